Source: an optimization exercise on an open RTL-to-GDS flow (aim: small area). Production flows keep margins and buffers that such runs may drop. Only simulation tests tie the RTL to the original design; equivalence was not proved. Order is by start time. A run may have started before the one above it ended, and the first run may already hold edits. Some runs may be left out. An edit can pass the tests and still lose a function that they never use. The clock port is modelled as an ideal driver, which makes a skipped or thinned clock tree look cheaper than it is; a real chip needs a root buffer or a tree. No activity file was given, so power comes from the tool's default toggle rates.

===== flow/design.v =====
module Mul(
  input         clock,
  input         reset,
  input         io_mulValid,
  input  [31:0] io_multiplicand,
  input  [31:0] io_multiplier,
  output        io_outValid,
  output [31:0] io_resultLow
);
  reg  _T;  
  wire [63:0] _T_1 = io_multiplicand * io_multiplier;  
  reg [63:0] _T_2;  
  assign io_outValid = _T;  
  assign io_resultLow = _T_2[31:0];  
  always @(posedge clock) begin
    if (reset) begin
      _T <= 1'h0;
    end else begin
      _T <= io_mulValid;
    end
    if (reset) begin
      _T_2 <= 64'h0;
    end else begin
      _T_2 <= _T_1;
    end
  end
endmodule
module Acc(
  input         clock,
  input         reset,
  input  [7:0]  io_iniVal,
  input  [7:0]  io_counter,
  input  [32:0] io_inputVal,
  output [32:0] io_outputVal
);
  wire  valid = io_inputVal[32];  
  wire [31:0] inVal = io_inputVal[31:0];  
  reg [7:0] accCntReg;  
  wire  cntFinish = accCntReg == io_counter;  
  wire [7:0] _T_3 = accCntReg + 8'h1;  
  wire  _T_5 = valid | cntFinish;  
  wire  _T_6 = accCntReg == 8'h0;  
  wire  _T_7 = cntFinish | _T_6;  
  wire [31:0] _GEN_2 = {{24'd0}, io_iniVal};  
  wire [31:0] _T_9 = inVal + _GEN_2;  
  reg [31:0] accValReg;  
  wire [31:0] _T_11 = inVal + accValReg;  
  wire [31:0] _T_15 = cntFinish ? accValReg : 32'h0;  
  assign io_outputVal = {cntFinish,_T_15};  
  always @(posedge clock) begin
    if (reset) begin
      accCntReg <= 8'h0;
    end else if (_T_5) begin
      if (cntFinish) begin
        accCntReg <= {{7'd0}, valid};
      end else begin
        accCntReg <= _T_3;
      end
    end
    if (reset) begin
      accValReg <= 32'h0;
    end else if (_T_5) begin
      if (valid) begin
        if (_T_7) begin
          accValReg <= _T_9;
        end else begin
          accValReg <= _T_11;
        end
      end else begin
        accValReg <= 32'h0;
      end
    end
  end
endmodule
module ALU0(
  input         clock,
  input         reset,
  input  [20:0] io_cfg,
  input  [32:0] io_inputs_0,
  input  [32:0] io_inputs_1,
  output [32:0] io_outputs_0
);
  wire  Mul_clock;  
  wire  Mul_reset;  
  wire  Mul_io_mulValid;  
  wire [31:0] Mul_io_multiplicand;  
  wire [31:0] Mul_io_multiplier;  
  wire  Mul_io_outValid;  
  wire [31:0] Mul_io_resultLow;  
  wire  Acc_clock;  
  wire  Acc_reset;  
  wire [7:0] Acc_io_iniVal;  
  wire [7:0] Acc_io_counter;  
  wire [32:0] Acc_io_inputVal;  
  wire [32:0] Acc_io_outputVal;  
  reg [32:0] inputsWire_0;  
  reg [32:0] inputsWire_1;  
  wire  _T_2 = inputsWire_0[32] & inputsWire_1[32];  
  wire  _T_18 = 5'h1 == io_cfg[4:0];  
  wire  _T_19 = _T_18 & _T_2;  
  wire  _T_20 = 5'h2 == io_cfg[4:0];  
  wire  _T_21 = _T_20 ? _T_2 : _T_19;  
  wire  _T_22 = 5'h3 == io_cfg[4:0];  
  wire  _T_23 = _T_22 ? _T_2 : _T_21;  
  wire  _T_24 = 5'h6 == io_cfg[4:0];  
  wire  _T_25 = _T_24 ? _T_2 : _T_23;  
  wire  _T_26 = 5'h7 == io_cfg[4:0];  
  wire  _T_27 = _T_26 ? _T_2 : _T_25;  
  wire  _T_28 = 5'hf == io_cfg[4:0];  
  wire  _T_29 = _T_28 ? inputsWire_0[32] : _T_27;  
  wire  _T_30 = 5'h10 == io_cfg[4:0];  
  wire  en = _T_30 ? inputsWire_0[32] : _T_29;  
  wire  _T_32 = ~io_inputs_0[32];  
  wire  _T_33 = en & _T_32;  
  wire  _T_35 = _T_33 | reset;  
  wire  _T_39 = ~io_inputs_1[32];  
  wire  _T_40 = en & _T_39;  
  wire  _T_42 = _T_40 | reset;  
  wire [31:0] _T_48 = inputsWire_0[31:0] + inputsWire_1[31:0];  
  wire [32:0] _T_49 = {en,_T_48};  
  wire [31:0] _T_53 = inputsWire_0[31:0] - inputsWire_1[31:0];  
  wire [32:0] _T_54 = {en,_T_53};  
  wire  _T_56 = io_cfg[4:0] == 5'h3;  
  wire [32:0] _T_60 = {Mul_io_outValid,Mul_io_resultLow};  
  wire [31:0] _T_63 = inputsWire_0[31:0] | inputsWire_1[31:0];  
  wire [32:0] _T_64 = {en,_T_63};  
  wire [31:0] _T_67 = inputsWire_0[31:0] ^ inputsWire_1[31:0];  
  wire [32:0] _T_68 = {en,_T_67};  
  reg [32:0] _T_71;  
  wire [32:0] _T_74 = _T_18 ? _T_49 : 33'h0;  
  wire [32:0] _T_76 = _T_20 ? _T_54 : _T_74;  
  wire [32:0] _T_78 = _T_22 ? _T_60 : _T_76;  
  wire [32:0] _T_80 = _T_24 ? _T_64 : _T_78;  
  wire [32:0] _T_82 = _T_26 ? _T_68 : _T_80;  
  wire [32:0] _T_84 = _T_28 ? inputsWire_0 : _T_82;  
  Mul Mul (  
    .clock(Mul_clock),
    .reset(Mul_reset),
    .io_mulValid(Mul_io_mulValid),
    .io_multiplicand(Mul_io_multiplicand),
    .io_multiplier(Mul_io_multiplier),
    .io_outValid(Mul_io_outValid),
    .io_resultLow(Mul_io_resultLow)
  );
  Acc Acc (  
    .clock(Acc_clock),
    .reset(Acc_reset),
    .io_iniVal(Acc_io_iniVal),
    .io_counter(Acc_io_counter),
    .io_inputVal(Acc_io_inputVal),
    .io_outputVal(Acc_io_outputVal)
  );
  assign io_outputs_0 = _T_30 ? Acc_io_outputVal : _T_84;  
  assign Mul_clock = clock;
  assign Mul_reset = reset;
  assign Mul_io_mulValid = en & _T_56;  
  assign Mul_io_multiplicand = inputsWire_0[31:0];  
  assign Mul_io_multiplier = inputsWire_1[31:0];  
  assign Acc_clock = clock;
  assign Acc_reset = reset;
  assign Acc_io_iniVal = io_cfg[20:13];  
  assign Acc_io_counter = io_cfg[12:5];  
  assign Acc_io_inputVal = _T_71;  
  always @(posedge clock) begin
    if (_T_35) begin
      inputsWire_0 <= 33'h0;
    end else if (io_inputs_0[32]) begin
      inputsWire_0 <= io_inputs_0;
    end
    if (_T_42) begin
      inputsWire_1 <= 33'h0;
    end else if (io_inputs_1[32]) begin
      inputsWire_1 <= io_inputs_1;
    end
    if (reset) begin
      _T_71 <= 33'h0;
    end else begin
      _T_71 <= io_inputs_0;
    end
  end
endmodule
module CfgMem(
  input         clock,
  input         reset,
  input         io_cfgEn,
  input  [31:0] io_cfgData,
  output [20:0] io_cfgOut
);
  reg [31:0] outWire_0;  
  assign io_cfgOut = outWire_0[20:0];  
  always @(posedge clock) begin
    if (reset) begin
      outWire_0 <= 32'h0;
    end else if (io_cfgEn) begin
      outWire_0 <= io_cfgData;
    end
  end
endmodule
module PE0(
  input         clock,
  input         reset,
  input         io_cfgEn,
  input  [31:0] io_cfgData,
  input  [32:0] io_inputs_0,
  input  [32:0] io_inputs_1,
  output [32:0] io_outputs_0
);
  wire  ALU0_clock;  
  wire  ALU0_reset;  
  wire [20:0] ALU0_io_cfg;  
  wire [32:0] ALU0_io_inputs_0;  
  wire [32:0] ALU0_io_inputs_1;  
  wire [32:0] ALU0_io_outputs_0;  
  wire  CfgMem_clock;  
  wire  CfgMem_reset;  
  wire  CfgMem_io_cfgEn;  
  wire [31:0] CfgMem_io_cfgData;  
  wire [20:0] CfgMem_io_cfgOut;  
  ALU0 ALU0 (  
    .clock(ALU0_clock),
    .reset(ALU0_reset),
    .io_cfg(ALU0_io_cfg),
    .io_inputs_0(ALU0_io_inputs_0),
    .io_inputs_1(ALU0_io_inputs_1),
    .io_outputs_0(ALU0_io_outputs_0)
  );
  CfgMem CfgMem (  
    .clock(CfgMem_clock),
    .reset(CfgMem_reset),
    .io_cfgEn(CfgMem_io_cfgEn),
    .io_cfgData(CfgMem_io_cfgData),
    .io_cfgOut(CfgMem_io_cfgOut)
  );
  assign io_outputs_0 = ALU0_io_outputs_0;  
  assign ALU0_clock = clock;
  assign ALU0_reset = reset;
  assign ALU0_io_cfg = CfgMem_io_cfgOut;  
  assign ALU0_io_inputs_0 = io_inputs_0;  
  assign ALU0_io_inputs_1 = io_inputs_1;  
  assign CfgMem_clock = clock;
  assign CfgMem_reset = reset;
  assign CfgMem_io_cfgEn = io_cfgEn;  
  assign CfgMem_io_cfgData = io_cfgData;  
endmodule

===== flow/run.sh =====
#!/bin/bash
# synth_recipe.tcl (not shown) runs the flow's synth.tcl, then flattens the netlist and writes it again
# the make line also repeats each setting of config.mk as NAME=value (left out here)
make -C /OpenROAD-flow-scripts/flow DESIGN_CONFIG=/design/flow/config.mk WORK_HOME=/design/flow/orfs CLKGATE_MAP_FILE= SYNTH_SCRIPT=/design/flow/synth_recipe.tcl finish

===== flow/config.mk =====
export PLATFORM = sky130hd
export DESIGN_NAME = PE0
export DESIGN_NICKNAME = PE0
export VERILOG_FILES = /design/flow/design.v
export SDC_FILE = /design/flow/constraint.sdc
export NUM_CORES = 8
export LEC_CHECK = 0
export CAP_MARGIN = 20
export CORE_MARGIN = 2
export CORE_UTILIZATION = 40
export SLEW_MARGIN = 20

===== flow/constraint.sdc =====
create_clock -name core_clock -period 10.0 [get_ports {clock}]
set_input_delay 2.0000 -clock core_clock [delete_from_list [all_inputs] [get_ports {clock}]]
set_output_delay 2.0000 -clock core_clock [all_outputs]
set_load 0.01 [all_outputs]

==> impl_metrics.py, run 1 <==
metrics = {
    "yosys": {
        "ys.flop_type": "dfxtp_1",
        "synth_area_leaders": "fa_1 (29%), dfxtp_1 (14%), ha_1 (11%), nor2_1 (7.8%), inv_1 (6.4%)",
        "synth_seq_cells": 193,
        "syn_area_per_cell_um2": 8.33,
        "yosysSeqAreaShare_pct": 13.7,
        "yosys.area.top_type_share_pct": 29.2,
        "synth_edf_count": 0,
        "yosysWarnings": 4,
        "synth_nets": 4143,
        "yosys.cell_types.count": 94,
        "async_flop_share_pct": 0,
        "synth_largest_area_cell": "fa_1",
        "synthCells": 3381,
        "yosysMostFrequentCell": "nor2_1",
        "synth_commonest_cells": "nor2_1 (582), inv_1 (478), fa_1 (411), nand2_1 (298), ha_1 (250)",
        "netlist_area_mm2": 0.0282,
    },
    "floorplan": {
        "num_rows": 97,
        "initial_core_util_pct": 40.3,
        "ios": 134,
        "core_area_mm2": 0.0699,
        "die_w_um": 269,
        "die-area_mm2": 0.0726,
        "die-height_um": 269,
    },
    "critical_path": {
        "worst-path-stages": 27,
        "start_kind": "flop",
        "rr_worst_depth": 27,
        "cp_slowest_cell": "a31oi_1",
        "worstSetupPathType": "reg2reg",
        "cp.buffers_inverters": 8,
        "worst_ep_arrival_time_ps": 8800,
        "cp_top_family": "adder cells",
        "critPathCaptureType": "flop",
        "slowest_delay_ps": 640,
        "crit_top_cell": "fa_1",
        "path_max_fanout": 13,
        "crit_required_ps": 10380,
    },
    "global_routing": {
        "grt.total_usage_pct": 27.4,
        "gr-usage-met1_pct": 35.7,
        "grt_max_degree": 79,
        "use_met2_pct": 43.8,
        "grt_pass1_vias": 24400,
        "globalRouteMet3Util_pct": 4.58,
        "grt_pass1_wl_um": 150000,
        "antenna_found_initial": 1,
        "grt_most_used_layer": "met2",
        "overflow": 0,
    },
    "place": {
        "port-buffer-count": 122,
        "dp_hpwl_um": 75800,
        "place_congestion": 0.967,
    },
    "pwr": {
        "cellLeakagePower_uw": 0.0142,
        "p_per_area_mw_per_mm2": 102,
        "ir_drop_mv": 0.141,
    },
    "final_layout": {
        "finish.utilization_pct": 44.4,
        "nets": 4181,
        "fillerInstances": 7014,
        "drive_above_1_share_pct": 4.52,
        "syn_to_final_growth_pct": 10.1,
    },
    "clock_tree": {
        "cts_tree": "yes",
        "cts_max_level": 4,
        "post-cts-setup-buffer-count": 0,
        "cts.sinks": 193,
        "clk_pin_slew_worst_paths_ps": 90,
        "cts_root_buf": "clkbuf_16",
        "ctsHoldBuffers": 0,
        "cts_buffers": 17,
        "clk_latency_ps": 510,
        "cts-resized-gates": 0,
        "cts.path.max_buffers": 2,
    },
    "sta": {
        "report.final.setup_viol": 0,
        "fmax_ghz": 0.119,
        "whs_ps": 484,
        "slew_violations": 0,
        "min_period_over_period_pct": 84.2,
        "worst_pin_slew_ps": 1120,
        "finalHoldViolations": 0,
        "rsz0062_at_grt": "no",
        "fin_skew_ps": 16.3,
        "relSlewSlack_pct": 25.5,
        "period_minus_slack_ps": 8420,
        "tns_ps": 0,
    },
    "routing": {
        "totalWireLength_um": 98200,
        "antenna_left": 0,
        "drc": 0,
        "drt_pass1_iterations": 6,
        "drtIter0Drc": 2438,
        "via_per_inst": 5.52,
        "vias": 24100,
        "wl_per_cell_um": 22.5,
    },
    "hold_path": {
        "hold_depth": 2,
        "hp-class": "reg2reg",
    },
    "run": {
        "max-cap-violations": 0,
    },
    "run_status": {
        "status": "complete, no violations",
    },
}
==> registers in the layout, summed over array words and instances, names as in the netlist <==
register            cells
ALU0.Acc.accCntReg      8
ALU0.Acc.accValReg     32
ALU0.inputsWire_1      33
ALU0._T_71             33
ALU0.inputsWire_0      33
CfgMem.outWire_0       21
ALU0.Mul._T_2          32
ALU0.Mul._T             1
==> final timing paths <==
check                                              to             startpoint  slack (ps)
worst min register to register  ALU0.inputsWire_1[32]  ALU0.inputsWire_1[32]         480
worst min-delay path            ALU0.inputsWire_1[32]  ALU0.inputsWire_1[32]         480
worst max register to register      ALU0.Mul._T_2[29]   ALU0.inputsWire_0[6]        1580
worst max-delay path                ALU0.Mul._T_2[29]   ALU0.inputsWire_0[6]        1580
==> cell type report <==
cell class              instances  area, µm²  area share [%]
flip-flops and latches        193       3860            12.5
repair buffers                192       1730            5.59
diodes                          1       2.50         0.00807
multi-input cells            2520      21800            70.2
inverters                     495       1860            5.99
well taps                     940       1180            3.79
clock buffers                  17        425            1.37
clock inverters                15        170           0.548
==> cell usage in the layout (no fill, tap or decap), drive strengths merged, types with 28 or more instances in the layout <==
cell             n
a21o            38
a21oi          150
and2            28
buf             73
clkdlybuf4s50  119
dfxtp          193
fa             411
ha             250
inv            489
mux2i          104
nand2          298
nand3           37
nor2           583
nor2b           47
o21ai          100
xnor2           82
xor2            43
==> per-stage QoR <==
step,setup WS (ps),instance area [µm²],cells,total power (µW)
2_1_floorplan,3190,28200,3381,1870
3_3_place_gp,1670,30400,4340,2380
3_5_place_dp,1700,30400,4340,2390
4_1_cts,1650,31000,4372,3150
5_1_grt,1340,31000,4372,3350
6_report,1580,31000,4373,3150
==> power breakdown <==
group / total [µW] / internal [µW] / switching (µW)
logic: 1470 / 584 / 890
registers: 931 / 837 / 94.5
clock network: 745 / 355 / 390
==> worst min-delay path, stage by stage (launching register included) <==
cell	delay [ps]
dfxtp_1	330
a21oi_1	60
nor2_1	70
==> metal layers <==
metal	vias to the layer above	wire length [µm]
li1	10900	-
met2	1126	44400
met3	205	7890
met1	11900	40500
met4	0	5370
met5	-	0
==> cell families (layout without fill, tap and decap cells) <==
group	after synthesis	after routing	synth area share, %
xor gates and xnor gates	125	125	3.89
buffers and inverters	668	719	9.00
and+or+nand+nor	1090	1090	16.3
DFF	193	193	13.7
other	0	1	0
AOI/OAI and AO/OA	530	530	12.7
muxes	114	114	4.10
adders and majority gates	661	661	40.3
==> inputs of run 2 (changes only) <==
==> flow/design.v (replaced) <==
module PE0(
  input         clock,
  input         reset,
  input         io_cfgEn,
  input  [31:0] io_cfgData,
  input  [32:0] io_inputs_0,
  input  [32:0] io_inputs_1,
  output [32:0] io_outputs_0
);
  reg  [4:0]  op;
  reg  [7:0]  accCnt;
  reg  [7:0]  accIni;
  always @(posedge clock) begin
    if (reset) begin
      op <= 5'h0; accCnt <= 8'h0; accIni <= 8'h0;
    end else if (io_cfgEn) begin
      op <= io_cfgData[4:0]; accCnt <= io_cfgData[12:5]; accIni <= io_cfgData[20:13];
    end
  end
  wire isAdd  = op == 5'h1;
  wire isSub  = op == 5'h2;
  wire isMul  = op == 5'h3;
  wire isOr   = op == 5'h6;
  wire isXor  = op == 5'h7;
  wire isPass = op == 5'hf;
  wire isAcc  = op == 5'h10;
  reg        v0, v1;
  reg [31:0] a, b;
  wire both = v0 & v1;
  wire en = ((isAdd | isSub | isMul | isOr | isXor) & both) | ((isPass | isAcc) & v0);
  always @(posedge clock) begin
    if (reset) v0 <= 1'b0;
    else if (io_inputs_0[32]) v0 <= 1'b1;
    else if (en) v0 <= 1'b0;
    if (reset) v1 <= 1'b0;
    else if (io_inputs_1[32]) v1 <= 1'b1;
    else if (en) v1 <= 1'b0;
    if (io_inputs_0[32]) a <= io_inputs_0[31:0];
    if (io_inputs_1[32]) b <= io_inputs_1[31:0];
  end
  wire [31:0] prodw;
  mul32 u_mul(.x(a), .y(b), .p(prodw));
  reg        mulV;
  reg [31:0] prod;
  always @(posedge clock) begin
    if (reset) mulV <= 1'b0;
    else mulV <= en & isMul;
    prod <= prodw;
  end
  reg        accV, accZ;
  reg [7:0]  cnt;
  reg [31:0] acc;
  wire fin = cnt == accCnt;
  wire first = fin | (cnt == 8'h0);
  wire [31:0] accB = first ? {24'h0, accIni} : acc;
  wire [31:0] accSum;
  add_acc u_acc(.x(a), .y(accB), .s(accSum));
  always @(posedge clock) begin
    if (reset) accV <= 1'b0;
    else accV <= io_inputs_0[32];
    if (reset) begin
      cnt <= 8'h0;
      accZ <= 1'b1;
    end else if (accV | fin) begin
      cnt <= fin ? {7'h0, accV} : cnt + 8'h1;
      accZ <= ~accV;
    end
    if (accV) acc <= accSum;
  end
  wire [31:0] addsub;
  add_sub u_as(.x(a), .y(b ^ {32{isSub}}), .ci(isSub), .s(addsub));
  wire selAS  = isAdd | isSub;
  wire selAcc = isAcc & ~accZ;
  wire [31:0] data;
  out_mux u_om(.addsub(addsub), .prod(prod), .acc(acc), .a(a), .b(b), .sAS(selAS), .sMul(isMul),
    .sAcc(selAcc), .sPass(isPass), .sOr(isOr), .sXor(isXor), .y(data));
  wire valid = ((selAS | isOr | isXor) & both) | (isPass & v0) | (isMul & mulV) | (isAcc & fin);
  wire [32:0] out = {valid, data};
  assign io_outputs_0 = out;
endmodule
module mul32(
  input  [31:0] x,
  input  [31:0] y,
  output [31:0] p
);
  wire two1 = y[1] & ~y[0];
  wire pp2;
  booth_pp0 u_pp2(.one(y[0]), .neg(y[1]), .x0(x[0]), .pp(pp2));
  wire pp3;
  booth_pp u_pp3(.one(y[0]), .two(two1), .neg(y[1]), .x1(x[1]), .x0(x[0]), .pp(pp3));
  wire pp4;
  booth_pp u_pp4(.one(y[0]), .two(two1), .neg(y[1]), .x1(x[2]), .x0(x[1]), .pp(pp4));
  wire pp5;
  booth_pp u_pp5(.one(y[0]), .two(two1), .neg(y[1]), .x1(x[3]), .x0(x[2]), .pp(pp5));
  wire pp6;
  booth_pp u_pp6(.one(y[0]), .two(two1), .neg(y[1]), .x1(x[4]), .x0(x[3]), .pp(pp6));
  wire pp7;
  booth_pp u_pp7(.one(y[0]), .two(two1), .neg(y[1]), .x1(x[5]), .x0(x[4]), .pp(pp7));
  wire pp8;
  booth_pp u_pp8(.one(y[0]), .two(two1), .neg(y[1]), .x1(x[6]), .x0(x[5]), .pp(pp8));
  wire pp9;
  booth_pp u_pp9(.one(y[0]), .two(two1), .neg(y[1]), .x1(x[7]), .x0(x[6]), .pp(pp9));
  wire pp10;
  booth_pp u_pp10(.one(y[0]), .two(two1), .neg(y[1]), .x1(x[8]), .x0(x[7]), .pp(pp10));
  wire pp11;
  booth_pp u_pp11(.one(y[0]), .two(two1), .neg(y[1]), .x1(x[9]), .x0(x[8]), .pp(pp11));
  wire pp12;
  booth_pp u_pp12(.one(y[0]), .two(two1), .neg(y[1]), .x1(x[10]), .x0(x[9]), .pp(pp12));
  wire pp13;
  booth_pp u_pp13(.one(y[0]), .two(two1), .neg(y[1]), .x1(x[11]), .x0(x[10]), .pp(pp13));
  wire pp14;
  booth_pp u_pp14(.one(y[0]), .two(two1), .neg(y[1]), .x1(x[12]), .x0(x[11]), .pp(pp14));
  wire pp15;
  booth_pp u_pp15(.one(y[0]), .two(two1), .neg(y[1]), .x1(x[13]), .x0(x[12]), .pp(pp15));
  wire pp16;
  booth_pp u_pp16(.one(y[0]), .two(two1), .neg(y[1]), .x1(x[14]), .x0(x[13]), .pp(pp16));
  wire pp17;
  booth_pp u_pp17(.one(y[0]), .two(two1), .neg(y[1]), .x1(x[15]), .x0(x[14]), .pp(pp17));
  wire pp18;
  booth_pp u_pp18(.one(y[0]), .two(two1), .neg(y[1]), .x1(x[16]), .x0(x[15]), .pp(pp18));
  wire pp19;
  booth_pp u_pp19(.one(y[0]), .two(two1), .neg(y[1]), .x1(x[17]), .x0(x[16]), .pp(pp19));
  wire pp20;
  booth_pp u_pp20(.one(y[0]), .two(two1), .neg(y[1]), .x1(x[18]), .x0(x[17]), .pp(pp20));
  wire pp21;
  booth_pp u_pp21(.one(y[0]), .two(two1), .neg(y[1]), .x1(x[19]), .x0(x[18]), .pp(pp21));
  wire pp22;
  booth_pp u_pp22(.one(y[0]), .two(two1), .neg(y[1]), .x1(x[20]), .x0(x[19]), .pp(pp22));
  wire pp23;
  booth_pp u_pp23(.one(y[0]), .two(two1), .neg(y[1]), .x1(x[21]), .x0(x[20]), .pp(pp23));
  wire pp24;
  booth_pp u_pp24(.one(y[0]), .two(two1), .neg(y[1]), .x1(x[22]), .x0(x[21]), .pp(pp24));
  wire pp25;
  booth_pp u_pp25(.one(y[0]), .two(two1), .neg(y[1]), .x1(x[23]), .x0(x[22]), .pp(pp25));
  wire pp26;
  booth_pp u_pp26(.one(y[0]), .two(two1), .neg(y[1]), .x1(x[24]), .x0(x[23]), .pp(pp26));
  wire pp27;
  booth_pp u_pp27(.one(y[0]), .two(two1), .neg(y[1]), .x1(x[25]), .x0(x[24]), .pp(pp27));
  wire pp28;
  booth_pp u_pp28(.one(y[0]), .two(two1), .neg(y[1]), .x1(x[26]), .x0(x[25]), .pp(pp28));
  wire pp29;
  booth_pp u_pp29(.one(y[0]), .two(two1), .neg(y[1]), .x1(x[27]), .x0(x[26]), .pp(pp29));
  wire pp30;
  booth_pp u_pp30(.one(y[0]), .two(two1), .neg(y[1]), .x1(x[28]), .x0(x[27]), .pp(pp30));
  wire pp31;
  booth_pp u_pp31(.one(y[0]), .two(two1), .neg(y[1]), .x1(x[29]), .x0(x[28]), .pp(pp31));
  wire pp32;
  booth_pp u_pp32(.one(y[0]), .two(two1), .neg(y[1]), .x1(x[30]), .x0(x[29]), .pp(pp32));
  wire pp33;
  booth_pp u_pp33(.one(y[0]), .two(two1), .neg(y[1]), .x1(x[31]), .x0(x[30]), .pp(pp33));
  wire one34 = y[2] ^ y[1];
  wire two35 = (y[3] & ~y[2] & ~y[1]) | (~y[3] & y[2] & y[1]);
  wire pp36;
  booth_pp0 u_pp36(.one(one34), .neg(y[3]), .x0(x[0]), .pp(pp36));
  wire pp37;
  booth_pp u_pp37(.one(one34), .two(two35), .neg(y[3]), .x1(x[1]), .x0(x[0]), .pp(pp37));
  wire pp38;
  booth_pp u_pp38(.one(one34), .two(two35), .neg(y[3]), .x1(x[2]), .x0(x[1]), .pp(pp38));
  wire pp39;
  booth_pp u_pp39(.one(one34), .two(two35), .neg(y[3]), .x1(x[3]), .x0(x[2]), .pp(pp39));
  wire pp40;
  booth_pp u_pp40(.one(one34), .two(two35), .neg(y[3]), .x1(x[4]), .x0(x[3]), .pp(pp40));
  wire pp41;
  booth_pp u_pp41(.one(one34), .two(two35), .neg(y[3]), .x1(x[5]), .x0(x[4]), .pp(pp41));
  wire pp42;
  booth_pp u_pp42(.one(one34), .two(two35), .neg(y[3]), .x1(x[6]), .x0(x[5]), .pp(pp42));
  wire pp43;
  booth_pp u_pp43(.one(one34), .two(two35), .neg(y[3]), .x1(x[7]), .x0(x[6]), .pp(pp43));
  wire pp44;
  booth_pp u_pp44(.one(one34), .two(two35), .neg(y[3]), .x1(x[8]), .x0(x[7]), .pp(pp44));
  wire pp45;
  booth_pp u_pp45(.one(one34), .two(two35), .neg(y[3]), .x1(x[9]), .x0(x[8]), .pp(pp45));
  wire pp46;
  booth_pp u_pp46(.one(one34), .two(two35), .neg(y[3]), .x1(x[10]), .x0(x[9]), .pp(pp46));
  wire pp47;
  booth_pp u_pp47(.one(one34), .two(two35), .neg(y[3]), .x1(x[11]), .x0(x[10]), .pp(pp47));
  wire pp48;
  booth_pp u_pp48(.one(one34), .two(two35), .neg(y[3]), .x1(x[12]), .x0(x[11]), .pp(pp48));
  wire pp49;
  booth_pp u_pp49(.one(one34), .two(two35), .neg(y[3]), .x1(x[13]), .x0(x[12]), .pp(pp49));
  wire pp50;
  booth_pp u_pp50(.one(one34), .two(two35), .neg(y[3]), .x1(x[14]), .x0(x[13]), .pp(pp50));
  wire pp51;
  booth_pp u_pp51(.one(one34), .two(two35), .neg(y[3]), .x1(x[15]), .x0(x[14]), .pp(pp51));
  wire pp52;
  booth_pp u_pp52(.one(one34), .two(two35), .neg(y[3]), .x1(x[16]), .x0(x[15]), .pp(pp52));
  wire pp53;
  booth_pp u_pp53(.one(one34), .two(two35), .neg(y[3]), .x1(x[17]), .x0(x[16]), .pp(pp53));
  wire pp54;
  booth_pp u_pp54(.one(one34), .two(two35), .neg(y[3]), .x1(x[18]), .x0(x[17]), .pp(pp54));
  wire pp55;
  booth_pp u_pp55(.one(one34), .two(two35), .neg(y[3]), .x1(x[19]), .x0(x[18]), .pp(pp55));
  wire pp56;
  booth_pp u_pp56(.one(one34), .two(two35), .neg(y[3]), .x1(x[20]), .x0(x[19]), .pp(pp56));
  wire pp57;
  booth_pp u_pp57(.one(one34), .two(two35), .neg(y[3]), .x1(x[21]), .x0(x[20]), .pp(pp57));
  wire pp58;
  booth_pp u_pp58(.one(one34), .two(two35), .neg(y[3]), .x1(x[22]), .x0(x[21]), .pp(pp58));
  wire pp59;
  booth_pp u_pp59(.one(one34), .two(two35), .neg(y[3]), .x1(x[23]), .x0(x[22]), .pp(pp59));
  wire pp60;
  booth_pp u_pp60(.one(one34), .two(two35), .neg(y[3]), .x1(x[24]), .x0(x[23]), .pp(pp60));
  wire pp61;
  booth_pp u_pp61(.one(one34), .two(two35), .neg(y[3]), .x1(x[25]), .x0(x[24]), .pp(pp61));
  wire pp62;
  booth_pp u_pp62(.one(one34), .two(two35), .neg(y[3]), .x1(x[26]), .x0(x[25]), .pp(pp62));
  wire pp63;
  booth_pp u_pp63(.one(one34), .two(two35), .neg(y[3]), .x1(x[27]), .x0(x[26]), .pp(pp63));
  wire pp64;
  booth_pp u_pp64(.one(one34), .two(two35), .neg(y[3]), .x1(x[28]), .x0(x[27]), .pp(pp64));
  wire pp65;
  booth_pp u_pp65(.one(one34), .two(two35), .neg(y[3]), .x1(x[29]), .x0(x[28]), .pp(pp65));
  wire one66 = y[4] ^ y[3];
  wire two67 = (y[5] & ~y[4] & ~y[3]) | (~y[5] & y[4] & y[3]);
  wire pp68;
  booth_pp0 u_pp68(.one(one66), .neg(y[5]), .x0(x[0]), .pp(pp68));
  wire pp69;
  booth_pp u_pp69(.one(one66), .two(two67), .neg(y[5]), .x1(x[1]), .x0(x[0]), .pp(pp69));
  wire pp70;
  booth_pp u_pp70(.one(one66), .two(two67), .neg(y[5]), .x1(x[2]), .x0(x[1]), .pp(pp70));
  wire pp71;
  booth_pp u_pp71(.one(one66), .two(two67), .neg(y[5]), .x1(x[3]), .x0(x[2]), .pp(pp71));
  wire pp72;
  booth_pp u_pp72(.one(one66), .two(two67), .neg(y[5]), .x1(x[4]), .x0(x[3]), .pp(pp72));
  wire pp73;
  booth_pp u_pp73(.one(one66), .two(two67), .neg(y[5]), .x1(x[5]), .x0(x[4]), .pp(pp73));
  wire pp74;
  booth_pp u_pp74(.one(one66), .two(two67), .neg(y[5]), .x1(x[6]), .x0(x[5]), .pp(pp74));
  wire pp75;
  booth_pp u_pp75(.one(one66), .two(two67), .neg(y[5]), .x1(x[7]), .x0(x[6]), .pp(pp75));
  wire pp76;
  booth_pp u_pp76(.one(one66), .two(two67), .neg(y[5]), .x1(x[8]), .x0(x[7]), .pp(pp76));
  wire pp77;
  booth_pp u_pp77(.one(one66), .two(two67), .neg(y[5]), .x1(x[9]), .x0(x[8]), .pp(pp77));
  wire pp78;
  booth_pp u_pp78(.one(one66), .two(two67), .neg(y[5]), .x1(x[10]), .x0(x[9]), .pp(pp78));
  wire pp79;
  booth_pp u_pp79(.one(one66), .two(two67), .neg(y[5]), .x1(x[11]), .x0(x[10]), .pp(pp79));
  wire pp80;
  booth_pp u_pp80(.one(one66), .two(two67), .neg(y[5]), .x1(x[12]), .x0(x[11]), .pp(pp80));
  wire pp81;
  booth_pp u_pp81(.one(one66), .two(two67), .neg(y[5]), .x1(x[13]), .x0(x[12]), .pp(pp81));
  wire pp82;
  booth_pp u_pp82(.one(one66), .two(two67), .neg(y[5]), .x1(x[14]), .x0(x[13]), .pp(pp82));
  wire pp83;
  booth_pp u_pp83(.one(one66), .two(two67), .neg(y[5]), .x1(x[15]), .x0(x[14]), .pp(pp83));
  wire pp84;
  booth_pp u_pp84(.one(one66), .two(two67), .neg(y[5]), .x1(x[16]), .x0(x[15]), .pp(pp84));
  wire pp85;
  booth_pp u_pp85(.one(one66), .two(two67), .neg(y[5]), .x1(x[17]), .x0(x[16]), .pp(pp85));
  wire pp86;
  booth_pp u_pp86(.one(one66), .two(two67), .neg(y[5]), .x1(x[18]), .x0(x[17]), .pp(pp86));
  wire pp87;
  booth_pp u_pp87(.one(one66), .two(two67), .neg(y[5]), .x1(x[19]), .x0(x[18]), .pp(pp87));
  wire pp88;
  booth_pp u_pp88(.one(one66), .two(two67), .neg(y[5]), .x1(x[20]), .x0(x[19]), .pp(pp88));
  wire pp89;
  booth_pp u_pp89(.one(one66), .two(two67), .neg(y[5]), .x1(x[21]), .x0(x[20]), .pp(pp89));
  wire pp90;
  booth_pp u_pp90(.one(one66), .two(two67), .neg(y[5]), .x1(x[22]), .x0(x[21]), .pp(pp90));
  wire pp91;
  booth_pp u_pp91(.one(one66), .two(two67), .neg(y[5]), .x1(x[23]), .x0(x[22]), .pp(pp91));
  wire pp92;
  booth_pp u_pp92(.one(one66), .two(two67), .neg(y[5]), .x1(x[24]), .x0(x[23]), .pp(pp92));
  wire pp93;
  booth_pp u_pp93(.one(one66), .two(two67), .neg(y[5]), .x1(x[25]), .x0(x[24]), .pp(pp93));
  wire pp94;
  booth_pp u_pp94(.one(one66), .two(two67), .neg(y[5]), .x1(x[26]), .x0(x[25]), .pp(pp94));
  wire pp95;
  booth_pp u_pp95(.one(one66), .two(two67), .neg(y[5]), .x1(x[27]), .x0(x[26]), .pp(pp95));
  wire one96 = y[6] ^ y[5];
  wire two97 = (y[7] & ~y[6] & ~y[5]) | (~y[7] & y[6] & y[5]);
  wire pp98;
  booth_pp0 u_pp98(.one(one96), .neg(y[7]), .x0(x[0]), .pp(pp98));
  wire pp99;
  booth_pp u_pp99(.one(one96), .two(two97), .neg(y[7]), .x1(x[1]), .x0(x[0]), .pp(pp99));
  wire pp100;
  booth_pp u_pp100(.one(one96), .two(two97), .neg(y[7]), .x1(x[2]), .x0(x[1]), .pp(pp100));
  wire pp101;
  booth_pp u_pp101(.one(one96), .two(two97), .neg(y[7]), .x1(x[3]), .x0(x[2]), .pp(pp101));
  wire pp102;
  booth_pp u_pp102(.one(one96), .two(two97), .neg(y[7]), .x1(x[4]), .x0(x[3]), .pp(pp102));
  wire pp103;
  booth_pp u_pp103(.one(one96), .two(two97), .neg(y[7]), .x1(x[5]), .x0(x[4]), .pp(pp103));
  wire pp104;
  booth_pp u_pp104(.one(one96), .two(two97), .neg(y[7]), .x1(x[6]), .x0(x[5]), .pp(pp104));
  wire pp105;
  booth_pp u_pp105(.one(one96), .two(two97), .neg(y[7]), .x1(x[7]), .x0(x[6]), .pp(pp105));
  wire pp106;
  booth_pp u_pp106(.one(one96), .two(two97), .neg(y[7]), .x1(x[8]), .x0(x[7]), .pp(pp106));
  wire pp107;
  booth_pp u_pp107(.one(one96), .two(two97), .neg(y[7]), .x1(x[9]), .x0(x[8]), .pp(pp107));
  wire pp108;
  booth_pp u_pp108(.one(one96), .two(two97), .neg(y[7]), .x1(x[10]), .x0(x[9]), .pp(pp108));
  wire pp109;
  booth_pp u_pp109(.one(one96), .two(two97), .neg(y[7]), .x1(x[11]), .x0(x[10]), .pp(pp109));
  wire pp110;
  booth_pp u_pp110(.one(one96), .two(two97), .neg(y[7]), .x1(x[12]), .x0(x[11]), .pp(pp110));
  wire pp111;
  booth_pp u_pp111(.one(one96), .two(two97), .neg(y[7]), .x1(x[13]), .x0(x[12]), .pp(pp111));
  wire pp112;
  booth_pp u_pp112(.one(one96), .two(two97), .neg(y[7]), .x1(x[14]), .x0(x[13]), .pp(pp112));
  wire pp113;
  booth_pp u_pp113(.one(one96), .two(two97), .neg(y[7]), .x1(x[15]), .x0(x[14]), .pp(pp113));
  wire pp114;
  booth_pp u_pp114(.one(one96), .two(two97), .neg(y[7]), .x1(x[16]), .x0(x[15]), .pp(pp114));
  wire pp115;
  booth_pp u_pp115(.one(one96), .two(two97), .neg(y[7]), .x1(x[17]), .x0(x[16]), .pp(pp115));
  wire pp116;
  booth_pp u_pp116(.one(one96), .two(two97), .neg(y[7]), .x1(x[18]), .x0(x[17]), .pp(pp116));
  wire pp117;
  booth_pp u_pp117(.one(one96), .two(two97), .neg(y[7]), .x1(x[19]), .x0(x[18]), .pp(pp117));
  wire pp118;
  booth_pp u_pp118(.one(one96), .two(two97), .neg(y[7]), .x1(x[20]), .x0(x[19]), .pp(pp118));
  wire pp119;
  booth_pp u_pp119(.one(one96), .two(two97), .neg(y[7]), .x1(x[21]), .x0(x[20]), .pp(pp119));
  wire pp120;
  booth_pp u_pp120(.one(one96), .two(two97), .neg(y[7]), .x1(x[22]), .x0(x[21]), .pp(pp120));
  wire pp121;
  booth_pp u_pp121(.one(one96), .two(two97), .neg(y[7]), .x1(x[23]), .x0(x[22]), .pp(pp121));
  wire pp122;
  booth_pp u_pp122(.one(one96), .two(two97), .neg(y[7]), .x1(x[24]), .x0(x[23]), .pp(pp122));
  wire pp123;
  booth_pp u_pp123(.one(one96), .two(two97), .neg(y[7]), .x1(x[25]), .x0(x[24]), .pp(pp123));
  wire one124 = y[8] ^ y[7];
  wire two125 = (y[9] & ~y[8] & ~y[7]) | (~y[9] & y[8] & y[7]);
  wire pp126;
  booth_pp0 u_pp126(.one(one124), .neg(y[9]), .x0(x[0]), .pp(pp126));
  wire pp127;
  booth_pp u_pp127(.one(one124), .two(two125), .neg(y[9]), .x1(x[1]), .x0(x[0]), .pp(pp127));
  wire pp128;
  booth_pp u_pp128(.one(one124), .two(two125), .neg(y[9]), .x1(x[2]), .x0(x[1]), .pp(pp128));
  wire pp129;
  booth_pp u_pp129(.one(one124), .two(two125), .neg(y[9]), .x1(x[3]), .x0(x[2]), .pp(pp129));
  wire pp130;
  booth_pp u_pp130(.one(one124), .two(two125), .neg(y[9]), .x1(x[4]), .x0(x[3]), .pp(pp130));
  wire pp131;
  booth_pp u_pp131(.one(one124), .two(two125), .neg(y[9]), .x1(x[5]), .x0(x[4]), .pp(pp131));
  wire pp132;
  booth_pp u_pp132(.one(one124), .two(two125), .neg(y[9]), .x1(x[6]), .x0(x[5]), .pp(pp132));
  wire pp133;
  booth_pp u_pp133(.one(one124), .two(two125), .neg(y[9]), .x1(x[7]), .x0(x[6]), .pp(pp133));
  wire pp134;
  booth_pp u_pp134(.one(one124), .two(two125), .neg(y[9]), .x1(x[8]), .x0(x[7]), .pp(pp134));
  wire pp135;
  booth_pp u_pp135(.one(one124), .two(two125), .neg(y[9]), .x1(x[9]), .x0(x[8]), .pp(pp135));
  wire pp136;
  booth_pp u_pp136(.one(one124), .two(two125), .neg(y[9]), .x1(x[10]), .x0(x[9]), .pp(pp136));
  wire pp137;
  booth_pp u_pp137(.one(one124), .two(two125), .neg(y[9]), .x1(x[11]), .x0(x[10]), .pp(pp137));
  wire pp138;
  booth_pp u_pp138(.one(one124), .two(two125), .neg(y[9]), .x1(x[12]), .x0(x[11]), .pp(pp138));
  wire pp139;
  booth_pp u_pp139(.one(one124), .two(two125), .neg(y[9]), .x1(x[13]), .x0(x[12]), .pp(pp139));
  wire pp140;
  booth_pp u_pp140(.one(one124), .two(two125), .neg(y[9]), .x1(x[14]), .x0(x[13]), .pp(pp140));
  wire pp141;
  booth_pp u_pp141(.one(one124), .two(two125), .neg(y[9]), .x1(x[15]), .x0(x[14]), .pp(pp141));
  wire pp142;
  booth_pp u_pp142(.one(one124), .two(two125), .neg(y[9]), .x1(x[16]), .x0(x[15]), .pp(pp142));
  wire pp143;
  booth_pp u_pp143(.one(one124), .two(two125), .neg(y[9]), .x1(x[17]), .x0(x[16]), .pp(pp143));
  wire pp144;
  booth_pp u_pp144(.one(one124), .two(two125), .neg(y[9]), .x1(x[18]), .x0(x[17]), .pp(pp144));
  wire pp145;
  booth_pp u_pp145(.one(one124), .two(two125), .neg(y[9]), .x1(x[19]), .x0(x[18]), .pp(pp145));
  wire pp146;
  booth_pp u_pp146(.one(one124), .two(two125), .neg(y[9]), .x1(x[20]), .x0(x[19]), .pp(pp146));
  wire pp147;
  booth_pp u_pp147(.one(one124), .two(two125), .neg(y[9]), .x1(x[21]), .x0(x[20]), .pp(pp147));
  wire pp148;
  booth_pp u_pp148(.one(one124), .two(two125), .neg(y[9]), .x1(x[22]), .x0(x[21]), .pp(pp148));
  wire pp149;
  booth_pp u_pp149(.one(one124), .two(two125), .neg(y[9]), .x1(x[23]), .x0(x[22]), .pp(pp149));
  wire one150 = y[10] ^ y[9];
  wire two151 = (y[11] & ~y[10] & ~y[9]) | (~y[11] & y[10] & y[9]);
  wire pp152;
  booth_pp0 u_pp152(.one(one150), .neg(y[11]), .x0(x[0]), .pp(pp152));
  wire pp153;
  booth_pp u_pp153(.one(one150), .two(two151), .neg(y[11]), .x1(x[1]), .x0(x[0]), .pp(pp153));
  wire pp154;
  booth_pp u_pp154(.one(one150), .two(two151), .neg(y[11]), .x1(x[2]), .x0(x[1]), .pp(pp154));
  wire pp155;
  booth_pp u_pp155(.one(one150), .two(two151), .neg(y[11]), .x1(x[3]), .x0(x[2]), .pp(pp155));
  wire pp156;
  booth_pp u_pp156(.one(one150), .two(two151), .neg(y[11]), .x1(x[4]), .x0(x[3]), .pp(pp156));
  wire pp157;
  booth_pp u_pp157(.one(one150), .two(two151), .neg(y[11]), .x1(x[5]), .x0(x[4]), .pp(pp157));
  wire pp158;
  booth_pp u_pp158(.one(one150), .two(two151), .neg(y[11]), .x1(x[6]), .x0(x[5]), .pp(pp158));
  wire pp159;
  booth_pp u_pp159(.one(one150), .two(two151), .neg(y[11]), .x1(x[7]), .x0(x[6]), .pp(pp159));
  wire pp160;
  booth_pp u_pp160(.one(one150), .two(two151), .neg(y[11]), .x1(x[8]), .x0(x[7]), .pp(pp160));
  wire pp161;
  booth_pp u_pp161(.one(one150), .two(two151), .neg(y[11]), .x1(x[9]), .x0(x[8]), .pp(pp161));
  wire pp162;
  booth_pp u_pp162(.one(one150), .two(two151), .neg(y[11]), .x1(x[10]), .x0(x[9]), .pp(pp162));
  wire pp163;
  booth_pp u_pp163(.one(one150), .two(two151), .neg(y[11]), .x1(x[11]), .x0(x[10]), .pp(pp163));
  wire pp164;
  booth_pp u_pp164(.one(one150), .two(two151), .neg(y[11]), .x1(x[12]), .x0(x[11]), .pp(pp164));
  wire pp165;
  booth_pp u_pp165(.one(one150), .two(two151), .neg(y[11]), .x1(x[13]), .x0(x[12]), .pp(pp165));
  wire pp166;
  booth_pp u_pp166(.one(one150), .two(two151), .neg(y[11]), .x1(x[14]), .x0(x[13]), .pp(pp166));
  wire pp167;
  booth_pp u_pp167(.one(one150), .two(two151), .neg(y[11]), .x1(x[15]), .x0(x[14]), .pp(pp167));
  wire pp168;
  booth_pp u_pp168(.one(one150), .two(two151), .neg(y[11]), .x1(x[16]), .x0(x[15]), .pp(pp168));
  wire pp169;
  booth_pp u_pp169(.one(one150), .two(two151), .neg(y[11]), .x1(x[17]), .x0(x[16]), .pp(pp169));
  wire pp170;
  booth_pp u_pp170(.one(one150), .two(two151), .neg(y[11]), .x1(x[18]), .x0(x[17]), .pp(pp170));
  wire pp171;
  booth_pp u_pp171(.one(one150), .two(two151), .neg(y[11]), .x1(x[19]), .x0(x[18]), .pp(pp171));
  wire pp172;
  booth_pp u_pp172(.one(one150), .two(two151), .neg(y[11]), .x1(x[20]), .x0(x[19]), .pp(pp172));
  wire pp173;
  booth_pp u_pp173(.one(one150), .two(two151), .neg(y[11]), .x1(x[21]), .x0(x[20]), .pp(pp173));
  wire one174 = y[12] ^ y[11];
  wire two175 = (y[13] & ~y[12] & ~y[11]) | (~y[13] & y[12] & y[11]);
  wire pp176;
  booth_pp0 u_pp176(.one(one174), .neg(y[13]), .x0(x[0]), .pp(pp176));
  wire pp177;
  booth_pp u_pp177(.one(one174), .two(two175), .neg(y[13]), .x1(x[1]), .x0(x[0]), .pp(pp177));
  wire pp178;
  booth_pp u_pp178(.one(one174), .two(two175), .neg(y[13]), .x1(x[2]), .x0(x[1]), .pp(pp178));
  wire pp179;
  booth_pp u_pp179(.one(one174), .two(two175), .neg(y[13]), .x1(x[3]), .x0(x[2]), .pp(pp179));
  wire pp180;
  booth_pp u_pp180(.one(one174), .two(two175), .neg(y[13]), .x1(x[4]), .x0(x[3]), .pp(pp180));
  wire pp181;
  booth_pp u_pp181(.one(one174), .two(two175), .neg(y[13]), .x1(x[5]), .x0(x[4]), .pp(pp181));
  wire pp182;
  booth_pp u_pp182(.one(one174), .two(two175), .neg(y[13]), .x1(x[6]), .x0(x[5]), .pp(pp182));
  wire pp183;
  booth_pp u_pp183(.one(one174), .two(two175), .neg(y[13]), .x1(x[7]), .x0(x[6]), .pp(pp183));
  wire pp184;
  booth_pp u_pp184(.one(one174), .two(two175), .neg(y[13]), .x1(x[8]), .x0(x[7]), .pp(pp184));
  wire pp185;
  booth_pp u_pp185(.one(one174), .two(two175), .neg(y[13]), .x1(x[9]), .x0(x[8]), .pp(pp185));
  wire pp186;
  booth_pp u_pp186(.one(one174), .two(two175), .neg(y[13]), .x1(x[10]), .x0(x[9]), .pp(pp186));
  wire pp187;
  booth_pp u_pp187(.one(one174), .two(two175), .neg(y[13]), .x1(x[11]), .x0(x[10]), .pp(pp187));
  wire pp188;
  booth_pp u_pp188(.one(one174), .two(two175), .neg(y[13]), .x1(x[12]), .x0(x[11]), .pp(pp188));
  wire pp189;
  booth_pp u_pp189(.one(one174), .two(two175), .neg(y[13]), .x1(x[13]), .x0(x[12]), .pp(pp189));
  wire pp190;
  booth_pp u_pp190(.one(one174), .two(two175), .neg(y[13]), .x1(x[14]), .x0(x[13]), .pp(pp190));
  wire pp191;
  booth_pp u_pp191(.one(one174), .two(two175), .neg(y[13]), .x1(x[15]), .x0(x[14]), .pp(pp191));
  wire pp192;
  booth_pp u_pp192(.one(one174), .two(two175), .neg(y[13]), .x1(x[16]), .x0(x[15]), .pp(pp192));
  wire pp193;
  booth_pp u_pp193(.one(one174), .two(two175), .neg(y[13]), .x1(x[17]), .x0(x[16]), .pp(pp193));
  wire pp194;
  booth_pp u_pp194(.one(one174), .two(two175), .neg(y[13]), .x1(x[18]), .x0(x[17]), .pp(pp194));
  wire pp195;
  booth_pp u_pp195(.one(one174), .two(two175), .neg(y[13]), .x1(x[19]), .x0(x[18]), .pp(pp195));
  wire one196 = y[14] ^ y[13];
  wire two197 = (y[15] & ~y[14] & ~y[13]) | (~y[15] & y[14] & y[13]);
  wire pp198;
  booth_pp0 u_pp198(.one(one196), .neg(y[15]), .x0(x[0]), .pp(pp198));
  wire pp199;
  booth_pp u_pp199(.one(one196), .two(two197), .neg(y[15]), .x1(x[1]), .x0(x[0]), .pp(pp199));
  wire pp200;
  booth_pp u_pp200(.one(one196), .two(two197), .neg(y[15]), .x1(x[2]), .x0(x[1]), .pp(pp200));
  wire pp201;
  booth_pp u_pp201(.one(one196), .two(two197), .neg(y[15]), .x1(x[3]), .x0(x[2]), .pp(pp201));
  wire pp202;
  booth_pp u_pp202(.one(one196), .two(two197), .neg(y[15]), .x1(x[4]), .x0(x[3]), .pp(pp202));
  wire pp203;
  booth_pp u_pp203(.one(one196), .two(two197), .neg(y[15]), .x1(x[5]), .x0(x[4]), .pp(pp203));
  wire pp204;
  booth_pp u_pp204(.one(one196), .two(two197), .neg(y[15]), .x1(x[6]), .x0(x[5]), .pp(pp204));
  wire pp205;
  booth_pp u_pp205(.one(one196), .two(two197), .neg(y[15]), .x1(x[7]), .x0(x[6]), .pp(pp205));
  wire pp206;
  booth_pp u_pp206(.one(one196), .two(two197), .neg(y[15]), .x1(x[8]), .x0(x[7]), .pp(pp206));
  wire pp207;
  booth_pp u_pp207(.one(one196), .two(two197), .neg(y[15]), .x1(x[9]), .x0(x[8]), .pp(pp207));
  wire pp208;
  booth_pp u_pp208(.one(one196), .two(two197), .neg(y[15]), .x1(x[10]), .x0(x[9]), .pp(pp208));
  wire pp209;
  booth_pp u_pp209(.one(one196), .two(two197), .neg(y[15]), .x1(x[11]), .x0(x[10]), .pp(pp209));
  wire pp210;
  booth_pp u_pp210(.one(one196), .two(two197), .neg(y[15]), .x1(x[12]), .x0(x[11]), .pp(pp210));
  wire pp211;
  booth_pp u_pp211(.one(one196), .two(two197), .neg(y[15]), .x1(x[13]), .x0(x[12]), .pp(pp211));
  wire pp212;
  booth_pp u_pp212(.one(one196), .two(two197), .neg(y[15]), .x1(x[14]), .x0(x[13]), .pp(pp212));
  wire pp213;
  booth_pp u_pp213(.one(one196), .two(two197), .neg(y[15]), .x1(x[15]), .x0(x[14]), .pp(pp213));
  wire pp214;
  booth_pp u_pp214(.one(one196), .two(two197), .neg(y[15]), .x1(x[16]), .x0(x[15]), .pp(pp214));
  wire pp215;
  booth_pp u_pp215(.one(one196), .two(two197), .neg(y[15]), .x1(x[17]), .x0(x[16]), .pp(pp215));
  wire one216 = y[16] ^ y[15];
  wire two217 = (y[17] & ~y[16] & ~y[15]) | (~y[17] & y[16] & y[15]);
  wire pp218;
  booth_pp0 u_pp218(.one(one216), .neg(y[17]), .x0(x[0]), .pp(pp218));
  wire pp219;
  booth_pp u_pp219(.one(one216), .two(two217), .neg(y[17]), .x1(x[1]), .x0(x[0]), .pp(pp219));
  wire pp220;
  booth_pp u_pp220(.one(one216), .two(two217), .neg(y[17]), .x1(x[2]), .x0(x[1]), .pp(pp220));
  wire pp221;
  booth_pp u_pp221(.one(one216), .two(two217), .neg(y[17]), .x1(x[3]), .x0(x[2]), .pp(pp221));
  wire pp222;
  booth_pp u_pp222(.one(one216), .two(two217), .neg(y[17]), .x1(x[4]), .x0(x[3]), .pp(pp222));
  wire pp223;
  booth_pp u_pp223(.one(one216), .two(two217), .neg(y[17]), .x1(x[5]), .x0(x[4]), .pp(pp223));
  wire pp224;
  booth_pp u_pp224(.one(one216), .two(two217), .neg(y[17]), .x1(x[6]), .x0(x[5]), .pp(pp224));
  wire pp225;
  booth_pp u_pp225(.one(one216), .two(two217), .neg(y[17]), .x1(x[7]), .x0(x[6]), .pp(pp225));
  wire pp226;
  booth_pp u_pp226(.one(one216), .two(two217), .neg(y[17]), .x1(x[8]), .x0(x[7]), .pp(pp226));
  wire pp227;
  booth_pp u_pp227(.one(one216), .two(two217), .neg(y[17]), .x1(x[9]), .x0(x[8]), .pp(pp227));
  wire pp228;
  booth_pp u_pp228(.one(one216), .two(two217), .neg(y[17]), .x1(x[10]), .x0(x[9]), .pp(pp228));
  wire pp229;
  booth_pp u_pp229(.one(one216), .two(two217), .neg(y[17]), .x1(x[11]), .x0(x[10]), .pp(pp229));
  wire pp230;
  booth_pp u_pp230(.one(one216), .two(two217), .neg(y[17]), .x1(x[12]), .x0(x[11]), .pp(pp230));
  wire pp231;
  booth_pp u_pp231(.one(one216), .two(two217), .neg(y[17]), .x1(x[13]), .x0(x[12]), .pp(pp231));
  wire pp232;
  booth_pp u_pp232(.one(one216), .two(two217), .neg(y[17]), .x1(x[14]), .x0(x[13]), .pp(pp232));
  wire pp233;
  booth_pp u_pp233(.one(one216), .two(two217), .neg(y[17]), .x1(x[15]), .x0(x[14]), .pp(pp233));
  wire one234 = y[18] ^ y[17];
  wire two235 = (y[19] & ~y[18] & ~y[17]) | (~y[19] & y[18] & y[17]);
  wire pp236;
  booth_pp0 u_pp236(.one(one234), .neg(y[19]), .x0(x[0]), .pp(pp236));
  wire pp237;
  booth_pp u_pp237(.one(one234), .two(two235), .neg(y[19]), .x1(x[1]), .x0(x[0]), .pp(pp237));
  wire pp238;
  booth_pp u_pp238(.one(one234), .two(two235), .neg(y[19]), .x1(x[2]), .x0(x[1]), .pp(pp238));
  wire pp239;
  booth_pp u_pp239(.one(one234), .two(two235), .neg(y[19]), .x1(x[3]), .x0(x[2]), .pp(pp239));
  wire pp240;
  booth_pp u_pp240(.one(one234), .two(two235), .neg(y[19]), .x1(x[4]), .x0(x[3]), .pp(pp240));
  wire pp241;
  booth_pp u_pp241(.one(one234), .two(two235), .neg(y[19]), .x1(x[5]), .x0(x[4]), .pp(pp241));
  wire pp242;
  booth_pp u_pp242(.one(one234), .two(two235), .neg(y[19]), .x1(x[6]), .x0(x[5]), .pp(pp242));
  wire pp243;
  booth_pp u_pp243(.one(one234), .two(two235), .neg(y[19]), .x1(x[7]), .x0(x[6]), .pp(pp243));
  wire pp244;
  booth_pp u_pp244(.one(one234), .two(two235), .neg(y[19]), .x1(x[8]), .x0(x[7]), .pp(pp244));
  wire pp245;
  booth_pp u_pp245(.one(one234), .two(two235), .neg(y[19]), .x1(x[9]), .x0(x[8]), .pp(pp245));
  wire pp246;
  booth_pp u_pp246(.one(one234), .two(two235), .neg(y[19]), .x1(x[10]), .x0(x[9]), .pp(pp246));
  wire pp247;
  booth_pp u_pp247(.one(one234), .two(two235), .neg(y[19]), .x1(x[11]), .x0(x[10]), .pp(pp247));
  wire pp248;
  booth_pp u_pp248(.one(one234), .two(two235), .neg(y[19]), .x1(x[12]), .x0(x[11]), .pp(pp248));
  wire pp249;
  booth_pp u_pp249(.one(one234), .two(two235), .neg(y[19]), .x1(x[13]), .x0(x[12]), .pp(pp249));
  wire one250 = y[20] ^ y[19];
  wire two251 = (y[21] & ~y[20] & ~y[19]) | (~y[21] & y[20] & y[19]);
  wire pp252;
  booth_pp0 u_pp252(.one(one250), .neg(y[21]), .x0(x[0]), .pp(pp252));
  wire pp253;
  booth_pp u_pp253(.one(one250), .two(two251), .neg(y[21]), .x1(x[1]), .x0(x[0]), .pp(pp253));
  wire pp254;
  booth_pp u_pp254(.one(one250), .two(two251), .neg(y[21]), .x1(x[2]), .x0(x[1]), .pp(pp254));
  wire pp255;
  booth_pp u_pp255(.one(one250), .two(two251), .neg(y[21]), .x1(x[3]), .x0(x[2]), .pp(pp255));
  wire pp256;
  booth_pp u_pp256(.one(one250), .two(two251), .neg(y[21]), .x1(x[4]), .x0(x[3]), .pp(pp256));
  wire pp257;
  booth_pp u_pp257(.one(one250), .two(two251), .neg(y[21]), .x1(x[5]), .x0(x[4]), .pp(pp257));
  wire pp258;
  booth_pp u_pp258(.one(one250), .two(two251), .neg(y[21]), .x1(x[6]), .x0(x[5]), .pp(pp258));
  wire pp259;
  booth_pp u_pp259(.one(one250), .two(two251), .neg(y[21]), .x1(x[7]), .x0(x[6]), .pp(pp259));
  wire pp260;
  booth_pp u_pp260(.one(one250), .two(two251), .neg(y[21]), .x1(x[8]), .x0(x[7]), .pp(pp260));
  wire pp261;
  booth_pp u_pp261(.one(one250), .two(two251), .neg(y[21]), .x1(x[9]), .x0(x[8]), .pp(pp261));
  wire pp262;
  booth_pp u_pp262(.one(one250), .two(two251), .neg(y[21]), .x1(x[10]), .x0(x[9]), .pp(pp262));
  wire pp263;
  booth_pp u_pp263(.one(one250), .two(two251), .neg(y[21]), .x1(x[11]), .x0(x[10]), .pp(pp263));
  wire one264 = y[22] ^ y[21];
  wire two265 = (y[23] & ~y[22] & ~y[21]) | (~y[23] & y[22] & y[21]);
  wire pp266;
  booth_pp0 u_pp266(.one(one264), .neg(y[23]), .x0(x[0]), .pp(pp266));
  wire pp267;
  booth_pp u_pp267(.one(one264), .two(two265), .neg(y[23]), .x1(x[1]), .x0(x[0]), .pp(pp267));
  wire pp268;
  booth_pp u_pp268(.one(one264), .two(two265), .neg(y[23]), .x1(x[2]), .x0(x[1]), .pp(pp268));
  wire pp269;
  booth_pp u_pp269(.one(one264), .two(two265), .neg(y[23]), .x1(x[3]), .x0(x[2]), .pp(pp269));
  wire pp270;
  booth_pp u_pp270(.one(one264), .two(two265), .neg(y[23]), .x1(x[4]), .x0(x[3]), .pp(pp270));
  wire pp271;
  booth_pp u_pp271(.one(one264), .two(two265), .neg(y[23]), .x1(x[5]), .x0(x[4]), .pp(pp271));
  wire pp272;
  booth_pp u_pp272(.one(one264), .two(two265), .neg(y[23]), .x1(x[6]), .x0(x[5]), .pp(pp272));
  wire pp273;
  booth_pp u_pp273(.one(one264), .two(two265), .neg(y[23]), .x1(x[7]), .x0(x[6]), .pp(pp273));
  wire pp274;
  booth_pp u_pp274(.one(one264), .two(two265), .neg(y[23]), .x1(x[8]), .x0(x[7]), .pp(pp274));
  wire pp275;
  booth_pp u_pp275(.one(one264), .two(two265), .neg(y[23]), .x1(x[9]), .x0(x[8]), .pp(pp275));
  wire one276 = y[24] ^ y[23];
  wire two277 = (y[25] & ~y[24] & ~y[23]) | (~y[25] & y[24] & y[23]);
  wire pp278;
  booth_pp0 u_pp278(.one(one276), .neg(y[25]), .x0(x[0]), .pp(pp278));
  wire pp279;
  booth_pp u_pp279(.one(one276), .two(two277), .neg(y[25]), .x1(x[1]), .x0(x[0]), .pp(pp279));
  wire pp280;
  booth_pp u_pp280(.one(one276), .two(two277), .neg(y[25]), .x1(x[2]), .x0(x[1]), .pp(pp280));
  wire pp281;
  booth_pp u_pp281(.one(one276), .two(two277), .neg(y[25]), .x1(x[3]), .x0(x[2]), .pp(pp281));
  wire pp282;
  booth_pp u_pp282(.one(one276), .two(two277), .neg(y[25]), .x1(x[4]), .x0(x[3]), .pp(pp282));
  wire pp283;
  booth_pp u_pp283(.one(one276), .two(two277), .neg(y[25]), .x1(x[5]), .x0(x[4]), .pp(pp283));
  wire pp284;
  booth_pp u_pp284(.one(one276), .two(two277), .neg(y[25]), .x1(x[6]), .x0(x[5]), .pp(pp284));
  wire pp285;
  booth_pp u_pp285(.one(one276), .two(two277), .neg(y[25]), .x1(x[7]), .x0(x[6]), .pp(pp285));
  wire one286 = y[26] ^ y[25];
  wire two287 = (y[27] & ~y[26] & ~y[25]) | (~y[27] & y[26] & y[25]);
  wire pp288;
  booth_pp0 u_pp288(.one(one286), .neg(y[27]), .x0(x[0]), .pp(pp288));
  wire pp289;
  booth_pp u_pp289(.one(one286), .two(two287), .neg(y[27]), .x1(x[1]), .x0(x[0]), .pp(pp289));
  wire pp290;
  booth_pp u_pp290(.one(one286), .two(two287), .neg(y[27]), .x1(x[2]), .x0(x[1]), .pp(pp290));
  wire pp291;
  booth_pp u_pp291(.one(one286), .two(two287), .neg(y[27]), .x1(x[3]), .x0(x[2]), .pp(pp291));
  wire pp292;
  booth_pp u_pp292(.one(one286), .two(two287), .neg(y[27]), .x1(x[4]), .x0(x[3]), .pp(pp292));
  wire pp293;
  booth_pp u_pp293(.one(one286), .two(two287), .neg(y[27]), .x1(x[5]), .x0(x[4]), .pp(pp293));
  wire one294 = y[28] ^ y[27];
  wire two295 = (y[29] & ~y[28] & ~y[27]) | (~y[29] & y[28] & y[27]);
  wire pp296;
  booth_pp0 u_pp296(.one(one294), .neg(y[29]), .x0(x[0]), .pp(pp296));
  wire pp297;
  booth_pp u_pp297(.one(one294), .two(two295), .neg(y[29]), .x1(x[1]), .x0(x[0]), .pp(pp297));
  wire pp298;
  booth_pp u_pp298(.one(one294), .two(two295), .neg(y[29]), .x1(x[2]), .x0(x[1]), .pp(pp298));
  wire pp299;
  booth_pp u_pp299(.one(one294), .two(two295), .neg(y[29]), .x1(x[3]), .x0(x[2]), .pp(pp299));
  wire one300 = y[30] ^ y[29];
  wire two301 = (y[31] & ~y[30] & ~y[29]) | (~y[31] & y[30] & y[29]);
  wire pp302;
  booth_pp0 u_pp302(.one(one300), .neg(y[31]), .x0(x[0]), .pp(pp302));
  wire pp303;
  booth_pp u_pp303(.one(one300), .two(two301), .neg(y[31]), .x1(x[1]), .x0(x[0]), .pp(pp303));
  wire s304, c305;
  ha_cell u_s304(.a(y[25]), .b(pp116), .s(s304), .co(c305));
  wire s306, c307;
  ha_cell u_s306(.a(pp117), .b(pp143), .s(s306), .co(c307));
  wire s308, c309;
  fa_cell u_s308(.a(y[27]), .b(pp118), .c(pp144), .s(s308), .co(c309));
  wire s310, c311;
  ha_cell u_s310(.a(pp168), .b(pp190), .s(s310), .co(c311));
  wire s312, c313;
  fa_cell u_s312(.a(pp119), .b(pp145), .c(pp169), .s(s312), .co(c313));
  wire s314, c315;
  ha_cell u_s314(.a(pp191), .b(pp211), .s(s314), .co(c315));
  wire s316, c317;
  fa_cell u_s316(.a(y[29]), .b(pp120), .c(pp146), .s(s316), .co(c317));
  wire s318, c319;
  fa_cell u_s318(.a(pp170), .b(pp192), .c(pp212), .s(s318), .co(c319));
  wire s320, c321;
  ha_cell u_s320(.a(pp230), .b(pp246), .s(s320), .co(c321));
  wire s322, c323;
  fa_cell u_s322(.a(pp121), .b(pp147), .c(pp171), .s(s322), .co(c323));
  wire s324, c325;
  fa_cell u_s324(.a(pp193), .b(pp213), .c(pp231), .s(s324), .co(c325));
  wire s326, c327;
  ha_cell u_s326(.a(pp247), .b(pp261), .s(s326), .co(c327));
  wire s328, c329;
  fa_cell u_s328(.a(y[31]), .b(pp122), .c(pp148), .s(s328), .co(c329));
  wire s330, c331;
  fa_cell u_s330(.a(pp172), .b(pp194), .c(pp214), .s(s330), .co(c331));
  wire s332, c333;
  fa_cell u_s332(.a(pp232), .b(pp248), .c(pp262), .s(s332), .co(c333));
  wire s334, c335;
  ha_cell u_s334(.a(pp274), .b(pp284), .s(s334), .co(c335));
  wire s336, c337;
  fa_cell u_s336(.a(pp123), .b(pp149), .c(pp173), .s(s336), .co(c337));
  wire s338, c339;
  fa_cell u_s338(.a(pp195), .b(pp215), .c(pp233), .s(s338), .co(c339));
  wire s340, c341;
  fa_cell u_s340(.a(pp249), .b(pp263), .c(pp275), .s(s340), .co(c341));
  wire n342 = pp285 ^ pp293;
  wire s343, c344;
  ha_cell u_s343(.a(y[17]), .b(pp108), .s(s343), .co(c344));
  wire s345, c346;
  ha_cell u_s345(.a(pp109), .b(pp135), .s(s345), .co(c346));
  wire s347, c348;
  fa_cell u_s347(.a(y[19]), .b(pp110), .c(pp136), .s(s347), .co(c348));
  wire s349, c350;
  ha_cell u_s349(.a(pp160), .b(pp182), .s(s349), .co(c350));
  wire s351, c352;
  fa_cell u_s351(.a(pp111), .b(pp137), .c(pp161), .s(s351), .co(c352));
  wire s353, c354;
  ha_cell u_s353(.a(pp183), .b(pp203), .s(s353), .co(c354));
  wire s355, c356;
  fa_cell u_s355(.a(y[21]), .b(pp112), .c(pp138), .s(s355), .co(c356));
  wire s357, c358;
  fa_cell u_s357(.a(pp162), .b(pp184), .c(pp204), .s(s357), .co(c358));
  wire s359, c360;
  ha_cell u_s359(.a(pp22), .b(pp222), .s(s359), .co(c360));
  wire s361, c362;
  fa_cell u_s361(.a(pp113), .b(pp139), .c(pp163), .s(s361), .co(c362));
  wire s363, c364;
  fa_cell u_s363(.a(pp185), .b(pp205), .c(pp223), .s(s363), .co(c364));
  wire s365, c366;
  ha_cell u_s365(.a(pp23), .b(pp239), .s(s365), .co(c366));
  wire s367, c368;
  fa_cell u_s367(.a(y[23]), .b(pp114), .c(pp140), .s(s367), .co(c368));
  wire s369, c370;
  fa_cell u_s369(.a(pp164), .b(pp186), .c(pp206), .s(s369), .co(c370));
  wire s371, c372;
  fa_cell u_s371(.a(pp224), .b(pp24), .c(pp240), .s(s371), .co(c372));
  wire s373, c374;
  ha_cell u_s373(.a(pp254), .b(pp266), .s(s373), .co(c374));
  wire s375, c376;
  fa_cell u_s375(.a(pp115), .b(pp141), .c(pp165), .s(s375), .co(c376));
  wire s377, c378;
  fa_cell u_s377(.a(pp187), .b(pp207), .c(pp225), .s(s377), .co(c378));
  wire s379, c380;
  fa_cell u_s379(.a(pp241), .b(pp25), .c(pp255), .s(s379), .co(c380));
  wire s381, c382;
  ha_cell u_s381(.a(pp267), .b(pp57), .s(s381), .co(c382));
  wire s383, c384;
  fa_cell u_s383(.a(pp142), .b(pp166), .c(pp188), .s(s383), .co(c384));
  wire s385, c386;
  fa_cell u_s385(.a(pp208), .b(pp226), .c(pp242), .s(s385), .co(c386));
  wire s387, c388;
  fa_cell u_s387(.a(pp256), .b(pp26), .c(pp268), .s(s387), .co(c388));
  wire s389, c390;
  fa_cell u_s389(.a(pp278), .b(pp58), .c(pp88), .s(s389), .co(c390));
  wire s391, c392;
  fa_cell u_s391(.a(pp167), .b(pp189), .c(pp209), .s(s391), .co(c392));
  wire s393, c394;
  fa_cell u_s393(.a(pp227), .b(pp243), .c(pp257), .s(s393), .co(c394));
  wire s395, c396;
  fa_cell u_s395(.a(pp269), .b(pp27), .c(pp279), .s(s395), .co(c396));
  wire s397, c398;
  fa_cell u_s397(.a(pp59), .b(pp89), .c(c305), .s(s397), .co(c398));
  wire s399, c400;
  fa_cell u_s399(.a(pp210), .b(pp228), .c(pp244), .s(s399), .co(c400));
  wire s401, c402;
  fa_cell u_s401(.a(pp258), .b(pp270), .c(pp28), .s(s401), .co(c402));
  wire s403, c404;
  fa_cell u_s403(.a(pp280), .b(pp288), .c(pp60), .s(s403), .co(c404));
  wire s405, c406;
  fa_cell u_s405(.a(pp90), .b(c307), .c(s308), .s(s405), .co(c406));
  wire s407, c408;
  fa_cell u_s407(.a(pp229), .b(pp245), .c(pp259), .s(s407), .co(c408));
  wire s409, c410;
  fa_cell u_s409(.a(pp271), .b(pp281), .c(pp289), .s(s409), .co(c410));
  wire s411, c412;
  fa_cell u_s411(.a(pp29), .b(pp61), .c(pp91), .s(s411), .co(c412));
  wire s413, c414;
  fa_cell u_s413(.a(c309), .b(c311), .c(s312), .s(s413), .co(c414));
  wire s415, c416;
  fa_cell u_s415(.a(pp260), .b(pp272), .c(pp282), .s(s415), .co(c416));
  wire s417, c418;
  fa_cell u_s417(.a(pp290), .b(pp296), .c(pp30), .s(s417), .co(c418));
  wire s419, c420;
  fa_cell u_s419(.a(pp62), .b(pp92), .c(c313), .s(s419), .co(c420));
  wire s421, c422;
  fa_cell u_s421(.a(c315), .b(s316), .c(s318), .s(s421), .co(c422));
  wire s423, c424;
  fa_cell u_s423(.a(pp273), .b(pp283), .c(pp291), .s(s423), .co(c424));
  wire s425, c426;
  fa_cell u_s425(.a(pp297), .b(pp31), .c(pp63), .s(s425), .co(c426));
  wire s427, c428;
  fa_cell u_s427(.a(pp93), .b(c317), .c(c319), .s(s427), .co(c428));
  wire s429, c430;
  fa_cell u_s429(.a(c321), .b(s322), .c(s324), .s(s429), .co(c430));
  wire s431, c432;
  fa_cell u_s431(.a(pp292), .b(pp298), .c(pp302), .s(s431), .co(c432));
  wire s433, c434;
  fa_cell u_s433(.a(pp32), .b(pp64), .c(pp94), .s(s433), .co(c434));
  wire s435, c436;
  fa_cell u_s435(.a(c323), .b(c325), .c(c327), .s(s435), .co(c436));
  wire s437, c438;
  fa_cell u_s437(.a(s328), .b(s330), .c(s332), .s(s437), .co(c438));
  wire s439, c440;
  fa_cell u_s439(.a(pp299), .b(pp303), .c(pp33), .s(s439), .co(c440));
  wire s441, c442;
  fa_cell u_s441(.a(pp65), .b(pp95), .c(c329), .s(s441), .co(c442));
  wire s443, c444;
  fa_cell u_s443(.a(c331), .b(c333), .c(c335), .s(s443), .co(c444));
  wire s445, c446;
  fa_cell u_s445(.a(n342), .b(s336), .c(s338), .s(s445), .co(c446));
  wire s447, c448;
  ha_cell u_s447(.a(y[11]), .b(pp102), .s(s447), .co(c448));
  wire s449, c450;
  ha_cell u_s449(.a(pp103), .b(pp129), .s(s449), .co(c450));
  wire s451, c452;
  fa_cell u_s451(.a(y[13]), .b(pp104), .c(pp130), .s(s451), .co(c452));
  wire s453, c454;
  ha_cell u_s453(.a(pp14), .b(pp154), .s(s453), .co(c454));
  wire s455, c456;
  fa_cell u_s455(.a(pp105), .b(pp131), .c(pp15), .s(s455), .co(c456));
  wire s457, c458;
  ha_cell u_s457(.a(pp155), .b(pp177), .s(s457), .co(c458));
  wire s459, c460;
  fa_cell u_s459(.a(y[15]), .b(pp106), .c(pp132), .s(s459), .co(c460));
  wire s461, c462;
  fa_cell u_s461(.a(pp156), .b(pp16), .c(pp178), .s(s461), .co(c462));
  wire s463, c464;
  ha_cell u_s463(.a(pp198), .b(pp48), .s(s463), .co(c464));
  wire s465, c466;
  fa_cell u_s465(.a(pp107), .b(pp133), .c(pp157), .s(s465), .co(c466));
  wire s467, c468;
  fa_cell u_s467(.a(pp17), .b(pp179), .c(pp199), .s(s467), .co(c468));
  wire s469, c470;
  ha_cell u_s469(.a(pp49), .b(pp79), .s(s469), .co(c470));
  wire s471, c472;
  fa_cell u_s471(.a(pp134), .b(pp158), .c(pp18), .s(s471), .co(c472));
  wire s473, c474;
  fa_cell u_s473(.a(pp180), .b(pp200), .c(pp218), .s(s473), .co(c474));
  wire s475, c476;
  fa_cell u_s475(.a(pp50), .b(pp80), .c(s343), .s(s475), .co(c476));
  wire s477, c478;
  fa_cell u_s477(.a(pp159), .b(pp181), .c(pp19), .s(s477), .co(c478));
  wire s479, c480;
  fa_cell u_s479(.a(pp201), .b(pp219), .c(pp51), .s(s479), .co(c480));
  wire s481, c482;
  fa_cell u_s481(.a(pp81), .b(c344), .c(s345), .s(s481), .co(c482));
  wire s483, c484;
  fa_cell u_s483(.a(pp20), .b(pp202), .c(pp220), .s(s483), .co(c484));
  wire s485, c486;
  fa_cell u_s485(.a(pp236), .b(pp52), .c(pp82), .s(s485), .co(c486));
  wire s487, c488;
  fa_cell u_s487(.a(c346), .b(s347), .c(s349), .s(s487), .co(c488));
  wire s489, c490;
  fa_cell u_s489(.a(pp21), .b(pp221), .c(pp237), .s(s489), .co(c490));
  wire s491, c492;
  fa_cell u_s491(.a(pp53), .b(pp83), .c(c348), .s(s491), .co(c492));
  wire s493, c494;
  fa_cell u_s493(.a(c350), .b(s351), .c(s353), .s(s493), .co(c494));
  wire s495, c496;
  fa_cell u_s495(.a(pp238), .b(pp252), .c(pp54), .s(s495), .co(c496));
  wire s497, c498;
  fa_cell u_s497(.a(pp84), .b(c352), .c(c354), .s(s497), .co(c498));
  wire s499, c500;
  fa_cell u_s499(.a(s355), .b(s357), .c(s359), .s(s499), .co(c500));
  wire s501, c502;
  fa_cell u_s501(.a(pp253), .b(pp55), .c(pp85), .s(s501), .co(c502));
  wire s503, c504;
  fa_cell u_s503(.a(c356), .b(c358), .c(c360), .s(s503), .co(c504));
  wire s505, c506;
  fa_cell u_s505(.a(s361), .b(s363), .c(s365), .s(s505), .co(c506));
  wire s507, c508;
  fa_cell u_s507(.a(pp56), .b(pp86), .c(c362), .s(s507), .co(c508));
  wire s509, c510;
  fa_cell u_s509(.a(c364), .b(c366), .c(s367), .s(s509), .co(c510));
  wire s511, c512;
  fa_cell u_s511(.a(s369), .b(s371), .c(s373), .s(s511), .co(c512));
  wire s513, c514;
  fa_cell u_s513(.a(pp87), .b(c368), .c(c370), .s(s513), .co(c514));
  wire s515, c516;
  fa_cell u_s515(.a(c372), .b(c374), .c(s375), .s(s515), .co(c516));
  wire s517, c518;
  fa_cell u_s517(.a(s377), .b(s379), .c(s381), .s(s517), .co(c518));
  wire s519, c520;
  fa_cell u_s519(.a(c376), .b(c378), .c(c380), .s(s519), .co(c520));
  wire s521, c522;
  fa_cell u_s521(.a(c382), .b(s304), .c(s383), .s(s521), .co(c522));
  wire s523, c524;
  fa_cell u_s523(.a(s385), .b(s387), .c(s389), .s(s523), .co(c524));
  wire s525, c526;
  fa_cell u_s525(.a(c384), .b(c386), .c(c388), .s(s525), .co(c526));
  wire s527, c528;
  fa_cell u_s527(.a(c390), .b(s306), .c(s391), .s(s527), .co(c528));
  wire s529, c530;
  fa_cell u_s529(.a(s393), .b(s395), .c(s397), .s(s529), .co(c530));
  wire s531, c532;
  fa_cell u_s531(.a(c392), .b(c394), .c(c396), .s(s531), .co(c532));
  wire s533, c534;
  fa_cell u_s533(.a(s310), .b(s399), .c(s401), .s(s533), .co(c534));
  wire s535, c536;
  fa_cell u_s535(.a(s403), .b(c398), .c(s405), .s(s535), .co(c536));
  wire s537, c538;
  fa_cell u_s537(.a(c400), .b(c402), .c(c404), .s(s537), .co(c538));
  wire s539, c540;
  fa_cell u_s539(.a(s314), .b(s407), .c(s409), .s(s539), .co(c540));
  wire s541, c542;
  fa_cell u_s541(.a(s411), .b(c406), .c(s413), .s(s541), .co(c542));
  wire s543, c544;
  fa_cell u_s543(.a(c408), .b(c410), .c(c412), .s(s543), .co(c544));
  wire s545, c546;
  fa_cell u_s545(.a(s320), .b(s415), .c(s417), .s(s545), .co(c546));
  wire s547, c548;
  fa_cell u_s547(.a(s419), .b(c414), .c(s421), .s(s547), .co(c548));
  wire s549, c550;
  fa_cell u_s549(.a(c416), .b(c418), .c(s326), .s(s549), .co(c550));
  wire s551, c552;
  fa_cell u_s551(.a(s423), .b(s425), .c(c420), .s(s551), .co(c552));
  wire s553, c554;
  fa_cell u_s553(.a(s427), .b(c422), .c(s429), .s(s553), .co(c554));
  wire s555, c556;
  fa_cell u_s555(.a(c424), .b(c426), .c(s334), .s(s555), .co(c556));
  wire s557, c558;
  fa_cell u_s557(.a(s431), .b(s433), .c(c428), .s(s557), .co(c558));
  wire s559, c560;
  fa_cell u_s559(.a(s435), .b(c430), .c(s437), .s(s559), .co(c560));
  wire s561, c562;
  fa_cell u_s561(.a(c432), .b(c434), .c(s340), .s(s561), .co(c562));
  wire s563, c564;
  fa_cell u_s563(.a(s439), .b(c436), .c(s441), .s(s563), .co(c564));
  wire s565, c566;
  fa_cell u_s565(.a(s443), .b(c438), .c(s445), .s(s565), .co(c566));
  wire s567, c568;
  ha_cell u_s567(.a(y[7]), .b(pp40), .s(s567), .co(c568));
  wire s569, c570;
  ha_cell u_s569(.a(pp41), .b(pp71), .s(s569), .co(c570));
  wire s571, c572;
  fa_cell u_s571(.a(y[9]), .b(pp10), .c(pp100), .s(s571), .co(c572));
  wire s573, c574;
  ha_cell u_s573(.a(pp126), .b(pp42), .s(s573), .co(c574));
  wire s575, c576;
  fa_cell u_s575(.a(pp101), .b(pp11), .c(pp127), .s(s575), .co(c576));
  wire s577, c578;
  ha_cell u_s577(.a(pp43), .b(pp73), .s(s577), .co(c578));
  wire s579, c580;
  fa_cell u_s579(.a(pp12), .b(pp128), .c(pp152), .s(s579), .co(c580));
  wire s581, c582;
  fa_cell u_s581(.a(pp44), .b(pp74), .c(s447), .s(s581), .co(c582));
  wire s583, c584;
  fa_cell u_s583(.a(pp13), .b(pp153), .c(pp45), .s(s583), .co(c584));
  wire s585, c586;
  fa_cell u_s585(.a(pp75), .b(c448), .c(s449), .s(s585), .co(c586));
  wire s587, c588;
  fa_cell u_s587(.a(pp176), .b(pp46), .c(pp76), .s(s587), .co(c588));
  wire s589, c590;
  fa_cell u_s589(.a(c450), .b(s451), .c(s453), .s(s589), .co(c590));
  wire s591, c592;
  fa_cell u_s591(.a(pp47), .b(pp77), .c(c452), .s(s591), .co(c592));
  wire s593, c594;
  fa_cell u_s593(.a(c454), .b(s455), .c(s457), .s(s593), .co(c594));
  wire s595, c596;
  fa_cell u_s595(.a(pp78), .b(c456), .c(c458), .s(s595), .co(c596));
  wire s597, c598;
  fa_cell u_s597(.a(s459), .b(s461), .c(s463), .s(s597), .co(c598));
  wire s599, c600;
  fa_cell u_s599(.a(c460), .b(c462), .c(c464), .s(s599), .co(c600));
  wire s601, c602;
  fa_cell u_s601(.a(s465), .b(s467), .c(s469), .s(s601), .co(c602));
  wire s603, c604;
  fa_cell u_s603(.a(c466), .b(c468), .c(c470), .s(s603), .co(c604));
  wire s605, c606;
  fa_cell u_s605(.a(s471), .b(s473), .c(s475), .s(s605), .co(c606));
  wire s607, c608;
  fa_cell u_s607(.a(c472), .b(c474), .c(s477), .s(s607), .co(c608));
  wire s609, c610;
  fa_cell u_s609(.a(s479), .b(c476), .c(s481), .s(s609), .co(c610));
  wire s611, c612;
  fa_cell u_s611(.a(c478), .b(c480), .c(s483), .s(s611), .co(c612));
  wire s613, c614;
  fa_cell u_s613(.a(s485), .b(c482), .c(s487), .s(s613), .co(c614));
  wire s615, c616;
  fa_cell u_s615(.a(c484), .b(c486), .c(s489), .s(s615), .co(c616));
  wire s617, c618;
  fa_cell u_s617(.a(s491), .b(c488), .c(s493), .s(s617), .co(c618));
  wire s619, c620;
  fa_cell u_s619(.a(c490), .b(s495), .c(c492), .s(s619), .co(c620));
  wire s621, c622;
  fa_cell u_s621(.a(s497), .b(c494), .c(s499), .s(s621), .co(c622));
  wire s623, c624;
  fa_cell u_s623(.a(c496), .b(s501), .c(c498), .s(s623), .co(c624));
  wire s625, c626;
  fa_cell u_s625(.a(s503), .b(c500), .c(s505), .s(s625), .co(c626));
  wire s627, c628;
  fa_cell u_s627(.a(c502), .b(c504), .c(s507), .s(s627), .co(c628));
  wire s629, c630;
  fa_cell u_s629(.a(c506), .b(s509), .c(s511), .s(s629), .co(c630));
  wire s631, c632;
  fa_cell u_s631(.a(c508), .b(s513), .c(c510), .s(s631), .co(c632));
  wire s633, c634;
  fa_cell u_s633(.a(c512), .b(s515), .c(s517), .s(s633), .co(c634));
  wire s635, c636;
  fa_cell u_s635(.a(c514), .b(s519), .c(c516), .s(s635), .co(c636));
  wire s637, c638;
  fa_cell u_s637(.a(c518), .b(s521), .c(s523), .s(s637), .co(c638));
  wire s639, c640;
  fa_cell u_s639(.a(c520), .b(s525), .c(c522), .s(s639), .co(c640));
  wire s641, c642;
  fa_cell u_s641(.a(c524), .b(s527), .c(s529), .s(s641), .co(c642));
  wire s643, c644;
  fa_cell u_s643(.a(c526), .b(s531), .c(c528), .s(s643), .co(c644));
  wire s645, c646;
  fa_cell u_s645(.a(s533), .b(c530), .c(s535), .s(s645), .co(c646));
  wire s647, c648;
  fa_cell u_s647(.a(c532), .b(s537), .c(c534), .s(s647), .co(c648));
  wire s649, c650;
  fa_cell u_s649(.a(s539), .b(c536), .c(s541), .s(s649), .co(c650));
  wire s651, c652;
  fa_cell u_s651(.a(c538), .b(s543), .c(c540), .s(s651), .co(c652));
  wire s653, c654;
  fa_cell u_s653(.a(s545), .b(c542), .c(s547), .s(s653), .co(c654));
  wire s655, c656;
  fa_cell u_s655(.a(c544), .b(c546), .c(s549), .s(s655), .co(c656));
  wire s657, c658;
  fa_cell u_s657(.a(s551), .b(c548), .c(s553), .s(s657), .co(c658));
  wire s659, c660;
  fa_cell u_s659(.a(c550), .b(s555), .c(c552), .s(s659), .co(c660));
  wire s661, c662;
  fa_cell u_s661(.a(s557), .b(c554), .c(s559), .s(s661), .co(c662));
  wire s663, c664;
  fa_cell u_s663(.a(c556), .b(s561), .c(c558), .s(s663), .co(c664));
  wire s665, c666;
  fa_cell u_s665(.a(c560), .b(s563), .c(s565), .s(s665), .co(c666));
  wire s667, c668;
  ha_cell u_s667(.a(y[5]), .b(pp38), .s(s667), .co(c668));
  wire s669, c670;
  ha_cell u_s669(.a(pp39), .b(pp69), .s(s669), .co(c670));
  wire s671, c672;
  fa_cell u_s671(.a(pp70), .b(pp8), .c(pp98), .s(s671), .co(c672));
  wire s673, c674;
  fa_cell u_s673(.a(pp9), .b(pp99), .c(c568), .s(s673), .co(c674));
  wire s675, c676;
  fa_cell u_s675(.a(pp72), .b(c570), .c(s571), .s(s675), .co(c676));
  wire s677, c678;
  fa_cell u_s677(.a(c572), .b(c574), .c(s575), .s(s677), .co(c678));
  wire s679, c680;
  fa_cell u_s679(.a(c576), .b(c578), .c(s579), .s(s679), .co(c680));
  wire s681, c682;
  fa_cell u_s681(.a(c580), .b(s583), .c(c582), .s(s681), .co(c682));
  wire s683, c684;
  fa_cell u_s683(.a(c584), .b(s587), .c(c586), .s(s683), .co(c684));
  wire s685, c686;
  fa_cell u_s685(.a(c588), .b(s591), .c(c590), .s(s685), .co(c686));
  wire s687, c688;
  fa_cell u_s687(.a(c592), .b(s595), .c(c594), .s(s687), .co(c688));
  wire s689, c690;
  fa_cell u_s689(.a(c596), .b(s599), .c(c598), .s(s689), .co(c690));
  wire s691, c692;
  fa_cell u_s691(.a(c600), .b(s603), .c(c602), .s(s691), .co(c692));
  wire s693, c694;
  fa_cell u_s693(.a(c604), .b(s607), .c(c606), .s(s693), .co(c694));
  wire s695, c696;
  fa_cell u_s695(.a(c608), .b(s611), .c(c610), .s(s695), .co(c696));
  wire s697, c698;
  fa_cell u_s697(.a(c612), .b(s615), .c(c614), .s(s697), .co(c698));
  wire s699, c700;
  fa_cell u_s699(.a(c616), .b(s619), .c(c618), .s(s699), .co(c700));
  wire s701, c702;
  fa_cell u_s701(.a(c620), .b(s623), .c(c622), .s(s701), .co(c702));
  wire s703, c704;
  fa_cell u_s703(.a(c624), .b(c626), .c(s627), .s(s703), .co(c704));
  wire s705, c706;
  fa_cell u_s705(.a(c628), .b(c630), .c(s631), .s(s705), .co(c706));
  wire s707, c708;
  fa_cell u_s707(.a(c632), .b(c634), .c(s635), .s(s707), .co(c708));
  wire s709, c710;
  fa_cell u_s709(.a(c636), .b(c638), .c(s639), .s(s709), .co(c710));
  wire s711, c712;
  fa_cell u_s711(.a(c640), .b(s643), .c(c642), .s(s711), .co(c712));
  wire s713, c714;
  fa_cell u_s713(.a(c644), .b(s647), .c(c646), .s(s713), .co(c714));
  wire s715, c716;
  fa_cell u_s715(.a(c648), .b(s651), .c(c650), .s(s715), .co(c716));
  wire s717, c718;
  fa_cell u_s717(.a(c652), .b(s655), .c(c654), .s(s717), .co(c718));
  wire s719, c720;
  fa_cell u_s719(.a(c656), .b(s659), .c(c658), .s(s719), .co(c720));
  wire s721, c722;
  fa_cell u_s721(.a(c660), .b(s663), .c(c662), .s(s721), .co(c722));
  wire s723, c724;
  ha_cell u_s723(.a(y[3]), .b(pp36), .s(s723), .co(c724));
  wire s725, c726;
  ha_cell u_s725(.a(pp37), .b(pp5), .s(s725), .co(c726));
  wire s727, c728;
  fa_cell u_s727(.a(pp6), .b(pp68), .c(s667), .s(s727), .co(c728));
  wire s729, c730;
  fa_cell u_s729(.a(pp7), .b(c668), .c(s669), .s(s729), .co(c730));
  wire s731, c732;
  fa_cell u_s731(.a(c670), .b(s567), .c(s671), .s(s731), .co(c732));
  wire s733, c734;
  fa_cell u_s733(.a(c672), .b(s569), .c(s673), .s(s733), .co(c734));
  wire s735, c736;
  fa_cell u_s735(.a(s573), .b(c674), .c(s675), .s(s735), .co(c736));
  wire s737, c738;
  fa_cell u_s737(.a(s577), .b(c676), .c(s677), .s(s737), .co(c738));
  wire s739, c740;
  fa_cell u_s739(.a(c678), .b(s581), .c(s679), .s(s739), .co(c740));
  wire s741, c742;
  fa_cell u_s741(.a(c680), .b(s585), .c(s681), .s(s741), .co(c742));
  wire s743, c744;
  fa_cell u_s743(.a(s589), .b(c682), .c(s683), .s(s743), .co(c744));
  wire s745, c746;
  fa_cell u_s745(.a(s593), .b(c684), .c(s685), .s(s745), .co(c746));
  wire s747, c748;
  fa_cell u_s747(.a(s597), .b(c686), .c(s687), .s(s747), .co(c748));
  wire s749, c750;
  fa_cell u_s749(.a(s601), .b(c688), .c(s689), .s(s749), .co(c750));
  wire s751, c752;
  fa_cell u_s751(.a(c690), .b(s691), .c(s605), .s(s751), .co(c752));
  wire s753, c754;
  fa_cell u_s753(.a(c692), .b(s609), .c(s693), .s(s753), .co(c754));
  wire s755, c756;
  fa_cell u_s755(.a(s613), .b(c694), .c(s695), .s(s755), .co(c756));
  wire s757, c758;
  fa_cell u_s757(.a(s617), .b(c696), .c(s697), .s(s757), .co(c758));
  wire s759, c760;
  fa_cell u_s759(.a(s621), .b(c698), .c(s699), .s(s759), .co(c760));
  wire s761, c762;
  fa_cell u_s761(.a(s625), .b(c700), .c(s701), .s(s761), .co(c762));
  wire s763, c764;
  fa_cell u_s763(.a(s629), .b(c702), .c(s703), .s(s763), .co(c764));
  wire s765, c766;
  fa_cell u_s765(.a(s633), .b(c704), .c(s705), .s(s765), .co(c766));
  wire s767, c768;
  fa_cell u_s767(.a(s637), .b(c706), .c(s707), .s(s767), .co(c768));
  wire s769, c770;
  fa_cell u_s769(.a(c708), .b(s641), .c(s709), .s(s769), .co(c770));
  wire s771, c772;
  fa_cell u_s771(.a(c710), .b(s645), .c(s711), .s(s771), .co(c772));
  wire s773, c774;
  fa_cell u_s773(.a(s649), .b(c712), .c(s713), .s(s773), .co(c774));
  wire s775, c776;
  fa_cell u_s775(.a(s653), .b(c714), .c(s715), .s(s775), .co(c776));
  wire s777, c778;
  fa_cell u_s777(.a(s657), .b(c716), .c(s717), .s(s777), .co(c778));
  wire s779, c780;
  fa_cell u_s779(.a(s661), .b(c718), .c(s719), .s(s779), .co(c780));
  wire s781, c782;
  fa_cell u_s781(.a(s665), .b(c720), .c(s721), .s(s781), .co(c782));
  wire s783, c784;
  ha_cell u_s783(.a(y[1]), .b(pp2), .s(s783), .co(c784));
  wire s785, c786;
  ha_cell u_s785(.a(pp3), .b(c784), .s(s785), .co(c786));
  wire s787, c788;
  fa_cell u_s787(.a(pp4), .b(s723), .c(c786), .s(s787), .co(c788));
  wire s789, c790;
  fa_cell u_s789(.a(s725), .b(c724), .c(c788), .s(s789), .co(c790));
  wire s791, c792;
  fa_cell u_s791(.a(s727), .b(c726), .c(c790), .s(s791), .co(c792));
  wire s793, c794;
  fa_cell u_s793(.a(s729), .b(c728), .c(c792), .s(s793), .co(c794));
  wire s795, c796;
  fa_cell u_s795(.a(s731), .b(c730), .c(c794), .s(s795), .co(c796));
  wire s797, c798;
  fa_cell u_s797(.a(s733), .b(c732), .c(c796), .s(s797), .co(c798));
  wire s799, c800;
  fa_cell u_s799(.a(s735), .b(c734), .c(c798), .s(s799), .co(c800));
  wire s801, c802;
  fa_cell u_s801(.a(s737), .b(c736), .c(c800), .s(s801), .co(c802));
  wire s803, c804;
  fa_cell u_s803(.a(s739), .b(c738), .c(c802), .s(s803), .co(c804));
  wire s805, c806;
  fa_cell u_s805(.a(s741), .b(c740), .c(c804), .s(s805), .co(c806));
  wire s807, c808;
  fa_cell u_s807(.a(s743), .b(c742), .c(c806), .s(s807), .co(c808));
  wire s809, c810;
  fa_cell u_s809(.a(s745), .b(c744), .c(c808), .s(s809), .co(c810));
  wire s811, c812;
  ha_cell u_s811(.a(s747), .b(c746), .s(s811), .co(c812));
  wire s813, c814;
  fa_cell u_s813(.a(s749), .b(c748), .c(c812), .s(s813), .co(c814));
  wire s815, c816;
  fa_cell u_s815(.a(s751), .b(c750), .c(c814), .s(s815), .co(c816));
  wire s817, c818;
  fa_cell u_s817(.a(s753), .b(c752), .c(c816), .s(s817), .co(c818));
  wire s819, c820;
  fa_cell u_s819(.a(s755), .b(c754), .c(c818), .s(s819), .co(c820));
  wire s821, c822;
  fa_cell u_s821(.a(s757), .b(c756), .c(c820), .s(s821), .co(c822));
  wire s823, c824;
  fa_cell u_s823(.a(s759), .b(c758), .c(c822), .s(s823), .co(c824));
  wire s825, c826;
  fa_cell u_s825(.a(s761), .b(c760), .c(c824), .s(s825), .co(c826));
  wire s827, c828;
  fa_cell u_s827(.a(s763), .b(c762), .c(c826), .s(s827), .co(c828));
  wire n829 = s811 ^ c810;
  wire n830 = s813 ^ (c810 & s811);
  wire n831 = s811 & s813;
  wire n832 = s815 ^ (c810 & n831);
  wire n833 = n831 & s815;
  wire n834 = s817 ^ (c810 & n833);
  wire n835 = n833 & s817;
  wire n836 = s819 ^ (c810 & n835);
  wire n837 = n835 & s819;
  wire n838 = s821 ^ (c810 & n837);
  wire n839 = n837 & s821;
  wire n840 = s823 ^ (c810 & n839);
  wire n841 = n839 & s823;
  wire n842 = s825 ^ (c810 & n841);
  wire n843 = n841 & s825;
  wire n844 = s827 ^ (c810 & n843);
  wire n845 = n843 & s827;
  wire n846 = c810 & n845;
  wire n847 = c828 | n846;
  wire s848, c849;
  ha_cell u_s848(.a(s765), .b(c764), .s(s848), .co(c849));
  wire s850, c851;
  fa_cell u_s850(.a(s767), .b(c766), .c(c849), .s(s850), .co(c851));
  wire s852, c853;
  fa_cell u_s852(.a(s769), .b(c768), .c(c851), .s(s852), .co(c853));
  wire s854, c855;
  fa_cell u_s854(.a(s771), .b(c770), .c(c853), .s(s854), .co(c855));
  wire s856, c857;
  fa_cell u_s856(.a(s773), .b(c772), .c(c855), .s(s856), .co(c857));
  wire s858, c859;
  fa_cell u_s858(.a(s775), .b(c774), .c(c857), .s(s858), .co(c859));
  wire s860, c861;
  fa_cell u_s860(.a(s777), .b(c776), .c(c859), .s(s860), .co(c861));
  wire s862, c863;
  fa_cell u_s862(.a(s779), .b(c778), .c(c861), .s(s862), .co(c863));
  wire s864, c865;
  fa_cell u_s864(.a(s781), .b(c780), .c(c863), .s(s864), .co(c865));
  wire n866 = s848 ^ n847;
  wire n867 = s850 ^ (n847 & s848);
  wire n868 = s848 & s850;
  wire n869 = s852 ^ (n847 & n868);
  wire n870 = n868 & s852;
  wire n871 = s854 ^ (n847 & n870);
  wire n872 = n870 & s854;
  wire n873 = s856 ^ (n847 & n872);
  wire n874 = n872 & s856;
  wire n875 = s858 ^ (n847 & n874);
  wire n876 = n874 & s858;
  wire n877 = s860 ^ (n847 & n876);
  wire n878 = n876 & s860;
  wire n879 = s862 ^ (n847 & n878);
  wire n880 = n878 & s862;
  wire n881 = s864 ^ (n847 & n880);
  wire n882 = n880 & s864;
  assign p = {n881, n879, n877, n875, n873, n871, n869, n867, n866, n844, n842, n840, n838, n836, n834, n832, n830, n829, s809, s807, s805, s803, s801, s799, s797, s795, s793, s791, s789, s787, s785, s783};
endmodule
module add_acc(
  input  [31:0] x,
  input  [31:0] y,
  output [31:0] s
);
  wire s1, c2;
  ha_cell u_s1(.a(x[0]), .b(y[0]), .s(s1), .co(c2));
  wire s3, c4;
  fa_cell u_s3(.a(x[1]), .b(y[1]), .c(c2), .s(s3), .co(c4));
  wire s5, c6;
  fa_cell u_s5(.a(x[2]), .b(y[2]), .c(c4), .s(s5), .co(c6));
  wire s7, c8;
  fa_cell u_s7(.a(x[3]), .b(y[3]), .c(c6), .s(s7), .co(c8));
  wire s9, c10;
  fa_cell u_s9(.a(x[4]), .b(y[4]), .c(c8), .s(s9), .co(c10));
  wire s11, c12;
  fa_cell u_s11(.a(x[5]), .b(y[5]), .c(c10), .s(s11), .co(c12));
  wire s13, c14;
  fa_cell u_s13(.a(x[6]), .b(y[6]), .c(c12), .s(s13), .co(c14));
  wire s15, c16;
  fa_cell u_s15(.a(x[7]), .b(y[7]), .c(c14), .s(s15), .co(c16));
  wire s17, c18;
  fa_cell u_s17(.a(x[8]), .b(y[8]), .c(c16), .s(s17), .co(c18));
  wire s19, c20;
  fa_cell u_s19(.a(x[9]), .b(y[9]), .c(c18), .s(s19), .co(c20));
  wire s21, c22;
  fa_cell u_s21(.a(x[10]), .b(y[10]), .c(c20), .s(s21), .co(c22));
  wire s23, c24;
  fa_cell u_s23(.a(x[11]), .b(y[11]), .c(c22), .s(s23), .co(c24));
  wire s25, c26;
  fa_cell u_s25(.a(x[12]), .b(y[12]), .c(c24), .s(s25), .co(c26));
  wire s27, c28;
  fa_cell u_s27(.a(x[13]), .b(y[13]), .c(c26), .s(s27), .co(c28));
  wire s29, c30;
  fa_cell u_s29(.a(x[14]), .b(y[14]), .c(c28), .s(s29), .co(c30));
  wire s31, c32;
  fa_cell u_s31(.a(x[15]), .b(y[15]), .c(c30), .s(s31), .co(c32));
  wire s33, c34;
  fa_cell u_s33(.a(x[16]), .b(y[16]), .c(c32), .s(s33), .co(c34));
  wire s35, c36;
  fa_cell u_s35(.a(x[17]), .b(y[17]), .c(c34), .s(s35), .co(c36));
  wire s37, c38;
  fa_cell u_s37(.a(x[18]), .b(y[18]), .c(c36), .s(s37), .co(c38));
  wire s39, c40;
  fa_cell u_s39(.a(x[19]), .b(y[19]), .c(c38), .s(s39), .co(c40));
  wire s41, c42;
  ha_cell u_s41(.a(x[20]), .b(y[20]), .s(s41), .co(c42));
  wire s43, c44;
  fa_cell u_s43(.a(x[21]), .b(y[21]), .c(c42), .s(s43), .co(c44));
  wire s45, c46;
  fa_cell u_s45(.a(x[22]), .b(y[22]), .c(c44), .s(s45), .co(c46));
  wire s47, c48;
  fa_cell u_s47(.a(x[23]), .b(y[23]), .c(c46), .s(s47), .co(c48));
  wire s49, c50;
  fa_cell u_s49(.a(x[24]), .b(y[24]), .c(c48), .s(s49), .co(c50));
  wire s51, c52;
  fa_cell u_s51(.a(x[25]), .b(y[25]), .c(c50), .s(s51), .co(c52));
  wire s53, c54;
  fa_cell u_s53(.a(x[26]), .b(y[26]), .c(c52), .s(s53), .co(c54));
  wire s55, c56;
  fa_cell u_s55(.a(x[27]), .b(y[27]), .c(c54), .s(s55), .co(c56));
  wire s57, c58;
  fa_cell u_s57(.a(x[28]), .b(y[28]), .c(c56), .s(s57), .co(c58));
  wire s59, c60;
  fa_cell u_s59(.a(x[29]), .b(y[29]), .c(c58), .s(s59), .co(c60));
  wire s61, c62;
  fa_cell u_s61(.a(x[30]), .b(y[30]), .c(c60), .s(s61), .co(c62));
  wire s63, c64;
  fa_cell u_s63(.a(x[31]), .b(y[31]), .c(c62), .s(s63), .co(c64));
  wire n65 = s41 ^ c40;
  wire n66 = s43 ^ (c40 & s41);
  wire n67 = s41 & s43;
  wire n68 = s45 ^ (c40 & n67);
  wire n69 = n67 & s45;
  wire n70 = s47 ^ (c40 & n69);
  wire n71 = n69 & s47;
  wire n72 = s49 ^ (c40 & n71);
  wire n73 = n71 & s49;
  wire n74 = s51 ^ (c40 & n73);
  wire n75 = n73 & s51;
  wire n76 = s53 ^ (c40 & n75);
  wire n77 = n75 & s53;
  wire n78 = s55 ^ (c40 & n77);
  wire n79 = n77 & s55;
  wire n80 = s57 ^ (c40 & n79);
  wire n81 = n79 & s57;
  wire n82 = s59 ^ (c40 & n81);
  wire n83 = n81 & s59;
  wire n84 = s61 ^ (c40 & n83);
  wire n85 = n83 & s61;
  wire n86 = s63 ^ (c40 & n85);
  wire n87 = n85 & s63;
  assign s = {n86, n84, n82, n80, n78, n76, n74, n72, n70, n68, n66, n65, s39, s37, s35, s33, s31, s29, s27, s25, s23, s21, s19, s17, s15, s13, s11, s9, s7, s5, s3, s1};
endmodule
module add_sub(
  input  [31:0] x,
  input  [31:0] y,
  input  ci,
  output [31:0] s
);
  wire s1, c2;
  fa_cell u_s1(.a(x[0]), .b(y[0]), .c(ci), .s(s1), .co(c2));
  wire s3, c4;
  fa_cell u_s3(.a(x[1]), .b(y[1]), .c(c2), .s(s3), .co(c4));
  wire s5, c6;
  fa_cell u_s5(.a(x[2]), .b(y[2]), .c(c4), .s(s5), .co(c6));
  wire s7, c8;
  fa_cell u_s7(.a(x[3]), .b(y[3]), .c(c6), .s(s7), .co(c8));
  wire s9, c10;
  fa_cell u_s9(.a(x[4]), .b(y[4]), .c(c8), .s(s9), .co(c10));
  wire s11, c12;
  fa_cell u_s11(.a(x[5]), .b(y[5]), .c(c10), .s(s11), .co(c12));
  wire s13, c14;
  fa_cell u_s13(.a(x[6]), .b(y[6]), .c(c12), .s(s13), .co(c14));
  wire s15, c16;
  fa_cell u_s15(.a(x[7]), .b(y[7]), .c(c14), .s(s15), .co(c16));
  wire s17, c18;
  fa_cell u_s17(.a(x[8]), .b(y[8]), .c(c16), .s(s17), .co(c18));
  wire s19, c20;
  fa_cell u_s19(.a(x[9]), .b(y[9]), .c(c18), .s(s19), .co(c20));
  wire s21, c22;
  fa_cell u_s21(.a(x[10]), .b(y[10]), .c(c20), .s(s21), .co(c22));
  wire s23, c24;
  fa_cell u_s23(.a(x[11]), .b(y[11]), .c(c22), .s(s23), .co(c24));
  wire s25, c26;
  ha_cell u_s25(.a(x[12]), .b(y[12]), .s(s25), .co(c26));
  wire s27, c28;
  fa_cell u_s27(.a(x[13]), .b(y[13]), .c(c26), .s(s27), .co(c28));
  wire s29, c30;
  fa_cell u_s29(.a(x[14]), .b(y[14]), .c(c28), .s(s29), .co(c30));
  wire s31, c32;
  fa_cell u_s31(.a(x[15]), .b(y[15]), .c(c30), .s(s31), .co(c32));
  wire s33, c34;
  fa_cell u_s33(.a(x[16]), .b(y[16]), .c(c32), .s(s33), .co(c34));
  wire s35, c36;
  fa_cell u_s35(.a(x[17]), .b(y[17]), .c(c34), .s(s35), .co(c36));
  wire s37, c38;
  fa_cell u_s37(.a(x[18]), .b(y[18]), .c(c36), .s(s37), .co(c38));
  wire s39, c40;
  fa_cell u_s39(.a(x[19]), .b(y[19]), .c(c38), .s(s39), .co(c40));
  wire s41, c42;
  fa_cell u_s41(.a(x[20]), .b(y[20]), .c(c40), .s(s41), .co(c42));
  wire s43, c44;
  fa_cell u_s43(.a(x[21]), .b(y[21]), .c(c42), .s(s43), .co(c44));
  wire n45 = s25 ^ c24;
  wire n46 = s27 ^ (c24 & s25);
  wire n47 = s25 & s27;
  wire n48 = s29 ^ (c24 & n47);
  wire n49 = n47 & s29;
  wire n50 = s31 ^ (c24 & n49);
  wire n51 = n49 & s31;
  wire n52 = s33 ^ (c24 & n51);
  wire n53 = n51 & s33;
  wire n54 = s35 ^ (c24 & n53);
  wire n55 = n53 & s35;
  wire n56 = s37 ^ (c24 & n55);
  wire n57 = n55 & s37;
  wire n58 = s39 ^ (c24 & n57);
  wire n59 = n57 & s39;
  wire n60 = s41 ^ (c24 & n59);
  wire n61 = n59 & s41;
  wire n62 = s43 ^ (c24 & n61);
  wire n63 = n61 & s43;
  wire n64 = c24 & n63;
  wire n65 = c44 | n64;
  wire s66, c67;
  ha_cell u_s66(.a(x[22]), .b(y[22]), .s(s66), .co(c67));
  wire s68, c69;
  fa_cell u_s68(.a(x[23]), .b(y[23]), .c(c67), .s(s68), .co(c69));
  wire s70, c71;
  fa_cell u_s70(.a(x[24]), .b(y[24]), .c(c69), .s(s70), .co(c71));
  wire s72, c73;
  fa_cell u_s72(.a(x[25]), .b(y[25]), .c(c71), .s(s72), .co(c73));
  wire s74, c75;
  fa_cell u_s74(.a(x[26]), .b(y[26]), .c(c73), .s(s74), .co(c75));
  wire s76, c77;
  fa_cell u_s76(.a(x[27]), .b(y[27]), .c(c75), .s(s76), .co(c77));
  wire s78, c79;
  fa_cell u_s78(.a(x[28]), .b(y[28]), .c(c77), .s(s78), .co(c79));
  wire s80, c81;
  fa_cell u_s80(.a(x[29]), .b(y[29]), .c(c79), .s(s80), .co(c81));
  wire s82, c83;
  fa_cell u_s82(.a(x[30]), .b(y[30]), .c(c81), .s(s82), .co(c83));
  wire s84, c85;
  fa_cell u_s84(.a(x[31]), .b(y[31]), .c(c83), .s(s84), .co(c85));
  wire n86 = s66 ^ n65;
  wire n87 = s68 ^ (n65 & s66);
  wire n88 = s66 & s68;
  wire n89 = s70 ^ (n65 & n88);
  wire n90 = n88 & s70;
  wire n91 = s72 ^ (n65 & n90);
  wire n92 = n90 & s72;
  wire n93 = s74 ^ (n65 & n92);
  wire n94 = n92 & s74;
  wire n95 = s76 ^ (n65 & n94);
  wire n96 = n94 & s76;
  wire n97 = s78 ^ (n65 & n96);
  wire n98 = n96 & s78;
  wire n99 = s80 ^ (n65 & n98);
  wire n100 = n98 & s80;
  wire n101 = s82 ^ (n65 & n100);
  wire n102 = n100 & s82;
  wire n103 = s84 ^ (n65 & n102);
  wire n104 = n102 & s84;
  assign s = {n103, n101, n99, n97, n95, n93, n91, n89, n87, n86, n62, n60, n58, n56, n54, n52, n50, n48, n46, n45, s23, s21, s19, s17, s15, s13, s11, s9, s7, s5, s3, s1};
endmodule
module out_mux(input [31:0] addsub, input [31:0] prod, input [31:0] acc, input [31:0] a,
  input [31:0] b, input sAS, input sMul, input sAcc, input sPass, input sOr, input sXor, output [31:0] y);
  wire [31:0] nor_ab = ~(a | b);
  wire [31:0] nand_ab = ~(a & b);
  wire [31:0] nv = ~(({32{sXor}} & nand_ab) | {32{sOr}});
  wire [31:0] lg = ~(nor_ab | nv);
  assign y = ({32{sAS}} & addsub) | ({32{sMul}} & prod) | ({32{sAcc}} & acc) | ({32{sPass}} & a) | lg;
endmodule
module logic_unit(input [31:0] a, input [31:0] b, input s1, input s2, input s3, output [31:0] y);
  genvar i;
  generate for (i = 0; i < 32; i = i + 1) begin : g
    assign y[i] = a[i] ? (b[i] ? s2 : s3) : (b[i] & s1);
  end endgenerate
endmodule
module booth_pp(input one, input two, input neg, input x1, input x0, output pp);
  assign pp = ((one & x1) | (two & x0)) ^ neg;
endmodule
module booth_pp0(input one, input neg, input x0, output pp);
  assign pp = (one & x0) ^ neg;
endmodule
module fa_cell(input a, input b, input c, output s, output co);
  assign s = a ^ b ^ c;
  assign co = (a & b) | (a & c) | (b & c);
endmodule
module ha_cell(input a, input b, output s, output co);
  assign s = a ^ b;
  assign co = a & b;
endmodule
==> flow/flow/run.sh (new file) <==
#!/bin/bash
# Standard ORFS layout with two area steps added:
#  1. after synthesis, every combinational cell starts at the smallest drive strength of its family
#     (the flow's repair steps size up what timing needs);
#  2. after clock tree synthesis, cells sized up by repair are tried at a smaller size again and kept
#     there when timing, slew and capacitance limits still hold.
# Each tool's output goes to a log of its own in the work folder.
set -euo pipefail
W=$(pwd)
R=$W/orfs/results/$FLOW_PLATFORM/PE0/base
LIB=$(ls $FLOW_HOME/platforms/$FLOW_PLATFORM/lib/sky130_fd_sc_hd__tt_025C_1v80.lib)

bash standard.sh synth > $W/log_synth.txt 2>&1

cat > $W/minsize_run.tcl <<EOT
read_db $R/1_synth.odb
source $W/flow/minsize.tcl
write_db $R/1_synth.odb
EOT
openroad -no_init -exit $W/minsize_run.tcl > $W/log_minsize.txt 2>&1
touch $R/1_synth.sdc

bash standard.sh cts > $W/log_cts.txt 2>&1

cat > $W/recover_run.tcl <<EOT
read_liberty $LIB
read_db $R/4_cts.odb
read_sdc $R/4_cts.sdc
source $FLOW_HOME/platforms/$FLOW_PLATFORM/setRC.tcl
set_propagated_clock [all_clocks]
source $W/flow/recover.tcl
write_db $R/4_cts.odb
EOT
RECOVER_MARGIN=${RECOVER_MARGIN:-0.1} openroad -no_init -exit $W/recover_run.tcl > $W/log_recover.txt 2>&1
touch $R/4_cts.sdc

bash standard.sh finish > $W/log_finish.txt 2>&1
==> flow/flow/minsize.tcl (new file) <==
# Swap every standard cell for the smallest-area cell of its family (same name apart from the
# drive-strength suffix), so that later repair steps size up only where timing needs it.
set db [ord::get_db]
set lib_masters [dict create]
foreach lib [$db getLibs] {
  foreach m [$lib getMasters] {
    set n [$m getName]
    if {[regexp {^(sky130_fd_sc_hd__[a-z0-9]+)_([0-9]+)$} $n -> base sz]} {
      dict lappend lib_masters $base $m
    }
  }
}
set dont_use [split [string trim [expr {[info exists ::env(DONT_USE_CELLS)] ? $::env(DONT_USE_CELLS) : ""}]]]
set swapped 0
set saved 0
foreach inst [[$db getChip] getBlock] { }
foreach inst [[[$db getChip] getBlock] getInsts] {
  set m [$inst getMaster]
  if {![regexp {^(sky130_fd_sc_hd__[a-z0-9]+)_([0-9]+)$} [$m getName] -> base sz]} { continue }
  if {[string match "*dfx*" $base] || [string match "*edf*" $base] || [string match "*conb*" $base]} { continue }
  set best $m
  set barea [expr {[$m getWidth] * [$m getHeight]}]
  foreach c [dict get $lib_masters $base] {
    if {[lsearch -exact $dont_use [$c getName]] >= 0} { continue }
    set a [expr {[$c getWidth] * [$c getHeight]}]
    if {$a < $barea} { set best $c; set barea $a }
  }
  if {$best ne $m} {
    set saved [expr {$saved + [$m getWidth] * [$m getHeight] - $barea}]
    $inst swapMaster $best
    incr swapped
  }
}
puts "minsize: swapped $swapped cells, [expr {$saved / 1e6}] um2"
==> flow/flow/recover.tcl (new file) <==
# Area recovery after placement: try each sized-up standard cell at the smallest size of its
# family, keep the swap when setup/hold slack stays above the margins and no slew or capacitance
# limit is broken.
set margin [expr {1e-9 * ([info exists ::env(RECOVER_MARGIN)] ? $::env(RECOVER_MARGIN) : 0.05)}]
set db [ord::get_db]
set block [[$db getChip] getBlock]
set fam [dict create]
foreach lib [$db getLibs] {
  foreach m [$lib getMasters] {
    if {[regexp {^(sky130_fd_sc_hd__[a-z0-9]+)_([0-9]+)$} [$m getName] -> base sz]} { dict lappend fam $base $m }
  }
}
proc area {m} { return [expr {[$m getWidth] * [$m getHeight]}] }
proc ok {margin} {
  estimate_parasitics -placement
  if {[sta::max_slew_violation_count] > 0} { return 0 }
  if {[sta::max_capacitance_violation_count] > 0} { return 0 }
  if {[sta::worst_slack_cmd max] < $margin} { return 0 }
  if {[sta::worst_slack_cmd min] < 0} { return 0 }
  return 1
}
estimate_parasitics -placement
set margin [expr {min($margin, [sta::worst_slack_cmd max])}]
puts "recover: start ws [sta::worst_slack_cmd max] slew [sta::max_slew_violation_count] cap [sta::max_capacitance_violation_count]"
set cands {}
foreach inst [$block getInsts] {
  set m [$inst getMaster]
  if {[$m getType] ne "CORE"} { continue }
  if {![regexp {^(sky130_fd_sc_hd__[a-z0-9]+)_([0-9]+)$} [$m getName] -> base sz]} { continue }
  if {[string match "*clkbuf*" $base] || [string match "*clkinv*" $base] || [string match "*conb*" $base]} { continue }
  if {[$inst isFixed]} { continue }
  set opts {}
  foreach c [dict get $fam $base] {
    if {[area $c] < [area $m] && [$c getWidth] <= [$m getWidth]} { lappend opts [list [area $c] $c] }
  }
  if {[llength $opts]} { lappend cands [list [expr {[area $m] - [lindex [lsort -real -index 0 $opts] 0 0]}] $inst [lsort -real -index 0 $opts]] }
}
set saved 0; set n 0
foreach c [lsort -real -decreasing -index 0 $cands] {
  lassign $c d inst opts
  set orig [$inst getMaster]
  foreach o $opts {
    lassign $o a m
    replace_cell [$inst getName] [$m getName]
    if {[ok $margin]} { set saved [expr {$saved + [area $orig] - $a}]; incr n; break }
    replace_cell [$inst getName] [$orig getName]
    estimate_parasitics -placement
  }
}
puts "recover: swapped $n cells, saved [expr {$saved / 1e6}] um2, ws [sta::worst_slack_cmd max]"
==> flow/standard.sh (new file) <==
#!/bin/bash
# synth_recipe.tcl (not shown) runs the flow's synth.tcl, then flattens the netlist and writes it again
# the make line also repeats each setting of config.mk as NAME=value (left out here)
make -C /OpenROAD-flow-scripts/flow DESIGN_CONFIG=/design/flow/config.mk WORK_HOME=/design/flow/orfs CLKGATE_MAP_FILE= SYNTH_SCRIPT=/design/flow/synth_recipe.tcl "${@:-finish}"
--- a/flow/config.mk
+++ b/flow/config.mk
@@ -10,2 +10,4 @@
 export CORE_UTILIZATION = 40
 export SLEW_MARGIN = 20
+export SYNTH_HIERARCHICAL = 1
+export SYNTH_MINIMUM_KEEP_SIZE = 0
removed: flow/run.sh
==> run 2 against run 1 <==
Core utilization up 1.6 points. Routed wire length shrank 36%. Clock skew increased by 11 ps. Via count is 38% lower.
==> impl_metrics.py, run 2 <==
metrics = {
    "run_status": {
        "status": "complete, no violations",
    },
    "floorplan": {
        "initial_core_util_pct": 40.5,
        "num_rows": 80,
        "core_area_mm2": 0.0476,
        "die-height_um": 224,
        "die-area_mm2": 0.0500,
        "die_w_um": 224,
        "ios": 134,
    },
    "critical_path": {
        "crit_required_ps": 10230,
        "crit_top_cell": "fa_2",
        "worstSetupPathType": "reg2reg",
        "cp_slowest_cell": "or4b_4",
        "slowest_delay_ps": 480,
        "cp_top_family": "adder cells",
        "critPathCaptureType": "flop",
        "worst_ep_arrival_time_ps": 9950,
        "path_max_fanout": 6,
        "cp.buffers_inverters": 1,
        "reg2reg_setup_slack_ps": 280,
        "start_kind": "flop",
        "rr_worst_depth": 29,
        "r2r-end": "acc[31]",
        "regToRegStartpoint": "cnt[0]",
    },
    "routing": {
        "via_per_inst": 6.12,
        "antenna_left": 0,
        "wl_met3_um": 4840,
        "totalWireLength_um": 63100,
        "highest_layer": "met4",
        "drt_pass1_iterations": 6,
        "vias": 15000,
        "dr_wl_met2_um": 29700,
        "drt-met1-wl_um": 25700,
        "drc": 0,
        "wl_per_cell_um": 25.7,
        "drtIter0Drc": 1607,
    },
    "clock_tree": {
        "clk_latency_ps": 490,
        "cts_buffers": 17,
        "cts_tree": "yes",
        "cts_root_buf": "clkbuf_16",
        "cts.sinks": 162,
        "clk_pin_slew_worst_paths_ps": 80,
        "cts.path.max_buffers": 2,
        "cts_max_level": 4,
        "ctsHoldBuffers": 0,
    },
    "final_layout": {
        "multiInputGateArea_mm2": 0.0146,
        "final_common_cell": "xnor2_1",
        "seqCellArea_mm2": 0.00421,
        "fillerInstances": 4495,
        "nets": 2268,
        "syn_to_final_growth_pct": 13.6,
        "layout_common_cells": "xnor2_1 (340), a22oi_1 (320), fa_1 (287), clkdlybuf4s50_1 (108), edfxtp_1 (96)",
        "drive_above_1_share_pct": 5.06,
        "layoutNonFillerInstCount": 2454,
    },
    "global_routing": {
        "antenna_found_initial": 1,
        "grt_pass1_vias": 15800,
        "grt_pass1_wl_um": 95900,
        "grt_max_degree": 41,
        "overflow": 0,
        "grt.total_usage_pct": 25.7,
    },
    "yosys": {
        "synthCells": 1710,
        "synth_nets": 2153,
        "yosysWarnings": 7,
        "netlist_area_mm2": 0.0193,
        "syn_area_per_cell_um2": 11.3,
    },
    "place": {
        "pre_cts_slack_ps": -334,
        "port-buffer-count": 122,
        "dp_cells": 2416,
        "place_congestion": 0.921,
        "dp_hpwl_um": 46000,
    },
    "sta": {
        "slew_violations": 0,
        "period_minus_slack_ps": 9720,
        "rsz0062_at_grt": "no",
        "relSlewSlack_pct": 19.6,
        "finalHoldViolations": 0,
        "worst_pin_slew_ps": 1210,
        "fin_ws_ps": 277,
        "fin_skew_ps": 27.2,
        "min_period_over_period_pct": 97.2,
        "fmax_ghz": 0.103,
        "report.final.setup_viol": 0,
    },
    "hold_path": {
        "hold_end": "mulV",
        "min_from": "v0",
        "hold_depth": 2,
        "hp-class": "reg2reg",
    },
    "run": {
        "max-cap-violations": 0,
    },
}
## run 2: routing by layer
layer	track usage, %	vias up
met1	33.0	7734
met2	41.3	762
li1	-	6352
met3	5.68	162
met5	0	-
met4	12.0	0
## run 2: stage by stage
stage               hold WS (ps)  util (%)  TNS (ps)  area (µm²)
detailed placement           481      45.4     -2740       21600
global route                 538      46.0         0       21900
floorplan                    451         -         0       19300
global placement             471      45.4     -1340       21600
finish                       497      46.0         0       21900
CTS                          490      46.8         0       22300
## run 2: worst max-delay path by stage
stage,from,endpoint,slack (ps),cells past startpoint
after global routing,op[2],io_outputs_0[31],20,24
after detailed placement,cnt[0],acc[30],-330,29
after global placement,cnt[0],acc[31],-200,29
final,cnt[0],acc[31],280,29
after CTS,op[2],io_outputs_0[23],8,23
after floorplan,cnt[2],acc[31],210,29
## run 2: layout make-up
type | count | area share, %
clock inverters | 13 | 0.383
flip-flops and latches | 162 | 19.2
clock buffers | 19 | 2.12
multi-input cells | 1406 | 66.7
repair buffers | 230 | 7.91
inverters | 8 | 0.137
diodes | 1 | 0.0114
well taps | 615 | 3.51
## run 2: worst reg2reg max path, delay by kind of cell (launching register included)
kind | cells | cell delay, ps
compound gates | 1 | 70
xor+xnor | 1 | 150
fa+ha+maj | 21 | 7520
buf+inv | 1 | 70
flops | 1 | 320
mux | 1 | 280
simple gates | 4 | 1060
## run 2: repair_timing
action | 4_1_cts | 5_1_grt
setup buffers | 2 | 0
cloned | 0 | 0
setup endpoints to repair | 22 | 26
pin swaps | 3 | 1
resized for setup | 10 | 24
Power of run 2 is not shown: default switching activity piles up to over one toggle a cycle in this logic, so the estimate is an artifact.
==> run 3: too many edits to list; what changed since run 2 <==
flow/design.v: 1475 -> 1419 lines; modules unchanged: 6
  mul32: edited, 1161 -> 1101 lines, shown in part
  add_acc: edited, 94 -> 102 lines
  add_sub: edited, 112 -> 111 lines
  removed: booth_pp0
==> module mul32, changes in run 3, first 33 of 1916 lines <==
@@ -5,1157 +5,1097 @@
 );
   wire two1 = y[1] & ~y[0];
-  wire pp2;
-  booth_pp0 u_pp2(.one(y[0]), .neg(y[1]), .x0(x[0]), .pp(pp2));
-  wire pp3;
-  booth_pp u_pp3(.one(y[0]), .two(two1), .neg(y[1]), .x1(x[1]), .x0(x[0]), .pp(pp3));
+  wire t2 = y[0] & x[0];
+  wire nb3 = y[1] & ~t2;
   wire pp4;
-  booth_pp u_pp4(.one(y[0]), .two(two1), .neg(y[1]), .x1(x[2]), .x0(x[1]), .pp(pp4));
+  booth_pp u_pp4(.one(y[0]), .two(two1), .neg(y[1]), .x1(x[1]), .x0(x[0]), .pp(pp4));
   wire pp5;
-  booth_pp u_pp5(.one(y[0]), .two(two1), .neg(y[1]), .x1(x[3]), .x0(x[2]), .pp(pp5));
+  booth_pp u_pp5(.one(y[0]), .two(two1), .neg(y[1]), .x1(x[2]), .x0(x[1]), .pp(pp5));
   wire pp6;
-  booth_pp u_pp6(.one(y[0]), .two(two1), .neg(y[1]), .x1(x[4]), .x0(x[3]), .pp(pp6));
+  booth_pp u_pp6(.one(y[0]), .two(two1), .neg(y[1]), .x1(x[3]), .x0(x[2]), .pp(pp6));
   wire pp7;
-  booth_pp u_pp7(.one(y[0]), .two(two1), .neg(y[1]), .x1(x[5]), .x0(x[4]), .pp(pp7));
+  booth_pp u_pp7(.one(y[0]), .two(two1), .neg(y[1]), .x1(x[4]), .x0(x[3]), .pp(pp7));
   wire pp8;
-  booth_pp u_pp8(.one(y[0]), .two(two1), .neg(y[1]), .x1(x[6]), .x0(x[5]), .pp(pp8));
+  booth_pp u_pp8(.one(y[0]), .two(two1), .neg(y[1]), .x1(x[5]), .x0(x[4]), .pp(pp8));
   wire pp9;
-  booth_pp u_pp9(.one(y[0]), .two(two1), .neg(y[1]), .x1(x[7]), .x0(x[6]), .pp(pp9));
+  booth_pp u_pp9(.one(y[0]), .two(two1), .neg(y[1]), .x1(x[6]), .x0(x[5]), .pp(pp9));
   wire pp10;
-  booth_pp u_pp10(.one(y[0]), .two(two1), .neg(y[1]), .x1(x[8]), .x0(x[7]), .pp(pp10));
+  booth_pp u_pp10(.one(y[0]), .two(two1), .neg(y[1]), .x1(x[7]), .x0(x[6]), .pp(pp10));
   wire pp11;
-  booth_pp u_pp11(.one(y[0]), .two(two1), .neg(y[1]), .x1(x[9]), .x0(x[8]), .pp(pp11));
+  booth_pp u_pp11(.one(y[0]), .two(two1), .neg(y[1]), .x1(x[8]), .x0(x[7]), .pp(pp11));
==> module add_acc as of run 3 <==
module add_acc(
  input  [31:0] x,
  input  [31:0] y,
  output [31:0] s
);
  wire s1, c2;
  ha_cell u_s1(.a(x[0]), .b(y[0]), .s(s1), .co(c2));
  wire s3, c4;
  fa_cell u_s3(.a(x[1]), .b(y[1]), .c(c2), .s(s3), .co(c4));
  wire s5, c6;
  fa_cell u_s5(.a(x[2]), .b(y[2]), .c(c4), .s(s5), .co(c6));
  wire s7, c8;
  fa_cell u_s7(.a(x[3]), .b(y[3]), .c(c6), .s(s7), .co(c8));
  wire s9, c10;
  fa_cell u_s9(.a(x[4]), .b(y[4]), .c(c8), .s(s9), .co(c10));
  wire s11, c12;
  fa_cell u_s11(.a(x[5]), .b(y[5]), .c(c10), .s(s11), .co(c12));
  wire s13, c14;
  fa_cell u_s13(.a(x[6]), .b(y[6]), .c(c12), .s(s13), .co(c14));
  wire s15, c16;
  fa_cell u_s15(.a(x[7]), .b(y[7]), .c(c14), .s(s15), .co(c16));
  wire s17, c18;
  fa_cell u_s17(.a(x[8]), .b(y[8]), .c(c16), .s(s17), .co(c18));
  wire s19, c20;
  fa_cell u_s19(.a(x[9]), .b(y[9]), .c(c18), .s(s19), .co(c20));
  wire s21, c22;
  fa_cell u_s21(.a(x[10]), .b(y[10]), .c(c20), .s(s21), .co(c22));
  wire s23, c24;
  fa_cell u_s23(.a(x[11]), .b(y[11]), .c(c22), .s(s23), .co(c24));
  wire s25, c26;
  fa_cell u_s25(.a(x[12]), .b(y[12]), .c(c24), .s(s25), .co(c26));
  wire s27, c28;
  fa_cell u_s27(.a(x[13]), .b(y[13]), .c(c26), .s(s27), .co(c28));
  wire s29, c30;
  fa_cell u_s29(.a(x[14]), .b(y[14]), .c(c28), .s(s29), .co(c30));
  wire s31, c32;
  fa_cell u_s31(.a(x[15]), .b(y[15]), .c(c30), .s(s31), .co(c32));
  wire s33, c34;
  ha_cell u_s33(.a(x[16]), .b(y[16]), .s(s33), .co(c34));
  wire s35, c36;
  fa_cell u_s35(.a(x[17]), .b(y[17]), .c(c34), .s(s35), .co(c36));
  wire s37, c38;
  fa_cell u_s37(.a(x[18]), .b(y[18]), .c(c36), .s(s37), .co(c38));
  wire s39, c40;
  fa_cell u_s39(.a(x[19]), .b(y[19]), .c(c38), .s(s39), .co(c40));
  wire s41, c42;
  fa_cell u_s41(.a(x[20]), .b(y[20]), .c(c40), .s(s41), .co(c42));
  wire s43, c44;
  fa_cell u_s43(.a(x[21]), .b(y[21]), .c(c42), .s(s43), .co(c44));
  wire s45, c46;
  fa_cell u_s45(.a(x[22]), .b(y[22]), .c(c44), .s(s45), .co(c46));
  wire s47, c48;
  fa_cell u_s47(.a(x[23]), .b(y[23]), .c(c46), .s(s47), .co(c48));
  wire n49 = s33 ^ c32;
  wire n50 = s35 ^ (c32 & s33);
  wire n51 = s33 & s35;
  wire n52 = s37 ^ (c32 & n51);
  wire n53 = n51 & s37;
  wire n54 = s39 ^ (c32 & n53);
  wire n55 = n53 & s39;
  wire n56 = s41 ^ (c32 & n55);
  wire n57 = n55 & s41;
  wire n58 = s43 ^ (c32 & n57);
  wire n59 = n57 & s43;
  wire n60 = s45 ^ (c32 & n59);
  wire n61 = n59 & s45;
  wire n62 = s47 ^ (c32 & n61);
  wire n63 = n61 & s47;
  wire n64 = c32 & n63;
  wire n65 = c48 | n64;
  wire s66, c67;
  ha_cell u_s66(.a(x[24]), .b(y[24]), .s(s66), .co(c67));
  wire s68, c69;
  fa_cell u_s68(.a(x[25]), .b(y[25]), .c(c67), .s(s68), .co(c69));
  wire s70, c71;
  fa_cell u_s70(.a(x[26]), .b(y[26]), .c(c69), .s(s70), .co(c71));
  wire s72, c73;
  fa_cell u_s72(.a(x[27]), .b(y[27]), .c(c71), .s(s72), .co(c73));
  wire s74, c75;
  fa_cell u_s74(.a(x[28]), .b(y[28]), .c(c73), .s(s74), .co(c75));
  wire s76, c77;
  fa_cell u_s76(.a(x[29]), .b(y[29]), .c(c75), .s(s76), .co(c77));
  wire s78, c79;
  fa_cell u_s78(.a(x[30]), .b(y[30]), .c(c77), .s(s78), .co(c79));
  wire n80 = x[31] ^ y[31] ^ c79;
  wire n81 = s66 ^ n65;
  wire n82 = s68 ^ (n65 & s66);
  wire n83 = s66 & s68;
  wire n84 = s70 ^ (n65 & n83);
  wire n85 = n83 & s70;
  wire n86 = s72 ^ (n65 & n85);
  wire n87 = n85 & s72;
  wire n88 = s74 ^ (n65 & n87);
  wire n89 = n87 & s74;
  wire n90 = s76 ^ (n65 & n89);
  wire n91 = n89 & s76;
  wire n92 = s78 ^ (n65 & n91);
  wire n93 = n91 & s78;
  wire n94 = n80 ^ (n65 & n93);
  wire n95 = n93 & n80;
  assign s = {n94, n92, n90, n88, n86, n84, n82, n81, n62, n60, n58, n56, n54, n52, n50, n49, s31, s29, s27, s25, s23, s21, s19, s17, s15, s13, s11, s9, s7, s5, s3, s1};
endmodule
==> module add_sub, changes in run 3 <==
@@ -88,25 +88,24 @@
   wire s82, c83;
   fa_cell u_s82(.a(x[30]), .b(y[30]), .c(c81), .s(s82), .co(c83));
-  wire s84, c85;
-  fa_cell u_s84(.a(x[31]), .b(y[31]), .c(c83), .s(s84), .co(c85));
-  wire n86 = s66 ^ n65;
-  wire n87 = s68 ^ (n65 & s66);
-  wire n88 = s66 & s68;
-  wire n89 = s70 ^ (n65 & n88);
-  wire n90 = n88 & s70;
-  wire n91 = s72 ^ (n65 & n90);
-  wire n92 = n90 & s72;
-  wire n93 = s74 ^ (n65 & n92);
-  wire n94 = n92 & s74;
-  wire n95 = s76 ^ (n65 & n94);
-  wire n96 = n94 & s76;
-  wire n97 = s78 ^ (n65 & n96);
-  wire n98 = n96 & s78;
-  wire n99 = s80 ^ (n65 & n98);
-  wire n100 = n98 & s80;
-  wire n101 = s82 ^ (n65 & n100);
-  wire n102 = n100 & s82;
-  wire n103 = s84 ^ (n65 & n102);
-  wire n104 = n102 & s84;
-  assign s = {n103, n101, n99, n97, n95, n93, n91, n89, n87, n86, n62, n60, n58, n56, n54, n52, n50, n48, n46, n45, s23, s21, s19, s17, s15, s13, s11, s9, s7, s5, s3, s1};
+  wire n84 = x[31] ^ y[31] ^ c83;
+  wire n85 = s66 ^ n65;
+  wire n86 = s68 ^ (n65 & s66);
+  wire n87 = s66 & s68;
+  wire n88 = s70 ^ (n65 & n87);
+  wire n89 = n87 & s70;
+  wire n90 = s72 ^ (n65 & n89);
+  wire n91 = n89 & s72;
+  wire n92 = s74 ^ (n65 & n91);
+  wire n93 = n91 & s74;
+  wire n94 = s76 ^ (n65 & n93);
+  wire n95 = n93 & s76;
+  wire n96 = s78 ^ (n65 & n95);
+  wire n97 = n95 & s78;
+  wire n98 = s80 ^ (n65 & n97);
+  wire n99 = n97 & s80;
+  wire n100 = s82 ^ (n65 & n99);
+  wire n101 = n99 & s82;
+  wire n102 = n84 ^ (n65 & n101);
+  wire n103 = n101 & n84;
+  assign s = {n102, n100, n98, n96, n94, n92, n90, n88, n86, n85, n62, n60, n58, n56, n54, n52, n50, n48, n46, n45, s23, s21, s19, s17, s15, s13, s11, s9, s7, s5, s3, s1};
 endmodule
==> run 3 against run 2 <==
Still clean. Maximum frequency decreased by 0.19%. Critical path depth decreased by 5. Via count decreased by 2.9%. Critical endpoint is now prod[31]. Clock skew decreased by 10 ps. Final cell count decreased by 0.41%. Largest cell class unchanged.
==> impl_metrics.py, run 3 <==
metrics = {
    "run_status": {
        "status": "complete, no violations",
    },
    "routing": {
        "drtIter0Drc": 1498,
        "drt_pass1_iterations": 17,
        "drc": 0,
        "via_per_inst": 5.97,
        "wl_per_cell_um": 24.8,
        "totalWireLength_um": 60600,
        "vias": 14600,
        "antenna_left": 0,
    },
    "sta": {
        "fin_skew_ps": 17.0,
        "period_minus_slack_ps": 9740,
        "report.final.setup_viol": 0,
        "slew_violations": 0,
        "fin_ws_ps": 258,
        "min_period_over_period_pct": 97.4,
        "rsz0062_at_grt": "yes",
        "relSlewSlack_pct": 22.3,
        "fmax_ghz": 0.103,
        "whs_ps": 491,
        "worst_pin_slew_ps": 1170,
        "finalHoldViolations": 0,
    },
    "final_layout": {
        "drive_above_1_share_pct": 5.77,
        "nets": 2234,
        "final_common_cell": "xnor2_1",
        "antennaDiodeCount": 0,
        "fillerInstances": 4431,
        "layout_common_cells": "xnor2_1 (346), a22oi_1 (319), fa_1 (263), clkdlybuf4s50_1 (105), edfxtp_1 (96)",
        "syn_to_final_growth_pct": 13.7,
    },
    "run": {
        "max-cap-violations": 0,
    },
    "global_routing": {
        "grt.total_usage_pct": 25.3,
        "antenna_found_initial": 1,
        "grt_pass1_wl_um": 93700,
        "grt_pass1_vias": 15100,
        "overflow": 0,
        "grt_max_degree": 41,
    },
    "place": {
        "dp_hpwl_um": 45500,
        "pre_cts_slack_ps": 228,
        "place_congestion": 0.927,
        "port-buffer-count": 122,
    },
    "clock_tree": {
        "cts_root_buf": "clkbuf_16",
        "cts_buffers": 17,
        "cts.path.max_buffers": 2,
        "cts_max_level": 4,
        "clk_latency_ps": 490,
        "clk_pin_slew_worst_paths_ps": 70,
        "cts.sinks": 162,
        "cts_tree": "yes",
    },
    "critical_path": {
        "worst_ep_arrival_time_ps": 10110,
        "crit_top_cell": "fa_1",
        "path_cells": "buf_1 > buf_1 > a22oi_1 > xnor2_1 > fa_1 > fa_1 > fa_1 > fa_1 > ha_1 > fa_2 > fa_1 > fa_1 > fa_1 > fa_1 > fa_1 > fa_1 > fa_2 > fa_2 > fa_1 > xor2_1 > xnor2_1 > xnor2_1 > xnor3_1 > xnor3_1",
        "cp.buffers_inverters": 2,
        "cp_slowest_cell": "buf_1",
        "critPathCaptureType": "flop",
        "worstSetupPathType": "reg2reg",
        "cp_top_family": "adder cells",
        "start_kind": "flop",
        "path_max_fanout": 17,
        "crit_required_ps": 10370,
        "slowest_delay_ps": 790,
    },
    "yosys": {
        "syn_area_per_cell_um2": 11.1,
        "synthCells": 1709,
        "netlist_area_mm2": 0.0189,
        "synth_nets": 2119,
        "yosysWarnings": 7,
    },
    "floorplan": {
        "initial_core_util_pct": 40.5,
        "core_area_mm2": 0.0467,
        "num_rows": 79,
        "die_w_um": 221,
        "ios": 134,
        "die-height_um": 221,
        "die-area_mm2": 0.0490,
    },
    "hold_path": {
        "hp-class": "reg2reg",
    },
}
[run 3: path summary, 6_finish.rpt]
path / startpoint / endpoint / slack, ps / cells after the start
setup / recovery: a[6] / prod[31] / 260 / 24
hold / removal: v0 / mulV / 490 / 2
setup reg to reg: a[6] / prod[31] / 260 / 24
hold reg to reg: v0 / mulV / 490 / 2
[run 3: timing repair]
action | 4_1_cts | 5_1_grt
endpoints found under the setup margin | 14 | 22
pin swaps | 1 | 1
hold buffers | 0 | 0
resized for setup | 14 | 40
setup buffers | 2 | 2
[run 3: worst reg2reg max path: cells and delay by family (launching register included)]
kind / cells / cell delay (ps)
xor+xnor: 6 / 1610
flops: 1 / 630
buf+inv: 2 / 1270
compound gates: 1 / 200
fa+ha+maj: 15 / 5920
[run 3: through the flow]
step | instance area, µm² | TNS, ps | instances | util (%)
finish | 21500 | 0 | 2444 | 46.1
global route | 21500 | -13.0 | 2444 | 46.1
CTS | 21900 | 0 | 2442 | 46.9
detailed placement | 21300 | 0 | 2408 | 45.7
global placement | 21300 | 0 | 2408 | 45.7
floorplan | 19000 | 0 | 1709 | -
[run 3: layout make-up]
class                           instances  area [µm²]  share of cell area (%)
Multi-Input combinational cell       1404       14300                    66.4
Sequential cell                       162        4210                    19.6
Timing Repair Buffer                  230        1690                    7.86
Tap cell                              607         759                    3.53
Clock buffer                           19         454                    2.11
Clock inverter                         13        80.1                   0.372
Inverter                                9        33.8                   0.157
[run 3: per-layer routing]
layer  share of wire (%)  GRT usage [%]  vias to the layer above  wire length (µm)
li1                    -              -                     6312                 -
met1                  42           35.0                     7531             25600
met2                  47           40.4                      632             28600
met3                 7.2           3.73                      102              4360
met4                 3.3           9.52                        2              2000
met5               0.015              0                        -                 9
Power of run 3 is left out for the same reason.
==> inputs of run 4 (changes only) <==
--- a/flow/design.v
+++ b/flow/design.v
@@ -683,500 +683,530 @@
   wire s342, c343;
   fa_cell u_s342(.a(pp258), .b(pp273), .c(pp286), .s(s342), .co(c343));
-  wire n344 = nb318 ^ pp127 ^ pp154;
-  wire n345 = pp179 ^ pp202 ^ pp223;
-  wire n346 = pp242 ^ pp259 ^ pp274;
-  wire n347 = pp287 ^ pp298;
-  wire s348, c349;
-  ha_cell u_s348(.a(nb227), .b(pp113), .s(s348), .co(c349));
-  wire s350, c351;
-  fa_cell u_s350(.a(pp114), .b(pp141), .c(pp166), .s(s350), .co(c351));
-  wire s352, c353;
-  fa_cell u_s352(.a(nb246), .b(pp115), .c(pp142), .s(s352), .co(c353));
-  wire s354, c355;
-  ha_cell u_s354(.a(pp167), .b(pp190), .s(s354), .co(c355));
-  wire s356, c357;
-  fa_cell u_s356(.a(pp116), .b(pp143), .c(pp168), .s(s356), .co(c357));
-  wire s358, c359;
-  fa_cell u_s358(.a(pp191), .b(pp212), .c(pp23), .s(s358), .co(c359));
-  wire s360, c361;
-  fa_cell u_s360(.a(nb263), .b(pp117), .c(pp144), .s(s360), .co(c361));
-  wire s362, c363;
-  fa_cell u_s362(.a(pp169), .b(pp192), .c(pp213), .s(s362), .co(c363));
-  wire s364, c365;
-  ha_cell u_s364(.a(pp232), .b(pp24), .s(s364), .co(c365));
-  wire s366, c367;
-  fa_cell u_s366(.a(pp118), .b(pp145), .c(pp170), .s(s366), .co(c367));
-  wire s368, c369;
-  fa_cell u_s368(.a(pp193), .b(pp214), .c(pp233), .s(s368), .co(c369));
-  wire s370, c371;
-  fa_cell u_s370(.a(pp25), .b(pp250), .c(pp265), .s(s370), .co(c371));
-  wire s372, c373;
-  fa_cell u_s372(.a(nb278), .b(pp119), .c(pp146), .s(s372), .co(c373));
-  wire s374, c375;
-  fa_cell u_s374(.a(pp171), .b(pp194), .c(pp215), .s(s374), .co(c375));
-  wire s376, c377;
-  fa_cell u_s376(.a(pp234), .b(pp251), .c(pp26), .s(s376), .co(c377));
-  wire s378, c379;
-  ha_cell u_s378(.a(pp266), .b(pp279), .s(s378), .co(c379));
-  wire s380, c381;
-  fa_cell u_s380(.a(pp120), .b(pp147), .c(pp172), .s(s380), .co(c381));
-  wire s382, c383;
-  fa_cell u_s382(.a(pp195), .b(pp216), .c(pp235), .s(s382), .co(c383));
-  wire s384, c385;
-  fa_cell u_s384(.a(pp252), .b(pp267), .c(pp27), .s(s384), .co(c385));
-  wire s386, c387;
-  fa_cell u_s386(.a(pp280), .b(pp60), .c(pp91), .s(s386), .co(c387));
-  wire s388, c389;
-  fa_cell u_s388(.a(pp148), .b(pp173), .c(pp196), .s(s388), .co(c389));
-  wire s390, c391;
-  fa_cell u_s390(.a(pp217), .b(pp236), .c(pp253), .s(s390), .co(c391));
-  wire s392, c393;
-  fa_cell u_s392(.a(pp268), .b(pp28), .c(pp281), .s(s392), .co(c393));
-  wire s394, c395;
-  fa_cell u_s394(.a(pp292), .b(pp61), .c(pp92), .s(s394), .co(c395));
-  wire s396, c397;
-  fa_cell u_s396(.a(pp197), .b(pp218), .c(pp237), .s(s396), .co(c397));
-  wire s398, c399;
-  fa_cell u_s398(.a(pp254), .b(pp269), .c(pp282), .s(s398), .co(c399));
-  wire s400, c401;
-  fa_cell u_s400(.a(pp29), .b(pp293), .c(pp62), .s(s400), .co(c401));
-  wire s402, c403;
-  fa_cell u_s402(.a(pp93), .b(t301), .c(c321), .s(s402), .co(c403));
-  wire s404, c405;
-  fa_cell u_s404(.a(pp219), .b(pp238), .c(pp255), .s(s404), .co(c405));
-  wire s406, c407;
-  fa_cell u_s406(.a(pp270), .b(pp283), .c(pp294), .s(s406), .co(c407));
-  wire s408, c409;
-  fa_cell u_s408(.a(pp30), .b(pp303), .c(pp63), .s(s408), .co(c409));
-  wire s410, c411;
-  fa_cell u_s410(.a(pp94), .b(c323), .c(s324), .s(s410), .co(c411));
-  wire s412, c413;
-  fa_cell u_s412(.a(pp256), .b(pp271), .c(pp284), .s(s412), .co(c413));
-  wire s414, c415;
-  fa_cell u_s414(.a(pp295), .b(pp304), .c(pp31), .s(s414), .co(c415));
-  wire s416, c417;
-  fa_cell u_s416(.a(pp64), .b(pp95), .c(t310), .s(s416), .co(c417));
-  wire s418, c419;
-  fa_cell u_s418(.a(c325), .b(c327), .c(s328), .s(s418), .co(c419));
-  wire s420, c421;
-  fa_cell u_s420(.a(pp272), .b(pp285), .c(pp296), .s(s420), .co(c421));
-  wire s422, c423;
-  fa_cell u_s422(.a(pp305), .b(pp312), .c(pp32), .s(s422), .co(c423));
-  wire s424, c425;
-  fa_cell u_s424(.a(pp65), .b(pp96), .c(c329), .s(s424), .co(c425));
-  wire s426, c427;
-  fa_cell u_s426(.a(c331), .b(s332), .c(s334), .s(s426), .co(c427));
-  wire s428, c429;
-  fa_cell u_s428(.a(pp297), .b(pp306), .c(pp313), .s(s428), .co(c429));
-  wire s430, c431;
-  fa_cell u_s430(.a(pp33), .b(pp66), .c(pp97), .s(s430), .co(c431));
-  wire s432, c433;
-  fa_cell u_s432(.a(t317), .b(c333), .c(c335), .s(s432), .co(c433));
-  wire s434, c435;
-  fa_cell u_s434(.a(c337), .b(s338), .c(s340), .s(s434), .co(c435));
-  wire n436 = pp307 ^ pp314 ^ pp319;
-  wire n437 = pp34 ^ pp67 ^ pp98;
-  wire n438 = c339 ^ c341 ^ c343;
-  wire n439 = n344 ^ n345 ^ n346;
-  wire s440, c441;
-  ha_cell u_s440(.a(nb158), .b(pp107), .s(s440), .co(c441));
-  wire s442, c443;
-  fa_cell u_s442(.a(pp108), .b(pp135), .c(pp15), .s(s442), .co(c443));
-  wire s444, c445;
-  fa_cell u_s444(.a(nb183), .b(pp109), .c(pp136), .s(s444), .co(c445));
-  wire s446, c447;
-  ha_cell u_s446(.a(pp16), .b(pp161), .s(s446), .co(c447));
-  wire s448, c449;
-  fa_cell u_s448(.a(pp110), .b(pp137), .c(pp162), .s(s448), .co(c449));
-  wire s450, c451;
-  fa_cell u_s450(.a(pp17), .b(pp185), .c(pp50), .s(s450), .co(c451));
-  wire s452, c453;
-  fa_cell u_s452(.a(nb206), .b(pp111), .c(pp138), .s(s452), .co(c453));
-  wire s454, c455;
-  fa_cell u_s454(.a(pp163), .b(pp18), .c(pp186), .s(s454), .co(c455));
-  wire s456, c457;
-  ha_cell u_s456(.a(pp207), .b(pp51), .s(s456), .co(c457));
-  wire s458, c459;
-  fa_cell u_s458(.a(pp112), .b(pp139), .c(pp164), .s(s458), .co(c459));
-  wire s460, c461;
-  fa_cell u_s460(.a(pp187), .b(pp19), .c(pp208), .s(s460), .co(c461));
-  wire s462, c463;
-  fa_cell u_s462(.a(pp52), .b(pp83), .c(t226), .s(s462), .co(c463));
-  wire s464, c465;
-  fa_cell u_s464(.a(pp140), .b(pp165), .c(pp188), .s(s464), .co(c465));
-  wire s466, c467;
-  fa_cell u_s466(.a(pp20), .b(pp209), .c(pp228), .s(s466), .co(c467));
-  wire s468, c469;
-  fa_cell u_s468(.a(pp53), .b(pp84), .c(s348), .s(s468), .co(c469));
-  wire s470, c471;
-  fa_cell u_s470(.a(pp189), .b(pp21), .c(pp210), .s(s470), .co(c471));
-  wire s472, c473;
-  fa_cell u_s472(.a(pp229), .b(pp54), .c(pp85), .s(s472), .co(c473));
-  wire s474, c475;
-  fa_cell u_s474(.a(t245), .b(c349), .c(s350), .s(s474), .co(c475));
-  wire s476, c477;
-  fa_cell u_s476(.a(pp211), .b(pp22), .c(pp230), .s(s476), .co(c477));
-  wire s478, c479;
-  fa_cell u_s478(.a(pp247), .b(pp55), .c(pp86), .s(s478), .co(c479));
-  wire s480, c481;
-  fa_cell u_s480(.a(c351), .b(s352), .c(s354), .s(s480), .co(c481));
-  wire s482, c483;
-  fa_cell u_s482(.a(pp231), .b(pp248), .c(pp56), .s(s482), .co(c483));
-  wire s484, c485;
-  fa_cell u_s484(.a(pp87), .b(t262), .c(c353), .s(s484), .co(c485));
-  wire s486, c487;
-  fa_cell u_s486(.a(c355), .b(s356), .c(s358), .s(s486), .co(c487));
-  wire s488, c489;
-  fa_cell u_s488(.a(pp249), .b(pp264), .c(pp57), .s(s488), .co(c489));
-  wire s490, c491;
-  fa_cell u_s490(.a(pp88), .b(c357), .c(c359), .s(s490), .co(c491));
-  wire s492, c493;
-  fa_cell u_s492(.a(s360), .b(s362), .c(s364), .s(s492), .co(c493));
-  wire s494, c495;
-  fa_cell u_s494(.a(pp58), .b(pp89), .c(t277), .s(s494), .co(c495));
-  wire s496, c497;
-  fa_cell u_s496(.a(c361), .b(c363), .c(c365), .s(s496), .co(c497));
-  wire s498, c499;
-  fa_cell u_s498(.a(s366), .b(s368), .c(s370), .s(s498), .co(c499));
-  wire s500, c501;
-  fa_cell u_s500(.a(pp59), .b(pp90), .c(c367), .s(s500), .co(c501));
-  wire s502, c503;
-  fa_cell u_s502(.a(c369), .b(c371), .c(s372), .s(s502), .co(c503));
-  wire s504, c505;
-  fa_cell u_s504(.a(s374), .b(s376), .c(s378), .s(s504), .co(c505));
-  wire s506, c507;
-  fa_cell u_s506(.a(t290), .b(c373), .c(c375), .s(s506), .co(c507));
-  wire s508, c509;
-  fa_cell u_s508(.a(c377), .b(c379), .c(s380), .s(s508), .co(c509));
-  wire s510, c511;
-  fa_cell u_s510(.a(s382), .b(s384), .c(s386), .s(s510), .co(c511));
-  wire s512, c513;
-  fa_cell u_s512(.a(c381), .b(c383), .c(c385), .s(s512), .co(c513));
-  wire s514, c515;
-  fa_cell u_s514(.a(c387), .b(s320), .c(s388), .s(s514), .co(c515));
-  wire s516, c517;
-  fa_cell u_s516(.a(s390), .b(s392), .c(s394), .s(s516), .co(c517));
-  wire s518, c519;
-  fa_cell u_s518(.a(c389), .b(c391), .c(c393), .s(s518), .co(c519));
-  wire s520, c521;
-  fa_cell u_s520(.a(c395), .b(s322), .c(s396), .s(s520), .co(c521));
-  wire s522, c523;
-  fa_cell u_s522(.a(s398), .b(s400), .c(s402), .s(s522), .co(c523));
-  wire s524, c525;
-  fa_cell u_s524(.a(c397), .b(c399), .c(c401), .s(s524), .co(c525));
-  wire s526, c527;
-  fa_cell u_s526(.a(s326), .b(s404), .c(s406), .s(s526), .co(c527));
-  wire s528, c529;
-  fa_cell u_s528(.a(s408), .b(c403), .c(s410), .s(s528), .co(c529));
-  wire s530, c531;
-  fa_cell u_s530(.a(c405), .b(c407), .c(c409), .s(s530), .co(c531));
-  wire s532, c533;
-  fa_cell u_s532(.a(s330), .b(s412), .c(s414), .s(s532), .co(c533));
-  wire s534, c535;
-  fa_cell u_s534(.a(s416), .b(c411), .c(s418), .s(s534), .co(c535));
-  wire s536, c537;
-  fa_cell u_s536(.a(c413), .b(c415), .c(c417), .s(s536), .co(c537));
-  wire s538, c539;
-  fa_cell u_s538(.a(s336), .b(s420), .c(s422), .s(s538), .co(c539));
-  wire s540, c541;
-  fa_cell u_s540(.a(s424), .b(c419), .c(s426), .s(s540), .co(c541));
-  wire s542, c543;
-  fa_cell u_s542(.a(c421), .b(c423), .c(s342), .s(s542), .co(c543));
-  wire s544, c545;
-  fa_cell u_s544(.a(s428), .b(s430), .c(c425), .s(s544), .co(c545));
-  wire s546, c547;
-  fa_cell u_s546(.a(s432), .b(c427), .c(s434), .s(s546), .co(c547));
-  wire n548 = c429 ^ c431 ^ n347;
-  wire n549 = n436 ^ n437 ^ c433;
-  wire n550 = n438 ^ c435 ^ n439;
+  wire x344, x345;
+  xor2_cell u_x344(.a(nb318), .b(pp127), .y(x344));
+  xor2_cell u_x345(.a(x344), .b(pp154), .y(x345));
+  wire x346, x347;
+  xor2_cell u_x346(.a(pp179), .b(pp202), .y(x346));
+  xor2_cell u_x347(.a(x346), .b(pp223), .y(x347));
+  wire x348, x349;
+  xor2_cell u_x348(.a(pp242), .b(pp259), .y(x348));
+  xor2_cell u_x349(.a(x348), .b(pp274), .y(x349));
+  wire n350 = pp287 ^ pp298;
+  wire s351, c352;
+  ha_cell u_s351(.a(nb227), .b(pp113), .s(s351), .co(c352));
+  wire s353, c354;
+  fa_cell u_s353(.a(pp114), .b(pp141), .c(pp166), .s(s353), .co(c354));
+  wire s355, c356;
+  fa_cell u_s355(.a(nb246), .b(pp115), .c(pp142), .s(s355), .co(c356));
+  wire s357, c358;
+  ha_cell u_s357(.a(pp167), .b(pp190), .s(s357), .co(c358));
+  wire s359, c360;
+  fa_cell u_s359(.a(pp116), .b(pp143), .c(pp168), .s(s359), .co(c360));
+  wire s361, c362;
+  fa_cell u_s361(.a(pp191), .b(pp212), .c(pp23), .s(s361), .co(c362));
+  wire s363, c364;
+  fa_cell u_s363(.a(nb263), .b(pp117), .c(pp144), .s(s363), .co(c364));
+  wire s365, c366;
+  fa_cell u_s365(.a(pp169), .b(pp192), .c(pp213), .s(s365), .co(c366));
+  wire s367, c368;
+  ha_cell u_s367(.a(pp232), .b(pp24), .s(s367), .co(c368));
+  wire s369, c370;
+  fa_cell u_s369(.a(pp118), .b(pp145), .c(pp170), .s(s369), .co(c370));
+  wire s371, c372;
+  fa_cell u_s371(.a(pp193), .b(pp214), .c(pp233), .s(s371), .co(c372));
+  wire s373, c374;
+  fa_cell u_s373(.a(pp25), .b(pp250), .c(pp265), .s(s373), .co(c374));
+  wire s375, c376;
+  fa_cell u_s375(.a(nb278), .b(pp119), .c(pp146), .s(s375), .co(c376));
+  wire s377, c378;
+  fa_cell u_s377(.a(pp171), .b(pp194), .c(pp215), .s(s377), .co(c378));
+  wire s379, c380;
+  fa_cell u_s379(.a(pp234), .b(pp251), .c(pp26), .s(s379), .co(c380));
+  wire s381, c382;
+  ha_cell u_s381(.a(pp266), .b(pp279), .s(s381), .co(c382));
+  wire s383, c384;
+  fa_cell u_s383(.a(pp120), .b(pp147), .c(pp172), .s(s383), .co(c384));
+  wire s385, c386;
+  fa_cell u_s385(.a(pp195), .b(pp216), .c(pp235), .s(s385), .co(c386));
+  wire s387, c388;
+  fa_cell u_s387(.a(pp252), .b(pp267), .c(pp27), .s(s387), .co(c388));
+  wire s389, c390;
+  fa_cell u_s389(.a(pp280), .b(pp60), .c(pp91), .s(s389), .co(c390));
+  wire s391, c392;
+  fa_cell u_s391(.a(pp148), .b(pp173), .c(pp196), .s(s391), .co(c392));
+  wire s393, c394;
+  fa_cell u_s393(.a(pp217), .b(pp236), .c(pp253), .s(s393), .co(c394));
+  wire s395, c396;
+  fa_cell u_s395(.a(pp268), .b(pp28), .c(pp281), .s(s395), .co(c396));
+  wire s397, c398;
+  fa_cell u_s397(.a(pp292), .b(pp61), .c(pp92), .s(s397), .co(c398));
+  wire s399, c400;
+  fa_cell u_s399(.a(pp197), .b(pp218), .c(pp237), .s(s399), .co(c400));
+  wire s401, c402;
+  fa_cell u_s401(.a(pp254), .b(pp269), .c(pp282), .s(s401), .co(c402));
+  wire s403, c404;
+  fa_cell u_s403(.a(pp29), .b(pp293), .c(pp62), .s(s403), .co(c404));
+  wire s405, c406;
+  fa_cell u_s405(.a(pp93), .b(t301), .c(c321), .s(s405), .co(c406));
+  wire s407, c408;
+  fa_cell u_s407(.a(pp219), .b(pp238), .c(pp255), .s(s407), .co(c408));
+  wire s409, c410;
+  fa_cell u_s409(.a(pp270), .b(pp283), .c(pp294), .s(s409), .co(c410));
+  wire s411, c412;
+  fa_cell u_s411(.a(pp30), .b(pp303), .c(pp63), .s(s411), .co(c412));
+  wire s413, c414;
+  fa_cell u_s413(.a(pp94), .b(c323), .c(s324), .s(s413), .co(c414));
+  wire s415, c416;
+  fa_cell u_s415(.a(pp256), .b(pp271), .c(pp284), .s(s415), .co(c416));
+  wire s417, c418;
+  fa_cell u_s417(.a(pp295), .b(pp304), .c(pp31), .s(s417), .co(c418));
+  wire s419, c420;
+  fa_cell u_s419(.a(pp64), .b(pp95), .c(t310), .s(s419), .co(c420));
+  wire s421, c422;
+  fa_cell u_s421(.a(c325), .b(c327), .c(s328), .s(s421), .co(c422));
+  wire s423, c424;
+  fa_cell u_s423(.a(pp272), .b(pp285), .c(pp296), .s(s423), .co(c424));
+  wire s425, c426;
+  fa_cell u_s425(.a(pp305), .b(pp312), .c(pp32), .s(s425), .co(c426));
+  wire s427, c428;
+  fa_cell u_s427(.a(pp65), .b(pp96), .c(c329), .s(s427), .co(c428));
+  wire s429, c430;
+  fa_cell u_s429(.a(c331), .b(s332), .c(s334), .s(s429), .co(c430));
+  wire s431, c432;
+  fa_cell u_s431(.a(pp297), .b(pp306), .c(pp313), .s(s431), .co(c432));
+  wire s433, c434;
+  fa_cell u_s433(.a(pp33), .b(pp66), .c(pp97), .s(s433), .co(c434));
+  wire s435, c436;
+  fa_cell u_s435(.a(t317), .b(c333), .c(c335), .s(s435), .co(c436));
+  wire s437, c438;
+  fa_cell u_s437(.a(c337), .b(s338), .c(s340), .s(s437), .co(c438));
+  wire x439, x440;
+  xor2_cell u_x439(.a(pp307), .b(pp314), .y(x439));
+  xor2_cell u_x440(.a(x439), .b(pp319), .y(x440));
+  wire x441, x442;
+  xor2_cell u_x441(.a(pp34), .b(pp67), .y(x441));
+  xor2_cell u_x442(.a(x441), .b(pp98), .y(x442));
+  wire x443, x444;
+  xor2_cell u_x443(.a(c339), .b(c341), .y(x443));
+  xor2_cell u_x444(.a(x443), .b(c343), .y(x444));
+  wire x445, x446;
+  xor2_cell u_x445(.a(n350), .b(x345), .y(x445));
+  xor2_cell u_x446(.a(x445), .b(x347), .y(x446));
+  wire s447, c448;
+  ha_cell u_s447(.a(nb158), .b(pp107), .s(s447), .co(c448));
+  wire s449, c450;
+  fa_cell u_s449(.a(pp108), .b(pp135), .c(pp15), .s(s449), .co(c450));
+  wire s451, c452;
+  fa_cell u_s451(.a(nb183), .b(pp109), .c(pp136), .s(s451), .co(c452));
+  wire s453, c454;
+  ha_cell u_s453(.a(pp16), .b(pp161), .s(s453), .co(c454));
+  wire s455, c456;
+  fa_cell u_s455(.a(pp110), .b(pp137), .c(pp162), .s(s455), .co(c456));
+  wire s457, c458;
+  fa_cell u_s457(.a(pp17), .b(pp185), .c(pp50), .s(s457), .co(c458));
+  wire s459, c460;
+  fa_cell u_s459(.a(nb206), .b(pp111), .c(pp138), .s(s459), .co(c460));
+  wire s461, c462;
+  fa_cell u_s461(.a(pp163), .b(pp18), .c(pp186), .s(s461), .co(c462));
+  wire s463, c464;
+  ha_cell u_s463(.a(pp207), .b(pp51), .s(s463), .co(c464));
+  wire s465, c466;
+  fa_cell u_s465(.a(pp112), .b(pp139), .c(pp164), .s(s465), .co(c466));
+  wire s467, c468;
+  fa_cell u_s467(.a(pp187), .b(pp19), .c(pp208), .s(s467), .co(c468));
+  wire s469, c470;
+  fa_cell u_s469(.a(pp52), .b(pp83), .c(t226), .s(s469), .co(c470));
+  wire s471, c472;
+  fa_cell u_s471(.a(pp140), .b(pp165), .c(pp188), .s(s471), .co(c472));
+  wire s473, c474;
+  fa_cell u_s473(.a(pp20), .b(pp209), .c(pp228), .s(s473), .co(c474));
+  wire s475, c476;
+  fa_cell u_s475(.a(pp53), .b(pp84), .c(s351), .s(s475), .co(c476));
+  wire s477, c478;
+  fa_cell u_s477(.a(pp189), .b(pp21), .c(pp210), .s(s477), .co(c478));
+  wire s479, c480;
+  fa_cell u_s479(.a(pp229), .b(pp54), .c(pp85), .s(s479), .co(c480));
+  wire s481, c482;
+  fa_cell u_s481(.a(t245), .b(c352), .c(s353), .s(s481), .co(c482));
+  wire s483, c484;
+  fa_cell u_s483(.a(pp211), .b(pp22), .c(pp230), .s(s483), .co(c484));
+  wire s485, c486;
+  fa_cell u_s485(.a(pp247), .b(pp55), .c(pp86), .s(s485), .co(c486));
+  wire s487, c488;
+  fa_cell u_s487(.a(c354), .b(s355), .c(s357), .s(s487), .co(c488));
+  wire s489, c490;
+  fa_cell u_s489(.a(pp231), .b(pp248), .c(pp56), .s(s489), .co(c490));
+  wire s491, c492;
+  fa_cell u_s491(.a(pp87), .b(t262), .c(c356), .s(s491), .co(c492));
+  wire s493, c494;
+  fa_cell u_s493(.a(c358), .b(s359), .c(s361), .s(s493), .co(c494));
+  wire s495, c496;
+  fa_cell u_s495(.a(pp249), .b(pp264), .c(pp57), .s(s495), .co(c496));
+  wire s497, c498;
+  fa_cell u_s497(.a(pp88), .b(c360), .c(c362), .s(s497), .co(c498));
+  wire s499, c500;
+  fa_cell u_s499(.a(s363), .b(s365), .c(s367), .s(s499), .co(c500));
+  wire s501, c502;
+  fa_cell u_s501(.a(pp58), .b(pp89), .c(t277), .s(s501), .co(c502));
+  wire s503, c504;
+  fa_cell u_s503(.a(c364), .b(c366), .c(c368), .s(s503), .co(c504));
+  wire s505, c506;
+  fa_cell u_s505(.a(s369), .b(s371), .c(s373), .s(s505), .co(c506));
+  wire s507, c508;
+  fa_cell u_s507(.a(pp59), .b(pp90), .c(c370), .s(s507), .co(c508));
+  wire s509, c510;
+  fa_cell u_s509(.a(c372), .b(c374), .c(s375), .s(s509), .co(c510));
+  wire s511, c512;
+  fa_cell u_s511(.a(s377), .b(s379), .c(s381), .s(s511), .co(c512));
+  wire s513, c514;
+  fa_cell u_s513(.a(t290), .b(c376), .c(c378), .s(s513), .co(c514));
+  wire s515, c516;
+  fa_cell u_s515(.a(c380), .b(c382), .c(s383), .s(s515), .co(c516));
+  wire s517, c518;
+  fa_cell u_s517(.a(s385), .b(s387), .c(s389), .s(s517), .co(c518));
+  wire s519, c520;
+  fa_cell u_s519(.a(c384), .b(c386), .c(c388), .s(s519), .co(c520));
+  wire s521, c522;
+  fa_cell u_s521(.a(c390), .b(s320), .c(s391), .s(s521), .co(c522));
+  wire s523, c524;
+  fa_cell u_s523(.a(s393), .b(s395), .c(s397), .s(s523), .co(c524));
+  wire s525, c526;
+  fa_cell u_s525(.a(c392), .b(c394), .c(c396), .s(s525), .co(c526));
+  wire s527, c528;
+  fa_cell u_s527(.a(c398), .b(s322), .c(s399), .s(s527), .co(c528));
+  wire s529, c530;
+  fa_cell u_s529(.a(s401), .b(s403), .c(s405), .s(s529), .co(c530));
+  wire s531, c532;
+  fa_cell u_s531(.a(c400), .b(c402), .c(c404), .s(s531), .co(c532));
+  wire s533, c534;
+  fa_cell u_s533(.a(s326), .b(s407), .c(s409), .s(s533), .co(c534));
+  wire s535, c536;
+  fa_cell u_s535(.a(s411), .b(c406), .c(s413), .s(s535), .co(c536));
+  wire s537, c538;
+  fa_cell u_s537(.a(c408), .b(c410), .c(c412), .s(s537), .co(c538));
+  wire s539, c540;
+  fa_cell u_s539(.a(s330), .b(s415), .c(s417), .s(s539), .co(c540));
+  wire s541, c542;
+  fa_cell u_s541(.a(s419), .b(c414), .c(s421), .s(s541), .co(c542));
+  wire s543, c544;
+  fa_cell u_s543(.a(c416), .b(c418), .c(c420), .s(s543), .co(c544));
+  wire s545, c546;
+  fa_cell u_s545(.a(s336), .b(s423), .c(s425), .s(s545), .co(c546));
+  wire s547, c548;
+  fa_cell u_s547(.a(s427), .b(c422), .c(s429), .s(s547), .co(c548));
+  wire s549, c550;
+  fa_cell u_s549(.a(c424), .b(c426), .c(s342), .s(s549), .co(c550));
   wire s551, c552;
-  ha_cell u_s551(.a(nb102), .b(pp10), .s(s551), .co(c552));
+  fa_cell u_s551(.a(s431), .b(s433), .c(c428), .s(s551), .co(c552));
   wire s553, c554;
-  fa_cell u_s553(.a(pp104), .b(pp11), .c(pp44), .s(s553), .co(c554));
-  wire s555, c556;
-  fa_cell u_s555(.a(nb131), .b(pp105), .c(pp12), .s(s555), .co(c556));
-  wire s557, c558;
-  ha_cell u_s557(.a(pp132), .b(pp45), .s(s557), .co(c558));
-  wire s559, c560;
-  fa_cell u_s559(.a(pp106), .b(pp13), .c(pp133), .s(s559), .co(c560));
+  fa_cell u_s553(.a(s435), .b(c430), .c(s437), .s(s553), .co(c554));
+  wire x555, x556;
+  xor2_cell u_x555(.a(c432), .b(c434), .y(x555));
+  xor2_cell u_x556(.a(x555), .b(x349), .y(x556));
+  wire x557, x558;
+  xor2_cell u_x557(.a(x440), .b(x442), .y(x557));
+  xor2_cell u_x558(.a(x557), .b(c436), .y(x558));
+  wire x559, x560;
+  xor2_cell u_x559(.a(x444), .b(c438), .y(x559));
+  xor2_cell u_x560(.a(x559), .b(x446), .y(x560));
   wire s561, c562;
-  fa_cell u_s561(.a(pp46), .b(pp77), .c(t157), .s(s561), .co(c562));
+  ha_cell u_s561(.a(nb102), .b(pp10), .s(s561), .co(c562));
   wire s563, c564;
-  fa_cell u_s563(.a(pp134), .b(pp14), .c(pp159), .s(s563), .co(c564));
+  fa_cell u_s563(.a(pp104), .b(pp11), .c(pp44), .s(s563), .co(c564));
   wire s565, c566;
-  fa_cell u_s565(.a(pp47), .b(pp78), .c(s440), .s(s565), .co(c566));
+  fa_cell u_s565(.a(nb131), .b(pp105), .c(pp12), .s(s565), .co(c566));
   wire s567, c568;
-  fa_cell u_s567(.a(pp160), .b(pp48), .c(pp79), .s(s567), .co(c568));
+  ha_cell u_s567(.a(pp132), .b(pp45), .s(s567), .co(c568));
   wire s569, c570;
-  fa_cell u_s569(.a(t182), .b(c441), .c(s442), .s(s569), .co(c570));
+  fa_cell u_s569(.a(pp106), .b(pp13), .c(pp133), .s(s569), .co(c570));
   wire s571, c572;
-  fa_cell u_s571(.a(pp184), .b(pp49), .c(pp80), .s(s571), .co(c572));
+  fa_cell u_s571(.a(pp46), .b(pp77), .c(t157), .s(s571), .co(c572));
   wire s573, c574;
-  fa_cell u_s573(.a(c443), .b(s444), .c(s446), .s(s573), .co(c574));
+  fa_cell u_s573(.a(pp134), .b(pp14), .c(pp159), .s(s573), .co(c574));
   wire s575, c576;
-  fa_cell u_s575(.a(pp81), .b(t205), .c(c445), .s(s575), .co(c576));
+  fa_cell u_s575(.a(pp47), .b(pp78), .c(s447), .s(s575), .co(c576));
   wire s577, c578;
-  fa_cell u_s577(.a(c447), .b(s448), .c(s450), .s(s577), .co(c578));
+  fa_cell u_s577(.a(pp160), .b(pp48), .c(pp79), .s(s577), .co(c578));
   wire s579, c580;
-  fa_cell u_s579(.a(pp82), .b(c449), .c(c451), .s(s579), .co(c580));
+  fa_cell u_s579(.a(t182), .b(c448), .c(s449), .s(s579), .co(c580));
   wire s581, c582;
-  fa_cell u_s581(.a(s452), .b(s454), .c(s456), .s(s581), .co(c582));
+  fa_cell u_s581(.a(pp184), .b(pp49), .c(pp80), .s(s581), .co(c582));
   wire s583, c584;
-  fa_cell u_s583(.a(c453), .b(c455), .c(c457), .s(s583), .co(c584));
+  fa_cell u_s583(.a(c450), .b(s451), .c(s453), .s(s583), .co(c584));
   wire s585, c586;
-  fa_cell u_s585(.a(s458), .b(s460), .c(s462), .s(s585), .co(c586));
+  fa_cell u_s585(.a(pp81), .b(t205), .c(c452), .s(s585), .co(c586));
   wire s587, c588;
-  fa_cell u_s587(.a(c459), .b(c461), .c(c463), .s(s587), .co(c588));
+  fa_cell u_s587(.a(c454), .b(s455), .c(s457), .s(s587), .co(c588));
   wire s589, c590;
-  fa_cell u_s589(.a(s464), .b(s466), .c(s468), .s(s589), .co(c590));
+  fa_cell u_s589(.a(pp82), .b(c456), .c(c458), .s(s589), .co(c590));
   wire s591, c592;
-  fa_cell u_s591(.a(c465), .b(c467), .c(s470), .s(s591), .co(c592));
+  fa_cell u_s591(.a(s459), .b(s461), .c(s463), .s(s591), .co(c592));
   wire s593, c594;
-  fa_cell u_s593(.a(s472), .b(c469), .c(s474), .s(s593), .co(c594));
+  fa_cell u_s593(.a(c460), .b(c462), .c(c464), .s(s593), .co(c594));
   wire s595, c596;
-  fa_cell u_s595(.a(c471), .b(c473), .c(s476), .s(s595), .co(c596));
+  fa_cell u_s595(.a(s465), .b(s467), .c(s469), .s(s595), .co(c596));
   wire s597, c598;
-  fa_cell u_s597(.a(s478), .b(c475), .c(s480), .s(s597), .co(c598));
+  fa_cell u_s597(.a(c466), .b(c468), .c(c470), .s(s597), .co(c598));
   wire s599, c600;
-  fa_cell u_s599(.a(c477), .b(c479), .c(s482), .s(s599), .co(c600));
+  fa_cell u_s599(.a(s471), .b(s473), .c(s475), .s(s599), .co(c600));
   wire s601, c602;
-  fa_cell u_s601(.a(s484), .b(c481), .c(s486), .s(s601), .co(c602));
+  fa_cell u_s601(.a(c472), .b(c474), .c(s477), .s(s601), .co(c602));
   wire s603, c604;
-  fa_cell u_s603(.a(c483), .b(s488), .c(c485), .s(s603), .co(c604));
+  fa_cell u_s603(.a(s479), .b(c476), .c(s481), .s(s603), .co(c604));
   wire s605, c606;
-  fa_cell u_s605(.a(s490), .b(c487), .c(s492), .s(s605), .co(c606));
+  fa_cell u_s605(.a(c478), .b(c480), .c(s483), .s(s605), .co(c606));
   wire s607, c608;
-  fa_cell u_s607(.a(c489), .b(s494), .c(c491), .s(s607), .co(c608));
+  fa_cell u_s607(.a(s485), .b(c482), .c(s487), .s(s607), .co(c608));
   wire s609, c610;
-  fa_cell u_s609(.a(s496), .b(c493), .c(s498), .s(s609), .co(c610));
+  fa_cell u_s609(.a(c484), .b(c486), .c(s489), .s(s609), .co(c610));
   wire s611, c612;
-  fa_cell u_s611(.a(c495), .b(c497), .c(s500), .s(s611), .co(c612));
+  fa_cell u_s611(.a(s491), .b(c488), .c(s493), .s(s611), .co(c612));
   wire s613, c614;
-  fa_cell u_s613(.a(c499), .b(s502), .c(s504), .s(s613), .co(c614));
+  fa_cell u_s613(.a(c490), .b(s495), .c(c492), .s(s613), .co(c614));
   wire s615, c616;
-  fa_cell u_s615(.a(c501), .b(s506), .c(c503), .s(s615), .co(c616));
+  fa_cell u_s615(.a(s497), .b(c494), .c(s499), .s(s615), .co(c616));
   wire s617, c618;
-  fa_cell u_s617(.a(c505), .b(s508), .c(s510), .s(s617), .co(c618));
+  fa_cell u_s617(.a(c496), .b(s501), .c(c498), .s(s617), .co(c618));
   wire s619, c620;
-  fa_cell u_s619(.a(c507), .b(s512), .c(c509), .s(s619), .co(c620));
+  fa_cell u_s619(.a(s503), .b(c500), .c(s505), .s(s619), .co(c620));
   wire s621, c622;
-  fa_cell u_s621(.a(c511), .b(s514), .c(s516), .s(s621), .co(c622));
+  fa_cell u_s621(.a(c502), .b(c504), .c(s507), .s(s621), .co(c622));
   wire s623, c624;
-  fa_cell u_s623(.a(c513), .b(s518), .c(c515), .s(s623), .co(c624));
+  fa_cell u_s623(.a(c506), .b(s509), .c(s511), .s(s623), .co(c624));
   wire s625, c626;
-  fa_cell u_s625(.a(c517), .b(s520), .c(s522), .s(s625), .co(c626));
+  fa_cell u_s625(.a(c508), .b(s513), .c(c510), .s(s625), .co(c626));
   wire s627, c628;
-  fa_cell u_s627(.a(c519), .b(s524), .c(c521), .s(s627), .co(c628));
+  fa_cell u_s627(.a(c512), .b(s515), .c(s517), .s(s627), .co(c628));
   wire s629, c630;
-  fa_cell u_s629(.a(s526), .b(c523), .c(s528), .s(s629), .co(c630));
+  fa_cell u_s629(.a(c514), .b(s519), .c(c516), .s(s629), .co(c630));
   wire s631, c632;
-  fa_cell u_s631(.a(c525), .b(s530), .c(c527), .s(s631), .co(c632));
+  fa_cell u_s631(.a(c518), .b(s521), .c(s523), .s(s631), .co(c632));
   wire s633, c634;
-  fa_cell u_s633(.a(s532), .b(c529), .c(s534), .s(s633), .co(c634));
+  fa_cell u_s633(.a(c520), .b(s525), .c(c522), .s(s633), .co(c634));
   wire s635, c636;
-  fa_cell u_s635(.a(c531), .b(s536), .c(c533), .s(s635), .co(c636));
+  fa_cell u_s635(.a(c524), .b(s527), .c(s529), .s(s635), .co(c636));
   wire s637, c638;
-  fa_cell u_s637(.a(s538), .b(c535), .c(s540), .s(s637), .co(c638));
+  fa_cell u_s637(.a(c526), .b(s531), .c(c528), .s(s637), .co(c638));
   wire s639, c640;
-  fa_cell u_s639(.a(c537), .b(c539), .c(s542), .s(s639), .co(c640));
+  fa_cell u_s639(.a(s533), .b(c530), .c(s535), .s(s639), .co(c640));
   wire s641, c642;
-  fa_cell u_s641(.a(s544), .b(c541), .c(s546), .s(s641), .co(c642));
-  wire n643 = c543 ^ n548 ^ c545;
-  wire n644 = n549 ^ c547 ^ n550;
+  fa_cell u_s641(.a(c532), .b(s537), .c(c534), .s(s641), .co(c642));
+  wire s643, c644;
+  fa_cell u_s643(.a(s539), .b(c536), .c(s541), .s(s643), .co(c644));
   wire s645, c646;
-  ha_cell u_s645(.a(nb71), .b(pp41), .s(s645), .co(c646));
+  fa_cell u_s645(.a(c538), .b(s543), .c(c540), .s(s645), .co(c646));
   wire s647, c648;
-  fa_cell u_s647(.a(pp42), .b(pp73), .c(pp9), .s(s647), .co(c648));
+  fa_cell u_s647(.a(s545), .b(c542), .c(s547), .s(s647), .co(c648));
   wire s649, c650;
-  fa_cell u_s649(.a(pp103), .b(pp43), .c(pp74), .s(s649), .co(c650));
+  fa_cell u_s649(.a(c544), .b(c546), .c(s549), .s(s649), .co(c650));
   wire s651, c652;
-  fa_cell u_s651(.a(pp75), .b(t130), .c(c552), .s(s651), .co(c652));
-  wire s653, c654;
-  fa_cell u_s653(.a(pp76), .b(c554), .c(s555), .s(s653), .co(c654));
-  wire s655, c656;
-  fa_cell u_s655(.a(c556), .b(c558), .c(s559), .s(s655), .co(c656));
+  fa_cell u_s651(.a(s551), .b(c548), .c(s553), .s(s651), .co(c652));
+  wire x653, x654;
+  xor2_cell u_x653(.a(c550), .b(x556), .y(x653));
+  xor2_cell u_x654(.a(x653), .b(c552), .y(x654));
+  wire x655, x656;
+  xor2_cell u_x655(.a(x558), .b(c554), .y(x655));
+  xor2_cell u_x656(.a(x655), .b(x560), .y(x656));
   wire s657, c658;
-  fa_cell u_s657(.a(c560), .b(c562), .c(s563), .s(s657), .co(c658));
+  ha_cell u_s657(.a(nb71), .b(pp41), .s(s657), .co(c658));
   wire s659, c660;
-  fa_cell u_s659(.a(c564), .b(s567), .c(c566), .s(s659), .co(c660));
+  fa_cell u_s659(.a(pp42), .b(pp73), .c(pp9), .s(s659), .co(c660));
   wire s661, c662;
-  fa_cell u_s661(.a(c568), .b(s571), .c(c570), .s(s661), .co(c662));
+  fa_cell u_s661(.a(pp103), .b(pp43), .c(pp74), .s(s661), .co(c662));
   wire s663, c664;
-  fa_cell u_s663(.a(c572), .b(s575), .c(c574), .s(s663), .co(c664));
+  fa_cell u_s663(.a(pp75), .b(t130), .c(c562), .s(s663), .co(c664));
   wire s665, c666;
-  fa_cell u_s665(.a(c576), .b(s579), .c(c578), .s(s665), .co(c666));
+  fa_cell u_s665(.a(pp76), .b(c564), .c(s565), .s(s665), .co(c666));
   wire s667, c668;
-  fa_cell u_s667(.a(c580), .b(s583), .c(c582), .s(s667), .co(c668));
+  fa_cell u_s667(.a(c566), .b(c568), .c(s569), .s(s667), .co(c668));
   wire s669, c670;
-  fa_cell u_s669(.a(c584), .b(s587), .c(c586), .s(s669), .co(c670));
+  fa_cell u_s669(.a(c570), .b(c572), .c(s573), .s(s669), .co(c670));
   wire s671, c672;
-  fa_cell u_s671(.a(c588), .b(s591), .c(c590), .s(s671), .co(c672));
+  fa_cell u_s671(.a(c574), .b(s577), .c(c576), .s(s671), .co(c672));
   wire s673, c674;
-  fa_cell u_s673(.a(c592), .b(s595), .c(c594), .s(s673), .co(c674));
+  fa_cell u_s673(.a(c578), .b(s581), .c(c580), .s(s673), .co(c674));
   wire s675, c676;
-  fa_cell u_s675(.a(c596), .b(s599), .c(c598), .s(s675), .co(c676));
+  fa_cell u_s675(.a(c582), .b(s585), .c(c584), .s(s675), .co(c676));
   wire s677, c678;
-  fa_cell u_s677(.a(c600), .b(s603), .c(c602), .s(s677), .co(c678));
+  fa_cell u_s677(.a(c586), .b(s589), .c(c588), .s(s677), .co(c678));
   wire s679, c680;
-  fa_cell u_s679(.a(c604), .b(s607), .c(c606), .s(s679), .co(c680));
+  fa_cell u_s679(.a(c590), .b(s593), .c(c592), .s(s679), .co(c680));
   wire s681, c682;
-  fa_cell u_s681(.a(c608), .b(c610), .c(s611), .s(s681), .co(c682));
+  fa_cell u_s681(.a(c594), .b(s597), .c(c596), .s(s681), .co(c682));
   wire s683, c684;
-  fa_cell u_s683(.a(c612), .b(c614), .c(s615), .s(s683), .co(c684));
+  fa_cell u_s683(.a(c598), .b(s601), .c(c600), .s(s683), .co(c684));
   wire s685, c686;
-  fa_cell u_s685(.a(c616), .b(c618), .c(s619), .s(s685), .co(c686));
+  fa_cell u_s685(.a(c602), .b(s605), .c(c604), .s(s685), .co(c686));
   wire s687, c688;
-  fa_cell u_s687(.a(c620), .b(c622), .c(s623), .s(s687), .co(c688));
+  fa_cell u_s687(.a(c606), .b(s609), .c(c608), .s(s687), .co(c688));
   wire s689, c690;
-  fa_cell u_s689(.a(c624), .b(s627), .c(c626), .s(s689), .co(c690));
+  fa_cell u_s689(.a(c610), .b(s613), .c(c612), .s(s689), .co(c690));
   wire s691, c692;
-  fa_cell u_s691(.a(c628), .b(s631), .c(c630), .s(s691), .co(c692));
+  fa_cell u_s691(.a(c614), .b(s617), .c(c616), .s(s691), .co(c692));
   wire s693, c694;
-  fa_cell u_s693(.a(c632), .b(s635), .c(c634), .s(s693), .co(c694));
+  fa_cell u_s693(.a(c618), .b(c620), .c(s621), .s(s693), .co(c694));
   wire s695, c696;
-  fa_cell u_s695(.a(c636), .b(s639), .c(c638), .s(s695), .co(c696));
-  wire n697 = c640 ^ n643 ^ c642;
-  wire s698, c699;
-  ha_cell u_s698(.a(nb38), .b(pp39), .s(s698), .co(c699));
-  wire s700, c701;
-  fa_cell u_s700(.a(pp40), .b(pp7), .c(t70), .s(s700), .co(c701));
-  wire s702, c703;
-  fa_cell u_s702(.a(pp72), .b(pp8), .c(s645), .s(s702), .co(c703));
-  wire s704, c705;
-  fa_cell u_s704(.a(t101), .b(c646), .c(s647), .s(s704), .co(c705));
-  wire s706, c707;
-  fa_cell u_s706(.a(c648), .b(s551), .c(s649), .s(s706), .co(c707));
-  wire s708, c709;
-  fa_cell u_s708(.a(c650), .b(s553), .c(s651), .s(s708), .co(c709));
-  wire s710, c711;
-  fa_cell u_s710(.a(s557), .b(c652), .c(s653), .s(s710), .co(c711));
-  wire s712, c713;
-  fa_cell u_s712(.a(s561), .b(c654), .c(s655), .s(s712), .co(c713));
-  wire s714, c715;
-  fa_cell u_s714(.a(c656), .b(s565), .c(s657), .s(s714), .co(c715));
-  wire s716, c717;
-  fa_cell u_s716(.a(c658), .b(s569), .c(s659), .s(s716), .co(c717));
-  wire s718, c719;
-  fa_cell u_s718(.a(s573), .b(c660), .c(s661), .s(s718), .co(c719));
-  wire s720, c721;
-  fa_cell u_s720(.a(s577), .b(c662), .c(s663), .s(s720), .co(c721));
-  wire s722, c723;
-  fa_cell u_s722(.a(s581), .b(c664), .c(s665), .s(s722), .co(c723));
-  wire s724, c725;
-  fa_cell u_s724(.a(s585), .b(c666), .c(s667), .s(s724), .co(c725));
-  wire s726, c727;
-  fa_cell u_s726(.a(c668), .b(s669), .c(s589), .s(s726), .co(c727));
-  wire s728, c729;
-  fa_cell u_s728(.a(c670), .b(s593), .c(s671), .s(s728), .co(c729));
-  wire s730, c731;
-  fa_cell u_s730(.a(s597), .b(c672), .c(s673), .s(s730), .co(c731));
-  wire s732, c733;
-  fa_cell u_s732(.a(s601), .b(c674), .c(s675), .s(s732), .co(c733));
-  wire s734, c735;
-  fa_cell u_s734(.a(s605), .b(c676), .c(s677), .s(s734), .co(c735));
-  wire s736, c737;
-  fa_cell u_s736(.a(s609), .b(c678), .c(s679), .s(s736), .co(c737));
-  wire s738, c739;
-  fa_cell u_s738(.a(s613), .b(c680), .c(s681), .s(s738), .co(c739));
-  wire s740, c741;
-  fa_cell u_s740(.a(s617), .b(c682), .c(s683), .s(s740), .co(c741));
-  wire s742, c743;
-  fa_cell u_s742(.a(s621), .b(c684), .c(s685), .s(s742), .co(c743));
-  wire s744, c745;
-  fa_cell u_s744(.a(c686), .b(s625), .c(s687), .s(s744), .co(c745));
-  wire s746, c747;
-  fa_cell u_s746(.a(c688), .b(s629), .c(s689), .s(s746), .co(c747));
-  wire s748, c749;
-  fa_cell u_s748(.a(s633), .b(c690), .c(s691), .s(s748), .co(c749));
-  wire s750, c751;
-  fa_cell u_s750(.a(s637), .b(c692), .c(s693), .s(s750), .co(c751));
-  wire s752, c753;
-  fa_cell u_s752(.a(s641), .b(c694), .c(s695), .s(s752), .co(c753));
-  wire n754 = n644 ^ c696 ^ n697;
+  fa_cell u_s695(.a(c622), .b(c624), .c(s625), .s(s695), .co(c696));
+  wire s697, c698;
+  fa_cell u_s697(.a(c626), .b(c628), .c(s629), .s(s697), .co(c698));
+  wire s699, c700;
+  fa_cell u_s699(.a(c630), .b(c632), .c(s633), .s(s699), .co(c700));
+  wire s701, c702;
+  fa_cell u_s701(.a(c634), .b(s637), .c(c636), .s(s701), .co(c702));
+  wire s703, c704;
+  fa_cell u_s703(.a(c638), .b(s641), .c(c640), .s(s703), .co(c704));
+  wire s705, c706;
+  fa_cell u_s705(.a(c642), .b(s645), .c(c644), .s(s705), .co(c706));
+  wire s707, c708;
+  fa_cell u_s707(.a(c646), .b(s649), .c(c648), .s(s707), .co(c708));
+  wire x709, x710;
+  xor2_cell u_x709(.a(c650), .b(x654), .y(x709));
+  xor2_cell u_x710(.a(x709), .b(c652), .y(x710));
+  wire s711, c712;
+  ha_cell u_s711(.a(nb38), .b(pp39), .s(s711), .co(c712));
+  wire s713, c714;
+  fa_cell u_s713(.a(pp40), .b(pp7), .c(t70), .s(s713), .co(c714));
+  wire s715, c716;
+  fa_cell u_s715(.a(pp72), .b(pp8), .c(s657), .s(s715), .co(c716));
+  wire s717, c718;
+  fa_cell u_s717(.a(t101), .b(c658), .c(s659), .s(s717), .co(c718));
+  wire s719, c720;
+  fa_cell u_s719(.a(c660), .b(s561), .c(s661), .s(s719), .co(c720));
+  wire s721, c722;
+  fa_cell u_s721(.a(c662), .b(s563), .c(s663), .s(s721), .co(c722));
+  wire s723, c724;
+  fa_cell u_s723(.a(s567), .b(c664), .c(s665), .s(s723), .co(c724));
+  wire s725, c726;
+  fa_cell u_s725(.a(s571), .b(c666), .c(s667), .s(s725), .co(c726));
+  wire s727, c728;
+  fa_cell u_s727(.a(c668), .b(s575), .c(s669), .s(s727), .co(c728));
+  wire s729, c730;
+  fa_cell u_s729(.a(c670), .b(s579), .c(s671), .s(s729), .co(c730));
+  wire s731, c732;
+  fa_cell u_s731(.a(s583), .b(c672), .c(s673), .s(s731), .co(c732));
+  wire s733, c734;
+  fa_cell u_s733(.a(s587), .b(c674), .c(s675), .s(s733), .co(c734));
+  wire s735, c736;
+  fa_cell u_s735(.a(s591), .b(c676), .c(s677), .s(s735), .co(c736));
+  wire s737, c738;
+  fa_cell u_s737(.a(s595), .b(c678), .c(s679), .s(s737), .co(c738));
+  wire s739, c740;
+  fa_cell u_s739(.a(c680), .b(s681), .c(s599), .s(s739), .co(c740));
+  wire s741, c742;
+  fa_cell u_s741(.a(c682), .b(s603), .c(s683), .s(s741), .co(c742));
+  wire s743, c744;
+  fa_cell u_s743(.a(s607), .b(c684), .c(s685), .s(s743), .co(c744));
+  wire s745, c746;
+  fa_cell u_s745(.a(s611), .b(c686), .c(s687), .s(s745), .co(c746));
+  wire s747, c748;
+  fa_cell u_s747(.a(s615), .b(c688), .c(s689), .s(s747), .co(c748));
+  wire s749, c750;
+  fa_cell u_s749(.a(s619), .b(c690), .c(s691), .s(s749), .co(c750));
+  wire s751, c752;
+  fa_cell u_s751(.a(s623), .b(c692), .c(s693), .s(s751), .co(c752));
+  wire s753, c754;
+  fa_cell u_s753(.a(s627), .b(c694), .c(s695), .s(s753), .co(c754));
   wire s755, c756;
-  ha_cell u_s755(.a(nb3), .b(pp4), .s(s755), .co(c756));
+  fa_cell u_s755(.a(s631), .b(c696), .c(s697), .s(s755), .co(c756));
   wire s757, c758;
-  fa_cell u_s757(.a(pp5), .b(t37), .c(c756), .s(s757), .co(c758));
+  fa_cell u_s757(.a(c698), .b(s635), .c(s699), .s(s757), .co(c758));
   wire s759, c760;
-  fa_cell u_s759(.a(pp6), .b(s698), .c(c758), .s(s759), .co(c760));
+  fa_cell u_s759(.a(c700), .b(s639), .c(s701), .s(s759), .co(c760));
   wire s761, c762;
-  fa_cell u_s761(.a(s700), .b(c699), .c(c760), .s(s761), .co(c762));
+  fa_cell u_s761(.a(s643), .b(c702), .c(s703), .s(s761), .co(c762));
   wire s763, c764;
-  fa_cell u_s763(.a(s702), .b(c701), .c(c762), .s(s763), .co(c764));
+  fa_cell u_s763(.a(s647), .b(c704), .c(s705), .s(s763), .co(c764));
   wire s765, c766;
-  fa_cell u_s765(.a(s704), .b(c703), .c(c764), .s(s765), .co(c766));
-  wire s767, c768;
-  fa_cell u_s767(.a(s706), .b(c705), .c(c766), .s(s767), .co(c768));
+  fa_cell u_s765(.a(s651), .b(c706), .c(s707), .s(s765), .co(c766));
+  wire x767, x768;
+  xor2_cell u_x767(.a(x656), .b(c708), .y(x767));
+  xor2_cell u_x768(.a(x767), .b(x710), .y(x768));
   wire s769, c770;
-  fa_cell u_s769(.a(s708), .b(c707), .c(c768), .s(s769), .co(c770));
+  ha_cell u_s769(.a(nb3), .b(pp4), .s(s769), .co(c770));
   wire s771, c772;
-  fa_cell u_s771(.a(s710), .b(c709), .c(c770), .s(s771), .co(c772));
+  fa_cell u_s771(.a(pp5), .b(t37), .c(c770), .s(s771), .co(c772));
   wire s773, c774;
-  fa_cell u_s773(.a(s712), .b(c711), .c(c772), .s(s773), .co(c774));
+  fa_cell u_s773(.a(pp6), .b(s711), .c(c772), .s(s773), .co(c774));
   wire s775, c776;
-  fa_cell u_s775(.a(s714), .b(c713), .c(c774), .s(s775), .co(c776));
+  fa_cell u_s775(.a(s713), .b(c712), .c(c774), .s(s775), .co(c776));
   wire s777, c778;
-  fa_cell u_s777(.a(s716), .b(c715), .c(c776), .s(s777), .co(c778));
+  fa_cell u_s777(.a(s715), .b(c714), .c(c776), .s(s777), .co(c778));
   wire s779, c780;
-  fa_cell u_s779(.a(s718), .b(c717), .c(c778), .s(s779), .co(c780));
+  fa_cell u_s779(.a(s717), .b(c716), .c(c778), .s(s779), .co(c780));
   wire s781, c782;
-  fa_cell u_s781(.a(s720), .b(c719), .c(c780), .s(s781), .co(c782));
+  fa_cell u_s781(.a(s719), .b(c718), .c(c780), .s(s781), .co(c782));
   wire s783, c784;
-  fa_cell u_s783(.a(s722), .b(c721), .c(c782), .s(s783), .co(c784));
+  fa_cell u_s783(.a(s721), .b(c720), .c(c782), .s(s783), .co(c784));
   wire s785, c786;
-  fa_cell u_s785(.a(s724), .b(c723), .c(c784), .s(s785), .co(c786));
+  fa_cell u_s785(.a(s723), .b(c722), .c(c784), .s(s785), .co(c786));
   wire s787, c788;
-  fa_cell u_s787(.a(s726), .b(c725), .c(c786), .s(s787), .co(c788));
+  fa_cell u_s787(.a(s725), .b(c724), .c(c786), .s(s787), .co(c788));
   wire s789, c790;
-  fa_cell u_s789(.a(s728), .b(c727), .c(c788), .s(s789), .co(c790));
+  fa_cell u_s789(.a(s727), .b(c726), .c(c788), .s(s789), .co(c790));
   wire s791, c792;
-  fa_cell u_s791(.a(s730), .b(c729), .c(c790), .s(s791), .co(c792));
+  fa_cell u_s791(.a(s729), .b(c728), .c(c790), .s(s791), .co(c792));
   wire s793, c794;
-  ha_cell u_s793(.a(s732), .b(c731), .s(s793), .co(c794));
+  fa_cell u_s793(.a(s731), .b(c730), .c(c792), .s(s793), .co(c794));
   wire s795, c796;
-  fa_cell u_s795(.a(s734), .b(c733), .c(c794), .s(s795), .co(c796));
+  fa_cell u_s795(.a(s733), .b(c732), .c(c794), .s(s795), .co(c796));
   wire s797, c798;
-  fa_cell u_s797(.a(s736), .b(c735), .c(c796), .s(s797), .co(c798));
+  fa_cell u_s797(.a(s735), .b(c734), .c(c796), .s(s797), .co(c798));
   wire s799, c800;
-  fa_cell u_s799(.a(s738), .b(c737), .c(c798), .s(s799), .co(c800));
+  fa_cell u_s799(.a(s737), .b(c736), .c(c798), .s(s799), .co(c800));
   wire s801, c802;
-  fa_cell u_s801(.a(s740), .b(c739), .c(c800), .s(s801), .co(c802));
+  fa_cell u_s801(.a(s739), .b(c738), .c(c800), .s(s801), .co(c802));
   wire s803, c804;
-  fa_cell u_s803(.a(s742), .b(c741), .c(c802), .s(s803), .co(c804));
+  fa_cell u_s803(.a(s741), .b(c740), .c(c802), .s(s803), .co(c804));
   wire s805, c806;
-  fa_cell u_s805(.a(s744), .b(c743), .c(c804), .s(s805), .co(c806));
+  fa_cell u_s805(.a(s743), .b(c742), .c(c804), .s(s805), .co(c806));
   wire s807, c808;
-  fa_cell u_s807(.a(s746), .b(c745), .c(c806), .s(s807), .co(c808));
+  ha_cell u_s807(.a(s745), .b(c744), .s(s807), .co(c808));
   wire s809, c810;
-  fa_cell u_s809(.a(s748), .b(c747), .c(c808), .s(s809), .co(c810));
+  fa_cell u_s809(.a(s747), .b(c746), .c(c808), .s(s809), .co(c810));
   wire s811, c812;
-  fa_cell u_s811(.a(s750), .b(c749), .c(c810), .s(s811), .co(c812));
+  fa_cell u_s811(.a(s749), .b(c748), .c(c810), .s(s811), .co(c812));
   wire s813, c814;
-  fa_cell u_s813(.a(s752), .b(c751), .c(c812), .s(s813), .co(c814));
-  wire n815 = n754 ^ c753 ^ c814;
-  wire n816 = s793 ^ c792;
-  wire n817 = s795 ^ (c792 & s793);
-  wire n818 = s793 & s795;
-  wire n819 = s797 ^ (c792 & n818);
-  wire n820 = n818 & s797;
-  wire n821 = s799 ^ (c792 & n820);
-  wire n822 = n820 & s799;
-  wire n823 = s801 ^ (c792 & n822);
-  wire n824 = n822 & s801;
-  wire n825 = s803 ^ (c792 & n824);
-  wire n826 = n824 & s803;
-  wire n827 = s805 ^ (c792 & n826);
-  wire n828 = n826 & s805;
-  wire n829 = s807 ^ (c792 & n828);
-  wire n830 = n828 & s807;
-  wire n831 = s809 ^ (c792 & n830);
-  wire n832 = n830 & s809;
-  wire n833 = s811 ^ (c792 & n832);
-  wire n834 = n832 & s811;
-  wire n835 = s813 ^ (c792 & n834);
-  wire n836 = n834 & s813;
-  wire n837 = n815 ^ (c792 & n836);
-  wire n838 = n836 & n815;
-  assign p = {n837, n835, n833, n831, n829, n827, n825, n823, n821, n819, n817, n816, s791, s789, s787, s785, s783, s781, s779, s777, s775, s773, s771, s769, s767, s765, s763, s761, s759, s757, s755, t2};
+  fa_cell u_s813(.a(s751), .b(c750), .c(c812), .s(s813), .co(c814));
+  wire s815, c816;
+  fa_cell u_s815(.a(s753), .b(c752), .c(c814), .s(s815), .co(c816));
+  wire s817, c818;
+  fa_cell u_s817(.a(s755), .b(c754), .c(c816), .s(s817), .co(c818));
+  wire s819, c820;
+  fa_cell u_s819(.a(s757), .b(c756), .c(c818), .s(s819), .co(c820));
+  wire s821, c822;
+  fa_cell u_s821(.a(s759), .b(c758), .c(c820), .s(s821), .co(c822));
+  wire s823, c824;
+  fa_cell u_s823(.a(s761), .b(c760), .c(c822), .s(s823), .co(c824));
+  wire s825, c826;
+  fa_cell u_s825(.a(s763), .b(c762), .c(c824), .s(s825), .co(c826));
+  wire s827, c828;
+  fa_cell u_s827(.a(s765), .b(c764), .c(c826), .s(s827), .co(c828));
+  wire x829, x830;
+  xor2_cell u_x829(.a(x768), .b(c766), .y(x829));
+  xor2_cell u_x830(.a(x829), .b(c828), .y(x830));
+  wire n831 = s807 ^ c806;
+  wire n832 = s809 ^ (c806 & s807);
+  wire n833 = s807 & s809;
+  wire n834 = s811 ^ (c806 & n833);
+  wire n835 = n833 & s811;
+  wire n836 = s813 ^ (c806 & n835);
+  wire n837 = n835 & s813;
+  wire n838 = s815 ^ (c806 & n837);
+  wire n839 = n837 & s815;
+  wire n840 = s817 ^ (c806 & n839);
+  wire n841 = n839 & s817;
+  wire n842 = s819 ^ (c806 & n841);
+  wire n843 = n841 & s819;
+  wire n844 = s821 ^ (c806 & n843);
+  wire n845 = n843 & s821;
+  wire n846 = s823 ^ (c806 & n845);
+  wire n847 = n845 & s823;
+  wire n848 = s825 ^ (c806 & n847);
+  wire n849 = n847 & s825;
+  wire n850 = s827 ^ (c806 & n849);
+  wire n851 = n849 & s827;
+  wire n852 = x830 ^ (c806 & n851);
+  wire n853 = n851 & x830;
+  assign p = {n852, n850, n848, n846, n844, n842, n840, n838, n836, n834, n832, n831, s805, s803, s801, s799, s797, s795, s793, s791, s789, s787, s785, s783, s781, s779, s777, s775, s773, s771, s769, t2};
 endmodule
 module add_acc(
@@ -1264,21 +1294,23 @@
   wire s78, c79;
   fa_cell u_s78(.a(x[30]), .b(y[30]), .c(c77), .s(s78), .co(c79));
-  wire n80 = x[31] ^ y[31] ^ c79;
-  wire n81 = s66 ^ n65;
-  wire n82 = s68 ^ (n65 & s66);
-  wire n83 = s66 & s68;
-  wire n84 = s70 ^ (n65 & n83);
-  wire n85 = n83 & s70;
-  wire n86 = s72 ^ (n65 & n85);
-  wire n87 = n85 & s72;
-  wire n88 = s74 ^ (n65 & n87);
-  wire n89 = n87 & s74;
-  wire n90 = s76 ^ (n65 & n89);
-  wire n91 = n89 & s76;
-  wire n92 = s78 ^ (n65 & n91);
-  wire n93 = n91 & s78;
-  wire n94 = n80 ^ (n65 & n93);
-  wire n95 = n93 & n80;
-  assign s = {n94, n92, n90, n88, n86, n84, n82, n81, n62, n60, n58, n56, n54, n52, n50, n49, s31, s29, s27, s25, s23, s21, s19, s17, s15, s13, s11, s9, s7, s5, s3, s1};
+  wire x80, x81;
+  xor2_cell u_x80(.a(x[31]), .b(y[31]), .y(x80));
+  xor2_cell u_x81(.a(x80), .b(c79), .y(x81));
+  wire n82 = s66 ^ n65;
+  wire n83 = s68 ^ (n65 & s66);
+  wire n84 = s66 & s68;
+  wire n85 = s70 ^ (n65 & n84);
+  wire n86 = n84 & s70;
+  wire n87 = s72 ^ (n65 & n86);
+  wire n88 = n86 & s72;
+  wire n89 = s74 ^ (n65 & n88);
+  wire n90 = n88 & s74;
+  wire n91 = s76 ^ (n65 & n90);
+  wire n92 = n90 & s76;
+  wire n93 = s78 ^ (n65 & n92);
+  wire n94 = n92 & s78;
+  wire n95 = x81 ^ (n65 & n94);
+  wire n96 = n94 & x81;
+  assign s = {n95, n93, n91, n89, n87, n85, n83, n82, n62, n60, n58, n56, n54, n52, n50, n49, s31, s29, s27, s25, s23, s21, s19, s17, s15, s13, s11, s9, s7, s5, s3, s1};
 endmodule
 module add_sub(
@@ -1371,25 +1403,27 @@
   wire s82, c83;
   fa_cell u_s82(.a(x[30]), .b(y[30]), .c(c81), .s(s82), .co(c83));
-  wire n84 = x[31] ^ y[31] ^ c83;
-  wire n85 = s66 ^ n65;
-  wire n86 = s68 ^ (n65 & s66);
-  wire n87 = s66 & s68;
-  wire n88 = s70 ^ (n65 & n87);
-  wire n89 = n87 & s70;
-  wire n90 = s72 ^ (n65 & n89);
-  wire n91 = n89 & s72;
-  wire n92 = s74 ^ (n65 & n91);
-  wire n93 = n91 & s74;
-  wire n94 = s76 ^ (n65 & n93);
-  wire n95 = n93 & s76;
-  wire n96 = s78 ^ (n65 & n95);
-  wire n97 = n95 & s78;
-  wire n98 = s80 ^ (n65 & n97);
-  wire n99 = n97 & s80;
-  wire n100 = s82 ^ (n65 & n99);
-  wire n101 = n99 & s82;
-  wire n102 = n84 ^ (n65 & n101);
-  wire n103 = n101 & n84;
-  assign s = {n102, n100, n98, n96, n94, n92, n90, n88, n86, n85, n62, n60, n58, n56, n54, n52, n50, n48, n46, n45, s23, s21, s19, s17, s15, s13, s11, s9, s7, s5, s3, s1};
+  wire x84, x85;
+  xor2_cell u_x84(.a(x[31]), .b(y[31]), .y(x84));
+  xor2_cell u_x85(.a(x84), .b(c83), .y(x85));
+  wire n86 = s66 ^ n65;
+  wire n87 = s68 ^ (n65 & s66);
+  wire n88 = s66 & s68;
+  wire n89 = s70 ^ (n65 & n88);
+  wire n90 = n88 & s70;
+  wire n91 = s72 ^ (n65 & n90);
+  wire n92 = n90 & s72;
+  wire n93 = s74 ^ (n65 & n92);
+  wire n94 = n92 & s74;
+  wire n95 = s76 ^ (n65 & n94);
+  wire n96 = n94 & s76;
+  wire n97 = s78 ^ (n65 & n96);
+  wire n98 = n96 & s78;
+  wire n99 = s80 ^ (n65 & n98);
+  wire n100 = n98 & s80;
+  wire n101 = s82 ^ (n65 & n100);
+  wire n102 = n100 & s82;
+  wire n103 = x85 ^ (n65 & n102);
+  wire n104 = n102 & x85;
+  assign s = {n103, n101, n99, n97, n95, n93, n91, n89, n87, n86, n62, n60, n58, n56, n54, n52, n50, n48, n46, n45, s23, s21, s19, s17, s15, s13, s11, s9, s7, s5, s3, s1};
 endmodule
 module out_mux(input [31:0] addsub, input [31:0] prod, input [31:0] acc, input [31:0] a,
@@ -1414,4 +1448,7 @@
   assign co = (a & b) | (a & c) | (b & c);
 endmodule
+module xor2_cell(input a, input b, output y);
+  assign y = a ^ b;
+endmodule
 module ha_cell(input a, input b, output s, output co);
   assign s = a ^ b;
==> flow/flow/run.sh (replaced) <==
#!/bin/bash
# Standard ORFS layout with area-recovery steps added:
#  1. after synthesis, every combinational cell starts at the smallest cell of its Liberty
#     cell_footprint (the flow's own repair steps then size up what timing needs);
#  2. after clock tree synthesis and again after global routing, each cell is tried at a smaller
#     cell of the same footprint and kept there when setup/hold timing, slew and capacitance limits
#     still hold.
# Each tool's output goes to a log of its own in the work folder.
set -euo pipefail
W=$(pwd)
R=$W/orfs/results/$FLOW_PLATFORM/PE0/base
export RECOVER_LIB=$FLOW_HOME/platforms/$FLOW_PLATFORM/lib/sky130_fd_sc_hd__tt_025C_1v80.lib
SETRC=$FLOW_HOME/platforms/$FLOW_PLATFORM/setRC.tcl

bash standard.sh synth > $W/log_synth.txt 2>&1

cat > $W/minsize_run.tcl <<EOT
read_db $R/1_synth.odb
source $W/flow/minsize.tcl
write_db $R/1_synth.odb
EOT
openroad -no_init -exit $W/minsize_run.tcl > $W/log_minsize.txt 2>&1
touch $R/1_synth.sdc

bash standard.sh cts > $W/log_cts.txt 2>&1

recover() { # stage odb sdc global-routing-parasitics
cat > $W/recover_$1.tcl <<EOT
read_liberty $RECOVER_LIB
read_db $2
read_sdc $3
source $SETRC
set_propagated_clock [all_clocks]
source $W/flow/recover.tcl
write_db $2
EOT
RECOVER_GRT=$4 RECOVER_MARGIN=0.1 openroad -no_init -exit $W/recover_$1.tcl > $W/log_recover_$1.txt 2>&1
touch $3
}
recover cts $R/4_cts.odb $R/4_cts.sdc 0

bash standard.sh grt > $W/log_grt.txt 2>&1
recover grt $R/5_1_grt.odb $R/5_1_grt.sdc 1

bash standard.sh finish > $W/log_finish.txt 2>&1
==> flow/flow/footprints.tcl (new file) <==
# Reads each cell's cell_footprint from the Liberty file: dict cell -> footprint.
proc read_footprints {lib} {
  set f [open $lib r]
  set fp [dict create]
  set cell ""
  while {[gets $f line] >= 0} {
    if {[regexp {^\s*cell\s*\(\s*"?([A-Za-z0-9_]+)"?\s*\)} $line -> c]} { set cell $c; continue }
    if {$cell ne "" && [regexp {^\s*cell_footprint\s*:\s*"?([A-Za-z0-9_]+)"?} $line -> p]} {
      dict set fp $cell $p
      set cell ""
    }
  }
  close $f
  return $fp
}
==> flow/flow/minsize.tcl (replaced) <==
# Swap every combinational cell for the smallest-area cell with the same Liberty cell_footprint
# and pins, so that the later repair steps size up only what timing needs.
source [file join [file dirname [info script]] footprints.tcl]
set fpmap [read_footprints $::env(RECOVER_LIB)]
set dont_use [expr {[info exists ::env(DONT_USE_CELLS)] ? $::env(DONT_USE_CELLS) : ""}]
set db [ord::get_db]
proc pins_of {m} { set p {}; foreach t [$m getMTerms] { lappend p [$t getName] }; return [lsort $p] }
proc area {m} { return [expr {[$m getWidth] * [$m getHeight]}] }
set fam [dict create]
foreach lib [$db getLibs] {
  foreach m [$lib getMasters] {
    set n [$m getName]
    if {[dict exists $fpmap $n] && [lsearch -exact $dont_use $n] < 0} { dict lappend fam [dict get $fpmap $n] $m }
  }
}
set swapped 0
set saved 0
foreach inst [[[$db getChip] getBlock] getInsts] {
  set m [$inst getMaster]
  set mn [$m getName]
  if {![dict exists $fpmap $mn]} { continue }
  set base [dict get $fpmap $mn]
  set kind [string map {sky130_fd_sc_hd__ ""} $base]
  if {[regexp {^(clkbuf|clkinv|conb|edf|df|sdf|dl[a-z]*x|dlr|dlx|tap|fill|decap)} $kind]} { continue }
  set best $m
  foreach c [dict get $fam $base] {
    if {[area $c] < [area $best] && [pins_of $c] eq [pins_of $m]} { set best $c }
  }
  if {$best ne $m} {
    set saved [expr {$saved + [area $m] - [area $best]}]
    $inst swapMaster $best
    incr swapped
  }
}
puts "minsize: swapped $swapped cells, [expr {$saved / 1e6}] um2"
--- a/flow/flow/recover.tcl
+++ b/flow/flow/recover.tcl
@@ -5,13 +5,21 @@
 set db [ord::get_db]
 set block [[$db getChip] getBlock]
+# cells are grouped by their Liberty cell_footprint, as the resizer groups them with
+# -match_cell_footprint
+source [file join [file dirname [info script]] footprints.tcl]
+set fpmap [read_footprints $::env(RECOVER_LIB)]
+set dont_use [expr {[info exists ::env(DONT_USE_CELLS)] ? $::env(DONT_USE_CELLS) : ""}]
 set fam [dict create]
 foreach lib [$db getLibs] {
   foreach m [$lib getMasters] {
-    if {[regexp {^(sky130_fd_sc_hd__[a-z0-9]+)_([0-9]+)$} [$m getName] -> base sz]} { dict lappend fam $base $m }
+    set n [$m getName]
+    if {[dict exists $fpmap $n] && [lsearch -exact $dont_use $n] < 0} { dict lappend fam [dict get $fpmap $n] $m }
   }
 }
+proc pins_of {m} { set p {}; foreach t [$m getMTerms] { lappend p [$t getName] }; return [lsort $p] }
 proc area {m} { return [expr {[$m getWidth] * [$m getHeight]}] }
+set ::par_mode [expr {[info exists ::env(RECOVER_GRT)] && $::env(RECOVER_GRT) ? "-global_routing" : "-placement"}]
 proc ok {margin} {
-  estimate_parasitics -placement
+  estimate_parasitics $::par_mode
   if {[sta::max_slew_violation_count] > 0} { return 0 }
   if {[sta::max_capacitance_violation_count] > 0} { return 0 }
@@ -20,5 +28,5 @@
   return 1
 }
-estimate_parasitics -placement
+estimate_parasitics $::par_mode
 set margin [expr {min($margin, [sta::worst_slack_cmd max])}]
 puts "recover: start ws [sta::worst_slack_cmd max] slew [sta::max_slew_violation_count] cap [sta::max_capacitance_violation_count]"
@@ -27,10 +35,16 @@
   set m [$inst getMaster]
   if {[$m getType] ne "CORE"} { continue }
-  if {![regexp {^(sky130_fd_sc_hd__[a-z0-9]+)_([0-9]+)$} [$m getName] -> base sz]} { continue }
-  if {[string match "*clkbuf*" $base] || [string match "*clkinv*" $base] || [string match "*conb*" $base]} { continue }
+  set mn [$m getName]
+  if {![dict exists $fpmap $mn]} { continue }
+  set base [dict get $fpmap $mn]
+  set kind [string map {sky130_fd_sc_hd__ ""} $base]
+  if {[regexp {^(clkbuf|clkinv|conb|edf|df|sdf|dl[a-z]*x|dlr|dlx|tap|fill|decap)} $kind]} { continue }
+  set net_is_clock 0
+  foreach it [$inst getITerms] { set n [$it getNet]; if {$n ne "NULL" && [$n getSigType] eq "CLOCK"} { set net_is_clock 1 } }
+  if {$net_is_clock} { continue }
   if {[$inst isFixed]} { continue }
   set opts {}
   foreach c [dict get $fam $base] {
-    if {[area $c] < [area $m] && [$c getWidth] <= [$m getWidth]} { lappend opts [list [area $c] $c] }
+    if {[area $c] < [area $m] && [$c getWidth] <= [$m getWidth] && [pins_of $c] eq [pins_of $m]} { lappend opts [list [area $c] $c] }
   }
   if {[llength $opts]} { lappend cands [list [expr {[area $m] - [lindex [lsort -real -index 0 $opts] 0 0]}] $inst [lsort -real -index 0 $opts]] }
@@ -45,5 +59,5 @@
     if {[ok $margin]} { set saved [expr {$saved + [area $orig] - $a}]; incr n; break }
     replace_cell [$inst getName] [$orig getName]
-    estimate_parasitics -placement
+    estimate_parasitics $::par_mode
   }
 }
==> run 4 against run 3 <==
Still clean. Global-route usage shrank 0.40 points. Core utilization shrank 1.5 points. Maximum frequency grew 0.10%. Register-to-register slack gained 60 ps. Synthesized cell count grew 0.47%. Sequential share of layout area grew 0.63 points. Die area grew 0.23%. Hold slack gained 7.0 ps. Largest cell class unchanged.
==> impl_metrics.py, run 4 <==
metrics = {
    "run_status": {
        "status": "complete, no violations",
    },
    "global_routing": {
        "antenna_found_initial": 0,
        "grt_pass1_vias": 15100,
        "grt_pass1_wl_um": 92300,
        "overflow": 0,
        "grt_max_degree": 41,
        "grt.total_usage_pct": 24.9,
    },
    "sta": {
        "tns_ps": 0,
        "period_minus_slack_ps": 9730,
        "rsz0062_at_grt": "no",
        "report.final.setup_viol": 0,
        "relSlewSlack_pct": 22.2,
        "fin_skew_ps": 29.0,
        "slew_violations": 0,
        "fmax_ghz": 0.103,
        "worst_pin_slew_ps": 1170,
        "min_period_over_period_pct": 97.3,
        "finalHoldViolations": 0,
    },
    "yosys": {
        "syn_area_per_cell_um2": 11.0,
        "synthCells": 1717,
        "yosysWarnings": 7,
        "synth_nets": 2127,
        "netlist_area_mm2": 0.0190,
    },
    "critical_path": {
        "r2r-end": "acc[27]",
        "worstSetupPathType": "reg2out",
        "regToRegStartpoint": "cnt[0]",
        "slowest_delay_ps": 420,
        "reg2reg_setup_slack_ps": 320,
        "worst_ep_arrival_time_ps": 7730,
        "cp_slowest_cell": "fa_1",
        "start_kind": "flop",
        "rr_worst_depth": 27,
        "crit_top_cell": "fa_1",
        "path_max_fanout": 4,
        "critPathCaptureType": "primary output",
        "crit_required_ps": 8000,
        "cp_top_family": "adder cells",
        "path_cells": "nor2_2 > nand3_2 > xnor2_1 > fa_1 > fa_1 > fa_2 > fa_1 > fa_1 > fa_1 > fa_1 > fa_1 > fa_1 > fa_1 > fa_1 > fa_2 > nand4_1 > clkbuf_2 > nor2_1 > a41o_1 > ha_1 > xor2_1 > a22oi_2 > o311ai_2 > buf_1",
        "cp.buffers_inverters": 2,
    },
    "clock_tree": {
        "cts_root_buf": "clkbuf_16",
        "clk_latency_ps": 520,
        "cts.path.max_buffers": 2,
        "cts_buffers": 17,
        "cts_max_level": 4,
        "clk_pin_slew_worst_paths_ps": 80,
        "ctsHoldBuffers": 0,
        "cts.sinks": 162,
        "cts_tree": "yes",
    },
    "floorplan": {
        "ios": 134,
        "core_area_mm2": 0.0467,
        "die-height_um": 222,
        "num_rows": 79,
        "die_w_um": 222,
        "initial_core_util_pct": 40.6,
        "die-area_mm2": 0.0492,
    },
    "routing": {
        "antenna_left": 0,
        "drtIter0Drc": 1313,
        "wl_per_cell_um": 24.7,
        "drc": 0,
        "drt_pass1_iterations": 16,
        "totalWireLength_um": 60500,
        "via_per_inst": 5.94,
        "vias": 14500,
    },
    "final_layout": {
        "layout_common_cells": "xnor2_1 (319), a22oi_1 (319), fa_1 (270), buf_1 (185), edfxtp_1 (96)",
        "stdcell_area_mm2": 0.0208,
        "seqCellArea_mm2": 0.00421,
        "drive_above_1_share_pct": 5.27,
        "multiInputGateArea_mm2": 0.0143,
        "nets": 2236,
        "syn_to_final_growth_pct": 9.84,
        "antennaDiodeCount": 0,
        "fillerInstances": 4587,
    },
    "place": {
        "place_area_mm2": 0.0213,
        "dp_hpwl_um": 44400,
        "place_congestion": 0.882,
        "port-buffer-count": 122,
    },
    "hold_path": {
        "min_from": "v0",
        "hp-class": "reg2reg",
        "hold_end": "mulV",
        "hold_depth": 2,
    },
    "run": {
        "max-cap-violations": 0,
    },
}
-- run 4: worst min-delay path, cell delays in order, from the launching register on --
cell and delay (ps):
dfxtp_1 350, nand3_1 80, a21oi_1 40
-- run 4: metal layers --
layer | track usage [%] | share of wire (%) | routed length, µm
met5 | 0 | 0 | 0
met2 | 39.4 | 47 | 28300
met4 | 11.9 | 4.5 | 2730
met1 | 32.3 | 41 | 24700
met3 | 5.91 | 7.8 | 4730
-- run 4: area by class of cell --
type | instances | area share, %
tap | 607 | 3.65
clock inverter | 13 | 0.799
sequential | 162 | 20.2
inverter | 8 | 0.144
timing repair buffer | 226 | 4.33
multi-input combinational | 1411 | 68.6
clock buffer | 19 | 2.28
-- run 4: repair_timing --
| action | CTS | global route |
|---|---|---|
| cloned | 0 | 0 |
| pin swaps | 1 | 1 |
| buffers inserted | 1 | 0 |
| endpoints found under the setup margin | 11 | 29 |
| resized for setup | 7 | 13 |
-- run 4: worst max-delay path by stage --
stage / from / end / cells past startpoint
after global routing: op[2] / io_outputs_0[23] / 24
after global placement: op[2] / io_outputs_0[23] / 23
after detailed placement: cnt[0] / acc[25] / 27
final: op[2] / io_outputs_0[23] / 24
after CTS: op[2] / io_outputs_0[23] / 24
after floorplan: b[7] / prod[31] / 24
-- run 4: stage by stage --
stage | setup slack, ps | utilization (%) | hold slack, ps | std cells
detailed placement | 223 | 45.7 | 482 | 2413
global placement | 212 | 45.7 | 477 | 2413
global route | 7.02 | 44.7 | 521 | 2446
floorplan | 13.2 | - | 451 | 1717
CTS | 50.8 | 47.1 | 487 | 2446
finish | 268 | 44.6 | 498 | 2446
Power of run 4 is left out for the same reason.
==> inputs of run 5 (changes only) <==
--- a/flow/flow/run.sh
+++ b/flow/flow/run.sh
@@ -3,5 +3,6 @@
 #  1. after synthesis, every combinational cell starts at the smallest cell of its Liberty
 #     cell_footprint (the flow's own repair steps then size up what timing needs);
-#  2. after clock tree synthesis and again after global routing, each cell is tried at a smaller
+#  2. the clock tree is built without dummy loads;
+#  3. after clock tree synthesis and again after global routing, each cell is tried at a smaller
 #     cell of the same footprint and kept there when setup/hold timing, slew and capacitance limits
 #     still hold.
@@ -23,5 +24,6 @@
 touch $R/1_synth.sdc
 
-bash standard.sh cts > $W/log_cts.txt 2>&1
+# clock tree without dummy loads (CTS adds them only to balance its branches)
+bash standard.sh "CTS_ARGS=-sink_clustering_enable -repair_clock_nets -dont_use_dummy_load" cts > $W/log_cts.txt 2>&1
 
 recover() { # stage odb sdc global-routing-parasitics
==> run 5 against run 4 <==
Still clean. Sequential share of layout area rose by 0.21 points. Die area is the same. Register-to-register slack got worse by 20 ps. Synthesized area is the same. Critical path depth fell by 1. Final cell count decreased by 0.61%. Worst setup slack gained 28 ps. Hold slack got worse by 9.1 ps. Non-clock buffer count is the same. Maximum frequency grew 0.29%. Design area fell by 1.0%.
==> impl_metrics.py, run 5 <==
metrics = {
    "run_status": {
        "status": "complete, no violations",
    },
    "sta": {
        "rsz0062_at_grt": "no",
        "report.final.setup_viol": 0,
        "slew_violations": 0,
        "relSlewSlack_pct": 23.3,
        "period_minus_slack_ps": 9700,
        "tns_ps": 0,
        "fmax_ghz": 0.103,
        "finalHoldViolations": 0,
        "fin_skew_ps": 29.9,
        "min_period_over_period_pct": 97.0,
        "worst_pin_slew_ps": 1150,
    },
    "global_routing": {
        "overflow": 0,
        "grt.total_usage_pct": 24.9,
        "grt_max_degree": 41,
        "antenna_found_initial": 0,
        "grt_pass1_vias": 15000,
        "grt_pass1_wl_um": 92200,
    },
    "clock_tree": {
        "cts.sinks": 162,
        "cts_tree": "yes",
        "cts_root_buf": "clkbuf_16",
        "cts.path.max_buffers": 2,
        "cts_max_level": 4,
        "clk_pin_slew_worst_paths_ps": 80,
        "clk_latency_ps": 490,
        "cts_buffers": 17,
    },
    "routing": {
        "drtIter0Drc": 1226,
        "wl_per_cell_um": 24.9,
        "vias": 14500,
        "via_per_inst": 5.98,
        "drc": 0,
        "antenna_left": 0,
        "totalWireLength_um": 60600,
        "drt_pass1_iterations": 16,
        "wl_met3_um": 4430,
        "highest_layer": "met4",
        "drt-met1-wl_um": 25100,
        "dr_wl_met2_um": 28500,
    },
    "floorplan": {
        "die-area_mm2": 0.0492,
        "die-height_um": 222,
        "num_rows": 79,
        "core_area_mm2": 0.0467,
        "initial_core_util_pct": 40.6,
        "die_w_um": 222,
        "ios": 134,
    },
    "place": {
        "place_congestion": 0.882,
        "port-buffer-count": 122,
        "dp_hpwl_um": 44400,
    },
    "final_layout": {
        "antennaDiodeCount": 0,
        "layout_common_cells": "xnor2_1 (319), a22oi_1 (319), fa_1 (270), buf_1 (185), edfxtp_1 (96)",
        "syn_to_final_growth_pct": 8.70,
        "nets": 2236,
        "drive_above_1_share_pct": 4.50,
    },
    "yosys": {
        "synth_nets": 2127,
        "synthCells": 1717,
        "netlist_area_mm2": 0.0190,
        "syn_area_per_cell_um2": 11.0,
        "yosysWarnings": 7,
    },
    "hold_path": {
        "hold_end": "mulV",
        "min_from": "v0",
        "hp-class": "reg2reg",
        "hold_depth": 2,
    },
    "critical_path": {
        "path_max_fanout": 18,
        "worstSetupPathType": "reg2reg",
        "regToRegStartpoint": "b[13]",
        "r2r-end": "prod[31]",
        "start_kind": "flop",
        "reg2reg_setup_slack_ps": 300,
        "crit_required_ps": 10400,
        "critPathCaptureType": "flop",
        "worst_ep_arrival_time_ps": 10100,
        "rr_worst_depth": 23,
    },
    "run": {
        "max-cap-violations": 0,
    },
}
-- run 5: layout make-up --
cell class / instances / area [µm²]
tap: 607 / 759
sequential: 162 / 4210
multi-input combinational: 1411 / 14300
clock buffer: 17 / 425
fill: 4609 / 26000
inverter: 8 / 30.0
timing repair buffer: 226 / 902
-- run 5: through the flow --
step | hold WS (ps) | instances | worst slack (ps) | instance area, µm² | util, %
finish | 489 | 2431 | 296 | 20600 | 44.2
global route | 519 | 2431 | 13.2 | 20600 | 44.2
CTS | 477 | 2431 | 1.49 | 21800 | 46.6
detailed placement | 482 | 2413 | 223 | 21300 | 45.7
global placement | 477 | 2413 | 212 | 21300 | 45.7
floorplan | 451 | 1717 | 13.2 | 19000 | -
-- run 5: what timing repair did --
action | CTS | global route
gates resized for setup | 6 | 15
pin swaps | 1 | 1
buffers inserted | 1 | 0
setup endpoints to repair | 11 | 29
hold endpoints to repair | 0 | 0
hold buffers | 0 | 0
-- run 5: how the worst max path moves through the flow --
| stage | to | slack (ps) | depth (start not counted) | start |
|---|---|---|---|---|
| floorplan | prod[31] | 10 | 24 | b[7] |
| global placement | io_outputs_0[23] | 210 | 23 | op[2] |
| detailed placement | acc[25] | 220 | 27 | cnt[0] |
| CTS | io_outputs_0[23] | 1 | 24 | op[2] |
| global route | io_outputs_0[23] | 10 | 24 | op[2] |
| finish | prod[31] | 300 | 23 | b[13] |
-- run 5: per-layer routing --
metal / GRT usage, % / up-vias
met1: 32.6 / 7458
met5: 0 / -
li1: - / 6300
met2: 39.3 / 648
met4: 12.2 / 0
met3: 5.25 / 123
-- run 5: worst max-delay path: stages (launching register included) --
cell and delay [ps]:
edfxtp_1 310, buf_1 760, xor2_1 200, buf_1 790
a22oi_1 240, xnor2_1 210, fa_1 560, fa_1 440
fa_1 390, fa_1 510, fa_1 450, fa_1 440
fa_1 390, fa_1 390, fa_1 390, fa_1 400
fa_1 400, fa_1 400, fa_1 400, fa_1 390
fa_1 570, nand2_1 70, nor4_1 340, xor2_1 190
Power of run 5 is left out for the same reason.
==> inputs of run 6 (changes only) <==
--- a/flow/design.v
+++ b/flow/design.v
@@ -8,21 +8,23 @@
   output [32:0] io_outputs_0
 );
-  reg  [4:0]  op;
+  wire [4:0] opIn = io_cfgData[4:0];
+  reg  isAdd, isSub, isMul, isOr, isXor, isPass, isAcc;
   reg  [7:0]  accCnt;
   reg  [7:0]  accIni;
   always @(posedge clock) begin
     if (reset) begin
-      op <= 5'h0; accCnt <= 8'h0; accIni <= 8'h0;
+      {isAdd, isSub, isMul, isOr, isXor, isPass, isAcc} <= 7'h0;
+      accCnt <= 8'h0; accIni <= 8'h0;
     end else if (io_cfgEn) begin
-      op <= io_cfgData[4:0]; accCnt <= io_cfgData[12:5]; accIni <= io_cfgData[20:13];
+      isAdd <= opIn == 5'h1;
+      isSub <= opIn == 5'h2;
+      isMul <= opIn == 5'h3;
+      isOr <= opIn == 5'h6;
+      isXor <= opIn == 5'h7;
+      isPass <= opIn == 5'hf;
+      isAcc <= opIn == 5'h10;
+      accCnt <= io_cfgData[12:5]; accIni <= io_cfgData[20:13];
     end
   end
-  wire isAdd  = op == 5'h1;
-  wire isSub  = op == 5'h2;
-  wire isMul  = op == 5'h3;
-  wire isOr   = op == 5'h6;
-  wire isXor  = op == 5'h7;
-  wire isPass = op == 5'hf;
-  wire isAcc  = op == 5'h10;
   reg        v0, v1;
   reg [31:0] a, b;
@@ -660,553 +662,553 @@
   booth_pp u_pp319(.one(one315), .two(two316), .neg(y[31]), .x1(x[1]), .x0(x[0]), .pp(pp319));
   wire s320, c321;
-  ha_cell u_s320(.a(nb291), .b(pp121), .s(s320), .co(c321));
+  fa_cell u_s320(.a(nb38), .b(pp39), .c(pp6), .s(s320), .co(c321));
   wire s322, c323;
-  fa_cell u_s322(.a(pp122), .b(pp149), .c(pp174), .s(s322), .co(c323));
+  fa_cell u_s322(.a(pp40), .b(pp7), .c(t70), .s(s322), .co(c323));
   wire s324, c325;
-  fa_cell u_s324(.a(nb302), .b(pp123), .c(pp150), .s(s324), .co(c325));
+  fa_cell u_s324(.a(nb71), .b(pp41), .c(pp72), .s(s324), .co(c325));
   wire s326, c327;
-  ha_cell u_s326(.a(pp175), .b(pp198), .s(s326), .co(c327));
+  fa_cell u_s326(.a(pp8), .b(c323), .c(s324), .s(s326), .co(c327));
   wire s328, c329;
-  fa_cell u_s328(.a(pp124), .b(pp151), .c(pp176), .s(s328), .co(c329));
+  fa_cell u_s328(.a(pp42), .b(pp73), .c(pp9), .s(s328), .co(c329));
   wire s330, c331;
-  fa_cell u_s330(.a(pp199), .b(pp220), .c(pp239), .s(s330), .co(c331));
+  fa_cell u_s330(.a(t101), .b(c325), .c(s328), .s(s330), .co(c331));
   wire s332, c333;
-  fa_cell u_s332(.a(nb311), .b(pp125), .c(pp152), .s(s332), .co(c333));
+  fa_cell u_s332(.a(nb102), .b(pp10), .c(pp103), .s(s332), .co(c333));
   wire s334, c335;
-  fa_cell u_s334(.a(pp177), .b(pp200), .c(pp221), .s(s334), .co(c335));
+  fa_cell u_s334(.a(pp43), .b(pp74), .c(c329), .s(s334), .co(c335));
   wire s336, c337;
-  ha_cell u_s336(.a(pp240), .b(pp257), .s(s336), .co(c337));
+  fa_cell u_s336(.a(s332), .b(s334), .c(c331), .s(s336), .co(c337));
   wire s338, c339;
-  fa_cell u_s338(.a(pp126), .b(pp153), .c(pp178), .s(s338), .co(c339));
+  fa_cell u_s338(.a(pp104), .b(pp11), .c(pp44), .s(s338), .co(c339));
   wire s340, c341;
-  fa_cell u_s340(.a(pp201), .b(pp222), .c(pp241), .s(s340), .co(c341));
+  fa_cell u_s340(.a(pp75), .b(t130), .c(c333), .s(s340), .co(c341));
   wire s342, c343;
-  fa_cell u_s342(.a(pp258), .b(pp273), .c(pp286), .s(s342), .co(c343));
-  wire x344, x345;
-  xor2_cell u_x344(.a(nb318), .b(pp127), .y(x344));
-  xor2_cell u_x345(.a(x344), .b(pp154), .y(x345));
-  wire x346, x347;
-  xor2_cell u_x346(.a(pp179), .b(pp202), .y(x346));
-  xor2_cell u_x347(.a(x346), .b(pp223), .y(x347));
-  wire x348, x349;
-  xor2_cell u_x348(.a(pp242), .b(pp259), .y(x348));
-  xor2_cell u_x349(.a(x348), .b(pp274), .y(x349));
-  wire n350 = pp287 ^ pp298;
-  wire s351, c352;
-  ha_cell u_s351(.a(nb227), .b(pp113), .s(s351), .co(c352));
-  wire s353, c354;
-  fa_cell u_s353(.a(pp114), .b(pp141), .c(pp166), .s(s353), .co(c354));
-  wire s355, c356;
-  fa_cell u_s355(.a(nb246), .b(pp115), .c(pp142), .s(s355), .co(c356));
-  wire s357, c358;
-  ha_cell u_s357(.a(pp167), .b(pp190), .s(s357), .co(c358));
-  wire s359, c360;
-  fa_cell u_s359(.a(pp116), .b(pp143), .c(pp168), .s(s359), .co(c360));
-  wire s361, c362;
-  fa_cell u_s361(.a(pp191), .b(pp212), .c(pp23), .s(s361), .co(c362));
-  wire s363, c364;
-  fa_cell u_s363(.a(nb263), .b(pp117), .c(pp144), .s(s363), .co(c364));
-  wire s365, c366;
-  fa_cell u_s365(.a(pp169), .b(pp192), .c(pp213), .s(s365), .co(c366));
-  wire s367, c368;
-  ha_cell u_s367(.a(pp232), .b(pp24), .s(s367), .co(c368));
-  wire s369, c370;
-  fa_cell u_s369(.a(pp118), .b(pp145), .c(pp170), .s(s369), .co(c370));
-  wire s371, c372;
-  fa_cell u_s371(.a(pp193), .b(pp214), .c(pp233), .s(s371), .co(c372));
-  wire s373, c374;
-  fa_cell u_s373(.a(pp25), .b(pp250), .c(pp265), .s(s373), .co(c374));
-  wire s375, c376;
-  fa_cell u_s375(.a(nb278), .b(pp119), .c(pp146), .s(s375), .co(c376));
-  wire s377, c378;
-  fa_cell u_s377(.a(pp171), .b(pp194), .c(pp215), .s(s377), .co(c378));
-  wire s379, c380;
-  fa_cell u_s379(.a(pp234), .b(pp251), .c(pp26), .s(s379), .co(c380));
-  wire s381, c382;
-  ha_cell u_s381(.a(pp266), .b(pp279), .s(s381), .co(c382));
-  wire s383, c384;
-  fa_cell u_s383(.a(pp120), .b(pp147), .c(pp172), .s(s383), .co(c384));
-  wire s385, c386;
-  fa_cell u_s385(.a(pp195), .b(pp216), .c(pp235), .s(s385), .co(c386));
-  wire s387, c388;
-  fa_cell u_s387(.a(pp252), .b(pp267), .c(pp27), .s(s387), .co(c388));
-  wire s389, c390;
-  fa_cell u_s389(.a(pp280), .b(pp60), .c(pp91), .s(s389), .co(c390));
-  wire s391, c392;
-  fa_cell u_s391(.a(pp148), .b(pp173), .c(pp196), .s(s391), .co(c392));
-  wire s393, c394;
-  fa_cell u_s393(.a(pp217), .b(pp236), .c(pp253), .s(s393), .co(c394));
-  wire s395, c396;
-  fa_cell u_s395(.a(pp268), .b(pp28), .c(pp281), .s(s395), .co(c396));
-  wire s397, c398;
-  fa_cell u_s397(.a(pp292), .b(pp61), .c(pp92), .s(s397), .co(c398));
-  wire s399, c400;
-  fa_cell u_s399(.a(pp197), .b(pp218), .c(pp237), .s(s399), .co(c400));
-  wire s401, c402;
-  fa_cell u_s401(.a(pp254), .b(pp269), .c(pp282), .s(s401), .co(c402));
-  wire s403, c404;
-  fa_cell u_s403(.a(pp29), .b(pp293), .c(pp62), .s(s403), .co(c404));
-  wire s405, c406;
-  fa_cell u_s405(.a(pp93), .b(t301), .c(c321), .s(s405), .co(c406));
-  wire s407, c408;
-  fa_cell u_s407(.a(pp219), .b(pp238), .c(pp255), .s(s407), .co(c408));
-  wire s409, c410;
-  fa_cell u_s409(.a(pp270), .b(pp283), .c(pp294), .s(s409), .co(c410));
-  wire s411, c412;
-  fa_cell u_s411(.a(pp30), .b(pp303), .c(pp63), .s(s411), .co(c412));
-  wire s413, c414;
-  fa_cell u_s413(.a(pp94), .b(c323), .c(s324), .s(s413), .co(c414));
-  wire s415, c416;
-  fa_cell u_s415(.a(pp256), .b(pp271), .c(pp284), .s(s415), .co(c416));
-  wire s417, c418;
-  fa_cell u_s417(.a(pp295), .b(pp304), .c(pp31), .s(s417), .co(c418));
-  wire s419, c420;
-  fa_cell u_s419(.a(pp64), .b(pp95), .c(t310), .s(s419), .co(c420));
-  wire s421, c422;
-  fa_cell u_s421(.a(c325), .b(c327), .c(s328), .s(s421), .co(c422));
-  wire s423, c424;
-  fa_cell u_s423(.a(pp272), .b(pp285), .c(pp296), .s(s423), .co(c424));
-  wire s425, c426;
-  fa_cell u_s425(.a(pp305), .b(pp312), .c(pp32), .s(s425), .co(c426));
-  wire s427, c428;
-  fa_cell u_s427(.a(pp65), .b(pp96), .c(c329), .s(s427), .co(c428));
-  wire s429, c430;
-  fa_cell u_s429(.a(c331), .b(s332), .c(s334), .s(s429), .co(c430));
-  wire s431, c432;
-  fa_cell u_s431(.a(pp297), .b(pp306), .c(pp313), .s(s431), .co(c432));
-  wire s433, c434;
-  fa_cell u_s433(.a(pp33), .b(pp66), .c(pp97), .s(s433), .co(c434));
-  wire s435, c436;
-  fa_cell u_s435(.a(t317), .b(c333), .c(c335), .s(s435), .co(c436));
-  wire s437, c438;
-  fa_cell u_s437(.a(c337), .b(s338), .c(s340), .s(s437), .co(c438));
-  wire x439, x440;
-  xor2_cell u_x439(.a(pp307), .b(pp314), .y(x439));
-  xor2_cell u_x440(.a(x439), .b(pp319), .y(x440));
-  wire x441, x442;
-  xor2_cell u_x441(.a(pp34), .b(pp67), .y(x441));
-  xor2_cell u_x442(.a(x441), .b(pp98), .y(x442));
-  wire x443, x444;
-  xor2_cell u_x443(.a(c339), .b(c341), .y(x443));
-  xor2_cell u_x444(.a(x443), .b(c343), .y(x444));
-  wire x445, x446;
-  xor2_cell u_x445(.a(n350), .b(x345), .y(x445));
-  xor2_cell u_x446(.a(x445), .b(x347), .y(x446));
-  wire s447, c448;
-  ha_cell u_s447(.a(nb158), .b(pp107), .s(s447), .co(c448));
-  wire s449, c450;
-  fa_cell u_s449(.a(pp108), .b(pp135), .c(pp15), .s(s449), .co(c450));
-  wire s451, c452;
-  fa_cell u_s451(.a(nb183), .b(pp109), .c(pp136), .s(s451), .co(c452));
-  wire s453, c454;
-  ha_cell u_s453(.a(pp16), .b(pp161), .s(s453), .co(c454));
-  wire s455, c456;
-  fa_cell u_s455(.a(pp110), .b(pp137), .c(pp162), .s(s455), .co(c456));
-  wire s457, c458;
-  fa_cell u_s457(.a(pp17), .b(pp185), .c(pp50), .s(s457), .co(c458));
-  wire s459, c460;
-  fa_cell u_s459(.a(nb206), .b(pp111), .c(pp138), .s(s459), .co(c460));
-  wire s461, c462;
-  fa_cell u_s461(.a(pp163), .b(pp18), .c(pp186), .s(s461), .co(c462));
-  wire s463, c464;
-  ha_cell u_s463(.a(pp207), .b(pp51), .s(s463), .co(c464));
-  wire s465, c466;
-  fa_cell u_s465(.a(pp112), .b(pp139), .c(pp164), .s(s465), .co(c466));
-  wire s467, c468;
-  fa_cell u_s467(.a(pp187), .b(pp19), .c(pp208), .s(s467), .co(c468));
-  wire s469, c470;
-  fa_cell u_s469(.a(pp52), .b(pp83), .c(t226), .s(s469), .co(c470));
-  wire s471, c472;
-  fa_cell u_s471(.a(pp140), .b(pp165), .c(pp188), .s(s471), .co(c472));
-  wire s473, c474;
-  fa_cell u_s473(.a(pp20), .b(pp209), .c(pp228), .s(s473), .co(c474));
-  wire s475, c476;
-  fa_cell u_s475(.a(pp53), .b(pp84), .c(s351), .s(s475), .co(c476));
-  wire s477, c478;
-  fa_cell u_s477(.a(pp189), .b(pp21), .c(pp210), .s(s477), .co(c478));
-  wire s479, c480;
-  fa_cell u_s479(.a(pp229), .b(pp54), .c(pp85), .s(s479), .co(c480));
-  wire s481, c482;
-  fa_cell u_s481(.a(t245), .b(c352), .c(s353), .s(s481), .co(c482));
-  wire s483, c484;
-  fa_cell u_s483(.a(pp211), .b(pp22), .c(pp230), .s(s483), .co(c484));
-  wire s485, c486;
-  fa_cell u_s485(.a(pp247), .b(pp55), .c(pp86), .s(s485), .co(c486));
-  wire s487, c488;
-  fa_cell u_s487(.a(c354), .b(s355), .c(s357), .s(s487), .co(c488));
-  wire s489, c490;
-  fa_cell u_s489(.a(pp231), .b(pp248), .c(pp56), .s(s489), .co(c490));
-  wire s491, c492;
-  fa_cell u_s491(.a(pp87), .b(t262), .c(c356), .s(s491), .co(c492));
-  wire s493, c494;
-  fa_cell u_s493(.a(c358), .b(s359), .c(s361), .s(s493), .co(c494));
-  wire s495, c496;
-  fa_cell u_s495(.a(pp249), .b(pp264), .c(pp57), .s(s495), .co(c496));
-  wire s497, c498;
-  fa_cell u_s497(.a(pp88), .b(c360), .c(c362), .s(s497), .co(c498));
-  wire s499, c500;
-  fa_cell u_s499(.a(s363), .b(s365), .c(s367), .s(s499), .co(c500));
-  wire s501, c502;
-  fa_cell u_s501(.a(pp58), .b(pp89), .c(t277), .s(s501), .co(c502));
-  wire s503, c504;
-  fa_cell u_s503(.a(c364), .b(c366), .c(c368), .s(s503), .co(c504));
-  wire s505, c506;
-  fa_cell u_s505(.a(s369), .b(s371), .c(s373), .s(s505), .co(c506));
-  wire s507, c508;
-  fa_cell u_s507(.a(pp59), .b(pp90), .c(c370), .s(s507), .co(c508));
-  wire s509, c510;
-  fa_cell u_s509(.a(c372), .b(c374), .c(s375), .s(s509), .co(c510));
-  wire s511, c512;
-  fa_cell u_s511(.a(s377), .b(s379), .c(s381), .s(s511), .co(c512));
-  wire s513, c514;
-  fa_cell u_s513(.a(t290), .b(c376), .c(c378), .s(s513), .co(c514));
-  wire s515, c516;
-  fa_cell u_s515(.a(c380), .b(c382), .c(s383), .s(s515), .co(c516));
-  wire s517, c518;
-  fa_cell u_s517(.a(s385), .b(s387), .c(s389), .s(s517), .co(c518));
-  wire s519, c520;
-  fa_cell u_s519(.a(c384), .b(c386), .c(c388), .s(s519), .co(c520));
-  wire s521, c522;
-  fa_cell u_s521(.a(c390), .b(s320), .c(s391), .s(s521), .co(c522));
-  wire s523, c524;
-  fa_cell u_s523(.a(s393), .b(s395), .c(s397), .s(s523), .co(c524));
-  wire s525, c526;
-  fa_cell u_s525(.a(c392), .b(c394), .c(c396), .s(s525), .co(c526));
-  wire s527, c528;
-  fa_cell u_s527(.a(c398), .b(s322), .c(s399), .s(s527), .co(c528));
-  wire s529, c530;
-  fa_cell u_s529(.a(s401), .b(s403), .c(s405), .s(s529), .co(c530));
-  wire s531, c532;
-  fa_cell u_s531(.a(c400), .b(c402), .c(c404), .s(s531), .co(c532));
-  wire s533, c534;
-  fa_cell u_s533(.a(s326), .b(s407), .c(s409), .s(s533), .co(c534));
-  wire s535, c536;
-  fa_cell u_s535(.a(s411), .b(c406), .c(s413), .s(s535), .co(c536));
-  wire s537, c538;
-  fa_cell u_s537(.a(c408), .b(c410), .c(c412), .s(s537), .co(c538));
-  wire s539, c540;
-  fa_cell u_s539(.a(s330), .b(s415), .c(s417), .s(s539), .co(c540));
-  wire s541, c542;
-  fa_cell u_s541(.a(s419), .b(c414), .c(s421), .s(s541), .co(c542));
-  wire s543, c544;
-  fa_cell u_s543(.a(c416), .b(c418), .c(c420), .s(s543), .co(c544));
-  wire s545, c546;
-  fa_cell u_s545(.a(s336), .b(s423), .c(s425), .s(s545), .co(c546));
-  wire s547, c548;
-  fa_cell u_s547(.a(s427), .b(c422), .c(s429), .s(s547), .co(c548));
-  wire s549, c550;
-  fa_cell u_s549(.a(c424), .b(c426), .c(s342), .s(s549), .co(c550));
-  wire s551, c552;
-  fa_cell u_s551(.a(s431), .b(s433), .c(c428), .s(s551), .co(c552));
-  wire s553, c554;
-  fa_cell u_s553(.a(s435), .b(c430), .c(s437), .s(s553), .co(c554));
-  wire x555, x556;
-  xor2_cell u_x555(.a(c432), .b(c434), .y(x555));
-  xor2_cell u_x556(.a(x555), .b(x349), .y(x556));
-  wire x557, x558;
-  xor2_cell u_x557(.a(x440), .b(x442), .y(x557));
-  xor2_cell u_x558(.a(x557), .b(c436), .y(x558));
-  wire x559, x560;
-  xor2_cell u_x559(.a(x444), .b(c438), .y(x559));
-  xor2_cell u_x560(.a(x559), .b(x446), .y(x560));
-  wire s561, c562;
-  ha_cell u_s561(.a(nb102), .b(pp10), .s(s561), .co(c562));
-  wire s563, c564;
-  fa_cell u_s563(.a(pp104), .b(pp11), .c(pp44), .s(s563), .co(c564));
-  wire s565, c566;
-  fa_cell u_s565(.a(nb131), .b(pp105), .c(pp12), .s(s565), .co(c566));
-  wire s567, c568;
-  ha_cell u_s567(.a(pp132), .b(pp45), .s(s567), .co(c568));
-  wire s569, c570;
-  fa_cell u_s569(.a(pp106), .b(pp13), .c(pp133), .s(s569), .co(c570));
-  wire s571, c572;
-  fa_cell u_s571(.a(pp46), .b(pp77), .c(t157), .s(s571), .co(c572));
-  wire s573, c574;
-  fa_cell u_s573(.a(pp134), .b(pp14), .c(pp159), .s(s573), .co(c574));
-  wire s575, c576;
-  fa_cell u_s575(.a(pp47), .b(pp78), .c(s447), .s(s575), .co(c576));
-  wire s577, c578;
-  fa_cell u_s577(.a(pp160), .b(pp48), .c(pp79), .s(s577), .co(c578));
-  wire s579, c580;
-  fa_cell u_s579(.a(t182), .b(c448), .c(s449), .s(s579), .co(c580));
-  wire s581, c582;
-  fa_cell u_s581(.a(pp184), .b(pp49), .c(pp80), .s(s581), .co(c582));
-  wire s583, c584;
-  fa_cell u_s583(.a(c450), .b(s451), .c(s453), .s(s583), .co(c584));
-  wire s585, c586;
-  fa_cell u_s585(.a(pp81), .b(t205), .c(c452), .s(s585), .co(c586));
-  wire s587, c588;
-  fa_cell u_s587(.a(c454), .b(s455), .c(s457), .s(s587), .co(c588));
-  wire s589, c590;
-  fa_cell u_s589(.a(pp82), .b(c456), .c(c458), .s(s589), .co(c590));
-  wire s591, c592;
-  fa_cell u_s591(.a(s459), .b(s461), .c(s463), .s(s591), .co(c592));
-  wire s593, c594;
-  fa_cell u_s593(.a(c460), .b(c462), .c(c464), .s(s593), .co(c594));
-  wire s595, c596;
-  fa_cell u_s595(.a(s465), .b(s467), .c(s469), .s(s595), .co(c596));
-  wire s597, c598;
-  fa_cell u_s597(.a(c466), .b(c468), .c(c470), .s(s597), .co(c598));
-  wire s599, c600;
-  fa_cell u_s599(.a(s471), .b(s473), .c(s475), .s(s599), .co(c600));
-  wire s601, c602;
-  fa_cell u_s601(.a(c472), .b(c474), .c(s477), .s(s601), .co(c602));
-  wire s603, c604;
-  fa_cell u_s603(.a(s479), .b(c476), .c(s481), .s(s603), .co(c604));
-  wire s605, c606;
-  fa_cell u_s605(.a(c478), .b(c480), .c(s483), .s(s605), .co(c606));
-  wire s607, c608;
-  fa_cell u_s607(.a(s485), .b(c482), .c(s487), .s(s607), .co(c608));
-  wire s609, c610;
-  fa_cell u_s609(.a(c484), .b(c486), .c(s489), .s(s609), .co(c610));
-  wire s611, c612;
-  fa_cell u_s611(.a(s491), .b(c488), .c(s493), .s(s611), .co(c612));
-  wire s613, c614;
-  fa_cell u_s613(.a(c490), .b(s495), .c(c492), .s(s613), .co(c614));
-  wire s615, c616;
-  fa_cell u_s615(.a(s497), .b(c494), .c(s499), .s(s615), .co(c616));
-  wire s617, c618;
-  fa_cell u_s617(.a(c496), .b(s501), .c(c498), .s(s617), .co(c618));
-  wire s619, c620;
-  fa_cell u_s619(.a(s503), .b(c500), .c(s505), .s(s619), .co(c620));
-  wire s621, c622;
-  fa_cell u_s621(.a(c502), .b(c504), .c(s507), .s(s621), .co(c622));
-  wire s623, c624;
-  fa_cell u_s623(.a(c506), .b(s509), .c(s511), .s(s623), .co(c624));
-  wire s625, c626;
-  fa_cell u_s625(.a(c508), .b(s513), .c(c510), .s(s625), .co(c626));
-  wire s627, c628;
-  fa_cell u_s627(.a(c512), .b(s515), .c(s517), .s(s627), .co(c628));
-  wire s629, c630;
-  fa_cell u_s629(.a(c514), .b(s519), .c(c516), .s(s629), .co(c630));
-  wire s631, c632;
-  fa_cell u_s631(.a(c518), .b(s521), .c(s523), .s(s631), .co(c632));
-  wire s633, c634;
-  fa_cell u_s633(.a(c520), .b(s525), .c(c522), .s(s633), .co(c634));
-  wire s635, c636;
-  fa_cell u_s635(.a(c524), .b(s527), .c(s529), .s(s635), .co(c636));
-  wire s637, c638;
-  fa_cell u_s637(.a(c526), .b(s531), .c(c528), .s(s637), .co(c638));
-  wire s639, c640;
-  fa_cell u_s639(.a(s533), .b(c530), .c(s535), .s(s639), .co(c640));
-  wire s641, c642;
-  fa_cell u_s641(.a(c532), .b(s537), .c(c534), .s(s641), .co(c642));
-  wire s643, c644;
-  fa_cell u_s643(.a(s539), .b(c536), .c(s541), .s(s643), .co(c644));
-  wire s645, c646;
-  fa_cell u_s645(.a(c538), .b(s543), .c(c540), .s(s645), .co(c646));
-  wire s647, c648;
-  fa_cell u_s647(.a(s545), .b(c542), .c(s547), .s(s647), .co(c648));
-  wire s649, c650;
-  fa_cell u_s649(.a(c544), .b(c546), .c(s549), .s(s649), .co(c650));
-  wire s651, c652;
-  fa_cell u_s651(.a(s551), .b(c548), .c(s553), .s(s651), .co(c652));
-  wire x653, x654;
-  xor2_cell u_x653(.a(c550), .b(x556), .y(x653));
-  xor2_cell u_x654(.a(x653), .b(c552), .y(x654));
-  wire x655, x656;
-  xor2_cell u_x655(.a(x558), .b(c554), .y(x655));
-  xor2_cell u_x656(.a(x655), .b(x560), .y(x656));
-  wire s657, c658;
-  ha_cell u_s657(.a(nb71), .b(pp41), .s(s657), .co(c658));
-  wire s659, c660;
-  fa_cell u_s659(.a(pp42), .b(pp73), .c(pp9), .s(s659), .co(c660));
-  wire s661, c662;
-  fa_cell u_s661(.a(pp103), .b(pp43), .c(pp74), .s(s661), .co(c662));
-  wire s663, c664;
-  fa_cell u_s663(.a(pp75), .b(t130), .c(c562), .s(s663), .co(c664));
-  wire s665, c666;
-  fa_cell u_s665(.a(pp76), .b(c564), .c(s565), .s(s665), .co(c666));
-  wire s667, c668;
-  fa_cell u_s667(.a(c566), .b(c568), .c(s569), .s(s667), .co(c668));
-  wire s669, c670;
-  fa_cell u_s669(.a(c570), .b(c572), .c(s573), .s(s669), .co(c670));
-  wire s671, c672;
-  fa_cell u_s671(.a(c574), .b(s577), .c(c576), .s(s671), .co(c672));
-  wire s673, c674;
-  fa_cell u_s673(.a(c578), .b(s581), .c(c580), .s(s673), .co(c674));
-  wire s675, c676;
-  fa_cell u_s675(.a(c582), .b(s585), .c(c584), .s(s675), .co(c676));
-  wire s677, c678;
-  fa_cell u_s677(.a(c586), .b(s589), .c(c588), .s(s677), .co(c678));
-  wire s679, c680;
-  fa_cell u_s679(.a(c590), .b(s593), .c(c592), .s(s679), .co(c680));
-  wire s681, c682;
-  fa_cell u_s681(.a(c594), .b(s597), .c(c596), .s(s681), .co(c682));
-  wire s683, c684;
-  fa_cell u_s683(.a(c598), .b(s601), .c(c600), .s(s683), .co(c684));
-  wire s685, c686;
-  fa_cell u_s685(.a(c602), .b(s605), .c(c604), .s(s685), .co(c686));
-  wire s687, c688;
-  fa_cell u_s687(.a(c606), .b(s609), .c(c608), .s(s687), .co(c688));
-  wire s689, c690;
-  fa_cell u_s689(.a(c610), .b(s613), .c(c612), .s(s689), .co(c690));
-  wire s691, c692;
-  fa_cell u_s691(.a(c614), .b(s617), .c(c616), .s(s691), .co(c692));
-  wire s693, c694;
-  fa_cell u_s693(.a(c618), .b(c620), .c(s621), .s(s693), .co(c694));
-  wire s695, c696;
-  fa_cell u_s695(.a(c622), .b(c624), .c(s625), .s(s695), .co(c696));
-  wire s697, c698;
-  fa_cell u_s697(.a(c626), .b(c628), .c(s629), .s(s697), .co(c698));
-  wire s699, c700;
-  fa_cell u_s699(.a(c630), .b(c632), .c(s633), .s(s699), .co(c700));
-  wire s701, c702;
-  fa_cell u_s701(.a(c634), .b(s637), .c(c636), .s(s701), .co(c702));
-  wire s703, c704;
-  fa_cell u_s703(.a(c638), .b(s641), .c(c640), .s(s703), .co(c704));
-  wire s705, c706;
-  fa_cell u_s705(.a(c642), .b(s645), .c(c644), .s(s705), .co(c706));
-  wire s707, c708;
-  fa_cell u_s707(.a(c646), .b(s649), .c(c648), .s(s707), .co(c708));
-  wire x709, x710;
-  xor2_cell u_x709(.a(c650), .b(x654), .y(x709));
-  xor2_cell u_x710(.a(x709), .b(c652), .y(x710));
-  wire s711, c712;
-  ha_cell u_s711(.a(nb38), .b(pp39), .s(s711), .co(c712));
-  wire s713, c714;
-  fa_cell u_s713(.a(pp40), .b(pp7), .c(t70), .s(s713), .co(c714));
-  wire s715, c716;
-  fa_cell u_s715(.a(pp72), .b(pp8), .c(s657), .s(s715), .co(c716));
-  wire s717, c718;
-  fa_cell u_s717(.a(t101), .b(c658), .c(s659), .s(s717), .co(c718));
-  wire s719, c720;
-  fa_cell u_s719(.a(c660), .b(s561), .c(s661), .s(s719), .co(c720));
-  wire s721, c722;
-  fa_cell u_s721(.a(c662), .b(s563), .c(s663), .s(s721), .co(c722));
-  wire s723, c724;
-  fa_cell u_s723(.a(s567), .b(c664), .c(s665), .s(s723), .co(c724));
-  wire s725, c726;
-  fa_cell u_s725(.a(s571), .b(c666), .c(s667), .s(s725), .co(c726));
-  wire s727, c728;
-  fa_cell u_s727(.a(c668), .b(s575), .c(s669), .s(s727), .co(c728));
-  wire s729, c730;
-  fa_cell u_s729(.a(c670), .b(s579), .c(s671), .s(s729), .co(c730));
-  wire s731, c732;
-  fa_cell u_s731(.a(s583), .b(c672), .c(s673), .s(s731), .co(c732));
-  wire s733, c734;
-  fa_cell u_s733(.a(s587), .b(c674), .c(s675), .s(s733), .co(c734));
-  wire s735, c736;
-  fa_cell u_s735(.a(s591), .b(c676), .c(s677), .s(s735), .co(c736));
-  wire s737, c738;
-  fa_cell u_s737(.a(s595), .b(c678), .c(s679), .s(s737), .co(c738));
-  wire s739, c740;
-  fa_cell u_s739(.a(c680), .b(s681), .c(s599), .s(s739), .co(c740));
-  wire s741, c742;
-  fa_cell u_s741(.a(c682), .b(s603), .c(s683), .s(s741), .co(c742));
-  wire s743, c744;
-  fa_cell u_s743(.a(s607), .b(c684), .c(s685), .s(s743), .co(c744));
-  wire s745, c746;
-  fa_cell u_s745(.a(s611), .b(c686), .c(s687), .s(s745), .co(c746));
-  wire s747, c748;
-  fa_cell u_s747(.a(s615), .b(c688), .c(s689), .s(s747), .co(c748));
-  wire s749, c750;
-  fa_cell u_s749(.a(s619), .b(c690), .c(s691), .s(s749), .co(c750));
-  wire s751, c752;
-  fa_cell u_s751(.a(s623), .b(c692), .c(s693), .s(s751), .co(c752));
-  wire s753, c754;
-  fa_cell u_s753(.a(s627), .b(c694), .c(s695), .s(s753), .co(c754));
-  wire s755, c756;
-  fa_cell u_s755(.a(s631), .b(c696), .c(s697), .s(s755), .co(c756));
-  wire s757, c758;
-  fa_cell u_s757(.a(c698), .b(s635), .c(s699), .s(s757), .co(c758));
-  wire s759, c760;
-  fa_cell u_s759(.a(c700), .b(s639), .c(s701), .s(s759), .co(c760));
-  wire s761, c762;
-  fa_cell u_s761(.a(s643), .b(c702), .c(s703), .s(s761), .co(c762));
-  wire s763, c764;
-  fa_cell u_s763(.a(s647), .b(c704), .c(s705), .s(s763), .co(c764));
-  wire s765, c766;
-  fa_cell u_s765(.a(s651), .b(c706), .c(s707), .s(s765), .co(c766));
-  wire x767, x768;
-  xor2_cell u_x767(.a(x656), .b(c708), .y(x767));
-  xor2_cell u_x768(.a(x767), .b(x710), .y(x768));
-  wire s769, c770;
-  ha_cell u_s769(.a(nb3), .b(pp4), .s(s769), .co(c770));
-  wire s771, c772;
-  fa_cell u_s771(.a(pp5), .b(t37), .c(c770), .s(s771), .co(c772));
-  wire s773, c774;
-  fa_cell u_s773(.a(pp6), .b(s711), .c(c772), .s(s773), .co(c774));
-  wire s775, c776;
-  fa_cell u_s775(.a(s713), .b(c712), .c(c774), .s(s775), .co(c776));
-  wire s777, c778;
-  fa_cell u_s777(.a(s715), .b(c714), .c(c776), .s(s777), .co(c778));
-  wire s779, c780;
-  fa_cell u_s779(.a(s717), .b(c716), .c(c778), .s(s779), .co(c780));
-  wire s781, c782;
-  fa_cell u_s781(.a(s719), .b(c718), .c(c780), .s(s781), .co(c782));
-  wire s783, c784;
-  fa_cell u_s783(.a(s721), .b(c720), .c(c782), .s(s783), .co(c784));
-  wire s785, c786;
-  fa_cell u_s785(.a(s723), .b(c722), .c(c784), .s(s785), .co(c786));
-  wire s787, c788;
-  fa_cell u_s787(.a(s725), .b(c724), .c(c786), .s(s787), .co(c788));
-  wire s789, c790;
-  fa_cell u_s789(.a(s727), .b(c726), .c(c788), .s(s789), .co(c790));
-  wire s791, c792;
-  fa_cell u_s791(.a(s729), .b(c728), .c(c790), .s(s791), .co(c792));
-  wire s793, c794;
-  fa_cell u_s793(.a(s731), .b(c730), .c(c792), .s(s793), .co(c794));
-  wire s795, c796;
-  fa_cell u_s795(.a(s733), .b(c732), .c(c794), .s(s795), .co(c796));
-  wire s797, c798;
-  fa_cell u_s797(.a(s735), .b(c734), .c(c796), .s(s797), .co(c798));
-  wire s799, c800;
-  fa_cell u_s799(.a(s737), .b(c736), .c(c798), .s(s799), .co(c800));
-  wire s801, c802;
-  fa_cell u_s801(.a(s739), .b(c738), .c(c800), .s(s801), .co(c802));
-  wire s803, c804;
-  fa_cell u_s803(.a(s741), .b(c740), .c(c802), .s(s803), .co(c804));
-  wire s805, c806;
-  fa_cell u_s805(.a(s743), .b(c742), .c(c804), .s(s805), .co(c806));
-  wire s807, c808;
-  ha_cell u_s807(.a(s745), .b(c744), .s(s807), .co(c808));
-  wire s809, c810;
-  fa_cell u_s809(.a(s747), .b(c746), .c(c808), .s(s809), .co(c810));
-  wire s811, c812;
-  fa_cell u_s811(.a(s749), .b(c748), .c(c810), .s(s811), .co(c812));
-  wire s813, c814;
-  fa_cell u_s813(.a(s751), .b(c750), .c(c812), .s(s813), .co(c814));
-  wire s815, c816;
-  fa_cell u_s815(.a(s753), .b(c752), .c(c814), .s(s815), .co(c816));
-  wire s817, c818;
-  fa_cell u_s817(.a(s755), .b(c754), .c(c816), .s(s817), .co(c818));
-  wire s819, c820;
-  fa_cell u_s819(.a(s757), .b(c756), .c(c818), .s(s819), .co(c820));
-  wire s821, c822;
-  fa_cell u_s821(.a(s759), .b(c758), .c(c820), .s(s821), .co(c822));
-  wire s823, c824;
-  fa_cell u_s823(.a(s761), .b(c760), .c(c822), .s(s823), .co(c824));
-  wire s825, c826;
-  fa_cell u_s825(.a(s763), .b(c762), .c(c824), .s(s825), .co(c826));
-  wire s827, c828;
-  fa_cell u_s827(.a(s765), .b(c764), .c(c826), .s(s827), .co(c828));
-  wire x829, x830;
-  xor2_cell u_x829(.a(x768), .b(c766), .y(x829));
-  xor2_cell u_x830(.a(x829), .b(c828), .y(x830));
-  wire n831 = s807 ^ c806;
-  wire n832 = s809 ^ (c806 & s807);
-  wire n833 = s807 & s809;
-  wire n834 = s811 ^ (c806 & n833);
-  wire n835 = n833 & s811;
-  wire n836 = s813 ^ (c806 & n835);
-  wire n837 = n835 & s813;
-  wire n838 = s815 ^ (c806 & n837);
-  wire n839 = n837 & s815;
-  wire n840 = s817 ^ (c806 & n839);
-  wire n841 = n839 & s817;
-  wire n842 = s819 ^ (c806 & n841);
-  wire n843 = n841 & s819;
-  wire n844 = s821 ^ (c806 & n843);
-  wire n845 = n843 & s821;
-  wire n846 = s823 ^ (c806 & n845);
-  wire n847 = n845 & s823;
-  wire n848 = s825 ^ (c806 & n847);
-  wire n849 = n847 & s825;
-  wire n850 = s827 ^ (c806 & n849);
-  wire n851 = n849 & s827;
-  wire n852 = x830 ^ (c806 & n851);
-  wire n853 = n851 & x830;
-  assign p = {n852, n850, n848, n846, n844, n842, n840, n838, n836, n834, n832, n831, s805, s803, s801, s799, s797, s795, s793, s791, s789, s787, s785, s783, s781, s779, s777, s775, s773, s771, s769, t2};
+  fa_cell u_s342(.a(s338), .b(c335), .c(s340), .s(s342), .co(c343));
+  wire s344, c345;
+  fa_cell u_s344(.a(nb131), .b(pp105), .c(pp12), .s(s344), .co(c345));
+  wire s346, c347;
+  fa_cell u_s346(.a(pp132), .b(pp45), .c(pp76), .s(s346), .co(c347));
+  wire s348, c349;
+  fa_cell u_s348(.a(c339), .b(s344), .c(s346), .s(s348), .co(c349));
+  wire s350, c351;
+  ha_cell u_s350(.a(c341), .b(s348), .s(s350), .co(c351));
+  wire s352, c353;
+  fa_cell u_s352(.a(pp106), .b(pp13), .c(pp133), .s(s352), .co(c353));
+  wire s354, c355;
+  fa_cell u_s354(.a(pp46), .b(pp77), .c(t157), .s(s354), .co(c355));
+  wire s356, c357;
+  fa_cell u_s356(.a(c345), .b(c347), .c(s352), .s(s356), .co(c357));
+  wire s358, c359;
+  fa_cell u_s358(.a(s354), .b(c349), .c(s356), .s(s358), .co(c359));
+  wire s360, c361;
+  fa_cell u_s360(.a(nb158), .b(pp107), .c(pp134), .s(s360), .co(c361));
+  wire s362, c363;
+  fa_cell u_s362(.a(pp14), .b(pp159), .c(pp47), .s(s362), .co(c363));
+  wire s364, c365;
+  fa_cell u_s364(.a(pp78), .b(c353), .c(c355), .s(s364), .co(c365));
+  wire s366, c367;
+  fa_cell u_s366(.a(s360), .b(s362), .c(s364), .s(s366), .co(c367));
+  wire s368, c369;
+  fa_cell u_s368(.a(c357), .b(c359), .c(s366), .s(s368), .co(c369));
+  wire s370, c371;
+  fa_cell u_s370(.a(pp108), .b(pp135), .c(pp15), .s(s370), .co(c371));
+  wire s372, c373;
+  fa_cell u_s372(.a(pp160), .b(pp48), .c(pp79), .s(s372), .co(c373));
+  wire s374, c375;
+  fa_cell u_s374(.a(t182), .b(c361), .c(c363), .s(s374), .co(c375));
+  wire s376, c377;
+  fa_cell u_s376(.a(s370), .b(s372), .c(c365), .s(s376), .co(c377));
+  wire s378, c379;
+  fa_cell u_s378(.a(s374), .b(c367), .c(s376), .s(s378), .co(c379));
+  wire s380, c381;
+  fa_cell u_s380(.a(nb183), .b(pp109), .c(pp136), .s(s380), .co(c381));
+  wire s382, c383;
+  fa_cell u_s382(.a(pp16), .b(pp161), .c(pp184), .s(s382), .co(c383));
+  wire s384, c385;
+  fa_cell u_s384(.a(pp49), .b(pp80), .c(c371), .s(s384), .co(c385));
+  wire s386, c387;
+  fa_cell u_s386(.a(c373), .b(s380), .c(s382), .s(s386), .co(c387));
+  wire s388, c389;
+  fa_cell u_s388(.a(c375), .b(s384), .c(s386), .s(s388), .co(c389));
+  wire s390, c391;
+  fa_cell u_s390(.a(c377), .b(s388), .c(c379), .s(s390), .co(c391));
+  wire s392, c393;
+  fa_cell u_s392(.a(pp110), .b(pp137), .c(pp162), .s(s392), .co(c393));
+  wire s394, c395;
+  fa_cell u_s394(.a(pp17), .b(pp185), .c(pp50), .s(s394), .co(c395));
+  wire s396, c397;
+  fa_cell u_s396(.a(pp81), .b(t205), .c(c381), .s(s396), .co(c397));
+  wire s398, c399;
+  fa_cell u_s398(.a(c383), .b(s392), .c(s394), .s(s398), .co(c399));
+  wire s400, c401;
+  fa_cell u_s400(.a(c385), .b(s396), .c(c387), .s(s400), .co(c401));
+  wire s402, c403;
+  fa_cell u_s402(.a(s398), .b(c389), .c(s400), .s(s402), .co(c403));
+  wire s404, c405;
+  fa_cell u_s404(.a(nb206), .b(pp111), .c(pp138), .s(s404), .co(c405));
+  wire s406, c407;
+  fa_cell u_s406(.a(pp163), .b(pp18), .c(pp186), .s(s406), .co(c407));
+  wire s408, c409;
+  fa_cell u_s408(.a(pp207), .b(pp51), .c(pp82), .s(s408), .co(c409));
+  wire s410, c411;
+  fa_cell u_s410(.a(c393), .b(c395), .c(s404), .s(s410), .co(c411));
+  wire s412, c413;
+  fa_cell u_s412(.a(s406), .b(s408), .c(c397), .s(s412), .co(c413));
+  wire s414, c415;
+  fa_cell u_s414(.a(c399), .b(s410), .c(c401), .s(s414), .co(c415));
+  wire s416, c417;
+  fa_cell u_s416(.a(s412), .b(c403), .c(s414), .s(s416), .co(c417));
+  wire s418, c419;
+  fa_cell u_s418(.a(pp112), .b(pp139), .c(pp164), .s(s418), .co(c419));
+  wire s420, c421;
+  fa_cell u_s420(.a(pp187), .b(pp19), .c(pp208), .s(s420), .co(c421));
+  wire s422, c423;
+  fa_cell u_s422(.a(pp52), .b(pp83), .c(t226), .s(s422), .co(c423));
+  wire s424, c425;
+  fa_cell u_s424(.a(c405), .b(c407), .c(c409), .s(s424), .co(c425));
+  wire s426, c427;
+  fa_cell u_s426(.a(s418), .b(s420), .c(s422), .s(s426), .co(c427));
+  wire s428, c429;
+  fa_cell u_s428(.a(s424), .b(c411), .c(s426), .s(s428), .co(c429));
+  wire s430, c431;
+  fa_cell u_s430(.a(c413), .b(s428), .c(c415), .s(s430), .co(c431));
+  wire s432, c433;
+  fa_cell u_s432(.a(nb227), .b(pp113), .c(pp140), .s(s432), .co(c433));
+  wire s434, c435;
+  fa_cell u_s434(.a(pp165), .b(pp188), .c(pp20), .s(s434), .co(c435));
+  wire s436, c437;
+  fa_cell u_s436(.a(pp209), .b(pp228), .c(pp53), .s(s436), .co(c437));
+  wire s438, c439;
+  fa_cell u_s438(.a(pp84), .b(c419), .c(c421), .s(s438), .co(c439));
+  wire s440, c441;
+  fa_cell u_s440(.a(c423), .b(s432), .c(s434), .s(s440), .co(c441));
+  wire s442, c443;
+  fa_cell u_s442(.a(s436), .b(c425), .c(s438), .s(s442), .co(c443));
+  wire s444, c445;
+  fa_cell u_s444(.a(c427), .b(s440), .c(c429), .s(s444), .co(c445));
+  wire s446, c447;
+  fa_cell u_s446(.a(s442), .b(s444), .c(c431), .s(s446), .co(c447));
+  wire s448, c449;
+  fa_cell u_s448(.a(pp114), .b(pp141), .c(pp166), .s(s448), .co(c449));
+  wire s450, c451;
+  fa_cell u_s450(.a(pp189), .b(pp21), .c(pp210), .s(s450), .co(c451));
+  wire s452, c453;
+  fa_cell u_s452(.a(pp229), .b(pp54), .c(pp85), .s(s452), .co(c453));
+  wire s454, c455;
+  fa_cell u_s454(.a(t245), .b(c433), .c(c435), .s(s454), .co(c455));
+  wire s456, c457;
+  fa_cell u_s456(.a(c437), .b(s448), .c(s450), .s(s456), .co(c457));
+  wire s458, c459;
+  fa_cell u_s458(.a(s452), .b(c439), .c(s454), .s(s458), .co(c459));
+  wire s460, c461;
+  fa_cell u_s460(.a(c441), .b(s456), .c(c443), .s(s460), .co(c461));
+  wire s462, c463;
+  fa_cell u_s462(.a(s458), .b(c445), .c(s460), .s(s462), .co(c463));
+  wire s464, c465;
+  fa_cell u_s464(.a(nb246), .b(pp115), .c(pp142), .s(s464), .co(c465));
+  wire s466, c467;
+  fa_cell u_s466(.a(pp167), .b(pp190), .c(pp211), .s(s466), .co(c467));
+  wire s468, c469;
+  fa_cell u_s468(.a(pp22), .b(pp230), .c(pp247), .s(s468), .co(c469));
+  wire s470, c471;
+  fa_cell u_s470(.a(pp55), .b(pp86), .c(c449), .s(s470), .co(c471));
+  wire s472, c473;
+  fa_cell u_s472(.a(c451), .b(c453), .c(s464), .s(s472), .co(c473));
+  wire s474, c475;
+  fa_cell u_s474(.a(s466), .b(s468), .c(c455), .s(s474), .co(c475));
+  wire s476, c477;
+  fa_cell u_s476(.a(s470), .b(c457), .c(s472), .s(s476), .co(c477));
+  wire s478, c479;
+  fa_cell u_s478(.a(c459), .b(s474), .c(s476), .s(s478), .co(c479));
+  wire s480, c481;
+  fa_cell u_s480(.a(c461), .b(s478), .c(c463), .s(s480), .co(c481));
+  wire s482, c483;
+  fa_cell u_s482(.a(pp116), .b(pp143), .c(pp168), .s(s482), .co(c483));
+  wire s484, c485;
+  fa_cell u_s484(.a(pp191), .b(pp212), .c(pp23), .s(s484), .co(c485));
+  wire s486, c487;
+  fa_cell u_s486(.a(pp231), .b(pp248), .c(pp56), .s(s486), .co(c487));
+  wire s488, c489;
+  fa_cell u_s488(.a(pp87), .b(t262), .c(c465), .s(s488), .co(c489));
+  wire s490, c491;
+  fa_cell u_s490(.a(c467), .b(c469), .c(s482), .s(s490), .co(c491));
+  wire s492, c493;
+  fa_cell u_s492(.a(s484), .b(s486), .c(c471), .s(s492), .co(c493));
+  wire s494, c495;
+  fa_cell u_s494(.a(s488), .b(c473), .c(s490), .s(s494), .co(c495));
+  wire s496, c497;
+  fa_cell u_s496(.a(c475), .b(s492), .c(c477), .s(s496), .co(c497));
+  wire s498, c499;
+  fa_cell u_s498(.a(s494), .b(c479), .c(s496), .s(s498), .co(c499));
+  wire s500, c501;
+  fa_cell u_s500(.a(nb263), .b(pp117), .c(pp144), .s(s500), .co(c501));
+  wire s502, c503;
+  fa_cell u_s502(.a(pp169), .b(pp192), .c(pp213), .s(s502), .co(c503));
+  wire s504, c505;
+  fa_cell u_s504(.a(pp232), .b(pp24), .c(pp249), .s(s504), .co(c505));
+  wire s506, c507;
+  fa_cell u_s506(.a(pp264), .b(pp57), .c(pp88), .s(s506), .co(c507));
+  wire s508, c509;
+  fa_cell u_s508(.a(c483), .b(c485), .c(c487), .s(s508), .co(c509));
+  wire s510, c511;
+  fa_cell u_s510(.a(s500), .b(s502), .c(s504), .s(s510), .co(c511));
+  wire s512, c513;
+  fa_cell u_s512(.a(s506), .b(c489), .c(s508), .s(s512), .co(c513));
+  wire s514, c515;
+  fa_cell u_s514(.a(c491), .b(s510), .c(c493), .s(s514), .co(c515));
+  wire s516, c517;
+  fa_cell u_s516(.a(c495), .b(s512), .c(s514), .s(s516), .co(c517));
+  wire s518, c519;
+  fa_cell u_s518(.a(c497), .b(s516), .c(c499), .s(s518), .co(c519));
+  wire s520, c521;
+  fa_cell u_s520(.a(pp118), .b(pp145), .c(pp170), .s(s520), .co(c521));
+  wire s522, c523;
+  fa_cell u_s522(.a(pp193), .b(pp214), .c(pp233), .s(s522), .co(c523));
+  wire s524, c525;
+  fa_cell u_s524(.a(pp25), .b(pp250), .c(pp265), .s(s524), .co(c525));
+  wire s526, c527;
+  fa_cell u_s526(.a(pp58), .b(pp89), .c(t277), .s(s526), .co(c527));
+  wire s528, c529;
+  fa_cell u_s528(.a(c501), .b(c503), .c(c505), .s(s528), .co(c529));
+  wire s530, c531;
+  fa_cell u_s530(.a(c507), .b(s520), .c(s522), .s(s530), .co(c531));
+  wire s532, c533;
+  fa_cell u_s532(.a(s524), .b(s526), .c(c509), .s(s532), .co(c533));
+  wire s534, c535;
+  fa_cell u_s534(.a(s528), .b(c511), .c(s530), .s(s534), .co(c535));
+  wire s536, c537;
+  fa_cell u_s536(.a(c513), .b(s532), .c(s534), .s(s536), .co(c537));
+  wire s538, c539;
+  fa_cell u_s538(.a(c515), .b(s536), .c(c517), .s(s538), .co(c539));
+  wire s540, c541;
+  fa_cell u_s540(.a(nb278), .b(pp119), .c(pp146), .s(s540), .co(c541));
+  wire s542, c543;
+  fa_cell u_s542(.a(pp171), .b(pp194), .c(pp215), .s(s542), .co(c543));
+  wire s544, c545;
+  fa_cell u_s544(.a(pp234), .b(pp251), .c(pp26), .s(s544), .co(c545));
+  wire s546, c547;
+  fa_cell u_s546(.a(pp266), .b(pp279), .c(pp59), .s(s546), .co(c547));
+  wire s548, c549;
+  fa_cell u_s548(.a(pp90), .b(c521), .c(c523), .s(s548), .co(c549));
+  wire s550, c551;
+  fa_cell u_s550(.a(c525), .b(c527), .c(s540), .s(s550), .co(c551));
+  wire s552, c553;
+  fa_cell u_s552(.a(s542), .b(s544), .c(s546), .s(s552), .co(c553));
+  wire s554, c555;
+  fa_cell u_s554(.a(c529), .b(s548), .c(c531), .s(s554), .co(c555));
+  wire s556, c557;
+  fa_cell u_s556(.a(s550), .b(s552), .c(c533), .s(s556), .co(c557));
+  wire s558, c559;
+  fa_cell u_s558(.a(c535), .b(s554), .c(s556), .s(s558), .co(c559));
+  wire s560, c561;
+  ha_cell u_s560(.a(c537), .b(s558), .s(s560), .co(c561));
+  wire s562, c563;
+  fa_cell u_s562(.a(pp120), .b(pp147), .c(pp172), .s(s562), .co(c563));
+  wire s564, c565;
+  fa_cell u_s564(.a(pp195), .b(pp216), .c(pp235), .s(s564), .co(c565));
+  wire s566, c567;
+  fa_cell u_s566(.a(pp252), .b(pp267), .c(pp27), .s(s566), .co(c567));
+  wire s568, c569;
+  fa_cell u_s568(.a(pp280), .b(pp60), .c(pp91), .s(s568), .co(c569));
+  wire s570, c571;
+  fa_cell u_s570(.a(t290), .b(c541), .c(c543), .s(s570), .co(c571));
+  wire s572, c573;
+  fa_cell u_s572(.a(c545), .b(c547), .c(s562), .s(s572), .co(c573));
+  wire s574, c575;
+  fa_cell u_s574(.a(s564), .b(s566), .c(s568), .s(s574), .co(c575));
+  wire s576, c577;
+  fa_cell u_s576(.a(c549), .b(s570), .c(c551), .s(s576), .co(c577));
+  wire s578, c579;
+  fa_cell u_s578(.a(c553), .b(s572), .c(s574), .s(s578), .co(c579));
+  wire s580, c581;
+  fa_cell u_s580(.a(c555), .b(s576), .c(s578), .s(s580), .co(c581));
+  wire s582, c583;
+  fa_cell u_s582(.a(c557), .b(s580), .c(c559), .s(s582), .co(c583));
+  wire s584, c585;
+  fa_cell u_s584(.a(nb291), .b(pp121), .c(pp148), .s(s584), .co(c585));
+  wire s586, c587;
+  fa_cell u_s586(.a(pp173), .b(pp196), .c(pp217), .s(s586), .co(c587));
+  wire s588, c589;
+  fa_cell u_s588(.a(pp236), .b(pp253), .c(pp268), .s(s588), .co(c589));
+  wire s590, c591;
+  fa_cell u_s590(.a(pp28), .b(pp281), .c(pp292), .s(s590), .co(c591));
+  wire s592, c593;
+  fa_cell u_s592(.a(pp61), .b(pp92), .c(c563), .s(s592), .co(c593));
+  wire s594, c595;
+  fa_cell u_s594(.a(c565), .b(c567), .c(c569), .s(s594), .co(c595));
+  wire s596, c597;
+  fa_cell u_s596(.a(s584), .b(s586), .c(s588), .s(s596), .co(c597));
+  wire s598, c599;
+  fa_cell u_s598(.a(s590), .b(c571), .c(s592), .s(s598), .co(c599));
+  wire s600, c601;
+  fa_cell u_s600(.a(s594), .b(c573), .c(c575), .s(s600), .co(c601));
+  wire s602, c603;
+  fa_cell u_s602(.a(s596), .b(c577), .c(c579), .s(s602), .co(c603));
+  wire s604, c605;
+  fa_cell u_s604(.a(s598), .b(s600), .c(c581), .s(s604), .co(c605));
+  wire s606, c607;
+  fa_cell u_s606(.a(s602), .b(s604), .c(c583), .s(s606), .co(c607));
+  wire s608, c609;
+  fa_cell u_s608(.a(pp122), .b(pp149), .c(pp174), .s(s608), .co(c609));
+  wire s610, c611;
+  fa_cell u_s610(.a(pp197), .b(pp218), .c(pp237), .s(s610), .co(c611));
+  wire s612, c613;
+  fa_cell u_s612(.a(pp254), .b(pp269), .c(pp282), .s(s612), .co(c613));
+  wire s614, c615;
+  fa_cell u_s614(.a(pp29), .b(pp293), .c(pp62), .s(s614), .co(c615));
+  wire s616, c617;
+  fa_cell u_s616(.a(pp93), .b(t301), .c(c585), .s(s616), .co(c617));
+  wire s618, c619;
+  fa_cell u_s618(.a(c587), .b(c589), .c(c591), .s(s618), .co(c619));
+  wire s620, c621;
+  fa_cell u_s620(.a(s608), .b(s610), .c(s612), .s(s620), .co(c621));
+  wire s622, c623;
+  fa_cell u_s622(.a(s614), .b(c593), .c(c595), .s(s622), .co(c623));
+  wire s624, c625;
+  fa_cell u_s624(.a(s616), .b(s618), .c(c597), .s(s624), .co(c625));
+  wire s626, c627;
+  fa_cell u_s626(.a(s620), .b(c599), .c(c601), .s(s626), .co(c627));
+  wire s628, c629;
+  fa_cell u_s628(.a(s622), .b(s624), .c(c603), .s(s628), .co(c629));
+  wire s630, c631;
+  fa_cell u_s630(.a(s626), .b(c605), .c(s628), .s(s630), .co(c631));
+  wire s632, c633;
+  fa_cell u_s632(.a(nb302), .b(pp123), .c(pp150), .s(s632), .co(c633));
+  wire s634, c635;
+  fa_cell u_s634(.a(pp175), .b(pp198), .c(pp219), .s(s634), .co(c635));
+  wire s636, c637;
+  fa_cell u_s636(.a(pp238), .b(pp255), .c(pp270), .s(s636), .co(c637));
+  wire s638, c639;
+  fa_cell u_s638(.a(pp283), .b(pp294), .c(pp30), .s(s638), .co(c639));
+  wire s640, c641;
+  fa_cell u_s640(.a(pp303), .b(pp63), .c(pp94), .s(s640), .co(c641));
+  wire s642, c643;
+  fa_cell u_s642(.a(c609), .b(c611), .c(c613), .s(s642), .co(c643));
+  wire s644, c645;
+  fa_cell u_s644(.a(c615), .b(s632), .c(s634), .s(s644), .co(c645));
+  wire s646, c647;
+  fa_cell u_s646(.a(s636), .b(s638), .c(s640), .s(s646), .co(c647));
+  wire s648, c649;
+  fa_cell u_s648(.a(c617), .b(c619), .c(s642), .s(s648), .co(c649));
+  wire s650, c651;
+  fa_cell u_s650(.a(c621), .b(s644), .c(s646), .s(s650), .co(c651));
+  wire s652, c653;
+  fa_cell u_s652(.a(c623), .b(c625), .c(s648), .s(s652), .co(c653));
+  wire s654, c655;
+  fa_cell u_s654(.a(s650), .b(c627), .c(s652), .s(s654), .co(c655));
+  wire s656, c657;
+  ha_cell u_s656(.a(c629), .b(s654), .s(s656), .co(c657));
+  wire s658, c659;
+  fa_cell u_s658(.a(pp124), .b(pp151), .c(pp176), .s(s658), .co(c659));
+  wire s660, c661;
+  fa_cell u_s660(.a(pp199), .b(pp220), .c(pp239), .s(s660), .co(c661));
+  wire s662, c663;
+  fa_cell u_s662(.a(pp256), .b(pp271), .c(pp284), .s(s662), .co(c663));
+  wire s664, c665;
+  fa_cell u_s664(.a(pp295), .b(pp304), .c(pp31), .s(s664), .co(c665));
+  wire s666, c667;
+  fa_cell u_s666(.a(pp64), .b(pp95), .c(t310), .s(s666), .co(c667));
+  wire s668, c669;
+  fa_cell u_s668(.a(c633), .b(c635), .c(c637), .s(s668), .co(c669));
+  wire s670, c671;
+  fa_cell u_s670(.a(c639), .b(c641), .c(s658), .s(s670), .co(c671));
+  wire s672, c673;
+  fa_cell u_s672(.a(s660), .b(s662), .c(s664), .s(s672), .co(c673));
+  wire s674, c675;
+  fa_cell u_s674(.a(s666), .b(c643), .c(s668), .s(s674), .co(c675));
+  wire s676, c677;
+  fa_cell u_s676(.a(c645), .b(c647), .c(s670), .s(s676), .co(c677));
+  wire s678, c679;
+  fa_cell u_s678(.a(s672), .b(c649), .c(c651), .s(s678), .co(c679));
+  wire s680, c681;
+  fa_cell u_s680(.a(s674), .b(s676), .c(c653), .s(s680), .co(c681));
+  wire s682, c683;
+  fa_cell u_s682(.a(s678), .b(c655), .c(s680), .s(s682), .co(c683));
+  wire s684, c685;
+  fa_cell u_s684(.a(nb311), .b(pp125), .c(pp152), .s(s684), .co(c685));
+  wire s686, c687;
+  fa_cell u_s686(.a(pp177), .b(pp200), .c(pp221), .s(s686), .co(c687));
+  wire s688, c689;
+  fa_cell u_s688(.a(pp240), .b(pp257), .c(pp272), .s(s688), .co(c689));
+  wire s690, c691;
+  fa_cell u_s690(.a(pp285), .b(pp296), .c(pp305), .s(s690), .co(c691));
+  wire s692, c693;
+  fa_cell u_s692(.a(pp312), .b(pp32), .c(pp65), .s(s692), .co(c693));
+  wire s694, c695;
+  fa_cell u_s694(.a(pp96), .b(c659), .c(c661), .s(s694), .co(c695));
+  wire s696, c697;
+  fa_cell u_s696(.a(c663), .b(c665), .c(c667), .s(s696), .co(c697));
+  wire s698, c699;
+  fa_cell u_s698(.a(s684), .b(s686), .c(s688), .s(s698), .co(c699));
+  wire s700, c701;
+  fa_cell u_s700(.a(s690), .b(s692), .c(c669), .s(s700), .co(c701));
+  wire s702, c703;
+  fa_cell u_s702(.a(s694), .b(s696), .c(c671), .s(s702), .co(c703));
+  wire s704, c705;
+  fa_cell u_s704(.a(c673), .b(s698), .c(c675), .s(s704), .co(c705));
+  wire s706, c707;
+  fa_cell u_s706(.a(s700), .b(c677), .c(s702), .s(s706), .co(c707));
+  wire s708, c709;
+  fa_cell u_s708(.a(c679), .b(s704), .c(s706), .s(s708), .co(c709));
+  wire s710, c711;
+  ha_cell u_s710(.a(c681), .b(s708), .s(s710), .co(c711));
+  wire s712, c713;
+  fa_cell u_s712(.a(pp126), .b(pp153), .c(pp178), .s(s712), .co(c713));
+  wire s714, c715;
+  fa_cell u_s714(.a(pp201), .b(pp222), .c(pp241), .s(s714), .co(c715));
+  wire s716, c717;
+  fa_cell u_s716(.a(pp258), .b(pp273), .c(pp286), .s(s716), .co(c717));
+  wire s718, c719;
+  fa_cell u_s718(.a(pp297), .b(pp306), .c(pp313), .s(s718), .co(c719));
+  wire s720, c721;
+  fa_cell u_s720(.a(pp33), .b(pp66), .c(pp97), .s(s720), .co(c721));
+  wire s722, c723;
+  fa_cell u_s722(.a(t317), .b(c685), .c(c687), .s(s722), .co(c723));
+  wire s724, c725;
+  fa_cell u_s724(.a(c689), .b(c691), .c(c693), .s(s724), .co(c725));
+  wire s726, c727;
+  fa_cell u_s726(.a(s712), .b(s714), .c(s716), .s(s726), .co(c727));
+  wire s728, c729;
+  fa_cell u_s728(.a(s718), .b(s720), .c(c695), .s(s728), .co(c729));
+  wire s730, c731;
+  fa_cell u_s730(.a(c697), .b(s722), .c(s724), .s(s730), .co(c731));
+  wire s732, c733;
+  fa_cell u_s732(.a(c699), .b(s726), .c(c701), .s(s732), .co(c733));
+  wire s734, c735;
+  fa_cell u_s734(.a(c703), .b(s728), .c(s730), .s(s734), .co(c735));
+  wire s736, c737;
+  fa_cell u_s736(.a(c705), .b(s732), .c(c707), .s(s736), .co(c737));
+  wire s738, c739;
+  fa_cell u_s738(.a(s734), .b(c709), .c(s736), .s(s738), .co(c739));
+  wire x740, x741;
+  xor2_cell u_x740(.a(nb318), .b(pp127), .y(x740));
+  xor2_cell u_x741(.a(x740), .b(pp154), .y(x741));
+  wire x742, x743;
+  xor2_cell u_x742(.a(pp179), .b(pp202), .y(x742));
+  xor2_cell u_x743(.a(x742), .b(pp223), .y(x743));
+  wire x744, x745;
+  xor2_cell u_x744(.a(pp242), .b(pp259), .y(x744));
+  xor2_cell u_x745(.a(x744), .b(pp274), .y(x745));
+  wire x746, x747;
+  xor2_cell u_x746(.a(pp287), .b(pp298), .y(x746));
+  xor2_cell u_x747(.a(x746), .b(pp307), .y(x747));
+  wire x748, x749;
+  xor2_cell u_x748(.a(pp314), .b(pp319), .y(x748));
+  xor2_cell u_x749(.a(x748), .b(pp34), .y(x749));
+  wire x750, x751;
+  xor2_cell u_x750(.a(pp67), .b(pp98), .y(x750));
+  xor2_cell u_x751(.a(x750), .b(c713), .y(x751));
+  wire x752, x753;
+  xor2_cell u_x752(.a(c715), .b(c717), .y(x752));
+  xor2_cell u_x753(.a(x752), .b(c719), .y(x753));
+  wire x754, x755;
+  xor2_cell u_x754(.a(c721), .b(x741), .y(x754));
+  xor2_cell u_x755(.a(x754), .b(x743), .y(x755));
+  wire x756, x757;
+  xor2_cell u_x756(.a(x745), .b(x747), .y(x756));
+  xor2_cell u_x757(.a(x756), .b(x749), .y(x757));
+  wire x758, x759;
+  xor2_cell u_x758(.a(c723), .b(c725), .y(x758));
+  xor2_cell u_x759(.a(x758), .b(x751), .y(x759));
+  wire x760, x761;
+  xor2_cell u_x760(.a(x753), .b(c727), .y(x760));
+  xor2_cell u_x761(.a(x760), .b(x755), .y(x761));
+  wire x762, x763;
+  xor2_cell u_x762(.a(x757), .b(c729), .y(x762));
+  xor2_cell u_x763(.a(x762), .b(c731), .y(x763));
+  wire x764, x765;
+  xor2_cell u_x764(.a(x759), .b(x761), .y(x764));
+  xor2_cell u_x765(.a(x764), .b(c733), .y(x765));
+  wire x766, x767;
+  xor2_cell u_x766(.a(c735), .b(x763), .y(x766));
+  xor2_cell u_x767(.a(x766), .b(x765), .y(x767));
+  wire x768, x769;
+  xor2_cell u_x768(.a(c737), .b(x767), .y(x768));
+  xor2_cell u_x769(.a(x768), .b(c739), .y(x769));
+  wire s770, c771;
+  ha_cell u_s770(.a(nb3), .b(pp4), .s(s770), .co(c771));
+  wire s772, c773;
+  fa_cell u_s772(.a(pp5), .b(t37), .c(c771), .s(s772), .co(c773));
+  wire s774, c775;
+  ha_cell u_s774(.a(s320), .b(c773), .s(s774), .co(c775));
+  wire s776, c777;
+  fa_cell u_s776(.a(c321), .b(s322), .c(c775), .s(s776), .co(c777));
+  wire s778, c779;
+  ha_cell u_s778(.a(s326), .b(c777), .s(s778), .co(c779));
+  wire s780, c781;
+  fa_cell u_s780(.a(c327), .b(s330), .c(c779), .s(s780), .co(c781));
+  wire s782, c783;
+  ha_cell u_s782(.a(s336), .b(c781), .s(s782), .co(c783));
+  wire s784, c785;
+  fa_cell u_s784(.a(c337), .b(s342), .c(c783), .s(s784), .co(c785));
+  wire s786, c787;
+  fa_cell u_s786(.a(c343), .b(s350), .c(c785), .s(s786), .co(c787));
+  wire s788, c789;
+  fa_cell u_s788(.a(c351), .b(s358), .c(c787), .s(s788), .co(c789));
+  wire s790, c791;
+  ha_cell u_s790(.a(s368), .b(c789), .s(s790), .co(c791));
+  wire s792, c793;
+  fa_cell u_s792(.a(c369), .b(s378), .c(c791), .s(s792), .co(c793));
+  wire s794, c795;
+  ha_cell u_s794(.a(s390), .b(c793), .s(s794), .co(c795));
+  wire s796, c797;
+  fa_cell u_s796(.a(s402), .b(c391), .c(c795), .s(s796), .co(c797));
+  wire s798, c799;
+  ha_cell u_s798(.a(s416), .b(c797), .s(s798), .co(c799));
+  wire s800, c801;
+  fa_cell u_s800(.a(c417), .b(s430), .c(c799), .s(s800), .co(c801));
+  wire s802, c803;
+  ha_cell u_s802(.a(s446), .b(c801), .s(s802), .co(c803));
+  wire s804, c805;
+  fa_cell u_s804(.a(s462), .b(c447), .c(c803), .s(s804), .co(c805));
+  wire s806, c807;
+  ha_cell u_s806(.a(s480), .b(c805), .s(s806), .co(c807));
+  wire s808, c809;
+  ha_cell u_s808(.a(s498), .b(c481), .s(s808), .co(c809));
+  wire s810, c811;
+  ha_cell u_s810(.a(s518), .b(c809), .s(s810), .co(c811));
+  wire s812, c813;
+  fa_cell u_s812(.a(s538), .b(c519), .c(c811), .s(s812), .co(c813));
+  wire s814, c815;
+  fa_cell u_s814(.a(c539), .b(s560), .c(c813), .s(s814), .co(c815));
+  wire s816, c817;
+  fa_cell u_s816(.a(c561), .b(s582), .c(c815), .s(s816), .co(c817));
+  wire s818, c819;
+  ha_cell u_s818(.a(s606), .b(c817), .s(s818), .co(c819));
+  wire s820, c821;
+  fa_cell u_s820(.a(s630), .b(c607), .c(c819), .s(s820), .co(c821));
+  wire s822, c823;
+  fa_cell u_s822(.a(c631), .b(s656), .c(c821), .s(s822), .co(c823));
+  wire s824, c825;
+  fa_cell u_s824(.a(c657), .b(s682), .c(c823), .s(s824), .co(c825));
+  wire s826, c827;
+  fa_cell u_s826(.a(c683), .b(s710), .c(c825), .s(s826), .co(c827));
+  wire s828, c829;
+  fa_cell u_s828(.a(c711), .b(s738), .c(c827), .s(s828), .co(c829));
+  wire n830 = x769 ^ c829;
+  wire n831 = s808 ^ c807;
+  wire n832 = s810 ^ (c807 & s808);
+  wire n833 = s808 & s810;
+  wire n834 = s812 ^ (c807 & n833);
+  wire n835 = n833 & s812;
+  wire n836 = s814 ^ (c807 & n835);
+  wire n837 = n835 & s814;
+  wire n838 = s816 ^ (c807 & n837);
+  wire n839 = n837 & s816;
+  wire n840 = s818 ^ (c807 & n839);
+  wire n841 = n839 & s818;
+  wire n842 = s820 ^ (c807 & n841);
+  wire n843 = n841 & s820;
+  wire n844 = s822 ^ (c807 & n843);
+  wire n845 = n843 & s822;
+  wire n846 = s824 ^ (c807 & n845);
+  wire n847 = n845 & s824;
+  wire n848 = s826 ^ (c807 & n847);
+  wire n849 = n847 & s826;
+  wire n850 = s828 ^ (c807 & n849);
+  wire n851 = n849 & s828;
+  wire n852 = n830 ^ (c807 & n851);
+  wire n853 = n851 & n830;
+  assign p = {n852, n850, n848, n846, n844, n842, n840, n838, n836, n834, n832, n831, s806, s804, s802, s800, s798, s796, s794, s792, s790, s788, s786, s784, s782, s780, s778, s776, s774, s772, s770, t2};
 endmodule
 module add_acc(
==> run 6 against run 5 <==
Still clean on timing, DRC and antenna. Routed wire length up 4.6%. Clock skew up 1.5 ps. First-iteration DRC count up 37%. Synthesized cell count down 0.41%. Final cell count down 0.49%.
==> impl_metrics.py, run 6 <==
metrics = {
    "final_layout": {
        "drive_above_1_share_pct": 3.48,
        "layout_common_cells": "a22oi_1 (320), xnor2_1 (288), fa_1 (281), buf_1 (178), xor2_1 (107)",
        "fillerInstances": 4517,
        "syn_to_final_growth_pct": 8.27,
        "nets": 2223,
        "final_common_cell": "a22oi_1",
        "finish.utilization_pct": 43.9,
    },
    "place": {
        "port-buffer-count": 122,
        "place_congestion": 0.951,
        "dp_hpwl_um": 46400,
    },
    "floorplan": {
        "core_area_mm2": 0.0467,
        "initial_core_util_pct": 40.5,
        "die_w_um": 221,
        "die-height_um": 221,
        "ios": 134,
        "num_rows": 79,
        "die-area_mm2": 0.0490,
    },
    "critical_path": {
        "path_cells": "xor2_1 > fa_1 > fa_1 > fa_1 > fa_1 > fa_1 > fa_1 > fa_1 > fa_1 > fa_1 > fa_1 > fa_1 > fa_1 > nand4_1 > clkbuf_2 > nor4_1 > clkbuf_2 > o2111ai_1 > xnor2_1 > a22oi_1 > o311ai_1 > buf_1",
        "start_kind": "flop",
        "critPathCaptureType": "primary output",
        "worstSetupPathType": "reg2out",
        "slowest_delay_ps": 470,
        "worst_ep_arrival_time_ps": 7740,
        "r2r-end": "prod[31]",
        "crit_start": "b[0]",
        "regToRegStartpoint": "b[13]",
        "cp_slowest_cell": "fa_1",
        "path_max_fanout": 8,
        "rr_worst_depth": 24,
        "crit_top_cell": "fa_1",
        "reg2reg_setup_slack_ps": 290,
        "crit_required_ps": 8000,
        "crit_end": "io_outputs_0[31]",
    },
    "sta": {
        "slew_violations": 0,
        "min_period_over_period_pct": 97.4,
        "worst_pin_slew_ps": 1280,
        "finalHoldViolations": 0,
        "tns_ps": 0,
        "relSlewSlack_pct": 14.7,
        "period_minus_slack_ps": 9740,
        "rsz0062_at_grt": "no",
        "report.final.setup_viol": 0,
        "fin_skew_ps": 31.4,
        "fmax_ghz": 0.103,
    },
    "routing": {
        "drtIter0Drc": 1682,
        "wl_per_cell_um": 26.2,
        "totalWireLength_um": 63400,
        "antenna_left": 0,
        "drc": 0,
        "vias": 14800,
        "drt_pass1_iterations": 17,
        "via_per_inst": 6.12,
    },
    "global_routing": {
        "grt_max_degree": 41,
        "grt_pass1_vias": 15700,
        "antenna_found_initial": 0,
        "grt.total_usage_pct": 26.3,
        "overflow": 0,
        "grt_pass1_wl_um": 97500,
    },
    "clock_tree": {
        "cts_tree": "yes",
        "cts_buffers": 17,
        "cts.path.max_buffers": 2,
        "cts.sinks": 164,
        "cts_max_level": 4,
        "clk_pin_slew_worst_paths_ps": 70,
        "ctsHoldBuffers": 0,
        "clk_latency_ps": 480,
        "cts_root_buf": "clkbuf_16",
    },
    "run": {
        "max-cap-violations": 0,
    },
    "yosys": {
        "netlist_area_mm2": 0.0189,
        "synthCells": 1710,
        "syn_area_per_cell_um2": 11.1,
        "yosysWarnings": 7,
        "synth_nets": 2120,
    },
    "hold_path": {
        "hp-class": "reg2reg",
    },
    "run_status": {
        "status": "complete, no violations",
    },
}
[run 6: how the worst min path moves through the flow]
stage	to	slack (ps)	start	depth (start not counted)
after floorplan	mulV	440	v0	2
after global placement	mulV	440	v0	2
after detailed placement	mulV	460	v0	2
after CTS	mulV	470	v0	2
after global routing	isAdd	500	isAdd	2
final	mulV	470	v0	2
[run 6: area by class of cell]
class	instances	area, µm²	area share [%]
clock buffer	17	425	2.08
multi-input combinational	1406	14200	69.1
sequential	164	4250	20.7
timing repair buffer	216	861	4.20
tap	607	759	3.71
antenna	1	2.50	0.0122
inverter	8	30.0	0.147
[run 6: timing repair]
action | 4_1_cts | 5_1_grt
setup buffers | 0 | 0
endpoints found under the hold margin | 0 | 0
resized for setup | 0 | 11
endpoints found under the setup margin | 0 | 19
[run 6: per-layer routing]
metal  track usage (%)  share of wire (%)  wire [µm]
met1              34.0                 40      25600
met2              43.3                 48      30400
met3              4.98                7.5       4740
met4              11.4                4.2       2690
met5                 0                  0          0
[run 6: stage by stage]
stage	area [µm²]	instances	hold WS (ps)	worst slack, ps
6_report	20500	2419	473	258
5_1_grt	20500	2418	503	50.2
4_1_cts	21600	2417	467	1.03
3_5_place_dp	21100	2400	456	371
3_3_place_gp	21100	2400	440	416
2_1_floorplan	18900	1710	437	28.8
[run 6: worst max-delay path, delay by kind of cell (launching register included)]
| kind | cells | cell delay [ps] |
|---|---|---|
| and+or+nand+nor | 2 | 310 |
| buffers and inverters | 3 | 680 |
| xor gates and xnor gates | 2 | 330 |
| adders and majority gates | 12 | 5050 |
| AOI/OAI and AO/OA | 3 | 510 |
| DFF | 1 | 410 |
Power of run 6 is left out for the same reason.
==> inputs of run 7 (changes only) <==
--- a/flow/design.v
+++ b/flow/design.v
@@ -1165,5 +1165,5 @@
   ha_cell u_s806(.a(s480), .b(c805), .s(s806), .co(c807));
   wire s808, c809;
-  ha_cell u_s808(.a(s498), .b(c481), .s(s808), .co(c809));
+  fa_cell u_s808(.a(s498), .b(c481), .c(c807), .s(s808), .co(c809));
   wire s810, c811;
   ha_cell u_s810(.a(s518), .b(c809), .s(s810), .co(c811));
@@ -1173,5 +1173,5 @@
   fa_cell u_s814(.a(c539), .b(s560), .c(c813), .s(s814), .co(c815));
   wire s816, c817;
-  fa_cell u_s816(.a(c561), .b(s582), .c(c815), .s(s816), .co(c817));
+  ha_cell u_s816(.a(c561), .b(s582), .s(s816), .co(c817));
   wire s818, c819;
   ha_cell u_s818(.a(s606), .b(c817), .s(s818), .co(c819));
@@ -1187,28 +1187,20 @@
   fa_cell u_s828(.a(c711), .b(s738), .c(c827), .s(s828), .co(c829));
   wire n830 = x769 ^ c829;
-  wire n831 = s808 ^ c807;
-  wire n832 = s810 ^ (c807 & s808);
-  wire n833 = s808 & s810;
-  wire n834 = s812 ^ (c807 & n833);
-  wire n835 = n833 & s812;
-  wire n836 = s814 ^ (c807 & n835);
-  wire n837 = n835 & s814;
-  wire n838 = s816 ^ (c807 & n837);
-  wire n839 = n837 & s816;
-  wire n840 = s818 ^ (c807 & n839);
-  wire n841 = n839 & s818;
-  wire n842 = s820 ^ (c807 & n841);
-  wire n843 = n841 & s820;
-  wire n844 = s822 ^ (c807 & n843);
-  wire n845 = n843 & s822;
-  wire n846 = s824 ^ (c807 & n845);
-  wire n847 = n845 & s824;
-  wire n848 = s826 ^ (c807 & n847);
-  wire n849 = n847 & s826;
-  wire n850 = s828 ^ (c807 & n849);
-  wire n851 = n849 & s828;
-  wire n852 = n830 ^ (c807 & n851);
-  wire n853 = n851 & n830;
-  assign p = {n852, n850, n848, n846, n844, n842, n840, n838, n836, n834, n832, n831, s806, s804, s802, s800, s798, s796, s794, s792, s790, s788, s786, s784, s782, s780, s778, s776, s774, s772, s770, t2};
+  wire n831 = s816 ^ c815;
+  wire n832 = s818 ^ (c815 & s816);
+  wire n833 = s816 & s818;
+  wire n834 = s820 ^ (c815 & n833);
+  wire n835 = n833 & s820;
+  wire n836 = s822 ^ (c815 & n835);
+  wire n837 = n835 & s822;
+  wire n838 = s824 ^ (c815 & n837);
+  wire n839 = n837 & s824;
+  wire n840 = s826 ^ (c815 & n839);
+  wire n841 = n839 & s826;
+  wire n842 = s828 ^ (c815 & n841);
+  wire n843 = n841 & s828;
+  wire n844 = n830 ^ (c815 & n843);
+  wire n845 = n843 & n830;
+  assign p = {n844, n842, n840, n838, n836, n834, n832, n831, s814, s812, s810, s808, s806, s804, s802, s800, s798, s796, s794, s792, s790, s788, s786, s784, s782, s780, s778, s776, s774, s772, s770, t2};
 endmodule
 module add_acc(
@@ -1347,7 +1339,7 @@
   fa_cell u_s23(.a(x[11]), .b(y[11]), .c(c22), .s(s23), .co(c24));
   wire s25, c26;
-  ha_cell u_s25(.a(x[12]), .b(y[12]), .s(s25), .co(c26));
+  fa_cell u_s25(.a(x[12]), .b(y[12]), .c(c24), .s(s25), .co(c26));
   wire s27, c28;
-  fa_cell u_s27(.a(x[13]), .b(y[13]), .c(c26), .s(s27), .co(c28));
+  ha_cell u_s27(.a(x[13]), .b(y[13]), .s(s27), .co(c28));
   wire s29, c30;
   fa_cell u_s29(.a(x[14]), .b(y[14]), .c(c28), .s(s29), .co(c30));
@@ -1366,29 +1358,29 @@
   wire s43, c44;
   fa_cell u_s43(.a(x[21]), .b(y[21]), .c(c42), .s(s43), .co(c44));
-  wire n45 = s25 ^ c24;
-  wire n46 = s27 ^ (c24 & s25);
-  wire n47 = s25 & s27;
-  wire n48 = s29 ^ (c24 & n47);
-  wire n49 = n47 & s29;
-  wire n50 = s31 ^ (c24 & n49);
+  wire s45, c46;
+  fa_cell u_s45(.a(x[22]), .b(y[22]), .c(c44), .s(s45), .co(c46));
+  wire n47 = s27 ^ c26;
+  wire n48 = s29 ^ (c26 & s27);
+  wire n49 = s27 & s29;
+  wire n50 = s31 ^ (c26 & n49);
   wire n51 = n49 & s31;
-  wire n52 = s33 ^ (c24 & n51);
+  wire n52 = s33 ^ (c26 & n51);
   wire n53 = n51 & s33;
-  wire n54 = s35 ^ (c24 & n53);
+  wire n54 = s35 ^ (c26 & n53);
   wire n55 = n53 & s35;
-  wire n56 = s37 ^ (c24 & n55);
+  wire n56 = s37 ^ (c26 & n55);
   wire n57 = n55 & s37;
-  wire n58 = s39 ^ (c24 & n57);
+  wire n58 = s39 ^ (c26 & n57);
   wire n59 = n57 & s39;
-  wire n60 = s41 ^ (c24 & n59);
+  wire n60 = s41 ^ (c26 & n59);
   wire n61 = n59 & s41;
-  wire n62 = s43 ^ (c24 & n61);
+  wire n62 = s43 ^ (c26 & n61);
   wire n63 = n61 & s43;
-  wire n64 = c24 & n63;
-  wire n65 = c44 | n64;
-  wire s66, c67;
-  ha_cell u_s66(.a(x[22]), .b(y[22]), .s(s66), .co(c67));
+  wire n64 = s45 ^ (c26 & n63);
+  wire n65 = n63 & s45;
+  wire n66 = c26 & n65;
+  wire n67 = c46 | n66;
   wire s68, c69;
-  fa_cell u_s68(.a(x[23]), .b(y[23]), .c(c67), .s(s68), .co(c69));
+  ha_cell u_s68(.a(x[23]), .b(y[23]), .s(s68), .co(c69));
   wire s70, c71;
   fa_cell u_s70(.a(x[24]), .b(y[24]), .c(c69), .s(s70), .co(c71));
@@ -1408,24 +1400,22 @@
   xor2_cell u_x84(.a(x[31]), .b(y[31]), .y(x84));
   xor2_cell u_x85(.a(x84), .b(c83), .y(x85));
-  wire n86 = s66 ^ n65;
-  wire n87 = s68 ^ (n65 & s66);
-  wire n88 = s66 & s68;
-  wire n89 = s70 ^ (n65 & n88);
-  wire n90 = n88 & s70;
-  wire n91 = s72 ^ (n65 & n90);
-  wire n92 = n90 & s72;
-  wire n93 = s74 ^ (n65 & n92);
-  wire n94 = n92 & s74;
-  wire n95 = s76 ^ (n65 & n94);
-  wire n96 = n94 & s76;
-  wire n97 = s78 ^ (n65 & n96);
-  wire n98 = n96 & s78;
-  wire n99 = s80 ^ (n65 & n98);
-  wire n100 = n98 & s80;
-  wire n101 = s82 ^ (n65 & n100);
-  wire n102 = n100 & s82;
-  wire n103 = x85 ^ (n65 & n102);
-  wire n104 = n102 & x85;
-  assign s = {n103, n101, n99, n97, n95, n93, n91, n89, n87, n86, n62, n60, n58, n56, n54, n52, n50, n48, n46, n45, s23, s21, s19, s17, s15, s13, s11, s9, s7, s5, s3, s1};
+  wire n86 = s68 ^ n67;
+  wire n87 = s70 ^ (n67 & s68);
+  wire n88 = s68 & s70;
+  wire n89 = s72 ^ (n67 & n88);
+  wire n90 = n88 & s72;
+  wire n91 = s74 ^ (n67 & n90);
+  wire n92 = n90 & s74;
+  wire n93 = s76 ^ (n67 & n92);
+  wire n94 = n92 & s76;
+  wire n95 = s78 ^ (n67 & n94);
+  wire n96 = n94 & s78;
+  wire n97 = s80 ^ (n67 & n96);
+  wire n98 = n96 & s80;
+  wire n99 = s82 ^ (n67 & n98);
+  wire n100 = n98 & s82;
+  wire n101 = x85 ^ (n67 & n100);
+  wire n102 = n100 & x85;
+  assign s = {n101, n99, n97, n95, n93, n91, n89, n87, n86, n64, n62, n60, n58, n56, n54, n52, n50, n48, n47, s25, s23, s21, s19, s17, s15, s13, s11, s9, s7, s5, s3, s1};
 endmodule
 module out_mux(input [31:0] addsub, input [31:0] prod, input [31:0] acc, input [31:0] a,
==> run 7 against run 6 <==
Via count decreased by 1.1%. Critical path depth shrank 1. Final cell count fell by 0.87%. Critical path type unchanged. Critical endpoint is now io_outputs_0[23].
==> impl_metrics.py, run 7 <==
metrics = {
    "run_status": {
        "status": "complete, no violations",
    },
    "hold_path": {
        "hold_end": "isAdd",
        "hold_depth": 2,
        "hp-class": "reg2reg",
        "min_from": "isAdd",
    },
    "yosys": {
        "synthCells": 1697,
        "yosysWarnings": 7,
        "synth_nets": 2107,
        "syn_area_per_cell_um2": 11.1,
        "netlist_area_mm2": 0.0188,
    },
    "routing": {
        "drc": 0,
        "totalWireLength_um": 62400,
        "drtIter0Drc": 1772,
        "drt_pass1_iterations": 6,
        "antenna_left": 0,
        "vias": 14600,
        "via_per_inst": 6.11,
        "wl_per_cell_um": 26.0,
    },
    "sta": {
        "tns_ps": 0,
        "fmax_ghz": 0.102,
        "rsz0062_at_grt": "no",
        "report.final.setup_viol": 0,
        "whs_ps": 479,
        "slew_violations": 0,
        "period_minus_slack_ps": 9770,
        "finalHoldViolations": 0,
        "relSlewSlack_pct": 14.7,
        "worst_pin_slew_ps": 1280,
        "min_period_over_period_pct": 97.7,
        "fin_skew_ps": 31.1,
    },
    "clock_tree": {
        "clk_pin_slew_worst_paths_ps": 70,
        "cts_max_level": 4,
        "ctsHoldBuffers": 0,
        "cts_tree": "yes",
        "clk_latency_ps": 510,
        "cts.path.max_buffers": 2,
        "cts_root_buf": "clkbuf_16",
        "cts.sinks": 164,
        "cts_buffers": 17,
    },
    "critical_path": {
        "path_max_fanout": 3,
        "slowest_delay_ps": 420,
        "cp.buffers_inverters": 2,
        "worstSetupPathType": "reg2out",
        "crit_start": "b[0]",
        "crit_top_cell": "fa_1",
        "rr_worst_depth": 28,
        "cp_top_family": "adder cells",
        "start_kind": "flop",
        "cp_slowest_cell": "fa_1",
        "path_cells": "xor2_1 > fa_1 > fa_2 > fa_1 > fa_1 > fa_1 > fa_1 > fa_2 > fa_1 > fa_2 > fa_1 > fa_1 > fa_1 > fa_2 > nand4_1 > buf_1 > o31ai_2 > ha_1 > a22oi_1 > o311ai_1 > clkbuf_2",
        "crit_required_ps": 8000,
        "reg2reg_setup_slack_ps": 250,
        "critPathCaptureType": "primary output",
        "r2r-end": "acc[25]",
        "worst_ep_arrival_time_ps": 7770,
        "regToRegStartpoint": "cnt[0]",
    },
    "final_layout": {
        "syn_to_final_growth_pct": 8.41,
        "layout_common_cells": "a22oi_1 (320), xnor2_1 (281), fa_1 (277), buf_1 (154), xor2_1 (109)",
        "final_common_cell": "a22oi_1",
        "nets": 2203,
        "drive_above_1_share_pct": 4.63,
        "antennaDiodeCount": 0,
    },
    "place": {
        "port-buffer-count": 122,
        "place_congestion": 0.897,
        "dp_hpwl_um": 44000,
    },
    "global_routing": {
        "grt_pass1_wl_um": 96200,
        "overflow": 0,
        "grt.total_usage_pct": 26.1,
        "antenna_found_initial": 1,
        "grt_max_degree": 41,
        "grt_pass1_vias": 15400,
    },
    "floorplan": {
        "initial_core_util_pct": 40.5,
        "die_w_um": 221,
        "num_rows": 79,
        "die-area_mm2": 0.0488,
        "core_area_mm2": 0.0465,
        "die-height_um": 221,
        "ios": 134,
    },
    "run": {
        "max-cap-violations": 0,
    },
}
-- run 7: worst min-delay path: stages (launching register included) --
cell	delay [ps]
dfxtp_1	310
nand2_1	60
a21oi_1	60
-- run 7: metrics by stage --
step,setup slack (ps),instances,instance area (µm²),utilization (%)
finish,226,2398,20400,43.9
global route,2.65,2398,20400,43.9
CTS,46.5,2396,21400,46.1
detailed placement,325,2378,21000,45.2
global placement,303,2378,21000,45.2
floorplan,49.5,1697,18800,-
-- run 7: worst max-delay path by stage --
stage               cells after the start  slack, ps                to
global placement                       20        300  io_outputs_0[23]
finish                                 21        230  io_outputs_0[23]
floorplan                              28         50          prod[29]
CTS                                    22         50  io_outputs_0[24]
detailed placement                     20        330  io_outputs_0[23]
global route                           27          3          prod[31]
-- run 7: final cells by class --
type                       instances  area, µm²
clock buffer                      17        425
fill                            4544      26100
inverter                          10       37.5
multi-input combinational       1392      14100
sequential                       164       4250
tap                              607        759
timing repair buffer             208        861
-- run 7: what timing repair did --
item | CTS | global route
pin swaps | 1 | 0
buffers inserted | 1 | 1
gates resized for setup | 18 | 26
endpoints found under the hold margin | 0 | 0
setup endpoints to repair | 16 | 26
-- run 7: per-layer routing --
metal,vias to the layer above,wire length [µm],track usage [%]
li1,6194,-,-
met1,7487,25500,34.6
met2,804,29400,41.2
met3,158,4890,5.29
met4,0,2550,11.8
met5,-,0,0
Power of run 7 is left out for the same reason.
==> inputs of run 8 (changes only) <==
--- a/flow/design.v
+++ b/flow/design.v
@@ -1242,7 +1242,7 @@
   fa_cell u_s31(.a(x[15]), .b(y[15]), .c(c30), .s(s31), .co(c32));
   wire s33, c34;
-  ha_cell u_s33(.a(x[16]), .b(y[16]), .s(s33), .co(c34));
+  fa_cell u_s33(.a(x[16]), .b(y[16]), .c(c32), .s(s33), .co(c34));
   wire s35, c36;
-  fa_cell u_s35(.a(x[17]), .b(y[17]), .c(c34), .s(s35), .co(c36));
+  ha_cell u_s35(.a(x[17]), .b(y[17]), .s(s35), .co(c36));
   wire s37, c38;
   fa_cell u_s37(.a(x[18]), .b(y[18]), .c(c36), .s(s37), .co(c38));
@@ -1257,25 +1257,25 @@
   wire s47, c48;
   fa_cell u_s47(.a(x[23]), .b(y[23]), .c(c46), .s(s47), .co(c48));
-  wire n49 = s33 ^ c32;
-  wire n50 = s35 ^ (c32 & s33);
-  wire n51 = s33 & s35;
-  wire n52 = s37 ^ (c32 & n51);
-  wire n53 = n51 & s37;
-  wire n54 = s39 ^ (c32 & n53);
+  wire s49, c50;
+  fa_cell u_s49(.a(x[24]), .b(y[24]), .c(c48), .s(s49), .co(c50));
+  wire n51 = s35 ^ c34;
+  wire n52 = s37 ^ (c34 & s35);
+  wire n53 = s35 & s37;
+  wire n54 = s39 ^ (c34 & n53);
   wire n55 = n53 & s39;
-  wire n56 = s41 ^ (c32 & n55);
+  wire n56 = s41 ^ (c34 & n55);
   wire n57 = n55 & s41;
-  wire n58 = s43 ^ (c32 & n57);
+  wire n58 = s43 ^ (c34 & n57);
   wire n59 = n57 & s43;
-  wire n60 = s45 ^ (c32 & n59);
+  wire n60 = s45 ^ (c34 & n59);
   wire n61 = n59 & s45;
-  wire n62 = s47 ^ (c32 & n61);
+  wire n62 = s47 ^ (c34 & n61);
   wire n63 = n61 & s47;
-  wire n64 = c32 & n63;
-  wire n65 = c48 | n64;
-  wire s66, c67;
-  ha_cell u_s66(.a(x[24]), .b(y[24]), .s(s66), .co(c67));
+  wire n64 = s49 ^ (c34 & n63);
+  wire n65 = n63 & s49;
+  wire n66 = c34 & n65;
+  wire n67 = c50 | n66;
   wire s68, c69;
-  fa_cell u_s68(.a(x[25]), .b(y[25]), .c(c67), .s(s68), .co(c69));
+  ha_cell u_s68(.a(x[25]), .b(y[25]), .s(s68), .co(c69));
   wire s70, c71;
   fa_cell u_s70(.a(x[26]), .b(y[26]), .c(c69), .s(s70), .co(c71));
@@ -1291,20 +1291,18 @@
   xor2_cell u_x80(.a(x[31]), .b(y[31]), .y(x80));
   xor2_cell u_x81(.a(x80), .b(c79), .y(x81));
-  wire n82 = s66 ^ n65;
-  wire n83 = s68 ^ (n65 & s66);
-  wire n84 = s66 & s68;
-  wire n85 = s70 ^ (n65 & n84);
-  wire n86 = n84 & s70;
-  wire n87 = s72 ^ (n65 & n86);
-  wire n88 = n86 & s72;
-  wire n89 = s74 ^ (n65 & n88);
-  wire n90 = n88 & s74;
-  wire n91 = s76 ^ (n65 & n90);
-  wire n92 = n90 & s76;
-  wire n93 = s78 ^ (n65 & n92);
-  wire n94 = n92 & s78;
-  wire n95 = x81 ^ (n65 & n94);
-  wire n96 = n94 & x81;
-  assign s = {n95, n93, n91, n89, n87, n85, n83, n82, n62, n60, n58, n56, n54, n52, n50, n49, s31, s29, s27, s25, s23, s21, s19, s17, s15, s13, s11, s9, s7, s5, s3, s1};
+  wire n82 = s68 ^ n67;
+  wire n83 = s70 ^ (n67 & s68);
+  wire n84 = s68 & s70;
+  wire n85 = s72 ^ (n67 & n84);
+  wire n86 = n84 & s72;
+  wire n87 = s74 ^ (n67 & n86);
+  wire n88 = n86 & s74;
+  wire n89 = s76 ^ (n67 & n88);
+  wire n90 = n88 & s76;
+  wire n91 = s78 ^ (n67 & n90);
+  wire n92 = n90 & s78;
+  wire n93 = x81 ^ (n67 & n92);
+  wire n94 = n92 & x81;
+  assign s = {n93, n91, n89, n87, n85, n83, n82, n64, n62, n60, n58, n56, n54, n52, n51, s33, s31, s29, s27, s25, s23, s21, s19, s17, s15, s13, s11, s9, s7, s5, s3, s1};
 endmodule
 module add_sub(
==> run 8 against run 7 <==
Largest cell class unchanged. Die area is 0.16% lower. Via count down 0.29%. Count of clock-buffer cells in the layout stayed put. Highest routed layer unchanged. Still clean. Sequential share of layout area hardly changed. Hold slack worse by 11 ps. Non-clock buffer count down 2. Final cell count down 0.17%. Design area down 0.12%. Core utilization shrank 0.054 points. Worst setup slack lost 67 ps. Synthesized area down 0.16%.
==> impl_metrics.py, run 8 <==
metrics = {
    "run_status": {
        "status": "complete, no violations",
    },
    "sta": {
        "min_period_over_period_pct": 98.4,
        "fin_ws_ps": 159,
        "relSlewSlack_pct": 21.0,
        "whs_ps": 468,
        "report.final.setup_viol": 0,
        "worst_pin_slew_ps": 1180,
        "tns_ps": 0,
        "finalHoldViolations": 0,
        "fin_skew_ps": 30.9,
        "slew_violations": 0,
        "period_minus_slack_ps": 9840,
        "fmax_ghz": 0.102,
    },
    "run": {
        "max-cap-violations": 0,
    },
    "clock_tree": {
        "clk_pin_slew_worst_paths_ps": 70,
        "cts_buffers": 17,
        "cts_root_buf": "clkbuf_16",
        "cts.path.max_buffers": 2,
        "cts.sinks": 164,
        "clk_latency_ps": 500,
        "post-cts-setup-buffer-count": 0,
        "cts_tree": "yes",
        "cts_max_level": 4,
        "ctsHoldBuffers": 0,
    },
    "final_layout": {
        "final_common_cell": "a22oi_1",
        "finish.utilization_pct": 43.8,
        "fillerInstances": 4544,
        "syn_to_final_growth_pct": 8.45,
        "antennaDiodeCount": 0,
        "nets": 2199,
        "drive_above_1_share_pct": 4.64,
        "layout_common_cells": "a22oi_1 (319), xnor2_1 (286), fa_1 (280), buf_1 (152), xor2_1 (103)",
    },
    "routing": {
        "vias": 14600,
        "antenna_left": 0,
        "drc": 0,
        "via_per_inst": 6.10,
        "wl_per_cell_um": 26.1,
        "totalWireLength_um": 62500,
        "drt_pass1_iterations": 8,
        "drtIter0Drc": 1489,
    },
    "place": {
        "dp_hpwl_um": 44100,
        "pre_cts_slack_ps": 349,
        "port-buffer-count": 122,
        "place_congestion": 0.903,
    },
    "floorplan": {
        "die-area_mm2": 0.0487,
        "die-height_um": 221,
        "core_area_mm2": 0.0465,
        "initial_core_util_pct": 40.4,
        "num_rows": 79,
        "die_w_um": 221,
        "ios": 134,
    },
    "critical_path": {
        "regToRegStartpoint": "cnt[0]",
        "cp_slowest_cell": "fa_1",
        "rr_worst_depth": 27,
        "path_max_fanout": 4,
        "start_kind": "flop",
        "reg2reg_setup_slack_ps": 290,
        "cp.buffers_inverters": 2,
        "crit_top_cell": "fa_1",
        "crit_required_ps": 8000,
        "r2r-end": "acc[26]",
        "cp_top_family": "adder cells",
        "slowest_delay_ps": 440,
        "worst_ep_arrival_time_ps": 7840,
        "path_cells": "xor2_1 > fa_1 > fa_1 > fa_1 > fa_1 > fa_1 > fa_1 > fa_1 > fa_1 > fa_1 > fa_1 > fa_1 > fa_1 > fa_2 > nand4_1 > buf_2 > nor2_1 > nand3_1 > xnor2_1 > a22oi_2 > o311ai_1 > buf_1",
        "worstSetupPathType": "reg2out",
        "critPathCaptureType": "primary output",
    },
    "global_routing": {
        "grt_max_degree": 41,
        "overflow": 0,
        "grt_pass1_wl_um": 95600,
        "antenna_found_initial": 0,
        "grt_pass1_vias": 15300,
        "grt.total_usage_pct": 26.8,
    },
    "yosys": {
        "synth_nets": 2104,
        "syn_area_per_cell_um2": 11.1,
        "synthCells": 1694,
        "netlist_area_mm2": 0.0188,
        "yosysWarnings": 7,
    },
    "hold_path": {
        "hp-class": "reg2reg",
        "hold_depth": 2,
        "hold_end": "mulV",
        "min_from": "v0",
    },
}
## run 8: worst min-delay path, cell delays in order (launching register included)
cell,delay (ps)
dfxtp_1,330
nand2_1,70
nor3_1,40
## run 8: what timing repair did
action,in CTS,in global routing
setup endpoints to repair,14,26
hold endpoints to repair,0,0
gates resized for setup,14,25
pin swaps,1,2
## run 8: final cells by class
cell class / instances / area, µm² / share of cell area (%)
Tap cell: 607 / 759 / 3.73
Inverter: 11 / 41.3 / 0.203
Clock buffer: 17 / 425 / 2.09
Sequential cell: 164 / 4250 / 20.9
Multi-Input combinational cell: 1389 / 14000 / 69.0
Timing Repair Buffer: 206 / 848 / 4.17
## run 8: routing by layer
layer  global-route usage (%)  wire length (µm)
met1                     34.5             24600
met2                     42.7             30300
met3                     5.69              4810
met4                     13.4              2800
met5                        0                 0
## run 8: through the flow
stage,instances,area [µm²]
after global placement,2377,21000
final,2394,20400
after global routing,2394,20400
after CTS,2394,21400
after floorplan,1694,18800
after detailed placement,2377,21000
## run 8: worst max-delay path by stage
stage / from / end / slack (ps) / cells after the start
3_3_place_gp: b[0] / io_outputs_0[31] / 370 / 22
5_1_grt: b[0] / io_outputs_0[26] / -40 / 22
2_1_floorplan: b[3] / prod[29] / 50 / 28
4_1_cts: b[0] / io_outputs_0[18] / 3 / 21
6_report: b[0] / io_outputs_0[22] / 160 / 22
3_5_place_dp: b[0] / io_outputs_0[31] / 350 / 22
Power of run 8 is left out for the same reason.
==> inputs of run 9 (changes only) <==
--- a/flow/flow/run.sh
+++ b/flow/flow/run.sh
@@ -6,5 +6,7 @@
 #  3. after clock tree synthesis and again after global routing, each cell is tried at a smaller
 #     cell of the same footprint and kept there when setup/hold timing, slew and capacitance limits
-#     still hold.
+#     still hold;
+#  4. after clock tree synthesis, leaf clock buffers are merged into their nearest neighbour while
+#     the flip-flop clock pin slew stays under 100 ps and timing still holds.
 # Each tool's output goes to a log of its own in the work folder.
 set -euo pipefail
@@ -42,4 +44,16 @@
 recover cts $R/4_cts.odb $R/4_cts.sdc 0
 
+cat > $W/clkmerge_run.tcl <<EOT
+read_liberty $RECOVER_LIB
+read_db $R/4_cts.odb
+read_sdc $R/4_cts.sdc
+source $SETRC
+set_propagated_clock [all_clocks]
+source $W/flow/clkmerge.tcl
+write_db $R/4_cts.odb
+EOT
+CLK_SLEW_MAX_PS=100 RECOVER_MARGIN=0.05 openroad -no_init -exit $W/clkmerge_run.tcl > $W/log_clkmerge.txt 2>&1
+touch $R/4_cts.sdc
+
 bash standard.sh grt > $W/log_grt.txt 2>&1
 recover grt $R/5_1_grt.odb $R/5_1_grt.sdc 1
==> flow/flow/clkmerge.tcl (new file) <==
# Clock tree leaf merging: a leaf clock buffer's flip-flops are moved to the nearest other leaf
# buffer and the emptied buffer is removed, when every flip-flop clock pin's slew stays under
# CLK_SLEW_MAX_PS and setup/hold timing, slew and capacitance limits still hold.
set limit [expr {([info exists ::env(CLK_SLEW_MAX_PS)] ? $::env(CLK_SLEW_MAX_PS) : 100) * 1e-12}]
set margin [expr {1e-9 * ([info exists ::env(RECOVER_MARGIN)] ? $::env(RECOVER_MARGIN) : 0.05)}]
set block [ord::get_db_block]
set clk_pins [all_registers -clock_pins -edge_triggered]
proc clk_slew {} {
  set worst 0
  foreach pin $::clk_pins {
    foreach rf {rise fall} { foreach a {min max} {
      set s [get_property $pin slew_${a}_$rf]
      if {$s > $worst} { set worst $s }
    } }
  }
  return [expr {$worst * 1e-9}]
}
proc ok {margin limit} {
  estimate_parasitics -placement
  if {[sta::max_slew_violation_count] > 0} { return 0 }
  if {[sta::max_capacitance_violation_count] > 0} { return 0 }
  if {[sta::worst_slack_cmd max] < $margin} { return 0 }
  if {[sta::worst_slack_cmd min] < 0} { return 0 }
  if {[clk_slew] > $limit} { return 0 }
  return 1
}
# leaf buffers: clock buffers whose output net reaches flip-flop clock pins
proc leaves {} {
  set res {}
  foreach inst [$::block getInsts] {
    if {![string match "*clkbuf*" [[$inst getMaster] getName]]} { continue }
    set out [$inst findITerm X]
    if {$out eq "NULL" || [$out getNet] eq "NULL"} { continue }
    set sinks {}
    foreach it [[$out getNet] getITerms] {
      if {[$it isInputSignal] || [$it getIoType] eq "INPUT"} {
        set m [[$it getInst] getMaster]
        if {[$it getInst] ne $inst && [string match "*df*" [$m getName]]} { lappend sinks $it }
      }
    }
    if {[llength $sinks]} { lappend res [list $inst $sinks] }
  }
  return $res
}
proc loc {inst} { set b [$inst getBBox]; return [list [expr {([$b xMin] + [$b xMax]) / 2}] [expr {([$b yMin] + [$b yMax]) / 2}]] }
estimate_parasitics -placement
set margin [expr {min($margin, [sta::worst_slack_cmd max])}]
puts "clkmerge: start [llength [leaves]] leaves, clk slew [clk_slew], ws [sta::worst_slack_cmd max]"
set removed 0
set tried {}
while 1 {
  set ls [leaves]
  set ls [lsort -integer -index 0 [lmap l $ls { list [llength [lindex $l 1]] {*}$l }]]
  set done 1
  foreach l $ls {
    lassign $l n L sinks
    if {[lsearch -exact $tried [$L getName]] >= 0} { continue }
    lappend tried [$L getName]
    lassign [loc $L] x y
    set best ""; set bd 1e18
    foreach k $ls {
      set K [lindex $k 1]
      if {$K eq $L} { continue }
      lassign [loc $K] kx ky
      set d [expr {abs($kx - $x) + abs($ky - $y)}]
      if {$d < $bd} { set bd $d; set best $K }
    }
    if {$best eq ""} { continue }
    set lnet [[$L findITerm X] getNet]
    set knet [[$best findITerm X] getNet]
    foreach it $sinks { $it disconnect; $it connect $knet }
    if {[ok $margin $limit]} {
      set in [$L findITerm A]
      $in disconnect
      [$L findITerm X] disconnect
      odb::dbInst_destroy $L
      if {[llength [$lnet getITerms]] == 0} { odb::dbNet_destroy $lnet }
      incr removed
      set done 0
      break
    }
    foreach it $sinks { $it disconnect; $it connect $lnet }
    estimate_parasitics -placement
  }
  if {$done} { break }
}
estimate_parasitics -placement
puts "clkmerge: removed $removed leaf buffers, clk slew [clk_slew], ws [sta::worst_slack_cmd max]"
==> run 9 against run 8 <==
Still clean on timing, DRC and antenna. Register-to-register slack about the same. Critical path depth unchanged. Largest cell class unchanged. First-iteration DRC count down 2.4%.
==> impl_metrics.py, run 9 <==
metrics = {
    "run_status": {
        "status": "complete, no violations",
    },
    "place": {
        "dp_hpwl_um": 44100,
        "place_area_mm2": 0.0210,
        "place_congestion": 0.903,
        "dp_cells": 2377,
        "port-buffer-count": 122,
    },
    "floorplan": {
        "initial_core_util_pct": 40.4,
        "die_w_um": 221,
        "ios": 134,
        "die-height_um": 221,
        "core_area_mm2": 0.0465,
        "die-area_mm2": 0.0487,
        "num_rows": 79,
    },
    "routing": {
        "totalWireLength_um": 62600,
        "vias": 14600,
        "via_per_inst": 6.09,
        "wl_per_cell_um": 26.2,
        "drc": 0,
        "antenna_left": 0,
        "drt_pass1_iterations": 5,
        "drtIter0Drc": 1453,
    },
    "clock_tree": {
        "clk_latency_ps": 460,
        "cts.sinks": 164,
        "post-cts-setup-buffer-count": 0,
        "clk_pin_slew_worst_paths_ps": 60,
        "ctsHoldBuffers": 0,
    },
    "final_layout": {
        "final_common_cell": "a22oi_1",
        "nets": 2194,
        "layout_common_cells": "a22oi_1 (319), xnor2_1 (286), fa_1 (281), buf_1 (152), xor2_1 (103)",
        "stdcell_area_mm2": 0.0202,
        "drive_above_1_share_pct": 4.32,
        "syn_to_final_growth_pct": 7.77,
        "antennaDiodeCount": 0,
        "layoutNonFillerInstCount": 2389,
    },
    "hold_path": {
        "hp-class": "reg2reg",
        "min_from": "v0",
    },
    "yosys": {
        "synth_nets": 2104,
        "synthCells": 1694,
        "syn_area_per_cell_um2": 11.1,
        "netlist_area_mm2": 0.0188,
        "yosysWarnings": 7,
    },
    "global_routing": {
        "antenna_found_initial": 0,
        "grt_max_degree": 41,
        "grt_pass1_vias": 15200,
        "overflow": 0,
        "grt.total_usage_pct": 26.6,
        "grt_pass1_wl_um": 95400,
    },
    "sta": {
        "slew_violations": 0,
        "relSlewSlack_pct": 19.2,
        "fmax_ghz": 0.102,
        "period_minus_slack_ps": 9830,
        "worst_pin_slew_ps": 1210,
        "min_period_over_period_pct": 98.3,
        "report.final.setup_viol": 0,
        "fin_skew_ps": 29.9,
        "finalHoldViolations": 0,
    },
    "run": {
        "max-cap-violations": 0,
    },
    "critical_path": {
        "slowest_delay_ps": 440,
        "start_kind": "flop",
        "crit_top_cell": "fa_1",
        "path_cells": "xor2_1 > fa_1 > fa_1 > fa_1 > fa_1 > fa_1 > fa_1 > fa_1 > fa_1 > fa_1 > fa_1 > fa_1 > fa_1 > fa_1 > nand4_1 > clkbuf_2 > nor2_1 > nand3_1 > xnor2_1 > a22oi_2 > o311ai_1 > buf_1",
        "worst_ep_arrival_time_ps": 7830,
        "crit_required_ps": 8000,
        "worstSetupPathType": "reg2out",
        "path_max_fanout": 4,
        "cp_slowest_cell": "fa_1",
        "critPathCaptureType": "primary output",
        "regToRegStartpoint": "cnt[0]",
        "crit_start": "b[0]",
    },
}
run 9: layout make-up:
| cell class | instances | area, µm² |
|---|---|---|
| sequential | 164 | 4250 |
| tap | 607 | 759 |
| fill | 4556 | 26200 |
| timing repair buffer | 206 | 848 |
| inverter | 11 | 41.3 |
| clock buffer | 12 | 300 |
| multi-input combinational | 1389 | 14000 |
run 9: layer usage:
layer	vias up	global-route usage, %	wire [µm]
met1	7514	34.7	25300
met2	719	42.5	30100
li1	6168	-	-
met4	0	14.2	2980
met3	154	4.60	4160
met5	-	0	0
run 9: worst paths after layout:
check / endpoint / slack (ps) / depth (start not counted)
worst min-delay path: mulV / 470 / 2
worst max register to register: acc[26] / 280 / 27
worst max-delay path: io_outputs_0[22] / 170 / 22
worst min register to register: mulV / 470 / 2
run 9: per-stage QoR:
step / setup TNS, ps / utilization, % / hold slack (ps) / setup WS, ps
6_report: 0 / 43.5 / 469 / 165
5_1_grt: -123 / 43.6 / 489 / -37.7
4_1_cts: 0 / 46.0 / 471 / 2.75
3_5_place_dp: 0 / 45.1 / 462 / 349
3_3_place_gp: 0 / 45.1 / 442 / 372
2_1_floorplan: 0 / - / 437 / 49.5
run 9: worst max-delay path, delay by kind of cell (launching register included):
family                   cells  cell delay [ps]
AO/OA/AOI/OAI                2              430
XOR/XNOR                     2              260
adder cells (fa/ha/maj)     13             5430
buffers and inverters        2              440
flip-flops                   1              400
AND/OR/NAND/NOR              3              440
run 9: repair_timing:
action,4_1_cts,5_1_grt
pin swaps,1,1
gates resized for setup,14,23
endpoints found under the hold margin,0,0
cloned,0,0
setup endpoints to repair,14,25
Power of run 9 is left out for the same reason.

afterwards: timing with drivers on the ports:
No port has a modelled driver above. Below, the same layouts with a new extraction and two added sets of constraints. Step 1 (the two cells are an assumption about what drives the block):
set clk [get_ports {clock}]
set_driving_cell -lib_cell sky130_fd_sc_hd__clkbuf_16 $clk
set_driving_cell -lib_cell sky130_fd_sc_hd__buf_2 [delete_from_list [all_inputs] $clk]
Step 2, shift: input delay + t, output delay - t, t = (earliest + latest rising clock arrival at the registers) / 2. This alone moves slack from input paths to output paths. a / b / c = ideal / step 1 / step 2; a / b = the first two.
run | t (ns) | setup slack, ns | hold slack, ns | worst register clock-pin slew, ns | cell pins on the clock port's net
run 1 | 0.569 | 1.579 / 1.579 / 1.579 | 0.484 / 0.484 / 0.484 | 0.09 / 0.09 | 1
run 2 | 0.541 | 0.277 / 0.264 / 0.277 | 0.497 / 0.497 / 0.497 | 0.08 / 0.08 | 1
run 3 | 0.538 | 0.258 / 0.213 / 0.258 | 0.491 / 0.491 / 0.491 | 0.07 / 0.07 | 1
run 4 | 0.560 | 0.268 / 0.213 / 0.319 | 0.498 / 0.498 / 0.498 | 0.10 / 0.10 | 1
run 5 | 0.537 | 0.296 / 0.252 / 0.296 | 0.489 / 0.489 / 0.489 | 0.08 / 0.08 | 1
run 6 | 0.516 | 0.258 / 0.203 / 0.286 | 0.473 / 0.473 / 0.473 | 0.07 / 0.07 | 1
run 7 | 0.551 | 0.226 / 0.170 / 0.250 | 0.479 / 0.479 / 0.479 | 0.08 / 0.08 | 1
run 8 | 0.536 | 0.159 / 0.106 / 0.287 | 0.468 / 0.468 / 0.468 | 0.08 / 0.08 | 1
run 9 | 0.498 | 0.165 / 0.111 / 0.276 | 0.469 / 0.469 / 0.469 | 0.10 / 0.10 | 1
After both steps every run listed still meets setup and hold.
